This design comes from an exercise in tuning for small area and a short achievable clock period on the open sky130 flow, not from production work. Only simulation tests tie the RTL to the original design; equivalence was not proved. Order is by start time. A run may have started before the one above it ended, and the first run may already hold edits. The series may have gaps, and a smaller design here may also do less where the tests do not look. Power and IR drop assume default switching activity.

**design/flow/run.sh**
```bash
#!/bin/bash
# synth_recipe.tcl (not shown) runs the flow's synth.tcl, then flattens the netlist and writes it again
# the make line also repeats each setting of config.mk as NAME=value (left out here)
make -C /OpenROAD-flow-scripts/flow DESIGN_CONFIG=/design/flow/config.mk WORK_HOME=/design/flow/orfs CLKGATE_MAP_FILE= SYNTH_SCRIPT=/design/flow/synth_recipe.tcl finish
```
**design/flow/config.mk**
```make
export PLATFORM = sky130hd
export DESIGN_NAME = tv80s
export DESIGN_NICKNAME = tv80s
export VERILOG_FILES = /design/flow/design.v
export SDC_FILE = /design/flow/constraint.sdc
export NUM_CORES = 4
export LEC_CHECK = 0
export CAP_MARGIN = 20
export CORE_MARGIN = 2
export CORE_UTILIZATION = 40
export SLEW_MARGIN = 20
```
**design/flow/constraint.sdc**
```tcl
create_clock -name core_clock -period 10.5 [get_ports {clk}]
set_input_delay 2.1000 -clock core_clock [delete_from_list [all_inputs] [get_ports {clk}]]
set_output_delay 2.1000 -clock core_clock [all_outputs]
set_load 0.01 [all_outputs]
```
**design/flow/design.v**
```verilog
module tv80s ( 
  m1_n, mreq_n, iorq_n, rd_n, wr_n, rfsh_n, halt_n, busak_n, A, dout, 
  reset_n, clk, wait_n, int_n, nmi_n, busrq_n, di
  );
  parameter Mode = 0;     
  parameter T2Write = 1;  
  parameter IOWait  = 1;  
  input         reset_n; 
  input         clk; 
  input         wait_n; 
  input         int_n; 
  input         nmi_n; 
  input         busrq_n; 
  output        m1_n; 
  output        mreq_n; 
  output        iorq_n; 
  output        rd_n; 
  output        wr_n; 
  output        rfsh_n; 
  output        halt_n; 
  output        busak_n; 
  output [15:0] A;
  input [7:0]   di;
  output [7:0]  dout;
  reg           mreq_n; 
  reg           iorq_n; 
  reg           rd_n; 
  reg           wr_n; 
  wire          cen;
  wire          intcycle_n;
  wire          no_read;
  wire          write;
  wire          iorq;
  reg [7:0]     di_reg;
  wire [6:0]    mcycle;
  wire [6:0]    tstate;
  assign    cen = 1;
  tv80_core #(Mode, IOWait) i_tv80_core
    (
     .cen (cen),
     .m1_n (m1_n),
     .iorq (iorq),
     .no_read (no_read),
     .write (write),
     .rfsh_n (rfsh_n),
     .halt_n (halt_n),
     .wait_n (wait_n),
     .int_n (int_n),
     .nmi_n (nmi_n),
     .reset_n (reset_n),
     .busrq_n (busrq_n),
     .busak_n (busak_n),
     .clk (clk),
     .IntE (),
     .stop (),
     .A (A),
     .dinst (di),
     .di (di_reg),
     .dout (dout),
     .mc (mcycle),
     .ts (tstate),
     .intcycle_n (intcycle_n)
     );  
  always @(posedge clk or negedge reset_n)
    begin
      if (!reset_n)
        begin
          rd_n   <= #1 1'b1;
          wr_n   <= #1 1'b1;
          iorq_n <= #1 1'b1;
          mreq_n <= #1 1'b1;
          di_reg <= #1 0;
        end
      else
        begin
          rd_n <= #1 1'b1;
          wr_n <= #1 1'b1;
          iorq_n <= #1 1'b1;
          mreq_n <= #1 1'b1;
          if (mcycle[0])
            begin
              if (tstate[1] || (tstate[2] && wait_n == 1'b0))
                begin
                  rd_n <= #1 ~ intcycle_n;
                  mreq_n <= #1 ~ intcycle_n;
                  iorq_n <= #1 intcycle_n;
                end
            end  
          else
            begin
              if ((tstate[1] || (tstate[2] && wait_n == 1'b0)) && no_read == 1'b0 && write == 1'b0)
                begin
                  rd_n <= #1 1'b0;
                  iorq_n <= #1 ~ iorq;
                  mreq_n <= #1 iorq;
                end
              if (T2Write == 0)
                begin                          
                  if (tstate[2] && write == 1'b1)
                    begin
                      wr_n <= #1 1'b0;
                      iorq_n <= #1 ~ iorq;
                      mreq_n <= #1 iorq;
                    end
                end
              else
                begin
                  if ((tstate[1] || (tstate[2] && wait_n == 1'b0)) && write == 1'b1)
                    begin
                      wr_n <= #1 1'b0;
                      iorq_n <= #1 ~ iorq;
                      mreq_n <= #1 iorq;
                  end
                end  
            end  
          if (tstate[2] && wait_n == 1'b1)
            di_reg <= #1 di;
        end  
    end  
endmodule  
module tv80_core ( 
  m1_n, iorq, no_read, write, rfsh_n, halt_n, busak_n, A, dout, mc,
  ts, intcycle_n, IntE, stop,
  reset_n, clk, cen, wait_n, int_n, nmi_n, busrq_n, dinst, di
  );
  parameter Mode = 1;    
  parameter IOWait = 1;  
  parameter Flag_C = 0;
  parameter Flag_N = 1;
  parameter Flag_P = 2;
  parameter Flag_X = 3;
  parameter Flag_H = 4;
  parameter Flag_Y = 5;
  parameter Flag_Z = 6;
  parameter Flag_S = 7;
  input     reset_n;            
  input     clk;                
  input     cen;                
  input     wait_n;             
  input     int_n;              
  input     nmi_n;              
  input     busrq_n;            
  output    m1_n;               
  output    iorq;               
  output    no_read;            
  output    write;              
  output    rfsh_n;             
  output    halt_n;             
  output    busak_n;            
  output [15:0] A; 
  input [7:0]   dinst;  
  input [7:0]   di;     
  output [7:0]  dout;     
  output [6:0]  mc;     
  output [6:0]  ts;     
  output        intcycle_n;     
  output        IntE;           
  output        stop;           
  reg    m1_n;          
  reg    iorq; 
  reg    halt_n;                
  reg    busak_n;               
  reg [15:0] A; 
  reg [7:0]  dout;        
  reg [6:0]  mc;        
  reg [6:0]  ts;        
  reg   intcycle_n;     
  reg   IntE;           
  reg   stop;           
  parameter     aNone    = 3'b111;
  parameter     aBC      = 3'b000;
  parameter     aDE      = 3'b001;
  parameter     aXY      = 3'b010;
  parameter     aIOA     = 3'b100;
  parameter     aSP      = 3'b101;
  parameter     aZI      = 3'b110;
  reg [7:0]     ACC, F;
  reg [7:0]     Ap, Fp;
  reg [7:0]     I;
  reg [15:0]    SP, PC;
  reg [7:0]     RegDIH;
  reg [7:0]     RegDIL;
  wire [15:0]   RegBusA;
  wire [15:0]   RegBusB;
  wire [15:0]   RegBusC;
  reg [2:0]     RegAddrA_r;
  reg [2:0]     RegAddrA;
  reg [2:0]     RegAddrB_r;
  reg [2:0]     RegAddrB;
  reg [2:0]     RegAddrC;
  reg           RegWEH;
  reg           RegWEL;
  reg           Alternate;
  reg [15:0]    TmpAddr;         
  reg [7:0]     IR;              
  reg [1:0]     ISet;            
  reg [15:0]    RegBusA_r;
  reg [15:0]    ID16;
  reg [7:0]     Save_Mux;
  reg [6:0]     tstate;
  reg [6:0]     mcycle;
  reg           last_mcycle, last_tstate;
  reg           IntE_FF1;
  reg           IntE_FF2;
  reg           Halt_FF;
  reg           BusReq_s;
  reg           BusAck;
  reg           ClkEn;
  reg           NMI_s;
  reg           INT_s;
  reg [1:0]     IStatus;
  reg [7:0]     DI_Reg;
  reg           T_Res;
  reg [1:0]     XY_State;
  reg [2:0]     Pre_XY_F_M;
  reg           NextIs_XY_Fetch;
  reg           XY_Ind;
  reg           No_BTR;
  reg           BTR_r;
  reg           Auto_Wait;
  reg           Auto_Wait_t1;
  reg           Auto_Wait_t2;
  reg           IncDecZ;
  reg [7:0]     BusB;
  reg [7:0]     BusA;
  wire [7:0]    ALU_Q;
  wire [7:0]    F_Out;
  reg [4:0]     Read_To_Reg_r;
  reg           Arith16_r;
  reg           Z16_r;
  reg [3:0]     ALU_Op_r;
  reg           Save_ALU_r;
  reg           PreserveC_r;
  reg [2:0]     mcycles;
  wire [2:0]    mcycles_d;
  wire [2:0]    tstates;
  reg           IntCycle;
  reg           NMICycle;
  wire          Inc_PC;
  wire          Inc_WZ;
  wire [3:0]    IncDec_16;
  wire [1:0]    Prefix;
  wire          Read_To_Acc;
  wire          Read_To_Reg;
  wire [3:0]     Set_BusB_To;
  wire [3:0]     Set_BusA_To;
  wire [3:0]     ALU_Op;
  wire           Save_ALU;
  wire           PreserveC;
  wire           Arith16;
  wire [2:0]     Set_Addr_To;
  wire           Jump;
  wire           JumpE;
  wire           JumpXY;
  wire           Call;
  wire           RstP;
  wire           LDZ;
  wire           LDW;
  wire           LDSPHL;
  wire           iorq_i;
  wire [2:0]     Special_LD;
  wire           ExchangeDH;
  wire           ExchangeRp;
  wire           ExchangeAF;
  wire           ExchangeRS;
  wire           I_DJNZ;
  wire           I_CPL;
  wire           I_CCF;
  wire           I_SCF;
  wire           I_RETN;
  wire           I_BT;
  wire           I_BC;
  wire           I_BTR;
  wire           I_RLD;
  wire           I_RRD;
  wire           I_INRC;
  wire           SetDI;
  wire           SetEI;
  wire [1:0]     IMode;
  wire           Halt;
  reg [15:0]     PC16;
  reg [15:0]     PC16_B;
  reg [15:0]     SP16, SP16_A, SP16_B;
  reg [15:0]     ID16_B;
  reg            Oldnmi_n;
  tv80_mcode #(Mode, Flag_C, Flag_N, Flag_P, Flag_X, Flag_H, Flag_Y, Flag_Z, Flag_S) i_mcode
    (
     .IR                   (IR),
     .ISet                 (ISet),
     .MCycle               (mcycle),
     .F                    (F),
     .NMICycle             (NMICycle),
     .IntCycle             (IntCycle),
     .MCycles              (mcycles_d),
     .TStates              (tstates),
     .Prefix               (Prefix),
     .Inc_PC               (Inc_PC),
     .Inc_WZ               (Inc_WZ),
     .IncDec_16            (IncDec_16),
     .Read_To_Acc          (Read_To_Acc),
     .Read_To_Reg          (Read_To_Reg),
     .Set_BusB_To          (Set_BusB_To),
     .Set_BusA_To          (Set_BusA_To),
     .ALU_Op               (ALU_Op),
     .Save_ALU             (Save_ALU),
     .PreserveC            (PreserveC),
     .Arith16              (Arith16),
     .Set_Addr_To          (Set_Addr_To),
     .IORQ                 (iorq_i),
     .Jump                 (Jump),
     .JumpE                (JumpE),
     .JumpXY               (JumpXY),
     .Call                 (Call),
     .RstP                 (RstP),
     .LDZ                  (LDZ),
     .LDW                  (LDW),
     .LDSPHL               (LDSPHL),
     .Special_LD           (Special_LD),
     .ExchangeDH           (ExchangeDH),
     .ExchangeRp           (ExchangeRp),
     .ExchangeAF           (ExchangeAF),
     .ExchangeRS           (ExchangeRS),
     .I_DJNZ               (I_DJNZ),
     .I_CPL                (I_CPL),
     .I_CCF                (I_CCF),
     .I_SCF                (I_SCF),
     .I_RETN               (I_RETN),
     .I_BT                 (I_BT),
     .I_BC                 (I_BC),
     .I_BTR                (I_BTR),
     .I_RLD                (I_RLD),
     .I_RRD                (I_RRD),
     .I_INRC               (I_INRC),
     .SetDI                (SetDI),
     .SetEI                (SetEI),
     .IMode                (IMode),
     .Halt                 (Halt),
     .NoRead               (no_read),
     .Write                (write)
     );
  tv80_alu #(Mode, Flag_C, Flag_N, Flag_P, Flag_X, Flag_H, Flag_Y, Flag_Z, Flag_S) i_alu
    (
     .Arith16              (Arith16_r),
     .Z16                  (Z16_r),
     .ALU_Op               (ALU_Op_r),
     .IR                   (IR[5:0]),
     .ISet                 (ISet),
     .BusA                 (BusA),
     .BusB                 (BusB),
     .F_In                 (F),
     .Q                    (ALU_Q),
     .F_Out                (F_Out)
     );
  function [6:0] number_to_bitvec;
    input [2:0] num;
    begin
      case (num)
        1 : number_to_bitvec = 7'b0000001;
        2 : number_to_bitvec = 7'b0000010;
        3 : number_to_bitvec = 7'b0000100;
        4 : number_to_bitvec = 7'b0001000;
        5 : number_to_bitvec = 7'b0010000;
        6 : number_to_bitvec = 7'b0100000;
        7 : number_to_bitvec = 7'b1000000;
        default : number_to_bitvec = 7'bx;
      endcase  
    end
  endfunction  
  function [2:0] mcyc_to_number;
    input [6:0] mcyc;
    begin
      casez (mcyc)
        7'b1zzzzzz : mcyc_to_number = 3'h7;
        7'b01zzzzz : mcyc_to_number = 3'h6;
        7'b001zzzz : mcyc_to_number = 3'h5;
        7'b0001zzz : mcyc_to_number = 3'h4;
        7'b00001zz : mcyc_to_number = 3'h3;
        7'b000001z : mcyc_to_number = 3'h2;
        7'b0000001 : mcyc_to_number = 3'h1;
        default : mcyc_to_number = 3'h1;
      endcase
    end
  endfunction
  always @( mcycle or mcycles or tstate or tstates)
    begin
      case (mcycles)
        1 : last_mcycle = mcycle[0];
        2 : last_mcycle = mcycle[1];
        3 : last_mcycle = mcycle[2];
        4 : last_mcycle = mcycle[3];
        5 : last_mcycle = mcycle[4];
        6 : last_mcycle = mcycle[5];
        7 : last_mcycle = mcycle[6];
        default : last_mcycle = 1'bx;
      endcase  
      case (tstates)
        0 : last_tstate = tstate[0];
        1 : last_tstate = tstate[1];
        2 : last_tstate = tstate[2];
        3 : last_tstate = tstate[3];
        4 : last_tstate = tstate[4];
        5 : last_tstate = tstate[5];
        6 : last_tstate = tstate[6];
        default : last_tstate = 1'bx;
      endcase
    end  
  always @( ALU_Q or BusAck or BusB or DI_Reg
	   or ExchangeRp or IR or Save_ALU_r or Set_Addr_To or XY_Ind
	   or XY_State or cen or last_tstate or mcycle)
    begin
      ClkEn = cen && ~ BusAck;
      if (last_tstate)
        T_Res = 1'b1;
      else T_Res = 1'b0;
      if (XY_State != 2'b00 && XY_Ind == 1'b0 &&
          ((Set_Addr_To == aXY) ||
           (mcycle[0] && IR == 8'b11001011) ||
           (mcycle[0] && IR == 8'b00110110)))
        NextIs_XY_Fetch = 1'b1;
      else 
        NextIs_XY_Fetch = 1'b0;
      if (ExchangeRp)
        Save_Mux = BusB;
      else if (!Save_ALU_r)
        Save_Mux = DI_Reg;
      else
        Save_Mux = ALU_Q;
    end  
  always @ (posedge clk or negedge reset_n)
    begin
      if (reset_n == 1'b0 ) 
        begin
          PC <= #1 0;   
          A <= #1 0;
          TmpAddr <= #1 0;
          IR <= #1 8'b00000000;
          ISet <= #1 2'b00;
          XY_State <= #1 2'b00;
          IStatus <= #1 2'b00;
          mcycles <= #1 3'b000;
          dout <= #1 8'b00000000;
          ACC <= #1 8'hFF;
          F <= #1 8'hFF;
          Ap <= #1 8'hFF;
          Fp <= #1 8'hFF;
          I <= #1 0;
          SP <= #1 16'hFFFF;
          Alternate <= #1 1'b0;
          Read_To_Reg_r <= #1 5'b00000;
          Arith16_r <= #1 1'b0;
          BTR_r <= #1 1'b0;
          Z16_r <= #1 1'b0;
          ALU_Op_r <= #1 4'b0000;
          Save_ALU_r <= #1 1'b0;
          PreserveC_r <= #1 1'b0;
          XY_Ind <= #1 1'b0;
        end 
      else 
        begin
          if (ClkEn == 1'b1 ) 
            begin
              ALU_Op_r <= #1 4'b0000;
              Save_ALU_r <= #1 1'b0;
              Read_To_Reg_r <= #1 5'b00000;
              mcycles <= #1 mcycles_d;
              if (IMode != 2'b11 ) 
                begin
                  IStatus <= #1 IMode;
                end
              Arith16_r <= #1 Arith16;
              PreserveC_r <= #1 PreserveC;
              if (ISet == 2'b10 && ALU_Op[2] == 1'b0 && ALU_Op[0] == 1'b1 && mcycle[2] ) 
                begin
                  Z16_r <= #1 1'b1;
                end 
              else 
                begin
                  Z16_r <= #1 1'b0;
                end
              if (mcycle[0] && (tstate[1] | tstate[2] | tstate[3] )) 
                begin
                  if (tstate[2] && wait_n == 1'b1 ) 
                    begin
                      if (Jump == 1'b0 && Call == 1'b0 && NMICycle == 1'b0 && IntCycle == 1'b0 && ~ (Halt_FF == 1'b1 || Halt == 1'b1) ) 
                        begin
                          PC <= #1 PC16;
                        end
                      if (IntCycle == 1'b1 && IStatus == 2'b01 ) 
                        begin
                          IR <= #1 8'b11111111;
                        end 
                      else if (Halt_FF == 1'b1 || (IntCycle == 1'b1 && IStatus == 2'b10) || NMICycle == 1'b1 ) 
                        begin
                          IR <= #1 8'b00000000;
			  TmpAddr[7:0] <= #1 dinst;  
                        end 
                      else 
                        begin
                          IR <= #1 dinst;
                        end
                      ISet <= #1 2'b00;
                      if (Prefix != 2'b00 ) 
                        begin
                          if (Prefix == 2'b11 ) 
                            begin
                              if (IR[5] == 1'b1 ) 
                                begin
                                  XY_State <= #1 2'b10;
                                end 
                              else 
                                begin
                                  XY_State <= #1 2'b01;
                                end
                            end 
                          else 
                            begin
                              if (Prefix == 2'b10 ) 
                                begin
                                  XY_State <= #1 2'b00;
                                  XY_Ind <= #1 1'b0;
                                end
                              ISet <= #1 Prefix;
                            end
                        end 
                      else 
                        begin
                          XY_State <= #1 2'b00;
                          XY_Ind <= #1 1'b0;
                        end
                    end  
                end 
              else 
                begin
                  if (mcycle[5] ) 
                    begin
                      XY_Ind <= #1 1'b1;
                      if (Prefix == 2'b01 ) 
                        begin
                          ISet <= #1 2'b01;
                        end
                    end
                  if (T_Res == 1'b1 ) 
                    begin
                      BTR_r <= #1 (I_BT || I_BC || I_BTR) && ~ No_BTR;
                      if (Jump == 1'b1 ) 
                        begin
                          A[15:8] <= #1 DI_Reg;
                          A[7:0] <= #1 TmpAddr[7:0];
                          PC[15:8] <= #1 DI_Reg;
                          PC[7:0] <= #1 TmpAddr[7:0];
                        end 
                      else if (JumpXY == 1'b1 ) 
                        begin
                          A <= #1 RegBusC;
                          PC <= #1 RegBusC;
                        end else if (Call == 1'b1 || RstP == 1'b1 ) 
                          begin
                            A <= #1 TmpAddr;
                            PC <= #1 TmpAddr;
                          end 
                        else if (last_mcycle && NMICycle == 1'b1 ) 
                          begin
                            A <= #1 16'b0000000001100110;
                            PC <= #1 16'b0000000001100110;
                          end 
                        else if (mcycle[2] && IntCycle == 1'b1 && IStatus == 2'b10 ) 
                          begin
                            A[15:8] <= #1 I;
                            A[7:0] <= #1 TmpAddr[7:0];
                            PC[15:8] <= #1 I;
                            PC[7:0] <= #1 TmpAddr[7:0];
                          end 
                        else 
                          begin
                            case (Set_Addr_To)
                              aXY :
                                begin
                                  if (XY_State == 2'b00 ) 
                                    begin
                                      A <= #1 RegBusC;
                                    end 
                                  else 
                                    begin
                                      if (NextIs_XY_Fetch == 1'b1 )
                                        begin
                                          A <= #1 PC;
                                        end 
                                      else 
                                        begin
                                          A <= #1 TmpAddr;
                                        end
                                    end  
                                end  
                              aIOA :
                                begin
                                  if (Mode == 3 ) 
                                    begin
                                      A[15:8] <= #1 8'hFF;
                                    end 
                                  else if (Mode == 2 ) 
                                    begin
                                      A[15:8] <= #1 DI_Reg;
                                    end 
                                  else 
                                    begin
                                      A[15:8] <= #1 ACC;
                                    end
                                  A[7:0] <= #1 DI_Reg;
                                end  
                              aSP :
                                begin
                                  A <= #1 SP;
                                end
                              aBC :
                                begin
                                  if (Mode == 3 && iorq_i == 1'b1 ) 
                                    begin
                                      A[15:8] <= #1 8'hFF;
                                      A[7:0] <= #1 RegBusC[7:0];
                                    end 
                                  else 
                                    begin
                                      A <= #1 RegBusC;
                                    end
                                end  
                              aDE :
                                begin
                                  A <= #1 RegBusC;
                                end
                              aZI :
                                begin                                  
                                  if (Inc_WZ == 1'b1 ) 
                                    begin
                                      A <= #1 TmpAddr + 1;
                                    end 
                                  else 
                                    begin
                                      A[15:8] <= #1 DI_Reg;
                                      A[7:0] <= #1 TmpAddr[7:0];
                                    end
                                end  
                              default   :
                                begin                                    
                                  A <= #1 PC;
                                end
                            endcase  
                          end  
                      Save_ALU_r <= #1 Save_ALU;
                      ALU_Op_r <= #1 ALU_Op;
                      if (I_CPL == 1'b1 ) 
                        begin
                          ACC <= #1 ~ ACC;
                          F[Flag_Y] <= #1 ~ ACC[5];
                          F[Flag_H] <= #1 1'b1;
                          F[Flag_X] <= #1 ~ ACC[3];
                          F[Flag_N] <= #1 1'b1;
                        end
                      if (I_CCF == 1'b1 ) 
                        begin
                          F[Flag_C] <= #1 ~ F[Flag_C];
                          F[Flag_Y] <= #1 ACC[5];
                          F[Flag_H] <= #1 F[Flag_C];
                          F[Flag_X] <= #1 ACC[3];
                          F[Flag_N] <= #1 1'b0;
                        end
                      if (I_SCF == 1'b1 ) 
                        begin
                          F[Flag_C] <= #1 1'b1;
                          F[Flag_Y] <= #1 ACC[5];
                          F[Flag_H] <= #1 1'b0;
                          F[Flag_X] <= #1 ACC[3];
                          F[Flag_N] <= #1 1'b0;
                        end
                    end  
                  if (tstate[2] && wait_n == 1'b1 ) 
                    begin
                      if (ISet == 2'b01 && mcycle[6] ) 
                        begin
                          IR <= #1 dinst;
                        end
                      if (JumpE == 1'b1 ) 
                        begin
                          PC <= #1 PC16;
                        end 
                      else if (Inc_PC == 1'b1 ) 
                        begin
                          PC <= #1 PC16;
                        end
                      if (BTR_r == 1'b1 ) 
                        begin
                          PC <= #1 PC16;
                        end
                      if (RstP == 1'b1 ) 
                        begin
                          TmpAddr <= #1 { 10'h0, IR[5:3], 3'h0 };
                        end
                    end
                  if (tstate[3] && mcycle[5] ) 
                    begin
                      TmpAddr <= #1 SP16;
                    end
                  if ((tstate[2] && wait_n == 1'b1) || (tstate[4] && mcycle[0]) ) 
                    begin
                      if (IncDec_16[2:0] == 3'b111 ) 
                        begin
                          SP <= #1 SP16;
                        end
                    end
                  if (LDSPHL == 1'b1 ) 
                    begin
                      SP <= #1 RegBusC;
                    end
                  if (ExchangeAF == 1'b1 ) 
                    begin
                      Ap <= #1 ACC;
                      ACC <= #1 Ap;
                      Fp <= #1 F;
                      F <= #1 Fp;
                    end
                  if (ExchangeRS == 1'b1 ) 
                    begin
                      Alternate <= #1 ~ Alternate;
                    end
                end  
              if (tstate[3] ) 
                begin
                  if (LDZ == 1'b1 ) 
                    begin
                      TmpAddr[7:0] <= #1 DI_Reg;
                    end
                  if (LDW == 1'b1 ) 
                    begin
                      TmpAddr[15:8] <= #1 DI_Reg;
                    end
                  if (Special_LD[2] == 1'b1 ) 
                    begin
                      case (Special_LD[1:0])
                        2'b00 :
                          begin
                            ACC <= #1 I;
                            F[Flag_P] <= #1 IntE_FF2;
			    F[Flag_Z] <= (I == 0);
			    F[Flag_S] <= I[7];
			    F[Flag_H] <= 0;
			    F[Flag_N] <= 0; 
                          end
                        2'b01 :
                          begin
                            ACC <= #1 0;
                            F[Flag_P] <= #1 IntE_FF2;
			    F[Flag_Z] <= (I == 0);
			    F[Flag_S] <= I[7];
			    F[Flag_H] <= 0;
			    F[Flag_N] <= 0; 
                          end
                        2'b10 :
                          I <= #1 ACC;
                        default : ;
                      endcase
                    end
                end  
              if ((I_DJNZ == 1'b0 && Save_ALU_r == 1'b1) || ALU_Op_r == 4'b1001 ) 
                begin
                  if (Mode == 3 ) 
                    begin
                      F[6] <= #1 F_Out[6];
                      F[5] <= #1 F_Out[5];
                      F[7] <= #1 F_Out[7];
                      if (PreserveC_r == 1'b0 ) 
                        begin
                          F[4] <= #1 F_Out[4];
                        end
                    end 
                  else 
                    begin
                      F[7:1] <= #1 F_Out[7:1];
                      if (PreserveC_r == 1'b0 ) 
                        begin
                          F[Flag_C] <= #1 F_Out[0];
                        end
                    end
                end  
              if (T_Res == 1'b1 && I_INRC == 1'b1 ) 
                begin
                  F[Flag_H] <= #1 1'b0;
                  F[Flag_N] <= #1 1'b0;
                  if (DI_Reg[7:0] == 8'b00000000 ) 
                    begin
                      F[Flag_Z] <= #1 1'b1;
                    end 
                  else 
                    begin
                      F[Flag_Z] <= #1 1'b0;
                    end
                  F[Flag_S] <= #1 DI_Reg[7];
                  F[Flag_P] <= #1 ~ (^DI_Reg[7:0]);
                end  
              if (tstate[1] && Auto_Wait_t1 == 1'b0 ) 
                begin
                  dout <= #1 BusB;
                  if (I_RLD == 1'b1 ) 
                    begin
                      dout[3:0] <= #1 BusA[3:0];
                      dout[7:4] <= #1 BusB[3:0];
                    end
                  if (I_RRD == 1'b1 ) 
                    begin
                      dout[3:0] <= #1 BusB[7:4];
                      dout[7:4] <= #1 BusA[3:0];
                    end
                end
              if (T_Res == 1'b1 ) 
                begin
                  Read_To_Reg_r[3:0] <= #1 Set_BusA_To;
                  Read_To_Reg_r[4] <= #1 Read_To_Reg;
                  if (Read_To_Acc == 1'b1 ) 
                    begin
                      Read_To_Reg_r[3:0] <= #1 4'b0111;
                      Read_To_Reg_r[4] <= #1 1'b1;
                    end
                end
              if (tstate[1] && I_BT == 1'b1 ) 
                begin
                  F[Flag_X] <= #1 ALU_Q[3];
                  F[Flag_Y] <= #1 ALU_Q[1];
                  F[Flag_H] <= #1 1'b0;
                  F[Flag_N] <= #1 1'b0;
                end
              if (I_BC == 1'b1 || I_BT == 1'b1 ) 
                begin
                  F[Flag_P] <= #1 IncDecZ;
                end
              if ((tstate[1] && Save_ALU_r == 1'b0 && Auto_Wait_t1 == 1'b0) ||
                  (Save_ALU_r == 1'b1 && ALU_Op_r != 4'b0111) ) 
                begin
                  case (Read_To_Reg_r)
                    5'b10111 :
                      ACC <= #1 Save_Mux;
                    5'b10110 :
                      dout <= #1 Save_Mux;
                    5'b11000 :
                      SP[7:0] <= #1 Save_Mux;
                    5'b11001 :
                      SP[15:8] <= #1 Save_Mux;
                    5'b11011 :
                      F <= #1 Save_Mux;
                    default : ;
                  endcase
                end  
            end  
        end  
    end
  always @ (posedge clk)
    begin
      if (ClkEn == 1'b1 ) 
        begin
          RegAddrA_r <= #1  { Alternate, Set_BusA_To[2:1] };
          if (XY_Ind == 1'b0 && XY_State != 2'b00 && Set_BusA_To[2:1] == 2'b10 ) 
            begin
              RegAddrA_r <= #1 { XY_State[1],  2'b11 };
            end
          RegAddrB_r <= #1 { Alternate, Set_BusB_To[2:1] };
          if (XY_Ind == 1'b0 && XY_State != 2'b00 && Set_BusB_To[2:1] == 2'b10 ) 
            begin
              RegAddrB_r <= #1 { XY_State[1],  2'b11 };
            end
          RegAddrC <= #1 { Alternate,  Set_Addr_To[1:0] };
          if ((JumpXY == 1'b1 || LDSPHL == 1'b1) ) 
            begin
              RegAddrC <= #1 { Alternate, 2'b10 };
            end
          if (((JumpXY == 1'b1 || LDSPHL == 1'b1) && XY_State != 2'b00) || (mcycle[5]) ) 
            begin
              RegAddrC <= #1 { XY_State[1],  2'b11 };
            end
          if (I_DJNZ == 1'b1 && Save_ALU_r == 1'b1 && Mode < 2 ) 
            begin
              IncDecZ <= #1 F_Out[Flag_Z];
            end
          if ((tstate[2] || (tstate[3] && mcycle[0])) && IncDec_16[2:0] == 3'b100 ) 
            begin
              if (ID16 == 0 ) 
                begin
                  IncDecZ <= #1 1'b0;
                end 
              else 
                begin
                  IncDecZ <= #1 1'b1;
                end
            end
          RegBusA_r <= #1 RegBusA;
        end
    end  
  always @( Alternate or ExchangeDH or IncDec_16
	   or RegAddrA_r or RegAddrB_r or XY_State or mcycle or tstate)
    begin
      if ((tstate[2] || (tstate[3] && mcycle[0] && IncDec_16[2] == 1'b1)) && XY_State == 2'b00)
        RegAddrA = { Alternate, IncDec_16[1:0] };
      else if ((tstate[2] || (tstate[3] && mcycle[0] && IncDec_16[2] == 1'b1)) && IncDec_16[1:0] == 2'b10)
        RegAddrA = { XY_State[1], 2'b11 };
      else if (ExchangeDH == 1'b1 && tstate[3])
        RegAddrA = { Alternate, 2'b10 };
      else if (ExchangeDH == 1'b1 && tstate[4])
        RegAddrA = { Alternate, 2'b01 };
      else
        RegAddrA = RegAddrA_r;
      if (ExchangeDH == 1'b1 && tstate[3])
        RegAddrB = { Alternate, 2'b01 };
      else
        RegAddrB = RegAddrB_r;
    end  
  always @( ALU_Op_r or Auto_Wait_t1 or ExchangeDH
	   or IncDec_16 or Read_To_Reg_r or Save_ALU_r or mcycle
	   or tstate or wait_n)
    begin
      RegWEH = 1'b0;
      RegWEL = 1'b0;
      if ((tstate[1] && ~Save_ALU_r && ~Auto_Wait_t1) ||
          (Save_ALU_r && (ALU_Op_r != 4'b0111)) ) 
        begin
          case (Read_To_Reg_r)
            5'b10000 , 5'b10001 , 5'b10010 , 5'b10011 , 5'b10100 , 5'b10101 :
              begin
                RegWEH = ~ Read_To_Reg_r[0];
                RegWEL = Read_To_Reg_r[0];
              end  
            default : ;
          endcase  
        end  
      if (ExchangeDH && (tstate[3] || tstate[4]) ) 
        begin
          RegWEH = 1'b1;
          RegWEL = 1'b1;
        end
      if (IncDec_16[2] && ((tstate[2] && wait_n && ~mcycle[0]) || (tstate[3] && mcycle[0])) ) 
        begin
          case (IncDec_16[1:0])
            2'b00 , 2'b01 , 2'b10 :
              begin
                RegWEH = 1'b1;
                RegWEL = 1'b1;
              end  
            default : ;
          endcase
        end
    end  
  always @( ExchangeDH or ID16 or IncDec_16 or RegBusA_r
	   or RegBusB or Save_Mux or mcycle or tstate)
    begin
      RegDIH = Save_Mux;
      RegDIL = Save_Mux;
      if (ExchangeDH == 1'b1 && tstate[3] ) 
        begin
          RegDIH = RegBusB[15:8];
          RegDIL = RegBusB[7:0];
        end
      else if (ExchangeDH == 1'b1 && tstate[4] ) 
        begin
          RegDIH = RegBusA_r[15:8];
          RegDIL = RegBusA_r[7:0];
        end
      else if (IncDec_16[2] == 1'b1 && ((tstate[2] && ~mcycle[0]) || (tstate[3] && mcycle[0])) ) 
        begin
          RegDIH = ID16[15:8];
          RegDIL = ID16[7:0];
        end
    end
  tv80_reg i_reg
    (
     .clk                  (clk),
     .CEN                  (ClkEn),
     .WEH                  (RegWEH),
     .WEL                  (RegWEL),
     .AddrA                (RegAddrA),
     .AddrB                (RegAddrB),
     .AddrC                (RegAddrC),
     .DIH                  (RegDIH),
     .DIL                  (RegDIL),
     .DOAH                 (RegBusA[15:8]),
     .DOAL                 (RegBusA[7:0]),
     .DOBH                 (RegBusB[15:8]),
     .DOBL                 (RegBusB[7:0]),
     .DOCH                 (RegBusC[15:8]),
     .DOCL                 (RegBusC[7:0])
     );
  always @ (posedge clk)
    begin
      if (ClkEn == 1'b1 ) 
        begin
          case (Set_BusB_To)
            4'b0111 :
              BusB <= #1 ACC;
            4'b0000 , 4'b0001 , 4'b0010 , 4'b0011 , 4'b0100 , 4'b0101 :
              begin
                if (Set_BusB_To[0] == 1'b1 ) 
                  begin
                    BusB <= #1 RegBusB[7:0];
                  end 
                else 
                  begin
                    BusB <= #1 RegBusB[15:8];
                  end
              end
            4'b0110 :
              BusB <= #1 DI_Reg;
            4'b1000 :
              BusB <= #1 SP[7:0];
            4'b1001 :
              BusB <= #1 SP[15:8];
            4'b1010 :
              BusB <= #1 8'b00000001;
            4'b1011 :
              BusB <= #1 F;
            4'b1100 :
              BusB <= #1 PC[7:0];
            4'b1101 :
              BusB <= #1 PC[15:8];
            4'b1110 :
              BusB <= #1 8'b00000000;
            default :
              BusB <= #1 8'h0;
          endcase
          case (Set_BusA_To)
            4'b0111 :
              BusA <= #1 ACC;
            4'b0000 , 4'b0001 , 4'b0010 , 4'b0011 , 4'b0100 , 4'b0101 :
              begin
                if (Set_BusA_To[0] == 1'b1 )
                  begin
                    BusA <= #1 RegBusA[7:0];
                  end 
                else 
                  begin
                    BusA <= #1 RegBusA[15:8];
                  end
              end
            4'b0110 :
              BusA <= #1 DI_Reg;
            4'b1000 :
              BusA <= #1 SP[7:0];
            4'b1001 :
              BusA <= #1 SP[15:8];
            4'b1010 :
              BusA <= #1 8'b00000000;
            default :
              BusA <= #1  8'h0;
          endcase
        end
    end
  assign rfsh_n = 1'b1;
  always @( BusAck or Halt_FF or I_DJNZ or IntCycle
	   or IntE_FF1 or di or iorq_i or mcycle or tstate)
    begin
      mc = mcycle;
      ts = tstate;
      DI_Reg = di;
      halt_n = ~ Halt_FF;
      busak_n = ~ BusAck;
      intcycle_n = ~ IntCycle;
      IntE = IntE_FF1;
      iorq = iorq_i;
      stop = I_DJNZ;
    end
  always @ (posedge clk or negedge reset_n)
    begin : sync_inputs
      if (~reset_n) 
        begin
          BusReq_s <= #1 1'b0;
          INT_s <= #1 1'b0;
          NMI_s <= #1 1'b0;
          Oldnmi_n <= #1 1'b0;
        end 
      else
        begin
          if (cen == 1'b1 ) 
            begin
              BusReq_s <= #1 ~ busrq_n;
              INT_s <= #1 ~ int_n;
              if (NMICycle == 1'b1 ) 
                begin
                  NMI_s <= #1 1'b0;
                end 
              else if (nmi_n == 1'b0 && Oldnmi_n == 1'b1 ) 
                begin
                  NMI_s <= #1 1'b1;
                end
              Oldnmi_n <= #1 nmi_n;
            end
        end
    end
  always @ (posedge clk or negedge reset_n)
    begin
      if (reset_n == 1'b0 ) 
        begin
          mcycle <= #1 7'b0000001;
          tstate <= #1 7'b0000001;
          Pre_XY_F_M <= #1 3'b000;
          Halt_FF <= #1 1'b0;
          BusAck <= #1 1'b0;
          NMICycle <= #1 1'b0;
          IntCycle <= #1 1'b0;
          IntE_FF1 <= #1 1'b0;
          IntE_FF2 <= #1 1'b0;
          No_BTR <= #1 1'b0;
          Auto_Wait_t1 <= #1 1'b0;
          Auto_Wait_t2 <= #1 1'b0;
          m1_n <= #1 1'b1;
        end 
      else
        begin
          if (cen == 1'b1 ) 
            begin
              if (T_Res == 1'b1 ) 
                begin
                  Auto_Wait_t1 <= #1 1'b0;
                end 
              else 
                begin
		  Auto_Wait_t1 <= #1 Auto_Wait || (iorq_i & ~Auto_Wait_t2);
                end
              Auto_Wait_t2 <= #1 Auto_Wait_t1 & !T_Res;
              No_BTR <= #1 (I_BT && (~ IR[4] || ~ F[Flag_P])) ||
                        (I_BC && (~ IR[4] || F[Flag_Z] || ~ F[Flag_P])) ||
                        (I_BTR && (~ IR[4] || F[Flag_Z]));
              if (tstate[2] ) 
                begin
                  if (SetEI == 1'b1 ) 
                    begin
                      if (!NMICycle)
                        IntE_FF1 <= #1 1'b1;
                      IntE_FF2 <= #1 1'b1;
                    end
                  if (I_RETN == 1'b1 ) 
                    begin
                      IntE_FF1 <= #1 IntE_FF2;
                    end
                end
              if (tstate[3] ) 
                begin
                  if (SetDI == 1'b1 ) 
                    begin
                      IntE_FF1 <= #1 1'b0;
                      IntE_FF2 <= #1 1'b0;
                    end
                end
              if (IntCycle == 1'b1 || NMICycle == 1'b1 ) 
                begin
                  Halt_FF <= #1 1'b0;
                end
              if (mcycle[0] && tstate[2] && wait_n == 1'b1 ) 
                begin
                  m1_n <= #1 1'b1;
                end
              if (BusReq_s == 1'b1 && BusAck == 1'b1 ) 
                begin
                end 
              else 
                begin
                  BusAck <= #1 1'b0;
                  if (tstate[2] && wait_n == 1'b0 ) 
                    begin
                    end 
                  else if (T_Res == 1'b1 ) 
                    begin
                      if (Halt == 1'b1 ) 
                        begin
                          Halt_FF <= #1 1'b1;
                        end
                      if (BusReq_s == 1'b1 ) 
                        begin
                          BusAck <= #1 1'b1;
                        end 
                      else 
                        begin
                          tstate <= #1 7'b0000010;
                          if (NextIs_XY_Fetch == 1'b1 ) 
                            begin
                              mcycle <= #1 7'b0100000;
                              Pre_XY_F_M <= #1 mcyc_to_number(mcycle);
                              if (IR == 8'b00110110 && Mode == 0 ) 
                                begin
                                  Pre_XY_F_M <= #1 3'b010;
                                end
                            end 
                          else if ((mcycle[6]) || (mcycle[5] && Mode == 1 && ISet != 2'b01) ) 
                            begin
                              mcycle <= #1 number_to_bitvec(Pre_XY_F_M + 1);
                            end 
                          else if ((last_mcycle) ||
                                   No_BTR == 1'b1 ||
                                   (mcycle[1] && I_DJNZ == 1'b1 && IncDecZ == 1'b1) ) 
                            begin
                              m1_n <= #1 1'b0;
                              mcycle <= #1 7'b0000001;
                              IntCycle <= #1 1'b0;
                              NMICycle <= #1 1'b0;
                              if (NMI_s == 1'b1 && Prefix == 2'b00 ) 
                                begin
                                  NMICycle <= #1 1'b1;
                                  IntE_FF1 <= #1 1'b0;
                                end 
                              else if ((IntE_FF1 == 1'b1 && INT_s == 1'b1) && Prefix == 2'b00 && SetEI == 1'b0 ) 
                                begin
                                  IntCycle <= #1 1'b1;
                                  IntE_FF1 <= #1 1'b0;
                                  IntE_FF2 <= #1 1'b0;
                                end
                            end 
                          else 
                            begin
                              mcycle <= #1 { mcycle[5:0], mcycle[6] };
                            end
                        end
                    end 
                  else 
                    begin    
                      if ( ~(Auto_Wait == 1'b1 && Auto_Wait_t2 == 1'b0) &&
                           ~(IOWait == 1 && iorq_i == 1'b1 && Auto_Wait_t1 == 1'b0) ) 
                        begin
                          tstate <= #1 { tstate[5:0], tstate[6] };
                        end
                    end
                end
              if (tstate[0]) 
                begin
                  m1_n <= #1 1'b0;
                end
            end
        end
    end
  always @( BTR_r or DI_Reg or IncDec_16 or JumpE or PC
	   or RegBusA or RegBusC or SP or tstate)
    begin
      if (JumpE == 1'b1 ) 
        begin
          PC16_B = { {8{DI_Reg[7]}}, DI_Reg };
        end 
      else if (BTR_r == 1'b1 ) 
        begin
          PC16_B = -2;
        end
      else
        begin
          PC16_B = 1;
        end
      if (tstate[3])
        begin
          SP16_A = RegBusC;
          SP16_B = { {8{DI_Reg[7]}}, DI_Reg };
        end
      else
        begin
          SP16_A = SP;
          if (IncDec_16[3] == 1'b1)
            SP16_B = -1;
          else
            SP16_B = 1;
        end
      if (IncDec_16[3])  
        ID16_B = -1;
      else
        ID16_B = 1;
      ID16 = RegBusA + ID16_B;
      PC16 = PC + PC16_B;
      SP16 = SP16_A + SP16_B;
    end  
  always @( IntCycle or NMICycle or mcycle)
    begin
      Auto_Wait = 1'b0;
      if (IntCycle == 1'b1 || NMICycle == 1'b1 ) 
        begin
          if (mcycle[0] ) 
            begin
              Auto_Wait = 1'b1;
            end
        end
    end  
endmodule  
module tv80_mcode 
  ( 
  MCycles, TStates, Prefix, Inc_PC, Inc_WZ, IncDec_16, Read_To_Reg, 
  Read_To_Acc, Set_BusA_To, Set_BusB_To, ALU_Op, Save_ALU, PreserveC, 
  Arith16, Set_Addr_To, IORQ, Jump, JumpE, JumpXY, Call, RstP, LDZ, 
  LDW, LDSPHL, Special_LD, ExchangeDH, ExchangeRp, ExchangeAF, 
  ExchangeRS, I_DJNZ, I_CPL, I_CCF, I_SCF, I_RETN, I_BT, I_BC, I_BTR, 
  I_RLD, I_RRD, I_INRC, SetDI, SetEI, IMode, Halt, NoRead, Write, 
  IR, ISet, MCycle, F, NMICycle, IntCycle
  );
  parameter             Mode   = 0;
  parameter             Flag_C = 0;
  parameter             Flag_N = 1;
  parameter             Flag_P = 2;
  parameter             Flag_X = 3;
  parameter             Flag_H = 4;
  parameter             Flag_Y = 5;
  parameter             Flag_Z = 6;
  parameter             Flag_S = 7;
  input [7:0]           IR;
  input [1:0]           ISet                    ;
  input [6:0]           MCycle                  ;
  input [7:0]           F                       ;
  input                 NMICycle                ;
  input                 IntCycle                ;
  output [2:0]          MCycles                 ;
  output [2:0]          TStates                 ;
  output [1:0]          Prefix                  ;  
  output                Inc_PC                  ;
  output                Inc_WZ                  ;
  output [3:0]          IncDec_16               ;  
  output                Read_To_Reg             ;
  output                Read_To_Acc             ;
  output [3:0]          Set_BusA_To     ;  
  output [3:0]          Set_BusB_To     ;  
  output [3:0]          ALU_Op                  ;
  output                Save_ALU                ;
  output                PreserveC               ;
  output                Arith16                 ;
  output [2:0]          Set_Addr_To             ;  
  output                IORQ                    ;
  output                Jump                    ;
  output                JumpE                   ;
  output                JumpXY                  ;
  output                Call                    ;
  output                RstP                    ;
  output                LDZ                     ;
  output                LDW                     ;
  output                LDSPHL                  ;
  output [2:0]          Special_LD              ;  
  output                ExchangeDH              ;
  output                ExchangeRp              ;
  output                ExchangeAF              ;
  output                ExchangeRS              ;
  output                I_DJNZ                  ;
  output                I_CPL                   ;
  output                I_CCF                   ;
  output                I_SCF                   ;
  output                I_RETN                  ;
  output                I_BT                    ;
  output                I_BC                    ;
  output                I_BTR                   ;
  output                I_RLD                   ;
  output                I_RRD                   ;
  output                I_INRC                  ;
  output                SetDI                   ;
  output                SetEI                   ;
  output [1:0]          IMode                   ;
  output                Halt                    ;
  output                NoRead                  ;
  output                Write   ;                
  reg [2:0]             MCycles                 ;
  reg [2:0]             TStates                 ;
  reg [1:0]             Prefix                  ;  
  reg                   Inc_PC                  ;
  reg                   Inc_WZ                  ;
  reg [3:0]             IncDec_16               ;  
  reg                   Read_To_Reg             ;
  reg                   Read_To_Acc             ;
  reg [3:0]             Set_BusA_To     ;  
  reg [3:0]             Set_BusB_To     ;  
  reg [3:0]             ALU_Op                  ;
  reg                   Save_ALU                ;
  reg                   PreserveC               ;
  reg                   Arith16                 ;
  reg [2:0]             Set_Addr_To             ;  
  reg                   IORQ                    ;
  reg                   Jump                    ;
  reg                   JumpE                   ;
  reg                   JumpXY                  ;
  reg                   Call                    ;
  reg                   RstP                    ;
  reg                   LDZ                     ;
  reg                   LDW                     ;
  reg                   LDSPHL                  ;
  reg [2:0]             Special_LD              ;  
  reg                   ExchangeDH              ;
  reg                   ExchangeRp              ;
  reg                   ExchangeAF              ;
  reg                   ExchangeRS              ;
  reg                   I_DJNZ                  ;
  reg                   I_CPL                   ;
  reg                   I_CCF                   ;
  reg                   I_SCF                   ;
  reg                   I_RETN                  ;
  reg                   I_BT                    ;
  reg                   I_BC                    ;
  reg                   I_BTR                   ;
  reg                   I_RLD                   ;
  reg                   I_RRD                   ;
  reg                   I_INRC                  ;
  reg                   SetDI                   ;
  reg                   SetEI                   ;
  reg [1:0]             IMode                   ;
  reg                   Halt                    ;
  reg                   NoRead                  ;
  reg                   Write   ;                
  parameter             aNone   = 3'b111;
  parameter             aBC     = 3'b000;
  parameter             aDE     = 3'b001;
  parameter             aXY     = 3'b010;
  parameter             aIOA    = 3'b100;
  parameter             aSP     = 3'b101;
  parameter             aZI     = 3'b110;
  function is_cc_true;
    input [7:0] FF;
    input [2:0] cc;
    begin
      if (Mode == 3 ) 
        begin
          case (cc)
            3'b000  : is_cc_true = FF[7] == 1'b0;  
            3'b001  : is_cc_true = FF[7] == 1'b1;  
            3'b010  : is_cc_true = FF[4] == 1'b0;  
            3'b011  : is_cc_true = FF[4] == 1'b1;  
            3'b100  : is_cc_true = 0;
            3'b101  : is_cc_true = 0;
            3'b110  : is_cc_true = 0;
            3'b111  : is_cc_true = 0;
          endcase
        end 
      else 
        begin
          case (cc)
            3'b000  : is_cc_true = FF[6] == 1'b0;  
            3'b001  : is_cc_true = FF[6] == 1'b1;  
            3'b010  : is_cc_true = FF[0] == 1'b0;  
            3'b011  : is_cc_true = FF[0] == 1'b1;  
            3'b100  : is_cc_true = FF[2] == 1'b0;  
            3'b101  : is_cc_true = FF[2] == 1'b1;  
            3'b110  : is_cc_true = FF[7] == 1'b0;  
            3'b111  : is_cc_true = FF[7] == 1'b1;  
          endcase
        end
    end
  endfunction  
  reg [2:0] DDD;
  reg [2:0] SSS;
  reg [1:0] DPAIR;
  always @ ( F or IR or ISet or IntCycle or MCycle
            or NMICycle)
    begin
      DDD = IR[5:3];
      SSS = IR[2:0];
      DPAIR = IR[5:4];
      MCycles = 3'b001;
      if (MCycle[0] ) 
        begin
          TStates = 3'b100;
        end 
      else 
        begin
          TStates = 3'b011;
        end
      Prefix = 2'b00;
      Inc_PC = 1'b0;
      Inc_WZ = 1'b0;
      IncDec_16 = 4'b0000;
      Read_To_Acc = 1'b0;
      Read_To_Reg = 1'b0;
      Set_BusB_To = 4'b0000;
      Set_BusA_To = 4'b0000;
      ALU_Op = { 1'b0, IR[5:3] };
      Save_ALU = 1'b0;
      PreserveC = 1'b0;
      Arith16 = 1'b0;
      IORQ = 1'b0;
      Set_Addr_To = aNone;
      Jump = 1'b0;
      JumpE = 1'b0;
      JumpXY = 1'b0;
      Call = 1'b0;
      RstP = 1'b0;
      LDZ = 1'b0;
      LDW = 1'b0;
      LDSPHL = 1'b0;
      Special_LD = 3'b000;
      ExchangeDH = 1'b0;
      ExchangeRp = 1'b0;
      ExchangeAF = 1'b0;
      ExchangeRS = 1'b0;
      I_DJNZ = 1'b0;
      I_CPL = 1'b0;
      I_CCF = 1'b0;
      I_SCF = 1'b0;
      I_RETN = 1'b0;
      I_BT = 1'b0;
      I_BC = 1'b0;
      I_BTR = 1'b0;
      I_RLD = 1'b0;
      I_RRD = 1'b0;
      I_INRC = 1'b0;
      SetDI = 1'b0;
      SetEI = 1'b0;
      IMode = 2'b11;
      Halt = 1'b0;
      NoRead = 1'b0;
      Write = 1'b0;
      case (ISet)
        2'b00  :
          begin
            casez (IR)
              8'b01zzzzzz :
                begin
                  if (IR[5:0] == 6'b110110)
                    Halt = 1'b1;
                  else if (IR[2:0] == 3'b110)
                    begin
                      MCycles = 3'b010;
                      if (MCycle[0])
                        Set_Addr_To = aXY;
                      if (MCycle[1])
                        begin
                          Set_BusA_To[2:0] = DDD;
                          Read_To_Reg = 1'b1;
                        end
                    end  
                  else if (IR[5:3] == 3'b110)
                    begin
                      MCycles = 3'b010;
                      if (MCycle[0])
                        begin
                          Set_Addr_To = aXY;
                          Set_BusB_To[2:0] = SSS;
                          Set_BusB_To[3] = 1'b0;
                        end
                      if (MCycle[1])
                        Write = 1'b1;
                    end  
                  else
                    begin
                      Set_BusB_To[2:0] = SSS;
                      ExchangeRp = 1'b1;
                      Set_BusA_To[2:0] = DDD;
                      Read_To_Reg = 1'b1;
                    end  
                end  
              8'b00zzz110 :
                begin
                  if (IR[5:3] == 3'b110)
                    begin
                      MCycles = 3'b011;
                      if (MCycle[1])
                        begin
                          Inc_PC = 1'b1;
                          Set_Addr_To = aXY;
                          Set_BusB_To[2:0] = SSS;
                          Set_BusB_To[3] = 1'b0;
                        end
                      if (MCycle[2])
                        Write = 1'b1;
                    end  
                  else
                    begin
                      MCycles = 3'b010;
                      if (MCycle[1])
                        begin
                          Inc_PC = 1'b1;
                          Set_BusA_To[2:0] = DDD;
                          Read_To_Reg = 1'b1;
                        end
                    end
                end
              8'b00001010  :
                begin
                  MCycles = 3'b010;
                  if (MCycle[0])
                    Set_Addr_To = aBC;
                  if (MCycle[1])
                    Read_To_Acc = 1'b1;
                end  
              8'b00011010  :
                begin
                  MCycles = 3'b010;
                  if (MCycle[0])
                    Set_Addr_To = aDE;
                  if (MCycle[1])
                    Read_To_Acc = 1'b1;
                end  
              8'b00111010  :
                begin
                  if (Mode == 3 ) 
                    begin
                      MCycles = 3'b010;
                      if (MCycle[0])
                        Set_Addr_To = aXY;
                      if (MCycle[1])
                        begin
                          Read_To_Acc = 1'b1;
                          IncDec_16 = 4'b1110;
                        end
                    end 
                  else 
                    begin
                      MCycles = 3'b100;
                      if (MCycle[1])
                        begin
                          Inc_PC = 1'b1;
                          LDZ = 1'b1;
                        end
                      if (MCycle[2])
                        begin
                          Set_Addr_To = aZI;
                          Inc_PC = 1'b1;
                        end
                      if (MCycle[3])
                        begin
                          Read_To_Acc = 1'b1;
                        end
                    end  
                end  
              8'b00000010  :
                begin
                  MCycles = 3'b010;
                  if (MCycle[0])
                    begin
                      Set_Addr_To = aBC;
                      Set_BusB_To = 4'b0111;
                    end
                  if (MCycle[1])
                    begin
                      Write = 1'b1;
                    end
                end  
              8'b00010010  :
                begin
                  MCycles = 3'b010;
                  case (1'b1)  
                    MCycle[0] :
                      begin
                        Set_Addr_To = aDE;
                        Set_BusB_To = 4'b0111;
                      end
                    MCycle[1] :
                      Write = 1'b1;
                    default :;
                  endcase  
                end  
              8'b00110010  :
                begin
                  if (Mode == 3 ) 
                    begin
                      MCycles = 3'b010;
                      case (1'b1)  
                        MCycle[0] :
                          begin
                            Set_Addr_To = aXY;
                            Set_BusB_To = 4'b0111;
                          end
                        MCycle[1] :
                          begin
                            Write = 1'b1;
                            IncDec_16 = 4'b1110;
                          end
                        default :;
                      endcase  
                    end 
                  else 
                    begin
                      MCycles = 3'b100;
                      case (1'b1)  
                        MCycle[1] :
                          begin
                            Inc_PC = 1'b1;
                            LDZ = 1'b1;
                          end
                        MCycle[2] :
                          begin
                            Set_Addr_To = aZI;
                            Inc_PC = 1'b1;
                            Set_BusB_To = 4'b0111;
                          end
                        MCycle[3] :
                          begin
                            Write = 1'b1;
                          end
                        default :;
                      endcase
                    end  
                end  
              8'b00000001,8'b00010001,8'b00100001,8'b00110001  :
                begin
                  MCycles = 3'b011;
                  case (1'b1)  
                    MCycle[1] :
                      begin
                        Inc_PC = 1'b1;
                        Read_To_Reg = 1'b1;
                        if (DPAIR == 2'b11 ) 
                          begin
                            Set_BusA_To[3:0] = 4'b1000;
                          end 
                        else 
                          begin
                            Set_BusA_To[2:1] = DPAIR;
                            Set_BusA_To[0] = 1'b1;
                          end
                      end  
                    MCycle[2] :
                      begin
                        Inc_PC = 1'b1;
                        Read_To_Reg = 1'b1;
                        if (DPAIR == 2'b11 ) 
                          begin
                            Set_BusA_To[3:0] = 4'b1001;
                          end 
                        else 
                          begin
                            Set_BusA_To[2:1] = DPAIR;
                            Set_BusA_To[0] = 1'b0;
                          end
                      end  
                    default :;
                  endcase  
                end  
              8'b00101010  :
                begin
                  if (Mode == 3 ) 
                    begin
                      MCycles = 3'b010;
                      case (1'b1)  
                        MCycle[0] :
                          Set_Addr_To = aXY;
                        MCycle[1] :
                          begin
                            Read_To_Acc = 1'b1;
                            IncDec_16 = 4'b0110;
                          end
                        default :;
                      endcase
                    end 
                  else 
                    begin
                      MCycles = 3'b101;
                      case (1'b1)  
                        MCycle[1] :
                          begin
                            Inc_PC = 1'b1;
                            LDZ = 1'b1;
                          end
                        MCycle[2] :
                          begin
                            Set_Addr_To = aZI;
                            Inc_PC = 1'b1;
                            LDW = 1'b1;
                          end
                        MCycle[3] :
                          begin
                            Set_BusA_To[2:0] = 3'b101;  
                            Read_To_Reg = 1'b1;
                            Inc_WZ = 1'b1;
                            Set_Addr_To = aZI;
                          end
                        MCycle[4] :
                          begin
                            Set_BusA_To[2:0] = 3'b100;  
                            Read_To_Reg = 1'b1;
                          end
                        default :;
                      endcase
                    end  
                end  
              8'b00100010  :
                begin
                  if (Mode == 3 ) 
                    begin
                      MCycles = 3'b010;
                      case (1'b1)  
                        MCycle[0] :
                          begin
                            Set_Addr_To = aXY;
                            Set_BusB_To = 4'b0111;
                          end
                        MCycle[1] :
                          begin
                            Write = 1'b1;
                            IncDec_16 = 4'b0110;
                          end
                        default :;
                      endcase
                    end 
                  else 
                    begin
                      MCycles = 3'b101;
                      case (1'b1)  
                        MCycle[1] :
                          begin
                            Inc_PC = 1'b1;
                            LDZ = 1'b1;
                          end
                        MCycle[2] :
                          begin
                            Set_Addr_To = aZI;
                            Inc_PC = 1'b1;
                            LDW = 1'b1;
                            Set_BusB_To = 4'b0101;  
                          end
                        MCycle[3] :
                          begin
                            Inc_WZ = 1'b1;
                            Set_Addr_To = aZI;
                            Write = 1'b1;
                            Set_BusB_To = 4'b0100;  
                          end
                        MCycle[4] :                          
                          Write = 1'b1;
                        default :;
                      endcase
                    end  
                end  
              8'b11111001  :
                begin
                  TStates = 3'b110;
                  LDSPHL = 1'b1;
                end
              8'b11zz0101 :
                begin
                  MCycles = 3'b011;
                  case (1'b1)  
                    MCycle[0] :
                      begin
                        TStates = 3'b101;
                        IncDec_16 = 4'b1111;
                        Set_Addr_To = aSP;
                        if (DPAIR == 2'b11 ) 
                          begin
                            Set_BusB_To = 4'b0111;
                          end 
                        else
                          begin
                            Set_BusB_To[2:1] = DPAIR;
                            Set_BusB_To[0] = 1'b0;
                            Set_BusB_To[3] = 1'b0;
                          end
                      end  
                    MCycle[1] :
                      begin
                        IncDec_16 = 4'b1111;
                        Set_Addr_To = aSP;
                        if (DPAIR == 2'b11 ) 
                          begin
                            Set_BusB_To = 4'b1011;
                          end 
                        else 
                          begin
                            Set_BusB_To[2:1] = DPAIR;
                            Set_BusB_To[0] = 1'b1;
                            Set_BusB_To[3] = 1'b0;
                          end
                        Write = 1'b1;
                      end  
                    MCycle[2] :
                      Write = 1'b1;
                    default :;
                  endcase  
                end  
              8'b11zz0001 :
                begin
                  MCycles = 3'b011;
                  case (1'b1)  
                    MCycle[0] :
                      Set_Addr_To = aSP;
                    MCycle[1] :
                      begin
                        IncDec_16 = 4'b0111;
                        Set_Addr_To = aSP;
                        Read_To_Reg = 1'b1;
                        if (DPAIR == 2'b11 ) 
                          begin
                            Set_BusA_To[3:0] = 4'b1011;
                          end 
                        else 
                          begin
                            Set_BusA_To[2:1] = DPAIR;
                            Set_BusA_To[0] = 1'b1;
                          end
                      end  
                    MCycle[2] :
                      begin
                        IncDec_16 = 4'b0111;
                        Read_To_Reg = 1'b1;
                        if (DPAIR == 2'b11 ) 
                          begin
                            Set_BusA_To[3:0] = 4'b0111;
                          end 
                        else 
                          begin
                            Set_BusA_To[2:1] = DPAIR;
                            Set_BusA_To[0] = 1'b0;
                          end
                      end  
                    default :;
                  endcase  
                end  
              8'b11101011  :
                begin
                  if (Mode != 3 ) 
                    begin
                      ExchangeDH = 1'b1;
                    end
                end
              8'b00001000  :
                begin
                  if (Mode == 3 ) 
                    begin
                      MCycles = 3'b101;
                      case (1'b1)  
                        MCycle[1] :
                          begin
                            Inc_PC = 1'b1;
                            LDZ = 1'b1;
                          end
                        MCycle[2] :
                          begin
                            Set_Addr_To = aZI;
                            Inc_PC = 1'b1;
                            LDW = 1'b1;
                            Set_BusB_To = 4'b1000;
                          end
                        MCycle[3] :
                          begin
                            Inc_WZ = 1'b1;
                            Set_Addr_To = aZI;
                            Write = 1'b1;
                            Set_BusB_To = 4'b1001;
                          end
                        MCycle[4] :
                          Write = 1'b1;
                        default :;
                      endcase
                    end 
                  else if (Mode < 2 ) 
                    begin
                      ExchangeAF = 1'b1;
                    end
                end  
              8'b11011001  :
                begin
                  if (Mode == 3 ) 
                    begin
                      MCycles = 3'b011;
                      case (1'b1)  
                        MCycle[0] :
                          Set_Addr_To = aSP;
                        MCycle[1] :
                          begin
                            IncDec_16 = 4'b0111;
                            Set_Addr_To = aSP;
                            LDZ = 1'b1;
                          end
                        MCycle[2] :
                          begin
                            Jump = 1'b1;
                            IncDec_16 = 4'b0111;
                            I_RETN = 1'b1;
                            SetEI = 1'b1;
                          end
                        default :;
                      endcase
                    end 
                  else if (Mode < 2 ) 
                    begin
                      ExchangeRS = 1'b1;
                    end
                end  
              8'b11100011  :
                begin
                  if (Mode != 3 ) 
                    begin
                      MCycles = 3'b101;
                      case (1'b1)  
                        MCycle[0] :
                          Set_Addr_To = aSP;
                        MCycle[1] :
                          begin
                            Read_To_Reg = 1'b1;
                            Set_BusA_To = 4'b0101;
                            Set_BusB_To = 4'b0101;
                            Set_Addr_To = aSP;
                          end
                        MCycle[2] :
                          begin
                            IncDec_16 = 4'b0111;
                            Set_Addr_To = aSP;
                            TStates = 3'b100;
                            Write = 1'b1;
                          end
                        MCycle[3] :
                          begin
                            Read_To_Reg = 1'b1;
                            Set_BusA_To = 4'b0100;
                            Set_BusB_To = 4'b0100;
                            Set_Addr_To = aSP;
                          end
                        MCycle[4] :
                          begin
                            IncDec_16 = 4'b1111;
                            TStates = 3'b101;
                            Write = 1'b1;
                          end
                        default :;
                      endcase
                    end  
                end  
              8'b10zzzzzz :
                begin
                  if (IR[2:0] == 3'b110)
                    begin
                      MCycles = 3'b010;
                      case (1'b1)  
                        MCycle[0] :
                          Set_Addr_To = aXY;
                        MCycle[1] :
                          begin
                            Read_To_Reg = 1'b1;
                            Save_ALU = 1'b1;
                            Set_BusB_To[2:0] = SSS;
                            Set_BusA_To[2:0] = 3'b111;
                          end
                        default :;
                      endcase  
                    end  
                  else
                    begin
                      Set_BusB_To[2:0] = SSS;
                      Set_BusA_To[2:0] = 3'b111;
                      Read_To_Reg = 1'b1;
                      Save_ALU = 1'b1;
                    end  
                end  
              8'b11zzz110 :
                begin
                  MCycles = 3'b010;
                  if (MCycle[1] ) 
                    begin
                      Inc_PC = 1'b1;
                      Read_To_Reg = 1'b1;
                      Save_ALU = 1'b1;
                      Set_BusB_To[2:0] = SSS;
                      Set_BusA_To[2:0] = 3'b111;
                    end
                end
              8'b00zzz100 :
                begin
                  if (IR[5:3] == 3'b110)
                    begin
                      MCycles = 3'b011;
                      case (1'b1)  
                        MCycle[0] :
                          Set_Addr_To = aXY;
                        MCycle[1] :
                          begin
                            TStates = 3'b100;
                            Set_Addr_To = aXY;
                            Read_To_Reg = 1'b1;
                            Save_ALU = 1'b1;
                            PreserveC = 1'b1;
                            ALU_Op = 4'b0000;
                            Set_BusB_To = 4'b1010;
                            Set_BusA_To[2:0] = DDD;
                          end  
                        MCycle[2] :
                          Write = 1'b1;
                        default :;
                      endcase  
                    end  
                  else
                    begin
                      Set_BusB_To = 4'b1010;
                      Set_BusA_To[2:0] = DDD;
                      Read_To_Reg = 1'b1;
                      Save_ALU = 1'b1;
                      PreserveC = 1'b1;
                      ALU_Op = 4'b0000;
                    end
                end
              8'b00zzz101 :
                begin               
                  if (IR[5:3] == 3'b110)
                    begin
                      MCycles = 3'b011;
                      case (1'b1)  
                        MCycle[0] :
                          Set_Addr_To = aXY;
                        MCycle[1] :
                          begin
                            TStates = 3'b100;
                            Set_Addr_To = aXY;
                            ALU_Op = 4'b0010;
                            Read_To_Reg = 1'b1;
                            Save_ALU = 1'b1;
                            PreserveC = 1'b1;
                            Set_BusB_To = 4'b1010;
                            Set_BusA_To[2:0] = DDD;
                          end  
                        MCycle[2] :
                          Write = 1'b1;
                        default :;
                      endcase  
                    end
                  else
                    begin
                      Set_BusB_To = 4'b1010;
                      Set_BusA_To[2:0] = DDD;
                      Read_To_Reg = 1'b1;
                      Save_ALU = 1'b1;
                      PreserveC = 1'b1;
                      ALU_Op = 4'b0010;
                    end
                end
              8'b00100111  :
                begin
                  Set_BusA_To[2:0] = 3'b111;
                  Read_To_Reg = 1'b1;
                  ALU_Op = 4'b1100;
                  Save_ALU = 1'b1;
                end
              8'b00101111  :
                I_CPL = 1'b1;
              8'b00111111  :
                I_CCF = 1'b1;
              8'b00110111  :
                I_SCF = 1'b1;
              8'b00000000  :
                begin
                  if (NMICycle == 1'b1 ) 
                    begin
                      MCycles = 3'b011;
                      case (1'b1)  
                        MCycle[0] :
                          begin
                            TStates = 3'b101;
                            IncDec_16 = 4'b1111;
                            Set_Addr_To = aSP;
                            Set_BusB_To = 4'b1101;
                          end
                        MCycle[1] :
                          begin
                            TStates = 3'b100;
                            Write = 1'b1;
                            IncDec_16 = 4'b1111;
                            Set_Addr_To = aSP;
                            Set_BusB_To = 4'b1100;
                          end
                        MCycle[2] :
                          begin
                            TStates = 3'b100;
                            Write = 1'b1;
                          end
                        default :;
                      endcase  
                    end 
                  else if (IntCycle == 1'b1 ) 
                    begin
                      MCycles = 3'b101;
                      case (1'b1)  
                        MCycle[0] :
                          begin
                            LDZ = 1'b1;
                            TStates = 3'b101;
                            IncDec_16 = 4'b1111;
                            Set_Addr_To = aSP;
                            Set_BusB_To = 4'b1101;
                          end
                        MCycle[1] :
                          begin
                            TStates = 3'b100;
                            Write = 1'b1;
                            IncDec_16 = 4'b1111;
                            Set_Addr_To = aSP;
                            Set_BusB_To = 4'b1100;
                          end
                        MCycle[2] :
                          begin
                            TStates = 3'b100;
                            Write = 1'b1;
                          end
                        MCycle[3] :
                          begin
                            Inc_PC = 1'b1;
                            LDZ = 1'b1;
                          end
                        MCycle[4] :
                          Jump = 1'b1;
                        default :;
                      endcase
                    end
                end  
              8'b11110011  :
                SetDI = 1'b1;
              8'b11111011  :
                SetEI = 1'b1;
              8'b00zz1001  :
                begin
                  MCycles = 3'b011;
                  case (1'b1)  
                    MCycle[1] :
                      begin
                        NoRead = 1'b1;
                        ALU_Op = 4'b0000;
                        Read_To_Reg = 1'b1;
                        Save_ALU = 1'b1;
                        Set_BusA_To[2:0] = 3'b101;
                        case (IR[5:4])
                          0,1,2  :
                            begin
                              Set_BusB_To[2:1] = IR[5:4];
                              Set_BusB_To[0] = 1'b1;
                            end
                          default :
                            Set_BusB_To = 4'b1000;
                        endcase  
                        TStates = 3'b100;
                        Arith16 = 1'b1;
                      end  
                    MCycle[2] :
                      begin
                        NoRead = 1'b1;
                        Read_To_Reg = 1'b1;
                        Save_ALU = 1'b1;
                        ALU_Op = 4'b0001;
                        Set_BusA_To[2:0] = 3'b100;
                        case (IR[5:4])
                          0,1,2  :
                            Set_BusB_To[2:1] = IR[5:4];
                          default :
                            Set_BusB_To = 4'b1001;
                        endcase
                        Arith16 = 1'b1;
                      end  
                    default :;
                  endcase  
                end  
              8'b00zz0011 :
                begin
                  TStates = 3'b110;
                  IncDec_16[3:2] = 2'b01;
                  IncDec_16[1:0] = DPAIR;
                end
              8'b00zz1011 :
                begin
                  TStates = 3'b110;
                  IncDec_16[3:2] = 2'b11;
                  IncDec_16[1:0] = DPAIR;
                end
              8'b00000111,
                  8'b00010111,
                  8'b00001111,
                  8'b00011111 :
                    begin
                      Set_BusA_To[2:0] = 3'b111;
                      ALU_Op = 4'b1000;
                      Read_To_Reg = 1'b1;
                      Save_ALU = 1'b1;
                    end  
              8'b11000011  :
                begin
                  MCycles = 3'b011;
                  if (MCycle[1])
                    begin
                      Inc_PC = 1'b1;
                      LDZ = 1'b1;
                    end
                  if (MCycle[2])
                    begin
                      Inc_PC = 1'b1;
                      Jump = 1'b1;
                    end
                end  
              8'b11zzz010  :
                begin
                  if (IR[5] == 1'b1 && Mode == 3 ) 
                    begin
                      case (IR[4:3])
                        2'b00  :
                          begin
                            MCycles = 3'b010;
                            case (1'b1)  
                              MCycle[0] :
                                begin
                                  Set_Addr_To = aBC;
                                  Set_BusB_To   = 4'b0111;
                                end
                              MCycle[1] :
                                begin
                                  Write = 1'b1;
                                  IORQ = 1'b1;
                                end
                              default :;
                            endcase  
                          end  
                        2'b01  :
                          begin
                            MCycles = 3'b100;
                            case (1'b1)  
                              MCycle[1] :
                                begin
                                  Inc_PC = 1'b1;
                                  LDZ = 1'b1;
                                end
                              MCycle[2] :
                                begin
                                  Set_Addr_To = aZI;
                                  Inc_PC = 1'b1;
                                  Set_BusB_To = 4'b0111;
                                end
                              MCycle[3] :
                                Write = 1'b1;
                              default :;
                            endcase  
                          end  
                        2'b10  :
                          begin
                            MCycles = 3'b010;
                            case (1'b1)  
                              MCycle[0] :
                                Set_Addr_To = aBC;
                              MCycle[1] :
                                begin
                                  Read_To_Acc = 1'b1;
                                  IORQ = 1'b1;
                                end
                              default :;
                            endcase  
                          end  
                        2'b11  :
                          begin
                            MCycles = 3'b100;
                            case (1'b1)  
                              MCycle[1] :
                                begin
                                  Inc_PC = 1'b1;
                                  LDZ = 1'b1;
                                end
                              MCycle[2] :
                                begin
                                  Set_Addr_To = aZI;
                                  Inc_PC = 1'b1;
                                end
                              MCycle[3] :
                                Read_To_Acc = 1'b1;
                              default :;
                            endcase  
                          end
                      endcase
                    end 
                  else 
                    begin
                      MCycles = 3'b011;
                      case (1'b1)  
                        MCycle[1] :
                          begin
                            Inc_PC = 1'b1;
                            LDZ = 1'b1;
                          end
                        MCycle[2] :
                          begin
                            Inc_PC = 1'b1;
                            if (is_cc_true(F, IR[5:3]) ) 
                              begin
                                Jump = 1'b1;
                              end
                          end
                        default :;
                      endcase
                    end  
                end  
              8'b00011000  :
                begin
                  if (Mode != 2 ) 
                    begin
                      MCycles = 3'b011;
                      case (1'b1)  
                        MCycle[1] :
                          Inc_PC = 1'b1;
                        MCycle[2] :
                          begin
                            NoRead = 1'b1;
                            JumpE = 1'b1;
                            TStates = 3'b101;
                          end
                        default :;
                      endcase
                    end  
                end  
              8'b001zz000  :
                begin
                  if (Mode != 2 ) 
                    begin
                      MCycles = 3'd3;
                      case (1'b1)  
                        MCycle[1] :
                          begin
                            Inc_PC = 1'b1;
                            case (IR[4:3])
                              0 : MCycles = (F[Flag_Z]) ? 3'd2 : 3'd3;
                              1 : MCycles = (!F[Flag_Z]) ? 3'd2 : 3'd3;
                              2 : MCycles = (F[Flag_C]) ? 3'd2 : 3'd3;
                              3 : MCycles = (!F[Flag_C]) ? 3'd2 : 3'd3;
                            endcase
                          end
                        MCycle[2] :
                          begin
                            NoRead = 1'b1;
                            JumpE = 1'b1;
                            TStates = 3'd5;
                          end
                        default :;
                      endcase
                    end  
                end  
              8'b11101001  :
                JumpXY = 1'b1;
              8'b00010000  :
                begin
                  if (Mode == 3 ) 
                    begin
                      I_DJNZ = 1'b1;
                    end 
                  else if (Mode < 2 ) 
                    begin
                      MCycles = 3'b011;
                      case (1'b1)  
                        MCycle[0] :
                          begin
                            TStates = 3'b101;
                            I_DJNZ = 1'b1;
                            Set_BusB_To = 4'b1010;
                            Set_BusA_To[2:0] = 3'b000;
                            Read_To_Reg = 1'b1;
                            Save_ALU = 1'b1;
                            ALU_Op = 4'b0010;
                          end
                        MCycle[1] :
                          begin
                            I_DJNZ = 1'b1;
                            Inc_PC = 1'b1;
                          end
                        MCycle[2] :
                          begin
                            NoRead = 1'b1;
                            JumpE = 1'b1;
                            TStates = 3'b101;
                          end
                        default :;
                      endcase
                    end  
                end  
              8'b11001101  :
                begin
                  MCycles = 3'b101;
                  case (1'b1)  
                    MCycle[1] :
                      begin
                        Inc_PC = 1'b1;
                        LDZ = 1'b1;
                      end
                    MCycle[2] :
                      begin
                        IncDec_16 = 4'b1111;
                        Inc_PC = 1'b1;
                        TStates = 3'b100;
                        Set_Addr_To = aSP;
                        LDW = 1'b1;
                        Set_BusB_To = 4'b1101;
                      end
                    MCycle[3] :
                      begin
                        Write = 1'b1;
                        IncDec_16 = 4'b1111;
                        Set_Addr_To = aSP;
                        Set_BusB_To = 4'b1100;
                      end
                    MCycle[4] :
                      begin
                        Write = 1'b1;
                        Call = 1'b1;
                      end
                    default :;
                  endcase  
                end  
              8'b11zzz100  :
                begin
                  if (IR[5] == 1'b0 || Mode != 3 ) 
                    begin
                      MCycles = 3'b101;
                      case (1'b1)  
                        MCycle[1] :
                          begin
                            Inc_PC = 1'b1;
                            LDZ = 1'b1;
                          end
                        MCycle[2] :
                          begin
                            Inc_PC = 1'b1;
                            LDW = 1'b1;
                            if (is_cc_true(F, IR[5:3]) ) 
                              begin
                                IncDec_16 = 4'b1111;
                                Set_Addr_To = aSP;
                                TStates = 3'b100;
                                Set_BusB_To = 4'b1101;
                              end 
                            else 
                              begin
                                MCycles = 3'b011;
                              end  
                          end  
                        MCycle[3] :
                          begin
                            Write = 1'b1;
                            IncDec_16 = 4'b1111;
                            Set_Addr_To = aSP;
                            Set_BusB_To = 4'b1100;
                          end
                        MCycle[4] :
                          begin
                            Write = 1'b1;
                            Call = 1'b1;
                          end
                        default :;
                      endcase
                    end  
                end  
              8'b11001001  :
                begin
                  MCycles = 3'b011;
                  case (1'b1)  
                    MCycle[0] :
                      begin
                        TStates = 3'b101;
                        Set_Addr_To = aSP;
                      end
                    MCycle[1] :
                      begin
                        IncDec_16 = 4'b0111;
                        Set_Addr_To = aSP;
                        LDZ = 1'b1;
                      end
                    MCycle[2] :
                      begin
                        Jump = 1'b1;
                        IncDec_16 = 4'b0111;
                      end
                    default :;
                  endcase  
                end  
              8'b11000000,8'b11001000,8'b11010000,8'b11011000,8'b11100000,8'b11101000,8'b11110000,8'b11111000  :
                begin                  
                  if (IR[5] == 1'b1 && Mode == 3 ) 
                    begin
                      case (IR[4:3])
                        2'b00  :
                          begin
                            MCycles = 3'b011;
                            case (1'b1)  
                              MCycle[1] :
                                begin
                                  Inc_PC = 1'b1;
                                  Set_Addr_To = aIOA;
                                  Set_BusB_To   = 4'b0111;
                                end
                              MCycle[2] :
                                Write = 1'b1;
                              default :;
                            endcase  
                          end  
                        2'b01  :
                          begin
                            MCycles = 3'b011;
                            case (1'b1)  
                              MCycle[1] :
                                begin
                                  ALU_Op = 4'b0000;
                                  Inc_PC = 1'b1;
                                  Read_To_Reg = 1'b1;
                                  Save_ALU = 1'b1;
                                  Set_BusA_To = 4'b1000;
                                  Set_BusB_To = 4'b0110;
                                end
                              MCycle[2] :
                                begin
                                  NoRead = 1'b1;
                                  Read_To_Reg = 1'b1;
                                  Save_ALU = 1'b1;
                                  ALU_Op = 4'b0001;
                                  Set_BusA_To = 4'b1001;
                                  Set_BusB_To = 4'b1110;         
                                end
                              default :;
                            endcase  
                          end  
                        2'b10  :
                          begin
                            MCycles = 3'b011;
                            case (1'b1)  
                              MCycle[1] :
                                begin
                                  Inc_PC = 1'b1;
                                  Set_Addr_To = aIOA;
                                end
                              MCycle[2] :
                                Read_To_Acc = 1'b1;
                              default :;
                            endcase  
                          end  
                        2'b11  :
                          begin
                            MCycles = 3'b101;
                            case (1'b1)  
                              MCycle[1] :
                                begin
                                  Inc_PC = 1'b1;
                                  LDZ = 1'b1;
                                end
                              MCycle[2] :
                                begin
                                  Set_Addr_To = aZI;
                                  Inc_PC = 1'b1;
                                  LDW = 1'b1;
                                end
                              MCycle[3] :
                                begin
                                  Set_BusA_To[2:0] = 3'b101;  
                                  Read_To_Reg = 1'b1;
                                  Inc_WZ = 1'b1;
                                  Set_Addr_To = aZI;
                                end
                              MCycle[4] :
                                begin
                                  Set_BusA_To[2:0] = 3'b100;  
                                  Read_To_Reg = 1'b1;
                                end
                              default :;
                            endcase  
                          end  
                      endcase  
                    end 
                  else 
                    begin
                      MCycles = 3'b011;
                      case (1'b1)  
                        MCycle[0] :
                          begin
                            if (is_cc_true(F, IR[5:3]) )                              
                              begin
                                Set_Addr_To = aSP;
                              end 
                            else 
                              begin
                                MCycles = 3'b001;
                              end
                            TStates = 3'b101;
                          end  
                        MCycle[1] :
                          begin
                            IncDec_16 = 4'b0111;
                            Set_Addr_To = aSP;
                            LDZ = 1'b1;
                          end
                        MCycle[2] :
                          begin
                            Jump = 1'b1;
                            IncDec_16 = 4'b0111;
                          end
                        default :;
                      endcase
                    end  
                end  
              8'b11000111,8'b11001111,8'b11010111,8'b11011111,8'b11100111,8'b11101111,8'b11110111,8'b11111111  :
                begin
                  MCycles = 3'b011;
                  case (1'b1)  
                    MCycle[0] :
                      begin
                        TStates = 3'b101;
                        IncDec_16 = 4'b1111;
                        Set_Addr_To = aSP;
                        Set_BusB_To = 4'b1101;
                      end
                    MCycle[1] :
                      begin
                        Write = 1'b1;
                        IncDec_16 = 4'b1111;
                        Set_Addr_To = aSP;
                        Set_BusB_To = 4'b1100;
                      end
                    MCycle[2] :
                      begin
                        Write = 1'b1;
                        RstP = 1'b1;
                      end
                    default :;
                  endcase  
                end  
              8'b11011011  :
                begin
                  if (Mode != 3 ) 
                    begin
                      MCycles = 3'b011;
                      case (1'b1)  
                        MCycle[1] :
                          begin
                            Inc_PC = 1'b1;
                            Set_Addr_To = aIOA;
                          end
                        MCycle[2] :
                          begin
                            Read_To_Acc = 1'b1;
                            IORQ = 1'b1;
                          end
                        default :;
                      endcase
                    end  
                end  
              8'b11010011  :
                begin
                  if (Mode != 3 ) 
                    begin
                      MCycles = 3'b011;
                      case (1'b1)  
                        MCycle[1] :
                          begin
                            Inc_PC = 1'b1;
                            Set_Addr_To = aIOA;
                            Set_BusB_To = 4'b0111;
                          end
                        MCycle[2] :
                          begin
                            Write = 1'b1;
                            IORQ = 1'b1;
                          end
                        default :;
                      endcase
                    end  
                end  
              8'b11001011  :
                begin
                  if (Mode != 2 ) 
                    begin
                      Prefix = 2'b01;
                    end
                end              
              8'b11101101  :
                begin
                  if (Mode < 2 ) 
                    begin
                      Prefix = 2'b10;
                    end
                end
              8'b11011101,8'b11111101  :
                begin
                  if (Mode < 2 ) 
                    begin
                      Prefix = 2'b11;
                    end
                end
            endcase  
          end  
        2'b01  :
          begin
            Set_BusA_To[2:0] = IR[2:0];
            Set_BusB_To[2:0] = IR[2:0];
            casez (IR)
              8'b00000000,8'b00000001,8'b00000010,8'b00000011,8'b00000100,8'b00000101,8'b00000111,
              8'b00010000,8'b00010001,8'b00010010,8'b00010011,8'b00010100,8'b00010101,8'b00010111,
              8'b00001000,8'b00001001,8'b00001010,8'b00001011,8'b00001100,8'b00001101,8'b00001111,
              8'b00011000,8'b00011001,8'b00011010,8'b00011011,8'b00011100,8'b00011101,8'b00011111,
              8'b00100000,8'b00100001,8'b00100010,8'b00100011,8'b00100100,8'b00100101,8'b00100111,
              8'b00101000,8'b00101001,8'b00101010,8'b00101011,8'b00101100,8'b00101101,8'b00101111,
              8'b00110000,8'b00110001,8'b00110010,8'b00110011,8'b00110100,8'b00110101,8'b00110111,
              8'b00111000,8'b00111001,8'b00111010,8'b00111011,8'b00111100,8'b00111101,8'b00111111 :
                begin
                  if (MCycle[0] ) begin
                    ALU_Op = 4'b1000;
                    Read_To_Reg = 1'b1;
                    Save_ALU = 1'b1;
                  end
                end  
              8'b00zzz110  :
                begin
                  MCycles = 3'b011;
                  case (1'b1)  
                    MCycle[0], MCycle[6] :
                      Set_Addr_To = aXY;
                    MCycle[1] :
                      begin
                        ALU_Op = 4'b1000;
                        Read_To_Reg = 1'b1;
                        Save_ALU = 1'b1;
                        Set_Addr_To = aXY;
                        TStates = 3'b100;
                      end
                    MCycle[2] :
                      Write = 1'b1;
                    default :;
                  endcase  
                end  
              8'b01000000,8'b01000001,8'b01000010,8'b01000011,8'b01000100,8'b01000101,8'b01000111,
                  8'b01001000,8'b01001001,8'b01001010,8'b01001011,8'b01001100,8'b01001101,8'b01001111,
                  8'b01010000,8'b01010001,8'b01010010,8'b01010011,8'b01010100,8'b01010101,8'b01010111,
                  8'b01011000,8'b01011001,8'b01011010,8'b01011011,8'b01011100,8'b01011101,8'b01011111,
                  8'b01100000,8'b01100001,8'b01100010,8'b01100011,8'b01100100,8'b01100101,8'b01100111,
                  8'b01101000,8'b01101001,8'b01101010,8'b01101011,8'b01101100,8'b01101101,8'b01101111,
                  8'b01110000,8'b01110001,8'b01110010,8'b01110011,8'b01110100,8'b01110101,8'b01110111,
                  8'b01111000,8'b01111001,8'b01111010,8'b01111011,8'b01111100,8'b01111101,8'b01111111 :
                    begin
                      if (MCycle[0] )
                        begin
                          Set_BusB_To[2:0] = IR[2:0];
                          ALU_Op = 4'b1001;
                        end
                    end  
              8'b01000110,8'b01001110,8'b01010110,8'b01011110,8'b01100110,8'b01101110,8'b01110110,8'b01111110  :
                begin
                  MCycles = 3'b010;
                  case (1'b1)  
                    MCycle[0], MCycle[6] :
                      Set_Addr_To = aXY;
                    MCycle[1] :
                      begin
                        ALU_Op = 4'b1001;
                        TStates = 3'b100;
                      end
                    default :;
                  endcase  
                end  
              8'b11000000,8'b11000001,8'b11000010,8'b11000011,8'b11000100,8'b11000101,8'b11000111,
                  8'b11001000,8'b11001001,8'b11001010,8'b11001011,8'b11001100,8'b11001101,8'b11001111,
                  8'b11010000,8'b11010001,8'b11010010,8'b11010011,8'b11010100,8'b11010101,8'b11010111,
                  8'b11011000,8'b11011001,8'b11011010,8'b11011011,8'b11011100,8'b11011101,8'b11011111,
                  8'b11100000,8'b11100001,8'b11100010,8'b11100011,8'b11100100,8'b11100101,8'b11100111,
                  8'b11101000,8'b11101001,8'b11101010,8'b11101011,8'b11101100,8'b11101101,8'b11101111,
                  8'b11110000,8'b11110001,8'b11110010,8'b11110011,8'b11110100,8'b11110101,8'b11110111,
                  8'b11111000,8'b11111001,8'b11111010,8'b11111011,8'b11111100,8'b11111101,8'b11111111 :
                    begin
                      if (MCycle[0] ) 
                        begin
                          ALU_Op = 4'b1010;
                          Read_To_Reg = 1'b1;
                          Save_ALU = 1'b1;
                        end
                    end  
              8'b11000110,8'b11001110,8'b11010110,8'b11011110,8'b11100110,8'b11101110,8'b11110110,8'b11111110  :
                begin
                  MCycles = 3'b011;
                  case (1'b1)  
                    MCycle[0], MCycle[6] :
                      Set_Addr_To = aXY;
                    MCycle[1] :
                      begin
                        ALU_Op = 4'b1010;
                        Read_To_Reg = 1'b1;
                        Save_ALU = 1'b1;
                        Set_Addr_To = aXY;
                        TStates = 3'b100;
                      end
                    MCycle[2] :
                      Write = 1'b1;
                    default :;
                  endcase  
                end  
              8'b10000000,8'b10000001,8'b10000010,8'b10000011,8'b10000100,8'b10000101,8'b10000111,
                  8'b10001000,8'b10001001,8'b10001010,8'b10001011,8'b10001100,8'b10001101,8'b10001111,
                  8'b10010000,8'b10010001,8'b10010010,8'b10010011,8'b10010100,8'b10010101,8'b10010111,
                  8'b10011000,8'b10011001,8'b10011010,8'b10011011,8'b10011100,8'b10011101,8'b10011111,
                  8'b10100000,8'b10100001,8'b10100010,8'b10100011,8'b10100100,8'b10100101,8'b10100111,
                  8'b10101000,8'b10101001,8'b10101010,8'b10101011,8'b10101100,8'b10101101,8'b10101111,
                  8'b10110000,8'b10110001,8'b10110010,8'b10110011,8'b10110100,8'b10110101,8'b10110111,
                  8'b10111000,8'b10111001,8'b10111010,8'b10111011,8'b10111100,8'b10111101,8'b10111111 :
                    begin
                      if (MCycle[0] ) 
                        begin
                          ALU_Op = 4'b1011;
                          Read_To_Reg = 1'b1;
                          Save_ALU = 1'b1;
                        end
                    end  
              8'b10000110,8'b10001110,8'b10010110,8'b10011110,8'b10100110,8'b10101110,8'b10110110,8'b10111110  :
                begin
                  MCycles = 3'b011;
                  case (1'b1)  
                    MCycle[0], MCycle[6] :
                      Set_Addr_To = aXY;
                    MCycle[1] :
                      begin
                        ALU_Op = 4'b1011;
                        Read_To_Reg = 1'b1;
                        Save_ALU = 1'b1;
                        Set_Addr_To = aXY;
                        TStates = 3'b100;
                      end
                    MCycle[2] :
                      Write = 1'b1;
                    default :;
                  endcase  
                end  
            endcase  
          end  
        default :
          begin : default_ed_block
            casez (IR)
              8'b01010111  :
                begin
                  Special_LD = 3'b100;
                  TStates = 3'b101;
                end
              8'b01011111  :
                begin
                  Special_LD = 3'b101;
                  TStates = 3'b101;
                end
              8'b01000111  :
                begin
                  Special_LD = 3'b110;
                  TStates = 3'b101;
                end
              8'b01001111  :
                begin
                  Special_LD = 3'b111;
                  TStates = 3'b101;
                end
              8'b01001011,8'b01011011,8'b01101011,8'b01111011  :
                begin
                  MCycles = 3'b101;
                  case (1'b1)  
                    MCycle[1] :
                      begin
                        Inc_PC = 1'b1;
                        LDZ = 1'b1;
                      end
                    MCycle[2] :
                      begin
                        Set_Addr_To = aZI;
                        Inc_PC = 1'b1;
                        LDW = 1'b1;
                      end
                    MCycle[3] :
                      begin
                        Read_To_Reg = 1'b1;
                        if (IR[5:4] == 2'b11 ) 
                          begin
                            Set_BusA_To = 4'b1000;
                          end 
                        else 
                          begin
                            Set_BusA_To[2:1] = IR[5:4];
                            Set_BusA_To[0] = 1'b1;
                          end
                        Inc_WZ = 1'b1;
                        Set_Addr_To = aZI;
                      end  
                    MCycle[4] :
                      begin
                        Read_To_Reg = 1'b1;
                        if (IR[5:4] == 2'b11 ) 
                          begin
                            Set_BusA_To = 4'b1001;
                          end 
                        else 
                          begin
                            Set_BusA_To[2:1] = IR[5:4];
                            Set_BusA_To[0] = 1'b0;
                          end
                      end  
                    default :;
                  endcase  
                end  
              8'b01000011,8'b01010011,8'b01100011,8'b01110011  :
                begin
                  MCycles = 3'b101;
                  case (1'b1)  
                    MCycle[1] :
                      begin
                        Inc_PC = 1'b1;
                        LDZ = 1'b1;
                      end
                    MCycle[2] :
                      begin
                        Set_Addr_To = aZI;
                        Inc_PC = 1'b1;
                        LDW = 1'b1;
                        if (IR[5:4] == 2'b11 ) 
                          begin
                            Set_BusB_To = 4'b1000;
                          end 
                        else 
                          begin
                            Set_BusB_To[2:1] = IR[5:4];
                            Set_BusB_To[0] = 1'b1;
                            Set_BusB_To[3] = 1'b0;
                          end
                      end  
                    MCycle[3] :
                      begin
                        Inc_WZ = 1'b1;
                        Set_Addr_To = aZI;
                        Write = 1'b1;
                        if (IR[5:4] == 2'b11 ) 
                          begin
                            Set_BusB_To = 4'b1001;
                          end 
                        else 
                          begin
                            Set_BusB_To[2:1] = IR[5:4];
                            Set_BusB_To[0] = 1'b0;
                            Set_BusB_To[3] = 1'b0;
                          end
                      end  
                    MCycle[4] :
                      begin
                        Write = 1'b1;
                      end
                    default :;
                  endcase  
                end  
              8'b10100000 , 8'b10101000 , 8'b10110000 , 8'b10111000  :
                begin
                  MCycles = 3'b100;
                  case (1'b1)  
                    MCycle[0] :
                      begin
                        Set_Addr_To = aXY;
                        IncDec_16 = 4'b1100;  
                      end
                    MCycle[1] :
                      begin
                        Set_BusB_To = 4'b0110;
                        Set_BusA_To[2:0] = 3'b111;
                        ALU_Op = 4'b0000;
                        Set_Addr_To = aDE;
                        if (IR[3] == 1'b0 ) 
                          begin
                            IncDec_16 = 4'b0110;  
                          end 
                        else 
                          begin
                            IncDec_16 = 4'b1110;
                          end
                      end  
                    MCycle[2] :
                      begin
                        I_BT = 1'b1;
                        TStates = 3'b101;
                        Write = 1'b1;
                        if (IR[3] == 1'b0 ) 
                          begin
                            IncDec_16 = 4'b0101;  
                          end 
                        else 
                          begin
                            IncDec_16 = 4'b1101;
                          end
                      end  
                    MCycle[3] :
                      begin
                        NoRead = 1'b1;
                        TStates = 3'b101;
                      end
                    default :;
                  endcase  
                end  
              8'b10100001 , 8'b10101001 , 8'b10110001 , 8'b10111001  :
                begin
                  MCycles = 3'b100;
                  case (1'b1)  
                    MCycle[0] :
                      begin
                        Set_Addr_To = aXY;
                        IncDec_16 = 4'b1100;  
                      end
                    MCycle[1] :
                      begin
                        Set_BusB_To = 4'b0110;
                        Set_BusA_To[2:0] = 3'b111;
                        ALU_Op = 4'b0111;
                        Save_ALU = 1'b1;
                        PreserveC = 1'b1;
                        if (IR[3] == 1'b0 ) 
                          begin
                            IncDec_16 = 4'b0110;
                          end 
                        else 
                          begin
                            IncDec_16 = 4'b1110;
                          end
                      end  
                    MCycle[2] :
                      begin
                        NoRead = 1'b1;
                        I_BC = 1'b1;
                        TStates = 3'b101;
                      end
                    MCycle[3] :
                      begin
                        NoRead = 1'b1;
                        TStates = 3'b101;
                      end
                    default :;
                  endcase  
                end  
              8'b01000100,8'b01001100,8'b01010100,8'b01011100,8'b01100100,8'b01101100,8'b01110100,8'b01111100  :
                begin
                  ALU_Op = 4'b0010;
                  Set_BusB_To = 4'b0111;
                  Set_BusA_To = 4'b1010;
                  Read_To_Acc = 1'b1;
                  Save_ALU = 1'b1;
                end
              8'b01000110,8'b01001110,8'b01100110,8'b01101110  :
                begin
                  IMode = 2'b00;
                end
              8'b01010110,8'b01110110  :
                IMode = 2'b01;
              8'b01011110,8'b01110111  :
                IMode = 2'b10;
              8'b01001010,8'b01011010,8'b01101010,8'b01111010  :
                begin
                  MCycles = 3'b011;
                  case (1'b1)  
                    MCycle[1] :
                      begin
                        NoRead = 1'b1;
                        ALU_Op = 4'b0001;
                        Read_To_Reg = 1'b1;
                        Save_ALU = 1'b1;
                        Set_BusA_To[2:0] = 3'b101;
                        case (IR[5:4])
                          0,1,2  :
                            begin
                              Set_BusB_To[2:1] = IR[5:4];
                              Set_BusB_To[0] = 1'b1;
                            end
                          default :
                            Set_BusB_To = 4'b1000;
                        endcase
                        TStates = 3'b100;
                      end  
                    MCycle[2] :
                      begin
                        NoRead = 1'b1;
                        Read_To_Reg = 1'b1;
                        Save_ALU = 1'b1;
                        ALU_Op = 4'b0001;
                        Set_BusA_To[2:0] = 3'b100;
                        case (IR[5:4])
                          0,1,2  :
                            begin
                              Set_BusB_To[2:1] = IR[5:4];
                              Set_BusB_To[0] = 1'b0;
                            end
                          default :
                            Set_BusB_To = 4'b1001;
                        endcase  
                      end  
                    default :;
                  endcase  
                end  
              8'b01000010,8'b01010010,8'b01100010,8'b01110010  :
                begin
                  MCycles = 3'b011;
                  case (1'b1)  
                    MCycle[1] :
                      begin
                        NoRead = 1'b1;
                        ALU_Op = 4'b0011;
                        Read_To_Reg = 1'b1;
                        Save_ALU = 1'b1;
                        Set_BusA_To[2:0] = 3'b101;
                        case (IR[5:4])
                          0,1,2  :
                            begin
                              Set_BusB_To[2:1] = IR[5:4];
                              Set_BusB_To[0] = 1'b1;
                            end
                          default :
                            Set_BusB_To = 4'b1000;
                        endcase
                        TStates = 3'b100;
                      end  
                    MCycle[2] :
                      begin
                        NoRead = 1'b1;
                        ALU_Op = 4'b0011;
                        Read_To_Reg = 1'b1;
                        Save_ALU = 1'b1;
                        Set_BusA_To[2:0] = 3'b100;
                        case (IR[5:4])
                          0,1,2  :
                            Set_BusB_To[2:1] = IR[5:4];
                          default :
                            Set_BusB_To = 4'b1001;
                        endcase
                      end  
                    default :;
                  endcase  
                end  
              8'b01101111  :
                begin
                  MCycles = 3'b100;
                  case (1'b1)  
                    MCycle[1] :
                      begin
                        NoRead = 1'b1;
                        Set_Addr_To = aXY;
                      end
                    MCycle[2] :
                      begin
                        Read_To_Reg = 1'b1;
                        Set_BusB_To[2:0] = 3'b110;
                        Set_BusA_To[2:0] = 3'b111;
                        ALU_Op = 4'b1101;
                        TStates = 3'b100;
                        Set_Addr_To = aXY;
                        Save_ALU = 1'b1;
                      end
                    MCycle[3] :
                      begin
                        I_RLD = 1'b1;
                        Write = 1'b1;
                      end
                    default :;
                  endcase  
                end  
              8'b01100111  :
                begin
                  MCycles = 3'b100;
                  case (1'b1)  
                    MCycle[1] :
                      Set_Addr_To = aXY;
                    MCycle[2] :
                      begin
                        Read_To_Reg = 1'b1;
                        Set_BusB_To[2:0] = 3'b110;
                        Set_BusA_To[2:0] = 3'b111;
                        ALU_Op = 4'b1110;
                        TStates = 3'b100;
                        Set_Addr_To = aXY;
                        Save_ALU = 1'b1;
                      end
                    MCycle[3] :
                      begin
                        I_RRD = 1'b1;
                        Write = 1'b1;
                      end
                    default :;
                  endcase  
                end  
              8'b01000101,8'b01001101,8'b01010101,8'b01011101,8'b01100101,8'b01101101,8'b01110101,8'b01111101  :
                begin
                  MCycles = 3'b011;
                  case (1'b1)  
                    MCycle[0] :
                      Set_Addr_To = aSP;
                    MCycle[1] :
                      begin
                        IncDec_16 = 4'b0111;
                        Set_Addr_To = aSP;
                        LDZ = 1'b1;
                      end
                    MCycle[2] :
                      begin
                        Jump = 1'b1;
                        IncDec_16 = 4'b0111;
                        I_RETN = 1'b1;
                      end
                    default :;
                  endcase  
                end  
              8'b01000000,8'b01001000,8'b01010000,8'b01011000,8'b01100000,8'b01101000,8'b01110000,8'b01111000  :
                begin
                  MCycles = 3'b010;
                  case (1'b1)  
                    MCycle[0] :
                      Set_Addr_To = aBC;
                    MCycle[1] :
                      begin
                        IORQ = 1'b1;
                        if (IR[5:3] != 3'b110 ) 
                          begin
                            Read_To_Reg = 1'b1;
                            Set_BusA_To[2:0] = IR[5:3];
                          end
                        I_INRC = 1'b1;
                      end
                    default :;
                  endcase  
                end  
              8'b01000001,8'b01001001,8'b01010001,8'b01011001,8'b01100001,8'b01101001,8'b01110001,8'b01111001  :
                begin
                  MCycles = 3'b010;
                  case (1'b1)  
                    MCycle[0] :
                      begin
                        Set_Addr_To = aBC;
                        Set_BusB_To[2:0]        = IR[5:3];
                        if (IR[5:3] == 3'b110 ) 
                          begin
                            Set_BusB_To[3] = 1'b1;
                          end
                      end
                    MCycle[1] :
                      begin
                        Write = 1'b1;
                        IORQ = 1'b1;
                      end
                    default :;
                  endcase  
                end  
              8'b10100010 , 8'b10101010 , 8'b10110010 , 8'b10111010  :
                begin
                  MCycles = 3'b100;
                  case (1'b1)  
                    MCycle[0] :
                      begin
                        Set_Addr_To = aBC;
                        Set_BusB_To = 4'b1010;
                        Set_BusA_To = 4'b0000;
                        Read_To_Reg = 1'b1;
                        Save_ALU = 1'b1;
                        ALU_Op = 4'b0010;
                      end
                    MCycle[1] :
                      begin
                        IORQ = 1'b1;
                        Set_BusB_To = 4'b0110;
                        Set_Addr_To = aXY;
                      end
                    MCycle[2] :
                      begin
                        if (IR[3] == 1'b0 ) 
                          begin
			    IncDec_16 = 4'b0110;
                          end 
                        else 
                          begin
			    IncDec_16 = 4'b1110;
                          end
                        TStates = 3'b100;
                        Write = 1'b1;
                        I_BTR = 1'b1;
                      end  
                    MCycle[3] :
                      begin
                        NoRead = 1'b1;
                        TStates = 3'b101;
                      end
                    default :;
                  endcase  
                end  
              8'b10100011 , 8'b10101011 , 8'b10110011 , 8'b10111011  :
                begin
                  MCycles = 3'b100;
                  case (1'b1)  
                    MCycle[0] :
                      begin
                        TStates = 3'b101;
                        Set_Addr_To = aXY;
                        Set_BusB_To = 4'b1010;
                        Set_BusA_To = 4'b0000;
                        Read_To_Reg = 1'b1;
                        Save_ALU = 1'b1;
                        ALU_Op = 4'b0010;
                      end
                    MCycle[1] :
                      begin
                        Set_BusB_To = 4'b0110;
                        Set_Addr_To = aBC;
                        if (IR[3] == 1'b0 ) 
                          begin
                            IncDec_16 = 4'b0110;
                          end 
                        else 
                          begin
                            IncDec_16 = 4'b1110;
                          end
                      end
                    MCycle[2] :
                      begin
                        if (IR[3] == 1'b0 ) 
                          begin
                            IncDec_16 = 4'b0010;
                          end 
                        else 
                          begin
                            IncDec_16 = 4'b1010;
                          end
                        IORQ = 1'b1;
                        Write = 1'b1;
                        I_BTR = 1'b1;
                      end  
                    MCycle[3] :
                      begin
                        NoRead = 1'b1;
                        TStates = 3'b101;
                      end
                    default :;
                  endcase  
                end  
              default : ;
            endcase  
          end  
      endcase  
      if (Mode == 1 ) 
        begin
          if (MCycle[0] ) 
            begin
            end 
          else 
            begin
              TStates = 3'b011;
            end
        end
      if (Mode == 3 ) 
        begin
          if (MCycle[0] ) 
            begin
            end 
          else 
            begin
              TStates = 3'b100;
            end
        end
      if (Mode < 2 ) 
        begin
          if (MCycle[5] ) 
            begin
              Inc_PC = 1'b1;
              if (Mode == 1 ) 
                begin
                  Set_Addr_To = aXY;
                  TStates = 3'b100;
                  Set_BusB_To[2:0] = SSS;
                  Set_BusB_To[3] = 1'b0;
                end
              if (IR == 8'b00110110 || IR == 8'b11001011 ) 
                begin
                  Set_Addr_To = aNone;
                end
            end
          if (MCycle[6] ) 
            begin
              if (Mode == 0 ) 
                begin
                  TStates = 3'b101;
                end
              if (ISet != 2'b01 ) 
                begin
                  Set_Addr_To = aXY;
                end
              Set_BusB_To[2:0] = SSS;
              Set_BusB_To[3] = 1'b0;
              if (IR == 8'b00110110 || ISet == 2'b01 ) 
                begin
                  Inc_PC = 1'b1;
                end 
              else 
                begin
                  NoRead = 1'b1;
                end
            end
        end  
    end  
endmodule  
module tv80_alu ( 
  Q, F_Out, 
  Arith16, Z16, ALU_Op, IR, ISet, BusA, BusB, F_In
  );
  parameter		Mode   = 0;
  parameter		Flag_C = 0;
  parameter		Flag_N = 1;
  parameter		Flag_P = 2;
  parameter		Flag_X = 3;
  parameter		Flag_H = 4;
  parameter		Flag_Y = 5;
  parameter		Flag_Z = 6;
  parameter		Flag_S = 7;
  input 		Arith16;
  input 		Z16;
  input [3:0]           ALU_Op ;
  input [5:0]           IR;
  input [1:0]           ISet;
  input [7:0]           BusA;
  input [7:0]           BusB;
  input [7:0]           F_In;
  output [7:0]          Q;
  output [7:0]          F_Out;
  reg [7:0]             Q;
  reg [7:0]             F_Out;
  function [4:0] AddSub4;
    input [3:0] A;
    input [3:0] B;
    input Sub;
    input Carry_In;
    begin
      AddSub4 = { 1'b0, A } + { 1'b0, (Sub)?~B:B } + {4'h0,Carry_In};
    end
  endfunction  
  function [3:0] AddSub3;
    input [2:0] A;
    input [2:0] B;
    input Sub;
    input Carry_In;
    begin
      AddSub3 = { 1'b0, A } + { 1'b0, (Sub)?~B:B } + {3'h0,Carry_In};
    end
  endfunction  
  function [1:0] AddSub1;
    input A;
    input B;
    input Sub;
    input Carry_In;
    begin
      AddSub1 = { 1'b0, A } + { 1'b0, (Sub)?~B:B } + {1'h0,Carry_In};
    end
  endfunction  
  reg UseCarry;
  reg Carry7_v;
  reg OverFlow_v;
  reg HalfCarry_v;
  reg Carry_v;
  reg [7:0] Q_v;
  reg [7:0] BitMask;
  always @( ALU_Op or BusA or BusB or F_In or IR)
    begin
      case (IR[5:3])
        3'b000 : BitMask = 8'b00000001;
        3'b001 : BitMask = 8'b00000010;
        3'b010 : BitMask = 8'b00000100; 
        3'b011 : BitMask = 8'b00001000; 
        3'b100 : BitMask = 8'b00010000; 
        3'b101 : BitMask = 8'b00100000; 
        3'b110 : BitMask = 8'b01000000; 
        default: BitMask = 8'b10000000; 
      endcase  
      UseCarry = ~ ALU_Op[2] && ALU_Op[0];
      { HalfCarry_v, Q_v[3:0] } = AddSub4(BusA[3:0], BusB[3:0], ALU_Op[1], ALU_Op[1] ^ (UseCarry && F_In[Flag_C]) );
      { Carry7_v, Q_v[6:4]  } = AddSub3(BusA[6:4], BusB[6:4], ALU_Op[1], HalfCarry_v);
      { Carry_v, Q_v[7] } = AddSub1(BusA[7], BusB[7], ALU_Op[1], Carry7_v);
      OverFlow_v = Carry_v ^ Carry7_v;
    end  
  reg [7:0] Q_t;
  reg [8:0] DAA_Q;
  always @ ( ALU_Op or Arith16 or BitMask or BusA or BusB
	    or Carry_v or F_In or HalfCarry_v or IR or ISet
	    or OverFlow_v or Q_v or Z16)
    begin
      Q_t = 8'hxx;
      DAA_Q = {9{1'bx}};
      F_Out = F_In;
      case (ALU_Op)
	4'b0000, 4'b0001,  4'b0010, 4'b0011, 4'b0100, 4'b0101, 4'b0110, 4'b0111 :
          begin
	    F_Out[Flag_N] = 1'b0;
	    F_Out[Flag_C] = 1'b0;
	    case (ALU_Op[2:0])
	      3'b000, 3'b001 :  
                begin
		  Q_t = Q_v;
		  F_Out[Flag_C] = Carry_v;
		  F_Out[Flag_H] = HalfCarry_v;
		  F_Out[Flag_P] = OverFlow_v;
                end
	      3'b010, 3'b011, 3'b111 :  
                begin
		  Q_t = Q_v;
		  F_Out[Flag_N] = 1'b1;
		  F_Out[Flag_C] = ~ Carry_v;
		  F_Out[Flag_H] = ~ HalfCarry_v;
		  F_Out[Flag_P] = OverFlow_v;
                end
	      3'b100 :  
                begin
		  Q_t[7:0] = BusA & BusB;
		  F_Out[Flag_H] = 1'b1;
                end
	      3'b101 :  
                begin
		  Q_t[7:0] = BusA ^ BusB;
		  F_Out[Flag_H] = 1'b0;
                end
	      default :  
                begin
		  Q_t[7:0] = BusA | BusB;
		  F_Out[Flag_H] = 1'b0;
                end
	    endcase  
	    if (ALU_Op[2:0] == 3'b111 ) 
              begin  
		F_Out[Flag_X] = BusB[3];
		F_Out[Flag_Y] = BusB[5];
	      end 
            else 
              begin
		F_Out[Flag_X] = Q_t[3];
		F_Out[Flag_Y] = Q_t[5];
	      end
	    if (Q_t[7:0] == 8'b00000000 ) 
              begin
		F_Out[Flag_Z] = 1'b1;
		if (Z16 == 1'b1 ) 
                  begin
		    F_Out[Flag_Z] = F_In[Flag_Z];	 
		  end
	      end 
            else 
              begin
		F_Out[Flag_Z] = 1'b0;
	      end  
	    F_Out[Flag_S] = Q_t[7];
	    case (ALU_Op[2:0])
	      3'b000, 3'b001, 3'b010, 3'b011, 3'b111 :  
                ;
	      default :
	        F_Out[Flag_P] = ~(^Q_t);                    
	    endcase  
	    if (Arith16 == 1'b1 ) 
              begin
		F_Out[Flag_S] = F_In[Flag_S];
		F_Out[Flag_Z] = F_In[Flag_Z];
		F_Out[Flag_P] = F_In[Flag_P];
	      end
          end  
	4'b1100 :
          begin
	    F_Out[Flag_H] = F_In[Flag_H];
	    F_Out[Flag_C] = F_In[Flag_C];
	    DAA_Q[7:0] = BusA;
	    DAA_Q[8] = 1'b0;
	    if (F_In[Flag_N] == 1'b0 ) 
              begin
		if (DAA_Q[3:0] > 9 || F_In[Flag_H] == 1'b1 ) 
                  begin
		    if ((DAA_Q[3:0] > 9) ) 
                      begin
			F_Out[Flag_H] = 1'b1;
		      end 
                    else 
                      begin
			F_Out[Flag_H] = 1'b0;
		      end
		    DAA_Q = DAA_Q + 6;
		  end  
		if (DAA_Q[8:4] > 9 || F_In[Flag_C] == 1'b1 ) 
                  begin
		    DAA_Q = DAA_Q + 96;  
		  end
	      end 
            else 
              begin
		if (DAA_Q[3:0] > 9 || F_In[Flag_H] == 1'b1 ) 
                  begin
		    if (DAA_Q[3:0] > 5 ) 
                      begin
			F_Out[Flag_H] = 1'b0;
		      end
		    DAA_Q[7:0] = DAA_Q[7:0] - 6;
		  end
		if (BusA > 153 || F_In[Flag_C] == 1'b1 ) 
                  begin
		    DAA_Q = DAA_Q - 352;  
		  end
	      end  
	    F_Out[Flag_X] = DAA_Q[3];
	    F_Out[Flag_Y] = DAA_Q[5];
	    F_Out[Flag_C] = F_In[Flag_C] || DAA_Q[8];
	    Q_t = DAA_Q[7:0];
	    if (DAA_Q[7:0] == 8'b00000000 ) 
              begin
		F_Out[Flag_Z] = 1'b1;
	      end 
            else 
              begin
		F_Out[Flag_Z] = 1'b0;
	      end
	    F_Out[Flag_S] = DAA_Q[7];
	    F_Out[Flag_P] = ~ (^DAA_Q);
          end  
	4'b1101, 4'b1110 :
          begin
	    Q_t[7:4] = BusA[7:4];
	    if (ALU_Op[0] == 1'b1 ) 
              begin
		Q_t[3:0] = BusB[7:4];
	      end 
            else 
              begin
		Q_t[3:0] = BusB[3:0];
	      end
	    F_Out[Flag_H] = 1'b0;
	    F_Out[Flag_N] = 1'b0;
	    F_Out[Flag_X] = Q_t[3];
	    F_Out[Flag_Y] = Q_t[5];
	    if (Q_t[7:0] == 8'b00000000 ) 
              begin
		F_Out[Flag_Z] = 1'b1;
	      end 
            else 
              begin
		F_Out[Flag_Z] = 1'b0;
	      end
	    F_Out[Flag_S] = Q_t[7];
            F_Out[Flag_P] = ~(^Q_t);
          end  
	4'b1001 :
          begin
	    Q_t[7:0] = BusB & BitMask;
	    F_Out[Flag_S] = Q_t[7];
	    if (Q_t[7:0] == 8'b00000000 ) 
              begin
		F_Out[Flag_Z] = 1'b1;
		F_Out[Flag_P] = 1'b1;
	      end 
            else 
              begin
		F_Out[Flag_Z] = 1'b0;
		F_Out[Flag_P] = 1'b0;
	      end
	    F_Out[Flag_H] = 1'b1;
	    F_Out[Flag_N] = 1'b0;
	    F_Out[Flag_X] = 1'b0;
	    F_Out[Flag_Y] = 1'b0;
	    if (IR[2:0] != 3'b110 ) 
              begin
		F_Out[Flag_X] = BusB[3];
		F_Out[Flag_Y] = BusB[5];
	      end
          end  
	4'b1010 :
	  Q_t[7:0] = BusB | BitMask;
	4'b1011 :
	  Q_t[7:0] = BusB & ~ BitMask;
	4'b1000 :
          begin
	    case (IR[5:3])
	      3'b000 :  
                begin
		  Q_t[7:1] = BusA[6:0];
		  Q_t[0] = BusA[7];
		  F_Out[Flag_C] = BusA[7];
                end
	      3'b010 :  
                begin
		  Q_t[7:1] = BusA[6:0];
		  Q_t[0] = F_In[Flag_C];
		  F_Out[Flag_C] = BusA[7];
                end
	      3'b001 :  
                begin
		  Q_t[6:0] = BusA[7:1];
		  Q_t[7] = BusA[0];
		  F_Out[Flag_C] = BusA[0];
                end
	      3'b011 :  
                begin                        
		  Q_t[6:0] = BusA[7:1];
		  Q_t[7] = F_In[Flag_C];
		  F_Out[Flag_C] = BusA[0];
                end
	      3'b100 :  
                begin
		  Q_t[7:1] = BusA[6:0];
		  Q_t[0] = 1'b0;
		  F_Out[Flag_C] = BusA[7];
                end
	      3'b110 :  
                begin
		  if (Mode == 3 ) 
                    begin
		      Q_t[7:4] = BusA[3:0];
		      Q_t[3:0] = BusA[7:4];
		      F_Out[Flag_C] = 1'b0;                            
		    end 
                  else 
                    begin
		      Q_t[7:1] = BusA[6:0];
		      Q_t[0] = 1'b1;
		      F_Out[Flag_C] = BusA[7];
		    end  
                end  
	      3'b101 :  
                begin
		  Q_t[6:0] = BusA[7:1];
		  Q_t[7] = BusA[7];
		  F_Out[Flag_C] = BusA[0];
                end
	      default :  
                begin
		  Q_t[6:0] = BusA[7:1];
		  Q_t[7] = 1'b0;
		  F_Out[Flag_C] = BusA[0];
                end
	    endcase  
	    F_Out[Flag_H] = 1'b0;
	    F_Out[Flag_N] = 1'b0;
	    F_Out[Flag_X] = Q_t[3];
	    F_Out[Flag_Y] = Q_t[5];
	    F_Out[Flag_S] = Q_t[7];
	    if (Q_t[7:0] == 8'b00000000 ) 
              begin
		F_Out[Flag_Z] = 1'b1;
	      end 
            else 
              begin
		F_Out[Flag_Z] = 1'b0;
	      end
            F_Out[Flag_P] = ~(^Q_t);
	    if (ISet == 2'b00 ) 
              begin
		F_Out[Flag_P] = F_In[Flag_P];
		F_Out[Flag_S] = F_In[Flag_S];
		F_Out[Flag_Z] = F_In[Flag_Z];
	      end
          end  
	default :
	  ;
      endcase  
      Q = Q_t;
    end  
endmodule  
module tv80_reg ( 
  DOBH, DOAL, DOCL, DOBL, DOCH, DOAH, 
  AddrC, AddrA, AddrB, DIH, DIL, clk, CEN, WEH, WEL
  );
    input  [2:0] AddrC;
    output [7:0] DOBH;
    input  [2:0] AddrA;
    input  [2:0] AddrB;
    input  [7:0] DIH;
    output [7:0] DOAL;
    output [7:0] DOCL;
    input  [7:0] DIL;
    output [7:0] DOBL;
    output [7:0] DOCH;
    output [7:0] DOAH;
    input  clk, CEN, WEH, WEL;
  reg [7:0] RegsH [0:7];
  reg [7:0] RegsL [0:7];
  always @(posedge clk)
    begin
      if (CEN)
        begin
          if (WEH) RegsH[AddrA] <= DIH;
          if (WEL) RegsL[AddrA] <= DIL;
        end
    end
  assign DOAH = RegsH[AddrA];
  assign DOAL = RegsL[AddrA];
  assign DOBH = RegsH[AddrB];
  assign DOBL = RegsL[AddrB];
  assign DOCH = RegsH[AddrC];
  assign DOCL = RegsL[AddrC];
  wire [7:0] B = RegsH[0];
  wire [7:0] C = RegsL[0];
  wire [7:0] D = RegsH[1];
  wire [7:0] E = RegsL[1];
  wire [7:0] H = RegsH[2];
  wire [7:0] L = RegsL[2];
  wire [15:0] IX = { RegsH[3], RegsL[3] };
  wire [15:0] IY = { RegsH[7], RegsL[7] };
endmodule
```
==> flow_metrics.tcl, run 1 <==
set metrics [dict create \
    drc_errors 0 \
    syn_nets 4636 \
    synth.distinct_cells 128 \
    crit_required_ns 10.84 \
    critPathKind "register to register" \
    ys_seq_area_frac 0.281 \
    fmax_mhz 103 \
    die_x_um 300 \
    drtIter0Drc 7012 \
    cts_tree "yes" \
    fin_cells 5612 \
    netlist_instances 4512 \
    synth_top_cell_area_share 0.145 \
    gp_congestion 1.10 \
    fin_worst_hold_slack_ns 0.478 \
    place_hpwl_mm 156 \
    rsz0062_at_grt "false" \
    run_status "timing/DRC/antenna clean" \
    num_vias 40400 \
    layout_commonest_cell "nand2_1" \
    insertion_delay_ns 0.66 \
    holdBufCountCts 0 \
    fin_worst_skew_ns 0.0382 \
    grt_pass1_wl_mm 288 \
    drive_gt1_frac 0.120 \
    dieArea_mm2 0.0903 \
    synthTopCellsByArea "edfxtp_1 15%, dfrtp_1 9.5%, nand2_1 6.2%, o21ai_0 5.4%, a21oi_1 5.4%" \
    netlist_area_mm2 0.0352 \
    worstHoldPathType "register to register" \
    postRouteAntennaNets 0 \
    antenna_found_initial 9 \
    cp_max_fo 18 \
    syn_avg_cell_area_um2 7.79 \
    tightest_slew_ns 1.17 \
    nNetsFinal 4540 \
    area_delta_synth_final_pct 9.95 \
    post_drt_wl_per_cell_um 36.5 \
    post-route-min-period_ns 9.70 \
    top_regs "i_tv80_core.i_reg.RegsH: 64 flops, i_tv80_core.i_reg.RegsL: 64 flops" \
    tns_ns 0 \
    synth_enable_flop_cells 170 \
    fill_cells 8695 \
    cts.clk_slew.worst_paths_ns 0.06 \
    layout_common_cells "579 x nand2_1, 408 x nor2_1, 378 x o21ai_0, 375 x a21oi_1, 178 x buf_4" \
    first_pass_iters 10 \
    h-tree-depth 2 \
    grt_max_degree 110 \
    cp.arrival_ns 10.04 \
    max_cap_viol_count 0 \
    cts_root_buffer "clkbuf_16" \
    rows 108 \
    yosys.area.top_type "edfxtp_1" \
    synth_warnings 5 \
    cts_sinks 358 \
    end_kind "register" \
    port_buffers 44 \
    die_h_um 300 \
    gr-total-overflow 0 \
    ctsResizeCount 0 \
    start_kind "register" \
    max_slew_margin 0.218 \
    via_per_inst 7.20 \
    setup_viol 0 \
    synth_seq_cells 358 \
    grt_usage 0.442 \
    slew_violations 0 \
    first_global_vias 37300 \
    drt_wl_total_mm 205 \
    synthFlopType "edfxtp_1" \
    coreArea_mm2 0.0869 \
    finalCritPeriodShare 0.924 \
    dp.cells 5525 \
    cts_made_buffers 44 \
    hold_viol_final 0 \
    rrSetupSlack_ns 0.80 \
    cts_setup_buffers 0 \
    synthArstFlopShare 0.525 \
    clockBufferDepth 3 \
    start_util 0.405 \
    io_pins 46 \
]
cells by family after synthesis:
logic type | Yosys count | share of synthesized area
simple gates | 1667 | 0.228
compound gates | 1560 | 0.292
buf+inv | 503 | 0.0579
flops | 358 | 0.281
mux | 215 | 0.0756
fa+ha+maj | 110 | 0.0409
xor+xnor | 98 | 0.0252
other cells | 1 | 0.000107
cells in the mapped netlist, types with 46 or more instances:
cell	instances
o211ai_1	64
nand4_1	48
nand3_1	174
nor3_1	98
a31oi_1	52
nand2b_1	46
edfxtp_1	170
a211oi_1	54
ha_1	102
mux2_2	61
inv_1	128
dfstp_2	55
a22oi_1	87
xnor2_1	66
mux2i_1	118
o21ai_0	381
nor2_1	412
nand2_1	579
clkbuf_1	275
a21oi_1	380
dfrtp_1	133
o22ai_1	81
critical path, cell delays in order, from the launching register on:
cell and delay, ns:
dfrtp_1 0.50, inv_1 0.19, ha_1 0.89, nor3b_4 0.65, o21ai_2 0.11, a21oi_1 0.58, and4b_1 0.34, a41oi_2 0.39
a21bo_2 0.31, a211oi_4 0.26, mux2i_1 0.56, or2_1 0.65, nor2_1 0.08, nor2_1 0.13, o22ai_1 0.07, nor3_1 0.41
ha_1 0.37, a21o_1 0.18, a21o_1 0.17, a21oi_1 0.19, inv_1 0.08, a2111oi_2 0.52, a2111oi_2 0.22, o41ai_4 0.57
a211oi_2 0.14, or3_1 0.36, a21oi_1 0.20, o21ai_1 0.23
path summary, 6_finish.rpt:
| path | start | to | depth (start not counted) |
|---|---|---|---|
| hold / removal | i_tv80_core.A[0] | i_tv80_core.A[0] | 2 |
| setup reg to reg | i_tv80_core.IR[7] | i_tv80_core.i_reg.RegsH[2][7] | 27 |
| setup / recovery | i_tv80_core.IR[7] | i_tv80_core.i_reg.RegsH[2][7] | 27 |
| hold reg to reg | i_tv80_core.A[0] | i_tv80_core.A[0] | 2 |
| max in group asynchronous | reset_n | i_tv80_core.IR[3] | 2 |
| min in group asynchronous | reset_n | i_tv80_core.NMICycle | 1 |
layer usage:
layer | track usage | routed length (um) | vias up
met1 | 0.585 | 80100 | 19600
met3 | 0.149 | 27900 | 742
met5 | 0 | 42 | -
met2 | 0.634 | 83000 | 3220
met4 | 0.232 | 13500 | 6
li1 | - | - | 16800
area by class of cell:
cell class / instances / area (um2) / area share
antenna: 6 / 15.0 / 0.000388
clock buffer: 51 / 1140 / 0.0294
clock inverter: 30 / 333 / 0.00861
inverter: 136 / 510 / 0.0132
multi-input combinational: 3651 / 23500 / 0.607
sequential: 358 / 9890 / 0.256
tap: 1155 / 1450 / 0.0374
timing repair buffer: 225 / 1840 / 0.0476
stage by stage:
step | worst slack, ns | area [um2] | utilization
floorplan | 3.41 | 35200 | -
global placement | 1.30 | 37100 | 0.427
detailed placement | 1.24 | 37200 | 0.428
CTS | 1.19 | 38600 | 0.444
global route | 0.534 | 38600 | 0.445
finish | 0.802 | 38700 | 0.445
Power of run 1 is left out: the tool's default activity adds up to more than one toggle a clock period on the data nets, which glitch-free logic cannot reach.
==> inputs of run 2 (changes only) <==
--- a/design/flow/design.v
+++ b/design/flow/design.v
@@ -283,61 +283,382 @@
   reg [15:0]     SP16, SP16_A, SP16_B;
   reg [15:0]     ID16_B;
   reg            Oldnmi_n;
+  wire [2:0] MCycles_nA;
+  wire [2:0] MCycles_nB;
+  reg  [2:0] MCycles_qA;
+  reg  [2:0] MCycles_qB;
+  wire [2:0] TStates_nA;
+  wire [2:0] TStates_nB;
+  reg  [2:0] TStates_qA;
+  reg  [2:0] TStates_qB;
+  wire [1:0] Prefix_nA;
+  reg  [1:0] Prefix_qA;
+  wire Inc_PC_nA;
+  reg  Inc_PC_qA;
+  wire Inc_WZ_nA;
+  reg  Inc_WZ_qA;
+  wire [3:0] IncDec_16_nA;
+  wire [3:0] IncDec_16_nB;
+  reg  [3:0] IncDec_16_qA;
+  reg  [3:0] IncDec_16_qB;
+  wire Read_To_Acc_nA;
+  reg  Read_To_Acc_qA;
+  wire Read_To_Reg_nA;
+  reg  Read_To_Reg_qA;
+  wire [3:0] Set_BusB_To_nA;
+  wire [3:0] Set_BusB_To_nB;
+  reg  [3:0] Set_BusB_To_qA;
+  reg  [3:0] Set_BusB_To_qB;
+  wire [3:0] Set_BusA_To_nA;
+  reg  [3:0] Set_BusA_To_qA;
+  wire [3:0] ALU_Op_nA;
+  reg  [3:0] ALU_Op_qA;
+  wire Save_ALU_nA;
+  reg  Save_ALU_qA;
+  wire PreserveC_nA;
+  reg  PreserveC_qA;
+  wire Arith16_nA;
+  reg  Arith16_qA;
+  wire [2:0] Set_Addr_To_nA;
+  wire [2:0] Set_Addr_To_nB;
+  reg  [2:0] Set_Addr_To_qA;
+  reg  [2:0] Set_Addr_To_qB;
+  wire IORQ_nA;
+  reg  IORQ_qA;
+  wire Jump_nA;
+  wire Jump_nB;
+  reg  Jump_qA;
+  reg  Jump_qB;
+  wire JumpE_nA;
+  reg  JumpE_qA;
+  wire JumpXY_nA;
+  reg  JumpXY_qA;
+  wire Call_nA;
+  reg  Call_qA;
+  wire RstP_nA;
+  reg  RstP_qA;
+  wire LDZ_nA;
+  reg  LDZ_qA;
+  wire LDW_nA;
+  reg  LDW_qA;
+  wire LDSPHL_nA;
+  reg  LDSPHL_qA;
+  wire [2:0] Special_LD_nA;
+  reg  [2:0] Special_LD_qA;
+  wire ExchangeDH_nA;
+  reg  ExchangeDH_qA;
+  wire ExchangeRp_nA;
+  reg  ExchangeRp_qA;
+  wire ExchangeAF_nA;
+  reg  ExchangeAF_qA;
+  wire ExchangeRS_nA;
+  reg  ExchangeRS_qA;
+  wire I_DJNZ_nA;
+  reg  I_DJNZ_qA;
+  wire I_CPL_nA;
+  reg  I_CPL_qA;
+  wire I_CCF_nA;
+  reg  I_CCF_qA;
+  wire I_SCF_nA;
+  reg  I_SCF_qA;
+  wire I_RETN_nA;
+  reg  I_RETN_qA;
+  wire I_BT_nA;
+  reg  I_BT_qA;
+  wire I_BC_nA;
+  reg  I_BC_qA;
+  wire I_BTR_nA;
+  reg  I_BTR_qA;
+  wire I_RLD_nA;
+  reg  I_RLD_qA;
+  wire I_RRD_nA;
+  reg  I_RRD_qA;
+  wire I_INRC_nA;
+  reg  I_INRC_qA;
+  wire SetDI_nA;
+  reg  SetDI_qA;
+  wire SetEI_nA;
+  reg  SetEI_qA;
+  wire [1:0] IMode_nA;
+  reg  [1:0] IMode_qA;
+  wire Halt_nA;
+  reg  Halt_qA;
+  wire NoRead_nA;
+  reg  NoRead_qA;
+  wire Write_nA;
+  reg  Write_qA;
   tv80_mcode #(Mode, Flag_C, Flag_N, Flag_P, Flag_X, Flag_H, Flag_Y, Flag_Z, Flag_S) i_mcode
     (
-     .IR                   (IR),
-     .ISet                 (ISet),
-     .MCycle               (mcycle),
-     .F                    (F),
-     .NMICycle             (NMICycle),
-     .IntCycle             (IntCycle),
-     .MCycles              (mcycles_d),
-     .TStates              (tstates),
-     .Prefix               (Prefix),
-     .Inc_PC               (Inc_PC),
-     .Inc_WZ               (Inc_WZ),
-     .IncDec_16            (IncDec_16),
-     .Read_To_Acc          (Read_To_Acc),
-     .Read_To_Reg          (Read_To_Reg),
-     .Set_BusB_To          (Set_BusB_To),
-     .Set_BusA_To          (Set_BusA_To),
-     .ALU_Op               (ALU_Op),
-     .Save_ALU             (Save_ALU),
-     .PreserveC            (PreserveC),
-     .Arith16              (Arith16),
-     .Set_Addr_To          (Set_Addr_To),
-     .IORQ                 (iorq_i),
-     .Jump                 (Jump),
-     .JumpE                (JumpE),
-     .JumpXY               (JumpXY),
-     .Call                 (Call),
-     .RstP                 (RstP),
-     .LDZ                  (LDZ),
-     .LDW                  (LDW),
-     .LDSPHL               (LDSPHL),
-     .Special_LD           (Special_LD),
-     .ExchangeDH           (ExchangeDH),
-     .ExchangeRp           (ExchangeRp),
-     .ExchangeAF           (ExchangeAF),
-     .ExchangeRS           (ExchangeRS),
-     .I_DJNZ               (I_DJNZ),
-     .I_CPL                (I_CPL),
-     .I_CCF                (I_CCF),
-     .I_SCF                (I_SCF),
-     .I_RETN               (I_RETN),
-     .I_BT                 (I_BT),
-     .I_BC                 (I_BC),
-     .I_BTR                (I_BTR),
-     .I_RLD                (I_RLD),
-     .I_RRD                (I_RRD),
-     .I_INRC               (I_INRC),
-     .SetDI                (SetDI),
-     .SetEI                (SetEI),
-     .IMode                (IMode),
-     .Halt                 (Halt),
-     .NoRead               (no_read),
-     .Write                (write)
+     .IR                   (IR_d),
+     .ISet                 (ISet_d),
+     .MCycle               (mcycle_d),
+     .CC                   (1'b0),
+     .CC2                  (1'b0),
+     .NMICycle             (NMICycle_d),
+     .IntCycle             (IntCycle_d),
+     .MCycles              (MCycles_nA),
+     .TStates              (TStates_nA),
+     .Prefix               (Prefix_nA),
+     .Inc_PC               (Inc_PC_nA),
+     .Inc_WZ               (Inc_WZ_nA),
+     .IncDec_16            (IncDec_16_nA),
+     .Read_To_Acc          (Read_To_Acc_nA),
+     .Read_To_Reg          (Read_To_Reg_nA),
+     .Set_BusB_To          (Set_BusB_To_nA),
+     .Set_BusA_To          (Set_BusA_To_nA),
+     .ALU_Op               (ALU_Op_nA),
+     .Save_ALU             (Save_ALU_nA),
+     .PreserveC            (PreserveC_nA),
+     .Arith16              (Arith16_nA),
+     .Set_Addr_To          (Set_Addr_To_nA),
+     .IORQ                 (IORQ_nA),
+     .Jump                 (Jump_nA),
+     .JumpE                (JumpE_nA),
+     .JumpXY               (JumpXY_nA),
+     .Call                 (Call_nA),
+     .RstP                 (RstP_nA),
+     .LDZ                  (LDZ_nA),
+     .LDW                  (LDW_nA),
+     .LDSPHL               (LDSPHL_nA),
+     .Special_LD           (Special_LD_nA),
+     .ExchangeDH           (ExchangeDH_nA),
+     .ExchangeRp           (ExchangeRp_nA),
+     .ExchangeAF           (ExchangeAF_nA),
+     .ExchangeRS           (ExchangeRS_nA),
+     .I_DJNZ               (I_DJNZ_nA),
+     .I_CPL                (I_CPL_nA),
+     .I_CCF                (I_CCF_nA),
+     .I_SCF                (I_SCF_nA),
+     .I_RETN               (I_RETN_nA),
+     .I_BT                 (I_BT_nA),
+     .I_BC                 (I_BC_nA),
+     .I_BTR                (I_BTR_nA),
+     .I_RLD                (I_RLD_nA),
+     .I_RRD                (I_RRD_nA),
+     .I_INRC               (I_INRC_nA),
+     .SetDI                (SetDI_nA),
+     .SetEI                (SetEI_nA),
+     .IMode                (IMode_nA),
+     .Halt                 (Halt_nA),
+     .NoRead               (NoRead_nA),
+     .Write                (Write_nA)
+     );
+  tv80_mcode #(Mode, Flag_C, Flag_N, Flag_P, Flag_X, Flag_H, Flag_Y, Flag_Z, Flag_S) i_mcode_cc
+    (
+     .IR                   (IR_d),
+     .ISet                 (ISet_d),
+     .MCycle               (mcycle_d),
+     .CC                   (1'b1),
+     .CC2                  (1'b1),
+     .NMICycle             (NMICycle_d),
+     .IntCycle             (IntCycle_d),
+     .MCycles              (MCycles_nB),
+     .TStates              (TStates_nB),
+     .Prefix               (),
+     .Inc_PC               (),
+     .Inc_WZ               (),
+     .IncDec_16            (IncDec_16_nB),
+     .Read_To_Acc          (),
+     .Read_To_Reg          (),
+     .Set_BusB_To          (Set_BusB_To_nB),
+     .Set_BusA_To          (),
+     .ALU_Op               (),
+     .Save_ALU             (),
+     .PreserveC            (),
+     .Arith16              (),
+     .Set_Addr_To          (Set_Addr_To_nB),
+     .IORQ                 (),
+     .Jump                 (Jump_nB),
+     .JumpE                (),
+     .JumpXY               (),
+     .Call                 (),
+     .RstP                 (),
+     .LDZ                  (),
+     .LDW                  (),
+     .LDSPHL               (),
+     .Special_LD           (),
+     .ExchangeDH           (),
+     .ExchangeRp           (),
+     .ExchangeAF           (),
+     .ExchangeRS           (),
+     .I_DJNZ               (),
+     .I_CPL                (),
+     .I_CCF                (),
+     .I_SCF                (),
+     .I_RETN               (),
+     .I_BT                 (),
+     .I_BC                 (),
+     .I_BTR                (),
+     .I_RLD                (),
+     .I_RRD                (),
+     .I_INRC               (),
+     .SetDI                (),
+     .SetEI                (),
+     .IMode                (),
+     .Halt                 (),
+     .NoRead               (),
+     .Write                ()
      );
+  always @(posedge clk or negedge reset_n)
+    begin
+      if (reset_n == 1'b0)
+        begin
+          MCycles_qA <= #1 3'd1;
+          MCycles_qB <= #1 3'd1;
+          TStates_qA <= #1 3'd4;
+          TStates_qB <= #1 3'd4;
+          Prefix_qA <= #1 2'd0;
+          Inc_PC_qA <= #1 1'd0;
+          Inc_WZ_qA <= #1 1'd0;
+          IncDec_16_qA <= #1 4'd0;
+          IncDec_16_qB <= #1 4'd0;
+          Read_To_Acc_qA <= #1 1'd0;
+          Read_To_Reg_qA <= #1 1'd0;
+          Set_BusB_To_qA <= #1 4'd0;
+          Set_BusB_To_qB <= #1 4'd0;
+          Set_BusA_To_qA <= #1 4'd0;
+          ALU_Op_qA <= #1 4'd0;
+          Save_ALU_qA <= #1 1'd0;
+          PreserveC_qA <= #1 1'd0;
+          Arith16_qA <= #1 1'd0;
+          Set_Addr_To_qA <= #1 3'd7;
+          Set_Addr_To_qB <= #1 3'd7;
+          IORQ_qA <= #1 1'd0;
+          Jump_qA <= #1 1'd0;
+          Jump_qB <= #1 1'd0;
+          JumpE_qA <= #1 1'd0;
+          JumpXY_qA <= #1 1'd0;
+          Call_qA <= #1 1'd0;
+          RstP_qA <= #1 1'd0;
+          LDZ_qA <= #1 1'd0;
+          LDW_qA <= #1 1'd0;
+          LDSPHL_qA <= #1 1'd0;
+          Special_LD_qA <= #1 3'd0;
+          ExchangeDH_qA <= #1 1'd0;
+          ExchangeRp_qA <= #1 1'd0;
+          ExchangeAF_qA <= #1 1'd0;
+          ExchangeRS_qA <= #1 1'd0;
+          I_DJNZ_qA <= #1 1'd0;
+          I_CPL_qA <= #1 1'd0;
+          I_CCF_qA <= #1 1'd0;
+          I_SCF_qA <= #1 1'd0;
+          I_RETN_qA <= #1 1'd0;
+          I_BT_qA <= #1 1'd0;
+          I_BC_qA <= #1 1'd0;
+          I_BTR_qA <= #1 1'd0;
+          I_RLD_qA <= #1 1'd0;
+          I_RRD_qA <= #1 1'd0;
+          I_INRC_qA <= #1 1'd0;
+          SetDI_qA <= #1 1'd0;
+          SetEI_qA <= #1 1'd0;
+          IMode_qA <= #1 2'd3;
+          Halt_qA <= #1 1'd0;
+          NoRead_qA <= #1 1'd0;
+          Write_qA <= #1 1'd0;
+        end
+      else
+        begin
+          MCycles_qA <= #1 MCycles_nA;
+          MCycles_qB <= #1 MCycles_nB;
+          TStates_qA <= #1 TStates_nA;
+          TStates_qB <= #1 TStates_nB;
+          Prefix_qA <= #1 Prefix_nA;
+          Inc_PC_qA <= #1 Inc_PC_nA;
+          Inc_WZ_qA <= #1 Inc_WZ_nA;
+          IncDec_16_qA <= #1 IncDec_16_nA;
+          IncDec_16_qB <= #1 IncDec_16_nB;
+          Read_To_Acc_qA <= #1 Read_To_Acc_nA;
+          Read_To_Reg_qA <= #1 Read_To_Reg_nA;
+          Set_BusB_To_qA <= #1 Set_BusB_To_nA;
+          Set_BusB_To_qB <= #1 Set_BusB_To_nB;
+          Set_BusA_To_qA <= #1 Set_BusA_To_nA;
+          ALU_Op_qA <= #1 ALU_Op_nA;
+          Save_ALU_qA <= #1 Save_ALU_nA;
+          PreserveC_qA <= #1 PreserveC_nA;
+          Arith16_qA <= #1 Arith16_nA;
+          Set_Addr_To_qA <= #1 Set_Addr_To_nA;
+          Set_Addr_To_qB <= #1 Set_Addr_To_nB;
+          IORQ_qA <= #1 IORQ_nA;
+          Jump_qA <= #1 Jump_nA;
+          Jump_qB <= #1 Jump_nB;
+          JumpE_qA <= #1 JumpE_nA;
+          JumpXY_qA <= #1 JumpXY_nA;
+          Call_qA <= #1 Call_nA;
+          RstP_qA <= #1 RstP_nA;
+          LDZ_qA <= #1 LDZ_nA;
+          LDW_qA <= #1 LDW_nA;
+          LDSPHL_qA <= #1 LDSPHL_nA;
+          Special_LD_qA <= #1 Special_LD_nA;
+          ExchangeDH_qA <= #1 ExchangeDH_nA;
+          ExchangeRp_qA <= #1 ExchangeRp_nA;
+          ExchangeAF_qA <= #1 ExchangeAF_nA;
+          ExchangeRS_qA <= #1 ExchangeRS_nA;
+          I_DJNZ_qA <= #1 I_DJNZ_nA;
+          I_CPL_qA <= #1 I_CPL_nA;
+          I_CCF_qA <= #1 I_CCF_nA;
+          I_SCF_qA <= #1 I_SCF_nA;
+          I_RETN_qA <= #1 I_RETN_nA;
+          I_BT_qA <= #1 I_BT_nA;
+          I_BC_qA <= #1 I_BC_nA;
+          I_BTR_qA <= #1 I_BTR_nA;
+          I_RLD_qA <= #1 I_RLD_nA;
+          I_RRD_qA <= #1 I_RRD_nA;
+          I_INRC_qA <= #1 I_INRC_nA;
+          SetDI_qA <= #1 SetDI_nA;
+          SetEI_qA <= #1 SetEI_nA;
+          IMode_qA <= #1 IMode_nA;
+          Halt_qA <= #1 Halt_nA;
+          NoRead_qA <= #1 NoRead_nA;
+          Write_qA <= #1 Write_nA;
+        end
+    end
+  wire cc_true = is_cc_true(F, { IR[7] & IR[5], IR[4:3] });
+  assign mcycles_d = cc_true ? MCycles_qB : MCycles_qA;
+  assign tstates = cc_true ? TStates_qB : TStates_qA;
+  assign Prefix = Prefix_qA;
+  assign Inc_PC = Inc_PC_qA;
+  assign Inc_WZ = Inc_WZ_qA;
+  assign IncDec_16 = cc_true ? IncDec_16_qB : IncDec_16_qA;
+  assign Read_To_Acc = Read_To_Acc_qA;
+  assign Read_To_Reg = Read_To_Reg_qA;
+  assign Set_BusB_To = cc_true ? Set_BusB_To_qB : Set_BusB_To_qA;
+  assign Set_BusA_To = Set_BusA_To_qA;
+  assign ALU_Op = ALU_Op_qA;
+  assign Save_ALU = Save_ALU_qA;
+  assign PreserveC = PreserveC_qA;
+  assign Arith16 = Arith16_qA;
+  assign Set_Addr_To = cc_true ? Set_Addr_To_qB : Set_Addr_To_qA;
+  assign iorq_i = IORQ_qA;
+  assign Jump = cc_true ? Jump_qB : Jump_qA;
+  assign JumpE = JumpE_qA;
+  assign JumpXY = JumpXY_qA;
+  assign Call = Call_qA;
+  assign RstP = RstP_qA;
+  assign LDZ = LDZ_qA;
+  assign LDW = LDW_qA;
+  assign LDSPHL = LDSPHL_qA;
+  assign Special_LD = Special_LD_qA;
+  assign ExchangeDH = ExchangeDH_qA;
+  assign ExchangeRp = ExchangeRp_qA;
+  assign ExchangeAF = ExchangeAF_qA;
+  assign ExchangeRS = ExchangeRS_qA;
+  assign I_DJNZ = I_DJNZ_qA;
+  assign I_CPL = I_CPL_qA;
+  assign I_CCF = I_CCF_qA;
+  assign I_SCF = I_SCF_qA;
+  assign I_RETN = I_RETN_qA;
+  assign I_BT = I_BT_qA;
+  assign I_BC = I_BC_qA;
+  assign I_BTR = I_BTR_qA;
+  assign I_RLD = I_RLD_qA;
+  assign I_RRD = I_RRD_qA;
+  assign I_INRC = I_INRC_qA;
+  assign SetDI = SetDI_qA;
+  assign SetEI = SetEI_qA;
+  assign IMode = IMode_qA;
+  assign Halt = Halt_qA;
+  assign no_read = NoRead_qA;
+  assign write = Write_qA;
   tv80_alu #(Mode, Flag_C, Flag_N, Flag_P, Flag_X, Flag_H, Flag_Y, Flag_Z, Flag_S) i_alu
     (
      .Arith16              (Arith16_r),
@@ -351,6 +672,22 @@
      .Q                    (ALU_Q),
      .F_Out                (F_Out)
      );
+  function is_cc_true;
+    input [7:0] FF;
+    input [2:0] cc;
+    begin
+      case (cc)
+        3'b000  : is_cc_true = FF[6] == 1'b0;  
+        3'b001  : is_cc_true = FF[6] == 1'b1;  
+        3'b010  : is_cc_true = FF[0] == 1'b0;  
+        3'b011  : is_cc_true = FF[0] == 1'b1;  
+        3'b100  : is_cc_true = FF[2] == 1'b0;  
+        3'b101  : is_cc_true = FF[2] == 1'b1;  
+        3'b110  : is_cc_true = FF[7] == 1'b0;  
+        3'b111  : is_cc_true = FF[7] == 1'b1;  
+      endcase
+    end
+  endfunction  
   function [6:0] number_to_bitvec;
     input [2:0] num;
     begin
@@ -433,8 +770,6 @@
           PC <= #1 0;   
           A <= #1 0;
           TmpAddr <= #1 0;
-          IR <= #1 8'b00000000;
-          ISet <= #1 2'b00;
           XY_State <= #1 2'b00;
           IStatus <= #1 2'b00;
           mcycles <= #1 3'b000;
@@ -487,18 +822,11 @@
                         end
                       if (IntCycle == 1'b1 && IStatus == 2'b01 ) 
                         begin
-                          IR <= #1 8'b11111111;
                         end 
                       else if (Halt_FF == 1'b1 || (IntCycle == 1'b1 && IStatus == 2'b10) || NMICycle == 1'b1 ) 
                         begin
-                          IR <= #1 8'b00000000;
 			  TmpAddr[7:0] <= #1 dinst;  
                         end 
-                      else 
-                        begin
-                          IR <= #1 dinst;
-                        end
-                      ISet <= #1 2'b00;
                       if (Prefix != 2'b00 ) 
                         begin
                           if (Prefix == 2'b11 ) 
@@ -519,7 +847,6 @@
                                   XY_State <= #1 2'b00;
                                   XY_Ind <= #1 1'b0;
                                 end
-                              ISet <= #1 Prefix;
                             end
                         end 
                       else 
@@ -534,10 +861,6 @@
                   if (mcycle[5] ) 
                     begin
                       XY_Ind <= #1 1'b1;
-                      if (Prefix == 2'b01 ) 
-                        begin
-                          ISet <= #1 2'b01;
-                        end
                     end
                   if (T_Res == 1'b1 ) 
                     begin
@@ -674,10 +997,6 @@
                     end  
                   if (tstate[2] && wait_n == 1'b1 ) 
                     begin
-                      if (ISet == 2'b01 && mcycle[6] ) 
-                        begin
-                          IR <= #1 dinst;
-                        end
                       if (JumpE == 1'b1 ) 
                         begin
                           PC <= #1 PC16;
@@ -1092,13 +1411,10 @@
     begin
       if (reset_n == 1'b0 ) 
         begin
-          mcycle <= #1 7'b0000001;
           tstate <= #1 7'b0000001;
           Pre_XY_F_M <= #1 3'b000;
           Halt_FF <= #1 1'b0;
           BusAck <= #1 1'b0;
-          NMICycle <= #1 1'b0;
-          IntCycle <= #1 1'b0;
           IntE_FF1 <= #1 1'b0;
           IntE_FF2 <= #1 1'b0;
           No_BTR <= #1 1'b0;
@@ -1175,7 +1491,6 @@
                           tstate <= #1 7'b0000010;
                           if (NextIs_XY_Fetch == 1'b1 ) 
                             begin
-                              mcycle <= #1 7'b0100000;
                               Pre_XY_F_M <= #1 mcyc_to_number(mcycle);
                               if (IR == 8'b00110110 && Mode == 0 ) 
                                 begin
@@ -1184,31 +1499,24 @@
                             end 
                           else if ((mcycle[6]) || (mcycle[5] && Mode == 1 && ISet != 2'b01) ) 
                             begin
-                              mcycle <= #1 number_to_bitvec(Pre_XY_F_M + 1);
                             end 
                           else if ((last_mcycle) ||
                                    No_BTR == 1'b1 ||
                                    (mcycle[1] && I_DJNZ == 1'b1 && IncDecZ == 1'b1) ) 
                             begin
                               m1_n <= #1 1'b0;
-                              mcycle <= #1 7'b0000001;
-                              IntCycle <= #1 1'b0;
-                              NMICycle <= #1 1'b0;
                               if (NMI_s == 1'b1 && Prefix == 2'b00 ) 
                                 begin
-                                  NMICycle <= #1 1'b1;
                                   IntE_FF1 <= #1 1'b0;
                                 end 
                               else if ((IntE_FF1 == 1'b1 && INT_s == 1'b1) && Prefix == 2'b00 && SetEI == 1'b0 ) 
                                 begin
-                                  IntCycle <= #1 1'b1;
                                   IntE_FF1 <= #1 1'b0;
                                   IntE_FF2 <= #1 1'b0;
                                 end
                             end 
                           else 
                             begin
-                              mcycle <= #1 { mcycle[5:0], mcycle[6] };
                             end
                         end
                     end 
@@ -1228,6 +1536,85 @@
             end
         end
     end
+  reg [7:0]     IR_d;
+  reg [1:0]     ISet_d;
+  reg [6:0]     mcycle_d;
+  reg           NMICycle_d;
+  reg           IntCycle_d;
+  always @(*)
+    begin
+      IR_d = IR;
+      ISet_d = ISet;
+      if (ClkEn == 1'b1)
+        begin
+          if (mcycle[0] && (tstate[1] | tstate[2] | tstate[3]))
+            begin
+              if (tstate[2] && wait_n == 1'b1)
+                begin
+                  if (IntCycle == 1'b1 && IStatus == 2'b01)
+                    IR_d = 8'b11111111;
+                  else if (Halt_FF == 1'b1 || (IntCycle == 1'b1 && IStatus == 2'b10) || NMICycle == 1'b1)
+                    IR_d = 8'b00000000;
+                  else
+                    IR_d = dinst;
+                  ISet_d = 2'b00;
+                  if (Prefix != 2'b00 && Prefix != 2'b11)
+                    ISet_d = Prefix;
+                end
+            end
+          else
+            begin
+              if (mcycle[5] && Prefix == 2'b01)
+                ISet_d = 2'b01;
+              if (tstate[2] && wait_n == 1'b1 && ISet == 2'b01 && mcycle[6])
+                IR_d = dinst;
+            end
+        end
+      mcycle_d = mcycle;
+      NMICycle_d = NMICycle;
+      IntCycle_d = IntCycle;
+      if (cen == 1'b1 && !(BusReq_s == 1'b1 && BusAck == 1'b1) &&
+          !(tstate[2] && wait_n == 1'b0) && T_Res == 1'b1 && BusReq_s == 1'b0)
+        begin
+          if (NextIs_XY_Fetch == 1'b1)
+            mcycle_d = 7'b0100000;
+          else if ((mcycle[6]) || (mcycle[5] && Mode == 1 && ISet != 2'b01))
+            mcycle_d = number_to_bitvec(Pre_XY_F_M + 1);
+          else if ((last_mcycle) ||
+                   No_BTR == 1'b1 ||
+                   (mcycle[1] && I_DJNZ == 1'b1 && IncDecZ == 1'b1))
+            begin
+              mcycle_d = 7'b0000001;
+              IntCycle_d = 1'b0;
+              NMICycle_d = 1'b0;
+              if (NMI_s == 1'b1 && Prefix == 2'b00)
+                NMICycle_d = 1'b1;
+              else if ((IntE_FF1 == 1'b1 && INT_s == 1'b1) && Prefix == 2'b00 && SetEI == 1'b0)
+                IntCycle_d = 1'b1;
+            end
+          else
+            mcycle_d = { mcycle[5:0], mcycle[6] };
+        end
+    end
+  always @(posedge clk or negedge reset_n)
+    begin
+      if (reset_n == 1'b0)
+        begin
+          IR <= #1 8'b00000000;
+          ISet <= #1 2'b00;
+          mcycle <= #1 7'b0000001;
+          NMICycle <= #1 1'b0;
+          IntCycle <= #1 1'b0;
+        end
+      else
+        begin
+          IR <= #1 IR_d;
+          ISet <= #1 ISet_d;
+          mcycle <= #1 mcycle_d;
+          NMICycle <= #1 NMICycle_d;
+          IntCycle <= #1 IntCycle_d;
+        end
+    end
   always @( BTR_r or DI_Reg or IncDec_16 or JumpE or PC
 	   or RegBusA or RegBusC or SP or tstate)
     begin
@@ -1284,7 +1671,7 @@
   LDW, LDSPHL, Special_LD, ExchangeDH, ExchangeRp, ExchangeAF, 
   ExchangeRS, I_DJNZ, I_CPL, I_CCF, I_SCF, I_RETN, I_BT, I_BC, I_BTR, 
   I_RLD, I_RRD, I_INRC, SetDI, SetEI, IMode, Halt, NoRead, Write, 
-  IR, ISet, MCycle, F, NMICycle, IntCycle
+  IR, ISet, MCycle, CC, CC2, NMICycle, IntCycle
   );
   parameter             Mode   = 0;
   parameter             Flag_C = 0;
@@ -1298,7 +1685,8 @@
   input [7:0]           IR;
   input [1:0]           ISet                    ;
   input [6:0]           MCycle                  ;
-  input [7:0]           F                       ;
+  input                 CC                      ;  
+  input                 CC2                     ;  
   input                 NMICycle                ;
   input                 IntCycle                ;
   output [2:0]          MCycles                 ;
@@ -1435,7 +1823,7 @@
   reg [2:0] DDD;
   reg [2:0] SSS;
   reg [1:0] DPAIR;
-  always @ ( F or IR or ISet or IntCycle or MCycle
+  always @ ( CC or CC2 or IR or ISet or IntCycle or MCycle
             or NMICycle)
     begin
       DDD = IR[5:3];
@@ -2354,7 +2742,7 @@
                         MCycle[2] :
                           begin
                             Inc_PC = 1'b1;
-                            if (is_cc_true(F, IR[5:3]) ) 
+                            if (CC ) 
                               begin
                                 Jump = 1'b1;
                               end
@@ -2390,12 +2778,7 @@
                         MCycle[1] :
                           begin
                             Inc_PC = 1'b1;
-                            case (IR[4:3])
-                              0 : MCycles = (F[Flag_Z]) ? 3'd2 : 3'd3;
-                              1 : MCycles = (!F[Flag_Z]) ? 3'd2 : 3'd3;
-                              2 : MCycles = (F[Flag_C]) ? 3'd2 : 3'd3;
-                              3 : MCycles = (!F[Flag_C]) ? 3'd2 : 3'd3;
-                            endcase
+                            MCycles = CC2 ? 3'd3 : 3'd2;
                           end
                         MCycle[2] :
                           begin
@@ -2492,7 +2875,7 @@
                           begin
                             Inc_PC = 1'b1;
                             LDW = 1'b1;
-                            if (is_cc_true(F, IR[5:3]) ) 
+                            if (CC ) 
                               begin
                                 IncDec_16 = 4'b1111;
                                 Set_Addr_To = aSP;
@@ -2640,7 +3023,7 @@
                       case (1'b1)  
                         MCycle[0] :
                           begin
-                            if (is_cc_true(F, IR[5:3]) )                              
+                            if (CC )                              
                               begin
                                 Set_Addr_To = aSP;
                               end 
==> flow_metrics.tcl, run 2 <==
set metrics [dict create \
    cts_setup_buffers 0 \
    postRouteAntennaNets 0 \
    ctsResizeCount 0 \
    cp-startpoint "i_tv80_core.IR[4]" \
    layout_common_cells "534 x nand2_1, 432 x nor2_1, 377 x o21ai_0, 368 x a21oi_1, 205 x dfrtp_1" \
    slew_violations 0 \
    tns_ns 0 \
    netlist_area_mm2 0.0365 \
    h-tree-depth 2 \
    use_met1 0.527 \
    cp_max_fo 22 \
    fin_worst_skew_ns 0.0521 \
    synth_enable_flop_cells 170 \
    nNetsFinal 4467 \
    post_drt_wl_per_cell_um 33.7 \
    syn_nets 4557 \
    post-route-min-period_ns 8.38 \
    fin_worst_hold_slack_ns 0.453 \
    top_regs "i_tv80_core.i_reg.RegsH: 64 flops, i_tv80_core.i_reg.RegsL: 64 flops" \
    gr-total-overflow 0 \
    area_delta_synth_final_pct 10.2 \
    first_global_vias 36500 \
    synth_warnings 5 \
    cts_tree "yes" \
    holdBufCountCts 0 \
    synthTopCellsByCount "535 x nand2_1, 437 x nor2_1, 377 x o21ai_0, 369 x a21oi_1, 261 x clkbuf_1" \
    slowest_delay_ns 0.72 \
    grt_pass1_wl_mm 268 \
    ff_latch_area_mm2 0.0121 \
    drc_errors 0 \
    place_hpwl_mm 138 \
    run_status "timing/DRC/antenna clean" \
    via_per_inst 7.08 \
    clockBufferDepth 3 \
    crit_required_ns 10.84 \
    syn_avg_cell_area_um2 8.22 \
    synth_top_cell_area_share 0.142 \
    port_buffers 44 \
    yosysMostFrequentCell "nand2_1" \
    grt_util_met3 0.0936 \
    coreArea_mm2 0.0901 \
    worstHoldPathType "register to register" \
    tightest_slew_ns 1.23 \
    netlist_instances 4438 \
    antenna_found_initial 6 \
    fmax_mhz 119 \
    io_pins 46 \
    multiInputGateArea_mm2 0.0228 \
    cts_made_buffers 53 \
    critPathKind "register to register" \
    busiest_layer "met2" \
    synth_seq_cells 444 \
    synth.distinct_cells 105 \
    drt_wl_total_mm 188 \
    synthTopCellsByArea "dfrtp_1 14%, edfxtp_1 14%, nand2_1 5.5%, o21ai_0 5.2%, a21oi_1 5.1%" \
    rows 110 \
    slowest_stage "o21ai_0" \
    worstHoldStart "i_tv80_core.ALU_Op_qA[3]" \
    cts_sinks 444 \
    drtIter0Drc 6105 \
    gp_congestion 1.11 \
    hold_viol_final 0 \
    synthFlopType "dfrtp_1" \
    end_kind "register" \
    grt.met2_usage 0.557 \
    synthArstFlopShare 0.617 \
    ys_seq_area_frac 0.330 \
    drive_gt1_frac 0.117 \
    start_util 0.405 \
    rr_startpoint "i_tv80_core.IR[4]" \
    cts_root_buffer "clkbuf_16" \
    cp_top_family "compound AO/OA/AOI/OAI gates" \
    insertion_delay_ns 0.69 \
    setup_viol 0 \
    max_cap_viol_count 0 \
    cts.clk_slew.worst_paths_ns 0.06 \
    start_kind "register" \
    dieArea_mm2 0.0937 \
    rsz0062_at_grt "false" \
    grt_usage 0.390 \
    layout_commonest_cell "nand2_1" \
    yosys.area.top_type "dfrtp_1" \
    cp.arrival_ns 8.72 \
    path_buf_inv 3 \
    die_h_um 306 \
    first_pass_iters 9 \
    die_x_um 306 \
    grt_max_degree 141 \
    fill_cells 8993 \
    finalCritPeriodShare 0.798 \
    max_slew_margin 0.177 \
    num_vias 39400 \
]
## run 2: cells by family (layout without fill, tap and decap cells)
logic type	Yosys count	count (layout)	synth area share
buf+inv	448	403	0.0470
mux	267	267	0.0924
simple gates	1490	1490	0.183
xor+xnor	88	88	0.0215
compound gates	1595	1595	0.288
fa+ha+maj	105	105	0.0377
other cells	1	5	0.000103
flops	444	444	0.330
## run 2: area by class of cell
type,count,share of cell area
antenna,4,0.000249
clock buffer,61,0.0355
clock inverter,39,0.0104
inverter,106,0.00989
multi-input combinational,3546,0.568
sequential,444,0.300
tap,1176,0.0366
timing repair buffer,197,0.0402
## run 2: path summary, 6_finish.rpt
kind	endpoint	slack, ns	cells after the start
hold / removal	i_tv80_core.ALU_Op_r[3]	0.45	2
setup / recovery	i_tv80_core.i_reg.RegsH[7][4]	2.12	26
hold reg to reg	i_tv80_core.ALU_Op_r[3]	0.45	2
max in group asynchronous	i_tv80_core.tstate[3]	7.76	2
setup reg to reg	i_tv80_core.i_reg.RegsH[7][4]	2.12	26
min in group asynchronous	i_tv80_core.PC[13]	1.37	1
## run 2: stage by stage
step | instance area, um2 | worst slack [ns] | std cells | util
final | 40200 | 2.12 | 5573 | 0.446
after global routing | 40200 | 1.53 | 5569 | 0.446
after CTS | 40200 | 2.35 | 5568 | 0.446
after detailed placement | 38400 | 2.12 | 5468 | 0.425
after global placement | 38300 | 2.19 | 5468 | 0.425
after floorplan | 36500 | 4.41 | 4438 | -
## run 2: per-layer routing
layer	vias to the layer above	wire length [um]
met5	-	86
met4	8	14700
met3	732	22400
met2	3003	76500
met1	19100	74100
li1	16600	-
## run 2: tightest hold or removal path, cell delays in order, from the launching register on
cell     delay [ns]
dfrtp_1        0.32
nand2_1        0.04
o21ai_0        0.06
Power of run 2 is not shown: the default activity estimate is doubtful for this run.
==> inputs of run 3 (changes only) <==
--- a/design/flow/design.v
+++ b/design/flow/design.v
@@ -185,6 +185,7 @@
   wire [15:0]   RegBusC;
   reg [2:0]     RegAddrA_r;
   reg [2:0]     RegAddrA;
+  reg [2:0]     RegAddrA_A, RegAddrA_B;
   reg [2:0]     RegAddrB_r;
   reg [2:0]     RegAddrB;
   reg [2:0]     RegAddrC;
@@ -236,6 +237,16 @@
   wire [2:0]    tstates;
   reg           IntCycle;
   reg           NMICycle;
+  reg [7:0]     IR_d;
+  reg [1:0]     ISet_d;
+  reg [6:0]     mcycle_d;
+  reg           NMICycle_d;
+  reg           IntCycle_d;
+  reg [7:0]     IR_d1;
+  reg [1:0]     ISet_d1;
+  reg [6:0]     mcycle_d1;
+  reg           NMICycle_d1;
+  reg           IntCycle_d1;
   wire          Inc_PC;
   wire          Inc_WZ;
   wire [3:0]    IncDec_16;
@@ -389,13 +400,13 @@
   reg  Write_qA;
   tv80_mcode #(Mode, Flag_C, Flag_N, Flag_P, Flag_X, Flag_H, Flag_Y, Flag_Z, Flag_S) i_mcode
     (
-     .IR                   (IR_d),
-     .ISet                 (ISet_d),
-     .MCycle               (mcycle_d),
+     .IR                   (IR_d1),
+     .ISet                 (ISet_d1),
+     .MCycle               (mcycle_d1),
      .CC                   (1'b0),
      .CC2                  (1'b0),
-     .NMICycle             (NMICycle_d),
-     .IntCycle             (IntCycle_d),
+     .NMICycle             (NMICycle_d1),
+     .IntCycle             (IntCycle_d1),
      .MCycles              (MCycles_nA),
      .TStates              (TStates_nA),
      .Prefix               (Prefix_nA),
@@ -445,13 +456,13 @@
      );
   tv80_mcode #(Mode, Flag_C, Flag_N, Flag_P, Flag_X, Flag_H, Flag_Y, Flag_Z, Flag_S) i_mcode_cc
     (
-     .IR                   (IR_d),
-     .ISet                 (ISet_d),
-     .MCycle               (mcycle_d),
+     .IR                   (IR_d1),
+     .ISet                 (ISet_d1),
+     .MCycle               (mcycle_d1),
      .CC                   (1'b1),
      .CC2                  (1'b1),
-     .NMICycle             (NMICycle_d),
-     .IntCycle             (IntCycle_d),
+     .NMICycle             (NMICycle_d1),
+     .IntCycle             (IntCycle_d1),
      .MCycles              (MCycles_nB),
      .TStates              (TStates_nB),
      .Prefix               (),
@@ -556,7 +567,7 @@
           NoRead_qA <= #1 1'd0;
           Write_qA <= #1 1'd0;
         end
-      else
+      else if (!(tstate[2] && wait_n == 1'b0))
         begin
           MCycles_qA <= #1 MCycles_nA;
           MCycles_qB <= #1 MCycles_nB;
@@ -612,7 +623,24 @@
           Write_qA <= #1 Write_nA;
         end
     end
-  wire cc_true = is_cc_true(F, { IR[7] & IR[5], IR[4:3] });
+  reg [7:0] cc_sel;
+  always @(posedge clk or negedge reset_n)
+    begin
+      if (reset_n == 1'b0)
+        cc_sel <= #1 8'b00000001;
+      else
+        case ({ IR_d[7] & IR_d[5], IR_d[4:3] })
+          3'd0 : cc_sel <= #1 8'b00000001;
+          3'd1 : cc_sel <= #1 8'b00000010;
+          3'd2 : cc_sel <= #1 8'b00000100;
+          3'd3 : cc_sel <= #1 8'b00001000;
+          3'd4 : cc_sel <= #1 8'b00010000;
+          3'd5 : cc_sel <= #1 8'b00100000;
+          3'd6 : cc_sel <= #1 8'b01000000;
+          default : cc_sel <= #1 8'b10000000;
+        endcase
+    end
+  wire cc_true = |(cc_sel & { F[7], ~F[7], F[2], ~F[2], F[0], ~F[0], F[6], ~F[6] });
   assign mcycles_d = cc_true ? MCycles_qB : MCycles_qA;
   assign tstates = cc_true ? TStates_qB : TStates_qA;
   assign Prefix = Prefix_qA;
@@ -1198,7 +1226,7 @@
             end
           if ((tstate[2] || (tstate[3] && mcycle[0])) && IncDec_16[2:0] == 3'b100 ) 
             begin
-              if (ID16 == 0 ) 
+              if (RegBusA == (IncDec_16[3] ? 16'h0001 : 16'hFFFF)) 
                 begin
                   IncDecZ <= #1 1'b0;
                 end 
@@ -1210,19 +1238,29 @@
           RegBusA_r <= #1 RegBusA;
         end
     end  
-  always @( Alternate or ExchangeDH or IncDec_16
-	   or RegAddrA_r or RegAddrB_r or XY_State or mcycle or tstate)
+  always @(*)
     begin
-      if ((tstate[2] || (tstate[3] && mcycle[0] && IncDec_16[2] == 1'b1)) && XY_State == 2'b00)
-        RegAddrA = { Alternate, IncDec_16[1:0] };
-      else if ((tstate[2] || (tstate[3] && mcycle[0] && IncDec_16[2] == 1'b1)) && IncDec_16[1:0] == 2'b10)
-        RegAddrA = { XY_State[1], 2'b11 };
+      if ((tstate[2] || (tstate[3] && mcycle[0] && IncDec_16_qA[2] == 1'b1)) && XY_State == 2'b00)
+        RegAddrA_A = { Alternate, IncDec_16_qA[1:0] };
+      else if ((tstate[2] || (tstate[3] && mcycle[0] && IncDec_16_qA[2] == 1'b1)) && IncDec_16_qA[1:0] == 2'b10)
+        RegAddrA_A = { XY_State[1], 2'b11 };
+      else if (ExchangeDH == 1'b1 && tstate[3])
+        RegAddrA_A = { Alternate, 2'b10 };
+      else if (ExchangeDH == 1'b1 && tstate[4])
+        RegAddrA_A = { Alternate, 2'b01 };
+      else
+        RegAddrA_A = RegAddrA_r;
+      if ((tstate[2] || (tstate[3] && mcycle[0] && IncDec_16_qB[2] == 1'b1)) && XY_State == 2'b00)
+        RegAddrA_B = { Alternate, IncDec_16_qB[1:0] };
+      else if ((tstate[2] || (tstate[3] && mcycle[0] && IncDec_16_qB[2] == 1'b1)) && IncDec_16_qB[1:0] == 2'b10)
+        RegAddrA_B = { XY_State[1], 2'b11 };
       else if (ExchangeDH == 1'b1 && tstate[3])
-        RegAddrA = { Alternate, 2'b10 };
+        RegAddrA_B = { Alternate, 2'b10 };
       else if (ExchangeDH == 1'b1 && tstate[4])
-        RegAddrA = { Alternate, 2'b01 };
+        RegAddrA_B = { Alternate, 2'b01 };
       else
-        RegAddrA = RegAddrA_r;
+        RegAddrA_B = RegAddrA_r;
+      RegAddrA = cc_true ? RegAddrA_B : RegAddrA_A;
       if (ExchangeDH == 1'b1 && tstate[3])
         RegAddrB = { Alternate, 2'b01 };
       else
@@ -1536,11 +1574,6 @@
             end
         end
     end
-  reg [7:0]     IR_d;
-  reg [1:0]     ISet_d;
-  reg [6:0]     mcycle_d;
-  reg           NMICycle_d;
-  reg           IntCycle_d;
   always @(*)
     begin
       IR_d = IR;
@@ -1596,6 +1629,61 @@
             mcycle_d = { mcycle[5:0], mcycle[6] };
         end
     end
+  always @(*)
+    begin
+      IR_d1 = IR;
+      ISet_d1 = ISet;
+      if (ClkEn == 1'b1)
+        begin
+          if (mcycle[0] && (tstate[1] | tstate[2] | tstate[3]))
+            begin
+              if (tstate[2] && 1'b1)
+                begin
+                  if (IntCycle == 1'b1 && IStatus == 2'b01)
+                    IR_d1 = 8'b11111111;
+                  else if (Halt_FF == 1'b1 || (IntCycle == 1'b1 && IStatus == 2'b10) || NMICycle == 1'b1)
+                    IR_d1 = 8'b00000000;
+                  else
+                    IR_d1 = dinst;
+                  ISet_d1 = 2'b00;
+                  if (Prefix != 2'b00 && Prefix != 2'b11)
+                    ISet_d1 = Prefix;
+                end
+            end
+          else
+            begin
+              if (mcycle[5] && Prefix == 2'b01)
+                ISet_d1 = 2'b01;
+              if (tstate[2] && 1'b1 && ISet == 2'b01 && mcycle[6])
+                IR_d1 = dinst;
+            end
+        end
+      mcycle_d1 = mcycle;
+      NMICycle_d1 = NMICycle;
+      IntCycle_d1 = IntCycle;
+      if (cen == 1'b1 && !(BusReq_s == 1'b1 && BusAck == 1'b1) &&
+          T_Res == 1'b1 && BusReq_s == 1'b0)
+        begin
+          if (NextIs_XY_Fetch == 1'b1)
+            mcycle_d1 = 7'b0100000;
+          else if ((mcycle[6]) || (mcycle[5] && Mode == 1 && ISet != 2'b01))
+            mcycle_d1 = number_to_bitvec(Pre_XY_F_M + 1);
+          else if ((last_mcycle) ||
+                   No_BTR == 1'b1 ||
+                   (mcycle[1] && I_DJNZ == 1'b1 && IncDecZ == 1'b1))
+            begin
+              mcycle_d1 = 7'b0000001;
+              IntCycle_d1 = 1'b0;
+              NMICycle_d1 = 1'b0;
+              if (NMI_s == 1'b1 && Prefix == 2'b00)
+                NMICycle_d1 = 1'b1;
+              else if ((IntE_FF1 == 1'b1 && INT_s == 1'b1) && Prefix == 2'b00 && SetEI == 1'b0)
+                IntCycle_d1 = 1'b1;
+            end
+          else
+            mcycle_d1 = { mcycle[5:0], mcycle[6] };
+        end
+    end
   always @(posedge clk or negedge reset_n)
     begin
       if (reset_n == 1'b0)
==> flow_metrics.tcl, run 3 <==
set metrics [dict create \
    run_status "timing/DRC/antenna clean" \
    nNetsFinal 4705 \
    hold_viol_final 0 \
    drc_errors 0 \
    netlist_instances 4657 \
    cts_tree "yes" \
    port_buffers 44 \
    gr-total-overflow 0 \
    cts_made_buffers 54 \
    place_hpwl_mm 153 \
    post_drt_wl_per_cell_um 35.5 \
    ys_seq_area_frac 0.325 \
    postRouteAntennaNets 0 \
    cts_root_buffer "clkbuf_16" \
    drive_gt1_frac 0.115 \
    worstHoldStart "i_tv80_core.Pre_XY_F_M[2]" \
    yosysMostFrequentCell "nand2_1" \
    critPathKind "input pin to register" \
    end_kind "register" \
    grt_max_degree 137 \
    cp.arrival_ns 7.68 \
    multiInputGateArea_mm2 0.0237 \
    first_pass_iters 7 \
    io_pins 46 \
    fmax_mhz 140 \
    cp_top_family "simple AND/OR/NAND/NOR gates" \
    syn_avg_cell_area_um2 8.08 \
    antenna_found_initial 13 \
    netlist_area_mm2 0.0376 \
    synth_enable_flop_cells 170 \
    start_kind "input pin" \
    die_x_um 311 \
    syn_nets 4777 \
    max_cap_viol_count 0 \
    num_vias 42200 \
    synthFlopType "dfrtp_1" \
    finalCritPeriodShare 0.681 \
    ctsResizeCount 0 \
    dieArea_mm2 0.0966 \
    yosys.area.top_type "dfrtp_1" \
    tns_ns 0 \
    holdBufCountCts 0 \
    slew_violations 0 \
    area_delta_synth_final_pct 11.0 \
    path_buf_inv 3 \
    clockBufferDepth 3 \
    cp_max_fo 14 \
    worstHoldPathType "register to register" \
    h-tree-depth 2 \
    synthArstFlopShare 0.624 \
    holdPathStages 2 \
    post-route-min-period_ns 7.15 \
    drt_wl_total_mm 209 \
    rrSetupSlack_ns 3.38 \
    holdPathEnd "i_tv80_core.Pre_XY_F_M[2]" \
    r2r_end "i_tv80_core.i_reg.RegsH[2][4]" \
    rsz0062_at_grt "false" \
    synthTopCellsByArea "dfrtp_1 14%, edfxtp_1 14%, nand2_1 5.5%, a21oi_1 5.2%, nor2_1 4.9%" \
    fin_worst_skew_ns 0.0366 \
    synthTopCellsByCount "555 x nand2_1, 489 x nor2_1, 390 x a21oi_1, 358 x o21ai_0, 266 x clkbuf_1" \
    cts.clk_slew.worst_paths_ns 0.05 \
    cts_sinks 452 \
    first_global_vias 39000 \
    insertion_delay_ns 0.66 \
    drtIter0Drc 6434 \
    rr_startpoint "i_tv80_core.F[0]" \
    crit_required_ns 11.03 \
    max_slew_margin 0.153 \
    top_regs "i_tv80_core.i_reg.RegsH: 64 flops, i_tv80_core.i_reg.RegsL: 64 flops" \
    ff2ff_path_depth 21 \
    grt_usage 0.416 \
    layout_common_cells "552 x nand2_1, 480 x nor2_1, 390 x a21oi_1, 358 x o21ai_0, 211 x dfrtp_1" \
    grt_pass1_wl_mm 294 \
    gp_congestion 1.04 \
    layout_commonest_cell "nand2_1" \
    slowest_delay_ns 1.06 \
    finish.utilization 0.448 \
    synth.distinct_cells 101 \
    rows 112 \
    start_util 0.403 \
    die_h_um 311 \
    crit_chain "clkdlybuf4s50_1, a21oi_1, o211ai_1, nand2_1, buf_4, nand2_1, nor4_1, buf_4, a211oi_1, nand4_1, or2_1, nor2_2, or4b_1, o221a_1" \
    path_depth 14 \
    ff_latch_area_mm2 0.0123 \
    fin_worst_hold_slack_ns 0.475 \
    coreArea_mm2 0.0933 \
    synth_top_cell_area_share 0.142 \
    tightest_slew_ns 1.27 \
    via_per_inst 7.17 \
    slowest_stage "nor4_1" \
    cts_setup_buffers 0 \
    synth_warnings 5 \
    synth_seq_cells 452 \
    fill_cells 9381 \
    setup_viol 0 \
]
run 3: changes by cell type in the layout (fill, tap and decap cells not counted), sizes merged, moves of 11 or more:
cell / before / now
o41ai: 9 / 25
a31oi: 62 / 78
o311ai: 16 / 37
nand4: 23 / 45
o21ai: 395 / 374
a221oi: 64 / 79
mux2: 70 / 59
buf: 154 / 198
o22a: 15 / 30
a21oi: 369 / 390
nand2: 535 / 555
mux4: 48 / 35
nor2: 440 / 495
o22ai: 83 / 113
run 3: worst max-delay path by stage:
stage,startpoint,endpoint,slack [ns]
2_1_floorplan,i_tv80_core.ALU_Op_r[1],i_tv80_core.F[2],4.42
6_report,di[1],i_tv80_core.TStates_qA[0],3.35
4_1_cts,i_tv80_core.F[0],i_tv80_core.i_reg.RegsH[2][4],3.56
3_3_place_gp,di[7],i_tv80_core.TStates_qA[0],3.03
3_5_place_dp,di[7],i_tv80_core.TStates_qA[0],3.00
5_1_grt,i_tv80_core.F[0],i_tv80_core.i_reg.RegsH[4][4],3.10
run 3: cells by family after synthesis:
family	count (synthesis)	synth area share
AOI/OAI and AO/OA	1704	0.300
and+or+nand+nor	1572	0.186
buffers and inverters	480	0.0503
DFF	452	0.325
muxes	248	0.0795
adders and majority gates	107	0.0371
xor gates and xnor gates	93	0.0216
other	1	0.0000996
run 3: layout make-up:
type | count | area share
clock buffer | 68 | 0.0355
antenna | 1 | 0.0000599
clock inverter | 32 | 0.00979
timing repair buffer | 241 | 0.0464
multi-input combinational | 3725 | 0.567
inverter | 111 | 0.0100
sequential | 452 | 0.293
tap | 1254 | 0.0376
run 3: tightest hold or removal path, stage by stage, from the launching register on:
cell,delay [ns]
dfrtp_1,0.34
nand2_1,0.05
o31ai_1,0.05
run 3: layer usage:
layer	share of wire	GRT usage
met1	0.38	0.542
met2	0.42	0.611
met3	0.13	0.115
met4	0.075	0.254
met5	0.00044	0
run 3: metrics by stage:
stage | cell area (um2) | cells | setup slack [ns]
detailed placement | 39900 | 5783 | 3.00
CTS | 41800 | 5883 | 3.56
floorplan | 37600 | 4657 | 4.42
global placement | 39900 | 5783 | 3.03
finish | 41800 | 5884 | 3.35
global route | 41800 | 5883 | 3.10
Power of run 3 is not shown: default switching activity piles up to over one toggle a cycle in this logic, so the estimate is an artifact.
==> inputs of run 4 (changes only) <==
--- a/design/flow/config.mk
+++ b/design/flow/config.mk
@@ -8,4 +8,5 @@
 export CAP_MARGIN = 20
 export CORE_MARGIN = 2
 export CORE_UTILIZATION = 40
+export SETUP_SLACK_MARGIN = 3.0
 export SLEW_MARGIN = 20
==> flow_metrics.tcl, run 4 <==
set metrics [dict create \
    crit_chain "clkdlybuf4s50_1, a21oi_1, o211ai_1, nand2_1, buf_4, nand2_1, nor4_1, buf_4, a211oi_1, nand4_1, or2_1, nor2_2, or4b_1, o221a_1" \
    drt_wl_total_mm 209 \
    setup_viol 0 \
    cp_top_family "simple AND/OR/NAND/NOR gates" \
    start_kind "input pin" \
    postLayoutSetupSlackWorst_ns 3.35 \
    nNetsFinal 4705 \
    syn_nets 4777 \
    met3_length_mm 26.1 \
    cts_sinks 452 \
    rrSetupSlack_ns 3.38 \
    grt_max_degree 137 \
    synth.distinct_cells 101 \
    routed-wl-met2_mm 87.1 \
    antenna_found_initial 13 \
    fin_worst_skew_ns 0.0366 \
    num_vias 42200 \
    worstHoldPathType "register to register" \
    port_buffers 44 \
    cts_root_buffer "clkbuf_16" \
    pre_cts_ws_ns 3.00 \
    yosys.area.top_type "dfrtp_1" \
    synth_seq_cells 452 \
    grt_usage 0.416 \
    cts_tree "yes" \
    slowest_delay_ns 1.06 \
    end_kind "register" \
    hold_viol_final 0 \
    syn_avg_cell_area_um2 8.08 \
    synthTopCellsByArea "dfrtp_1 14%, edfxtp_1 14%, nand2_1 5.5%, a21oi_1 5.2%, nor2_1 4.9%" \
    first_pass_iters 7 \
    drc_errors 0 \
    wl_met1_mm 80.0 \
    synthFlopType "dfrtp_1" \
    synthArstFlopShare 0.624 \
    holdBufCountCts 0 \
    synth_warnings 5 \
    grt_pass1_wl_mm 294 \
    tightest_slew_ns 1.27 \
    fmax_mhz 140 \
    cts_made_buffers 54 \
    cp.arrival_ns 7.68 \
    place_hpwl_mm 153 \
    insertion_delay_ns 0.66 \
    rows 112 \
    slowest_stage "nor4_1" \
    path_buf_inv 3 \
    cp_max_fo 14 \
    top_regs "i_tv80_core.i_reg.RegsH: 64 flops, i_tv80_core.i_reg.RegsL: 64 flops" \
    dieArea_mm2 0.0966 \
    synth_enable_flop_cells 170 \
    layout_common_cells "552 x nand2_1, 480 x nor2_1, 390 x a21oi_1, 358 x o21ai_0, 211 x dfrtp_1" \
    max_cap_viol_count 0 \
    clockBufferDepth 3 \
    post_drt_wl_per_cell_um 35.5 \
    netlist_area_mm2 0.0376 \
    synthTopCellsByCount "555 x nand2_1, 489 x nor2_1, 390 x a21oi_1, 358 x o21ai_0, 266 x clkbuf_1" \
    die_x_um 311 \
    crit_required_ns 11.03 \
    first_global_vias 39000 \
    synth_top_cell_area_share 0.142 \
    cts.clk_slew.worst_paths_ns 0.05 \
    max_slew_margin 0.153 \
    coreArea_mm2 0.0933 \
    io_pins 46 \
    ys_seq_area_frac 0.325 \
    gr-total-overflow 0 \
    routed.top_layer "met5" \
    area_delta_synth_final_pct 11.0 \
    critPathKind "input pin to register" \
    start_util 0.403 \
    layout_commonest_cell "nand2_1" \
    netlist_instances 4657 \
    cts_setup_buffers 0 \
    drive_gt1_frac 0.115 \
    post-route-min-period_ns 7.15 \
    slew_violations 0 \
    gp_congestion 1.04 \
    rsz0062_at_grt "false" \
    finalCritPeriodShare 0.681 \
    h-tree-depth 2 \
    drtIter0Drc 6434 \
    via_per_inst 7.17 \
    fill_cells 9381 \
    postRouteAntennaNets 0 \
    yosysMostFrequentCell "nand2_1" \
    die_h_um 311 \
    run_status "timing/DRC/antenna clean" \
    ctsResizeCount 0 \
    tns_ns 0 \
]
-- run 4: cell counts after synthesis --
No cell type changed its count.
-- run 4: worst paths after layout --
path                                           startpoint                            end  cells after the start
max in group asynchronous                         reset_n              i_tv80_core.PC[0]                      3
worst min-delay path            i_tv80_core.Pre_XY_F_M[2]      i_tv80_core.Pre_XY_F_M[2]                      2
worst min register to register  i_tv80_core.Pre_XY_F_M[2]      i_tv80_core.Pre_XY_F_M[2]                      2
worst max-delay path                                di[1]      i_tv80_core.TStates_qA[0]                     14
worst max register to register           i_tv80_core.F[0]  i_tv80_core.i_reg.RegsH[2][4]                     21
min in group asynchronous                         reset_n          i_tv80_core.cc_sel[4]                      1
-- run 4: cells by family (layout without fill, tap and decap cells) --
logic type	Yosys count	in the layout	synth area share
mux	248	248	0.0795
fa+ha+maj	107	107	0.0371
compound gates	1704	1704	0.300
xor+xnor	93	93	0.0216
other cells	1	2	0.0000996
flops	452	452	0.325
simple gates	1572	1572	0.186
buf+inv	480	452	0.0503
-- run 4: worst register-to-register path, cell delays in order (launching register included) --
cell and delay (ns):
dfstp_2 0.71, mux2i_1 0.27, nand4_1 0.27, buf_4 0.36
mux2_2 0.37, o311a_1 0.29, buf_4 0.21, nand2_1 0.54
o22a_1 0.25, o221ai_1 0.10, nor3_1 0.72, ha_1 0.41
nor2b_1 0.16, o21ai_0 0.15, nand2b_1 0.13, a211oi_1 0.49
o21ai_0 0.20, a21oi_1 0.26, xnor2_1 0.15, o211ai_1 0.10
o211ai_1 0.24, o21ai_0 0.37
-- run 4: cell type report --
| type | instances | area (um2) | share of cell area |
|---|---|---|---|
| flip-flops and latches | 452 | 12300 | 0.293 |
| clock inverters | 32 | 409 | 0.00979 |
| multi-input cells | 3725 | 23700 | 0.567 |
| repair buffers | 241 | 1940 | 0.0464 |
| clock buffers | 68 | 1480 | 0.0355 |
| diodes | 1 | 2.50 | 0.0000599 |
| well taps | 1254 | 1570 | 0.0376 |
| inverters | 111 | 418 | 0.0100 |
-- run 4: layer usage --
metal  vias to the layer above  track usage
met5                         -            0
met4                        16        0.254
met3                       814        0.115
met2                      3214        0.611
met1                     20500        0.542
li1                      17600            -
-- run 4: metrics by stage --
| stage | cell area (um2) | cells | util | hold slack, ns |
|---|---|---|---|---|
| 2_1_floorplan | 37600 | 4657 | - | 0.443 |
| 3_3_place_gp | 39900 | 5783 | 0.427 | 0.463 |
| 3_5_place_dp | 39900 | 5783 | 0.427 | 0.470 |
| 4_1_cts | 41800 | 5883 | 0.448 | 0.480 |
| 5_1_grt | 41800 | 5883 | 0.448 | 0.496 |
| 6_report | 41800 | 5884 | 0.448 | 0.475 |
Power of run 4 is left out for the same reason.
==> inputs of run 5 (changes only) <==
--- a/design/flow/design.v
+++ b/design/flow/design.v
@@ -185,7 +185,6 @@
   wire [15:0]   RegBusC;
   reg [2:0]     RegAddrA_r;
   reg [2:0]     RegAddrA;
-  reg [2:0]     RegAddrA_A, RegAddrA_B;
   reg [2:0]     RegAddrB_r;
   reg [2:0]     RegAddrB;
   reg [2:0]     RegAddrC;
@@ -293,6 +292,7 @@
   reg [15:0]     PC16_B;
   reg [15:0]     SP16, SP16_A, SP16_B;
   reg [15:0]     ID16_B;
+  integer        id_i;
   reg            Oldnmi_n;
   wire [2:0] MCycles_nA;
   wire [2:0] MCycles_nB;
@@ -801,13 +801,6 @@
           XY_State <= #1 2'b00;
           IStatus <= #1 2'b00;
           mcycles <= #1 3'b000;
-          dout <= #1 8'b00000000;
-          ACC <= #1 8'hFF;
-          F <= #1 8'hFF;
-          Ap <= #1 8'hFF;
-          Fp <= #1 8'hFF;
-          I <= #1 0;
-          SP <= #1 16'hFFFF;
           Alternate <= #1 1'b0;
           Read_To_Reg_r <= #1 5'b00000;
           Arith16_r <= #1 1'b0;
@@ -1241,26 +1234,15 @@
   always @(*)
     begin
       if ((tstate[2] || (tstate[3] && mcycle[0] && IncDec_16_qA[2] == 1'b1)) && XY_State == 2'b00)
-        RegAddrA_A = { Alternate, IncDec_16_qA[1:0] };
+        RegAddrA = { Alternate, IncDec_16_qA[1:0] };
       else if ((tstate[2] || (tstate[3] && mcycle[0] && IncDec_16_qA[2] == 1'b1)) && IncDec_16_qA[1:0] == 2'b10)
-        RegAddrA_A = { XY_State[1], 2'b11 };
+        RegAddrA = { XY_State[1], 2'b11 };
       else if (ExchangeDH == 1'b1 && tstate[3])
-        RegAddrA_A = { Alternate, 2'b10 };
+        RegAddrA = { Alternate, 2'b10 };
       else if (ExchangeDH == 1'b1 && tstate[4])
-        RegAddrA_A = { Alternate, 2'b01 };
+        RegAddrA = { Alternate, 2'b01 };
       else
-        RegAddrA_A = RegAddrA_r;
-      if ((tstate[2] || (tstate[3] && mcycle[0] && IncDec_16_qB[2] == 1'b1)) && XY_State == 2'b00)
-        RegAddrA_B = { Alternate, IncDec_16_qB[1:0] };
-      else if ((tstate[2] || (tstate[3] && mcycle[0] && IncDec_16_qB[2] == 1'b1)) && IncDec_16_qB[1:0] == 2'b10)
-        RegAddrA_B = { XY_State[1], 2'b11 };
-      else if (ExchangeDH == 1'b1 && tstate[3])
-        RegAddrA_B = { Alternate, 2'b10 };
-      else if (ExchangeDH == 1'b1 && tstate[4])
-        RegAddrA_B = { Alternate, 2'b01 };
-      else
-        RegAddrA_B = RegAddrA_r;
-      RegAddrA = cc_true ? RegAddrA_B : RegAddrA_A;
+        RegAddrA = RegAddrA_r;
       if (ExchangeDH == 1'b1 && tstate[3])
         RegAddrB = { Alternate, 2'b01 };
       else
@@ -1731,11 +1713,9 @@
           else
             SP16_B = 1;
         end
-      if (IncDec_16[3])  
-        ID16_B = -1;
-      else
-        ID16_B = 1;
-      ID16 = RegBusA + ID16_B;
+      ID16_B = IncDec_16[3] ? ~RegBusA : RegBusA;
+      for (id_i = 0; id_i < 16; id_i = id_i + 1)
+        ID16[id_i] = RegBusA[id_i] ^ ((ID16_B & ((16'h1 << id_i) - 16'h1)) == ((16'h1 << id_i) - 16'h1));
       PC16 = PC + PC16_B;
       SP16 = SP16_A + SP16_B;
     end  
@@ -1911,8 +1891,10 @@
   reg [2:0] DDD;
   reg [2:0] SSS;
   reg [1:0] DPAIR;
-  always @ ( CC or CC2 or IR or ISet or IntCycle or MCycle
-            or NMICycle)
+  wire [2:0] MNum = { MCycle[4] | MCycle[5] | MCycle[6],
+                      MCycle[2] | MCycle[3] | MCycle[6],
+                      MCycle[1] | MCycle[3] | MCycle[5] };
+  always @ (*)
     begin
       DDD = IR[5:3];
       SSS = IR[2:0];
@@ -2099,13 +2081,13 @@
               8'b00010010  :
                 begin
                   MCycles = 3'b010;
-                  case (1'b1)  
-                    MCycle[0] :
+                  case (MNum)  
+                    3'd0 :
                       begin
                         Set_Addr_To = aDE;
                         Set_BusB_To = 4'b0111;
                       end
-                    MCycle[1] :
+                    3'd1 :
                       Write = 1'b1;
                     default :;
                   endcase  
@@ -2115,13 +2097,13 @@
                   if (Mode == 3 ) 
                     begin
                       MCycles = 3'b010;
-                      case (1'b1)  
-                        MCycle[0] :
+                      case (MNum)  
+                        3'd0 :
                           begin
                             Set_Addr_To = aXY;
                             Set_BusB_To = 4'b0111;
                           end
-                        MCycle[1] :
+                        3'd1 :
                           begin
                             Write = 1'b1;
                             IncDec_16 = 4'b1110;
@@ -2132,19 +2114,19 @@
                   else 
                     begin
                       MCycles = 3'b100;
-                      case (1'b1)  
-                        MCycle[1] :
+                      case (MNum)  
+                        3'd1 :
                           begin
                             Inc_PC = 1'b1;
                             LDZ = 1'b1;
                           end
-                        MCycle[2] :
+                        3'd2 :
                           begin
                             Set_Addr_To = aZI;
                             Inc_PC = 1'b1;
                             Set_BusB_To = 4'b0111;
                           end
-                        MCycle[3] :
+                        3'd3 :
                           begin
                             Write = 1'b1;
                           end
@@ -2155,8 +2137,8 @@
               8'b00000001,8'b00010001,8'b00100001,8'b00110001  :
                 begin
                   MCycles = 3'b011;
-                  case (1'b1)  
-                    MCycle[1] :
+                  case (MNum)  
+                    3'd1 :
                       begin
                         Inc_PC = 1'b1;
                         Read_To_Reg = 1'b1;
@@ -2170,7 +2152,7 @@
                             Set_BusA_To[0] = 1'b1;
                           end
                       end  
-                    MCycle[2] :
+                    3'd2 :
                       begin
                         Inc_PC = 1'b1;
                         Read_To_Reg = 1'b1;
@@ -2192,10 +2174,10 @@
                   if (Mode == 3 ) 
                     begin
                       MCycles = 3'b010;
-                      case (1'b1)  
-                        MCycle[0] :
+                      case (MNum)  
+                        3'd0 :
                           Set_Addr_To = aXY;
-                        MCycle[1] :
+                        3'd1 :
                           begin
                             Read_To_Acc = 1'b1;
                             IncDec_16 = 4'b0110;
@@ -2206,26 +2188,26 @@
                   else 
                     begin
                       MCycles = 3'b101;
-                      case (1'b1)  
-                        MCycle[1] :
+                      case (MNum)  
+                        3'd1 :
                           begin
                             Inc_PC = 1'b1;
                             LDZ = 1'b1;
                           end
-                        MCycle[2] :
+                        3'd2 :
                           begin
                             Set_Addr_To = aZI;
                             Inc_PC = 1'b1;
                             LDW = 1'b1;
                           end
-                        MCycle[3] :
+                        3'd3 :
                           begin
                             Set_BusA_To[2:0] = 3'b101;  
                             Read_To_Reg = 1'b1;
                             Inc_WZ = 1'b1;
                             Set_Addr_To = aZI;
                           end
-                        MCycle[4] :
+                        3'd4 :
                           begin
                             Set_BusA_To[2:0] = 3'b100;  
                             Read_To_Reg = 1'b1;
@@ -2239,13 +2221,13 @@
                   if (Mode == 3 ) 
                     begin
                       MCycles = 3'b010;
-                      case (1'b1)  
-                        MCycle[0] :
+                      case (MNum)  
+                        3'd0 :
                           begin
                             Set_Addr_To = aXY;
                             Set_BusB_To = 4'b0111;
                           end
-                        MCycle[1] :
+                        3'd1 :
                           begin
                             Write = 1'b1;
                             IncDec_16 = 4'b0110;
@@ -2256,27 +2238,27 @@
                   else 
                     begin
                       MCycles = 3'b101;
-                      case (1'b1)  
-                        MCycle[1] :
+                      case (MNum)  
+                        3'd1 :
                           begin
                             Inc_PC = 1'b1;
                             LDZ = 1'b1;
                           end
-                        MCycle[2] :
+                        3'd2 :
                           begin
                             Set_Addr_To = aZI;
                             Inc_PC = 1'b1;
                             LDW = 1'b1;
                             Set_BusB_To = 4'b0101;  
                           end
-                        MCycle[3] :
+                        3'd3 :
                           begin
                             Inc_WZ = 1'b1;
                             Set_Addr_To = aZI;
                             Write = 1'b1;
                             Set_BusB_To = 4'b0100;  
                           end
-                        MCycle[4] :                          
+                        3'd4 :                          
                           Write = 1'b1;
                         default :;
                       endcase
@@ -2290,8 +2272,8 @@
               8'b11zz0101 :
                 begin
                   MCycles = 3'b011;
-                  case (1'b1)  
-                    MCycle[0] :
+                  case (MNum)  
+                    3'd0 :
                       begin
                         TStates = 3'b101;
                         IncDec_16 = 4'b1111;
@@ -2307,7 +2289,7 @@
                             Set_BusB_To[3] = 1'b0;
                           end
                       end  
-                    MCycle[1] :
+                    3'd1 :
                       begin
                         IncDec_16 = 4'b1111;
                         Set_Addr_To = aSP;
@@ -2323,7 +2305,7 @@
                           end
                         Write = 1'b1;
                       end  
-                    MCycle[2] :
+                    3'd2 :
                       Write = 1'b1;
                     default :;
                   endcase  
@@ -2331,10 +2313,10 @@
               8'b11zz0001 :
                 begin
                   MCycles = 3'b011;
-                  case (1'b1)  
-                    MCycle[0] :
+                  case (MNum)  
+                    3'd0 :
                       Set_Addr_To = aSP;
-                    MCycle[1] :
+                    3'd1 :
                       begin
                         IncDec_16 = 4'b0111;
                         Set_Addr_To = aSP;
@@ -2349,7 +2331,7 @@
                             Set_BusA_To[0] = 1'b1;
                           end
                       end  
-                    MCycle[2] :
+                    3'd2 :
                       begin
                         IncDec_16 = 4'b0111;
                         Read_To_Reg = 1'b1;
@@ -2378,27 +2360,27 @@
                   if (Mode == 3 ) 
                     begin
                       MCycles = 3'b101;
-                      case (1'b1)  
-                        MCycle[1] :
+                      case (MNum)  
+                        3'd1 :
                           begin
                             Inc_PC = 1'b1;
                             LDZ = 1'b1;
                           end
-                        MCycle[2] :
+                        3'd2 :
                           begin
                             Set_Addr_To = aZI;
                             Inc_PC = 1'b1;
                             LDW = 1'b1;
                             Set_BusB_To = 4'b1000;
                           end
-                        MCycle[3] :
+                        3'd3 :
                           begin
                             Inc_WZ = 1'b1;
                             Set_Addr_To = aZI;
                             Write = 1'b1;
                             Set_BusB_To = 4'b1001;
                           end
-                        MCycle[4] :
+                        3'd4 :
                           Write = 1'b1;
                         default :;
                       endcase
@@ -2413,16 +2395,16 @@
                   if (Mode == 3 ) 
                     begin
                       MCycles = 3'b011;
-                      case (1'b1)  
-                        MCycle[0] :
+                      case (MNum)  
+                        3'd0 :
                           Set_Addr_To = aSP;
-                        MCycle[1] :
+                        3'd1 :
                           begin
                             IncDec_16 = 4'b0111;
                             Set_Addr_To = aSP;
                             LDZ = 1'b1;
                           end
-                        MCycle[2] :
+                        3'd2 :
                           begin
                             Jump = 1'b1;
                             IncDec_16 = 4'b0111;
@@ -2442,31 +2424,31 @@
                   if (Mode != 3 ) 
                     begin
                       MCycles = 3'b101;
-                      case (1'b1)  
-                        MCycle[0] :
+                      case (MNum)  
+                        3'd0 :
                           Set_Addr_To = aSP;
-                        MCycle[1] :
+                        3'd1 :
                           begin
                             Read_To_Reg = 1'b1;
                             Set_BusA_To = 4'b0101;
                             Set_BusB_To = 4'b0101;
                             Set_Addr_To = aSP;
                           end
-                        MCycle[2] :
+                        3'd2 :
                           begin
                             IncDec_16 = 4'b0111;
                             Set_Addr_To = aSP;
                             TStates = 3'b100;
                             Write = 1'b1;
                           end
-                        MCycle[3] :
+                        3'd3 :
                           begin
                             Read_To_Reg = 1'b1;
                             Set_BusA_To = 4'b0100;
                             Set_BusB_To = 4'b0100;
                             Set_Addr_To = aSP;
                           end
-                        MCycle[4] :
+                        3'd4 :
                           begin
                             IncDec_16 = 4'b1111;
                             TStates = 3'b101;
@@ -2481,10 +2463,10 @@
                   if (IR[2:0] == 3'b110)
                     begin
                       MCycles = 3'b010;
-                      case (1'b1)  
-                        MCycle[0] :
+                      case (MNum)  
+                        3'd0 :
                           Set_Addr_To = aXY;
-                        MCycle[1] :
+                        3'd1 :
                           begin
                             Read_To_Reg = 1'b1;
                             Save_ALU = 1'b1;
@@ -2519,10 +2501,10 @@
                   if (IR[5:3] == 3'b110)
                     begin
                       MCycles = 3'b011;
-                      case (1'b1)  
-                        MCycle[0] :
+                      case (MNum)  
+                        3'd0 :
                           Set_Addr_To = aXY;
-                        MCycle[1] :
+                        3'd1 :
                           begin
                             TStates = 3'b100;
                             Set_Addr_To = aXY;
@@ -2533,7 +2515,7 @@
                             Set_BusB_To = 4'b1010;
                             Set_BusA_To[2:0] = DDD;
                           end  
-                        MCycle[2] :
+                        3'd2 :
                           Write = 1'b1;
                         default :;
                       endcase  
@@ -2553,10 +2535,10 @@
                   if (IR[5:3] == 3'b110)
                     begin
                       MCycles = 3'b011;
-                      case (1'b1)  
-                        MCycle[0] :
+                      case (MNum)  
+                        3'd0 :
                           Set_Addr_To = aXY;
-                        MCycle[1] :
+                        3'd1 :
                           begin
                             TStates = 3'b100;
                             Set_Addr_To = aXY;
@@ -2567,7 +2549,7 @@
                             Set_BusB_To = 4'b1010;
                             Set_BusA_To[2:0] = DDD;
                           end  
-                        MCycle[2] :
+                        3'd2 :
                           Write = 1'b1;
                         default :;
                       endcase  
@@ -2600,15 +2582,15 @@
                   if (NMICycle == 1'b1 ) 
                     begin
                       MCycles = 3'b011;
-                      case (1'b1)  
-                        MCycle[0] :
+                      case (MNum)  
+                        3'd0 :
                           begin
                             TStates = 3'b101;
                             IncDec_16 = 4'b1111;
                             Set_Addr_To = aSP;
                             Set_BusB_To = 4'b1101;
                           end
-                        MCycle[1] :
+                        3'd1 :
                           begin
                             TStates = 3'b100;
                             Write = 1'b1;
@@ -2616,7 +2598,7 @@
                             Set_Addr_To = aSP;
                             Set_BusB_To = 4'b1100;
                           end
-                        MCycle[2] :
+                        3'd2 :
                           begin
                             TStates = 3'b100;
                             Write = 1'b1;
@@ -2627,8 +2609,8 @@
                   else if (IntCycle == 1'b1 ) 
                     begin
                       MCycles = 3'b101;
-                      case (1'b1)  
-                        MCycle[0] :
+                      case (MNum)  
+                        3'd0 :
                           begin
                             LDZ = 1'b1;
                             TStates = 3'b101;
@@ -2636,7 +2618,7 @@
                             Set_Addr_To = aSP;
                             Set_BusB_To = 4'b1101;
                           end
-                        MCycle[1] :
+                        3'd1 :
                           begin
                             TStates = 3'b100;
                             Write = 1'b1;
@@ -2644,17 +2626,17 @@
                             Set_Addr_To = aSP;
                             Set_BusB_To = 4'b1100;
                           end
-                        MCycle[2] :
+                        3'd2 :
                           begin
                             TStates = 3'b100;
                             Write = 1'b1;
                           end
-                        MCycle[3] :
+                        3'd3 :
                           begin
                             Inc_PC = 1'b1;
                             LDZ = 1'b1;
                           end
-                        MCycle[4] :
+                        3'd4 :
                           Jump = 1'b1;
                         default :;
                       endcase
@@ -2667,8 +2649,8 @@
               8'b00zz1001  :
                 begin
                   MCycles = 3'b011;
-                  case (1'b1)  
-                    MCycle[1] :
+                  case (MNum)  
+                    3'd1 :
                       begin
                         NoRead = 1'b1;
                         ALU_Op = 4'b0000;
@@ -2687,7 +2669,7 @@
                         TStates = 3'b100;
                         Arith16 = 1'b1;
                       end  
-                    MCycle[2] :
+                    3'd2 :
                       begin
                         NoRead = 1'b1;
                         Read_To_Reg = 1'b1;
@@ -2749,13 +2731,13 @@
                         2'b00  :
                           begin
                             MCycles = 3'b010;
-                            case (1'b1)  
-                              MCycle[0] :
+                            case (MNum)  
+                              3'd0 :
                                 begin
                                   Set_Addr_To = aBC;
                                   Set_BusB_To   = 4'b0111;
                                 end
-                              MCycle[1] :
+                              3'd1 :
                                 begin
                                   Write = 1'b1;
                                   IORQ = 1'b1;
@@ -2766,19 +2748,19 @@
                         2'b01  :
                           begin
                             MCycles = 3'b100;
-                            case (1'b1)  
-                              MCycle[1] :
+                            case (MNum)  
+                              3'd1 :
                                 begin
                                   Inc_PC = 1'b1;
                                   LDZ = 1'b1;
                                 end
-                              MCycle[2] :
+                              3'd2 :
                                 begin
                                   Set_Addr_To = aZI;
                                   Inc_PC = 1'b1;
                                   Set_BusB_To = 4'b0111;
                                 end
-                              MCycle[3] :
+                              3'd3 :
                                 Write = 1'b1;
                               default :;
                             endcase  
@@ -2786,10 +2768,10 @@
                         2'b10  :
                           begin
                             MCycles = 3'b010;
-                            case (1'b1)  
-                              MCycle[0] :
+                            case (MNum)  
+                              3'd0 :
                                 Set_Addr_To = aBC;
-                              MCycle[1] :
+                              3'd1 :
                                 begin
                                   Read_To_Acc = 1'b1;
                                   IORQ = 1'b1;
@@ -2800,18 +2782,18 @@
                         2'b11  :
                           begin
                             MCycles = 3'b100;
-                            case (1'b1)  
-                              MCycle[1] :
+                            case (MNum)  
+                              3'd1 :
                                 begin
                                   Inc_PC = 1'b1;
                                   LDZ = 1'b1;
                                 end
-                              MCycle[2] :
+                              3'd2 :
                                 begin
                                   Set_Addr_To = aZI;
                                   Inc_PC = 1'b1;
                                 end
-                              MCycle[3] :
+                              3'd3 :
                                 Read_To_Acc = 1'b1;
                               default :;
                             endcase  
@@ -2821,13 +2803,13 @@
                   else 
                     begin
                       MCycles = 3'b011;
-                      case (1'b1)  
-                        MCycle[1] :
+                      case (MNum)  
+                        3'd1 :
                           begin
                             Inc_PC = 1'b1;
                             LDZ = 1'b1;
                           end
-                        MCycle[2] :
+                        3'd2 :
                           begin
                             Inc_PC = 1'b1;
                             if (CC ) 
@@ -2844,10 +2826,10 @@
                   if (Mode != 2 ) 
                     begin
                       MCycles = 3'b011;
-                      case (1'b1)  
-                        MCycle[1] :
+                      case (MNum)  
+                        3'd1 :
                           Inc_PC = 1'b1;
-                        MCycle[2] :
+                        3'd2 :
                           begin
                             NoRead = 1'b1;
                             JumpE = 1'b1;
@@ -2862,13 +2844,13 @@
                   if (Mode != 2 ) 
                     begin
                       MCycles = 3'd3;
-                      case (1'b1)  
-                        MCycle[1] :
+                      case (MNum)  
+                        3'd1 :
                           begin
                             Inc_PC = 1'b1;
                             MCycles = CC2 ? 3'd3 : 3'd2;
                           end
-                        MCycle[2] :
+                        3'd2 :
                           begin
                             NoRead = 1'b1;
                             JumpE = 1'b1;
@@ -2889,8 +2871,8 @@
                   else if (Mode < 2 ) 
                     begin
                       MCycles = 3'b011;
-                      case (1'b1)  
-                        MCycle[0] :
+                      case (MNum)  
+                        3'd0 :
                           begin
                             TStates = 3'b101;
                             I_DJNZ = 1'b1;
@@ -2900,12 +2882,12 @@
                             Save_ALU = 1'b1;
                             ALU_Op = 4'b0010;
                           end
-                        MCycle[1] :
+                        3'd1 :
                           begin
                             I_DJNZ = 1'b1;
                             Inc_PC = 1'b1;
                           end
-                        MCycle[2] :
+                        3'd2 :
                           begin
                             NoRead = 1'b1;
                             JumpE = 1'b1;
@@ -2918,13 +2900,13 @@
               8'b11001101  :
                 begin
                   MCycles = 3'b101;
-                  case (1'b1)  
-                    MCycle[1] :
+                  case (MNum)  
+                    3'd1 :
                       begin
                         Inc_PC = 1'b1;
                         LDZ = 1'b1;
                       end
-                    MCycle[2] :
+                    3'd2 :
                       begin
                         IncDec_16 = 4'b1111;
                         Inc_PC = 1'b1;
@@ -2933,14 +2915,14 @@
                         LDW = 1'b1;
                         Set_BusB_To = 4'b1101;
                       end
-                    MCycle[3] :
+                    3'd3 :
                       begin
                         Write = 1'b1;
                         IncDec_16 = 4'b1111;
                         Set_Addr_To = aSP;
                         Set_BusB_To = 4'b1100;
                       end
-                    MCycle[4] :
+                    3'd4 :
                       begin
                         Write = 1'b1;
                         Call = 1'b1;
@@ -2953,13 +2935,13 @@
                   if (IR[5] == 1'b0 || Mode != 3 ) 
                     begin
                       MCycles = 3'b101;
-                      case (1'b1)  
-                        MCycle[1] :
+                      case (MNum)  
+                        3'd1 :
                           begin
                             Inc_PC = 1'b1;
                             LDZ = 1'b1;
                           end
-                        MCycle[2] :
+                        3'd2 :
                           begin
                             Inc_PC = 1'b1;
                             LDW = 1'b1;
@@ -2975,14 +2957,14 @@
                                 MCycles = 3'b011;
                               end  
                           end  
-                        MCycle[3] :
+                        3'd3 :
                           begin
                             Write = 1'b1;
                             IncDec_16 = 4'b1111;
                             Set_Addr_To = aSP;
                             Set_BusB_To = 4'b1100;
                           end
-                        MCycle[4] :
+                        3'd4 :
                           begin
                             Write = 1'b1;
                             Call = 1'b1;
@@ -2994,19 +2976,19 @@
               8'b11001001  :
                 begin
                   MCycles = 3'b011;
-                  case (1'b1)  
-                    MCycle[0] :
+                  case (MNum)  
+                    3'd0 :
                       begin
                         TStates = 3'b101;
                         Set_Addr_To = aSP;
                       end
-                    MCycle[1] :
+                    3'd1 :
                       begin
                         IncDec_16 = 4'b0111;
                         Set_Addr_To = aSP;
                         LDZ = 1'b1;
                       end
-                    MCycle[2] :
+                    3'd2 :
                       begin
                         Jump = 1'b1;
                         IncDec_16 = 4'b0111;
@@ -3022,14 +3004,14 @@
                         2'b00  :
                           begin
                             MCycles = 3'b011;
-                            case (1'b1)  
-                              MCycle[1] :
+                            case (MNum)  
+                              3'd1 :
                                 begin
                                   Inc_PC = 1'b1;
                                   Set_Addr_To = aIOA;
                                   Set_BusB_To   = 4'b0111;
                                 end
-                              MCycle[2] :
+                              3'd2 :
                                 Write = 1'b1;
                               default :;
                             endcase  
@@ -3037,8 +3019,8 @@
                         2'b01  :
                           begin
                             MCycles = 3'b011;
-                            case (1'b1)  
-                              MCycle[1] :
+                            case (MNum)  
+                              3'd1 :
                                 begin
                                   ALU_Op = 4'b0000;
                                   Inc_PC = 1'b1;
@@ -3047,7 +3029,7 @@
                                   Set_BusA_To = 4'b1000;
                                   Set_BusB_To = 4'b0110;
                                 end
-                              MCycle[2] :
+                              3'd2 :
                                 begin
                                   NoRead = 1'b1;
                                   Read_To_Reg = 1'b1;
@@ -3062,13 +3044,13 @@
                         2'b10  :
                           begin
                             MCycles = 3'b011;
-                            case (1'b1)  
-                              MCycle[1] :
+                            case (MNum)  
+                              3'd1 :
                                 begin
                                   Inc_PC = 1'b1;
                                   Set_Addr_To = aIOA;
                                 end
-                              MCycle[2] :
+                              3'd2 :
                                 Read_To_Acc = 1'b1;
                               default :;
                             endcase  
@@ -3076,26 +3058,26 @@
                         2'b11  :
                           begin
                             MCycles = 3'b101;
-                            case (1'b1)  
-                              MCycle[1] :
+                            case (MNum)  
+                              3'd1 :
                                 begin
                                   Inc_PC = 1'b1;
                                   LDZ = 1'b1;
                                 end
-                              MCycle[2] :
+                              3'd2 :
                                 begin
                                   Set_Addr_To = aZI;
                                   Inc_PC = 1'b1;
                                   LDW = 1'b1;
                                 end
-                              MCycle[3] :
+                              3'd3 :
                                 begin
                                   Set_BusA_To[2:0] = 3'b101;  
                                   Read_To_Reg = 1'b1;
                                   Inc_WZ = 1'b1;
                                   Set_Addr_To = aZI;
                                 end
-                              MCycle[4] :
+                              3'd4 :
                                 begin
                                   Set_BusA_To[2:0] = 3'b100;  
                                   Read_To_Reg = 1'b1;
@@ -3108,8 +3090,8 @@
                   else 
                     begin
                       MCycles = 3'b011;
-                      case (1'b1)  
-                        MCycle[0] :
+                      case (MNum)  
+                        3'd0 :
                           begin
                             if (CC )                              
                               begin
@@ -3121,13 +3103,13 @@
                               end
                             TStates = 3'b101;
                           end  
-                        MCycle[1] :
+                        3'd1 :
                           begin
                             IncDec_16 = 4'b0111;
                             Set_Addr_To = aSP;
                             LDZ = 1'b1;
                           end
-                        MCycle[2] :
+                        3'd2 :
                           begin
                             Jump = 1'b1;
                             IncDec_16 = 4'b0111;
@@ -3139,22 +3121,22 @@
               8'b11000111,8'b11001111,8'b11010111,8'b11011111,8'b11100111,8'b11101111,8'b11110111,8'b11111111  :
                 begin
                   MCycles = 3'b011;
-                  case (1'b1)  
-                    MCycle[0] :
+                  case (MNum)  
+                    3'd0 :
                       begin
                         TStates = 3'b101;
                         IncDec_16 = 4'b1111;
                         Set_Addr_To = aSP;
                         Set_BusB_To = 4'b1101;
                       end
-                    MCycle[1] :
+                    3'd1 :
                       begin
                         Write = 1'b1;
                         IncDec_16 = 4'b1111;
                         Set_Addr_To = aSP;
                         Set_BusB_To = 4'b1100;
                       end
-                    MCycle[2] :
+                    3'd2 :
                       begin
                         Write = 1'b1;
                         RstP = 1'b1;
@@ -3167,13 +3149,13 @@
                   if (Mode != 3 ) 
                     begin
                       MCycles = 3'b011;
-                      case (1'b1)  
-                        MCycle[1] :
+                      case (MNum)  
+                        3'd1 :
                           begin
                             Inc_PC = 1'b1;
                             Set_Addr_To = aIOA;
                           end
-                        MCycle[2] :
+                        3'd2 :
                           begin
                             Read_To_Acc = 1'b1;
                             IORQ = 1'b1;
@@ -3187,14 +3169,14 @@
                   if (Mode != 3 ) 
                     begin
                       MCycles = 3'b011;
-                      case (1'b1)  
-                        MCycle[1] :
+                      case (MNum)  
+                        3'd1 :
                           begin
                             Inc_PC = 1'b1;
                             Set_Addr_To = aIOA;
                             Set_BusB_To = 4'b0111;
                           end
-                        MCycle[2] :
+                        3'd2 :
                           begin
                             Write = 1'b1;
                             IORQ = 1'b1;
@@ -3249,10 +3231,10 @@
               8'b00zzz110  :
                 begin
                   MCycles = 3'b011;
-                  case (1'b1)  
-                    MCycle[0], MCycle[6] :
+                  case (MNum)  
+                    3'd0, 3'd6 :
                       Set_Addr_To = aXY;
-                    MCycle[1] :
+                    3'd1 :
                       begin
                         ALU_Op = 4'b1000;
                         Read_To_Reg = 1'b1;
@@ -3260,7 +3242,7 @@
                         Set_Addr_To = aXY;
                         TStates = 3'b100;
                       end
-                    MCycle[2] :
+                    3'd2 :
                       Write = 1'b1;
                     default :;
                   endcase  
@@ -3283,10 +3265,10 @@
               8'b01000110,8'b01001110,8'b01010110,8'b01011110,8'b01100110,8'b01101110,8'b01110110,8'b01111110  :
                 begin
                   MCycles = 3'b010;
-                  case (1'b1)  
-                    MCycle[0], MCycle[6] :
+                  case (MNum)  
+                    3'd0, 3'd6 :
                       Set_Addr_To = aXY;
-                    MCycle[1] :
+                    3'd1 :
                       begin
                         ALU_Op = 4'b1001;
                         TStates = 3'b100;
@@ -3313,10 +3295,10 @@
               8'b11000110,8'b11001110,8'b11010110,8'b11011110,8'b11100110,8'b11101110,8'b11110110,8'b11111110  :
                 begin
                   MCycles = 3'b011;
-                  case (1'b1)  
-                    MCycle[0], MCycle[6] :
+                  case (MNum)  
+                    3'd0, 3'd6 :
                       Set_Addr_To = aXY;
-                    MCycle[1] :
+                    3'd1 :
                       begin
                         ALU_Op = 4'b1010;
                         Read_To_Reg = 1'b1;
@@ -3324,7 +3306,7 @@
                         Set_Addr_To = aXY;
                         TStates = 3'b100;
                       end
-                    MCycle[2] :
+                    3'd2 :
                       Write = 1'b1;
                     default :;
                   endcase  
@@ -3348,10 +3330,10 @@
               8'b10000110,8'b10001110,8'b10010110,8'b10011110,8'b10100110,8'b10101110,8'b10110110,8'b10111110  :
                 begin
                   MCycles = 3'b011;
-                  case (1'b1)  
-                    MCycle[0], MCycle[6] :
+                  case (MNum)  
+                    3'd0, 3'd6 :
                       Set_Addr_To = aXY;
-                    MCycle[1] :
+                    3'd1 :
                       begin
                         ALU_Op = 4'b1011;
                         Read_To_Reg = 1'b1;
@@ -3359,7 +3341,7 @@
                         Set_Addr_To = aXY;
                         TStates = 3'b100;
                       end
-                    MCycle[2] :
+                    3'd2 :
                       Write = 1'b1;
                     default :;
                   endcase  
@@ -3392,19 +3374,19 @@
               8'b01001011,8'b01011011,8'b01101011,8'b01111011  :
                 begin
                   MCycles = 3'b101;
-                  case (1'b1)  
-                    MCycle[1] :
+                  case (MNum)  
+                    3'd1 :
                       begin
                         Inc_PC = 1'b1;
                         LDZ = 1'b1;
                       end
-                    MCycle[2] :
+                    3'd2 :
                       begin
                         Set_Addr_To = aZI;
                         Inc_PC = 1'b1;
                         LDW = 1'b1;
                       end
-                    MCycle[3] :
+                    3'd3 :
                       begin
                         Read_To_Reg = 1'b1;
                         if (IR[5:4] == 2'b11 ) 
@@ -3419,7 +3401,7 @@
                         Inc_WZ = 1'b1;
                         Set_Addr_To = aZI;
                       end  
-                    MCycle[4] :
+                    3'd4 :
                       begin
                         Read_To_Reg = 1'b1;
                         if (IR[5:4] == 2'b11 ) 
@@ -3438,13 +3420,13 @@
               8'b01000011,8'b01010011,8'b01100011,8'b01110011  :
                 begin
                   MCycles = 3'b101;
-                  case (1'b1)  
-                    MCycle[1] :
+                  case (MNum)  
+                    3'd1 :
                       begin
                         Inc_PC = 1'b1;
                         LDZ = 1'b1;
                       end
-                    MCycle[2] :
+                    3'd2 :
                       begin
                         Set_Addr_To = aZI;
                         Inc_PC = 1'b1;
@@ -3460,7 +3442,7 @@
                             Set_BusB_To[3] = 1'b0;
                           end
                       end  
-                    MCycle[3] :
+                    3'd3 :
                       begin
                         Inc_WZ = 1'b1;
                         Set_Addr_To = aZI;
@@ -3476,7 +3458,7 @@
                             Set_BusB_To[3] = 1'b0;
                           end
                       end  
-                    MCycle[4] :
+                    3'd4 :
                       begin
                         Write = 1'b1;
                       end
@@ -3486,13 +3468,13 @@
               8'b10100000 , 8'b10101000 , 8'b10110000 , 8'b10111000  :
                 begin
                   MCycles = 3'b100;
-                  case (1'b1)  
-                    MCycle[0] :
+                  case (MNum)  
+                    3'd0 :
                       begin
                         Set_Addr_To = aXY;
                         IncDec_16 = 4'b1100;  
                       end
-                    MCycle[1] :
+                    3'd1 :
                       begin
                         Set_BusB_To = 4'b0110;
                         Set_BusA_To[2:0] = 3'b111;
@@ -3507,7 +3489,7 @@
                             IncDec_16 = 4'b1110;
                           end
                       end  
-                    MCycle[2] :
+                    3'd2 :
                       begin
                         I_BT = 1'b1;
                         TStates = 3'b101;
@@ -3521,7 +3503,7 @@
                             IncDec_16 = 4'b1101;
                           end
                       end  
-                    MCycle[3] :
+                    3'd3 :
                       begin
                         NoRead = 1'b1;
                         TStates = 3'b101;
@@ -3532,13 +3514,13 @@
               8'b10100001 , 8'b10101001 , 8'b10110001 , 8'b10111001  :
                 begin
                   MCycles = 3'b100;
-                  case (1'b1)  
-                    MCycle[0] :
+                  case (MNum)  
+                    3'd0 :
                       begin
                         Set_Addr_To = aXY;
                         IncDec_16 = 4'b1100;  
                       end
-                    MCycle[1] :
+                    3'd1 :
                       begin
                         Set_BusB_To = 4'b0110;
                         Set_BusA_To[2:0] = 3'b111;
@@ -3554,13 +3536,13 @@
                             IncDec_16 = 4'b1110;
                           end
                       end  
-                    MCycle[2] :
+                    3'd2 :
                       begin
                         NoRead = 1'b1;
                         I_BC = 1'b1;
                         TStates = 3'b101;
                       end
-                    MCycle[3] :
+                    3'd3 :
                       begin
                         NoRead = 1'b1;
                         TStates = 3'b101;
@@ -3587,8 +3569,8 @@
               8'b01001010,8'b01011010,8'b01101010,8'b01111010  :
                 begin
                   MCycles = 3'b011;
-                  case (1'b1)  
-                    MCycle[1] :
+                  case (MNum)  
+                    3'd1 :
                       begin
                         NoRead = 1'b1;
                         ALU_Op = 4'b0001;
@@ -3606,7 +3588,7 @@
                         endcase
                         TStates = 3'b100;
                       end  
-                    MCycle[2] :
+                    3'd2 :
                       begin
                         NoRead = 1'b1;
                         Read_To_Reg = 1'b1;
@@ -3629,8 +3611,8 @@
               8'b01000010,8'b01010010,8'b01100010,8'b01110010  :
                 begin
                   MCycles = 3'b011;
-                  case (1'b1)  
-                    MCycle[1] :
+                  case (MNum)  
+                    3'd1 :
                       begin
                         NoRead = 1'b1;
                         ALU_Op = 4'b0011;
@@ -3648,7 +3630,7 @@
                         endcase
                         TStates = 3'b100;
                       end  
-                    MCycle[2] :
+                    3'd2 :
                       begin
                         NoRead = 1'b1;
                         ALU_Op = 4'b0011;
@@ -3668,13 +3650,13 @@
               8'b01101111  :
                 begin
                   MCycles = 3'b100;
-                  case (1'b1)  
-                    MCycle[1] :
+                  case (MNum)  
+                    3'd1 :
                       begin
                         NoRead = 1'b1;
                         Set_Addr_To = aXY;
                       end
-                    MCycle[2] :
+                    3'd2 :
                       begin
                         Read_To_Reg = 1'b1;
                         Set_BusB_To[2:0] = 3'b110;
@@ -3684,7 +3666,7 @@
                         Set_Addr_To = aXY;
                         Save_ALU = 1'b1;
                       end
-                    MCycle[3] :
+                    3'd3 :
                       begin
                         I_RLD = 1'b1;
                         Write = 1'b1;
@@ -3695,10 +3677,10 @@
               8'b01100111  :
                 begin
                   MCycles = 3'b100;
-                  case (1'b1)  
-                    MCycle[1] :
+                  case (MNum)  
+                    3'd1 :
                       Set_Addr_To = aXY;
-                    MCycle[2] :
+                    3'd2 :
                       begin
                         Read_To_Reg = 1'b1;
                         Set_BusB_To[2:0] = 3'b110;
@@ -3708,7 +3690,7 @@
                         Set_Addr_To = aXY;
                         Save_ALU = 1'b1;
                       end
-                    MCycle[3] :
+                    3'd3 :
                       begin
                         I_RRD = 1'b1;
                         Write = 1'b1;
@@ -3719,16 +3701,16 @@
               8'b01000101,8'b01001101,8'b01010101,8'b01011101,8'b01100101,8'b01101101,8'b01110101,8'b01111101  :
                 begin
                   MCycles = 3'b011;
-                  case (1'b1)  
-                    MCycle[0] :
+                  case (MNum)  
+                    3'd0 :
                       Set_Addr_To = aSP;
-                    MCycle[1] :
+                    3'd1 :
                       begin
                         IncDec_16 = 4'b0111;
                         Set_Addr_To = aSP;
                         LDZ = 1'b1;
                       end
-                    MCycle[2] :
+                    3'd2 :
                       begin
                         Jump = 1'b1;
                         IncDec_16 = 4'b0111;
@@ -3740,10 +3722,10 @@
               8'b01000000,8'b01001000,8'b01010000,8'b01011000,8'b01100000,8'b01101000,8'b01110000,8'b01111000  :
                 begin
                   MCycles = 3'b010;
-                  case (1'b1)  
-                    MCycle[0] :
+                  case (MNum)  
+                    3'd0 :
                       Set_Addr_To = aBC;
-                    MCycle[1] :
+                    3'd1 :
                       begin
                         IORQ = 1'b1;
                         if (IR[5:3] != 3'b110 ) 
@@ -3759,8 +3741,8 @@
               8'b01000001,8'b01001001,8'b01010001,8'b01011001,8'b01100001,8'b01101001,8'b01110001,8'b01111001  :
                 begin
                   MCycles = 3'b010;
-                  case (1'b1)  
-                    MCycle[0] :
+                  case (MNum)  
+                    3'd0 :
                       begin
                         Set_Addr_To = aBC;
                         Set_BusB_To[2:0]        = IR[5:3];
@@ -3769,7 +3751,7 @@
                             Set_BusB_To[3] = 1'b1;
                           end
                       end
-                    MCycle[1] :
+                    3'd1 :
                       begin
                         Write = 1'b1;
                         IORQ = 1'b1;
@@ -3780,8 +3762,8 @@
               8'b10100010 , 8'b10101010 , 8'b10110010 , 8'b10111010  :
                 begin
                   MCycles = 3'b100;
-                  case (1'b1)  
-                    MCycle[0] :
+                  case (MNum)  
+                    3'd0 :
                       begin
                         Set_Addr_To = aBC;
                         Set_BusB_To = 4'b1010;
@@ -3790,13 +3772,13 @@
                         Save_ALU = 1'b1;
                         ALU_Op = 4'b0010;
                       end
-                    MCycle[1] :
+                    3'd1 :
                       begin
                         IORQ = 1'b1;
                         Set_BusB_To = 4'b0110;
                         Set_Addr_To = aXY;
                       end
-                    MCycle[2] :
+                    3'd2 :
                       begin
                         if (IR[3] == 1'b0 ) 
                           begin
@@ -3810,7 +3792,7 @@
                         Write = 1'b1;
                         I_BTR = 1'b1;
                       end  
-                    MCycle[3] :
+                    3'd3 :
                       begin
                         NoRead = 1'b1;
                         TStates = 3'b101;
@@ -3821,8 +3803,8 @@
               8'b10100011 , 8'b10101011 , 8'b10110011 , 8'b10111011  :
                 begin
                   MCycles = 3'b100;
-                  case (1'b1)  
-                    MCycle[0] :
+                  case (MNum)  
+                    3'd0 :
                       begin
                         TStates = 3'b101;
                         Set_Addr_To = aXY;
@@ -3832,7 +3814,7 @@
                         Save_ALU = 1'b1;
                         ALU_Op = 4'b0010;
                       end
-                    MCycle[1] :
+                    3'd1 :
                       begin
                         Set_BusB_To = 4'b0110;
                         Set_Addr_To = aBC;
@@ -3845,7 +3827,7 @@
                             IncDec_16 = 4'b1110;
                           end
                       end
-                    MCycle[2] :
+                    3'd2 :
                       begin
                         if (IR[3] == 1'b0 ) 
                           begin
@@ -3859,7 +3841,7 @@
                         Write = 1'b1;
                         I_BTR = 1'b1;
                       end  
-                    MCycle[3] :
+                    3'd3 :
                       begin
                         NoRead = 1'b1;
                         TStates = 3'b101;
--- a/design/flow/config.mk
+++ b/design/flow/config.mk
@@ -8,5 +8,4 @@
 export CAP_MARGIN = 20
 export CORE_MARGIN = 2
 export CORE_UTILIZATION = 40
-export SETUP_SLACK_MARGIN = 3.0
 export SLEW_MARGIN = 20
==> flow_metrics.tcl, run 5 <==
set metrics [dict create \
    critPathKind "register to register" \
    place_hpwl_mm 151 \
    run_status "timing/DRC/antenna clean" \
    drc_errors 0 \
    rrSetupSlack_ns 3.33 \
    fmax_mhz 139 \
    crit_required_ns 11.10 \
    io_pins 46 \
    max_slew_margin 0.198 \
    dp.cells 5637 \
    synth.distinct_cells 117 \
    clockBufferDepth 3 \
    synth_simple_gate_area_share 0.196 \
    cts_setup_buffers 0 \
    worstHoldStart "i_tv80_core.A[4]" \
    rr_startpoint "i_tv80_core.IR[5]" \
    slew_violations 0 \
    gp_congestion 1.08 \
    synthFlopType "edfxtp_1" \
    via_per_inst 7.05 \
    synth_enable_flop_cells 234 \
    synth_seq_cells 452 \
    cts.clk_slew.worst_paths_ns 0.06 \
    first_global_vias 37500 \
    cts_sinks 452 \
    ff_latch_area_mm2 0.0125 \
    cts_tree "yes" \
    postLayoutSetupSlackWorst_ns 3.33 \
    h-tree-depth 2 \
    first_pass_iters 8 \
    post_drt_wl_per_cell_um 35.6 \
    yosysMostFrequentCell "nand2_1" \
    finalCritPeriodShare 0.683 \
    synthXorXnorAreaFrac 0.0229 \
    synth_warnings 5 \
    ctsResizeCount 0 \
    yosys.area.top_type "edfxtp_1" \
    netlist_instances 4518 \
    cts_root_buffer "clkbuf_16" \
    cp-startpoint "i_tv80_core.IR[5]" \
    start_util 0.402 \
    nNetsFinal 4544 \
    slowest_delay_ns 0.98 \
    worstHoldPathType "register to register" \
    insertion_delay_ns 0.70 \
    cp.arrival_ns 7.76 \
    fill_cells 9356 \
    tns_ns 0 \
    synth_top_family_by_area "compound AO/OA/AOI/OAI gates" \
    syn_avg_cell_area_um2 8.29 \
    ys_seq_area_frac 0.334 \
    holdBufCountCts 0 \
    rsz0062_at_grt "false" \
    area_delta_synth_final_pct 10.3 \
    layout_common_cells "548 x nand2_1, 428 x nor2_1, 373 x a21oi_1, 353 x o21ai_0, 234 x edfxtp_1" \
    slowest_stage "o31ai_1" \
    synthArstFlopShare 0.482 \
    tightest_slew_ns 1.19 \
    grt_max_degree 64 \
    drtIter0Drc 6032 \
    synthAdderAreaFrac 0.0315 \
    syn_nets 4622 \
    post-route-min-period_ns 7.17 \
    synth_top_cell_area_share 0.188 \
    cp_max_fo 14 \
    fin_cells 5743 \
    antenna_found_initial 8 \
    max_cap_viol_count 0 \
    gr-total-overflow 0 \
    drive_gt1_frac 0.106 \
    netlist_area_mm2 0.0374 \
    postRouteAntennaNets 0 \
    cp_top_family "compound AO/OA/AOI/OAI gates" \
    fin_worst_hold_slack_ns 0.474 \
    port_buffers 44 \
    die_x_um 310 \
    path_buf_inv 1 \
    cts_made_buffers 55 \
    rows 112 \
    top_regs "i_tv80_core.i_reg.RegsH: 64 flops, i_tv80_core.i_reg.RegsL: 64 flops" \
    start_kind "register" \
    synthTopCellsByArea "edfxtp_1 19%, dfrtp_1 13%, nand2_1 5.5%, a21oi_1 5.0%, o21ai_0 4.7%" \
    fin_worst_skew_ns 0.0487 \
    layout_commonest_cell "nand2_1" \
    die_h_um 310 \
    synth_compound_area_frac 0.290 \
    synth_mux_area_frac 0.0769 \
    coreArea_mm2 0.0930 \
    hold_viol_final 0 \
    crit_chain "nand3b_1, or4_1, a21boi_0, o21a_1, buf_4, a211oi_1, o31ai_1, nand2_1, a211oi_1, nor3_1, and3_1, nor3_1" \
    grt_usage 0.416 \
    synthTopCellsByCount "550 x nand2_1, 432 x nor2_1, 374 x a21oi_1, 355 x o21ai_0, 257 x clkbuf_1" \
    grt_pass1_wl_mm 287 \
    multiInputGateArea_mm2 0.0233 \
    num_vias 40500 \
    dieArea_mm2 0.0961 \
    pre_cts_ws_ns 3.31 \
    end_kind "register" \
    drt_wl_total_mm 205 \
    setup_viol 0 \
]
[run 5: layout make-up]
type | count | share of cell area
Antenna cell | 2 | 0.000121
Clock buffer | 76 | 0.0376
Clock inverter | 28 | 0.00663
Inverter | 106 | 0.00963
Multi-Input combinational cell | 3611 | 0.563
Sequential cell | 452 | 0.303
Tap cell | 1254 | 0.0380
Timing Repair Buffer | 214 | 0.0417
[run 5: final timing paths]
path,endpoint,cells after the start
setup / recovery,i_tv80_core.IncDec_16_qA[0],12
hold / removal,i_tv80_core.A[4],2
setup reg to reg,i_tv80_core.IncDec_16_qA[0],12
hold reg to reg,i_tv80_core.A[4],2
max in group asynchronous,i_tv80_core.Set_BusB_To_qA[2],3
min in group asynchronous,i_tv80_core.A[12],1
[run 5: worst register-to-register path, delay by kind of cell (launching register included)]
kind	cells	cell delay, ns
flops	1	0.85
compound gates	5	3.37
simple gates	6	2.49
buf+inv	1	0.39
[run 5: cells by family after synthesis]
logic type                 count (synthesis)
adders and majority gates                 90
xor gates and xnor gates                  98
and+or+nand+nor                         1583
DFF                                      452
muxes                                    221
AOI/OAI and AO/OA                       1618
other                                      1
buffers and inverters                    455
[run 5: layer usage]
metal  track usage  wire [um]  up-vias
li1              -          -    17100
met4         0.266      16300       14
met1         0.549      80500    19800
met2         0.609      85100     2917
met3         0.101      22600      688
met5             0        122        -
[run 5: metrics by stage]
step / util / instance area [um2]
floorplan: - / 37400
global placement: 0.424 / 39500
detailed placement: 0.424 / 39500
CTS: 0.444 / 41300
global route: 0.444 / 41300
finish: 0.444 / 41300
Power of run 5 is left out for the same reason.
==> inputs of run 6 (changes only) <==
--- a/design/flow/config.mk
+++ b/design/flow/config.mk
@@ -8,4 +8,5 @@
 export CAP_MARGIN = 20
 export CORE_MARGIN = 2
 export CORE_UTILIZATION = 40
+export SETUP_SLACK_MARGIN = 4.2
 export SLEW_MARGIN = 20
==> flow_metrics.tcl, run 6 <==
set metrics [dict create \
    run_status "timing/DRC/antenna clean" \
    holdBufCountCts 0 \
    cp_max_fo 14 \
    setup_viol 0 \
    die_h_um 310 \
    cts_root_buffer "clkbuf_16" \
    dieArea_mm2 0.0961 \
    post_drt_wl_per_cell_um 35.6 \
    grt_pass1_wl_mm 287 \
    synthArstFlopShare 0.482 \
    h-tree-depth 2 \
    end_kind "register" \
    layout_common_cells "543 x nand2_1, 427 x nor2_1, 372 x a21oi_1, 353 x o21ai_0, 234 x edfxtp_1" \
    via_per_inst 7.07 \
    max_slew_margin 0.186 \
    place_hpwl_mm 151 \
    drt_wl_total_mm 205 \
    fmax_mhz 156 \
    fill_cells 9356 \
    grt_usage 0.416 \
    yosys.area.top_type "edfxtp_1" \
    synth_compound_area_frac 0.290 \
    syn_avg_cell_area_um2 8.29 \
    area_delta_synth_final_pct 10.8 \
    synth_seq_cells 452 \
    start_util 0.402 \
    ys_seq_area_frac 0.334 \
    synthAdderAreaFrac 0.0315 \
    yosysMostFrequentCell "nand2_1" \
    busiest_layer "met2" \
    cts.clk_slew.worst_paths_ns 0.06 \
    netlist_area_mm2 0.0374 \
    fin_worst_skew_ns 0.0450 \
    slew_violations 0 \
    post-route-min-period_ns 6.40 \
    drive_gt1_frac 0.112 \
    gr-total-overflow 0 \
    rsz0062_at_grt "true" \
    grt.met2_usage 0.606 \
    first_pass_iters 8 \
    grt_util_met3 0.105 \
    netlist_instances 4518 \
    cts_sinks 452 \
    hold_viol_final 0 \
    drc_errors 0 \
    rows 112 \
    drtIter0Drc 5925 \
    postRouteAntennaNets 0 \
    ff_latch_area_mm2 0.0125 \
    synth.distinct_cells 117 \
    worstHoldPathType "register to register" \
    synth_top_family_by_area "compound AO/OA/AOI/OAI gates" \
    coreArea_mm2 0.0930 \
    multiInputGateArea_mm2 0.0234 \
    tns_ns 0 \
    finalCritPeriodShare 0.609 \
    critPathKind "register to register" \
    synthXorXnorAreaFrac 0.0229 \
    insertion_delay_ns 0.69 \
    max_cap_viol_count 0 \
    synth_simple_gate_area_share 0.196 \
    synth_mux_area_frac 0.0769 \
    gp_congestion 1.08 \
    cts_made_buffers 55 \
    syn_nets 4622 \
    tightest_slew_ns 1.19 \
    antenna_found_initial 6 \
    cts_tree "yes" \
    num_vias 40700 \
    die_x_um 310 \
    io_pins 46 \
    use_met1 0.548 \
    grt_max_degree 64 \
    fin_worst_hold_slack_ns 0.474 \
    cp.arrival_ns 6.99 \
    synthTopCellsByCount "550 x nand2_1, 432 x nor2_1, 374 x a21oi_1, 355 x o21ai_0, 257 x clkbuf_1" \
    port_buffers 44 \
    nNetsFinal 4554 \
    clockBufferDepth 3 \
    first_global_vias 37600 \
    synth_enable_flop_cells 234 \
    synth_warnings 5 \
    synth_top_cell_area_share 0.188 \
    synthTopCellsByArea "edfxtp_1 19%, dfrtp_1 13%, nand2_1 5.5%, a21oi_1 5.0%, o21ai_0 4.7%" \
    start_kind "register" \
    top_regs "i_tv80_core.i_reg.RegsH: 64 flops, i_tv80_core.i_reg.RegsL: 64 flops" \
    synthFlopType "edfxtp_1" \
    crit_required_ns 11.09 \
    layout_commonest_cell "nand2_1" \
]
[run 6: timing repair]
item / in CTS / in global routing
gates cloned: 0 / 0
gates resized for setup: 10 / 17
pin swaps: 0 / 4
setup buffers: 0 / 9
setup endpoints to repair: 37 / 63
[run 6: layout make-up]
type / instances / area share
clock buffer: 76 / 0.0375
sequential: 452 / 0.302
tap: 1254 / 0.0378
timing repair buffer: 224 / 0.0436
inverter: 106 / 0.00959
multi-input combinational: 3611 / 0.563
clock inverter: 28 / 0.00660
antenna: 4 / 0.000241
[run 6: metal layers]
metal,share of wire,up-vias
li1,-,17100
met1,0.39,20000
met2,0.42,2829
met3,0.11,709
met4,0.079,6
met5,0.00019,-
[run 6: cells by family after synthesis]
logic type	Yosys count
AO/OA/AOI/OAI	1618
XOR/XNOR	98
adder cells (fa/ha/maj)	90
buffers and inverters	455
flip-flops	452
multiplexers	221
other	1
AND/OR/NAND/NOR	1583
[run 6: worst paths after layout]
kind / from / end / slack (ns) / depth (start not counted)
max in group asynchronous: reset_n / i_tv80_core.Set_BusB_To_qA[2] / 7.14 / 3
min in group asynchronous: reset_n / i_tv80_core.A[12] / 1.29 / 1
worst max-delay path: i_tv80_core.IR[5] / i_tv80_core.IncDec_16_qA[0] / 4.10 / 12
worst max register to register: i_tv80_core.IR[5] / i_tv80_core.IncDec_16_qA[0] / 4.10 / 12
worst min-delay path: i_tv80_core.A[4] / i_tv80_core.A[4] / 0.47 / 2
worst min register to register: i_tv80_core.A[4] / i_tv80_core.A[4] / 0.47 / 2
[run 6: through the flow]
stage	utilization	setup slack [ns]	cell area [um2]	instances
finish	0.446	4.10	41500	5755
global route	0.446	4.05	41500	5751
CTS	0.444	4.23	41300	5741
detailed placement	0.424	3.31	39500	5637
global placement	0.424	3.33	39500	5637
floorplan	-	4.61	37400	4518
[run 6: critical path: stages, from the launching register on]
cell and delay (ns):
dfrtp_1 0.86, nand3b_1 0.26, or4_1 0.74, a21boi_0 0.72
o21a_1 0.73, buf_4 0.38, a211oi_1 0.14, o31ai_2 0.69
nand2_2 0.54, a211oi_1 0.64, nor3_1 0.19, and3_1 0.22
nor3_1 0.15
Power of run 6 is left out for the same reason.
==> inputs of run 7 (changes only) <==
--- a/design/flow/design.v
+++ b/design/flow/design.v
@@ -295,13 +295,9 @@
   integer        id_i;
   reg            Oldnmi_n;
   wire [2:0] MCycles_nA;
-  wire [2:0] MCycles_nB;
   reg  [2:0] MCycles_qA;
-  reg  [2:0] MCycles_qB;
   wire [2:0] TStates_nA;
-  wire [2:0] TStates_nB;
   reg  [2:0] TStates_qA;
-  reg  [2:0] TStates_qB;
   wire [1:0] Prefix_nA;
   reg  [1:0] Prefix_qA;
   wire Inc_PC_nA;
@@ -309,17 +305,13 @@
   wire Inc_WZ_nA;
   reg  Inc_WZ_qA;
   wire [3:0] IncDec_16_nA;
-  wire [3:0] IncDec_16_nB;
   reg  [3:0] IncDec_16_qA;
-  reg  [3:0] IncDec_16_qB;
   wire Read_To_Acc_nA;
   reg  Read_To_Acc_qA;
   wire Read_To_Reg_nA;
   reg  Read_To_Reg_qA;
   wire [3:0] Set_BusB_To_nA;
-  wire [3:0] Set_BusB_To_nB;
   reg  [3:0] Set_BusB_To_qA;
-  reg  [3:0] Set_BusB_To_qB;
   wire [3:0] Set_BusA_To_nA;
   reg  [3:0] Set_BusA_To_qA;
   wire [3:0] ALU_Op_nA;
@@ -331,15 +323,11 @@
   wire Arith16_nA;
   reg  Arith16_qA;
   wire [2:0] Set_Addr_To_nA;
-  wire [2:0] Set_Addr_To_nB;
   reg  [2:0] Set_Addr_To_qA;
-  reg  [2:0] Set_Addr_To_qB;
   wire IORQ_nA;
   reg  IORQ_qA;
   wire Jump_nA;
-  wire Jump_nB;
   reg  Jump_qA;
-  reg  Jump_qB;
   wire JumpE_nA;
   reg  JumpE_qA;
   wire JumpXY_nA;
@@ -390,6 +378,8 @@
   reg  SetDI_qA;
   wire SetEI_nA;
   reg  SetEI_qA;
+  wire [3:0] CCUse_nA;
+  reg  [3:0] CCUse_qA;
   wire [1:0] IMode_nA;
   reg  [1:0] IMode_qA;
   wire Halt_nA;
@@ -452,91 +442,30 @@
      .IMode                (IMode_nA),
      .Halt                 (Halt_nA),
      .NoRead               (NoRead_nA),
-     .Write                (Write_nA)
-     );
-  tv80_mcode #(Mode, Flag_C, Flag_N, Flag_P, Flag_X, Flag_H, Flag_Y, Flag_Z, Flag_S) i_mcode_cc
-    (
-     .IR                   (IR_d1),
-     .ISet                 (ISet_d1),
-     .MCycle               (mcycle_d1),
-     .CC                   (1'b1),
-     .CC2                  (1'b1),
-     .NMICycle             (NMICycle_d1),
-     .IntCycle             (IntCycle_d1),
-     .MCycles              (MCycles_nB),
-     .TStates              (TStates_nB),
-     .Prefix               (),
-     .Inc_PC               (),
-     .Inc_WZ               (),
-     .IncDec_16            (IncDec_16_nB),
-     .Read_To_Acc          (),
-     .Read_To_Reg          (),
-     .Set_BusB_To          (Set_BusB_To_nB),
-     .Set_BusA_To          (),
-     .ALU_Op               (),
-     .Save_ALU             (),
-     .PreserveC            (),
-     .Arith16              (),
-     .Set_Addr_To          (Set_Addr_To_nB),
-     .IORQ                 (),
-     .Jump                 (Jump_nB),
-     .JumpE                (),
-     .JumpXY               (),
-     .Call                 (),
-     .RstP                 (),
-     .LDZ                  (),
-     .LDW                  (),
-     .LDSPHL               (),
-     .Special_LD           (),
-     .ExchangeDH           (),
-     .ExchangeRp           (),
-     .ExchangeAF           (),
-     .ExchangeRS           (),
-     .I_DJNZ               (),
-     .I_CPL                (),
-     .I_CCF                (),
-     .I_SCF                (),
-     .I_RETN               (),
-     .I_BT                 (),
-     .I_BC                 (),
-     .I_BTR                (),
-     .I_RLD                (),
-     .I_RRD                (),
-     .I_INRC               (),
-     .SetDI                (),
-     .SetEI                (),
-     .IMode                (),
-     .Halt                 (),
-     .NoRead               (),
-     .Write                ()
+     .Write                (Write_nA),
+     .CCUse                (CCUse_nA)
      );
   always @(posedge clk or negedge reset_n)
     begin
       if (reset_n == 1'b0)
         begin
           MCycles_qA <= #1 3'd1;
-          MCycles_qB <= #1 3'd1;
           TStates_qA <= #1 3'd4;
-          TStates_qB <= #1 3'd4;
           Prefix_qA <= #1 2'd0;
           Inc_PC_qA <= #1 1'd0;
           Inc_WZ_qA <= #1 1'd0;
           IncDec_16_qA <= #1 4'd0;
-          IncDec_16_qB <= #1 4'd0;
           Read_To_Acc_qA <= #1 1'd0;
           Read_To_Reg_qA <= #1 1'd0;
           Set_BusB_To_qA <= #1 4'd0;
-          Set_BusB_To_qB <= #1 4'd0;
           Set_BusA_To_qA <= #1 4'd0;
           ALU_Op_qA <= #1 4'd0;
           Save_ALU_qA <= #1 1'd0;
           PreserveC_qA <= #1 1'd0;
           Arith16_qA <= #1 1'd0;
           Set_Addr_To_qA <= #1 3'd7;
-          Set_Addr_To_qB <= #1 3'd7;
           IORQ_qA <= #1 1'd0;
           Jump_qA <= #1 1'd0;
-          Jump_qB <= #1 1'd0;
           JumpE_qA <= #1 1'd0;
           JumpXY_qA <= #1 1'd0;
           Call_qA <= #1 1'd0;
@@ -566,32 +495,27 @@
           Halt_qA <= #1 1'd0;
           NoRead_qA <= #1 1'd0;
           Write_qA <= #1 1'd0;
+          CCUse_qA <= #1 4'd0;
         end
       else if (!(tstate[2] && wait_n == 1'b0))
         begin
           MCycles_qA <= #1 MCycles_nA;
-          MCycles_qB <= #1 MCycles_nB;
           TStates_qA <= #1 TStates_nA;
-          TStates_qB <= #1 TStates_nB;
           Prefix_qA <= #1 Prefix_nA;
           Inc_PC_qA <= #1 Inc_PC_nA;
           Inc_WZ_qA <= #1 Inc_WZ_nA;
           IncDec_16_qA <= #1 IncDec_16_nA;
-          IncDec_16_qB <= #1 IncDec_16_nB;
           Read_To_Acc_qA <= #1 Read_To_Acc_nA;
           Read_To_Reg_qA <= #1 Read_To_Reg_nA;
           Set_BusB_To_qA <= #1 Set_BusB_To_nA;
-          Set_BusB_To_qB <= #1 Set_BusB_To_nB;
           Set_BusA_To_qA <= #1 Set_BusA_To_nA;
           ALU_Op_qA <= #1 ALU_Op_nA;
           Save_ALU_qA <= #1 Save_ALU_nA;
           PreserveC_qA <= #1 PreserveC_nA;
           Arith16_qA <= #1 Arith16_nA;
           Set_Addr_To_qA <= #1 Set_Addr_To_nA;
-          Set_Addr_To_qB <= #1 Set_Addr_To_nB;
           IORQ_qA <= #1 IORQ_nA;
           Jump_qA <= #1 Jump_nA;
-          Jump_qB <= #1 Jump_nB;
           JumpE_qA <= #1 JumpE_nA;
           JumpXY_qA <= #1 JumpXY_nA;
           Call_qA <= #1 Call_nA;
@@ -621,6 +545,7 @@
           Halt_qA <= #1 Halt_nA;
           NoRead_qA <= #1 NoRead_nA;
           Write_qA <= #1 Write_nA;
+          CCUse_qA <= #1 CCUse_nA;
         end
     end
   reg [7:0] cc_sel;
@@ -641,23 +566,27 @@
         endcase
     end
   wire cc_true = |(cc_sel & { F[7], ~F[7], F[2], ~F[2], F[0], ~F[0], F[6], ~F[6] });
-  assign mcycles_d = cc_true ? MCycles_qB : MCycles_qA;
-  assign tstates = cc_true ? TStates_qB : TStates_qA;
+  wire cc_jp   = CCUse_qA[0] & cc_true;    
+  wire cc_jr   = CCUse_qA[1] & cc_true;    
+  wire cc_call = CCUse_qA[2] & cc_true;    
+  wire cc_ret  = CCUse_qA[3] & cc_true;    
+  assign Jump        = Jump_qA | cc_jp;
+  assign mcycles_d   = cc_call ? 3'b101 : (cc_jr | cc_ret) ? 3'b011 : MCycles_qA;
+  assign IncDec_16   = cc_call ? 4'b1111 : IncDec_16_qA;
+  assign Set_Addr_To = (cc_call | cc_ret) ? aSP : Set_Addr_To_qA;
+  assign tstates     = cc_call ? 3'b100 : TStates_qA;
+  assign Set_BusB_To = cc_call ? 4'b1101 : Set_BusB_To_qA;
   assign Prefix = Prefix_qA;
   assign Inc_PC = Inc_PC_qA;
   assign Inc_WZ = Inc_WZ_qA;
-  assign IncDec_16 = cc_true ? IncDec_16_qB : IncDec_16_qA;
   assign Read_To_Acc = Read_To_Acc_qA;
   assign Read_To_Reg = Read_To_Reg_qA;
-  assign Set_BusB_To = cc_true ? Set_BusB_To_qB : Set_BusB_To_qA;
   assign Set_BusA_To = Set_BusA_To_qA;
   assign ALU_Op = ALU_Op_qA;
   assign Save_ALU = Save_ALU_qA;
   assign PreserveC = PreserveC_qA;
   assign Arith16 = Arith16_qA;
-  assign Set_Addr_To = cc_true ? Set_Addr_To_qB : Set_Addr_To_qA;
   assign iorq_i = IORQ_qA;
-  assign Jump = cc_true ? Jump_qB : Jump_qA;
   assign JumpE = JumpE_qA;
   assign JumpXY = JumpXY_qA;
   assign Call = Call_qA;
@@ -1738,7 +1667,7 @@
   Arith16, Set_Addr_To, IORQ, Jump, JumpE, JumpXY, Call, RstP, LDZ, 
   LDW, LDSPHL, Special_LD, ExchangeDH, ExchangeRp, ExchangeAF, 
   ExchangeRS, I_DJNZ, I_CPL, I_CCF, I_SCF, I_RETN, I_BT, I_BC, I_BTR, 
-  I_RLD, I_RRD, I_INRC, SetDI, SetEI, IMode, Halt, NoRead, Write, 
+  I_RLD, I_RRD, I_INRC, SetDI, SetEI, IMode, Halt, NoRead, Write, CCUse,
   IR, ISet, MCycle, CC, CC2, NMICycle, IntCycle
   );
   parameter             Mode   = 0;
@@ -1803,6 +1732,7 @@
   output                Halt                    ;
   output                NoRead                  ;
   output                Write   ;                
+  output [3:0]          CCUse                   ;  
   reg [2:0]             MCycles                 ;
   reg [2:0]             TStates                 ;
   reg [1:0]             Prefix                  ;  
@@ -1849,6 +1779,7 @@
   reg                   Halt                    ;
   reg                   NoRead                  ;
   reg                   Write   ;                
+  reg [3:0]             CCUse                   ;
   parameter             aNone   = 3'b111;
   parameter             aBC     = 3'b000;
   parameter             aDE     = 3'b001;
@@ -1952,6 +1883,7 @@
       Halt = 1'b0;
       NoRead = 1'b0;
       Write = 1'b0;
+      CCUse = 4'b0000;
       case (ISet)
         2'b00  :
           begin
@@ -2812,6 +2744,7 @@
                         3'd2 :
                           begin
                             Inc_PC = 1'b1;
+                            CCUse[0] = 1'b1;
                             if (CC ) 
                               begin
                                 Jump = 1'b1;
@@ -2848,6 +2781,7 @@
                         3'd1 :
                           begin
                             Inc_PC = 1'b1;
+                            CCUse[1] = 1'b1;
                             MCycles = CC2 ? 3'd3 : 3'd2;
                           end
                         3'd2 :
@@ -2945,6 +2879,7 @@
                           begin
                             Inc_PC = 1'b1;
                             LDW = 1'b1;
+                            CCUse[2] = 1'b1;
                             if (CC ) 
                               begin
                                 IncDec_16 = 4'b1111;
@@ -3093,6 +3028,7 @@
                       case (MNum)  
                         3'd0 :
                           begin
+                            CCUse[3] = 1'b1;
                             if (CC )                              
                               begin
                                 Set_Addr_To = aSP;
--- a/design/flow/config.mk
+++ b/design/flow/config.mk
@@ -8,5 +8,5 @@
 export CAP_MARGIN = 20
 export CORE_MARGIN = 2
 export CORE_UTILIZATION = 40
-export SETUP_SLACK_MARGIN = 4.2
+export SETUP_SLACK_MARGIN = 4.8
 export SLEW_MARGIN = 20
==> flow_metrics.tcl, run 7 <==
set metrics [dict create \
    dieArea_mm2 0.0926 \
    drtIter0Drc 6271 \
    num_vias 39900 \
    syn_avg_cell_area_um2 8.20 \
    antenna_cells 0 \
    clockBufferDepth 3 \
    h-tree-depth 2 \
    crit_chain "clkdlybuf4s50_1, and2_1, a32o_2, o221ai_4, buf_12, nor2_1, buf_4, a22oi_1, nor3_1, nor2_2, or4_1, o31ai_1" \
    synth_seq_cells 438 \
    place_hpwl_mm 139 \
    rr_startpoint "i_tv80_core.F[6]" \
    port_buffers 44 \
    grt_usage 0.398 \
    ys_seq_area_frac 0.337 \
    synth_warnings 5 \
    cts_made_buffers 51 \
    postRouteAntennaNets 0 \
    drt_wl_total_mm 193 \
    rows 110 \
    synthFlopType "edfxtp_1" \
    cts.clk_slew.worst_paths_ns 0.06 \
    insertion_delay_ns 0.67 \
    syn_nets 4505 \
    tns_ns 0 \
    max_slew_margin 0.139 \
    netlist_instances 4401 \
    pre_cts_ws_ns 3.24 \
    area_delta_synth_final_pct 12.3 \
    p_per_area_mw_per_mm2 97.9 \
    grt_max_degree 72 \
    p_leak_nw 14.5 \
    slowest_stage "nor3_1" \
    synth_top_cell_area_share 0.195 \
    end_kind "register" \
    yosys.area.top_type "edfxtp_1" \
    critPathKind "input pin to register" \
    fmax_mhz 172 \
    via_per_inst 7.18 \
    ir_drop_mv 0.117 \
    gr-total-overflow 0 \
    cts_sinks 438 \
    slowest_delay_ns 0.83 \
    nNetsFinal 4442 \
    slew_violations 0 \
    dp.cells 5428 \
    fin_worst_hold_slack_ns 0.470 \
    synthTopCellsByCount "585 x nand2_1, 431 x nor2_1, 371 x o21ai_0, 363 x a21oi_1, 270 x clkbuf_1" \
    cp.arrival_ns 6.35 \
    start_kind "input pin" \
    cp_max_fo 23 \
    gp_congestion 1.08 \
    fin_cells 5556 \
    die_h_um 304 \
    hold_viol_final 0 \
    antenna_found_initial 6 \
    drc_errors 0 \
    max_cap_viol_count 0 \
    worstHoldPathType "register to register" \
    ff2ff_path_depth 12 \
    finalCritPeriodShare 0.554 \
    grt_pass1_wl_mm 271 \
    run_status "timing/DRC/antenna clean" \
    synth_enable_flop_cells 234 \
    die_x_um 304 \
    drive_gt1_frac 0.115 \
    cp-startpoint "di[3]" \
    crit_required_ns 11.04 \
    rsz0062_at_grt "true" \
    layout_common_cells "579 x nand2_1, 418 x nor2_1, 364 x o21ai_0, 361 x a21oi_1, 234 x edfxtp_1" \
    holdPathStages 2 \
    setup_viol 0 \
    yosysMostFrequentCell "nand2_1" \
    tightest_slew_ns 1.29 \
    post_drt_wl_per_cell_um 34.7 \
    fin_worst_skew_ns 0.0358 \
    cts_tree "yes" \
    synth.distinct_cells 110 \
    post-route-min-period_ns 5.81 \
    first_global_vias 36600 \
    netlist_area_mm2 0.0361 \
    cts_root_buffer "clkbuf_16" \
    postLayoutSetupSlackWorst_ns 4.69 \
    layout_commonest_cell "nand2_1" \
    coreArea_mm2 0.0897 \
    synthArstFlopShare 0.466 \
    io_pins 46 \
    holdBufCountCts 0 \
    synthTopCellsByArea "edfxtp_1 19%, dfrtp_1 13%, nand2_1 6.1%, o21ai_0 5.1%, a21oi_1 5.0%" \
    start_util 0.402 \
    worstHoldStart "i_tv80_core.A[7]" \
    first_pass_iters 9 \
    top_regs "i_tv80_core.i_reg.RegsH: 64 flops, i_tv80_core.i_reg.RegsL: 64 flops" \
]
[run 7: kinds of logic (layout without fill, tap and decap cells)]
group / Yosys count / in the layout / synth area share
AOI/OAI and AO/OA: 1547 / 1548 / 0.284
xor gates and xnor gates: 98 / 98 / 0.0238
adders and majority gates: 91 / 91 / 0.0330
buffers and inverters: 431 / 409 / 0.0471
DFF: 438 / 438 / 0.337
muxes: 177 / 177 / 0.0675
other: 1 / 1 / 0.000104
and+or+nand+nor: 1618 / 1618 / 0.207
[run 7: final timing paths]
kind	to	slack (ns)
worst max-delay path	i_tv80_core.ExchangeDH_qA	4.69
worst min-delay path	i_tv80_core.A[7]	0.47
worst max register to register	i_tv80_core.Read_To_Reg_qA	4.76
worst min register to register	i_tv80_core.A[7]	0.47
max in group asynchronous	i_tv80_core.JumpXY_qA	6.27
min in group asynchronous	i_tv80_core.PC[1]	1.34
[run 7: timing repair]
action	CTS	global route
setup buffers	18	9
endpoints found under the setup margin	158	147
gates resized for setup	48	55
gates cloned	2	4
pin swaps	6	12
[run 7: metal layers]
layer  GRT usage  routed length [um]  vias up  part of all wire
met5           0                 143        -           0.00074
met4       0.219               13500       14             0.070
met3       0.105               24800      723              0.13
met2       0.581               79400     3003              0.41
met1       0.534               74900    19500              0.39
li1            -                   -    16700                 -
[run 7: critical path: cells and delay by family]
family	cells	cell delay [ns]
and+or+nand+nor	5	2.27
buffers and inverters	3	1.10
AOI/OAI and AO/OA	4	0.84
[run 7: power breakdown]
part / internal (W) / switching, W / total, W
registers: 0.00182 / 0.0000334 / 0.00185
clock network: 0.00110 / 0.000839 / 0.00193
logic: 0.0000625 / 0.000118 / 0.000181
total: 0.00298 / 0.000990 / 0.00397
[run 7: through the flow]
step / area (um2) / util / total power [W]
final: 40500 / 0.451 / 0.00397
after global routing: 40500 / 0.451 / 0.00405
after CTS: 40100 / 0.447 / 0.00397
after detailed placement: 37900 / 0.422 / 0.00206
after global placement: 37900 / 0.422 / 0.00206
after floorplan: 36100 / - / 0.00197
[run 7: final cells by class]
type	count	area (um2)
repair buffers	225	2030
clock buffers	67	1400
inverters	89	338
clock inverters	28	375
fillers	8961	49200
flip-flops and latches	438	12200
multi-input cells	3533	22700
well taps	1176	1470
==> inputs of run 8 (changes only) <==
--- a/design/flow/config.mk
+++ b/design/flow/config.mk
@@ -8,5 +8,6 @@
 export CAP_MARGIN = 20
 export CORE_MARGIN = 2
 export CORE_UTILIZATION = 40
+export CTS_BUF_LIST = sky130_fd_sc_hd__clkbuf_4 sky130_fd_sc_hd__clkbuf_8
 export SETUP_SLACK_MARGIN = 4.8
 export SLEW_MARGIN = 20
==> flow_metrics.tcl, run 8 <==
set metrics [dict create \
    run_status "timing/DRC/antenna clean" \
    start_kind "input pin" \
    internal-power_w 0.00306 \
    place_hpwl_mm 139 \
    post_drt_wl_per_cell_um 34.2 \
    fill_cells 8956 \
    syn_avg_cell_area_um2 8.20 \
    holdPathEnd "i_tv80_core.A[7]" \
    synthTopCellsByCount "585 x nand2_1, 431 x nor2_1, 371 x o21ai_0, 363 x a21oi_1, 270 x clkbuf_1" \
    postRouteAntennaNets 0 \
    grt_max_degree 72 \
    worstHoldStart "i_tv80_core.A[7]" \
    worstHoldPathType "register to register" \
    num_vias 40000 \
    synth_seq_cells 438 \
    ir_drop_mv 0.0861 \
    cp.arrival_ns 6.40 \
    setup_viol 0 \
    p_sw_frac 0.249 \
    p_switching_w 0.00101 \
    stdcell_area_mm2 0.0406 \
    rr_startpoint "i_tv80_core.tstate[3]" \
    synth_warnings 5 \
    h-tree-depth 3 \
    cts_made_buffers 82 \
    layout_common_cells "580 x nand2_1, 418 x nor2_1, 363 x o21ai_0, 361 x a21oi_1, 234 x edfxtp_1" \
    grt_usage 0.400 \
    netlist_area_mm2 0.0361 \
    slew_violations 0 \
    layout_commonest_cell "nand2_1" \
    crit_required_ns 11.14 \
    drt_wl_total_mm 192 \
    antenna_found_initial 9 \
    synth_top_cell_area_share 0.195 \
    cp-startpoint "di[1]" \
    clockBufferDepth 3 \
    end_kind "register" \
    via_per_inst 7.12 \
    pre_cts_ws_ns 3.24 \
    cts_root_buffer "clkbuf_8" \
    drive_gt1_frac 0.129 \
    r2r_end "i_tv80_core.Set_Addr_To_qA[0]" \
    nNetsFinal 4478 \
    cts.clk_slew.worst_paths_ns 0.06 \
    p_leak_nw 14.7 \
    top_regs "i_tv80_core.i_reg.RegsH: 64 flops, i_tv80_core.i_reg.RegsL: 64 flops" \
    area_delta_synth_final_pct 12.6 \
    cts_tree "yes" \
    port_buffers 44 \
    synthArstFlopShare 0.466 \
    syn_nets 4505 \
    rrSetupSlack_ns 4.81 \
    ys_seq_area_frac 0.337 \
    die_h_um 304 \
    yosys.area.top_type "edfxtp_1" \
    critPathKind "input pin to register" \
    cts_sinks 438 \
    hold_viol_final 0 \
    synthTopCellsByArea "edfxtp_1 19%, dfrtp_1 13%, nand2_1 6.1%, o21ai_0 5.1%, a21oi_1 5.0%" \
    cp_max_fo 35 \
    finish.utilization 0.452 \
    first_pass_iters 9 \
    drtIter0Drc 6088 \
    fin_worst_skew_ns 0.0602 \
    p_comb_frac 0.045 \
    p_clk_frac 0.500 \
    post-route-min-period_ns 5.77 \
    insertion_delay_ns 0.77 \
    start_util 0.402 \
    die_x_um 304 \
    netlist_instances 4401 \
    p_per_area_mw_per_mm2 100 \
    yosysMostFrequentCell "nand2_1" \
    dieArea_mm2 0.0926 \
    coreArea_mm2 0.0897 \
    gr-total-overflow 0 \
    gp_congestion 1.08 \
    rsz0062_at_grt "true" \
    rows 110 \
    first_global_vias 37000 \
    crit_chain "clkdlybuf4s50_1, or4_1, o221a_2, buf_4, nand2_1, nor2_1, buf_4, o41ai_1, nand4_1, a21oi_1, o311ai_0, o21ai_0, a21oi_1" \
    io_pins 46 \
    tns_ns 0 \
    power_frac_seq 0.455 \
    finalCritPeriodShare 0.549 \
    synthFlopType "edfxtp_1" \
    ff2ff_path_depth 15 \
    slowest_stage "o41ai_1" \
    max_slew_margin 0.202 \
    slowest_delay_ns 0.82 \
    synth_enable_flop_cells 234 \
    holdPathStages 2 \
    grt_pass1_wl_mm 273 \
    max_cap_viol_count 0 \
    fmax_mhz 173 \
    tightest_slew_ns 1.19 \
    drc_errors 0 \
    postLayoutSetupSlackWorst_ns 4.73 \
    synth.distinct_cells 110 \
    dpl_cell_area_mm2 0.0379 \
]
-- run 8: cell counts after synthesis --
No cell type changed its count.
-- run 8: stage by stage --
step	cells	hold slack, ns	power, W
finish	5620	0.467	0.00407
CTS	5595	0.472	0.00407
global route	5618	0.511	0.00418
global placement	5428	0.452	0.00206
floorplan	4401	0.424	0.00197
detailed placement	5428	0.459	0.00206
-- run 8: per-layer routing --
metal,global-route usage,wire length [um],vias up
met5,0,67,-
met2,0.582,80100,3066
met1,0.533,75200,19500
li1,-,-,16800
met4,0.232,13000,10
met3,0.109,24000,699
-- run 8: cells by family (layout without fill, tap and decap cells) --
family | Yosys count | after routing | share of synthesized area
other | 1 | 4 | 0.000104
buffers and inverters | 431 | 470 | 0.0471
xor gates and xnor gates | 98 | 98 | 0.0238
adders and majority gates | 91 | 91 | 0.0330
DFF | 438 | 438 | 0.337
muxes | 177 | 177 | 0.0675
AOI/OAI and AO/OA | 1547 | 1548 | 0.284
and+or+nand+nor | 1618 | 1618 | 0.207
-- run 8: worst max-delay path: cells and delay by family --
| kind | cells | cell delay [ns] |
|---|---|---|
| compound gates | 6 | 1.83 |
| simple gates | 4 | 1.40 |
| buf+inv | 3 | 1.03 |
-- run 8: worst max-delay path by stage --
stage,to,slack (ns),depth (start not counted)
finish,i_tv80_core.Set_Addr_To_qA[0],4.73,13
global route,i_tv80_core.IORQ_qA,4.73,14
CTS,i_tv80_core.IORQ_qA,4.81,14
detailed placement,i_tv80_core.Arith16_qA,3.24,14
global placement,i_tv80_core.Arith16_qA,3.44,14
floorplan,i_tv80_core.F[2],4.82,26
-- run 8: cell type report --
class / count / area [um2] / share of cell area
clock buffer: 118 / 1460 / 0.0360
inverter: 89 / 338 / 0.00832
antenna: 3 / 7.51 / 0.000185
timing repair buffer: 230 / 2000 / 0.0493
multi-input combinational: 3533 / 22700 / 0.559
sequential: 438 / 12200 / 0.299
tap: 1176 / 1470 / 0.0362
clock inverter: 33 / 478 / 0.0118
-- run 8: what timing repair did --
item                                    in CTS  in global routing
pin swaps                                    4                  8
hold endpoints to repair                     0                  0
gates cloned                                 2                  2
buffers inserted                            14                 19
resized for setup                           33                 60
endpoints found under the setup margin     157                152
hold buffers                                 0                  0
-- run 8: power by group through the flow --
| stage | registers (W) | clock network [W] | logic, W |
|---|---|---|---|
| floorplan | 0.00186 | 0 | 0.000107 |
| global placement | 0.00188 | 0 | 0.000174 |
| detailed placement | 0.00188 | 0 | 0.000174 |
| CTS | 0.00185 | 0.00205 | 0.000177 |
| global route | 0.00185 | 0.00213 | 0.000195 |
| finish | 0.00185 | 0.00204 | 0.000182 |
==> inputs of run 9 (changes only) <==
--- a/design/flow/design.v
+++ b/design/flow/design.v
@@ -294,8 +294,7 @@
   reg [15:0]     ID16_B;
   integer        id_i;
   reg            Oldnmi_n;
-  wire [2:0] MCycles_nA;
-  reg  [2:0] MCycles_qA;
+  wire [2:0] MCycles_c;
   wire [2:0] TStates_nA;
   reg  [2:0] TStates_qA;
   wire [1:0] Prefix_nA;
@@ -306,22 +305,16 @@
   reg  Inc_WZ_qA;
   wire [3:0] IncDec_16_nA;
   reg  [3:0] IncDec_16_qA;
-  wire Read_To_Acc_nA;
-  reg  Read_To_Acc_qA;
-  wire Read_To_Reg_nA;
-  reg  Read_To_Reg_qA;
+  wire Read_To_Acc_c;
+  wire Read_To_Reg_c;
   wire [3:0] Set_BusB_To_nA;
   reg  [3:0] Set_BusB_To_qA;
   wire [3:0] Set_BusA_To_nA;
   reg  [3:0] Set_BusA_To_qA;
-  wire [3:0] ALU_Op_nA;
-  reg  [3:0] ALU_Op_qA;
-  wire Save_ALU_nA;
-  reg  Save_ALU_qA;
-  wire PreserveC_nA;
-  reg  PreserveC_qA;
-  wire Arith16_nA;
-  reg  Arith16_qA;
+  wire [3:0] ALU_Op_c;
+  wire Save_ALU_c;
+  wire PreserveC_c;
+  wire Arith16_c;
   wire [2:0] Set_Addr_To_nA;
   reg  [2:0] Set_Addr_To_qA;
   wire IORQ_nA;
@@ -342,52 +335,34 @@
   reg  LDW_qA;
   wire LDSPHL_nA;
   reg  LDSPHL_qA;
-  wire [2:0] Special_LD_nA;
-  reg  [2:0] Special_LD_qA;
+  wire [2:0] Special_LD_c;
   wire ExchangeDH_nA;
   reg  ExchangeDH_qA;
   wire ExchangeRp_nA;
   reg  ExchangeRp_qA;
-  wire ExchangeAF_nA;
-  reg  ExchangeAF_qA;
-  wire ExchangeRS_nA;
-  reg  ExchangeRS_qA;
+  wire ExchangeAF_c;
+  wire ExchangeRS_c;
   wire I_DJNZ_nA;
   reg  I_DJNZ_qA;
-  wire I_CPL_nA;
-  reg  I_CPL_qA;
-  wire I_CCF_nA;
-  reg  I_CCF_qA;
-  wire I_SCF_nA;
-  reg  I_SCF_qA;
-  wire I_RETN_nA;
-  reg  I_RETN_qA;
-  wire I_BT_nA;
-  reg  I_BT_qA;
-  wire I_BC_nA;
-  reg  I_BC_qA;
-  wire I_BTR_nA;
-  reg  I_BTR_qA;
-  wire I_RLD_nA;
-  reg  I_RLD_qA;
-  wire I_RRD_nA;
-  reg  I_RRD_qA;
-  wire I_INRC_nA;
-  reg  I_INRC_qA;
-  wire SetDI_nA;
-  reg  SetDI_qA;
+  wire I_CPL_c;
+  wire I_CCF_c;
+  wire I_SCF_c;
+  wire I_RETN_c;
+  wire I_BT_c;
+  wire I_BC_c;
+  wire I_BTR_c;
+  wire I_RLD_c;
+  wire I_RRD_c;
+  wire I_INRC_c;
+  wire SetDI_c;
   wire SetEI_nA;
   reg  SetEI_qA;
   wire [3:0] CCUse_nA;
   reg  [3:0] CCUse_qA;
-  wire [1:0] IMode_nA;
-  reg  [1:0] IMode_qA;
-  wire Halt_nA;
-  reg  Halt_qA;
-  wire NoRead_nA;
-  reg  NoRead_qA;
-  wire Write_nA;
-  reg  Write_qA;
+  wire [1:0] IMode_c;
+  wire Halt_c;
+  wire NoRead_c;
+  wire Write_c;
   tv80_mcode #(Mode, Flag_C, Flag_N, Flag_P, Flag_X, Flag_H, Flag_Y, Flag_Z, Flag_S) i_mcode
     (
      .IR                   (IR_d1),
@@ -397,20 +372,20 @@
      .CC2                  (1'b0),
      .NMICycle             (NMICycle_d1),
      .IntCycle             (IntCycle_d1),
-     .MCycles              (MCycles_nA),
+     .MCycles              (),
      .TStates              (TStates_nA),
      .Prefix               (Prefix_nA),
      .Inc_PC               (Inc_PC_nA),
      .Inc_WZ               (Inc_WZ_nA),
      .IncDec_16            (IncDec_16_nA),
-     .Read_To_Acc          (Read_To_Acc_nA),
-     .Read_To_Reg          (Read_To_Reg_nA),
+     .Read_To_Acc          (),
+     .Read_To_Reg          (),
      .Set_BusB_To          (Set_BusB_To_nA),
      .Set_BusA_To          (Set_BusA_To_nA),
-     .ALU_Op               (ALU_Op_nA),
-     .Save_ALU             (Save_ALU_nA),
-     .PreserveC            (PreserveC_nA),
-     .Arith16              (Arith16_nA),
+     .ALU_Op               (),
+     .Save_ALU             (),
+     .PreserveC            (),
+     .Arith16              (),
      .Set_Addr_To          (Set_Addr_To_nA),
      .IORQ                 (IORQ_nA),
      .Jump                 (Jump_nA),
@@ -421,48 +396,98 @@
      .LDZ                  (LDZ_nA),
      .LDW                  (LDW_nA),
      .LDSPHL               (LDSPHL_nA),
-     .Special_LD           (Special_LD_nA),
+     .Special_LD           (),
      .ExchangeDH           (ExchangeDH_nA),
      .ExchangeRp           (ExchangeRp_nA),
-     .ExchangeAF           (ExchangeAF_nA),
-     .ExchangeRS           (ExchangeRS_nA),
+     .ExchangeAF           (),
+     .ExchangeRS           (),
      .I_DJNZ               (I_DJNZ_nA),
-     .I_CPL                (I_CPL_nA),
-     .I_CCF                (I_CCF_nA),
-     .I_SCF                (I_SCF_nA),
-     .I_RETN               (I_RETN_nA),
-     .I_BT                 (I_BT_nA),
-     .I_BC                 (I_BC_nA),
-     .I_BTR                (I_BTR_nA),
-     .I_RLD                (I_RLD_nA),
-     .I_RRD                (I_RRD_nA),
-     .I_INRC               (I_INRC_nA),
-     .SetDI                (SetDI_nA),
+     .I_CPL                (),
+     .I_CCF                (),
+     .I_SCF                (),
+     .I_RETN               (),
+     .I_BT                 (),
+     .I_BC                 (),
+     .I_BTR                (),
+     .I_RLD                (),
+     .I_RRD                (),
+     .I_INRC               (),
+     .SetDI                (),
      .SetEI                (SetEI_nA),
-     .IMode                (IMode_nA),
-     .Halt                 (Halt_nA),
-     .NoRead               (NoRead_nA),
-     .Write                (Write_nA),
+     .IMode                (),
+     .Halt                 (),
+     .NoRead               (),
+     .Write                (),
      .CCUse                (CCUse_nA)
      );
+  tv80_mcode #(Mode, Flag_C, Flag_N, Flag_P, Flag_X, Flag_H, Flag_Y, Flag_Z, Flag_S) i_mcode_c
+    (
+     .IR                   (IR),
+     .ISet                 (ISet),
+     .MCycle               (mcycle),
+     .CC                   (1'b0),
+     .CC2                  (1'b0),
+     .NMICycle             (NMICycle),
+     .IntCycle             (IntCycle),
+     .MCycles              (MCycles_c),
+     .TStates              (),
+     .Prefix               (),
+     .Inc_PC               (),
+     .Inc_WZ               (),
+     .IncDec_16            (),
+     .Read_To_Acc          (Read_To_Acc_c),
+     .Read_To_Reg          (Read_To_Reg_c),
+     .Set_BusB_To          (),
+     .Set_BusA_To          (),
+     .ALU_Op               (ALU_Op_c),
+     .Save_ALU             (Save_ALU_c),
+     .PreserveC            (PreserveC_c),
+     .Arith16              (Arith16_c),
+     .Set_Addr_To          (),
+     .IORQ                 (),
+     .Jump                 (),
+     .JumpE                (),
+     .JumpXY               (),
+     .Call                 (),
+     .RstP                 (),
+     .LDZ                  (),
+     .LDW                  (),
+     .LDSPHL               (),
+     .Special_LD           (Special_LD_c),
+     .ExchangeDH           (),
+     .ExchangeRp           (),
+     .ExchangeAF           (ExchangeAF_c),
+     .ExchangeRS           (ExchangeRS_c),
+     .I_DJNZ               (),
+     .I_CPL                (I_CPL_c),
+     .I_CCF                (I_CCF_c),
+     .I_SCF                (I_SCF_c),
+     .I_RETN               (I_RETN_c),
+     .I_BT                 (I_BT_c),
+     .I_BC                 (I_BC_c),
+     .I_BTR                (I_BTR_c),
+     .I_RLD                (I_RLD_c),
+     .I_RRD                (I_RRD_c),
+     .I_INRC               (I_INRC_c),
+     .SetDI                (SetDI_c),
+     .SetEI                (),
+     .IMode                (IMode_c),
+     .Halt                 (Halt_c),
+     .NoRead               (NoRead_c),
+     .Write                (Write_c),
+     .CCUse                ()
+     );
   always @(posedge clk or negedge reset_n)
     begin
       if (reset_n == 1'b0)
         begin
-          MCycles_qA <= #1 3'd1;
           TStates_qA <= #1 3'd4;
           Prefix_qA <= #1 2'd0;
           Inc_PC_qA <= #1 1'd0;
           Inc_WZ_qA <= #1 1'd0;
           IncDec_16_qA <= #1 4'd0;
-          Read_To_Acc_qA <= #1 1'd0;
-          Read_To_Reg_qA <= #1 1'd0;
           Set_BusB_To_qA <= #1 4'd0;
           Set_BusA_To_qA <= #1 4'd0;
-          ALU_Op_qA <= #1 4'd0;
-          Save_ALU_qA <= #1 1'd0;
-          PreserveC_qA <= #1 1'd0;
-          Arith16_qA <= #1 1'd0;
           Set_Addr_To_qA <= #1 3'd7;
           IORQ_qA <= #1 1'd0;
           Jump_qA <= #1 1'd0;
@@ -473,46 +498,21 @@
           LDZ_qA <= #1 1'd0;
           LDW_qA <= #1 1'd0;
           LDSPHL_qA <= #1 1'd0;
-          Special_LD_qA <= #1 3'd0;
           ExchangeDH_qA <= #1 1'd0;
           ExchangeRp_qA <= #1 1'd0;
-          ExchangeAF_qA <= #1 1'd0;
-          ExchangeRS_qA <= #1 1'd0;
           I_DJNZ_qA <= #1 1'd0;
-          I_CPL_qA <= #1 1'd0;
-          I_CCF_qA <= #1 1'd0;
-          I_SCF_qA <= #1 1'd0;
-          I_RETN_qA <= #1 1'd0;
-          I_BT_qA <= #1 1'd0;
-          I_BC_qA <= #1 1'd0;
-          I_BTR_qA <= #1 1'd0;
-          I_RLD_qA <= #1 1'd0;
-          I_RRD_qA <= #1 1'd0;
-          I_INRC_qA <= #1 1'd0;
-          SetDI_qA <= #1 1'd0;
           SetEI_qA <= #1 1'd0;
-          IMode_qA <= #1 2'd3;
-          Halt_qA <= #1 1'd0;
-          NoRead_qA <= #1 1'd0;
-          Write_qA <= #1 1'd0;
           CCUse_qA <= #1 4'd0;
         end
       else if (!(tstate[2] && wait_n == 1'b0))
         begin
-          MCycles_qA <= #1 MCycles_nA;
           TStates_qA <= #1 TStates_nA;
           Prefix_qA <= #1 Prefix_nA;
           Inc_PC_qA <= #1 Inc_PC_nA;
           Inc_WZ_qA <= #1 Inc_WZ_nA;
           IncDec_16_qA <= #1 IncDec_16_nA;
-          Read_To_Acc_qA <= #1 Read_To_Acc_nA;
-          Read_To_Reg_qA <= #1 Read_To_Reg_nA;
           Set_BusB_To_qA <= #1 Set_BusB_To_nA;
           Set_BusA_To_qA <= #1 Set_BusA_To_nA;
-          ALU_Op_qA <= #1 ALU_Op_nA;
-          Save_ALU_qA <= #1 Save_ALU_nA;
-          PreserveC_qA <= #1 PreserveC_nA;
-          Arith16_qA <= #1 Arith16_nA;
           Set_Addr_To_qA <= #1 Set_Addr_To_nA;
           IORQ_qA <= #1 IORQ_nA;
           Jump_qA <= #1 Jump_nA;
@@ -523,28 +523,10 @@
           LDZ_qA <= #1 LDZ_nA;
           LDW_qA <= #1 LDW_nA;
           LDSPHL_qA <= #1 LDSPHL_nA;
-          Special_LD_qA <= #1 Special_LD_nA;
           ExchangeDH_qA <= #1 ExchangeDH_nA;
           ExchangeRp_qA <= #1 ExchangeRp_nA;
-          ExchangeAF_qA <= #1 ExchangeAF_nA;
-          ExchangeRS_qA <= #1 ExchangeRS_nA;
           I_DJNZ_qA <= #1 I_DJNZ_nA;
-          I_CPL_qA <= #1 I_CPL_nA;
-          I_CCF_qA <= #1 I_CCF_nA;
-          I_SCF_qA <= #1 I_SCF_nA;
-          I_RETN_qA <= #1 I_RETN_nA;
-          I_BT_qA <= #1 I_BT_nA;
-          I_BC_qA <= #1 I_BC_nA;
-          I_BTR_qA <= #1 I_BTR_nA;
-          I_RLD_qA <= #1 I_RLD_nA;
-          I_RRD_qA <= #1 I_RRD_nA;
-          I_INRC_qA <= #1 I_INRC_nA;
-          SetDI_qA <= #1 SetDI_nA;
           SetEI_qA <= #1 SetEI_nA;
-          IMode_qA <= #1 IMode_nA;
-          Halt_qA <= #1 Halt_nA;
-          NoRead_qA <= #1 NoRead_nA;
-          Write_qA <= #1 Write_nA;
           CCUse_qA <= #1 CCUse_nA;
         end
     end
@@ -571,7 +553,7 @@
   wire cc_call = CCUse_qA[2] & cc_true;    
   wire cc_ret  = CCUse_qA[3] & cc_true;    
   assign Jump        = Jump_qA | cc_jp;
-  assign mcycles_d   = cc_call ? 3'b101 : (cc_jr | cc_ret) ? 3'b011 : MCycles_qA;
+  assign mcycles_d   = cc_call ? 3'b101 : (cc_jr | cc_ret) ? 3'b011 : MCycles_c;
   assign IncDec_16   = cc_call ? 4'b1111 : IncDec_16_qA;
   assign Set_Addr_To = (cc_call | cc_ret) ? aSP : Set_Addr_To_qA;
   assign tstates     = cc_call ? 3'b100 : TStates_qA;
@@ -579,13 +561,13 @@
   assign Prefix = Prefix_qA;
   assign Inc_PC = Inc_PC_qA;
   assign Inc_WZ = Inc_WZ_qA;
-  assign Read_To_Acc = Read_To_Acc_qA;
-  assign Read_To_Reg = Read_To_Reg_qA;
+  assign Read_To_Acc = Read_To_Acc_c;
+  assign Read_To_Reg = Read_To_Reg_c;
   assign Set_BusA_To = Set_BusA_To_qA;
-  assign ALU_Op = ALU_Op_qA;
-  assign Save_ALU = Save_ALU_qA;
-  assign PreserveC = PreserveC_qA;
-  assign Arith16 = Arith16_qA;
+  assign ALU_Op = ALU_Op_c;
+  assign Save_ALU = Save_ALU_c;
+  assign PreserveC = PreserveC_c;
+  assign Arith16 = Arith16_c;
   assign iorq_i = IORQ_qA;
   assign JumpE = JumpE_qA;
   assign JumpXY = JumpXY_qA;
@@ -594,28 +576,28 @@
   assign LDZ = LDZ_qA;
   assign LDW = LDW_qA;
   assign LDSPHL = LDSPHL_qA;
-  assign Special_LD = Special_LD_qA;
+  assign Special_LD = Special_LD_c;
   assign ExchangeDH = ExchangeDH_qA;
   assign ExchangeRp = ExchangeRp_qA;
-  assign ExchangeAF = ExchangeAF_qA;
-  assign ExchangeRS = ExchangeRS_qA;
+  assign ExchangeAF = ExchangeAF_c;
+  assign ExchangeRS = ExchangeRS_c;
   assign I_DJNZ = I_DJNZ_qA;
-  assign I_CPL = I_CPL_qA;
-  assign I_CCF = I_CCF_qA;
-  assign I_SCF = I_SCF_qA;
-  assign I_RETN = I_RETN_qA;
-  assign I_BT = I_BT_qA;
-  assign I_BC = I_BC_qA;
-  assign I_BTR = I_BTR_qA;
-  assign I_RLD = I_RLD_qA;
-  assign I_RRD = I_RRD_qA;
-  assign I_INRC = I_INRC_qA;
-  assign SetDI = SetDI_qA;
+  assign I_CPL = I_CPL_c;
+  assign I_CCF = I_CCF_c;
+  assign I_SCF = I_SCF_c;
+  assign I_RETN = I_RETN_c;
+  assign I_BT = I_BT_c;
+  assign I_BC = I_BC_c;
+  assign I_BTR = I_BTR_c;
+  assign I_RLD = I_RLD_c;
+  assign I_RRD = I_RRD_c;
+  assign I_INRC = I_INRC_c;
+  assign SetDI = SetDI_c;
   assign SetEI = SetEI_qA;
-  assign IMode = IMode_qA;
-  assign Halt = Halt_qA;
-  assign no_read = NoRead_qA;
-  assign write = Write_qA;
+  assign IMode = IMode_c;
+  assign Halt = Halt_c;
+  assign no_read = NoRead_c;
+  assign write = Write_c;
   tv80_alu #(Mode, Flag_C, Flag_N, Flag_P, Flag_X, Flag_H, Flag_Y, Flag_Z, Flag_S) i_alu
     (
      .Arith16              (Arith16_r),
@@ -3909,7 +3891,13 @@
   reg Carry_v;
   reg [7:0] Q_v;
   reg [7:0] BitMask;
-  always @( ALU_Op or BusA or BusB or F_In or IR)
+  reg [7:0] AS_B, AS_g, AS_p;
+  reg [8:0] AS_c;
+  reg       as_t;
+  reg       Zero_v;
+  reg [7:0] Q_log;
+  integer   as_i, as_j, as_k;
+  always @(*)
     begin
       case (IR[5:3])
         3'b000 : BitMask = 8'b00000001;
@@ -3922,16 +3910,45 @@
         default: BitMask = 8'b10000000; 
       endcase  
       UseCarry = ~ ALU_Op[2] && ALU_Op[0];
-      { HalfCarry_v, Q_v[3:0] } = AddSub4(BusA[3:0], BusB[3:0], ALU_Op[1], ALU_Op[1] ^ (UseCarry && F_In[Flag_C]) );
-      { Carry7_v, Q_v[6:4]  } = AddSub3(BusA[6:4], BusB[6:4], ALU_Op[1], HalfCarry_v);
-      { Carry_v, Q_v[7] } = AddSub1(BusA[7], BusB[7], ALU_Op[1], Carry7_v);
+      AS_B = ALU_Op[1] ? ~BusB : BusB;
+      AS_g = BusA & AS_B;
+      AS_p = BusA ^ AS_B;
+      AS_c[0] = ALU_Op[1] ^ (UseCarry && F_In[Flag_C]);
+      for (as_i = 1; as_i <= 8; as_i = as_i + 1)
+        begin
+          AS_c[as_i] = AS_c[0];
+          for (as_j = 0; as_j < as_i; as_j = as_j + 1)
+            AS_c[as_i] = AS_c[as_i] & AS_p[as_j];
+          for (as_j = 0; as_j < as_i; as_j = as_j + 1)
+            begin
+              as_t = AS_g[as_j];
+              for (as_k = as_j + 1; as_k < as_i; as_k = as_k + 1)
+                as_t = as_t & AS_p[as_k];
+              AS_c[as_i] = AS_c[as_i] | as_t;
+            end
+        end
+      Q_v = AS_p ^ AS_c[7:0];
+      HalfCarry_v = AS_c[4];
+      Carry7_v = AS_c[7];
+      Carry_v = AS_c[8];
       OverFlow_v = Carry_v ^ Carry7_v;
+      Zero_v = ~(AS_p[0] ^ AS_c[0]) & ~|(AS_p[7:1] ^ (BusA[6:0] | AS_B[6:0]));
+      case (ALU_Op[1:0])
+        2'b00 : Q_log = BusA & BusB;
+        2'b01 : Q_log = BusA ^ BusB;
+        default : Q_log = BusA | BusB;
+      endcase
     end  
   reg [7:0] Q_t;
   reg [8:0] DAA_Q;
-  always @ ( ALU_Op or Arith16 or BitMask or BusA or BusB
-	    or Carry_v or F_In or HalfCarry_v or IR or ISet
-	    or OverFlow_v or Q_v or Z16)
+  wire       DAA_lo_gt9 = BusA[3:0] > 9;
+  wire [8:0] DAA_A6   = { 1'b0, BusA } + 9'd6;
+  wire [8:0] DAA_A60  = { 1'b0, BusA } + 9'd96;
+  wire [8:0] DAA_A66  = { 1'b0, BusA } + 9'd102;
+  wire [7:0] DAA_U    = BusA - 8'd6;
+  wire [8:0] DAA_A160 = { 1'b0, BusA } - 9'd352;
+  wire [8:0] DAA_U160 = { 1'b0, DAA_U } - 9'd352;
+  always @ (*)
     begin
       Q_t = 8'hxx;
       DAA_Q = {9{1'bx}};
@@ -3959,17 +3976,17 @@
                 end
 	      3'b100 :  
                 begin
-		  Q_t[7:0] = BusA & BusB;
+		  Q_t[7:0] = Q_log;
 		  F_Out[Flag_H] = 1'b1;
                 end
 	      3'b101 :  
                 begin
-		  Q_t[7:0] = BusA ^ BusB;
+		  Q_t[7:0] = Q_log;
 		  F_Out[Flag_H] = 1'b0;
                 end
 	      default :  
                 begin
-		  Q_t[7:0] = BusA | BusB;
+		  Q_t[7:0] = Q_log;
 		  F_Out[Flag_H] = 1'b0;
                 end
 	    endcase  
@@ -3983,7 +4000,7 @@
 		F_Out[Flag_X] = Q_t[3];
 		F_Out[Flag_Y] = Q_t[5];
 	      end
-	    if (Q_t[7:0] == 8'b00000000 ) 
+	    if ((ALU_Op[2] && ALU_Op[1:0] != 2'b11) ? (Q_log == 8'b00000000) : Zero_v) 
               begin
 		F_Out[Flag_Z] = 1'b1;
 		if (Z16 == 1'b1 ) 
@@ -3999,8 +4016,8 @@
 	    case (ALU_Op[2:0])
 	      3'b000, 3'b001, 3'b010, 3'b011, 3'b111 :  
                 ;
-	      default :
-	        F_Out[Flag_P] = ~(^Q_t);                    
+	      default :  
+	        F_Out[Flag_P] = ~(^Q_log);                    
 	    endcase  
 	    if (Arith16 == 1'b1 ) 
               begin
@@ -4013,40 +4030,43 @@
           begin
 	    F_Out[Flag_H] = F_In[Flag_H];
 	    F_Out[Flag_C] = F_In[Flag_C];
-	    DAA_Q[7:0] = BusA;
-	    DAA_Q[8] = 1'b0;
 	    if (F_In[Flag_N] == 1'b0 ) 
               begin
-		if (DAA_Q[3:0] > 9 || F_In[Flag_H] == 1'b1 ) 
+		if (DAA_lo_gt9 || F_In[Flag_H] == 1'b1 ) 
                   begin
-		    if ((DAA_Q[3:0] > 9) ) 
-                      begin
-			F_Out[Flag_H] = 1'b1;
-		      end 
-                    else 
-                      begin
-			F_Out[Flag_H] = 1'b0;
-		      end
-		    DAA_Q = DAA_Q + 6;
-		  end  
-		if (DAA_Q[8:4] > 9 || F_In[Flag_C] == 1'b1 ) 
-                  begin
-		    DAA_Q = DAA_Q + 96;  
+		    F_Out[Flag_H] = DAA_lo_gt9;
+		    if (DAA_A6[8:4] > 9 || F_In[Flag_C] == 1'b1 ) 
+		      DAA_Q = DAA_A66;
+		    else
+		      DAA_Q = DAA_A6;
+		  end
+		else
+		  begin
+		    if (BusA[7:4] > 9 || F_In[Flag_C] == 1'b1 ) 
+		      DAA_Q = DAA_A60;
+		    else
+		      DAA_Q = { 1'b0, BusA };
 		  end
 	      end 
             else 
               begin
-		if (DAA_Q[3:0] > 9 || F_In[Flag_H] == 1'b1 ) 
+		if (DAA_lo_gt9 || F_In[Flag_H] == 1'b1 ) 
                   begin
-		    if (DAA_Q[3:0] > 5 ) 
+		    if (BusA[3:0] > 5 ) 
                       begin
 			F_Out[Flag_H] = 1'b0;
 		      end
-		    DAA_Q[7:0] = DAA_Q[7:0] - 6;
+		    if (BusA > 153 || F_In[Flag_C] == 1'b1 ) 
+		      DAA_Q = DAA_U160;
+		    else
+		      DAA_Q = { 1'b0, DAA_U };
 		  end
-		if (BusA > 153 || F_In[Flag_C] == 1'b1 ) 
-                  begin
-		    DAA_Q = DAA_Q - 352;  
+		else
+		  begin
+		    if (BusA > 153 || F_In[Flag_C] == 1'b1 ) 
+		      DAA_Q = DAA_A160;
+		    else
+		      DAA_Q = { 1'b0, BusA };
 		  end
 	      end  
 	    F_Out[Flag_X] = DAA_Q[3];
--- a/design/flow/config.mk
+++ b/design/flow/config.mk
@@ -8,6 +8,5 @@
 export CAP_MARGIN = 20
 export CORE_MARGIN = 2
 export CORE_UTILIZATION = 40
-export CTS_BUF_LIST = sky130_fd_sc_hd__clkbuf_4 sky130_fd_sc_hd__clkbuf_8
-export SETUP_SLACK_MARGIN = 4.8
+export SETUP_SLACK_MARGIN = 5.0
 export SLEW_MARGIN = 20
==> flow_metrics.tcl, run 9 <==
set metrics [dict create \
    wl_met1_mm 76.0 \
    post_drt_wl_per_cell_um 34.4 \
    netlist_instances 4573 \
    insertion_delay_ns 0.68 \
    syn_nets 4685 \
    worstHoldStart "i_tv80_core.A[1]" \
    synth_top_cell_area_share 0.191 \
    grt_max_degree 79 \
    top_regs "i_tv80_core.i_reg.RegsH: 64 flops, i_tv80_core.i_reg.RegsL: 64 flops" \
    grt_pass1_wl_mm 282 \
    yosys.area.top_type "edfxtp_1" \
    ff2ff_path_depth 12 \
    finalCritPeriodShare 0.537 \
    synth_seq_cells 405 \
    synthTopCellsByArea "edfxtp_1 19%, dfrtp_1 11%, nand2_1 5.9%, a21oi_1 5.0%, o21ai_0 5.0%" \
    slowest_delay_ns 0.92 \
    ys_seq_area_frac 0.307 \
    met3_length_mm 22.9 \
    max_slew_margin 0.115 \
    critPathKind "register to register" \
    io_pins 46 \
    gp_congestion 1.03 \
    cpMostUsedCell "a21oi_1" \
    post-route-min-period_ns 5.63 \
    num_vias 41200 \
    cp_top_family "compound AO/OA/AOI/OAI gates" \
    worstHoldPathType "register to register" \
    coreArea_mm2 0.0915 \
    gr-total-overflow 0 \
    path_depth 12 \
    cp.arrival_ns 6.15 \
    die_x_um 308 \
    synth_enable_flop_cells 234 \
    start_util 0.403 \
    cts_tree "yes" \
    postRouteAntennaNets 0 \
    endpoint "i_tv80_core.Set_BusA_To_qA[0]" \
    place_hpwl_mm 145 \
    run_status "timing/DRC/antenna clean" \
    rows 111 \
    slew_violations 0 \
    routed.top_layer "met5" \
    cts.clk_slew.worst_paths_ns 0.06 \
    synth.distinct_cells 118 \
    via_per_inst 7.19 \
    h-tree-depth 2 \
    p_per_area_mw_per_mm2 92.2 \
    path_buf_inv 0 \
    cts_root_buffer "clkbuf_16" \
    layout_commonest_cell "nand2_1" \
    dieArea_mm2 0.0946 \
    cp-startpoint "i_tv80_core.IR[6]" \
    cts_sinks 405 \
    setup_viol 0 \
    syn_avg_cell_area_um2 8.06 \
    synthFlopType "edfxtp_1" \
    yosysMostFrequentCell "nand2_1" \
    layout_common_cells "567 x nand2_1, 414 x nor2_1, 367 x a21oi_1, 361 x o21ai_0, 234 x edfxtp_1" \
    crit_chain "or4bb_1, o32a_1, o32ai_4, a21oi_1, nand4_1, o21a_1, a31oi_1, a222oi_1, o2111a_1, o41ai_1, a21oi_1, o22ai_1" \
    drc_errors 0 \
    start_kind "register" \
    area_delta_synth_final_pct 10.9 \
    synth_warnings 5 \
    tightest_slew_ns 1.30 \
    grt_usage 0.406 \
    drive_gt1_frac 0.117 \
    routed-wl-met2_mm 83.5 \
    rsz0062_at_grt "true" \
    crit_required_ns 11.01 \
    fin_worst_skew_ns 0.0441 \
    rrSetupSlack_ns 4.87 \
    p_leak_nw 15.2 \
    drt_wl_total_mm 197 \
    antenna_found_initial 8 \
    rr_startpoint "i_tv80_core.IR[6]" \
    tns_ns 0 \
    synthArstFlopShare 0.422 \
    r2r_end "i_tv80_core.Set_BusA_To_qA[0]" \
    clockBufferDepth 3 \
    cts_made_buffers 51 \
    cp_max_fo 20 \
    end_kind "register" \
    pre_cts_ws_ns 3.84 \
    first_global_vias 38600 \
    postLayoutSetupSlackWorst_ns 4.87 \
    fmax_mhz 177 \
    drtIter0Drc 6543 \
    first_pass_iters 10 \
    die_h_um 308 \
    ir_drop_mv 0.121 \
    hold_viol_final 0 \
    port_buffers 44 \
    nNetsFinal 4615 \
    synthTopCellsByCount "579 x nand2_1, 428 x nor2_1, 372 x a21oi_1, 366 x o21ai_0, 245 x clkbuf_1" \
    max_cap_viol_count 0 \
    holdBufCountCts 0 \
    slowest_stage "o21a_1" \
    netlist_area_mm2 0.0369 \
]
-- run 9: cell types whose count changed after synthesis, sizes merged, moves of 28 or more --
cell and delta:
inv +28, mux2i +50, nor3 +35, dfrtp -30, a211oi -36, buf +37, a221oi +49
-- run 9: report_power, final --
group | leakage, nW | internal (W) | switching (W)
clock | 0.819 | 0.00104 | 0.000811
sequential | 4.81 | 0.00169 | 0.0000414
combinational | 9.52 | 0.0000652 | 0.000119
-- run 9: layout make-up --
class,count,area (um2)
inverter,117,442
fill,9194,50600
sequential,405,11300
clock buffer,64,1380
clock inverter,31,335
timing repair buffer,231,1900
multi-input combinational,3697,24000
antenna,2,5.00
tap,1186,1480
-- run 9: worst min-delay path by stage --
stage,endpoint,slack [ns],cells past startpoint
floorplan,iorq_n,0.41,1
global placement,i_tv80_core.A[6],0.46,2
detailed placement,i_tv80_core.A[1],0.46,2
CTS,i_tv80_core.A[1],0.47,2
global route,i_tv80_core.A[1],0.48,2
finish,i_tv80_core.A[1],0.47,2
-- run 9: tightest hold or removal path, stage by stage, from the launching register on --
cell and delay (ns):
dfrtp_1 0.34, nand2_1 0.05, nand2_1 0.05
-- run 9: what timing repair did --
item	CTS	global route
pin swaps	5	3
gates cloned	0	0
resized for setup	32	54
setup endpoints to repair	105	112
buffers inserted	11	5
-- run 9: logic make-up (layout without fill, tap and decap cells) --
| kind of cell | Yosys count | count (layout) | synth area share |
|---|---|---|---|
| and+or+nand+nor | 1628 | 1628 | 0.205 |
| DFF | 405 | 405 | 0.307 |
| adders and majority gates | 98 | 98 | 0.0339 |
| xor gates and xnor gates | 105 | 105 | 0.0249 |
| other | 1 | 3 | 0.000102 |
| muxes | 238 | 238 | 0.0811 |
| buffers and inverters | 471 | 443 | 0.0523 |
| AOI/OAI and AO/OA | 1627 | 1627 | 0.295 |
-- run 9: layer usage --
metal / vias to the layer above / global-route usage
met1: 20000 / 0.530
met4: 8 / 0.242
met5: - / 0
li1: 17300 / -
met3: 748 / 0.0941
met2: 3119 / 0.609
-- run 9: through the flow --
step | std cells | instance area (um2) | util | power, W | hold WS, ns
2_1_floorplan | 4573 | 36900 | - | 0.00185 | 0.409
3_3_place_gp | 5618 | 38700 | 0.423 | 0.00194 | 0.459
3_5_place_dp | 5620 | 38700 | 0.423 | 0.00194 | 0.458
4_1_cts | 5726 | 40700 | 0.444 | 0.00377 | 0.470
5_1_grt | 5732 | 40900 | 0.447 | 0.00385 | 0.484
6_report | 5733 | 40900 | 0.447 | 0.00377 | 0.468
==> inputs of run 10 (changes only) <==
==> design/flow/flow/run.sh (new file) <==
#!/bin/bash
# The standard layout (standard.sh: the standard flow's synthesis, floorplan, placement,
# CTS, routing), with two changes to how the resizer may work:
#  - MATCH_CELL_FOOTPRINT=0 lets repair_timing swap a cell for any
#    equivalent cell of another footprint when it upsizes;
#  - the ports are buffered with buf_2 cells instead of delay buffers.
# make's full output goes to make.log here; ORFS keeps each step's log
# under orfs/logs/.
set -uo pipefail
bash standard.sh MATCH_CELL_FOOTPRINT=0 "BUFFER_PORTS_ARGS=-buffer_cell sky130_fd_sc_hd__buf_2" finish > make.log 2>&1
status=$?
tail -20 make.log
exit $status
==> design/flow/standard.sh (new file) <==
#!/bin/bash
# synth_recipe.tcl (not shown) runs the flow's synth.tcl, then flattens the netlist and writes it again
# the make line also repeats each setting of config.mk as NAME=value (left out here)
make -C /OpenROAD-flow-scripts/flow DESIGN_CONFIG=/design/flow/config.mk WORK_HOME=/design/flow/orfs CLKGATE_MAP_FILE= SYNTH_SCRIPT=/design/flow/synth_recipe.tcl "${@:-finish}"
removed: design/flow/run.sh
==> flow_metrics.tcl, run 10 <==
set metrics [dict create \
    run_status "timing/DRC/antenna clean" \
    syn_avg_cell_area_um2 8.06 \
    via_per_inst 7.18 \
    p_per_area_mw_per_mm2 94.1 \
    fill_cells 9262 \
    synthFlopType "edfxtp_1" \
    setup_viol 0 \
    yosys.area.top_type "edfxtp_1" \
    cts.clk_slew.worst_paths_ns 0.07 \
    hold_viol_final 0 \
    synthTopCellsByCount "579 x nand2_1, 428 x nor2_1, 372 x a21oi_1, 366 x o21ai_0, 245 x clkbuf_1" \
    synth.distinct_cells 118 \
    worstHoldStart "i_tv80_core.A[1]" \
    synthArstFlopShare 0.422 \
    end_kind "register" \
    rows 111 \
    netlist_instances 4573 \
    rsz0062_at_grt "true" \
    gp_congestion 1.01 \
    finalCritPeriodShare 0.524 \
    yosysMostFrequentCell "nand2_1" \
    antenna_found_initial 14 \
    top_regs "i_tv80_core.i_reg.RegsH: 64 flops, i_tv80_core.i_reg.RegsL: 64 flops" \
    cts_tree "yes" \
    synthTopCellsByArea "edfxtp_1 19%, dfrtp_1 11%, nand2_1 5.9%, a21oi_1 5.0%, o21ai_0 5.0%" \
    crit_required_ns 11.00 \
    grt_usage 0.411 \
    slowest_stage "nor4_1" \
    synth_warnings 5 \
    dieArea_mm2 0.0946 \
    h-tree-depth 2 \
    insertion_delay_ns 0.66 \
    fin_worst_skew_ns 0.0684 \
    synthXorXnorAreaFrac 0.0249 \
    pre_cts_ws_ns 4.14 \
    gr-total-overflow 0 \
    cts_root_buffer "clkbuf_16" \
    syn_nets 4685 \
    p_leak_nw 15.1 \
    netlist_area_mm2 0.0369 \
    cts_sinks 405 \
    drive_gt1_frac 0.122 \
    place_hpwl_mm 148 \
    synth_simple_gate_area_share 0.205 \
    cp.arrival_ns 6.01 \
    start_util 0.403 \
    fmax_mhz 182 \
    synth_enable_flop_cells 234 \
    area_delta_synth_final_pct 9.99 \
    multiInputGateArea_mm2 0.0240 \
    max_slew_margin 0.201 \
    drtIter0Drc 6749 \
    ff_latch_area_mm2 0.0113 \
    worstHoldPathType "register to register" \
    postLayoutSetupSlackWorst_ns 5.00 \
    io_pins 46 \
    port_buffers 44 \
    drt_wl_total_mm 200 \
    synth_compound_area_frac 0.295 \
    clockBufferDepth 3 \
    die_h_um 308 \
    cp_max_fo 28 \
    power_w 0.00382 \
    die_x_um 308 \
    fin_cells 5721 \
    cp-startpoint "i_tv80_core.IR[4]" \
    drc_errors 0 \
    max_cap_viol_count 0 \
    critPathKind "register to register" \
    slowest_delay_ns 0.81 \
    dp.cells 5614 \
    first_pass_iters 7 \
    layout_common_cells "575 x nand2_1, 413 x nor2_1, 370 x a21oi_1, 362 x o21ai_0, 234 x edfxtp_1" \
    rr_startpoint "i_tv80_core.IR[4]" \
    post-route-min-period_ns 5.50 \
    grt_pass1_wl_mm 284 \
    synthAdderAreaFrac 0.0339 \
    ir_drop_mv 0.106 \
    synth_mux_area_frac 0.0811 \
    postRouteAntennaNets 0 \
    num_vias 41100 \
    synth_top_cell_area_share 0.191 \
    cp_top_family "simple AND/OR/NAND/NOR gates" \
    fin_worst_hold_slack_ns 0.471 \
    crit_chain "buf_4, or4bb_1, o32a_1, o32ai_4, nand2_1, nand4_1, and2_1, a31oi_1, nor4_1, a211oi_1, a31oi_1, a311oi_1, a311oi_1" \
    path_buf_inv 1 \
    first_global_vias 38200 \
    cts_made_buffers 51 \
    post_drt_wl_per_cell_um 35.0 \
    grt_max_degree 64 \
    tns_ns 0 \
    layout_commonest_cell "nand2_1" \
    coreArea_mm2 0.0915 \
    start_kind "register" \
    nNetsFinal 4602 \
    ys_seq_area_frac 0.307 \
    slew_violations 0 \
    synth_seq_cells 405 \
    synth_top_family_by_area "compound AO/OA/AOI/OAI gates" \
    tightest_slew_ns 1.16 \
]
[run 10: cell counts after synthesis]
No cell type changed its count.
[run 10: kinds of logic (layout without fill, tap and decap cells)]
kind of cell	count (synthesis)	in the layout
multiplexers	238	238
AND/OR/NAND/NOR	1628	1628
XOR/XNOR	105	105
flip-flops	405	405
AO/OA/AOI/OAI	1627	1627
buffers and inverters	471	431
other	1	3
adder cells (fa/ha/maj)	98	98
[run 10: area by class of cell]
type / instances / share of cell area
clock buffers: 70 / 0.0357
repair buffers: 218 / 0.0382
diodes: 2 / 0.000123
flip-flops and latches: 405 / 0.279
clock inverters: 26 / 0.00827
inverters: 117 / 0.0109
well taps: 1186 / 0.0366
multi-input cells: 3697 / 0.591
[run 10: through the flow]
step / instance area, um2 / utilization
after floorplan: 36900 / -
after global placement: 38400 / 0.420
after detailed placement: 38500 / 0.420
after CTS: 40300 / 0.441
after global routing: 40600 / 0.443
final: 40600 / 0.443
[run 10: power by group]
part / internal (W) / leakage, nW / switching (W) / total (W)
logic: 0.0000606 / 9.45 / 0.000118 / 0.000179
registers: 0.00169 / 4.81 / 0.0000448 / 0.00174
clock network: 0.00110 / 0.856 / 0.000800 / 0.00190
[run 10: timing repair]
item	in CTS	in global routing
pin swaps	0	2
gates resized for setup	20	35
buffers inserted	3	5
endpoints found under the setup margin	92	123
hold buffers	0	0
hold endpoints to repair	0	0
cloned	0	0
[run 10: layer usage]
layer / up-vias / GRT usage / part of all wire
li1: 17300 / - / -
met1: 19800 / 0.540 / 0.39
met2: 3143 / 0.610 / 0.42
met3: 784 / 0.105 / 0.12
met4: 12 / 0.239 / 0.073
met5: - / 0 / 0.00039
[run 10: worst paths after layout]
check | to | slack (ns) | cells past startpoint
hold / removal | i_tv80_core.A[1] | 0.47 | 2
setup reg to reg | i_tv80_core.Set_BusB_To_qA[0] | 5.00 | 13
hold reg to reg | i_tv80_core.A[1] | 0.47 | 2
min in group asynchronous | i_tv80_core.mcycle[6] | 1.44 | 1
setup / recovery | i_tv80_core.Set_BusB_To_qA[0] | 5.00 | 13
max in group asynchronous | i_tv80_core.tstate[3] | 7.74 | 2
[run 10: worst reg2reg max path, stage by stage (launching register included)]
cell,delay (ns)
dfrtp_1,0.50
buf_4,0.44
or4bb_1,0.65
o32a_1,0.46
o32ai_4,0.23
nand2_1,0.50
nand4_1,0.44
and2_1,0.36
a31oi_1,0.14
nor4_1,0.81
a211oi_1,0.21
a31oi_1,0.24
a311oi_1,0.09
a311oi_1,0.29
==> inputs of run 11 (changes only) <==
--- a/design/flow/design.v
+++ b/design/flow/design.v
@@ -294,7 +294,8 @@
   reg [15:0]     ID16_B;
   integer        id_i;
   reg            Oldnmi_n;
-  wire [2:0] MCycles_c;
+  wire [2:0] MCycles_nA;
+  reg  [2:0] MCycles_qA;
   wire [2:0] TStates_nA;
   reg  [2:0] TStates_qA;
   wire [1:0] Prefix_nA;
@@ -305,16 +306,22 @@
   reg  Inc_WZ_qA;
   wire [3:0] IncDec_16_nA;
   reg  [3:0] IncDec_16_qA;
-  wire Read_To_Acc_c;
-  wire Read_To_Reg_c;
+  wire Read_To_Acc_nA;
+  reg  Read_To_Acc_qA;
+  wire Read_To_Reg_nA;
+  reg  Read_To_Reg_qA;
   wire [3:0] Set_BusB_To_nA;
   reg  [3:0] Set_BusB_To_qA;
   wire [3:0] Set_BusA_To_nA;
   reg  [3:0] Set_BusA_To_qA;
-  wire [3:0] ALU_Op_c;
-  wire Save_ALU_c;
-  wire PreserveC_c;
-  wire Arith16_c;
+  wire [3:0] ALU_Op_nA;
+  reg  [3:0] ALU_Op_qA;
+  wire Save_ALU_nA;
+  reg  Save_ALU_qA;
+  wire PreserveC_nA;
+  reg  PreserveC_qA;
+  wire Arith16_nA;
+  reg  Arith16_qA;
   wire [2:0] Set_Addr_To_nA;
   reg  [2:0] Set_Addr_To_qA;
   wire IORQ_nA;
@@ -335,34 +342,52 @@
   reg  LDW_qA;
   wire LDSPHL_nA;
   reg  LDSPHL_qA;
-  wire [2:0] Special_LD_c;
+  wire [2:0] Special_LD_nA;
+  reg  [2:0] Special_LD_qA;
   wire ExchangeDH_nA;
   reg  ExchangeDH_qA;
   wire ExchangeRp_nA;
   reg  ExchangeRp_qA;
-  wire ExchangeAF_c;
-  wire ExchangeRS_c;
+  wire ExchangeAF_nA;
+  reg  ExchangeAF_qA;
+  wire ExchangeRS_nA;
+  reg  ExchangeRS_qA;
   wire I_DJNZ_nA;
   reg  I_DJNZ_qA;
-  wire I_CPL_c;
-  wire I_CCF_c;
-  wire I_SCF_c;
-  wire I_RETN_c;
-  wire I_BT_c;
-  wire I_BC_c;
-  wire I_BTR_c;
-  wire I_RLD_c;
-  wire I_RRD_c;
-  wire I_INRC_c;
-  wire SetDI_c;
+  wire I_CPL_nA;
+  reg  I_CPL_qA;
+  wire I_CCF_nA;
+  reg  I_CCF_qA;
+  wire I_SCF_nA;
+  reg  I_SCF_qA;
+  wire I_RETN_nA;
+  reg  I_RETN_qA;
+  wire I_BT_nA;
+  reg  I_BT_qA;
+  wire I_BC_nA;
+  reg  I_BC_qA;
+  wire I_BTR_nA;
+  reg  I_BTR_qA;
+  wire I_RLD_nA;
+  reg  I_RLD_qA;
+  wire I_RRD_nA;
+  reg  I_RRD_qA;
+  wire I_INRC_nA;
+  reg  I_INRC_qA;
+  wire SetDI_nA;
+  reg  SetDI_qA;
   wire SetEI_nA;
   reg  SetEI_qA;
   wire [3:0] CCUse_nA;
   reg  [3:0] CCUse_qA;
-  wire [1:0] IMode_c;
-  wire Halt_c;
-  wire NoRead_c;
-  wire Write_c;
+  wire [1:0] IMode_nA;
+  reg  [1:0] IMode_qA;
+  wire Halt_nA;
+  reg  Halt_qA;
+  wire NoRead_nA;
+  reg  NoRead_qA;
+  wire Write_nA;
+  reg  Write_qA;
   tv80_mcode #(Mode, Flag_C, Flag_N, Flag_P, Flag_X, Flag_H, Flag_Y, Flag_Z, Flag_S) i_mcode
     (
      .IR                   (IR_d1),
@@ -372,20 +397,20 @@
      .CC2                  (1'b0),
      .NMICycle             (NMICycle_d1),
      .IntCycle             (IntCycle_d1),
-     .MCycles              (),
+     .MCycles              (MCycles_nA),
      .TStates              (TStates_nA),
      .Prefix               (Prefix_nA),
      .Inc_PC               (Inc_PC_nA),
      .Inc_WZ               (Inc_WZ_nA),
      .IncDec_16            (IncDec_16_nA),
-     .Read_To_Acc          (),
-     .Read_To_Reg          (),
+     .Read_To_Acc          (Read_To_Acc_nA),
+     .Read_To_Reg          (Read_To_Reg_nA),
      .Set_BusB_To          (Set_BusB_To_nA),
      .Set_BusA_To          (Set_BusA_To_nA),
-     .ALU_Op               (),
-     .Save_ALU             (),
-     .PreserveC            (),
-     .Arith16              (),
+     .ALU_Op               (ALU_Op_nA),
+     .Save_ALU             (Save_ALU_nA),
+     .PreserveC            (PreserveC_nA),
+     .Arith16              (Arith16_nA),
      .Set_Addr_To          (Set_Addr_To_nA),
      .IORQ                 (IORQ_nA),
      .Jump                 (Jump_nA),
@@ -396,98 +421,48 @@
      .LDZ                  (LDZ_nA),
      .LDW                  (LDW_nA),
      .LDSPHL               (LDSPHL_nA),
-     .Special_LD           (),
+     .Special_LD           (Special_LD_nA),
      .ExchangeDH           (ExchangeDH_nA),
      .ExchangeRp           (ExchangeRp_nA),
-     .ExchangeAF           (),
-     .ExchangeRS           (),
+     .ExchangeAF           (ExchangeAF_nA),
+     .ExchangeRS           (ExchangeRS_nA),
      .I_DJNZ               (I_DJNZ_nA),
-     .I_CPL                (),
-     .I_CCF                (),
-     .I_SCF                (),
-     .I_RETN               (),
-     .I_BT                 (),
-     .I_BC                 (),
-     .I_BTR                (),
-     .I_RLD                (),
-     .I_RRD                (),
-     .I_INRC               (),
-     .SetDI                (),
+     .I_CPL                (I_CPL_nA),
+     .I_CCF                (I_CCF_nA),
+     .I_SCF                (I_SCF_nA),
+     .I_RETN               (I_RETN_nA),
+     .I_BT                 (I_BT_nA),
+     .I_BC                 (I_BC_nA),
+     .I_BTR                (I_BTR_nA),
+     .I_RLD                (I_RLD_nA),
+     .I_RRD                (I_RRD_nA),
+     .I_INRC               (I_INRC_nA),
+     .SetDI                (SetDI_nA),
      .SetEI                (SetEI_nA),
-     .IMode                (),
-     .Halt                 (),
-     .NoRead               (),
-     .Write                (),
+     .IMode                (IMode_nA),
+     .Halt                 (Halt_nA),
+     .NoRead               (NoRead_nA),
+     .Write                (Write_nA),
      .CCUse                (CCUse_nA)
      );
-  tv80_mcode #(Mode, Flag_C, Flag_N, Flag_P, Flag_X, Flag_H, Flag_Y, Flag_Z, Flag_S) i_mcode_c
-    (
-     .IR                   (IR),
-     .ISet                 (ISet),
-     .MCycle               (mcycle),
-     .CC                   (1'b0),
-     .CC2                  (1'b0),
-     .NMICycle             (NMICycle),
-     .IntCycle             (IntCycle),
-     .MCycles              (MCycles_c),
-     .TStates              (),
-     .Prefix               (),
-     .Inc_PC               (),
-     .Inc_WZ               (),
-     .IncDec_16            (),
-     .Read_To_Acc          (Read_To_Acc_c),
-     .Read_To_Reg          (Read_To_Reg_c),
-     .Set_BusB_To          (),
-     .Set_BusA_To          (),
-     .ALU_Op               (ALU_Op_c),
-     .Save_ALU             (Save_ALU_c),
-     .PreserveC            (PreserveC_c),
-     .Arith16              (Arith16_c),
-     .Set_Addr_To          (),
-     .IORQ                 (),
-     .Jump                 (),
-     .JumpE                (),
-     .JumpXY               (),
-     .Call                 (),
-     .RstP                 (),
-     .LDZ                  (),
-     .LDW                  (),
-     .LDSPHL               (),
-     .Special_LD           (Special_LD_c),
-     .ExchangeDH           (),
-     .ExchangeRp           (),
-     .ExchangeAF           (ExchangeAF_c),
-     .ExchangeRS           (ExchangeRS_c),
-     .I_DJNZ               (),
-     .I_CPL                (I_CPL_c),
-     .I_CCF                (I_CCF_c),
-     .I_SCF                (I_SCF_c),
-     .I_RETN               (I_RETN_c),
-     .I_BT                 (I_BT_c),
-     .I_BC                 (I_BC_c),
-     .I_BTR                (I_BTR_c),
-     .I_RLD                (I_RLD_c),
-     .I_RRD                (I_RRD_c),
-     .I_INRC               (I_INRC_c),
-     .SetDI                (SetDI_c),
-     .SetEI                (),
-     .IMode                (IMode_c),
-     .Halt                 (Halt_c),
-     .NoRead               (NoRead_c),
-     .Write                (Write_c),
-     .CCUse                ()
-     );
   always @(posedge clk or negedge reset_n)
     begin
       if (reset_n == 1'b0)
         begin
+          MCycles_qA <= #1 3'd1;
           TStates_qA <= #1 3'd4;
           Prefix_qA <= #1 2'd0;
           Inc_PC_qA <= #1 1'd0;
           Inc_WZ_qA <= #1 1'd0;
           IncDec_16_qA <= #1 4'd0;
+          Read_To_Acc_qA <= #1 1'd0;
+          Read_To_Reg_qA <= #1 1'd0;
           Set_BusB_To_qA <= #1 4'd0;
           Set_BusA_To_qA <= #1 4'd0;
+          ALU_Op_qA <= #1 4'd0;
+          Save_ALU_qA <= #1 1'd0;
+          PreserveC_qA <= #1 1'd0;
+          Arith16_qA <= #1 1'd0;
           Set_Addr_To_qA <= #1 3'd7;
           IORQ_qA <= #1 1'd0;
           Jump_qA <= #1 1'd0;
@@ -498,21 +473,46 @@
           LDZ_qA <= #1 1'd0;
           LDW_qA <= #1 1'd0;
           LDSPHL_qA <= #1 1'd0;
+          Special_LD_qA <= #1 3'd0;
           ExchangeDH_qA <= #1 1'd0;
           ExchangeRp_qA <= #1 1'd0;
+          ExchangeAF_qA <= #1 1'd0;
+          ExchangeRS_qA <= #1 1'd0;
           I_DJNZ_qA <= #1 1'd0;
+          I_CPL_qA <= #1 1'd0;
+          I_CCF_qA <= #1 1'd0;
+          I_SCF_qA <= #1 1'd0;
+          I_RETN_qA <= #1 1'd0;
+          I_BT_qA <= #1 1'd0;
+          I_BC_qA <= #1 1'd0;
+          I_BTR_qA <= #1 1'd0;
+          I_RLD_qA <= #1 1'd0;
+          I_RRD_qA <= #1 1'd0;
+          I_INRC_qA <= #1 1'd0;
+          SetDI_qA <= #1 1'd0;
           SetEI_qA <= #1 1'd0;
+          IMode_qA <= #1 2'd3;
+          Halt_qA <= #1 1'd0;
+          NoRead_qA <= #1 1'd0;
+          Write_qA <= #1 1'd0;
           CCUse_qA <= #1 4'd0;
         end
       else if (!(tstate[2] && wait_n == 1'b0))
         begin
+          MCycles_qA <= #1 MCycles_nA;
           TStates_qA <= #1 TStates_nA;
           Prefix_qA <= #1 Prefix_nA;
           Inc_PC_qA <= #1 Inc_PC_nA;
           Inc_WZ_qA <= #1 Inc_WZ_nA;
           IncDec_16_qA <= #1 IncDec_16_nA;
+          Read_To_Acc_qA <= #1 Read_To_Acc_nA;
+          Read_To_Reg_qA <= #1 Read_To_Reg_nA;
           Set_BusB_To_qA <= #1 Set_BusB_To_nA;
           Set_BusA_To_qA <= #1 Set_BusA_To_nA;
+          ALU_Op_qA <= #1 ALU_Op_nA;
+          Save_ALU_qA <= #1 Save_ALU_nA;
+          PreserveC_qA <= #1 PreserveC_nA;
+          Arith16_qA <= #1 Arith16_nA;
           Set_Addr_To_qA <= #1 Set_Addr_To_nA;
           IORQ_qA <= #1 IORQ_nA;
           Jump_qA <= #1 Jump_nA;
@@ -523,10 +523,28 @@
           LDZ_qA <= #1 LDZ_nA;
           LDW_qA <= #1 LDW_nA;
           LDSPHL_qA <= #1 LDSPHL_nA;
+          Special_LD_qA <= #1 Special_LD_nA;
           ExchangeDH_qA <= #1 ExchangeDH_nA;
           ExchangeRp_qA <= #1 ExchangeRp_nA;
+          ExchangeAF_qA <= #1 ExchangeAF_nA;
+          ExchangeRS_qA <= #1 ExchangeRS_nA;
           I_DJNZ_qA <= #1 I_DJNZ_nA;
+          I_CPL_qA <= #1 I_CPL_nA;
+          I_CCF_qA <= #1 I_CCF_nA;
+          I_SCF_qA <= #1 I_SCF_nA;
+          I_RETN_qA <= #1 I_RETN_nA;
+          I_BT_qA <= #1 I_BT_nA;
+          I_BC_qA <= #1 I_BC_nA;
+          I_BTR_qA <= #1 I_BTR_nA;
+          I_RLD_qA <= #1 I_RLD_nA;
+          I_RRD_qA <= #1 I_RRD_nA;
+          I_INRC_qA <= #1 I_INRC_nA;
+          SetDI_qA <= #1 SetDI_nA;
           SetEI_qA <= #1 SetEI_nA;
+          IMode_qA <= #1 IMode_nA;
+          Halt_qA <= #1 Halt_nA;
+          NoRead_qA <= #1 NoRead_nA;
+          Write_qA <= #1 Write_nA;
           CCUse_qA <= #1 CCUse_nA;
         end
     end
@@ -553,7 +571,7 @@
   wire cc_call = CCUse_qA[2] & cc_true;    
   wire cc_ret  = CCUse_qA[3] & cc_true;    
   assign Jump        = Jump_qA | cc_jp;
-  assign mcycles_d   = cc_call ? 3'b101 : (cc_jr | cc_ret) ? 3'b011 : MCycles_c;
+  assign mcycles_d   = cc_call ? 3'b101 : (cc_jr | cc_ret) ? 3'b011 : MCycles_qA;
   assign IncDec_16   = cc_call ? 4'b1111 : IncDec_16_qA;
   assign Set_Addr_To = (cc_call | cc_ret) ? aSP : Set_Addr_To_qA;
   assign tstates     = cc_call ? 3'b100 : TStates_qA;
@@ -561,13 +579,13 @@
   assign Prefix = Prefix_qA;
   assign Inc_PC = Inc_PC_qA;
   assign Inc_WZ = Inc_WZ_qA;
-  assign Read_To_Acc = Read_To_Acc_c;
-  assign Read_To_Reg = Read_To_Reg_c;
+  assign Read_To_Acc = Read_To_Acc_qA;
+  assign Read_To_Reg = Read_To_Reg_qA;
   assign Set_BusA_To = Set_BusA_To_qA;
-  assign ALU_Op = ALU_Op_c;
-  assign Save_ALU = Save_ALU_c;
-  assign PreserveC = PreserveC_c;
-  assign Arith16 = Arith16_c;
+  assign ALU_Op = ALU_Op_qA;
+  assign Save_ALU = Save_ALU_qA;
+  assign PreserveC = PreserveC_qA;
+  assign Arith16 = Arith16_qA;
   assign iorq_i = IORQ_qA;
   assign JumpE = JumpE_qA;
   assign JumpXY = JumpXY_qA;
@@ -576,28 +594,28 @@
   assign LDZ = LDZ_qA;
   assign LDW = LDW_qA;
   assign LDSPHL = LDSPHL_qA;
-  assign Special_LD = Special_LD_c;
+  assign Special_LD = Special_LD_qA;
   assign ExchangeDH = ExchangeDH_qA;
   assign ExchangeRp = ExchangeRp_qA;
-  assign ExchangeAF = ExchangeAF_c;
-  assign ExchangeRS = ExchangeRS_c;
+  assign ExchangeAF = ExchangeAF_qA;
+  assign ExchangeRS = ExchangeRS_qA;
   assign I_DJNZ = I_DJNZ_qA;
-  assign I_CPL = I_CPL_c;
-  assign I_CCF = I_CCF_c;
-  assign I_SCF = I_SCF_c;
-  assign I_RETN = I_RETN_c;
-  assign I_BT = I_BT_c;
-  assign I_BC = I_BC_c;
-  assign I_BTR = I_BTR_c;
-  assign I_RLD = I_RLD_c;
-  assign I_RRD = I_RRD_c;
-  assign I_INRC = I_INRC_c;
-  assign SetDI = SetDI_c;
+  assign I_CPL = I_CPL_qA;
+  assign I_CCF = I_CCF_qA;
+  assign I_SCF = I_SCF_qA;
+  assign I_RETN = I_RETN_qA;
+  assign I_BT = I_BT_qA;
+  assign I_BC = I_BC_qA;
+  assign I_BTR = I_BTR_qA;
+  assign I_RLD = I_RLD_qA;
+  assign I_RRD = I_RRD_qA;
+  assign I_INRC = I_INRC_qA;
+  assign SetDI = SetDI_qA;
   assign SetEI = SetEI_qA;
-  assign IMode = IMode_c;
-  assign Halt = Halt_c;
-  assign no_read = NoRead_c;
-  assign write = Write_c;
+  assign IMode = IMode_qA;
+  assign Halt = Halt_qA;
+  assign no_read = NoRead_qA;
+  assign write = Write_qA;
   tv80_alu #(Mode, Flag_C, Flag_N, Flag_P, Flag_X, Flag_H, Flag_Y, Flag_Z, Flag_S) i_alu
     (
      .Arith16              (Arith16_r),
@@ -1471,7 +1489,6 @@
     begin
       IR_d = IR;
       ISet_d = ISet;
-      if (ClkEn == 1'b1)
         begin
           if (mcycle[0] && (tstate[1] | tstate[2] | tstate[3]))
             begin
@@ -1526,7 +1543,6 @@
     begin
       IR_d1 = IR;
       ISet_d1 = ISet;
-      if (ClkEn == 1'b1)
         begin
           if (mcycle[0] && (tstate[1] | tstate[2] | tstate[3]))
             begin
@@ -1596,8 +1612,7 @@
           IntCycle <= #1 IntCycle_d;
         end
     end
-  always @( BTR_r or DI_Reg or IncDec_16 or JumpE or PC
-	   or RegBusA or RegBusC or SP or tstate)
+  always @(*)
     begin
       if (JumpE == 1'b1 ) 
         begin
@@ -1619,7 +1634,7 @@
       else
         begin
           SP16_A = SP;
-          if (IncDec_16[3] == 1'b1)
+          if (IncDec_16_qA[3] == 1'b1 || CCUse_qA[2] == 1'b1)
             SP16_B = -1;
           else
             SP16_B = 1;
@@ -3891,13 +3906,7 @@
   reg Carry_v;
   reg [7:0] Q_v;
   reg [7:0] BitMask;
-  reg [7:0] AS_B, AS_g, AS_p;
-  reg [8:0] AS_c;
-  reg       as_t;
-  reg       Zero_v;
-  reg [7:0] Q_log;
-  integer   as_i, as_j, as_k;
-  always @(*)
+  always @( ALU_Op or BusA or BusB or F_In or IR)
     begin
       case (IR[5:3])
         3'b000 : BitMask = 8'b00000001;
@@ -3910,45 +3919,16 @@
         default: BitMask = 8'b10000000; 
       endcase  
       UseCarry = ~ ALU_Op[2] && ALU_Op[0];
-      AS_B = ALU_Op[1] ? ~BusB : BusB;
-      AS_g = BusA & AS_B;
-      AS_p = BusA ^ AS_B;
-      AS_c[0] = ALU_Op[1] ^ (UseCarry && F_In[Flag_C]);
-      for (as_i = 1; as_i <= 8; as_i = as_i + 1)
-        begin
-          AS_c[as_i] = AS_c[0];
-          for (as_j = 0; as_j < as_i; as_j = as_j + 1)
-            AS_c[as_i] = AS_c[as_i] & AS_p[as_j];
-          for (as_j = 0; as_j < as_i; as_j = as_j + 1)
-            begin
-              as_t = AS_g[as_j];
-              for (as_k = as_j + 1; as_k < as_i; as_k = as_k + 1)
-                as_t = as_t & AS_p[as_k];
-              AS_c[as_i] = AS_c[as_i] | as_t;
-            end
-        end
-      Q_v = AS_p ^ AS_c[7:0];
-      HalfCarry_v = AS_c[4];
-      Carry7_v = AS_c[7];
-      Carry_v = AS_c[8];
+      { HalfCarry_v, Q_v[3:0] } = AddSub4(BusA[3:0], BusB[3:0], ALU_Op[1], ALU_Op[1] ^ (UseCarry && F_In[Flag_C]) );
+      { Carry7_v, Q_v[6:4]  } = AddSub3(BusA[6:4], BusB[6:4], ALU_Op[1], HalfCarry_v);
+      { Carry_v, Q_v[7] } = AddSub1(BusA[7], BusB[7], ALU_Op[1], Carry7_v);
       OverFlow_v = Carry_v ^ Carry7_v;
-      Zero_v = ~(AS_p[0] ^ AS_c[0]) & ~|(AS_p[7:1] ^ (BusA[6:0] | AS_B[6:0]));
-      case (ALU_Op[1:0])
-        2'b00 : Q_log = BusA & BusB;
-        2'b01 : Q_log = BusA ^ BusB;
-        default : Q_log = BusA | BusB;
-      endcase
     end  
   reg [7:0] Q_t;
   reg [8:0] DAA_Q;
-  wire       DAA_lo_gt9 = BusA[3:0] > 9;
-  wire [8:0] DAA_A6   = { 1'b0, BusA } + 9'd6;
-  wire [8:0] DAA_A60  = { 1'b0, BusA } + 9'd96;
-  wire [8:0] DAA_A66  = { 1'b0, BusA } + 9'd102;
-  wire [7:0] DAA_U    = BusA - 8'd6;
-  wire [8:0] DAA_A160 = { 1'b0, BusA } - 9'd352;
-  wire [8:0] DAA_U160 = { 1'b0, DAA_U } - 9'd352;
-  always @ (*)
+  always @ ( ALU_Op or Arith16 or BitMask or BusA or BusB
+	    or Carry_v or F_In or HalfCarry_v or IR or ISet
+	    or OverFlow_v or Q_v or Z16)
     begin
       Q_t = 8'hxx;
       DAA_Q = {9{1'bx}};
@@ -3976,17 +3956,17 @@
                 end
 	      3'b100 :  
                 begin
-		  Q_t[7:0] = Q_log;
+		  Q_t[7:0] = BusA & BusB;
 		  F_Out[Flag_H] = 1'b1;
                 end
 	      3'b101 :  
                 begin
-		  Q_t[7:0] = Q_log;
+		  Q_t[7:0] = BusA ^ BusB;
 		  F_Out[Flag_H] = 1'b0;
                 end
 	      default :  
                 begin
-		  Q_t[7:0] = Q_log;
+		  Q_t[7:0] = BusA | BusB;
 		  F_Out[Flag_H] = 1'b0;
                 end
 	    endcase  
@@ -4000,7 +3980,7 @@
 		F_Out[Flag_X] = Q_t[3];
 		F_Out[Flag_Y] = Q_t[5];
 	      end
-	    if ((ALU_Op[2] && ALU_Op[1:0] != 2'b11) ? (Q_log == 8'b00000000) : Zero_v) 
+	    if (Q_t[7:0] == 8'b00000000 ) 
               begin
 		F_Out[Flag_Z] = 1'b1;
 		if (Z16 == 1'b1 ) 
@@ -4016,8 +3996,8 @@
 	    case (ALU_Op[2:0])
 	      3'b000, 3'b001, 3'b010, 3'b011, 3'b111 :  
                 ;
-	      default :  
-	        F_Out[Flag_P] = ~(^Q_log);                    
+	      default :
+	        F_Out[Flag_P] = ~(^Q_t);                    
 	    endcase  
 	    if (Arith16 == 1'b1 ) 
               begin
@@ -4030,43 +4010,40 @@
           begin
 	    F_Out[Flag_H] = F_In[Flag_H];
 	    F_Out[Flag_C] = F_In[Flag_C];
+	    DAA_Q[7:0] = BusA;
+	    DAA_Q[8] = 1'b0;
 	    if (F_In[Flag_N] == 1'b0 ) 
               begin
-		if (DAA_lo_gt9 || F_In[Flag_H] == 1'b1 ) 
+		if (DAA_Q[3:0] > 9 || F_In[Flag_H] == 1'b1 ) 
                   begin
-		    F_Out[Flag_H] = DAA_lo_gt9;
-		    if (DAA_A6[8:4] > 9 || F_In[Flag_C] == 1'b1 ) 
-		      DAA_Q = DAA_A66;
-		    else
-		      DAA_Q = DAA_A6;
-		  end
-		else
-		  begin
-		    if (BusA[7:4] > 9 || F_In[Flag_C] == 1'b1 ) 
-		      DAA_Q = DAA_A60;
-		    else
-		      DAA_Q = { 1'b0, BusA };
+		    if ((DAA_Q[3:0] > 9) ) 
+                      begin
+			F_Out[Flag_H] = 1'b1;
+		      end 
+                    else 
+                      begin
+			F_Out[Flag_H] = 1'b0;
+		      end
+		    DAA_Q = DAA_Q + 6;
+		  end  
+		if (DAA_Q[8:4] > 9 || F_In[Flag_C] == 1'b1 ) 
+                  begin
+		    DAA_Q = DAA_Q + 96;  
 		  end
 	      end 
             else 
               begin
-		if (DAA_lo_gt9 || F_In[Flag_H] == 1'b1 ) 
+		if (DAA_Q[3:0] > 9 || F_In[Flag_H] == 1'b1 ) 
                   begin
-		    if (BusA[3:0] > 5 ) 
+		    if (DAA_Q[3:0] > 5 ) 
                       begin
 			F_Out[Flag_H] = 1'b0;
 		      end
-		    if (BusA > 153 || F_In[Flag_C] == 1'b1 ) 
-		      DAA_Q = DAA_U160;
-		    else
-		      DAA_Q = { 1'b0, DAA_U };
+		    DAA_Q[7:0] = DAA_Q[7:0] - 6;
 		  end
-		else
-		  begin
-		    if (BusA > 153 || F_In[Flag_C] == 1'b1 ) 
-		      DAA_Q = DAA_A160;
-		    else
-		      DAA_Q = { 1'b0, BusA };
+		if (BusA > 153 || F_In[Flag_C] == 1'b1 ) 
+                  begin
+		    DAA_Q = DAA_Q - 352;  
 		  end
 	      end  
 	    F_Out[Flag_X] = DAA_Q[3];
==> flow_metrics.tcl, run 11 <==
set metrics [dict create \
    insertion_delay_ns 0.68 \
    max_slew_margin 0.194 \
    run_status "timing/DRC/antenna clean" \
    cts_made_buffers 52 \
    clockBufferDepth 3 \
    nNetsFinal 4300 \
    yosysMostFrequentCell "nand2_1" \
    slew_violations 0 \
    tns_ns 0 \
    die_h_um 303 \
    start_util 0.404 \
    max_cap_viol_count 0 \
    synth_mux_area_frac 0.0773 \
    drtIter0Drc 6503 \
    cts_root_buffer "clkbuf_16" \
    netlist_area_mm2 0.0358 \
    holdBufCountCts 0 \
    hold_viol_final 0 \
    area_delta_synth_final_pct 10.6 \
    h-tree-depth 2 \
    rows 109 \
    io_pins 46 \
    rsz0062_at_grt "true" \
    setup_viol 0 \
    netlist_instances 4278 \
    synthAdderAreaFrac 0.0329 \
    synth_top_cell_area_share 0.196 \
    post-route-min-period_ns 5.50 \
    die_x_um 303 \
    dieArea_mm2 0.0919 \
    post_drt_wl_per_cell_um 34.4 \
    top_regs "i_tv80_core.i_reg.RegsH: 64 flops, i_tv80_core.i_reg.RegsL: 64 flops" \
    synth_top_family_by_area "compound AO/OA/AOI/OAI gates" \
    fin_worst_skew_ns 0.0515 \
    syn_avg_cell_area_um2 8.37 \
    synth_warnings 5 \
    cts_sinks 438 \
    end_kind "register" \
    routed.top_layer "met5" \
    wl_met1_mm 72.1 \
    first_global_vias 35800 \
    cp.arrival_ns 6.06 \
    routed-wl-met2_mm 78.0 \
    synth_compound_area_frac 0.285 \
    finalCritPeriodShare 0.524 \
    synth_enable_flop_cells 234 \
    first_pass_iters 7 \
    cp_max_fo 24 \
    ys_seq_area_frac 0.339 \
    port_buffers 44 \
    gp_congestion 1.07 \
    postRouteAntennaNets 0 \
    layout_common_cells "519 x nand2_1, 385 x nor2_1, 366 x a21oi_1, 298 x o21ai_0, 234 x edfxtp_1" \
    yosys.area.top_type "edfxtp_1" \
    crit_required_ns 11.06 \
    grt_pass1_wl_mm 263 \
    met3_length_mm 21.9 \
    synthTopCellsByArea "edfxtp_1 20%, dfrtp_1 13%, nand2_1 5.5%, a21oi_1 5.2%, o21ai_0 4.2%" \
    synthFlopType "edfxtp_1" \
    fmax_mhz 182 \
    worstHoldPathType "register to register" \
    tightest_slew_ns 1.21 \
    synthArstFlopShare 0.466 \
    synth.distinct_cells 112 \
    drt_wl_total_mm 186 \
    antenna_found_initial 14 \
    synthTopCellsByCount "521 x nand2_1, 396 x nor2_1, 371 x a21oi_1, 299 x o21ai_0, 252 x clkbuf_1" \
    drc_errors 0 \
    synthXorXnorAreaFrac 0.0247 \
    start_kind "register" \
    layout_commonest_cell "nand2_1" \
    num_vias 38700 \
    cts.clk_slew.worst_paths_ns 0.06 \
    syn_nets 4382 \
    critPathKind "register to register" \
    cts_tree "yes" \
    grt_max_degree 87 \
    gr-total-overflow 0 \
    via_per_inst 7.15 \
    place_hpwl_mm 135 \
    synth_simple_gate_area_share 0.193 \
    synth_seq_cells 438 \
    coreArea_mm2 0.0885 \
    drive_gt1_frac 0.127 \
    grt_usage 0.394 \
]
## run 11: cell types whose count changed in the layout (fill, tap and decap cells not counted), moves of 29 or more
cell,before,now
inv_1,114,82
nand2_1,575,519
dfrtp_1,155,184
o21ai_0,362,298
nor3_1,156,121
o211ai_1,81,49
a22oi_1,41,70
a221oi_1,97,49
mux2i_1,139,110
a211oi_1,69,103
## run 11: path summary, 6_finish.rpt
| kind | from | endpoint | slack, ns | cells after the start |
|---|---|---|---|---|
| max in group asynchronous | reset_n | i_tv80_core.BusAck | 7.57 | 2 |
| max reg2reg | i_tv80_core.IR[3] | i_tv80_core.Set_Addr_To_qA[0] | 5.00 | 14 |
| max | i_tv80_core.IR[3] | i_tv80_core.Set_Addr_To_qA[0] | 5.00 | 14 |
| min | i_tv80_core.A[1] | i_tv80_core.A[1] | 0.47 | 2 |
| min in group asynchronous | reset_n | i_tv80_core.IR[0] | 1.44 | 1 |
| min reg2reg | i_tv80_core.A[1] | i_tv80_core.A[1] | 0.47 | 2 |
## run 11: metrics by stage
stage | cell area (um2) | utilization | hold WS [ns] | instances | setup WS [ns]
floorplan | 35800 | - | 0.421 | 4278 | 5.03
global placement | 37300 | 0.422 | 0.455 | 5293 | 4.33
detailed placement | 37300 | 0.422 | 0.465 | 5293 | 4.32
CTS | 39300 | 0.444 | 0.479 | 5394 | 4.90
global route | 39600 | 0.447 | 0.506 | 5404 | 4.89
finish | 39600 | 0.448 | 0.471 | 5409 | 5.00
## run 11: logic make-up after synthesis
group           after synthesis
xor+xnor                    101
other cells                   1
flops                       438
fa+ha+maj                    90
simple gates               1494
compound gates             1522
mux                         208
buf+inv                     424
## run 11: per-layer routing
layer / up-vias / GRT usage
met1: 18800 / 0.520
li1: 16200 / -
met5: - / 0
met3: 751 / 0.102
met4: 18 / 0.234
met2: 2883 / 0.582
## run 11: critical path, cell delays in order (launching register included)
cell      delay (ns)
dfrtp_1         0.35
buf_4           0.23
nand3b_1        0.27
or4_1           0.86
a211oi_4        0.60
nor4b_2         0.15
nand2b_1        0.23
o32a_1          0.48
nor2_2          0.45
buf_4           0.32
nand3_1         0.18
o311a_1         0.45
or3_1           0.36
o31ai_1         0.29
o311ai_1        0.14
## run 11: timing repair
action                     4_1_cts  5_1_grt
pin swaps                        2       14
setup buffers                    4       10
gates cloned                     0        0
resized for setup               11       43
setup endpoints to repair       25      104
## run 11: cell type report
type                    count  area [um2]
diodes                      5        12.5
clock buffers              67        1450
clock inverters            30         443
fillers                  8777       48900
inverters                  87         327
multi-input cells        3416       22300
flip-flops and latches    438       12200
well taps                1165        1460
repair buffers            201        1450
Power of run 11 is not shown: the default activity estimate is doubtful for this run.
==> inputs of run 12 (changes only) <==
==> design/flow/flow/run.sh (replaced) <==
#!/bin/bash
set -uo pipefail
bash standard.sh MATCH_CELL_FOOTPRINT=0 SETUP_SLACK_MARGIN=5.6 "BUFFER_PORTS_ARGS=-buffer_cell sky130_fd_sc_hd__buf_2" finish > make.log 2>&1
status=$?
tail -20 make.log
exit $status
==> flow_metrics.tcl, run 12 <==
set metrics [dict create \
    tightest_slew_ns 1.19 \
    die_h_um 303 \
    synth_mux_area_frac 0.0773 \
    holdPathEnd "i_tv80_core.BTR_r" \
    num_vias 39400 \
    area_delta_synth_final_pct 13.5 \
    layout_common_cells "508 x nand2_1, 377 x nor2_1, 357 x a21oi_1, 290 x o21ai_0, 234 x edfxtp_1" \
    yosysMostFrequentCell "nand2_1" \
    h-tree-depth 2 \
    stdcell_area_mm2 0.0406 \
    drc_errors 0 \
    post-route-min-period_ns 5.11 \
    max_slew_margin 0.204 \
    run_status "timing/DRC/antenna clean" \
    netlist_instances 4278 \
    gp_congestion 1.09 \
    worstHoldPathType "register to register" \
    first_pass_iters 14 \
    hold_viol_final 0 \
    fin_worst_skew_ns 0.0412 \
    die_x_um 303 \
    cp_max_fo 2 \
    drt_wl_total_mm 184 \
    rr_startpoint "i_tv80_core.F[0]" \
    synth_simple_gate_area_share 0.193 \
    postRouteAntennaNets 0 \
    cp.arrival_ns 5.56 \
    netlist_area_mm2 0.0358 \
    synthTopCellsByArea "edfxtp_1 20%, dfrtp_1 13%, nand2_1 5.5%, a21oi_1 5.2%, o21ai_0 4.2%" \
    gr-total-overflow 0 \
    start_kind "register" \
    synth_seq_cells 438 \
    antenna_found_initial 13 \
    synth_top_cell_area_share 0.196 \
    drive_gt1_frac 0.157 \
    syn_avg_cell_area_um2 8.37 \
    coreArea_mm2 0.0885 \
    fin_worst_hold_slack_ns 0.466 \
    fmax_mhz 196 \
    end_kind "register" \
    rows 109 \
    clockBufferDepth 3 \
    max_cap_viol_count 0 \
    insertion_delay_ns 0.66 \
    start_util 0.404 \
    place_hpwl_mm 132 \
    cts_root_buffer "clkbuf_16" \
    synth_top_family_by_area "compound AO/OA/AOI/OAI gates" \
    crit_required_ns 10.95 \
    finalCritPeriodShare 0.486 \
    via_per_inst 7.20 \
    cts_tree "yes" \
    first_global_vias 36100 \
    post_drt_wl_per_cell_um 33.6 \
    cts_made_buffers 53 \
    synth_compound_area_frac 0.285 \
    io_pins 46 \
    ys_seq_area_frac 0.339 \
    holdPathStages 1 \
    dpl_cell_area_mm2 0.0373 \
    rrSetupSlack_ns 5.39 \
    setup_viol 0 \
    yosys.area.top_type "edfxtp_1" \
    top_regs "i_tv80_core.i_reg.RegsH: 64 flops, i_tv80_core.i_reg.RegsL: 64 flops" \
    slew_violations 0 \
    nNetsFinal 4355 \
    synthXorXnorAreaFrac 0.0247 \
    synthFlopType "edfxtp_1" \
    synth_enable_flop_cells 234 \
    layout_commonest_cell "nand2_1" \
    r2r_end "i_tv80_core.F[2]" \
    ff2ff_path_depth 24 \
    cts.clk_slew.worst_paths_ns 0.07 \
    synthTopCellsByCount "521 x nand2_1, 396 x nor2_1, 371 x a21oi_1, 299 x o21ai_0, 252 x clkbuf_1" \
    worstHoldStart "i_tv80_core.No_BTR" \
    grt_usage 0.388 \
    cts_sinks 438 \
    grt_pass1_wl_mm 261 \
    critPathKind "register to register" \
    synth_warnings 5 \
    syn_nets 4382 \
    synthAdderAreaFrac 0.0329 \
    drtIter0Drc 6993 \
    holdBufCountCts 0 \
    synth.distinct_cells 112 \
    synthArstFlopShare 0.466 \
    grt_max_degree 73 \
    finish.utilization 0.459 \
    tns_ns 0 \
    rsz0062_at_grt "true" \
    port_buffers 44 \
    dieArea_mm2 0.0919 \
]
run 12: cell count changes in the layout (fill, tap and decap cells not counted), sizes merged:
| cell | previous run | this run |
|---|---|---|
| buf | 201 | 251 |
| clkinv | 16 | 27 |
| bufinv | 8 | 4 |
| inv | 88 | 86 |
| and2 | 23 | 24 |
| clkinvlp | 5 | 4 |
run 12: routing by layer:
metal / up-vias / part of all wire / GRT usage
met1: 18900 / 0.38 / 0.512
met2: 3220 / 0.41 / 0.565
met3: 858 / 0.13 / 0.102
met5: - / 0.00056 / 0
met4: 16 / 0.080 / 0.245
li1: 16400 / - / -
run 12: worst max-delay path by stage:
| stage | startpoint | end | slack [ns] | depth (start not counted) |
|---|---|---|---|---|
| after floorplan | i_tv80_core.ALU_Op_r[1] | i_tv80_core.F[2] | 5.38 | 26 |
| after global placement | di[6] | i_tv80_core.LDSPHL_qA | 4.19 | 12 |
| after detailed placement | di[0] | i_tv80_core.JumpXY_qA | 4.21 | 12 |
| after CTS | i_tv80_core.F[0] | i_tv80_core.F[2] | 5.31 | 24 |
| after global routing | i_tv80_core.F[0] | i_tv80_core.F[2] | 5.16 | 24 |
| final | i_tv80_core.F[0] | i_tv80_core.F[2] | 5.39 | 24 |
run 12: repair_timing:
action,in CTS,in global routing
endpoints found under the hold margin,0,0
gates resized for setup,109,123
gates cloned,4,0
buffers inserted,32,27
pin swaps,27,28
setup endpoints to repair,170,158
run 12: per-stage QoR:
step	cells	setup slack, ns
finish	5464	5.39
global route	5460	5.16
global placement	5296	4.19
floorplan	4278	5.38
CTS	5431	5.31
detailed placement	5297	4.21
run 12: cell type report:
type	count	area, um2
timing repair buffer	254	2040
clock inverter	34	337
multi-input combinational	3417	22900
inverter	87	327
sequential	438	12200
tap	1165	1460
fill	8611	47900
antenna	5	12.5
clock buffer	64	1400
run 12: kinds of logic after synthesis:
kind of cell             after synthesis
flip-flops                           438
AND/OR/NAND/NOR                     1494
other                                  1
multiplexers                         208
buffers and inverters                424
XOR/XNOR                             101
AO/OA/AOI/OAI                       1522
adder cells (fa/ha/maj)               90
run 12: critical path, stage by stage (launching register included):
cell      delay (ns)
edfxtp_1        0.43
buf_8           0.15
nand2_4         0.07
nor2_4          0.04
xor2_2          0.15
fa_2            0.37
fa_2            0.36
a21o_1          0.16
a21o_1          0.21
fa_2            0.38
a21o_1          0.16
a21o_1          0.17
fa_1            0.46
a22oi_2         0.20
ha_1            0.28
xnor2_2         0.16
xnor2_1         0.13
nor2_1          0.07
a211oi_2        0.20
a21oi_1         0.07
nor2_1          0.14
a211oi_2        0.07
o31ai_2         0.26
nand4_1         0.12
o211ai_1        0.12
Power of run 12 is not shown: the default activity estimate is doubtful for this run.
==> inputs of run 13 (changes only) <==
--- a/design/flow/design.v
+++ b/design/flow/design.v
@@ -290,7 +290,8 @@
   wire           Halt;
   reg [15:0]     PC16;
   reg [15:0]     PC16_B;
-  reg [15:0]     SP16, SP16_A, SP16_B;
+  reg [15:0]     SP16, SP16_A, SP16_B, XY16;
+  reg [8:0]      XY16_lo;
   reg [15:0]     ID16_B;
   integer        id_i;
   reg            Oldnmi_n;
@@ -966,7 +967,7 @@
                     end
                   if (tstate[3] && mcycle[5] ) 
                     begin
-                      TmpAddr <= #1 SP16;
+                      TmpAddr <= #1 XY16;
                     end
                   if ((tstate[2] && wait_n == 1'b1) || (tstate[4] && mcycle[0]) ) 
                     begin
@@ -1626,24 +1627,22 @@
         begin
           PC16_B = 1;
         end
-      if (tstate[3])
-        begin
-          SP16_A = RegBusC;
-          SP16_B = { {8{DI_Reg[7]}}, DI_Reg };
-        end
+      SP16_A = SP;
+      if (IncDec_16_qA[3] == 1'b1 || CCUse_qA[2] == 1'b1)
+        SP16_B = -1;
       else
-        begin
-          SP16_A = SP;
-          if (IncDec_16_qA[3] == 1'b1 || CCUse_qA[2] == 1'b1)
-            SP16_B = -1;
-          else
-            SP16_B = 1;
-        end
+        SP16_B = 1;
       ID16_B = IncDec_16[3] ? ~RegBusA : RegBusA;
       for (id_i = 0; id_i < 16; id_i = id_i + 1)
         ID16[id_i] = RegBusA[id_i] ^ ((ID16_B & ((16'h1 << id_i) - 16'h1)) == ((16'h1 << id_i) - 16'h1));
       PC16 = PC + PC16_B;
       SP16 = SP16_A + SP16_B;
+      XY16_lo = { 1'b0, RegBusC[7:0] } + { 1'b0, DI_Reg };
+      case ({ XY16_lo[8], DI_Reg[7] })
+        2'b10 : XY16 = { RegBusC[15:8] + 8'd1, XY16_lo[7:0] };
+        2'b01 : XY16 = { RegBusC[15:8] - 8'd1, XY16_lo[7:0] };
+        default : XY16 = { RegBusC[15:8], XY16_lo[7:0] };
+      endcase
     end  
   always @( IntCycle or NMICycle or mcycle)
     begin
==> design/flow/flow/run.sh (replaced) <==
#!/bin/bash
set -uo pipefail
bash standard.sh MATCH_CELL_FOOTPRINT=0 SETUP_SLACK_MARGIN=6.0 "BUFFER_PORTS_ARGS=-buffer_cell sky130_fd_sc_hd__buf_2" finish > make.log 2>&1
status=$?
tail -20 make.log
exit $status
==> flow_metrics.tcl, run 13 <==
set metrics [dict create \
    rsz0062_at_grt "true" \
    synth_top_cell_area_share 0.194 \
    cts_root_buffer "clkbuf_16" \
    synth_warnings 5 \
    cts_made_buffers 53 \
    cts.clk_slew.worst_paths_ns 0.06 \
    drive_gt1_frac 0.241 \
    postRouteAntennaNets 0 \
    crit_required_ns 10.94 \
    dieArea_mm2 0.0932 \
    synthArstFlopShare 0.466 \
    grt_max_degree 66 \
    gr-total-overflow 0 \
    syn_nets 4433 \
    ys_seq_area_frac 0.335 \
    grt_pass1_wl_mm 263 \
    gp_congestion 1.14 \
    post_drt_wl_per_cell_um 33.0 \
    first_pass_iters 16 \
    critPathKind "register to register" \
    multiInputGateArea_mm2 0.0249 \
    area_delta_synth_final_pct 23.9 \
    drtIter0Drc 8178 \
    post-route-min-period_ns 4.97 \
    cts_sinks 438 \
    die_x_um 305 \
    antenna_found_initial 5 \
    num_vias 41300 \
    via_per_inst 7.22 \
    synth_mux_area_frac 0.0797 \
    synth_simple_gate_area_share 0.194 \
    cts_tree "yes" \
    top_regs "i_tv80_core.i_reg.RegsH: 64 flops, i_tv80_core.i_reg.RegsL: 64 flops" \
    h-tree-depth 2 \
    tns_ns 0 \
    slowest_stage "fa_1" \
    layout_commonest_cell "nand2_1" \
    drt_wl_total_mm 189 \
    cp.arrival_ns 5.41 \
    crit_chain "buf_12, nand2_4, nor2_2, xnor2_1, fa_2, fa_2, a21o_1, a21o_1, fa_2, a21o_1, a21o_1, fa_1, a22oi_2, ha_2, xnor2_2, xnor2_1, nor2_1, a211oi_2, a21oi_2, o221ai_2, a21oi_2, o22ai_1" \
    end_kind "register" \
    first_global_vias 37700 \
    stdcell_area_mm2 0.0450 \
    grt_usage 0.379 \
    finish.utilization 0.500 \
    clockBufferDepth 3 \
    synthAdderAreaFrac 0.0384 \
    slew_violations 0 \
    synthTopCellsByCount "541 x nand2_1, 448 x nor2_1, 335 x a21oi_1, 319 x o21ai_0, 234 x edfxtp_1" \
    place_hpwl_mm 126 \
    finalCritPeriodShare 0.473 \
    insertion_delay_ns 0.66 \
    coreArea_mm2 0.0900 \
    hold_viol_final 0 \
    ff_latch_area_mm2 0.0122 \
    syn_avg_cell_area_um2 8.42 \
    max_cap_viol_count 0 \
    max_slew_margin 0.196 \
    cp_max_fo 2 \
    synthTopCellsByArea "edfxtp_1 19%, dfrtp_1 13%, nand2_1 5.6%, nor2_1 4.6%, a21oi_1 4.6%" \
    fill_cells 8402 \
    synth.distinct_cells 121 \
    synth_enable_flop_cells 234 \
    tightest_slew_ns 1.20 \
    io_pins 46 \
    fmax_mhz 201 \
    yosys.area.top_type "edfxtp_1" \
    slowest_delay_ns 0.48 \
    rows 110 \
    synthFlopType "edfxtp_1" \
    yosysMostFrequentCell "nand2_1" \
    setup_viol 0 \
    synth_seq_cells 438 \
    netlist_instances 4313 \
    cpMostUsedCell "a21o_1" \
    fin_worst_skew_ns 0.0413 \
    die_h_um 305 \
    port_buffers 44 \
    drc_errors 0 \
    synth_compound_area_frac 0.277 \
    start_kind "register" \
    synth_top_family_by_area "compound AO/OA/AOI/OAI gates" \
    layout_common_cells "496 x nand2_1, 402 x nor2_1, 327 x buf_4, 301 x a21oi_1, 287 x o21ai_0" \
    synthXorXnorAreaFrac 0.0275 \
    dpl_cell_area_mm2 0.0380 \
    netlist_area_mm2 0.0363 \
    nNetsFinal 4622 \
    worstHoldPathType "register to register" \
    run_status "timing/DRC/antenna clean" \
    start_util 0.403 \
]
==> run 13: metal layers <==
layer / GRT usage / wire length, um
met4: 0.244 / 17200
met1: 0.473 / 67200
met3: 0.140 / 27500
met2: 0.550 / 76500
met5: 0.0114 / 283
==> run 13: cell type report <==
type	count	share of cell area
sequential	438	0.271
tap	1176	0.0327
clock inverter	28	0.00573
clock buffer	70	0.0316
antenna	1	0.0000556
inverter	91	0.00810
multi-input combinational	3452	0.554
timing repair buffer	466	0.0975
==> run 13: critical path, delay by kind of cell (launching register included) <==
family                   cells  cell delay, ns
AO/OA/AOI/OAI               10            1.67
AND/OR/NAND/NOR              3            0.17
XOR/XNOR                     3            0.47
flip-flops                   1            0.42
buffers and inverters        1            0.13
adder cells (fa/ha/maj)      5            1.90
==> run 13: stage by stage <==
step | std cells | setup WS, ns | hold slack [ns]
6_report | 5722 | 5.53 | 0.475
5_1_grt | 5721 | 5.44 | 0.515
4_1_cts | 5568 | 5.69 | 0.480
3_5_place_dp | 5312 | 4.43 | 0.464
3_3_place_gp | 5312 | 4.45 | 0.461
2_1_floorplan | 4313 | 5.58 | 0.421
==> run 13: path summary, 6_finish.rpt <==
kind,endpoint,slack (ns),cells after the start,start
setup reg to reg,i_tv80_core.F[2],5.53,22,i_tv80_core.ALU_Op_r[0]
hold reg to reg,i_tv80_core.A[7],0.48,2,i_tv80_core.A[7]
hold / removal,i_tv80_core.A[7],0.48,2,i_tv80_core.A[7]
setup / recovery,i_tv80_core.F[2],5.53,22,i_tv80_core.ALU_Op_r[0]
max in group asynchronous,i_tv80_core.I_SCF_qA,6.90,3,reset_n
min in group asynchronous,i_tv80_core.A[1],1.43,1,reset_n
==> run 13: repair_timing <==
| action | CTS | global route |
|---|---|---|
| endpoints found under the setup margin | 222 | 181 |
| cloned | 13 | 10 |
| hold buffers | 0 | 0 |
| pin swaps | 99 | 157 |
| buffers inserted | 145 | 141 |
| gates resized for setup | 273 | 281 |
==> run 13: kinds of logic after synthesis <==
kind of cell	after synthesis
compound gates	1485
xor+xnor	114
fa+ha+maj	106
buf+inv	428
flops	438
mux	212
other cells	1
simple gates	1529
Power of run 13 is not shown: the default activity estimate is doubtful for this run.
==> inputs of run 14 (changes only) <==
==> design/flow/flow/run.sh (replaced) <==
#!/bin/bash
set -uo pipefail
bash standard.sh MATCH_CELL_FOOTPRINT=0 SETUP_SLACK_MARGIN=5.6 "BUFFER_PORTS_ARGS=-buffer_cell sky130_fd_sc_hd__buf_2" finish > make.log 2>&1
status=$?
tail -20 make.log
exit $status
==> flow_metrics.tcl, run 14 <==
set metrics [dict create \
    via_per_inst 7.11 \
    synth_mux_area_frac 0.0797 \
    tns_ns 0 \
    first_global_vias 35900 \
    coreArea_mm2 0.0900 \
    top_regs "i_tv80_core.i_reg.RegsH: 64 flops, i_tv80_core.i_reg.RegsL: 64 flops" \
    num_vias 39200 \
    synthXorXnorAreaFrac 0.0275 \
    cts.clk_slew.worst_paths_ns 0.07 \
    nNetsFinal 4416 \
    synth_warnings 5 \
    worstHoldPathType "register to register" \
    rsz0062_at_grt "true" \
    rows 110 \
    tightest_slew_ns 1.19 \
    yosysMostFrequentCell "nand2_1" \
    dpl_cell_area_mm2 0.0377 \
    synth_compound_area_frac 0.277 \
    netlist_area_mm2 0.0363 \
    grt_max_degree 164 \
    area_delta_synth_final_pct 14.4 \
    die_h_um 305 \
    synthFlopType "edfxtp_1" \
    layout_common_cells "516 x nand2_1, 428 x nor2_1, 320 x a21oi_1, 310 x o21ai_0, 234 x edfxtp_1" \
    synth_top_cell_area_share 0.194 \
    cts_sinks 438 \
    synth_top_family_by_area "compound AO/OA/AOI/OAI gates" \
    die_x_um 305 \
    start_kind "register" \
    clockBufferDepth 3 \
    max_cap_viol_count 0 \
    slew_violations 0 \
    fill_cells 8829 \
    fmax_mhz 193 \
    gp_congestion 1.07 \
    holdBufCountCts 0 \
    fin_worst_skew_ns 0.0447 \
    syn_nets 4433 \
    drt_wl_total_mm 185 \
    yosys.area.top_type "edfxtp_1" \
    start_util 0.403 \
    insertion_delay_ns 0.65 \
    antenna_found_initial 4 \
    synthTopCellsByArea "edfxtp_1 19%, dfrtp_1 13%, nand2_1 5.6%, nor2_1 4.6%, a21oi_1 4.6%" \
    post_drt_wl_per_cell_um 33.5 \
    synth_enable_flop_cells 234 \
    syn_avg_cell_area_um2 8.42 \
    finalCritPeriodShare 0.494 \
    critPathKind "register to register" \
    max_slew_margin 0.204 \
    drtIter0Drc 6002 \
    port_buffers 44 \
    setup_viol 0 \
    first_pass_iters 10 \
    run_status "timing/DRC/antenna clean" \
    synthArstFlopShare 0.466 \
    hold_viol_final 0 \
    finish.utilization 0.462 \
    h-tree-depth 2 \
    layout_commonest_cell "nand2_1" \
    cp_max_fo 7 \
    cts_tree "yes" \
    synthAdderAreaFrac 0.0384 \
    end_kind "register" \
    drive_gt1_frac 0.170 \
    postRouteAntennaNets 0 \
    ys_seq_area_frac 0.335 \
    cts_root_buffer "clkbuf_16" \
    cts_made_buffers 53 \
    stdcell_area_mm2 0.0415 \
    post-route-min-period_ns 5.19 \
    gr-total-overflow 0 \
    synth.distinct_cells 121 \
    dieArea_mm2 0.0932 \
    synth_seq_cells 438 \
    grt_pass1_wl_mm 260 \
    drc_errors 0 \
    place_hpwl_mm 132 \
    netlist_instances 4313 \
    grt_usage 0.380 \
    synthTopCellsByCount "541 x nand2_1, 448 x nor2_1, 335 x a21oi_1, 319 x o21ai_0, 234 x edfxtp_1" \
    crit_required_ns 11.01 \
    synth_simple_gate_area_share 0.194 \
    cp.arrival_ns 5.70 \
    io_pins 46 \
]
[run 14: per-stage QoR]
step,cells,setup WS (ns),hold slack (ns)
CTS,5473,5.49,0.479
global route,5516,5.09,0.489
detailed placement,5320,4.18,0.465
finish,5518,5.31,0.474
floorplan,4313,5.50,0.421
global placement,5319,4.25,0.458
[run 14: what timing repair did]
item,CTS,global route
pin swaps,37,45
setup endpoints to repair,183,160
buffers inserted,49,37
cloned,5,5
resized for setup,142,121
[run 14: kinds of logic after synthesis]
group	after synthesis
DFF	438
xor gates and xnor gates	114
buffers and inverters	428
muxes	212
AOI/OAI and AO/OA	1485
and+or+nand+nor	1529
adders and majority gates	106
other	1
[run 14: layout make-up]
| cell class | count | area, um2 | share of cell area |
|---|---|---|---|
| Antenna cell | 2 | 5.00 | 0.000120 |
| Tap cell | 1176 | 1470 | 0.0354 |
| Inverter | 91 | 358 | 0.00861 |
| Multi-Input combinational cell | 3449 | 23600 | 0.567 |
| Sequential cell | 438 | 12200 | 0.293 |
| Clock inverter | 37 | 408 | 0.00982 |
| Timing Repair Buffer | 263 | 2180 | 0.0524 |
| Clock buffer | 62 | 1410 | 0.0340 |
[run 14: layer usage]
metal | share of wire | GRT usage | vias to the layer above
met5 | 0.00015 | 0 | -
met4 | 0.075 | 0.224 | 4
met3 | 0.12 | 0.0982 | 781
met2 | 0.42 | 0.565 | 3012
met1 | 0.38 | 0.497 | 19000
li1 | - | - | 16500
[run 14: path summary, 6_finish.rpt]
kind                                            to  cells after the start  slack, ns                     from
max                        i_tv80_core.TmpAddr[12]                     27       5.31  i_tv80_core.RegAddrC[0]
min                               i_tv80_core.A[5]                      2       0.47         i_tv80_core.A[5]
max reg2reg                i_tv80_core.TmpAddr[12]                     27       5.31  i_tv80_core.RegAddrC[0]
min reg2reg                       i_tv80_core.A[5]                      2       0.47         i_tv80_core.A[5]
max in group asynchronous  i_tv80_core.ALU_Op_r[1]                      2       7.74                  reset_n
min in group asynchronous        i_tv80_core.PC[2]                      1       1.37                  reset_n
[run 14: worst max-delay path, stage by stage, from the launching register on]
cell and delay (ns):
edfxtp_1 0.41, buf_12 0.17, buf_4 0.14, mux4_2 0.48, mux2_4 0.37, ha_1 0.35, a21o_1 0.20, a21o_1 0.20
a21oi_2 0.12, nor2_1 0.05, nor2_1 0.14, o21bai_1 0.10, a21oi_2 0.32, ha_4 0.23, inv_1 0.08, fa_2 0.35
inv_1 0.06, a21oi_1 0.06, o21bai_1 0.20, buf_4 0.15, buf_4 0.09, buf_4 0.09, buf_4 0.09, buf_4 0.09
xnor2_1 0.10, o21ai_0 0.11, a22oi_1 0.18, o21ai_0 0.09
Power of run 14 is not shown: the default activity estimate is doubtful for this run.
==> inputs of run 15 (changes only) <==
--- a/design/flow/design.v
+++ b/design/flow/design.v
@@ -290,8 +290,7 @@
   wire           Halt;
   reg [15:0]     PC16;
   reg [15:0]     PC16_B;
-  reg [15:0]     SP16, SP16_A, SP16_B, XY16;
-  reg [8:0]      XY16_lo;
+  reg [15:0]     SP16, SP16_A, SP16_B;
   reg [15:0]     ID16_B;
   integer        id_i;
   reg            Oldnmi_n;
@@ -967,7 +966,7 @@
                     end
                   if (tstate[3] && mcycle[5] ) 
                     begin
-                      TmpAddr <= #1 XY16;
+                      TmpAddr <= #1 SP16;
                     end
                   if ((tstate[2] && wait_n == 1'b1) || (tstate[4] && mcycle[0]) ) 
                     begin
@@ -1627,22 +1626,24 @@
         begin
           PC16_B = 1;
         end
-      SP16_A = SP;
-      if (IncDec_16_qA[3] == 1'b1 || CCUse_qA[2] == 1'b1)
-        SP16_B = -1;
+      if (tstate[3])
+        begin
+          SP16_A = RegBusC;
+          SP16_B = { {8{DI_Reg[7]}}, DI_Reg };
+        end
       else
-        SP16_B = 1;
+        begin
+          SP16_A = SP;
+          if (IncDec_16_qA[3] == 1'b1 || CCUse_qA[2] == 1'b1)
+            SP16_B = -1;
+          else
+            SP16_B = 1;
+        end
       ID16_B = IncDec_16[3] ? ~RegBusA : RegBusA;
       for (id_i = 0; id_i < 16; id_i = id_i + 1)
         ID16[id_i] = RegBusA[id_i] ^ ((ID16_B & ((16'h1 << id_i) - 16'h1)) == ((16'h1 << id_i) - 16'h1));
       PC16 = PC + PC16_B;
       SP16 = SP16_A + SP16_B;
-      XY16_lo = { 1'b0, RegBusC[7:0] } + { 1'b0, DI_Reg };
-      case ({ XY16_lo[8], DI_Reg[7] })
-        2'b10 : XY16 = { RegBusC[15:8] + 8'd1, XY16_lo[7:0] };
-        2'b01 : XY16 = { RegBusC[15:8] - 8'd1, XY16_lo[7:0] };
-        default : XY16 = { RegBusC[15:8], XY16_lo[7:0] };
-      endcase
     end  
   always @( IntCycle or NMICycle or mcycle)
     begin
--- a/design/flow/config.mk
+++ b/design/flow/config.mk
@@ -8,5 +8,7 @@
 export CAP_MARGIN = 20
 export CORE_MARGIN = 2
 export CORE_UTILIZATION = 40
+export CTS_CLUSTER_DIAMETER = 80
+export CTS_CLUSTER_SIZE = 20
 export SETUP_SLACK_MARGIN = 5.0
 export SLEW_MARGIN = 20
==> flow_metrics.tcl, run 15 <==
set metrics [dict create \
    rr_startpoint "i_tv80_core.F[0]" \
    r2r_end "i_tv80_core.F[2]" \
    synth_enable_flop_cells 234 \
    dp.cells 5297 \
    tns_ns 0 \
    worstHoldPathType "register to register" \
    place_hpwl_mm 132 \
    antenna_found_initial 13 \
    setup_viol 0 \
    top_regs "i_tv80_core.i_reg.RegsH: 64 flops, i_tv80_core.i_reg.RegsL: 64 flops" \
    drive_gt1_frac 0.161 \
    cp.arrival_ns 5.53 \
    dieArea_mm2 0.0919 \
    max_slew_margin 0.171 \
    synthTopCellsByCount "521 x nand2_1, 396 x nor2_1, 371 x a21oi_1, 299 x o21ai_0, 252 x clkbuf_1" \
    postLayoutSetupSlackWorst_ns 5.40 \
    fill_cells 8627 \
    synth_warnings 5 \
    ys_seq_area_frac 0.339 \
    tightest_slew_ns 1.24 \
    first_pass_iters 10 \
    drt_wl_total_mm 184 \
    yosys.area.top_type "edfxtp_1" \
    grt_usage 0.387 \
    rrSetupSlack_ns 5.40 \
    holdPathEnd "i_tv80_core.A[8]" \
    gr-total-overflow 0 \
    critPathKind "register to register" \
    cts_made_buffers 37 \
    fin_worst_skew_ns 0.0428 \
    cts.clk_slew.worst_paths_ns 0.09 \
    run_status "timing/DRC/antenna clean" \
    clockBufferDepth 3 \
    cp_max_fo 2 \
    coreArea_mm2 0.0885 \
    cts_sinks 438 \
    die_h_um 303 \
    fmax_mhz 196 \
    postRouteAntennaNets 0 \
    crit_required_ns 10.93 \
    dpl_cell_area_mm2 0.0373 \
    ff2ff_path_depth 24 \
    worstHoldStart "i_tv80_core.A[8]" \
    grt_max_degree 73 \
    cts_root_buffer "clkbuf_16" \
    syn_avg_cell_area_um2 8.37 \
    netlist_area_mm2 0.0358 \
    start_util 0.404 \
    synth_top_cell_area_share 0.196 \
    num_vias 39300 \
    area_delta_synth_final_pct 13.0 \
    synthTopCellsByArea "edfxtp_1 20%, dfrtp_1 13%, nand2_1 5.5%, a21oi_1 5.2%, o21ai_0 4.2%" \
    grt_pass1_wl_mm 260 \
    post_drt_wl_per_cell_um 33.7 \
    layout_commonest_cell "nand2_1" \
    rsz0062_at_grt "true" \
    drc_errors 0 \
    netlist_instances 4278 \
    first_global_vias 35800 \
    synthArstFlopShare 0.466 \
    gp_congestion 1.09 \
    cp-startpoint "i_tv80_core.F[0]" \
    insertion_delay_ns 0.62 \
    synth_seq_cells 438 \
    start_kind "register" \
    stdcell_area_mm2 0.0405 \
    drtIter0Drc 7091 \
    finalCritPeriodShare 0.485 \
    synth.distinct_cells 112 \
    end_kind "register" \
    slew_violations 0 \
    post-route-min-period_ns 5.10 \
    max_cap_viol_count 0 \
    via_per_inst 7.22 \
    io_pins 46 \
    fin_cells 5449 \
    hold_viol_final 0 \
    syn_nets 4382 \
    synthFlopType "edfxtp_1" \
    layout_common_cells "501 x nand2_1, 377 x nor2_1, 354 x a21oi_1, 288 x o21ai_0, 234 x edfxtp_1" \
    nNetsFinal 4357 \
    h-tree-depth 2 \
    die_x_um 303 \
    rows 109 \
    port_buffers 44 \
    pre_cts_ws_ns 4.21 \
    cts_tree "yes" \
    holdPathStages 1 \
    holdBufCountCts 0 \
    yosysMostFrequentCell "nand2_1" \
]
==> run 15: stage by stage <==
stage | util | hold slack [ns]
after floorplan | - | 0.421
after global placement | 0.422 | 0.456
after detailed placement | 0.422 | 0.455
after CTS | 0.445 | 0.479
after global routing | 0.457 | 0.497
final | 0.457 | 0.475
==> run 15: worst max-delay path, cell delays in order, from the launching register on <==
cell      delay, ns
edfxtp_1       0.44
buf_8          0.16
nand2_4        0.07
nor2_4         0.04
xor2_2         0.15
fa_2           0.37
fa_2           0.36
a21o_1         0.16
a21o_1         0.20
fa_2           0.38
a21o_1         0.16
a21o_1         0.17
fa_1           0.46
a22oi_2        0.20
ha_1           0.28
xnor2_2        0.15
xnor2_1        0.13
nor2_1         0.07
a211oi_2       0.20
a21oi_1        0.07
nor2_1         0.13
a211oi_2       0.07
o31ai_2        0.26
nand4_1        0.12
o211ai_1       0.12
==> run 15: what timing repair did <==
item | 4_1_cts | 5_1_grt
resized for setup | 110 | 158
pin swaps | 26 | 38
buffers inserted | 31 | 44
setup endpoints to repair | 170 | 160
gates cloned | 4 | 2
==> run 15: logic make-up (layout without fill, tap and decap cells) <==
group	count (synthesis)	count (layout)	share of synthesized area
other	1	3	0.000105
DFF	438	438	0.339
xor gates and xnor gates	101	101	0.0247
adders and majority gates	90	90	0.0329
muxes	208	208	0.0773
buffers and inverters	424	427	0.0477
and+or+nand+nor	1494	1495	0.193
AOI/OAI and AO/OA	1522	1522	0.285
==> run 15: final cells by class <==
type | instances | area [um2] | area share
clock buffers | 47 | 1020 | 0.0251
inverters | 87 | 327 | 0.00807
diodes | 2 | 5.00 | 0.000124
multi-input cells | 3417 | 23000 | 0.569
flip-flops and latches | 438 | 12200 | 0.301
clock inverters | 21 | 256 | 0.00634
repair buffers | 272 | 2210 | 0.0547
well taps | 1165 | 1460 | 0.0360
==> run 15: how the worst max path moves through the flow <==
stage                                  to  slack [ns]  cells past startpoint
finish                   i_tv80_core.F[2]        5.40                     24
global route             i_tv80_core.F[2]        5.16                     24
CTS                      i_tv80_core.F[2]        5.31                     24
detailed placement  i_tv80_core.JumpXY_qA        4.21                     12
global placement    i_tv80_core.LDSPHL_qA        4.19                     12
floorplan                i_tv80_core.F[2]        5.38                     26
==> run 15: per-layer routing <==
metal,vias up,GRT usage,share of wire,routed length [um]
met5,-,0,0.00052,96
met2,3268,0.563,0.41,76000
li1,16400,-,-,-
met1,18800,0.513,0.37,68600
met4,16,0.243,0.081,14800
met3,871,0.101,0.13,24300
Power of run 15 is not shown: the default activity estimate is doubtful for this run.
==> inputs of run 16 (changes only) <==
--- a/design/flow/config.mk
+++ b/design/flow/config.mk
@@ -8,7 +8,7 @@
 export CAP_MARGIN = 20
 export CORE_MARGIN = 2
 export CORE_UTILIZATION = 40
-export CTS_CLUSTER_DIAMETER = 80
-export CTS_CLUSTER_SIZE = 20
+export CTS_CLUSTER_DIAMETER = 100
+export CTS_CLUSTER_SIZE = 16
 export SETUP_SLACK_MARGIN = 5.0
 export SLEW_MARGIN = 20
==> flow_metrics.tcl, run 16 <==
set metrics [dict create \
    run_status "timing/DRC/antenna clean" \
    first_global_vias 35700 \
    grt_pass1_wl_mm 259 \
    antenna_found_initial 15 \
    ys_seq_area_frac 0.339 \
    gp_congestion 1.09 \
    post_drt_wl_per_cell_um 33.7 \
    nNetsFinal 4345 \
    cp.arrival_ns 5.51 \
    area_delta_synth_final_pct 12.1 \
    netlist_area_mm2 0.0358 \
    worstHoldPathType "register to register" \
    critPathKind "register to register" \
    synth_enable_flop_cells 234 \
    synth.distinct_cells 112 \
    synthTopCellsByCount "521 x nand2_1, 396 x nor2_1, 371 x a21oi_1, 299 x o21ai_0, 252 x clkbuf_1" \
    synthTopCellsByArea "edfxtp_1 20%, dfrtp_1 13%, nand2_1 5.5%, a21oi_1 5.2%, o21ai_0 4.2%" \
    tns_ns 0 \
    max_cap_viol_count 0 \
    max_slew_margin 0.215 \
    io_pins 46 \
    dpl_cell_area_mm2 0.0373 \
    h-tree-depth 2 \
    yosys.area.top_type "edfxtp_1" \
    hold_viol_final 0 \
    die_h_um 303 \
    netlist_instances 4278 \
    fin_worst_skew_ns 0.0582 \
    num_vias 39100 \
    post-route-min-period_ns 5.11 \
    cts_made_buffers 35 \
    start_kind "register" \
    drt_wl_total_mm 183 \
    drive_gt1_frac 0.154 \
    layout_commonest_cell "nand2_1" \
    synth_warnings 5 \
    layout_common_cells "503 x nand2_1, 376 x nor2_1, 358 x a21oi_1, 289 x o21ai_0, 234 x edfxtp_1" \
    coreArea_mm2 0.0885 \
    cts_tree "yes" \
    syn_avg_cell_area_um2 8.37 \
    first_pass_iters 10 \
    postRouteAntennaNets 0 \
    drtIter0Drc 7190 \
    synthFlopType "edfxtp_1" \
    drc_errors 0 \
    synthArstFlopShare 0.466 \
    die_x_um 303 \
    synth_top_cell_area_share 0.196 \
    crit_required_ns 10.90 \
    cts.clk_slew.worst_paths_ns 0.09 \
    grt_usage 0.386 \
    gr-total-overflow 0 \
    fmax_mhz 196 \
    clockBufferDepth 3 \
    syn_nets 4382 \
    rsz0062_at_grt "true" \
    port_buffers 44 \
    stdcell_area_mm2 0.0401 \
    cts_sinks 438 \
    end_kind "register" \
    place_hpwl_mm 132 \
    start_util 0.404 \
    setup_viol 0 \
    finalCritPeriodShare 0.487 \
    dieArea_mm2 0.0919 \
    top_regs "i_tv80_core.i_reg.RegsH: 64 flops, i_tv80_core.i_reg.RegsL: 64 flops" \
    rows 109 \
    grt_max_degree 73 \
    synth_seq_cells 438 \
    yosysMostFrequentCell "nand2_1" \
    cp_max_fo 2 \
    slew_violations 0 \
    tightest_slew_ns 1.14 \
    insertion_delay_ns 0.62 \
    fill_cells 8645 \
    cts_root_buffer "clkbuf_16" \
    via_per_inst 7.19 \
]
==> run 16: path summary, 6_finish.rpt <==
path,start,to,slack [ns],depth (start not counted)
worst max-delay path,i_tv80_core.F[0],i_tv80_core.F[2],5.39,24
worst min-delay path,i_tv80_core.No_BTR,i_tv80_core.BTR_r,0.43,1
worst max register to register,i_tv80_core.F[0],i_tv80_core.F[2],5.39,24
worst min register to register,i_tv80_core.No_BTR,i_tv80_core.BTR_r,0.43,1
max in group asynchronous,reset_n,i_tv80_core.mcycle[6],7.51,2
min in group asynchronous,reset_n,i_tv80_core.INT_s,1.47,1
==> run 16: logic make-up (layout without fill, tap and decap cells) <==
logic type                 Yosys count  after routing  synth area share
AOI/OAI and AO/OA                 1522           1522             0.285
adders and majority gates           90             90            0.0329
and+or+nand+nor                   1494           1495             0.193
DFF                                438            438             0.339
buffers and inverters              424            412            0.0477
muxes                              208            208            0.0773
xor gates and xnor gates           101            101            0.0247
other                                1              3          0.000105
==> run 16: layer usage <==
metal	track usage	vias to the layer above	wire length [um]
met5	0	-	125
li1	-	16300	-
met3	0.0977	792	23600
met4	0.237	18	14300
met2	0.563	3185	76300
met1	0.513	18800	68800
==> run 16: per-stage QoR <==
stage                     setup slack [ns]   util  instances  hold slack [ns]
after floorplan                       5.38      -       4278            0.421
after global placement                4.19  0.422       5296            0.456
after detailed placement              4.21  0.422       5297            0.455
after CTS                             5.29  0.443       5392            0.420
after global routing                  5.16  0.454       5432            0.473
final                                 5.39  0.454       5434            0.428
==> run 16: cell type report <==
type                            instances  area (um2)  area share
Tap cell                             1165        1460      0.0363
Clock buffer                           56         986      0.0246
Multi-Input combinational cell       3417       22900       0.572
Antenna cell                            2        5.00    0.000125
Clock inverter                          7         125     0.00312
Sequential cell                       438       12200       0.303
Inverter                               87         327     0.00813
Timing Repair Buffer                  262        2130      0.0531
==> run 16: worst max-delay path, cell delays in order, from the launching register on <==
cell and delay, ns:
edfxtp_1 0.43, buf_8 0.16, nand2_4 0.07, nor2_4 0.04
xor2_2 0.15, fa_2 0.37, fa_2 0.36, a21o_1 0.17
a21o_1 0.18, fa_2 0.36, a21o_1 0.16, a21o_1 0.17
fa_1 0.46, a22oi_2 0.20, ha_1 0.28, xnor2_2 0.15
xnor2_1 0.16, nor2_1 0.07, a211oi_2 0.20, a21oi_1 0.07
nor2_1 0.14, a211oi_2 0.07, o31ai_2 0.27, nand4_1 0.12
o211ai_1 0.11
==> run 16: repair_timing <==
item,4_1_cts,5_1_grt
endpoints found under the setup margin,171,157
gates resized for setup,107,144
hold buffers,0,0
cloned,2,3
setup buffers,30,35
pin swaps,25,35
Power of run 16 is not shown: the default activity estimate is doubtful for this run.

## what the ideal ports hide
The results above use ideal ports. As a check the final layouts listed here were re-extracted and re-timed, cells and wires unchanged.
Step 1 (the two cells are an assumption about what drives the block):
set clk [get_ports {clk}]
set_driving_cell -lib_cell sky130_fd_sc_hd__clkbuf_16 $clk
set_driving_cell -lib_cell sky130_fd_sc_hd__buf_2 [delete_from_list [all_inputs] $clk]
Step 2 times the ports against the registers' clock, not the clock port: input delays grow and output delays shrink by t, the midpoint of the rising clock arrivals with the driver on.
Slacks: ideal ports / drivers / drivers and shift; pairs: ideal ports / drivers.
run	t, ns	setup WS [ns]	worst hold slack (ns)	latest minus earliest clock arrival (ns)
run 1	0.718	0.802 / 0.802 / 0.802	0.478 / 0.478 / 0.478	0.038 / 0.038
run 2	0.732	2.120 / 2.120 / 1.777	0.453 / 0.453 / 0.453	0.055 / 0.055
run 3	0.709	3.346 / 3.383 / 2.678	0.475 / 0.475 / 0.475	0.037 / 0.036
run 4	0.709	3.346 / 3.383 / 2.678	0.475 / 0.475 / 0.475	0.037 / 0.036
run 5	0.738	3.330 / 3.330 / 3.012	0.474 / 0.474 / 0.474	0.049 / 0.050
run 6	0.746	4.105 / 4.105 / 3.488	0.474 / 0.474 / 0.474	0.045 / 0.045
run 7	0.722	4.686 / 4.730 / 4.008	0.470 / 0.470 / 0.470	0.036 / 0.036
run 8	0.806	4.735 / 4.776 / 3.970	0.467 / 0.467 / 0.467	0.064 / 0.064
run 9	0.725	4.865 / 4.865 / 4.247	0.468 / 0.468 / 0.468	0.044 / 0.044
run 10	0.702	4.996 / 4.975 / 4.273	0.471 / 0.471 / 0.471	0.072 / 0.072
run 11	0.722	5.002 / 5.002 / 4.366	0.471 / 0.471 / 0.471	0.052 / 0.052
run 12	0.712	5.393 / 5.393 / 4.825	0.466 / 0.466 / 0.466	0.042 / 0.042
run 13	0.702	5.533 / 5.533 / 4.965	0.475 / 0.475 / 0.475	0.041 / 0.041
run 14	0.698	5.313 / 5.313 / 4.763	0.474 / 0.474 / 0.474	0.045 / 0.046
run 15	0.672	5.404 / 5.404 / 4.966	0.475 / 0.475 / 0.475	0.043 / 0.043
run 16	0.668	5.389 / 5.389 / 4.929	0.428 / 0.428 / 0.428	0.059 / 0.059
After both steps setup and hold are still met in every run listed. For run 8, which loses most, drivers alone change the setup slack by +0.041 ns; drivers and shift together by -0.765 ns.
